Context: an optimization exercise on an open-source flow, tuned for small area and a short achievable clock period. The choices shown serve that exercise and are no tape-out recipe. Where RTL was checked, it was by simulation tests only, not by an equivalence proof against the original. Runs are listed by start time; runs that overlapped did not see each other's results, and the first one shown may already differ from the original design. The series may have gaps, and a smaller design here may also do less where the tests do not look. No functional check of the RTL was part of runs 1, 5 to 8, 11, 12, 15 to 17, 24 to 26, 30, 34, 35, 37 and 38. The clock port is modelled as an ideal driver; clocking choices that lean on that would not hold on a real chip. Power and IR drop assume default switching activity.

===== flow/run.sh =====
#!/bin/bash
# synth_recipe.tcl (not shown) runs the flow's synth.tcl, then flattens the netlist and writes it again
# the make line also repeats each setting of config.mk as NAME=value (left out here)
make -C /OpenROAD-flow-scripts/flow DESIGN_CONFIG=/design/flow/config.mk WORK_HOME=/design/flow/orfs CLKGATE_MAP_FILE= SYNTH_SCRIPT=/design/flow/synth_recipe.tcl finish

===== flow/config.mk =====
export PLATFORM = sky130hd
export DESIGN_NAME = Scrambler
export DESIGN_NICKNAME = Scrambler
export VERILOG_FILES = /design/flow/design.v
export SDC_FILE = /design/flow/constraint.sdc
export NUM_CORES = 4
export LEC_CHECK = 0
export CAP_MARGIN = 20
export CORE_MARGIN = 2
export CORE_UTILIZATION = 40
export SLEW_MARGIN = 20

===== flow/constraint.sdc =====
create_clock -name core_clock -period 6.0 [get_ports {clock}]
set_input_delay 1.2000 -clock core_clock [delete_from_list [all_inputs] [get_ports {clock}]]
set_output_delay 1.2000 -clock core_clock [all_outputs]
set_load 0.01 [all_outputs]

===== flow/design.v =====
module Scrambler(
  input         clock,
  input         reset,
  input  [63:0] io_in,
  output [63:0] io_out
);
  reg [63:0] z1;  
  reg [63:0] z2;  
  reg [63:0] z3;  
  reg [63:0] z4;  
  reg [63:0] z5;  
  reg [63:0] z6;  
  reg [63:0] z7;  
  reg [63:0] z8;  
  reg [63:0] z9;  
  reg [63:0] z10;  
  reg [63:0] z11;  
  reg [63:0] z12;  
  reg [63:0] z13;  
  reg [63:0] z14;  
  reg [63:0] z15;  
  reg [63:0] z16;  
  reg [63:0] z17;  
  reg [63:0] z18;  
  reg [63:0] z19;  
  reg [63:0] z20;  
  reg [63:0] z21;  
  reg [63:0] z22;  
  reg [63:0] z23;  
  wire [63:0] y0 = z18 + z23;  
  assign io_out = y0 + io_in;  
  always @(posedge clock) begin
    if (reset) begin
      z1 <= 64'h0;
      z2 <= 64'h0;
      z3 <= 64'h0;
      z4 <= 64'h0;
      z5 <= 64'h0;
      z6 <= 64'h0;
      z7 <= 64'h0;
      z8 <= 64'h0;
      z9 <= 64'h0;
      z10 <= 64'h0;
      z11 <= 64'h0;
      z12 <= 64'h0;
      z13 <= 64'h0;
      z14 <= 64'h0;
      z15 <= 64'h0;
      z16 <= 64'h0;
      z17 <= 64'h0;
      z18 <= 64'h0;
      z19 <= 64'h0;
      z20 <= 64'h0;
      z21 <= 64'h0;
      z22 <= 64'h0;
      z23 <= 64'h0;
    end else begin
      z1 <= io_out;  
      z2 <= z1;  
      z3 <= z2;  
      z4 <= z3;  
      z5 <= z4;  
      z6 <= z5;  
      z7 <= z6;  
      z8 <= z7;  
      z9 <= z8;  
      z10 <= z9;  
      z11 <= z10;  
      z12 <= z11;  
      z13 <= z12;  
      z14 <= z13;  
      z15 <= z14;  
      z16 <= z15;  
      z17 <= z16;  
      z18 <= z17;  
      z19 <= z18;  
      z20 <= z19;  
      z21 <= z20;  
      z22 <= z21;  
      z23 <= z22;  
    end
  end
endmodule

==> out/qor.csv, run 1 <==
stage,metric,value,unit
routing,Post-route DRC,0,
floorplan,Ports,130,
min_path,Hold Crit Class,flip-flop to flip-flop,
clocking,Num CTS Buffers,145,
floorplan,Die Ht,337.7,um
sta,unrepaired setup endpoints after global routing,true,
synthesis,"FF+latch count, synth",1472,
synthesis,Synth Flop Type,dfxtp_1,
floorplan,num rows,122,
worst_setup_path,CP Launch Type,input pin,
floorplan,Chip Width,337.7,um
power,total power,19.27,mW
clocking,Root Driver,clkbuf_16,
grt,number of global-route vias before repair,21820,
synthesis,Synth cell types,69,
synthesis,post-synthesis async set-or-reset flop share,0,%
routing,Detailed Routing Iterations Pass 1,6,
routing,final WL,74860,um
synthesis,Post-synth EDFFs,0,
routing,post-DR wirelength/cell,13.20,um
clocking,clock sinks,1472,
status,outcome,no timing/DRC/antenna violations,
floorplan,DIE AREA,0.1140,sq mm
synthesis,Synth area leader,dfxtp_1,
synthesis,cells after synthesis,3724,
sta,fin crit share,98.68,%
grt,Total GRT Usage,13.10,%
routing,drt via density,4.145,
synthesis,Synth area leaders,"dfxtp_1 (66%), nor2b_1 (21%), fa_1 (2.9%)",
run,Max Cap Viol,0,
routing,post-route ant nets,0,
placed_design,HPWL Detailed,47320,um
grt,grt total ovfl,0,
worst_setup_path,Worst setup startpoint,io_in[23],
worst_setup_path,critical path data arrival time,4.72,ns
power,Peak VDD IR,0.2577,mV
sta,Setup Skew,0.02993,ns
synthesis,sequential area share after synthesis,66.17,%
clocking,H-tree Lvls,4,
sta,fmax,0.1689,GHz
cells_and_area,layout cells sized above 1,14.76,%
placed_design,Port-buffer cells,129,
synthesis,Syn. warnings,1,
floorplan,Initial Util,40.29,%
power,LEAKAGE,22.22,nW
worst_setup_path,Setup crit end,io_out[63],
clocking,clk buf depth,3,
worst_setup_path,"Data required, critical path",4.80,ns
sta,Max Slew Vio Count,0,
sta,Max-slew headroom,37.60,%
grt,first-pass GRT wire length,116800,um
cells_and_area,"Area growth, synth to finish",21.94,%
power,P_int,15.23,mW
routing,Via Count,23510,
synthesis,Syn Std Cell Area,0.04453,sq mm
sta,Slew @ Worst Pin,0.9360,ns
clocking,later-pin clock latency in the skew report,0.73,ns
power,Logic pwr share,3.0,%
sta,setup slack after layout,0.07927,ns
grt,antenna violations before repair,11,
synthesis,Yosys top cell area share,66.17,%
power,Clock Power Share,45.9,%
sta,Setup-failing EPs final,0,
power,sequential share of power,51.1,%
power,PwrDens,355.0,mW/mm^2
sta,Tmin final,5.921,ns
cells_and_area,Final #Nets,4260,
placed_design,Place WS,-0.7148,ns
placed_design,Placer Congestion,0.8306,
synthesis,Synthesized Nets,3916,
sta,Fin. Hold Viols,0,
worst_setup_path,Worst setup EP type,primary output,
grt,largest net degree at the start of global routing,208,
power,Psw,4.047,mW
worst_setup_path,Setup CP Type,input pin to primary output,
clocking,clock-pin slew on the worst setup and hold paths,0.06,ns
floorplan,Core Region,0.1105,sq mm
clocking,CTS tree,yes,
worst_setup_path,Crit Path Max Fanout,4,
worst_setup_path,reg2reg start,z23[22],
worst_setup_path,reg2reg setup slack,1.76,ns
worst_setup_path,reg2reg path depth,18,
routing,DR iter-0 viols,1054,
worst_setup_path,RR Endpoint,z1[63],
power,Sw Share,20.99,%
synthesis,syn_area_per_cell,11.96,sq um
-- stage by stage --
| step | hold slack [ns] | setup TNS (ns) | instances | utilization (%) | instance area (sq um) |
|---|---|---|---|---|---|
| after floorplan | 0.4138 | 0 | 3724 | - | 44530 |
| after global placement | 0.4150 | -18.47 | 5383 | 44.05 | 48680 |
| after detailed placement | 0.4204 | -17.71 | 5383 | 44.05 | 48680 |
| after CTS | 0.4242 | -0.2099 | 5654 | 48.71 | 53840 |
| after global routing | 0.4207 | -0.06074 | 5668 | 49.13 | 54290 |
| final | 0.4220 | 0 | 5672 | 49.14 | 54300 |
-- power groups by stage --
| stage | combinational, mW | sequential, mW | clock [mW] |
|---|---|---|---|
| after floorplan | 0.298 | 10.1 | 0 |
| after global placement | 0.570 | 10.1 | 0 |
| after detailed placement | 0.569 | 10.1 | 0 |
| after CTS | 0.575 | 9.85 | 9.15 |
| after global routing | 0.630 | 9.85 | 9.57 |
| final | 0.575 | 9.86 | 8.84 |
-- logic make-up after synthesis --
| kind of cell | synth area share [%] |
|---|---|
| flip-flops | 66.17 |
| buffers and inverters | 2.149 |
| multiplexers | 0.05899 |
| AO/OA/AOI/OAI | 3.535 |
| adder cells (fa/ha/maj) | 4.619 |
| XOR/XNOR | 1.239 |
| AND/OR/NAND/NOR | 22.22 |
-- per-layer routing --
| metal | routed length, um | track usage, % | vias up |
|---|---|---|---|
| met2 | 30240 | 18.20 | 320 |
| met3 | 3204 | 3.160 | 159 |
| met4 | 2384 | 5.957 | 4 |
| met5 | 19 | 0 | - |
| met1 | 39010 | 19.05 | 10770 |
| li1 | - | - | 12260 |
-- worst max-delay path, cell delays in order --
cell           delay (ns)
dlygate4sd2_1        0.29
fa_1                 0.54
ha_4                 0.31
nand4_1              0.21
nor3_4               0.23
inv_1                0.06
o22a_1               0.22
a311o_1              0.37
buf_6                0.14
a21oi_4              0.20
buf_6                0.14
buf_4                0.11
a21oi_4              0.07
o211ai_1             0.23
o31ai_2              0.10
nor2_1               0.13
buf_2                0.16
-- cell type report --
type / instances / area (sq um)
Clock buffer: 212 / 4233
Sequential cell: 1472 / 29470
Timing Repair Buffer: 393 / 3337
Multi-Input combinational cell: 2035 / 14750
Antenna cell: 5 / 12.51
Clock inverter: 46 / 561.8
Fill cell: 9832 / 56210
Inverter: 21 / 78.83
Tap cell: 1488 / 1862
-- worst min path at each step --
stage | start | endpoint | slack [ns] | depth (start not counted)
2_1_floorplan | z9[0] | z10[0] | 0.41 | 1
3_3_place_gp | z21[16] | z22[16] | 0.41 | 1
3_5_place_dp | z12[38] | z13[38] | 0.42 | 1
4_1_cts | z4[39] | z5[39] | 0.42 | 1
5_1_grt | z4[39] | z5[39] | 0.42 | 1
6_report | z4[39] | z5[39] | 0.42 | 1
-- cell usage after synthesis (12+ instances only) --
master    count
nor2b_1    1470
o211ai_1     12
inv_1        21
nor2_1       28
a21oi_1      76
nand2_1      59
clkbuf_1    168
xor2_1       31
xnor2_1      32
fa_1         64
a21o_1       39
dfxtp_1    1472
nand4_1      25
o21ai_0      28
ha_1         62
-- cells in the final DEF (no fill, tap or decap), types with 17 or more instances in the layout --
cell type        count
fa_1                57
xnor2_1             26
ha_4                23
nand4_1             25
inv_1               21
a21o_1              39
clkbuf_16          147
clkinv_2            17
dfxtp_1           1472
dlygate4sd2_1       26
ha_1                37
clkdlybuf4s50_1     58
buf_4              257
nor2b_1           1470
clkbuf_8            31
nor2_1              25
a21oi_1             56
clkbuf_1            34
nand2_1             58
dlymetal6s2s_1      24
a21oi_2             17
o21ai_0             23
xor2_1              31
-- timing repair --
| action | in CTS | in global routing |
|---|---|---|
| pin swaps | 39 | 78 |
| resized for setup | 130 | 91 |
| setup buffers | 13 | 15 |
| hold buffers | 0 | 0 |
| endpoints found under the setup margin | 46 | 29 |
==> inputs of run 2 (changes only) <==
==> flow/design.v (replaced) <==
module Scrambler(
  input         clock,
  input         reset,
  input  [63:0] io_in,
  output [63:0] io_out
);
  reg [63:0] c1;
  reg [63:0] c2;
  reg [63:0] c3;
  reg [63:0] c4;
  reg [63:0] c5;
  reg [63:0] c6;
  reg [63:0] c7;
  reg [63:0] c8;
  reg [63:0] c9;
  reg [63:0] c10;
  reg [63:0] c11;
  reg [63:0] c12;
  reg [63:0] c13;
  reg [63:0] c14;
  reg [63:0] c15;
  reg [63:0] c16;
  reg [63:0] c17;
  reg [63:0] c18;
  reg [63:0] c19;
  reg [63:0] c20;
  reg [63:0] c21;
  reg [63:0] c22;
  reg [63:0] c23;
  reg  [4:0] cnt;    
  reg        vb;     
  reg        va;     
  wire [63:0] c1m  = va ? c1  : 64'h0;
  wire [63:0] c19m = vb ? c19 : 64'h0;
  wire [63:0] s    = c1m + c19m;
  assign io_out = io_in + c1m;
  always @(posedge clock) begin
    c23 <= io_out;
    c22 <= c23;
    c21 <= c22;
    c20 <= c21;
    c19 <= c20;
    c18 <= io_in + s;
    c17 <= c18;
    c16 <= c17;
    c15 <= c16;
    c14 <= c15;
    c13 <= c14;
    c12 <= c13;
    c11 <= c12;
    c10 <= c11;
    c9 <= c10;
    c8 <= c9;
    c7 <= c8;
    c6 <= c7;
    c5 <= c6;
    c4 <= c5;
    c3 <= c4;
    c2 <= c3;
    c1 <= c2;
  end
  always @(posedge clock) begin
    if (reset) begin
      cnt <= 5'd0;
      va  <= 1'b0;
      vb  <= 1'b0;
    end else begin
      if (!va) cnt <= cnt + 5'd1;
      if (cnt == 5'd4)  vb <= 1'b1;
      if (cnt == 5'd17) va <= 1'b1;
    end
  end
endmodule
==> run 2 against run 1 <==
Net effect:
- cell count decreased by 17%
- combinational power grew 14%
- die area shrank 11%
- worst setup slack gained 0.097 ns
- sequential power is 12% higher
- clock power shrank 2.8%
- cell area fell by 9.7%
- worst hold slack got worse by 0.12 ns
- non-clock buffer count fell by 13
- utilization up 0.78 points
- critical endpoint is now io_out[33]
- largest cell class unchanged
==> out/qor.csv, run 2 <==
stage,metric,value,unit,change
floorplan,Chip Width,318.6,um,-5.7%
worst_setup_path,"Data required, critical path",4.80,ns,about the same
placed_design,Post-Place Cells,4430,,-18%
worst_setup_path,Worst setup startpoint,io_in[2],,
floorplan,Initial Util,40.27,%,about the same
floorplan,Ports,130,,unchanged
sta,setup slack after layout,0.1758,ns,+0.09651 ns
synthesis,Synth top cells by count,"dfxtp_1 (1479), a21oi_1 (142), and2_1 (137), ha_1 (128), nand2_1 (110)",,
floorplan,DIE AREA,0.1015,sq mm,-11%
synthesis,Synth Flop Type,dfxtp_1,,
worst_setup_path,CP Launch Type,input pin,,
power,Clock Power Share,42.4,%,-3.5 points
sta,Setup Skew,0.02071,ns,-0.009228 ns
routing,DR iter-0 viols,1158,,+9.9%
grt,number of global-route vias before repair,20580,,-5.7%
cells_and_area,most frequent cells in the layout,"dfxtp_1 (1477), buf_4 (248), clkbuf_16 (142)",,
worst_setup_path,RR Endpoint,c18[41],,
placed_design,Placer Congestion,0.8551,,+2.9%
sta,fin crit share,97.07,%,-1.6 points
sta,Total Negative Setup Slacks,0,ns,unchanged
cells_and_area,Non-Filler Instances,4699,,-17%
synthesis,Post-synth EDFFs,0,,unchanged
routing,Via Count,21000,,-11%
floorplan,Core Region,0.09828,sq mm,-11%
synthesis,syn_area_per_cell,13.91,sq um,+16%
synthesis,Syn. warnings,1,,unchanged
grt,grt total ovfl,0,,unchanged
synthesis,Yosys top cell area share,74.81,%,+8.6 points
clocking,"Hold-fix buffers, CTS",0,,unchanged
min_path,Hold Crit Class,flip-flop to flip-flop,,
worst_setup_path,reg2reg path depth,13,,-5
power,P_int,16.08,mW,+5.6%
worst_setup_path,Setup CP Type,input pin to primary output,,
synthesis,"FF+latch count, synth",1479,,+0.48%
power,Peak VDD IR,0.2303,mV,-11%
floorplan,Die Ht,318.6,um,-5.7%
sta,Max-slew headroom,36.55,%,-1.1 points
synthesis,sequential area share after synthesis,74.81,%,+8.6 points
cells_and_area,layout cells sized above 1,16.25,%,+1.5 points
cells_and_area,"Area growth, synth to finish",23.94,%,
power,Psw,4.175,mW,+3.2%
routing,Post-route DRC,0,,unchanged
power,total power,20.25,mW,+5.1%
synthesis,Synth area leader,dfxtp_1,,
clocking,Num CTS Buffers,138,,-4.8%
synthesis,post-synthesis async set-or-reset flop share,0,%,unchanged
sta,unrepaired setup endpoints after global routing,true,,
sta,Tmin final,5.824,ns,-0.09651 ns
clocking,H-tree Lvls,4,,unchanged
clocking,clock sinks,1479,,+0.48%
grt,antenna violations before repair,6,,-5
power,sequential share of power,54.4,%,+3.3 points
worst_setup_path,critical path data arrival time,4.62,ns,-0.10 ns
cells_and_area,fill cell count,8493,,-14%
clocking,later-pin clock latency in the skew report,0.73,ns,about the same
clocking,clock-pin slew on the worst setup and hold paths,0.06,ns,about the same
synthesis,Synth area leaders,"dfxtp_1 (75%), ha_1 (4.0%), fa_1 (3.3%)",,
cells_and_area,Final #Nets,3552,,-17%
power,PwrDens,412.9,mW/mm^2,+16%
clocking,CTS tree,yes,,
grt,largest net degree at the start of global routing,47,,-77%
power,Sw Share,20.61,%,-0.38 points
sta,Max Slew Vio Count,0,,unchanged
routing,post-DR wirelength/cell,16.37,um,+24%
run,Max Cap Viol,0,,unchanged
grt,Total GRT Usage,15.16,%,+2.1 points
clocking,Root Driver,clkbuf_16,,
cells_and_area,final core occ,49.91,%,+0.78 points
grt,first-pass GRT wire length,116500,um,-0.21%
routing,drt via density,4.469,,+7.8%
placed_design,HPWL Detailed,55540,um,+17%
status,outcome,no timing/DRC/antenna violations,,
sta,Setup-failing EPs final,0,,unchanged
worst_setup_path,Crit Path Max Fanout,4,,unchanged
worst_setup_path,Worst setup EP type,primary output,,
routing,Detailed Routing Iterations Pass 1,6,,unchanged
synthesis,"count leader, synth",dfxtp_1,,
power,Logic pwr share,3.2,%,+0.2 points
synthesis,Synthesized Nets,3104,,-21%
worst_setup_path,reg2reg start,vb,,
routing,final WL,76910,um,+2.7%
clocking,clk buf depth,3,,unchanged
synthesis,Synth cell types,82,,+19%
floorplan,num rows,115,,-5.7%
routing,post-route ant nets,0,,unchanged
cells_and_area,"most common cell after layout, fill and taps aside",dfxtp_1,,
placed_design,Place WS,-0.7481,ns,-0.03326 ns
synthesis,Syn Std Cell Area,0.03958,sq mm,-11%
sta,Slew @ Worst Pin,0.9415,ns,+0.005457 ns
synthesis,cells after synthesis,2845,,-24%
sta,Fin. Hold Viols,0,,unchanged
worst_setup_path,reg2reg setup slack,1.31,ns,-0.45 ns
power,LEAKAGE,21.43,nW,-3.6%
sta,fmax,0.1717,GHz,+1.7%
placed_design,Port-buffer cells,129,,unchanged
worst_setup_path,Setup crit end,io_out[33],,
[run 2: worst max-delay path: stages]
cell	delay [ns]
clkdlybuf4s50_1	0.46
ha_1	0.39
nand3_1	0.20
nor2_2	0.15
o21ai_0	0.09
buf_4	0.14
a21o_1	0.18
o311a_4	0.40
buf_4	0.17
o21ai_2	0.16
a21oi_1	0.09
buf_4	0.17
xnor2_2	0.23
clkdlybuf4s50_1	0.59
[run 2: stage by stage]
stage,cell area [sq um],hold WS (ns)
after global placement,44020,0.3095
final,49050,0.3056
after floorplan,39580,0.3096
after CTS,48810,0.3024
after detailed placement,44020,0.3121
after global routing,49030,0.2981
[run 2: how the worst min path moves through the flow]
stage                 start       to  slack (ns)  cells past startpoint
floorplan            c11[0]   c10[0]        0.31                      0
global placement    c20[49]  c19[49]        0.31                      0
detailed placement  c11[25]  c10[25]        0.31                      0
CTS                 c14[29]  c13[29]        0.30                      0
global route        c14[29]  c13[29]        0.30                      0
finish              c14[29]  c13[29]        0.31                      0
[run 2: cell families (layout without fill, tap and decap cells)]
kind of cell | after synthesis | count (layout) | synth area share [%]
flip-flops | 1479 | 1479 | 74.81
AND/OR/NAND/NOR | 501 | 501 | 6.658
adder cells (fa/ha/maj) | 193 | 193 | 7.335
AO/OA/AOI/OAI | 445 | 445 | 7.407
other | 0 | 9 | 0
multiplexers | 1 | 1 | 0.02529
buffers and inverters | 103 | 661 | 1.040
XOR/XNOR | 123 | 123 | 2.722
[run 2: what timing repair did]
action / CTS / global route
setup buffers: 7 / 2
resized for setup: 44 / 46
pin swaps: 18 / 11
gates cloned: 0 / 1
endpoints found under the setup margin: 28 / 22
[run 2: layout make-up]
type,instances,area [sq um],area share (%)
clock buffers,191,3926,8.005
diodes,9,22.52,0.04592
clock inverters,59,680.7,1.388
inverters,31,116.4,0.2372
multi-input cells,1263,9851,20.08
well taps,1287,1610,3.283
repair buffers,380,3229,6.584
flip-flops and latches,1479,29610,60.37
[run 2: power groups by stage]
stage / combinational, mW / sequential, mW / clock (mW)
2_1_floorplan: 0.313 / 11.1 / 0
3_3_place_gp: 0.649 / 11.2 / 0
3_5_place_dp: 0.646 / 11.2 / 0
4_1_cts: 0.654 / 11.0 / 8.85
5_1_grt: 0.713 / 11.1 / 9.26
6_report: 0.657 / 11.0 / 8.59
[run 2: routing by layer]
metal	GRT usage, %	part of all wire [%]
met5	0	0.017
met2	22.08	41
met4	6.603	3.2
met1	21.60	50
met3	3.332	5.0
==> inputs of run 3 (changes only) <==
--- a/flow/config.mk
+++ b/flow/config.mk
@@ -7,2 +7,3 @@
 export LEC_CHECK = 0
+export ABC_CLOCK_PERIOD_IN_PS = 3000
 export CAP_MARGIN = 20
@@ -10,2 +11,3 @@
 export CORE_UTILIZATION = 40
+export SETUP_SLACK_MARGIN = 2.2
 export SLEW_MARGIN = 20
==> run 3 against run 2 <==
Net effect:
- still clean on timing, DRC and antenna
- flip-flop and latch count stayed put
- area after synthesis stayed put
- synthesized cell count stayed put
- worst hold slack worse by 0.015 ns
- sequential power hardly changed
- global-route usage is 0.31 points higher
- clock power is 2% higher
- cell area is 6.3% higher
- combinational power is 16% higher
- fmax is 7.4% higher
- wire length is 4.0% higher
==> out/qor.csv, run 3 <==
stage,metric,value,unit,change
sta,unrepaired setup endpoints after global routing,true,,
synthesis,cells after synthesis,2845,,unchanged
cells_and_area,"Area growth, synth to finish",31.74,%,
floorplan,num rows,115,,unchanged
clocking,Num CTS Buffers,138,,unchanged
worst_setup_path,"Data required, critical path",4.80,ns,about the same
clocking,clock-pin slew on the worst setup and hold paths,0.08,ns,+0.02 ns
routing,post-route ant nets,0,,unchanged
clocking,"Hold-fix buffers, CTS",0,,unchanged
power,LEAKAGE,22.45,nW,+4.8%
worst_setup_path,Worst setup EP type,primary output,,
cells_and_area,most frequent cells in the layout,"dfxtp_1 (1477), buf_4 (220), clkbuf_16 (143)",,
routing,post-DR wirelength/cell,16.96,um,+3.6%
clocking,CTS tree,yes,,
cells_and_area,layout cells sized above 1,27.70,%,+11 points
synthesis,Syn Std Cell Area,0.03958,sq mm,unchanged
sta,fin crit share,90.38,%,-6.7 points
cells_and_area,Finished Cell Area,0.05214,sq mm,+6.3%
synthesis,Synth area leader,dfxtp_1,,
clocking,Root Driver,clkbuf_16,,
routing,Post-route DRC,0,,unchanged
status,outcome,no timing/DRC/antenna violations,,
floorplan,Initial Util,40.27,%,unchanged
placed_design,Port-buffer cells,129,,unchanged
clocking,later-pin clock latency in the skew report,0.73,ns,about the same
worst_setup_path,Setup CP Type,input pin to primary output,,
min_path,hold path depth,0,,unchanged
min_path,hold_sp,c2[26],,
synthesis,post-synthesis async set-or-reset flop share,0,%,unchanged
sta,Max-slew headroom,53.26,%,+17 points
sta,Setup Skew,0.03749,ns,+0.01678 ns
floorplan,Chip Width,318.6,um,unchanged
sta,Fin. Hold Viols,0,,unchanged
floorplan,Core Region,0.09828,sq mm,unchanged
routing,WL met2,35780,um,+12%
cells_and_area,Final #Nets,3585,,+0.93%
routing,Detailed Routing Iterations Pass 1,7,,+1
worst_setup_path,CP max stage delay,0.34,ns,-0.25 ns
synthesis,sequential area share after synthesis,74.81,%,unchanged
routing,top routing layer used,met4,,
worst_setup_path,critical path data arrival time,4.22,ns,-0.40 ns
power,PwrDens,393.5,mW/mm^2,-4.7%
synthesis,Post-synth EDFFs,0,,unchanged
worst_setup_path,RR Endpoint,c18[59],,
sta,Max Slew Vio Count,0,,unchanged
worst_setup_path,Crit Path Max Fanout,3,,-1
clocking,clk buf depth,3,,unchanged
min_path,Hold Crit Class,flip-flop to flip-flop,,
clocking,H-tree Lvls,4,,unchanged
routing,Via Count,21300,,+1.4%
routing,met3 wire len,3655,um,-4.0%
synthesis,Synthesized Nets,3104,,unchanged
grt,largest net degree at the start of global routing,40,,-15%
cells_and_area,fill cell count,8101,,-4.6%
routing,DR iter-0 viols,1147,,-0.95%
worst_setup_path,reg2reg setup slack,1.85,ns,+0.54 ns
placed_design,HPWL Detailed,54390,um,-2.1%
worst_setup_path,reg2reg path depth,18,,+5
synthesis,post-synthesis compound-gate area fraction,7.407,%,unchanged
synthesis,syn_area_per_cell,13.91,sq um,unchanged
power,Peak VDD IR,0.2665,mV,+16%
clocking,clock sinks,1479,,unchanged
synthesis,Syn. warnings,1,,unchanged
synthesis,"FF+latch count, synth",1479,,unchanged
synthesis,Synth Flop Type,dfxtp_1,,
worst_setup_path,"Slowest-stage cell, CP",fa_2,,
synthesis,Post-Synth Adder-Cell Area,7.335,%,unchanged
routing,final WL,79990,um,+4.0%
routing,DRT met1 WL,38990,um,+0.73%
floorplan,DIE AREA,0.1015,sq mm,unchanged
worst_setup_path,reg2reg start,va,,
synthesis,mux cell area share after synthesis,0.02529,%,unchanged
synthesis,Synth cell types,82,,unchanged
grt,number of global-route vias before repair,20790,,+1.0%
sta,Setup-failing EPs final,0,,unchanged
synthesis,largest family of logic cells by synthesized area,compound AO/OA/AOI/OAI gates,,
sta,Tmin final,5.423,ns,-0.4017 ns
synthesis,Synth area leaders,"dfxtp_1 (75%), ha_1 (4.0%), fa_1 (3.3%)",,
floorplan,Ports,130,,unchanged
grt,grt total ovfl,0,,unchanged
routing,drt via density,4.515,,+1.0%
grt,Total GRT Usage,15.47,%,+0.31 points
run,Max Cap Viol,0,,unchanged
synthesis,Yosys top cell area share,74.81,%,unchanged
cells_and_area,"most common cell after layout, fill and taps aside",dfxtp_1,,
sta,Slew @ Worst Pin,0.6938,ns,-0.2477 ns
placed_design,dpl cell area,0.04411,sq mm,+0.20%
synthesis,Post-Synth XOR/XNOR Area,2.722,%,unchanged
placed_design,Placer Congestion,0.8688,,+1.6%
synthesis,"count leader, synth",dfxtp_1,,
worst_setup_path,critical-path cell list,dlygate4sd2_1 > ha_4 > inv_2 > fa_2 > nand2b_4 > a21oi_4 > o21ai_4 > a21oi_4 > a211oi_4 > o31a_1 > buf_6 > o41ai_4 > buf_6 > a31oi_4 > xnor2_2 > buf_2,,
grt,first-pass GRT wire length,119900,um,+2.9%
sta,fmax,0.1844,GHz,+7.4%
floorplan,Die Ht,318.6,um,unchanged
synthesis,Post-Synth Simple-Gate Area,6.658,%,unchanged
synthesis,Synth top cells by count,"dfxtp_1 (1479), a21oi_1 (142), and2_1 (137), ha_1 (128), nand2_1 (110)",,
grt,antenna violations before repair,2,,-4
power,total power,20.51,mW,+1.3%
min_path,Hold Path End,c1[26],,
worst_setup_path,CP Launch Type,input pin,,
[run 3: cell count changes in the layout (fill, tap and decap cells not counted), moves of 28 or more]
cell             delta
buf_6              +71
ha_1               -59
buf_4              -28
clkdlybuf4s50_1    -80
xnor2_1            -41
and2_1             -32
a21oi_1            -36
ha_4               +43
[run 3: cells by family (layout without fill, tap and decap cells)]
logic type | after synthesis | after routing
adders and majority gates | 193 | 193
xor gates and xnor gates | 123 | 123
buffers and inverters | 103 | 687
muxes | 1 | 1
AOI/OAI and AO/OA | 445 | 445
and+or+nand+nor | 501 | 501
DFF | 1479 | 1479
other | 0 | 1
[run 3: worst max-delay path by stage]
stage	from	to	slack (ns)
2_1_floorplan	io_in[0]	io_out[58]	1.30
3_3_place_gp	io_in[0]	io_out[58]	-0.21
3_5_place_dp	io_in[0]	io_out[58]	-0.23
4_1_cts	va	io_out[60]	0.50
5_1_grt	va	io_out[58]	0.42
6_report	io_in[0]	io_out[58]	0.58
[run 3: routing by layer]
layer	GRT usage (%)	vias up
met1	21.74	10290
li1	-	10480
met3	3.472	125
met2	23.63	409
met4	5.024	0
met5	0	-
[run 3: final cells by class]
cell class | count | area [sq um] | share of cell area, %
antenna | 1 | 2.502 | 0.004800
clock buffer | 207 | 4169 | 7.996
clock inverter | 36 | 509.2 | 0.9767
inverter | 31 | 118.9 | 0.2280
multi-input combinational | 1263 | 12420 | 23.82
sequential | 1479 | 29620 | 56.80
tap | 1287 | 1610 | 3.089
timing repair buffer | 413 | 3692 | 7.082
[run 3: critical path, delay by kind of cell]
| family | cells | cell delay (ns) |
|---|---|---|
| adders and majority gates | 2 | 0.49 |
| buffers and inverters | 5 | 0.77 |
| xor gates and xnor gates | 1 | 0.19 |
| AOI/OAI and AO/OA | 7 | 1.38 |
| and+or+nand+nor | 1 | 0.18 |
[run 3: through the flow]
step | utilization, % | setup TNS [ns] | hold WS [ns] | cells | worst slack, ns
after floorplan | - | 0 | 0.3096 | 2845 | 1.297
after global placement | 44.88 | -0.8034 | 0.3098 | 4352 | -0.2088
after detailed placement | 44.88 | -0.9385 | 0.3121 | 4352 | -0.2288
after CTS | 50.99 | 0 | 0.2894 | 4644 | 0.4999
after global routing | 53.05 | 0 | 0.3023 | 4716 | 0.4201
final | 53.05 | 0 | 0.2902 | 4717 | 0.5774
[run 3: power breakdown]
group,switching [mW],internal (mW),leakage (nW)
registers,0.201,10.8,12.5
logic,0.429,0.333,7.69
clock network,3.50,5.24,2.29
total,4.13,16.4,22.5
[run 3: timing repair]
item	4_1_cts	5_1_grt
endpoints found under the setup margin	110	109
resized for setup	427	347
pin swaps	80	106
gates cloned	4	0
buffers inserted	45	72
==> inputs of run 4 (changes only) <==
--- a/flow/config.mk
+++ b/flow/config.mk
@@ -10,3 +10,4 @@
 export CORE_MARGIN = 2
-export CORE_UTILIZATION = 40
+export CORE_UTILIZATION = 55
+export CTS_BUF_LIST = sky130_fd_sc_hd__clkbuf_4 sky130_fd_sc_hd__clkbuf_8
 export SETUP_SLACK_MARGIN = 2.2
==> run 4 against run 3 <==
Net effect:
- still clean
- synthesized cell count unchanged
- die area down 27%
- via count grew 4.5%
- combinational power about the same
==> out/qor.csv, run 4 <==
stage,metric,value,unit,change
status,outcome,no timing/DRC/antenna violations,,
sta,Slew @ Worst Pin,0.6031,ns,-0.09065 ns
sta,Max-slew headroom,59.79,%,+6.5 points
routing,final WL,83830,um,+4.8%
synthesis,Synth top cells by count,"dfxtp_1 (1479), a21oi_1 (142), and2_1 (137), ha_1 (128), nand2_1 (110)",,
routing,Via Count,22260,,+4.5%
placed_design,Post-Place Cells,4007,,-7.9%
floorplan,Chip Width,272.3,um,-15%
synthesis,"FF+latch count, synth",1479,,unchanged
clocking,clock-pin slew on the worst setup and hold paths,0.06,ns,-0.02 ns
synthesis,syn_area_per_cell,13.91,sq um,unchanged
synthesis,cells after synthesis,2845,,unchanged
clocking,H-tree Lvls,4,,unchanged
clocking,Root Driver,clkbuf_8,,
cells_and_area,most frequent cells in the layout,"dfxtp_1 (1477), clkbuf_8 (257), buf_4 (211)",,
placed_design,Placer Congestion,0.9035,,+4.0%
sta,Tmin final,5.475,ns,+0.05208 ns
routing,Post-route DRC,0,,unchanged
power,PwrDens,388.7,mW/mm^2,-1.2%
floorplan,num rows,98,,-15%
run,Max Cap Viol,0,,unchanged
floorplan,Initial Util,55.46,%,+15 points
routing,post-DR wirelength/cell,18.56,um,+9.5%
cells_and_area,Final #Nets,3656,,+2.0%
worst_setup_path,"Data required, critical path",4.80,ns,about the same
clocking,clk buf depth,3,,unchanged
sta,unrepaired setup endpoints after global routing,true,,
grt,antenna violations before repair,1,,-1
sta,fin crit share,91.24,%,+0.87 points
worst_setup_path,Worst setup EP type,primary output,,
synthesis,"count leader, synth",dfxtp_1,,
sta,Setup Skew,0.03772,ns,+0.0002380 ns
power,LEAKAGE,22.68,nW,+0.99%
synthesis,Syn. warnings,1,,unchanged
grt,largest net degree at the start of global routing,38,,-5.0%
grt,Total GRT Usage,21.98,%,+6.5 points
floorplan,Ports,130,,unchanged
routing,DR iter-0 viols,1044,,-9.0%
floorplan,Core Region,0.07136,sq mm,-27%
clocking,CTS tree,yes,,
worst_setup_path,critical path data arrival time,4.27,ns,+0.05 ns
grt,number of global-route vias before repair,22980,,+11%
synthesis,Synth cell types,82,,unchanged
sta,setup slack after layout,0.5254,ns,-0.05208 ns
sta,Max Slew Vio Count,0,,unchanged
synthesis,Synth Flop Type,dfxtp_1,,
synthesis,Post-synth EDFFs,0,,unchanged
sta,Total Negative Setup Slacks,0,ns,unchanged
floorplan,Die Ht,272.3,um,-15%
cells_and_area,"most common cell after layout, fill and taps aside",dfxtp_1,,
synthesis,Yosys top cell area share,74.81,%,unchanged
routing,drt via density,4.929,,+9.2%
cells_and_area,Non-Filler Instances,4516,,-4.3%
sta,Fin. Hold Viols,0,,unchanged
synthesis,post-synthesis async set-or-reset flop share,0,%,unchanged
cells_and_area,final core occ,72.90,%,+20 points
worst_setup_path,Crit Path Max Fanout,5,,+2
placed_design,Port-buffer cells,129,,unchanged
clocking,"Hold-fix buffers, CTS",0,,unchanged
placed_design,HPWL Detailed,53580,um,-1.5%
power,Peak VDD IR,0.3737,mV,+40%
routing,post-route ant nets,0,,unchanged
clocking,later-pin clock latency in the skew report,0.84,ns,+0.11 ns
worst_setup_path,Setup CP Type,flip-flop to primary output,,
synthesis,Synth area leaders,"dfxtp_1 (75%), ha_1 (4.0%), fa_1 (3.3%)",,
min_path,Hold Crit Class,flip-flop to flip-flop,,
synthesis,Synth area leader,dfxtp_1,,
cells_and_area,"Area growth, synth to finish",31.45,%,
synthesis,Synthesized Nets,3104,,unchanged
cells_and_area,layout cells sized above 1,31.82,%,+4.1 points
grt,first-pass GRT wire length,125200,um,+4.4%
placed_design,Place WS,-0.3652,ns,-0.1364 ns
sta,Setup-failing EPs final,0,,unchanged
routing,Detailed Routing Iterations Pass 1,5,,-2
floorplan,DIE AREA,0.07412,sq mm,-27%
clocking,Num CTS Buffers,204,,+48%
sta,fmax,0.1827,GHz,-0.95%
clocking,clock sinks,1479,,unchanged
synthesis,sequential area share after synthesis,74.81,%,unchanged
worst_setup_path,CP Launch Type,flip-flop,,
grt,grt total ovfl,0,,unchanged
synthesis,Syn Std Cell Area,0.03958,sq mm,unchanged
power,total power,20.22,mW,-1.4%
[run 4: report_power, final]
group	internal (mW)	switching, mW	leakage, nW
Combinational	0.338	0.426	7.74
Sequential	10.8	0.235	12.5
Clock	4.78	3.63	2.47
Total	15.9	4.29	22.7
[run 4: final timing paths]
| check | slack (ns) | from | cells after the start | endpoint |
|---|---|---|---|---|
| min | 0.29 | c17[55] | 0 | c16[55] |
| min reg2reg | 0.29 | c17[55] | 0 | c16[55] |
| max | 0.53 | va | 15 | io_out[41] |
| max reg2reg | 1.97 | va | 15 | c18[45] |
[run 4: layout make-up]
cell class	instances	area (sq um)
Sequential cell	1479	29620
Fill cell	4617	19340
Multi-Input combinational cell	1263	12660
Clock buffer	313	3958
Timing Repair Buffer	418	3745
Tap cell	950	1189
Clock inverter	60	734.5
Inverter	31	116.4
Antenna cell	2	5.005
[run 4: layer usage]
metal | track usage, % | routed length (um) | up-vias | part of all wire [%]
li1 | - | - | 10680 | -
met1 | 30.26 | 39220 | 10840 | 47
met2 | 34.27 | 38730 | 574 | 46
met3 | 4.249 | 3613 | 164 | 4.3
met4 | 8.965 | 2272 | 0 | 2.7
met5 | 0 | 0 | - | 0
[run 4: critical path: stages (launching register included)]
cell      delay (ns)
dfxtp_4         0.37
buf_12          0.16
buf_12          0.16
and2_4          0.15
ha_4            0.28
and3_4          0.19
nand4_1         0.17
buf_4           0.20
buf_6           0.11
o311a_4         0.39
buf_8           0.14
o21ai_4         0.16
a21oi_4         0.09
o21a_1          0.23
a311oi_4        0.43
buf_2           0.22
[run 4: logic make-up (layout without fill, tap and decap cells)]
kind of cell               after synthesis  after routing  share of synthesized area, %
adders and majority gates              193            193                         7.335
and+or+nand+nor                        501            501                         6.658
muxes                                    1              1                       0.02529
buffers and inverters                  103            822                         1.040
DFF                                   1479           1479                         74.81
xor gates and xnor gates               123            123                         2.722
other                                    0              2                             0
AOI/OAI and AO/OA                      445            445                         7.407
[run 4: what timing repair did]
action | 4_1_cts | 5_1_grt
pin swaps | 97 | 130
cloned | 3 | 0
setup endpoints to repair | 111 | 112
resized for setup | 447 | 352
setup buffers | 46 | 85
[run 4: stage by stage]
| step | area (sq um) | hold WS [ns] |
|---|---|---|
| detailed placement | 43620 | 0.3121 |
| CTS | 49810 | 0.2964 |
| global placement | 43620 | 0.3095 |
| global route | 52020 | 0.2989 |
| floorplan | 40300 | 0.3096 |
| finish | 52020 | 0.2946 |
==> inputs of run 5 (changes only) <==
--- a/flow/design.v
+++ b/flow/design.v
@@ -1 +1,22 @@
+module add64_sk(input [63:0] a, input [63:0] b, output [63:0] s);
+  reg [63:0] g, p, gn, pn;
+  integer i, d;
+  always @* begin
+    g = a & b;
+    p = a ^ b;
+    for (d = 1; d < 64; d = d * 2) begin
+      gn = g;
+      pn = p;
+      for (i = 0; i < 64; i = i + 1) begin
+        if ((i / d) % 2 == 1) begin
+          gn[i] = g[i] | (p[i] & g[(i / d) * d - 1]);
+          pn[i] = p[i] & p[(i / d) * d - 1];
+        end
+      end
+      g = gn;
+      p = pn;
+    end
+  end
+  assign s = a ^ b ^ {g[62:0], 1'b0};
+endmodule
 module Scrambler(
@@ -32,6 +53,6 @@
   reg        va;     
-  wire [63:0] c1m  = va ? c1  : 64'h0;
-  wire [63:0] c19m = vb ? c19 : 64'h0;
-  wire [63:0] s    = c1m + c19m;
-  assign io_out = io_in + c1m;
+  wire vb_next = !reset && (vb || cnt == 5'd4);
+  wire va_next = !reset && (va || cnt == 5'd17);
+  wire [63:0] s = c1 + c19;
+  add64_sk u_out (.a(io_in), .b(c1), .s(io_out));
   always @(posedge clock) begin
@@ -41,3 +62,3 @@
     c20 <= c21;
-    c19 <= c20;
+    c19 <= vb_next ? c20 : 64'h0;
     c18 <= io_in + s;
@@ -59,3 +80,3 @@
     c2 <= c3;
-    c1 <= c2;
+    c1  <= va_next ? c2 : 64'h0;
   end
@@ -64,9 +85,7 @@
       cnt <= 5'd0;
-      va  <= 1'b0;
-      vb  <= 1'b0;
-    end else begin
-      if (!va) cnt <= cnt + 5'd1;
-      if (cnt == 5'd4)  vb <= 1'b1;
-      if (cnt == 5'd17) va <= 1'b1;
+    end else if (!va) begin
+      cnt <= cnt + 5'd1;
     end
+    vb <= vb_next;
+    va <= va_next;
   end
--- a/flow/config.mk
+++ b/flow/config.mk
@@ -11,4 +11,3 @@
 export CORE_UTILIZATION = 55
-export CTS_BUF_LIST = sky130_fd_sc_hd__clkbuf_4 sky130_fd_sc_hd__clkbuf_8
-export SETUP_SLACK_MARGIN = 2.2
+export SETUP_SLACK_MARGIN = 2.0
 export SLEW_MARGIN = 20
==> run 5 against run 4 <==
Net effect:
- non-clock buffer count is 69 lower
- sequential share of layout area is 4.3 points higher
- still clean
- synthesized cell count is 10% lower
- largest cell class unchanged
- highest routed layer unchanged
- fmax is 0.21% lower
- worst setup slack worse by 0.011 ns
- utilization is 2.3 points lower
- clock-buffer cell count is 121 lower
- cell count is 10% lower
- sequential power hardly changed
- critical path depth is 2 higher
- wire length is 22% lower
- clock skew is 0.018 ns lower
==> out/qor.csv, run 5 <==
stage,metric,value,unit,change
worst_setup_path,reg2reg start,c1[0],,
cells_and_area,area of the multi-input gates,0.009978,sq mm,-21%
floorplan,Die Ht,267.1,um,-1.9%
cells_and_area,most frequent cells in the layout,"dfxtp_1 (1479), buf_4 (199), clkbuf_16 (140)",,
synthesis,sequential area share after synthesis,77.80,%,+3.0 points
synthesis,syn_area_per_cell,14.86,sq um,+6.8%
synthesis,Synth cell types,62,,-24%
routing,Via Count,18890,,-15%
synthesis,Post-synth EDFFs,0,,unchanged
cells_and_area,Final #Nets,3275,,-10%
synthesis,"count leader, synth",dfxtp_1,,
min_path,Hold Crit Class,flip-flop to flip-flop,,
clocking,Root Driver,clkbuf_16,,
sta,Total Negative Setup Slacks,0,ns,unchanged
placed_design,Post-Place Cells,3705,,-7.5%
clocking,"Hold-fix buffers, CTS",0,,unchanged
cells_and_area,Finished Cell Area,0.04839,sq mm,-7.0%
worst_setup_path,"Data required, critical path",4.80,ns,about the same
synthesis,Syn Std Cell Area,0.03806,sq mm,-3.8%
clocking,clock-pin slew on the worst setup and hold paths,0.06,ns,about the same
floorplan,Initial Util,55.49,%,about the same
grt,first-pass GRT wire length,102300,um,-18%
worst_setup_path,Worst setup EP type,primary output,,
grt,grt total ovfl,0,,unchanged
power,PwrDens,419.5,mW/mm^2,+7.9%
routing,final WL,65200,um,-22%
clocking,clk buf depth,3,,unchanged
grt,Total GRT Usage,18.51,%,-3.5 points
placed_design,Placer Congestion,0.8524,,-5.7%
worst_setup_path,CP Launch Type,input pin,,
clocking,later-pin clock latency in the skew report,0.71,ns,-0.13 ns
cells_and_area,"Area growth, synth to finish",27.14,%,
routing,Post-route DRC,0,,unchanged
run,Max Cap Viol,0,,unchanged
synthesis,Synth top cells by count,"dfxtp_1 (1479), and2_1 (136), ha_1 (127), a21oi_1 (101), fa_1 (70)",,
sta,Setup Skew,0.01933,ns,-0.01840 ns
grt,number of global-route vias before repair,19480,,-15%
power,Peak VDD IR,0.3436,mV,-8.0%
clocking,Num CTS Buffers,137,,-33%
sta,Fin. Hold Viols,0,,unchanged
placed_design,dpl cell area,0.04160,sq mm,-4.6%
cells_and_area,layout cells sized above 1,23.94,%,-7.9 points
grt,antenna violations before repair,2,,+1
floorplan,Chip Width,267.1,um,-1.9%
placed_design,HPWL Detailed,41210,um,-23%
routing,drt via density,4.658,,-5.5%
clocking,H-tree Lvls,4,,unchanged
sta,fin crit share,91.44,%,+0.19 points
clocking,clock sinks,1479,,unchanged
sta,Tmin final,5.486,ns,+0.01147 ns
cells_and_area,Seq. cell area,0.02961,sq mm,about the same
sta,unrepaired setup endpoints after global routing,true,,
clocking,CTS tree,yes,,
floorplan,num rows,96,,-2.0%
synthesis,Syn. warnings,2,,+1
floorplan,DIE AREA,0.07132,sq mm,-3.8%
synthesis,Synth area leaders,"dfxtp_1 (78%), ha_1 (4.2%), fa_1 (3.7%)",,
synthesis,Synth Flop Type,dfxtp_1,,
sta,Max-slew headroom,30.95,%,-29 points
sta,fmax,0.1823,GHz,-0.21%
floorplan,Ports,130,,unchanged
sta,Setup-failing EPs final,0,,unchanged
synthesis,cells after synthesis,2561,,-10%
power,LEAKAGE,21.29,nW,-6.1%
synthesis,Synthesized Nets,2824,,-9.0%
worst_setup_path,Worst setup startpoint,io_in[30],,
sta,WHS,0.3124,ns,+0.01778 ns
sta,Max Slew Vio Count,0,,unchanged
routing,Detailed Routing Iterations Pass 1,4,,-1
routing,DR iter-0 viols,696,,-33%
cells_and_area,"most common cell after layout, fill and taps aside",dfxtp_1,,
grt,largest net degree at the start of global routing,54,,+42%
synthesis,post-synthesis async set-or-reset flop share,0,%,unchanged
placed_design,Port-buffer cells,129,,unchanged
synthesis,Yosys top cell area share,77.80,%,+3.0 points
routing,post-DR wirelength/cell,16.08,um,-13%
min_path,hold_sp,c22[13],,
sta,Slew @ Worst Pin,1.033,ns,+0.4301 ns
worst_setup_path,critical path data arrival time,4.29,ns,+0.02 ns
cells_and_area,fill cell count,4673,,+1.2%
worst_setup_path,Crit Path Max Fanout,3,,-2
floorplan,Core Region,0.06859,sq mm,-3.9%
synthesis,"FF+latch count, synth",1479,,unchanged
cells_and_area,Non-Filler Instances,4056,,-10%
status,outcome,no timing/DRC/antenna violations,,
routing,post-route ant nets,0,,unchanged
synthesis,Synth area leader,dfxtp_1,,
worst_setup_path,Setup CP Type,input pin to primary output,,
[run 5: cell types whose count changed after synthesis, sizes merged, moves of 12 or more]
| cell | change |
|---|---|
| o21ai | -24 |
| a21o | -15 |
| a21oi | -45 |
| clkbuf | -18 |
| buf | -17 |
| nor2 | -33 |
| nand3 | -17 |
| xor2 | -12 |
| nand2 | -53 |
[run 5: power by group]
part           switching (mW)  leakage (nW)  internal, mW
combinational           0.326          6.56         0.283
clock                    3.57          2.30          5.13
sequential              0.216          12.4          10.8
[run 5: path summary, 6_finish.rpt]
kind / end / slack [ns] / cells past startpoint
worst max-delay path: io_out[61] / 0.51 / 17
worst min register to register: c21[13] / 0.31 / 0
worst max register to register: c23[47] / 0.78 / 33
worst min-delay path: c21[13] / 0.31 / 0
[run 5: stage by stage]
step	worst slack, ns	power (mW)	utilization [%]
4_1_cts	0.3228	20.49	68.32
2_1_floorplan	1.092	11.39	-
3_3_place_gp	-0.4124	11.71	60.65
5_1_grt	0.3801	21.09	70.55
3_5_place_dp	-0.4679	11.73	60.65
6_report	0.5139	20.30	70.55
[run 5: area by class of cell]
type,count,share of cell area [%]
multi-input cells,1008,20.62
clock inverters,59,1.541
well taps,931,2.407
clock buffers,192,8.161
inverters,37,0.2922
repair buffers,349,5.782
diodes,1,0.005172
flip-flops and latches,1479,61.19
[run 5: logic make-up (layout without fill, tap and decap cells)]
group           after synthesis  after routing  share of synthesized area (%)
flops                      1479           1479                          77.80
simple gates                375            375                          5.369
compound gates              319            319                          5.549
fa+ha+maj                   197            197                          7.857
xor+xnor                    115            115                          2.646
buf+inv                      74            637                         0.7298
mux                           2              2                        0.05260
other cells                   0              1                              0
[run 5: what timing repair did]
| item | 4_1_cts | 5_1_grt |
|---|---|---|
| setup buffers | 43 | 56 |
| setup endpoints to repair | 97 | 96 |
| resized for setup | 324 | 275 |
| pin swaps | 78 | 129 |
[run 5: routing by layer]
metal / vias up / GRT usage (%) / share of wire, %
li1: 9355 / - / -
met1: 9134 / 24.88 / 47
met2: 291 / 29.41 / 48
met3: 113 / 3.567 / 3.1
met4: 0 / 7.971 / 2.4
met5: - / 0 / 0
[run 5: worst max-delay path, stage by stage]
cell and delay [ns]:
clkdlybuf4s15_1 0.25, ha_4 0.28, and4_4 0.20, and2_1 0.16
a221oi_2 0.21, buf_4 0.19, o22ai_4 0.09, a2111oi_4 0.33
o21ai_4 0.15, a31o_1 0.26, buf_4 0.14, buf_6 0.10
buf_6 0.11, o21a_1 0.17, nor2_2 0.15, xnor2_2 0.13
buf_2 0.15
==> inputs of run 6 (changes only) <==
--- a/flow/design.v
+++ b/flow/design.v
@@ -1,22 +1 @@
-module add64_sk(input [63:0] a, input [63:0] b, output [63:0] s);
-  reg [63:0] g, p, gn, pn;
-  integer i, d;
-  always @* begin
-    g = a & b;
-    p = a ^ b;
-    for (d = 1; d < 64; d = d * 2) begin
-      gn = g;
-      pn = p;
-      for (i = 0; i < 64; i = i + 1) begin
-        if ((i / d) % 2 == 1) begin
-          gn[i] = g[i] | (p[i] & g[(i / d) * d - 1]);
-          pn[i] = p[i] & p[(i / d) * d - 1];
-        end
-      end
-      g = gn;
-      p = pn;
-    end
-  end
-  assign s = a ^ b ^ {g[62:0], 1'b0};
-endmodule
 module Scrambler(
@@ -56,3 +35,3 @@
   wire [63:0] s = c1 + c19;
-  add64_sk u_out (.a(io_in), .b(c1), .s(io_out));
+  assign io_out = io_in + c1;
   always @(posedge clock) begin
==> run 6 against run 5 <==
Net effect:
- still clean on timing, DRC and antenna
- cell area up 4.2%
- flip-flop and latch count unchanged
- utilization up 1.1 points
- total power about the same
- clock-buffer cell count down 10
- sequential share of layout area down 2.5 points
- combinational power up 12%
- via count up 12%
- worst hold slack worse by 0.0015 ns
- wire length up 16%
- sequential power about the same
==> out/qor.csv, run 6 <==
stage,metric,value,unit,change
synthesis,Synthesized Nets,3058,,+8.3%
floorplan,DIE AREA,0.07357,sq mm,+3.2%
cells_and_area,fill cell count,4692,,+0.41%
min_path,Hold Crit Class,flip-flop to flip-flop,,
cells_and_area,"Area growth, synth to finish",28.35,%,
sta,Setup-failing EPs final,0,,unchanged
status,outcome,no timing/DRC/antenna violations,,
routing,Detailed Routing Iterations Pass 1,6,,+2
synthesis,Synth top cells by count,"dfxtp_1 (1479), and2_1 (139), a21oi_1 (138), ha_1 (128), nor2_1 (93)",,
clocking,clock-pin slew on the worst setup and hold paths,0.06,ns,about the same
min_path,hold path depth,0,,unchanged
sta,Max-slew headroom,40.74,%,+9.8 points
sta,Slew @ Worst Pin,0.8889,ns,-0.1444 ns
floorplan,Initial Util,55.80,%,+0.31 points
clocking,H-tree Lvls,4,,unchanged
floorplan,Core Region,0.07039,sq mm,+2.6%
cells_and_area,layout cells sized above 1,25.04,%,+1.1 points
worst_setup_path,reg2reg setup slack,2.25,ns,+1.47 ns
sta,Fin. Hold Viols,0,,unchanged
synthesis,"FF+latch count, synth",1479,,unchanged
sta,fmax,0.1821,GHz,about the same
routing,final WL,75790,um,+16%
sta,Setup Skew,0.02612,ns,+0.006793 ns
cells_and_area,"most common cell after layout, fill and taps aside",dfxtp_1,,
floorplan,Die Ht,271.2,um,+1.6%
sta,WHS,0.3109,ns,-0.001463 ns
sta,fin crit share,91.52,%,about the same
synthesis,cells after synthesis,2799,,+9.3%
grt,largest net degree at the start of global routing,66,,+22%
power,LEAKAGE,22.06,nW,+3.6%
worst_setup_path,Setup CP Type,input pin to primary output,,
power,Peak VDD IR,0.3202,mV,-6.8%
synthesis,Synth area leader,dfxtp_1,,
routing,DR iter-0 viols,1061,,+52%
worst_setup_path,CP Launch Type,input pin,,
clocking,Root Driver,clkbuf_16,,
synthesis,Synth area leaders,"dfxtp_1 (75%), ha_1 (4.1%), fa_1 (3.3%)",,
sta,Max Slew Vio Count,0,,unchanged
placed_design,Port-buffer cells,129,,unchanged
clocking,clock sinks,1479,,unchanged
worst_setup_path,critical path data arrival time,4.29,ns,about the same
worst_setup_path,reg2reg path depth,14,,-58%
synthesis,Synth Flop Type,dfxtp_1,,
grt,number of global-route vias before repair,21570,,+11%
synthesis,Syn Std Cell Area,0.03928,sq mm,+3.2%
power,PwrDens,402.5,mW/mm^2,-4.1%
cells_and_area,final core occ,71.62,%,+1.1 points
routing,post-route ant nets,0,,unchanged
cells_and_area,Final #Nets,3502,,+6.9%
worst_setup_path,Worst setup EP type,primary output,,
worst_setup_path,"Data required, critical path",4.80,ns,about the same
grt,antenna violations before repair,2,,unchanged
run,Max Cap Viol,0,,unchanged
synthesis,"count leader, synth",dfxtp_1,,
clocking,clk buf depth,3,,unchanged
grt,first-pass GRT wire length,117000,um,+14%
clocking,later-pin clock latency in the skew report,0.72,ns,about the same
synthesis,Yosys top cell area share,75.38,%,-2.4 points
routing,post-DR wirelength/cell,17.65,um,+9.8%
sta,Tmin final,5.491,ns,+0.005282 ns
synthesis,post-synthesis async set-or-reset flop share,0,%,unchanged
clocking,"Hold-fix buffers, CTS",0,,unchanged
worst_setup_path,Crit Path Max Fanout,3,,unchanged
clocking,Num CTS Buffers,135,,-1.5%
synthesis,syn_area_per_cell,14.03,sq um,-5.6%
synthesis,Synth cell types,72,,+16%
cells_and_area,most frequent cells in the layout,"dfxtp_1 (1478), buf_4 (180), and2_1 (135), clkbuf_16 (135), a21oi_1 (97)",,
sta,unrepaired setup endpoints after global routing,true,,
routing,Via Count,21190,,+12%
floorplan,num rows,97,,+1.0%
grt,Total GRT Usage,20.38,%,+1.9 points
synthesis,Syn. warnings,1,,-1
synthesis,Post-synth EDFFs,0,,unchanged
clocking,CTS tree,yes,,
power,total power,20.29,mW,about the same
placed_design,Placer Congestion,0.9338,,+9.5%
routing,Post-route DRC,0,,unchanged
floorplan,Ports,130,,unchanged
placed_design,HPWL Detailed,49100,um,+19%
grt,grt total ovfl,0,,unchanged
floorplan,Chip Width,271.2,um,+1.6%
synthesis,sequential area share after synthesis,75.38,%,-2.4 points
routing,drt via density,4.935,,+6.0%
run 6: cell types whose count changed after synthesis, moves of 5 or more:
| cell | before | now |
|---|---|---|
| nor2b_1 | 17 | 10 |
| a21o_1 | 63 | 84 |
| o21ai_1 | 1 | 12 |
| a221oi_1 | 1 | 7 |
| nand3_1 | 16 | 41 |
| fa_1 | 70 | 65 |
| nor2_1 | 60 | 93 |
| a21oi_1 | 101 | 138 |
| nand2_1 | 57 | 83 |
| o21a_1 | 10 | 17 |
| o21bai_1 | 17 | 31 |
| o21ai_0 | 51 | 62 |
| clkbuf_1 | 37 | 60 |
run 6: logic make-up after synthesis:
group | share of synthesized area (%)
xor+xnor | 2.631
compound gates | 7.447
mux | 0.07963
buf+inv | 0.9906
flops | 75.38
simple gates | 6.087
fa+ha+maj | 7.390
run 6: metrics by stage:
step / setup TNS, ns / worst slack, ns / cells / instance area [sq um]
2_1_floorplan: 0 / 1.145 / 2799 / 39930
3_3_place_gp: -3.292 / -0.4042 / 3942 / 43140
3_5_place_dp: -3.651 / -0.3928 / 3942 / 43140
4_1_cts: 0 / 0.5406 / 4234 / 49080
5_1_grt: 0 / 0.4536 / 4291 / 50410
6_report: 0 / 0.5086 / 4293 / 50420
run 6: metal layers:
layer	GRT usage [%]	wire, um
met1	28.13	35600
met2	32.15	35000
met3	3.777	3097
met4	7.620	2092
met5	0	0
run 6: worst max-delay path, stage by stage:
cell and delay (ns):
buf_6 0.10, ha_4 0.15, inv_2 0.05, fa_2 0.21, nor2b_2 0.05, o31a_1 0.25
o31a_1 0.28, o21a_4 0.24, a21oi_4 0.29, buf_6 0.16, o21bai_4 0.06, a311o_2 0.48
a21bo_4 0.27, a21oi_4 0.17, xnor2_2 0.14, buf_2 0.17
run 6: final timing paths:
| check | startpoint | to |
|---|---|---|
| worst max-delay path | io_in[0] | io_out[40] |
| worst min-delay path | c5[18] | c4[18] |
| worst max register to register | c1[7] | c18[54] |
| worst min register to register | c5[18] | c4[18] |
run 6: layout make-up:
cell class | instances | area [sq um] | share of cell area (%)
Antenna cell | 2 | 5.005 | 0.009927
Clock buffer | 182 | 3865 | 7.666
Clock inverter | 63 | 790.8 | 1.568
Inverter | 39 | 146.4 | 0.2904
Multi-Input combinational cell | 1217 | 11670 | 23.14
Sequential cell | 1479 | 29610 | 58.73
Tap cell | 940 | 1176 | 2.333
Timing Repair Buffer | 371 | 3159 | 6.266
run 6: repair_timing:
item | in CTS | in global routing
buffers inserted | 47 | 57
resized for setup | 526 | 202
endpoints found under the setup margin | 97 | 86
pin swaps | 101 | 109
run 6: report_power, final:
group          internal [mW]  total (mW)  leakage (nW)  switching (mW)
logic                  0.302       0.685          7.37           0.383
clock network           4.97        8.65          2.27            3.68
registers               10.7        11.0          12.4           0.211
--- run 7: outline of the changes from run 6 ---
flow/design.v: 71 -> 1718 lines; modules unchanged: 0
  sg_nand2: new, 1 line
  sg_nor2: new, 1 line
  sg_inv: new, 1 line
  sg_xor2: new, 1 line
  sg_xnor2: new, 1 line, not shown
  sg_aoi21: new, 1 line, not shown
  sg_oai21: new, 1 line, not shown
  add64_ks: new, 1640 lines, not shown
  Scrambler: edited, 71 -> 71 lines, not shown
==> module sg_nand2 as of run 7 <==
module sg_nand2(input a, input b, output y);  assign y = ~(a & b); endmodule
==> module sg_nor2 as of run 7 <==
module sg_nor2(input a, input b, output y);   assign y = ~(a | b); endmodule
==> module sg_inv as of run 7 <==
module sg_inv(input a, output y);             assign y = ~a; endmodule
==> module sg_xor2 as of run 7 <==
module sg_xor2(input a, input b, output y);   assign y = a ^ b; endmodule
--- a/flow/config.mk
+++ b/flow/config.mk
@@ -7,3 +7,2 @@
 export LEC_CHECK = 0
-export ABC_CLOCK_PERIOD_IN_PS = 3000
 export CAP_MARGIN = 20
@@ -11,3 +10,5 @@
 export CORE_UTILIZATION = 55
-export SETUP_SLACK_MARGIN = 2.0
+export SETUP_SLACK_MARGIN = 2.5
 export SLEW_MARGIN = 20
+export SYNTH_HIERARCHICAL = 1
+export SYNTH_MINIMUM_KEEP_SIZE = 0
==> run 7 against run 6 <==
Net effect:
- first-iteration DRC count grew 18%
- critical path type unchanged
- highest routed layer is now met5
- critical endpoint is now io_out[62]
- worst setup slack improved by 1.2 ns
- clock power up 0.5%
- critical path depth shrank 4
- area after synthesis grew 0.71%
- register-to-register slack improved by 0.28 ns
==> out/qor.csv, run 7 <==
stage,metric,value,unit,change
synthesis,"FF+latch count, synth",1480,,+0.068%
cells_and_area,most frequent cells in the layout,"dfxtp_1 (1473), and2_1 (192), nand2_1 (143)",,
worst_setup_path,cell seen most often among critical-path stages,a21oi_4,,
floorplan,Core Region,0.07136,sq mm,+1.4%
floorplan,DIE AREA,0.07409,sq mm,+0.70%
worst_setup_path,Setup CP Type,input pin to primary output,,
clocking,later-pin clock latency in the skew report,0.73,ns,about the same
sta,Tmin final,4.288,ns,-1.203 ns
clocking,CTS tree,yes,,
grt,number of global-route vias before repair,23930,,+11%
grt,largest net degree at the start of global routing,43,,-35%
power,LEAKAGE,21.89,nW,-0.77%
cells_and_area,Non-Filler Instances,4623,,+7.7%
power,total power,19.96,mW,-1.6%
synthesis,Syn Std Cell Area,0.03956,sq mm,+0.71%
sta,Max-slew headroom,32.52,%,-8.2 points
placed_design,Post-Place Cells,4164,,+5.6%
cells_and_area,"most common cell after layout, fill and taps aside",dfxtp_1,,
sta,fin crit share,71.47,%,-20 points
cells_and_area,Final #Nets,3699,,+5.6%
power,PwrDens,373.9,mW/mm^2,-7.1%
routing,met3 wire len,3750,um,+21%
worst_setup_path,CP max stage delay,0.26,ns,-0.22 ns
synthesis,Post-Synth Simple-Gate Area,9.017,%,+2.9 points
synthesis,Synth top cells by count,"dfxtp_1 (1480), nor2_1 (248), nand2_1 (238), and2_1 (194), o21ai_1 (187)",,
power,Peak VDD IR,0.3357,mV,+4.8%
grt,first-pass GRT wire length,137800,um,+18%
clocking,H-tree Lvls,4,,unchanged
cells_and_area,Seq. cell area,0.02964,sq mm,+0.11%
synthesis,Synth Flop Type,dfxtp_1,,
sta,setup slack after layout,1.712,ns,+1.203 ns
sta,Slew @ Worst Pin,1.003,ns,+0.1140 ns
synthesis,Synth area leaders,"dfxtp_1 (75%), a21oi_2 (3.3%), and2_1 (3.1%)",,
synthesis,largest family of logic cells by synthesized area,simple AND/OR/NAND/NOR gates,,
sta,unrepaired setup endpoints after global routing,true,,
cells_and_area,"Area growth, synth to finish",34.95,%,
synthesis,Post-synth EDFFs,0,,unchanged
worst_setup_path,"delay-heaviest family, CP",compound AO/OA/AOI/OAI gates,,
synthesis,sequential area share after synthesis,74.89,%,-0.48 points
clocking,clk buf depth,3,,unchanged
synthesis,"count leader, synth",dfxtp_1,,
worst_setup_path,CP Launch Type,input pin,,
worst_setup_path,CP Buf/Inv Count,4,,unchanged
cells_and_area,fill cell count,4512,,-3.8%
synthesis,cells after synthesis,3117,,+11%
sta,Setup Skew,0.03249,ns,+0.006367 ns
clocking,clock sinks,1480,,+0.068%
grt,grt total ovfl,0,,unchanged
worst_setup_path,Crit Path Max Fanout,3,,unchanged
sta,Setup-failing EPs final,0,,unchanged
worst_setup_path,Worst setup EP type,primary output,,
clocking,Root Driver,clkbuf_16,,
routing,top routing layer used,met5,,
worst_setup_path,"Slowest-stage cell, CP",a21oi_4,,
floorplan,Initial Util,55.44,%,-0.37 points
synthesis,Post-Synth XOR/XNOR Area,4.206,%,+1.6 points
synthesis,mux cell area share after synthesis,0.02530,%,-0.054 points
routing,DR iter-0 viols,1254,,+18%
synthesis,post-synthesis async set-or-reset flop share,0,%,unchanged
placed_design,HPWL Detailed,60890,um,+24%
sta,Total Negative Setup Slacks,0,ns,unchanged
routing,post-DR wirelength/cell,19.90,um,+13%
worst_setup_path,"Data required, critical path",4.80,ns,about the same
routing,WL met2,43870,um,+25%
worst_setup_path,critical path data arrival time,3.09,ns,-1.20 ns
cells_and_area,layout cells sized above 1,35.30,%,+10 points
routing,DRT met1 WL,40630,um,+14%
floorplan,num rows,98,,+1.0%
synthesis,Synth area leader,dfxtp_1,,
run,Max Cap Viol,0,,unchanged
routing,final WL,92010,um,+21%
min_path,Hold Crit Class,flip-flop to flip-flop,,
synthesis,syn_area_per_cell,12.69,sq um,-9.6%
floorplan,Ports,130,,unchanged
placed_design,Placer Congestion,0.9523,,+2.0%
placed_design,Port-buffer cells,129,,unchanged
clocking,clock-pin slew on the worst setup and hold paths,0.06,ns,about the same
cells_and_area,area of the multi-input gates,0.01426,sq mm,+22%
clocking,"Hold-fix buffers, CTS",0,,unchanged
synthesis,Synthesized Nets,3250,,+6.3%
status,outcome,no timing/DRC/antenna violations,,
floorplan,Die Ht,272.2,um,+0.35%
routing,Post-route DRC,0,,unchanged
synthesis,post-synthesis compound-gate area fraction,8.916,%,+1.5 points
synthesis,Yosys top cell area share,74.89,%,-0.48 points
synthesis,Post-Synth Adder-Cell Area,2.138,%,-5.3 points
sta,Max Slew Vio Count,0,,unchanged
routing,post-route ant nets,0,,unchanged
synthesis,Synth cell types,64,,-11%
grt,antenna violations before repair,8,,+6
placed_design,Place WS,0.3843,ns,+0.7771 ns
floorplan,Chip Width,272.2,um,+0.35%
routing,Detailed Routing Iterations Pass 1,5,,-1
worst_setup_path,critical-path cell list,buf_8 > nor2_4 > buf_6 > nor2_4 > a21oi_4 > o21ai_4 > a21oi_4 > o21ai_4 > buf_6 > a21oi_4 > xnor2_2 > buf_2,,
grt,Total GRT Usage,24.79,%,+4.4 points
clocking,Num CTS Buffers,134,,-0.74%
sta,fmax,0.2332,GHz,+28%
routing,Via Count,23060,,+8.9%
synthesis,Syn. warnings,7,,+6
sta,Fin. Hold Viols,0,,unchanged
routing,drt via density,4.989,,+1.1%
==> run 7: cell types whose count changed in the layout (fill, tap and decap cells not counted), sizes merged, moves of 27 or more <==
cell   previous run  this run
xor2             47       113
nor2             93       248
nand3            41        14
ha              128        66
and2            139       194
a21o             84        31
nand2            83       240
a21oi           141       227
o21ai            75       209
fa               65         1
==> run 7: area by class of cell <==
cell class | count | area share [%]
clock buffer | 185 | 7.263
inverter | 42 | 0.3328
timing repair buffer | 353 | 6.468
antenna | 2 | 0.009374
multi-input combinational | 1555 | 26.71
clock inverter | 56 | 1.469
sequential | 1480 | 55.52
tap | 950 | 2.226
==> run 7: worst paths after layout <==
check	start	to	slack (ns)	cells after the start
setup reg to reg	m1	q1[55]	2.53	13
hold / removal	q2[7]	q3[7]	0.30	0
setup / recovery	io_in[9]	io_out[62]	1.71	12
hold reg to reg	q2[7]	q3[7]	0.30	0
==> run 7: repair_timing <==
action / 4_1_cts / 5_1_grt
endpoints found under the setup margin: 102 / 79
pin swaps: 304 / 148
setup buffers: 170 / 44
cloned: 0 / 1
resized for setup: 1410 / 156
==> run 7: per-stage QoR <==
stage	utilization, %	hold WS (ns)	area [sq um]
floorplan	-	0.3096	39970
finish	74.81	0.2984	53390
CTS	73.32	0.3038	52320
global route	74.80	0.3057	53380
global placement	59.36	0.3095	42360
detailed placement	59.36	0.3121	42360
==> run 7: logic make-up after synthesis <==
| kind of cell | after synthesis |
|---|---|
| XOR/XNOR | 190 |
| flip-flops | 1480 |
| adder cells (fa/ha/maj) | 67 |
| multiplexers | 1 |
| AND/OR/NAND/NOR | 763 |
| buffers and inverters | 82 |
| AO/OA/AOI/OAI | 534 |
==> run 7: power by group <==
part / internal, mW / switching [mW] / total (mW)
sequential: 10.5 / 0.166 / 10.7
clock: 5.04 / 3.65 / 8.69
combinational: 0.252 / 0.356 / 0.609
==> run 7: Yosys stat by module (local to each module, per instance) <==
module	cell area, sq um	copies in the design	flops+latches
sg_inv	3.754	16	0
Scrambler	34830	1	1480
sg_xor2	8.758	85	0
add64_ks	7.507	1	0
sg_oai21	5.005	168	0
sg_aoi21	8.758	147	0
sg_nor2	3.754	209	0
sg_xnor2	8.758	42	0
sg_nand2	3.754	169	0
==> run 7: layer usage <==
| layer | GRT usage, % | up-vias |
|---|---|---|
| met5 | 0 | - |
| met2 | 41.25 | 541 |
| li1 | - | 11150 |
| met1 | 32.41 | 11160 |
| met3 | 4.117 | 202 |
| met4 | 9.803 | 6 |
==> inputs of run 8 (changes only) <==
--- a/flow/config.mk
+++ b/flow/config.mk
@@ -9,3 +9,5 @@
 export CORE_MARGIN = 2
-export CORE_UTILIZATION = 55
+export CORE_UTILIZATION = 65
+export CTS_CLUSTER_DIAMETER = 60
+export CTS_CLUSTER_SIZE = 24
 export SETUP_SLACK_MARGIN = 2.5
==> run 8 against run 7 <==
Net effect:
- still clean on timing, DRC and antenna
- clock-buffer cell count shrank 108
- critical path depth is the same
- flip-flop and latch count stayed put
- cell area fell by 5.2%
- clock skew increased by 0.0092 ns
- sequential power is essentially flat
- fmax down 1.4%
- die area is 15% lower
- register-to-register slack got worse by 0.24 ns
- cell count down 7.2%
- first-iteration DRC count grew 36%
- via count grew 2.5%
- largest cell class unchanged
- largest power group unchanged
==> out/qor.csv, run 8 <==
stage,metric,value,unit,change
clocking,CTS tree,yes,,
cells_and_area,Seq. cell area,0.02964,sq mm,about the same
routing,drt via density,5.509,,+10%
power,LEAKAGE,20.58,nW,-6.0%
routing,post-route ant nets,0,,unchanged
synthesis,Synth Flop Type,dfxtp_1,,
synthesis,Syn. warnings,7,,unchanged
worst_setup_path,Crit Path Max Fanout,3,,unchanged
worst_setup_path,CP Launch Type,input pin,,
floorplan,num rows,90,,-8.2%
cells_and_area,"Area growth, synth to finish",27.97,%,
clocking,H-tree Lvls,3,,-1
grt,number of global-route vias before repair,24220,,+1.2%
cells_and_area,layout cells sized above 1,32.62,%,-2.7 points
placed_design,HPWL Detailed,60500,um,-0.64%
floorplan,DIE AREA,0.06285,sq mm,-15%
clocking,clk buf depth,3,,unchanged
synthesis,post-synthesis async set-or-reset flop share,0,%,unchanged
routing,Detailed Routing Iterations Pass 1,5,,unchanged
synthesis,"FF+latch count, synth",1480,,unchanged
cells_and_area,final core occ,84.03,%,+9.2 points
synthesis,syn_area_per_cell,12.69,sq um,unchanged
routing,Via Count,23650,,+2.5%
clocking,clock-pin slew on the worst setup and hold paths,0.09,ns,+0.03 ns
cells_and_area,most frequent cells in the layout,"dfxtp_1 (1478), and2_1 (187), nand2_1 (142)",,
routing,Post-route DRC,0,,unchanged
routing,final WL,100700,um,+9.5%
sta,Setup-failing EPs final,0,,unchanged
synthesis,cells after synthesis,3117,,unchanged
floorplan,Chip Width,250.7,um,-7.9%
status,outcome,no timing/DRC/antenna violations,,
synthesis,Synth top cells by count,"dfxtp_1 (1480), nor2_1 (248), nand2_1 (238), and2_1 (194), o21ai_1 (187)",,
clocking,Root Driver,clkbuf_16,,
sta,Slew @ Worst Pin,1.138,ns,+0.1348 ns
worst_setup_path,Worst setup EP type,primary output,,
cells_and_area,area of the multi-input gates,0.01444,sq mm,+1.2%
sta,Setup Skew,0.04164,ns,+0.009153 ns
synthesis,Synthesized Nets,3250,,unchanged
clocking,later-pin clock latency in the skew report,0.65,ns,-0.08 ns
grt,antenna violations before repair,7,,-1
sta,fin crit share,72.46,%,+0.99 points
placed_design,Placer Congestion,0.9755,,+2.4%
grt,grt total ovfl,0,,unchanged
cells_and_area,Final #Nets,3628,,-1.9%
floorplan,Die Ht,250.7,um,-7.9%
sta,Total Negative Setup Slacks,0,ns,unchanged
sta,unrepaired setup endpoints after global routing,true,,
sta,Max-slew headroom,23.45,%,-9.1 points
synthesis,Synth cell types,64,,unchanged
cells_and_area,fill cell count,2812,,-38%
power,Peak VDD IR,0.2860,mV,-15%
clocking,clock sinks,1480,,unchanged
sta,fmax,0.2300,GHz,-1.4%
synthesis,Post-synth EDFFs,0,,unchanged
routing,DR iter-0 viols,1704,,+36%
worst_setup_path,"Data required, critical path",4.80,ns,about the same
clocking,Num CTS Buffers,73,,-46%
floorplan,Core Region,0.06025,sq mm,-16%
worst_setup_path,critical path data arrival time,3.15,ns,+0.06 ns
synthesis,"count leader, synth",dfxtp_1,,
synthesis,Synth area leaders,"dfxtp_1 (75%), a21oi_2 (3.3%), and2_1 (3.1%)",,
synthesis,Yosys top cell area share,74.89,%,unchanged
synthesis,Synth area leader,dfxtp_1,,
sta,Fin. Hold Viols,0,,unchanged
sta,Max Slew Vio Count,0,,unchanged
grt,largest net degree at the start of global routing,37,,-14%
grt,first-pass GRT wire length,142700,um,+3.5%
worst_setup_path,reg2reg path depth,14,,+1
placed_design,Port-buffer cells,129,,unchanged
min_path,hold path depth,0,,unchanged
sta,Tmin final,4.348,ns,+0.05941 ns
synthesis,Syn Std Cell Area,0.03956,sq mm,unchanged
synthesis,sequential area share after synthesis,74.89,%,unchanged
cells_and_area,"most common cell after layout, fill and taps aside",dfxtp_1,,
floorplan,Ports,130,,unchanged
min_path,Hold Crit Class,flip-flop to flip-flop,,
grt,Total GRT Usage,30.23,%,+5.4 points
floorplan,Initial Util,65.67,%,+10 points
power,PwrDens,328.4,mW/mm^2,-12%
routing,post-DR wirelength/cell,23.47,um,+18%
run,Max Cap Viol,0,,unchanged
worst_setup_path,Setup CP Type,input pin to primary output,,
==> run 8: power by group <==
| part | leakage [nW] | total, mW | switching [mW] | internal, mW |
|---|---|---|---|---|
| clock | 1.01 | 5.31 | 2.96 | 2.35 |
| sequential | 12.4 | 10.7 | 0.192 | 10.5 |
| combinational | 7.21 | 0.637 | 0.380 | 0.257 |
==> run 8: cell families (layout without fill, tap and decap cells) <==
kind of cell	Yosys count	after routing	share of synthesized area, %
compound gates	534	534	8.916
xor+xnor	190	190	4.206
other cells	0	3	0
simple gates	763	763	9.017
flops	1480	1480	74.89
mux	1	1	0.02530
buf+inv	82	472	0.8033
fa+ha+maj	67	67	2.138
==> run 8: stage by stage <==
step | cells | cell area [sq um] | hold WS [ns] | setup slack [ns] | power [mW]
after detailed placement | 3992 | 42120 | 0.3121 | 0.4116 | 11.31
after global placement | 3992 | 42120 | 0.3095 | 0.4194 | 11.26
after CTS | 4231 | 49230 | 0.3141 | 1.792 | 16.57
after global routing | 4290 | 50620 | 0.3250 | 1.629 | 17.08
after floorplan | 3117 | 39970 | 0.3096 | 2.455 | 11.03
final | 4292 | 50630 | 0.3192 | 1.652 | 16.62
==> run 8: per-module statistics from Yosys (local to each module, per instance) <==
| module | area [sq um] | cells |
|---|---|---|
| sg_aoi21 | 8.758 | 1 |
| sg_nand2 | 3.754 | 1 |
| sg_xor2 | 8.758 | 1 |
| sg_xnor2 | 8.758 | 1 |
| sg_nor2 | 3.754 | 1 |
| Scrambler | 34830 | 2280 |
| sg_oai21 | 5.005 | 1 |
| add64_ks | 7.507 | 1 |
| sg_inv | 3.754 | 1 |
==> run 8: timing repair <==
action,4_1_cts,5_1_grt
endpoints found under the setup margin,98,80
gates resized for setup,1337,232
pin swaps,284,142
hold buffers,0,0
buffers inserted,152,58
cloned,0,0
==> run 8: final timing paths <==
path	start	to	slack [ns]
max	io_in[10]	io_out[35]	1.65
min	p5[46]	p6[46]	0.32
max reg2reg	m6	q1[60]	2.29
min reg2reg	p5[46]	p6[46]	0.32
==> run 8: routing by layer <==
| metal | up-vias | track usage [%] | share of wire [%] |
|---|---|---|---|
| li1 | 10880 | - | - |
| met1 | 11500 | 37.69 | 39 |
| met2 | 938 | 51.79 | 49 |
| met3 | 320 | 5.435 | 6.3 |
| met4 | 4 | 13.00 | 5.1 |
| met5 | - | 0 | 0.020 |
==> run 8: area by class of cell <==
cell class / instances / share of cell area [%]
Clock inverter: 10 / 0.3287
Tap cell: 782 / 1.933
Multi-Input combinational cell: 1555 / 28.52
Antenna cell: 3 / 0.01483
Inverter: 42 / 0.3262
Timing Repair Buffer: 343 / 6.601
Sequential cell: 1480 / 58.54
Clock buffer: 77 / 3.742
==> run 8: critical path, stage by stage <==
cell,delay [ns]
buf_8,0.11
nor2_4,0.20
buf_6,0.14
nor2_4,0.05
a21oi_4,0.21
o21ai_2,0.12
a21oi_2,0.24
buf_4,0.18
o21ai_4,0.06
a21oi_4,0.24
xnor2_2,0.19
buf_2,0.19
==> inputs of run 9 (changes only) <==
--- a/flow/design.v
+++ b/flow/design.v
@@ -1677,6 +1677,5 @@
   reg  [4:0] cnt;    
-  reg        m1;     
   reg        m6;     
-  reg        m17;    
-  wire m17_next = !reset && (m17 || cnt == 5'd16);
+  reg        m18;    
+  wire m18_next = !reset && (m18 || cnt == 5'd17);
   add64_ks u_out (.a(io_in), .b(q17), .s(io_out));
@@ -1689,3 +1688,3 @@
     p6  <= p5;
-    q1  <= (m1 ? p1 : 64'h0) + (m6 ? p6 : 64'h0);
+    q1  <= p1 + (m6 ? p6 : 64'h0);
     q2 <= q1;
@@ -1705,3 +1704,3 @@
     q16 <= q15;
-    q17 <= m17_next ? q16 : 64'h0;
+    q17 <= m18_next ? q16 : 64'h0;
   end
@@ -1710,8 +1709,7 @@
       cnt <= 5'd0;
-    end else if (!m17) begin
+    end else if (!m18) begin
       cnt <= cnt + 5'd1;
     end
-    m1  <= !reset;
     m6  <= !reset && (m6 || cnt == 5'd5);
-    m17 <= m17_next;
+    m18 <= m18_next;
   end
--- a/flow/config.mk
+++ b/flow/config.mk
@@ -12,3 +12,3 @@
 export CTS_CLUSTER_SIZE = 24
-export SETUP_SLACK_MARGIN = 2.5
+export SETUP_SLACK_MARGIN = 2.0
 export SLEW_MARGIN = 20
==> run 9 against run 8 <==
Net effect:
- sequential power about the same
- critical path depth down 1
- register-to-register slack worse by 0.38 ns
- via count down 0.91%
- highest routed layer unchanged
- critical endpoint is now io_out[54]
- synthesized cell count down 3.1%
==> out/qor.csv, run 9 <==
stage,metric,value,unit,change
status,outcome,no timing/DRC/antenna violations,,
clocking,later-pin clock latency in the skew report,0.64,ns,about the same
clocking,"Hold-fix buffers, CTS",0,,unchanged
cells_and_area,"most common cell after layout, fill and taps aside",dfxtp_1,,
worst_setup_path,CP max stage delay,0.26,ns,+0.02 ns
cells_and_area,layout cells sized above 1,31.55,%,-1.1 points
synthesis,Synth Flop Type,dfxtp_1,,
sta,Setup Skew,0.02559,ns,-0.01605 ns
cells_and_area,most frequent cells in the layout,"dfxtp_1 (1478), nor2_4 (151), and2_1 (128)",,
grt,first-pass GRT wire length,147000,um,+3.0%
synthesis,Synth top cells by count,"dfxtp_1 (1479), nor2_1 (246), nand2_1 (223), o21ai_1 (175), a21oi_2 (153)",,
placed_design,Port-buffer cells,129,,unchanged
synthesis,Synthesized Nets,3151,,-3.0%
floorplan,Die Ht,249.2,um,-0.61%
sta,Tmin final,4.376,ns,+0.02811 ns
sta,Total Negative Setup Slacks,0,ns,unchanged
synthesis,post-synthesis compound-gate area fraction,9.332,%,+0.42 points
routing,drt via density,5.623,,+2.1%
floorplan,Initial Util,65.95,%,+0.28 points
worst_setup_path,"Slowest-stage cell, CP",a21oi_4,,
routing,final WL,102800,um,+2.1%
floorplan,num rows,89,,-1.1%
synthesis,Synth area leaders,"dfxtp_1 (76%), a21oi_2 (3.4%), xor2_1 (2.5%)",,
worst_setup_path,Crit Path Max Fanout,3,,unchanged
floorplan,Ports,130,,unchanged
min_path,Hold Crit Class,flip-flop to flip-flop,,
sta,Max Slew Vio Count,0,,unchanged
sta,fmax,0.2285,GHz,-0.64%
grt,Total GRT Usage,31.50,%,+1.3 points
grt,largest net degree at the start of global routing,41,,+11%
synthesis,"count leader, synth",dfxtp_1,,
synthesis,Yosys top cell area share,75.78,%,+0.89 points
synthesis,Synth cell types,64,,unchanged
synthesis,post-synthesis async set-or-reset flop share,0,%,unchanged
synthesis,mux cell area share after synthesis,0,%,-0.025 points
sta,Setup-failing EPs final,0,,unchanged
clocking,Root Driver,clkbuf_16,,
clocking,H-tree Lvls,3,,unchanged
power,Peak VDD IR,0.4481,mV,+57%
routing,DR iter-0 viols,1636,,-4.0%
worst_setup_path,CP Launch Type,input pin,,
synthesis,cells after synthesis,3019,,-3.1%
sta,Slew @ Worst Pin,1.032,ns,-0.1053 ns
floorplan,Chip Width,249.2,um,-0.61%
routing,Detailed Routing Iterations Pass 1,5,,unchanged
placed_design,Placer Congestion,0.9701,,-0.55%
synthesis,syn_area_per_cell,12.94,sq um,+2.0%
synthesis,Syn. warnings,7,,unchanged
worst_setup_path,critical path data arrival time,3.18,ns,+0.03 ns
worst_setup_path,Setup CP Type,input pin to primary output,,
power,LEAKAGE,20.19,nW,-1.9%
worst_setup_path,critical-path cell list,buf_8 > nand2_1 > o21ai_4 > a21oi_4 > buf_4 > o21ai_4 > a21oi_4 > o21ai_4 > a21oi_4 > xnor2_2 > buf_2,,
routing,Via Count,23430,,-0.91%
clocking,clock sinks,1479,,-0.068%
worst_setup_path,Worst setup EP type,primary output,,
synthesis,Syn Std Cell Area,0.03907,sq mm,-1.2%
placed_design,HPWL Detailed,63010,um,+4.1%
floorplan,DIE AREA,0.06209,sq mm,-1.2%
clocking,clock-pin slew on the worst setup and hold paths,0.09,ns,about the same
synthesis,Synth area leader,dfxtp_1,,
synthesis,sequential area share after synthesis,75.78,%,+0.89 points
grt,antenna violations before repair,5,,-2
synthesis,Post-Synth Adder-Cell Area,2.133,%,-0.0052 points
grt,number of global-route vias before repair,24070,,-0.63%
clocking,Num CTS Buffers,74,,+1.4%
routing,post-route ant nets,0,,unchanged
sta,unrepaired setup endpoints after global routing,true,,
sta,Fin. Hold Viols,0,,unchanged
clocking,CTS tree,yes,,
clocking,clk buf depth,3,,unchanged
cells_and_area,"Area growth, synth to finish",26.08,%,
routing,Post-route DRC,0,,unchanged
routing,post-DR wirelength/cell,24.67,um,+5.1%
power,total power,16.73,mW,+0.65%
power,PwrDens,339.7,mW/mm^2,+3.4%
synthesis,Post-Synth XOR/XNOR Area,4.327,%,+0.12 points
grt,grt total ovfl,0,,unchanged
synthesis,largest family of logic cells by synthesized area,compound AO/OA/AOI/OAI gates,,
sta,Max-slew headroom,31.17,%,+7.7 points
synthesis,"FF+latch count, synth",1479,,-0.068%
synthesis,Post-synth EDFFs,0,,unchanged
worst_setup_path,"Data required, critical path",4.80,ns,about the same
synthesis,Post-Synth Simple-Gate Area,7.689,%,-1.3 points
cells_and_area,Final #Nets,3510,,-3.3%
run,Max Cap Viol,0,,unchanged
sta,fin crit share,72.93,%,+0.47 points
floorplan,Core Region,0.05924,sq mm,-1.7%
## run 9: critical path: cells and delay by family
kind	cells	cell delay, ns
buffers and inverters	3	0.48
and+or+nand+nor	1	0.21
AOI/OAI and AO/OA	6	1.12
xor gates and xnor gates	1	0.17
## run 9: cells by family (layout without fill, tap and decap cells)
kind of cell | Yosys count | after routing
flops | 1479 | 1479
simple gates | 668 | 668
compound gates | 540 | 540
xor+xnor | 193 | 193
buf+inv | 73 | 445
fa+ha+maj | 66 | 66
other cells | 0 | 3
## run 9: per-layer routing
layer | global-route usage (%) | routed length [um]
met5 | 0 | 41
met4 | 13.27 | 5199
met3 | 5.361 | 6337
met2 | 53.50 | 49770
met1 | 40.00 | 41470
## run 9: per-module statistics from Yosys, one instance, submodules excluded, excerpt
module	flip-flops and latches	cell area, sq um
sg_xnor2	0	8.758
sg_nor2	0	3.754
sg_inv	0	3.754
sg_xor2	0	8.758
Scrambler	1479	34340
sg_oai21	0	5.005
sg_nand2	0	3.754
sg_aoi21	0	8.758
## run 9: through the flow
| stage | cell area (sq um) | hold WS, ns | cells | util [%] | setup slack (ns) |
|---|---|---|---|---|---|
| 2_1_floorplan | 39070 | 0.3096 | 3019 | - | 2.013 |
| 3_3_place_gp | 41330 | 0.3095 | 3902 | 69.77 | 0.2827 |
| 3_5_place_dp | 41330 | 0.3121 | 3902 | 69.77 | 0.3041 |
| 4_1_cts | 48560 | 0.3221 | 4131 | 81.97 | 1.771 |
| 5_1_grt | 49260 | 0.3262 | 4165 | 83.14 | 1.595 |
| 6_report | 49260 | 0.3221 | 4167 | 83.15 | 1.624 |
## run 9: worst paths after layout
path,from,end,slack [ns],cells past startpoint
max reg2reg,m6,q1[63],1.91,13
min reg2reg,q6[18],q7[18],0.32,0
max,io_in[11],io_out[54],1.62,11
min,q6[18],q7[18],0.32,0
## run 9: power by group
part           switching (mW)  internal [mW]  leakage, nW  total (mW)
combinational           0.392          0.244         6.73       0.636
sequential              0.221           10.5         12.5        10.8
clock                    3.00           2.33         1.01        5.33
total                    3.61           13.1         20.2        16.7
## run 9: area by class of cell
type / count / area, sq um
Multi-Input combinational cell: 1467 / 13390
Inverter: 33 / 146.4
Clock buffer: 77 / 1904
Fill cell: 2773 / 9981
Tap cell: 773 / 967.2
Sequential cell: 1479 / 29610
Clock inverter: 12 / 158.9
Antenna cell: 3 / 7.507
Timing Repair Buffer: 323 / 3073
## run 9: timing repair
action,in CTS,in global routing
gates resized for setup,1418,90
hold endpoints to repair,0,0
pin swaps,297,101
setup buffers,140,33
endpoints found under the setup margin,75,72
==> inputs of run 10 (changes only) <==
--- a/flow/config.mk
+++ b/flow/config.mk
@@ -12,3 +12,3 @@
 export CTS_CLUSTER_SIZE = 24
-export SETUP_SLACK_MARGIN = 2.0
+export SETUP_SLACK_MARGIN = 2.5
 export SLEW_MARGIN = 20
@@ -16 +16,2 @@
 export SYNTH_MINIMUM_KEEP_SIZE = 0
+export TNS_END_PERCENT = 5
==> run 10 against run 9 <==
Net effect:
- cell count shrank 1.1%
- area after synthesis did not move
- clock-buffer cell count decreased by 2
- largest power group unchanged
- critical path type unchanged
==> out/qor.csv, run 10 <==
stage,metric,value,unit,change
grt,largest net degree at the start of global routing,62,,+51%
clocking,CTS tree,yes,,
placed_design,dpl cell area,0.04150,sq mm,+0.41%
placed_design,Place WS,0.4416,ns,+0.1375 ns
power,LEAKAGE,19.80,nW,-1.9%
clocking,clock-pin slew on the worst setup and hold paths,0.10,ns,about the same
placed_design,Post-Place Cells,3887,,-0.38%
floorplan,Chip Width,249.2,um,unchanged
worst_setup_path,CP Launch Type,input pin,,
grt,first-pass GRT wire length,136800,um,-7.0%
floorplan,num rows,89,,unchanged
sta,fin crit share,71.41,%,-1.5 points
sta,WHS,0.3160,ns,-0.006121 ns
clocking,clk buf depth,3,,unchanged
sta,fmax,0.2334,GHz,+2.1%
grt,grt total ovfl,0,,unchanged
min_path,Hold Crit Class,flip-flop to flip-flop,,
synthesis,Synth area leader,dfxtp_1,,
sta,Setup-failing EPs final,0,,unchanged
cells_and_area,Non-Filler Instances,4123,,-1.1%
grt,Total GRT Usage,29.09,%,-2.4 points
synthesis,Synth area leaders,"dfxtp_1 (76%), a21oi_2 (3.4%), xor2_1 (2.5%)",,
clocking,H-tree Lvls,3,,unchanged
synthesis,Synth top cells by count,"dfxtp_1 (1479), nor2_1 (246), nand2_1 (223), o21ai_1 (175), a21oi_2 (153)",,
synthesis,syn_area_per_cell,12.94,sq um,unchanged
placed_design,Placer Congestion,0.9332,,-3.8%
sta,unrepaired setup endpoints after global routing,true,,
sta,Total Negative Setup Slacks,0,ns,unchanged
synthesis,Syn. warnings,7,,unchanged
clocking,Root Driver,clkbuf_16,,
grt,antenna violations before repair,5,,unchanged
floorplan,Ports,130,,unchanged
power,PwrDens,344.0,mW/mm^2,+1.3%
sta,Setup Skew,0.02861,ns,+0.003026 ns
routing,drt via density,5.414,,-3.7%
cells_and_area,Finished Cell Area,0.04833,sq mm,-1.9%
power,Peak VDD IR,0.3864,mV,-14%
synthesis,Syn Std Cell Area,0.03907,sq mm,unchanged
synthesis,Synth cell types,64,,unchanged
placed_design,Port-buffer cells,129,,unchanged
routing,Via Count,22320,,-4.7%
synthesis,Synthesized Nets,3151,,unchanged
clocking,Num CTS Buffers,73,,-1.4%
sta,Fin. Hold Viols,0,,unchanged
clocking,clock sinks,1479,,unchanged
power,total power,16.63,mW,-0.63%
placed_design,HPWL Detailed,59630,um,-5.4%
floorplan,Die Ht,249.2,um,unchanged
worst_setup_path,"Data required, critical path",4.80,ns,about the same
synthesis,sequential area share after synthesis,75.78,%,unchanged
synthesis,Synth Flop Type,dfxtp_1,,
floorplan,Core Region,0.05924,sq mm,unchanged
worst_setup_path,critical path data arrival time,3.08,ns,-0.10 ns
sta,Max Slew Vio Count,0,,unchanged
synthesis,Post-synth EDFFs,0,,unchanged
synthesis,"count leader, synth",dfxtp_1,,
synthesis,post-synthesis async set-or-reset flop share,0,%,unchanged
floorplan,Initial Util,65.95,%,unchanged
routing,post-route ant nets,0,,unchanged
routing,final WL,93390,um,-9.2%
clocking,later-pin clock latency in the skew report,0.65,ns,about the same
synthesis,"FF+latch count, synth",1479,,unchanged
run,Max Cap Viol,0,,unchanged
floorplan,DIE AREA,0.06209,sq mm,unchanged
synthesis,Yosys top cell area share,75.78,%,unchanged
synthesis,cells after synthesis,3019,,unchanged
worst_setup_path,Setup CP Type,input pin to primary output,,
cells_and_area,final core occ,81.58,%,-1.6 points
routing,Detailed Routing Iterations Pass 1,5,,unchanged
sta,Tmin final,4.285,ns,-0.09112 ns
cells_and_area,most frequent cells in the layout,"dfxtp_1 (1478), nor2_4 (141), nand2_1 (131)",,
sta,Max-slew headroom,38.26,%,+7.1 points
sta,Slew @ Worst Pin,0.9163,ns,-0.1161 ns
clocking,"Hold-fix buffers, CTS",0,,unchanged
status,outcome,no timing/DRC/antenna violations,,
routing,post-DR wirelength/cell,22.65,um,-8.2%
routing,DR iter-0 viols,1360,,-17%
routing,Post-route DRC,0,,unchanged
worst_setup_path,Crit Path Max Fanout,4,,+1
grt,number of global-route vias before repair,23390,,-2.8%
worst_setup_path,Worst setup EP type,primary output,,
cells_and_area,layout cells sized above 1,29.62,%,-1.9 points
cells_and_area,"most common cell after layout, fill and taps aside",dfxtp_1,,
cells_and_area,"Area growth, synth to finish",23.70,%,
sta,setup slack after layout,1.715,ns,+0.09112 ns
cells_and_area,Final #Nets,3470,,-1.1%
## run 10: logic make-up (layout without fill, tap and decap cells)
family / count (synthesis) / count (layout) / synth area share, %
adder cells (fa/ha/maj): 66 / 66 / 2.133
AO/OA/AOI/OAI: 540 / 540 / 9.332
buffers and inverters: 73 / 403 / 0.7366
other: 0 / 1 / 0
AND/OR/NAND/NOR: 668 / 668 / 7.689
XOR/XNOR: 193 / 193 / 4.327
flip-flops: 1479 / 1479 / 75.78
## run 10: modules after synthesis (local to each module, per instance)
module / cells inside / copies in the design / flip-flops and latches / cell area, sq um
sg_xor2: 1 / 85 / 0 / 8.758
sg_nand2: 1 / 169 / 0 / 3.754
sg_aoi21: 1 / 147 / 0 / 8.758
sg_oai21: 1 / 168 / 0 / 5.005
add64_ks: 1 / 1 / 0 / 7.507
Scrambler: 2182 / 1 / 1479 / 34340
sg_inv: 1 / 16 / 0 / 3.754
sg_nor2: 1 / 209 / 0 / 3.754
sg_xnor2: 1 / 42 / 0 / 8.758
## run 10: power by group
part / switching [mW] / total, mW / internal [mW]
clock network: 2.93 / 5.30 / 2.37
registers: 0.207 / 10.7 / 10.5
logic: 0.361 / 0.573 / 0.211
## run 10: critical path, cell delays in order
cell	delay, ns
buf_6	0.10
nor2_4	0.05
o21ai_4	0.29
inv_2	0.10
o21ai_4	0.22
buf_6	0.14
a21oi_4	0.06
buf_12	0.14
o21ai_4	0.22
a21oi_4	0.11
xnor2_2	0.24
buf_2	0.19
## run 10: repair_timing
action	in CTS	in global routing
setup endpoints to repair	98	101
pin swaps	229	147
resized for setup	1046	183
buffers inserted	113	36
## run 10: final timing paths
kind / startpoint / endpoint / slack (ns) / cells after the start
hold reg to reg: q1[35] / q2[35] / 0.32 / 0
hold / removal: q1[35] / q2[35] / 0.32 / 0
setup / recovery: io_in[1] / io_out[62] / 1.72 / 12
setup reg to reg: m6 / q1[63] / 1.99 / 14
## run 10: routing by layer
| layer | vias up | routed length [um] | GRT usage, % |
|---|---|---|---|
| li1 | 10480 | - | - |
| met1 | 10890 | 38510 | 36.91 |
| met2 | 699 | 46100 | 49.63 |
| met3 | 244 | 5017 | 5.214 |
| met4 | 6 | 3719 | 11.45 |
| met5 | - | 43 | 0 |
## run 10: final cells by class
| type | instances | area, sq um |
|---|---|---|
| sequential | 1479 | 29610 |
| multi-input combinational | 1467 | 13080 |
| fill | 3017 | 10910 |
| timing repair buffer | 284 | 2480 |
| clock buffer | 75 | 1877 |
| tap | 773 | 967.2 |
| clock inverter | 11 | 186.4 |
| inverter | 33 | 123.9 |
| antenna | 1 | 2.502 |
==> run 11: too many edits to list; what changed since run 10 <==
flow/design.v: 1716 -> 1588 lines; modules unchanged: 8
  add64_ks: edited, 1640 -> 1512 lines, shown in part
==> module add64_ks as of run 11, first 102 of 1512 lines <==
module add64_ks(input [63:0] a, input [63:0] b, output [63:0] s);
  wire g0_0;
  wire x_0;
  wire g0_1;
  wire x_1;
  wire g0_2;
  wire x_2;
  wire g0_3;
  wire x_3;
  wire g0_4;
  wire x_4;
  wire g0_5;
  wire x_5;
  wire g0_6;
  wire x_6;
  wire g0_7;
  wire x_7;
  wire g0_8;
  wire x_8;
  wire g0_9;
  wire x_9;
  wire g0_10;
  wire x_10;
  wire g0_11;
  wire x_11;
  wire g0_12;
  wire x_12;
  wire g0_13;
  wire x_13;
  wire g0_14;
  wire x_14;
  wire g0_15;
  wire x_15;
  wire g0_16;
  wire x_16;
  wire g0_17;
  wire x_17;
  wire g0_18;
  wire x_18;
  wire g0_19;
  wire x_19;
  wire g0_20;
  wire x_20;
  wire g0_21;
  wire x_21;
  wire g0_22;
  wire x_22;
  wire g0_23;
  wire x_23;
  wire g0_24;
  wire x_24;
  wire g0_25;
  wire x_25;
  wire g0_26;
  wire x_26;
  wire g0_27;
  wire x_27;
  wire g0_28;
  wire x_28;
  wire g0_29;
  wire x_29;
  wire g0_30;
  wire x_30;
  wire g0_31;
  wire x_31;
  wire g0_32;
  wire x_32;
  wire g0_33;
  wire x_33;
  wire g0_34;
  wire x_34;
  wire g0_35;
  wire x_35;
  wire g0_36;
  wire x_36;
  wire g0_37;
  wire x_37;
  wire g0_38;
  wire x_38;
  wire g0_39;
  wire x_39;
  wire g0_40;
  wire x_40;
  wire g0_41;
  wire x_41;
  wire g0_42;
  wire x_42;
  wire g0_43;
  wire x_43;
  wire g0_44;
  wire x_44;
  wire g0_45;
  wire x_45;
  wire g0_46;
  wire x_46;
  wire g0_47;
  wire x_47;
  wire g0_48;
  wire x_48;
  wire g0_49;
  wire x_49;
  wire g0_50;
==> run 11 against run 10 <==
Net effect:
- largest power group unchanged
- clock-buffer cell count stayed put
- critical path type is now flip-flop to flip-flop
- flip-flop and latch count is the same
- synthesized cell count decreased by 2.1%
- cell area is 1.2% higher
- die area is 0.60% lower
- area after synthesis fell by 0.61%
- clock power shrank 0.9%
==> out/qor.csv, run 11 <==
stage,metric,value,unit,change
status,outcome,no timing/DRC/antenna violations,,
worst_setup_path,Crit Path Max Fanout,31,,+27
floorplan,num rows,89,,unchanged
synthesis,Syn Std Cell Area,0.03883,sq mm,-0.61%
cells_and_area,layout cells sized above 1,31.10,%,+1.5 points
worst_setup_path,Worst setup EP type,flip-flop,,
routing,DR iter-0 viols,1620,,+19%
cells_and_area,"Area growth, synth to finish",26.00,%,
placed_design,dpl cell area,0.04164,sq mm,+0.33%
power,Peak VDD IR,0.3972,mV,+2.8%
placed_design,Placer Congestion,0.9810,,+5.1%
sta,fin crit share,75.18,%,+3.8 points
grt,largest net degree at the start of global routing,39,,-37%
sta,Max-slew headroom,34.89,%,-3.4 points
worst_setup_path,CP Launch Type,flip-flop,,
synthesis,"count leader, synth",dfxtp_1,,
synthesis,Synth top cells by count,"dfxtp_1 (1479), nand2_1 (223), nor2_1 (184), o21ai_1 (175), a21oi_2 (153)",,
routing,Detailed Routing Iterations Pass 1,7,,+2
floorplan,Die Ht,248.4,um,-0.30%
cells_and_area,Final #Nets,3528,,+1.7%
floorplan,Core Region,0.05902,sq mm,-0.38%
placed_design,Post-Place Cells,3851,,-0.93%
sta,Tmin final,4.511,ns,+0.2263 ns
synthesis,Post-synth EDFFs,0,,unchanged
sta,fmax,0.2217,GHz,-5.0%
clocking,H-tree Lvls,3,,unchanged
sta,unrepaired setup endpoints after global routing,true,,
floorplan,Chip Width,248.4,um,-0.30%
synthesis,cells after synthesis,2957,,-2.1%
sta,Fin. Hold Viols,0,,unchanged
synthesis,syn_area_per_cell,13.13,sq um,+1.5%
routing,post-DR wirelength/cell,23.23,um,+2.6%
grt,met1 GRT Util,39.03,%,+2.1 points
sta,Setup Skew,0.02287,ns,-0.005743 ns
grt,met3 usage,4.397,%,-0.82 points
cells_and_area,final core occ,82.91,%,+1.3 points
worst_setup_path,"Data required, critical path",6.52,ns,+1.72 ns
clocking,Num CTS Buffers,73,,unchanged
worst_setup_path,Worst setup startpoint,m6,,
sta,Max Slew Vio Count,0,,unchanged
grt,grt total ovfl,0,,unchanged
worst_setup_path,reg2reg start,m6,,
synthesis,Yosys top cell area share,76.24,%,+0.46 points
synthesis,Syn. warnings,7,,unchanged
clocking,Root Driver,clkbuf_16,,
grt,Total GRT Usage,30.48,%,+1.4 points
clocking,clock sinks,1479,,unchanged
routing,Via Count,23030,,+3.2%
synthesis,Synth cell types,63,,-1.6%
placed_design,Port-buffer cells,129,,unchanged
synthesis,Synth Flop Type,dfxtp_1,,
power,PwrDens,340.6,mW/mm^2,-0.99%
routing,Post-route DRC,0,,unchanged
run,Max Cap Viol,0,,unchanged
clocking,clk buf depth,3,,unchanged
sta,Total Negative Setup Slacks,0,ns,unchanged
placed_design,HPWL Detailed,61470,um,+3.1%
synthesis,Synth area leader,dfxtp_1,,
synthesis,"FF+latch count, synth",1479,,unchanged
synthesis,sequential area share after synthesis,76.24,%,+0.46 points
cells_and_area,Finished Cell Area,0.04893,sq mm,+1.2%
floorplan,Ports,130,,unchanged
clocking,CTS tree,yes,,
grt,GR peak layer,met2,,
cells_and_area,"most common cell after layout, fill and taps aside",dfxtp_1,,
worst_setup_path,critical path data arrival time,5.03,ns,+1.95 ns
clocking,clock-pin slew on the worst setup and hold paths,0.09,ns,about the same
routing,post-route ant nets,0,,unchanged
grt,number of global-route vias before repair,24100,,+3.0%
floorplan,DIE AREA,0.06172,sq mm,-0.60%
clocking,"Hold-fix buffers, CTS",0,,unchanged
grt,antenna violations before repair,4,,-1
worst_setup_path,Setup CP Type,flip-flop to flip-flop,,
power,LEAKAGE,19.87,nW,+0.35%
sta,Slew @ Worst Pin,0.9665,ns,+0.05010 ns
grt,first-pass GRT wire length,142500,um,+4.2%
floorplan,Initial Util,65.80,%,-0.15 points
grt,routing usage on met2,51.85,%,+2.2 points
cells_and_area,Non-Filler Instances,4183,,+1.5%
routing,final WL,97180,um,+4.1%
synthesis,Synthesized Nets,3089,,-2.0%
routing,drt via density,5.505,,+1.7%
min_path,hold_sp,q3[35],,
synthesis,Synth area leaders,"dfxtp_1 (76%), a21oi_2 (3.5%), xnor2_1 (2.8%)",,
cells_and_area,most frequent cells in the layout,"dfxtp_1 (1478), buf_4 (228), nand2_1 (158)",,
clocking,later-pin clock latency in the skew report,0.64,ns,about the same
sta,Setup-failing EPs final,0,,unchanged
sta,WHS,0.3166,ns,+0.0005590 ns
synthesis,post-synthesis async set-or-reset flop share,0,%,unchanged
min_path,Hold Crit Class,flip-flop to flip-flop,,
[run 11: cell count changes after synthesis]
cell     previous run  this run
buf_4               1         0
inv_1              33        34
nor2_1            246       184
xnor2_1            83       126
xor2_1            110        67
[run 11: cells by family after synthesis]
group / Yosys count / share of synthesized area, %
DFF: 1479 / 76.24
and+or+nand+nor: 606 / 7.137
buffers and inverters: 73 / 0.7314
xor gates and xnor gates: 193 / 4.353
AOI/OAI and AO/OA: 540 / 9.389
adders and majority gates: 66 / 2.146
[run 11: per-layer routing]
layer	share of wire, %	wire [um]
met5	0	0
met2	49	47700
met1	41	40010
met3	5.2	5082
met4	4.5	4384
[run 11: cell type report]
| class | instances | area [sq um] |
|---|---|---|
| inverter | 34 | 133.9 |
| antenna | 2 | 5.005 |
| clock inverter | 12 | 167.7 |
| timing repair buffer | 403 | 3437 |
| multi-input combinational | 1405 | 12750 |
| clock buffer | 75 | 1866 |
| fill | 2884 | 10090 |
| tap | 773 | 967.2 |
| sequential | 1479 | 29610 |
[run 11: modules after synthesis (local to each module, per instance), excerpt]
module | copies in the design | cells inside
sg_nor2 | 147 | 1
sg_inv | 17 | 1
sg_xnor2 | 85 | 1
sg_aoi21 | 147 | 1
sg_nand2 | 169 | 1
sg_xor2 | 42 | 1
sg_oai21 | 168 | 1
[run 11: path summary, 6_finish.rpt]
path                                to  slack [ns]  cells after the start
worst max-delay path            q1[63]        1.49                     12
worst min-delay path            q4[35]        0.32                      0
worst max register to register  q1[63]        1.49                     12
worst min register to register  q4[35]        0.32                      0
[run 11: where the power goes]
| part | total (mW) | switching, mW | internal (mW) |
|---|---|---|---|
| combinational | 0.664 | 0.384 | 0.280 |
| sequential | 10.8 | 0.212 | 10.5 |
| clock | 5.25 | 2.93 | 2.32 |
[run 11: worst max-delay path, cell delays in order (launching register included)]
cell     delay, ns
dfxtp_2       0.79
and2_1        0.24
ha_1          0.32
nand2_1       0.16
o21a_1        0.22
o21ai_0       0.75
o21ai_0       0.34
a21oi_1       0.46
o21ai_1       0.17
buf_4         0.21
o31ai_1       0.40
a21oi_1       0.15
xnor2_1       0.14
[run 11: what timing repair did]
item / in CTS / in global routing
setup endpoints to repair: 99 / 106
cloned: 0 / 0
pin swaps: 248 / 140
setup buffers: 206 / 37
gates resized for setup: 961 / 148
[run 11: stage by stage]
stage          setup slack, ns  power (mW)
5_1_grt                  1.442       17.15
2_1_floorplan            2.338       11.11
6_report                 1.489       16.67
4_1_cts                  1.595       16.65
3_5_place_dp            0.3388       11.42
3_3_place_gp            0.3109       11.36
==> run 12: too many edits to list; what changed since run 11 <==
flow/design.v: 1588 -> 1200 lines; modules unchanged: 7
  add64: new, 1124 lines, shown in part
  Scrambler: edited, 69 -> 69 lines
  removed: add64_ks
==> module add64 as of run 12, first 83 of 1124 lines <==
module add64(input [63:0] a, input [63:0] b, output [63:0] s);
  wire g0_0;
  wire p0_0;
  wire x_0;
  wire g0_1;
  wire p0_1;
  wire x_1;
  wire g0_2;
  wire p0_2;
  wire x_2;
  wire g0_3;
  wire p0_3;
  wire x_3;
  wire g0_4;
  wire p0_4;
  wire x_4;
  wire g0_5;
  wire p0_5;
  wire x_5;
  wire g0_6;
  wire p0_6;
  wire x_6;
  wire g0_7;
  wire p0_7;
  wire x_7;
  wire g0_8;
  wire p0_8;
  wire x_8;
  wire g0_9;
  wire p0_9;
  wire x_9;
  wire g0_10;
  wire p0_10;
  wire x_10;
  wire g0_11;
  wire p0_11;
  wire x_11;
  wire g0_12;
  wire p0_12;
  wire x_12;
  wire g0_13;
  wire p0_13;
  wire x_13;
  wire g0_14;
  wire p0_14;
  wire x_14;
  wire g0_15;
  wire p0_15;
  wire x_15;
  wire g0_16;
  wire p0_16;
  wire x_16;
  wire g0_17;
  wire p0_17;
  wire x_17;
  wire g0_18;
  wire p0_18;
  wire x_18;
  wire g0_19;
  wire p0_19;
  wire x_19;
  wire g0_20;
  wire p0_20;
  wire x_20;
  wire g0_21;
  wire p0_21;
  wire x_21;
  wire g0_22;
  wire p0_22;
  wire x_22;
  wire g0_23;
  wire p0_23;
  wire x_23;
  wire g0_24;
  wire p0_24;
  wire x_24;
  wire g0_25;
  wire p0_25;
  wire x_25;
  wire g0_26;
  wire p0_26;
  wire x_26;
  wire g0_27;
==> module Scrambler, changes in run 12 <==
@@ -33,3 +33,3 @@
   wire m18_next = !reset && (m18 || cnt == 5'd17);
-  add64_ks u_out (.a(io_in), .b(q17), .s(io_out));
+  add64 u_out (.a(io_in), .b(q17), .s(io_out));
   always @(posedge clock) begin
==> run 12 against run 11 <==
Net effect:
- clock skew rose by 0.015 ns
- die area fell by 3.0%
- still clean on timing, DRC and antenna
- sequential share of layout area grew 4.8 points
- synthesized cell count fell by 6.6%
- global-route usage is 1.6 points lower
==> out/qor.csv, run 12 <==
stage,metric,value,unit,change
status,outcome,no timing/DRC/antenna violations,,
clocking,CTS tree,yes,,
clocking,clock-pin slew on the worst setup and hold paths,0.09,ns,about the same
synthesis,"count leader, synth",dfxtp_1,,
sta,Setup-failing EPs final,0,,unchanged
sta,unrepaired setup endpoints after global routing,true,,
worst_setup_path,Setup CP Type,input pin to primary output,,
cells_and_area,layout cells sized above 1,23.84,%,-7.3 points
synthesis,Synth area leader,dfxtp_1,,
synthesis,cells after synthesis,2761,,-6.6%
clocking,clk buf depth,3,,unchanged
clocking,Root Driver,clkbuf_16,,
sta,Max-slew headroom,55.90,%,+21 points
routing,post-DR wirelength/cell,22.81,um,-1.8%
cells_and_area,most frequent cells in the layout,"dfxtp_1 (1478), and2_1 (128), buf_4 (119)",,
sta,Total Negative Setup Slacks,0,ns,unchanged
synthesis,Synth Flop Type,dfxtp_1,,
synthesis,Synth cell types,64,,+1.6%
grt,grt total ovfl,0,,unchanged
power,PwrDens,368.1,mW/mm^2,+8.1%
clocking,later-pin clock latency in the skew report,0.64,ns,about the same
routing,DR iter-0 viols,1312,,-19%
cells_and_area,Seq. cell area,0.02961,sq mm,unchanged
cells_and_area,area of the multi-input gates,0.01039,sq mm,-18%
sta,Max Slew Vio Count,0,,unchanged
power,Peak VDD IR,0.3344,mV,-16%
floorplan,Initial Util,65.52,%,-0.28 points
synthesis,Synth top cells by count,"dfxtp_1 (1479), nor2_1 (171), nand2_1 (169), xor2_1 (131), and2_1 (128)",,
clocking,clock sinks,1479,,unchanged
routing,post-route ant nets,0,,unchanged
clocking,H-tree Lvls,3,,unchanged
worst_setup_path,CP max stage delay,0.28,ns,-0.51 ns
synthesis,Syn Std Cell Area,0.03766,sq mm,-3.0%
floorplan,DIE AREA,0.05988,sq mm,-3.0%
floorplan,Core Region,0.05748,sq mm,-2.6%
worst_setup_path,CP Launch Type,input pin,,
worst_setup_path,"Data required, critical path",4.80,ns,-1.72 ns
routing,Detailed Routing Iterations Pass 1,5,,-2
cells_and_area,"Area growth, synth to finish",20.46,%,
sta,Tmin final,4.488,ns,-0.02241 ns
grt,first-pass GRT wire length,129500,um,-9.1%
clocking,Num CTS Buffers,75,,+2.7%
synthesis,post-synthesis async set-or-reset flop share,0,%,unchanged
worst_setup_path,"Slowest-stage cell, CP",xor2_2,,
synthesis,syn_area_per_cell,13.64,sq um,+3.9%
sta,Fin. Hold Viols,0,,unchanged
cells_and_area,fill cell count,3082,,+6.9%
grt,Total GRT Usage,28.88,%,-1.6 points
synthesis,Yosys top cell area share,78.62,%,+2.4 points
floorplan,Ports,130,,unchanged
min_path,Hold Crit Class,flip-flop to flip-flop,,
grt,number of global-route vias before repair,21380,,-11%
worst_setup_path,critical-path cell list,clkdlybuf4s15_2 > nor2_4 > nor2_4 > buf_4 > nand2_4 > nor2_4 > nand2_2 > o21ai_4 > a21oi_4 > buf_12 > o21ai_2 > xor2_2 > buf_2,,
routing,final WL,87530,um,-9.9%
placed_design,Placer Congestion,0.9430,,-3.9%
sta,fmax,0.2228,GHz,+0.50%
floorplan,Die Ht,244.7,um,-1.5%
synthesis,sequential area share after synthesis,78.62,%,+2.4 points
grt,antenna violations before repair,7,,+3
synthesis,Synth area leaders,"dfxtp_1 (79%), xor2_1 (3.0%), ha_1 (2.2%)",,
routing,Post-route DRC,0,,unchanged
cells_and_area,Final #Nets,3189,,-9.6%
synthesis,Syn. warnings,7,,unchanged
sta,setup slack after layout,1.512,ns,+0.02241 ns
placed_design,Port-buffer cells,129,,unchanged
floorplan,Chip Width,244.7,um,-1.5%
sta,Setup Skew,0.03778,ns,+0.01491 ns
worst_setup_path,critical path data arrival time,3.29,ns,-1.74 ns
worst_setup_path,Crit Path Max Fanout,3,,-90%
sta,fin crit share,74.81,%,-0.37 points
synthesis,"FF+latch count, synth",1479,,unchanged
sta,Slew @ Worst Pin,0.6615,ns,-0.3050 ns
synthesis,Synthesized Nets,2893,,-6.3%
worst_setup_path,Worst setup EP type,primary output,,
grt,largest net degree at the start of global routing,46,,+18%
run,Max Cap Viol,0,,unchanged
worst_setup_path,cell seen most often among critical-path stages,nor2_4,,
power,LEAKAGE,19.13,nW,-3.7%
placed_design,Place WS,0.3594,ns,+0.02062 ns
routing,Via Count,20110,,-13%
worst_setup_path,"delay-heaviest family, CP",buffers and inverters,,
cells_and_area,"most common cell after layout, fill and taps aside",dfxtp_1,,
worst_setup_path,CP Buf/Inv Count,4,,+3
floorplan,num rows,88,,-1.1%
placed_design,HPWL Detailed,53030,um,-14%
routing,drt via density,5.241,,-4.8%
synthesis,Post-synth EDFFs,0,,unchanged
[run 12: cell types whose count changed after synthesis, sizes merged]
cell	change
a21oi	-75
o21ai	-54
xnor2	-64
inv	-1
nand2	-54
buf	+1
nor2	-13
xor2	+64
[run 12: final timing paths]
check                 start         end  slack, ns  cells past startpoint
setup / recovery  io_in[39]  io_out[41]       1.51                     13
setup reg to reg         m6      q1[63]       1.91                     11
hold reg to reg       p2[4]       p3[4]       0.31                      0
hold / removal        p2[4]       p3[4]       0.31                      0
[run 12: final cells by class]
class	count	area share, %
sequential	1479	65.27
multi-input combinational	1209	22.91
timing repair buffer	259	4.733
clock buffer	82	4.380
tap	765	2.110
inverter	33	0.3006
clock inverter	9	0.2896
antenna	1	0.005516
[run 12: cells by family after synthesis]
family,Yosys count,synth area share (%)
flops,1479,78.62
simple gates,539,6.692
compound gates,411,7.220
xor+xnor,193,4.489
buf+inv,73,0.7642
fa+ha+maj,66,2.213
[run 12: what timing repair did]
action | 4_1_cts | 5_1_grt
pin swaps | 194 | 110
resized for setup | 848 | 110
buffers inserted | 101 | 24
hold buffers | 0 | 0
endpoints found under the setup margin | 88 | 94
[run 12: worst reg2reg max path, stage by stage, from the launching register on]
cell and delay [ns]:
dfxtp_2 0.63, and2_1 0.24, ha_1 0.21, a21oi_1 0.13, nand4b_1 0.33, a211oi_1 0.53, o21ai_0 0.25, a21oi_1 0.55
o21ai_1 0.36, o31ai_1 0.45, a21oi_1 0.15, xnor2_1 0.14
[run 12: report_power, final]
| part | internal [mW] | leakage, nW | total (mW) | switching (mW) |
|---|---|---|---|---|
| registers | 10.5 | 12.5 | 10.8 | 0.237 |
| logic | 0.185 | 5.64 | 0.497 | 0.313 |
| clock network | 2.41 | 1.04 | 5.42 | 3.01 |
[run 12: metal layers]
metal  track usage [%]  vias up  part of all wire (%)
li1                  -     9540                     -
met5                 0        -                 0.049
met4             8.824        8                   3.2
met2             48.61      491                    48
met3             4.669      177                   5.1
met1             38.62     9895                    43
[run 12: Yosys stat by module (local to each module, per instance), excerpt]
module,copies in the design,cells,area (sq um),flops+latches
add64,1,1,7.507,0
sg_nor2,134,1,3.754,0
sg_nand2,115,1,3.754,0
Scrambler,1,2182,34340,1479
sg_inv,16,1,3.754,0
sg_xnor2,21,1,8.758,0
[run 12: stage by stage]
step	total power, mW	cells	hold slack, ns	instance area [sq um]	util, %
6_report	16.70	3837	0.3126	45360	78.93
5_1_grt	17.18	3836	0.3169	45360	78.92
4_1_cts	16.67	3812	0.3203	44880	78.09
3_5_place_dp	11.36	3620	0.3121	39950	69.51
3_3_place_gp	11.31	3620	0.3095	39950	69.51
2_1_floorplan	11.08	2761	0.3096	37820	-
==> run 13: too many edits to list; what changed since run 12 <==
flow/design.v: 1200 -> 1052 lines; modules unchanged: 8
  add64: edited, 1124 -> 976 lines, shown in part
==> module add64, changes in run 13, first 93 of 887 lines <==
@@ -257,119 +257,75 @@
   wire g2_3;
-  wire g2_5;
-  wire p2_5;
   wire g2_7;
   wire p2_7;
-  wire g2_9;
-  wire p2_9;
   wire g2_11;
   wire p2_11;
-  wire g2_13;
-  wire p2_13;
   wire g2_15;
   wire p2_15;
-  wire g2_17;
-  wire p2_17;
   wire g2_19;
   wire p2_19;
-  wire g2_21;
-  wire p2_21;
   wire g2_23;
   wire p2_23;
-  wire g2_25;
-  wire p2_25;
   wire g2_27;
   wire p2_27;
-  wire g2_29;
-  wire p2_29;
   wire g2_31;
   wire p2_31;
-  wire g2_33;
-  wire p2_33;
   wire g2_35;
   wire p2_35;
-  wire g2_37;
-  wire p2_37;
   wire g2_39;
   wire p2_39;
-  wire g2_41;
-  wire p2_41;
   wire g2_43;
   wire p2_43;
-  wire g2_45;
-  wire p2_45;
   wire g2_47;
   wire p2_47;
-  wire g2_49;
-  wire p2_49;
   wire g2_51;
   wire p2_51;
-  wire g2_53;
-  wire p2_53;
   wire g2_55;
   wire p2_55;
-  wire g2_57;
-  wire p2_57;
   wire g2_59;
   wire p2_59;
-  wire g2_61;
-  wire p2_61;
   wire g2_63;
   wire p2_63;
-  wire g1_1_n;
+  wire g2_3_n;
   wire g3_5;
   wire g3_7;
-  wire g3_9;
-  wire p3_9;
-  wire g3_11;
-  wire p3_11;
+  wire g2_11_n;
   wire g3_13;
   wire p3_13;
+  wire p2_11_n;
   wire g3_15;
   wire p3_15;
-  wire g3_17;
-  wire p3_17;
-  wire g3_19;
-  wire p3_19;
+  wire g2_19_n;
   wire g3_21;
   wire p3_21;
+  wire p2_19_n;
   wire g3_23;
   wire p3_23;
-  wire g3_25;
-  wire p3_25;
-  wire g3_27;
-  wire p3_27;
+  wire g2_27_n;
   wire g3_29;
   wire p3_29;
==> run 13 against run 12 <==
Net effect:
- largest cell class unchanged
- the layout now fails its checks (antenna rules)
- area after synthesis fell by 1.2%
- first-iteration DRC count fell by 22%
- largest power group unchanged
- critical endpoint is now io_out[25]
- sequential power about the same
==> out/qor.csv, run 13 <==
stage,metric,value,unit,change
status,outcome,finished with violations,,
status,violated checks,antenna rules,,
min_path,Hold Crit Class,flip-flop to flip-flop,,
cells_and_area,"most common cell after layout, fill and taps aside",dfxtp_1,,
floorplan,num rows,87,,-1.1%
routing,DRT met1 WL,31480,um,-17%
floorplan,Initial Util,65.88,%,+0.36 points
routing,DR iter-0 viols,1027,,-22%
synthesis,Syn Std Cell Area,0.03722,sq mm,-1.2%
sta,unrepaired setup endpoints after global routing,true,,
synthesis,Synth top cells by count,"dfxtp_1 (1479), nand2_1 (147), nor2_1 (144), xor2_1 (136), and2_1 (128)",,
grt,Total GRT Usage,21.16,%,-7.7 points
routing,post-route ant nets,1,,+1
synthesis,Post-synth EDFFs,0,,unchanged
worst_setup_path,Worst setup EP type,primary output,,
synthesis,Synth cell types,64,,unchanged
clocking,CTS tree,yes,,
power,PwrDens,381.2,mW/mm^2,+3.5%
clocking,clock-pin slew on the worst setup and hold paths,0.09,ns,about the same
placed_design,Place WS,0.4099,ns,+0.05051 ns
grt,antenna violations before repair,2,,-5
clocking,H-tree Lvls,3,,unchanged
placed_design,Placer Congestion,0.8752,,-7.2%
sta,Max Slew Vio Count,0,,unchanged
grt,grt total ovfl,0,,unchanged
sta,Tmin final,4.481,ns,-0.007080 ns
synthesis,Yosys top cell area share,79.55,%,+0.93 points
synthesis,"count leader, synth",dfxtp_1,,
clocking,"Hold-fix buffers, CTS",0,,unchanged
worst_setup_path,CP Launch Type,input pin,,
sta,fin crit share,74.69,%,-0.12 points
clocking,later-pin clock latency in the skew report,0.63,ns,about the same
placed_design,Post-Place Cells,3540,,-2.2%
routing,WL met2,27370,um,-35%
floorplan,DIE AREA,0.05919,sq mm,-1.1%
synthesis,Synth Flop Type,dfxtp_1,,
grt,first-pass GRT wire length,98410,um,-24%
placed_design,HPWL Detailed,38690,um,-27%
routing,top routing layer used,met4,,
grt,largest net degree at the start of global routing,46,,unchanged
cells_and_area,Final #Nets,3085,,-3.3%
sta,Total Negative Setup Slacks,0,ns,unchanged
synthesis,post-synthesis async set-or-reset flop share,0,%,unchanged
cells_and_area,"Area growth, synth to finish",15.58,%,
cells_and_area,Non-Filler Instances,3729,,-2.8%
synthesis,syn_area_per_cell,13.85,sq um,+1.6%
power,Peak VDD IR,0.2877,mV,-14%
clocking,Root Driver,clkbuf_16,,
cells_and_area,Finished Cell Area,0.04302,sq mm,-5.2%
cells_and_area,layout cells sized above 1,16.98,%,-6.9 points
sta,Setup-failing EPs final,0,,unchanged
cells_and_area,most frequent cells in the layout,"dfxtp_1 (1478), and2_1 (128), xor2_1 (128)",,
sta,Max-slew headroom,40.30,%,-16 points
worst_setup_path,"Data required, critical path",4.80,ns,about the same
run,Max Cap Viol,0,,unchanged
worst_setup_path,Crit Path Max Fanout,4,,+1
routing,Post-route DRC,0,,unchanged
synthesis,cells after synthesis,2687,,-2.7%
placed_design,dpl cell area,0.03948,sq mm,-1.2%
routing,final WL,62470,um,-29%
cells_and_area,final core occ,76.14,%,-2.8 points
sta,Fin. Hold Viols,0,,unchanged
power,total power,16.40,mW,-1.8%
synthesis,Synth area leader,dfxtp_1,,
routing,drt via density,4.928,,-6.0%
floorplan,Core Region,0.05650,sq mm,-1.7%
clocking,Num CTS Buffers,74,,-1.3%
routing,post-DR wirelength/cell,16.75,um,-27%
sta,setup slack after layout,1.519,ns,+0.007080 ns
floorplan,Ports,130,,unchanged
floorplan,Die Ht,243.3,um,-0.58%
synthesis,sequential area share after synthesis,79.55,%,+0.93 points
placed_design,Port-buffer cells,129,,unchanged
clocking,clock sinks,1479,,unchanged
synthesis,Synthesized Nets,2819,,-2.6%
sta,WHS,0.3153,ns,+0.002676 ns
routing,Via Count,18380,,-8.6%
clocking,clk buf depth,3,,unchanged
power,LEAKAGE,18.43,nW,-3.7%
sta,fmax,0.2231,GHz,+0.16%
worst_setup_path,Setup CP Type,input pin to primary output,,
worst_setup_path,critical path data arrival time,3.28,ns,about the same
synthesis,"FF+latch count, synth",1479,,unchanged
synthesis,Synth area leaders,"dfxtp_1 (80%), xor2_1 (3.2%), ha_1 (2.2%)",,
routing,met3 wire len,2106,um,-53%
grt,number of global-route vias before repair,18630,,-13%
routing,Detailed Routing Iterations Pass 1,5,,unchanged
sta,Slew @ Worst Pin,0.8955,ns,+0.2341 ns
sta,Setup Skew,0.02573,ns,-0.01205 ns
floorplan,Chip Width,243.3,um,-0.58%
synthesis,Syn. warnings,7,,unchanged
## run 13: cell count changes after synthesis, sizes merged
cell,delta
xor2,+5
inv,+24
xnor2,-5
nand2,-22
a21oi,-27
nor2,-27
o21ai,-22
## run 13: what timing repair did
item / in CTS / in global routing
setup endpoints to repair: 96 / 101
buffers inserted: 74 / 19
resized for setup: 416 / 113
pin swaps: 99 / 72
cloned: 0 / 0
## run 13: cell type report
class	instances	area, sq um
fillers	3433	13480
clock buffers	80	1958
diodes	5	12.51
multi-input cells	1111	8267
well taps	756	945.9
inverters	57	239.0
repair buffers	230	1842
flip-flops and latches	1479	29610
clock inverters	11	138.9
## run 13: routing by layer
metal | up-vias | GRT usage (%)
li1 | 9172 | -
met1 | 8765 | 31.43
met2 | 320 | 32.19
met3 | 120 | 3.228
met4 | 0 | 6.586
met5 | - | 0
## run 13: worst max-delay path, stage by stage
cell,delay (ns)
buf_8,0.10
nor2_4,0.10
nor2_1,0.06
buf_4,0.16
a21oi_4,0.15
o21ai_4,0.09
a21oi_4,0.14
buf_12,0.15
clkinvlp_4,0.22
a21oi_4,0.22
o21ai_1,0.11
xor2_1,0.19
buf_4,0.16
clkdlybuf4s15_2,0.22
## run 13: final timing paths
kind | to | startpoint | slack (ns) | cells after the start
worst max-delay path | io_out[25] | io_in[14] | 1.52 | 14
worst min register to register | p4[57] | p3[57] | 0.32 | 0
worst max register to register | q1[55] | m6 | 2.14 | 11
worst min-delay path | p4[57] | p3[57] | 0.32 | 0
## run 13: report_power, final
part / internal (mW) / leakage, nW / switching (mW) / total (mW)
sequential: 10.5 / 12.5 / 0.197 / 10.7
combinational: 0.167 / 4.94 / 0.235 / 0.402
clock: 2.41 / 1.03 / 2.85 / 5.26
## run 13: Yosys stat by module, one instance, submodules excluded
module     times used  cells  flip-flops and latches  area [sq um]
add64               1      1                       0         7.507
sg_xnor2           16      1                       0         8.758
sg_nor2           107      1                       0         3.754
sg_xor2           111      1                       0         8.758
sg_nand2           93      1                       0         3.754
Scrambler           1   2182                    1479         34340
sg_aoi21           45      1                       0         8.758
sg_oai21           92      1                       0         5.005
sg_inv             40      1                       0         3.754
## run 13: kinds of logic (layout without fill, tap and decap cells)
family	count (synthesis)	in the layout	synth area share (%)
flip-flops	1479	1479	79.55
adder cells (fa/ha/maj)	66	66	2.239
AND/OR/NAND/NOR	490	490	6.277
XOR/XNOR	193	193	4.542
AO/OA/AOI/OAI	362	362	6.374
buffers and inverters	97	378	1.015
other	0	5	0
==> inputs of run 14 (changes only) <==
--- a/flow/config.mk
+++ b/flow/config.mk
@@ -12,3 +12,3 @@
 export CTS_CLUSTER_SIZE = 24
-export SETUP_SLACK_MARGIN = 2.5
+export SETUP_SLACK_MARGIN = 2.0
 export SLEW_MARGIN = 20
==> run 14 against run 13 <==
Net effect:
- largest power group unchanged
- worst setup slack got worse by 0.0050 ns
- flip-flop and latch count did not move
- register-to-register slack got worse by 0.07 ns
- die area did not move
- global-route usage did not move
- clock skew fell by 0.0031 ns
- still fails the layout checks on antenna rules
- critical path type unchanged
==> out/qor.csv, run 14 <==
stage,metric,value,unit,change
cells_and_area,"Area growth, synth to finish",15.58,%,unchanged
power,Clock Power Share,32.1,%,about the same
power,Psw,3.285,mW,about the same
placed_design,HPWL Detailed,38690,um,unchanged
synthesis,Synth top cells by count,"dfxtp_1 (1479), nand2_1 (147), nor2_1 (144), xor2_1 (136), and2_1 (128)",,
grt,antenna violations before repair,2,,unchanged
cells_and_area,layout cells sized above 1,16.95,%,-0.034 points
sta,Setup Skew,0.02260,ns,-0.003129 ns
routing,Via Count,18390,,+0.060%
synthesis,"FF+latch count, synth",1479,,unchanged
worst_setup_path,"Data required, critical path",4.80,ns,about the same
clocking,clk buf depth,3,,unchanged
synthesis,Synthesized Nets,2819,,unchanged
worst_setup_path,CP Launch Type,input pin,,
placed_design,dpl cell area,0.03948,sq mm,unchanged
clocking,"Hold-fix buffers, CTS",0,,unchanged
sta,fin crit share,74.77,%,+0.084 points
sta,Setup-failing EPs final,0,,unchanged
cells_and_area,"most common cell after layout, fill and taps aside",dfxtp_1,,
synthesis,Syn Std Cell Area,0.03722,sq mm,unchanged
sta,unrepaired setup endpoints after global routing,true,,
worst_setup_path,reg2reg start,m6,,
routing,Post-route DRC,0,,unchanged
grt,number of global-route vias before repair,18640,,+0.0054%
status,violated checks,antenna rules,,
sta,Slew @ Worst Pin,0.8950,ns,-0.0005043 ns
clocking,Num CTS Buffers,74,,unchanged
power,LEAKAGE,18.43,nW,about the same
synthesis,post-synthesis async set-or-reset flop share,0,%,unchanged
cells_and_area,Non-Filler Instances,3729,,unchanged
floorplan,Ports,130,,unchanged
worst_setup_path,Crit Path Max Fanout,4,,unchanged
sta,Tmin final,4.486,ns,+0.005030 ns
floorplan,Core Region,0.05650,sq mm,unchanged
cells_and_area,Finished Cell Area,0.04302,sq mm,unchanged
sta,Fin. Hold Viols,0,,unchanged
power,Sw Share,20.03,%,about the same
synthesis,Synth area leaders,"dfxtp_1 (80%), xor2_1 (3.2%), ha_1 (2.2%)",,
grt,grt total ovfl,0,,unchanged
worst_setup_path,Setup crit end,io_out[25],,
synthesis,syn_area_per_cell,13.85,sq um,unchanged
synthesis,Post-synth EDFFs,0,,unchanged
grt,Total GRT Usage,21.16,%,unchanged
worst_setup_path,CP max stage delay,0.23,ns,about the same
clocking,Root Driver,clkbuf_16,,
synthesis,Synth area leader,dfxtp_1,,
floorplan,DIE AREA,0.05919,sq mm,unchanged
cells_and_area,fill cell count,3433,,unchanged
routing,drt via density,4.931,,about the same
status,outcome,finished with violations,,
routing,post-DR wirelength/cell,16.77,um,+0.13%
grt,largest net degree at the start of global routing,46,,unchanged
sta,Max Slew Vio Count,0,,unchanged
worst_setup_path,Setup CP Type,input pin to primary output,,
sta,Max-slew headroom,40.33,%,about the same
worst_setup_path,RR Endpoint,q1[55],,
worst_setup_path,reg2reg path depth,11,,unchanged
clocking,clock-pin slew on the worst setup and hold paths,0.09,ns,about the same
clocking,clock sinks,1479,,unchanged
placed_design,Placer Congestion,0.8752,,unchanged
power,PwrDens,381.2,mW/mm^2,about the same
routing,final WL,62550,um,+0.13%
sta,Total Negative Setup Slacks,0,ns,unchanged
worst_setup_path,reg2reg setup slack,2.07,ns,-0.07 ns
worst_setup_path,cell seen most often among critical-path stages,a21oi_4,,
worst_setup_path,Worst setup startpoint,io_in[14],,
worst_setup_path,Worst setup EP type,primary output,,
power,Peak VDD IR,0.2877,mV,about the same
worst_setup_path,critical-path cell list,buf_8 > nor2_4 > nor2_1 > buf_4 > a21oi_4 > o21ai_4 > a21oi_4 > buf_12 > clkinvlp_4 > a21oi_4 > o21ai_1 > xor2_1 > buf_4 > clkdlybuf4s15_2,,
placed_design,Post-Place Cells,3540,,unchanged
clocking,H-tree Lvls,3,,unchanged
worst_setup_path,critical path data arrival time,3.29,ns,about the same
clocking,later-pin clock latency in the skew report,0.62,ns,about the same
synthesis,Synth cell types,64,,unchanged
floorplan,Die Ht,243.3,um,unchanged
power,total power,16.40,mW,about the same
synthesis,Yosys top cell area share,79.55,%,unchanged
routing,DR iter-0 viols,1025,,-0.19%
clocking,CTS tree,yes,,
synthesis,Synth Flop Type,dfxtp_1,,
run,Max Cap Viol,0,,unchanged
floorplan,Initial Util,65.88,%,unchanged
placed_design,Port-buffer cells,129,,unchanged
synthesis,cells after synthesis,2687,,unchanged
power,P_int,13.11,mW,about the same
floorplan,Chip Width,243.3,um,unchanged
grt,first-pass GRT wire length,98410,um,unchanged
synthesis,"count leader, synth",dfxtp_1,,
synthesis,sequential area share after synthesis,79.55,%,unchanged
worst_setup_path,"Slowest-stage cell, CP",a21oi_4,,
synthesis,Syn. warnings,7,,unchanged
min_path,Hold Crit Class,flip-flop to flip-flop,,
sta,fmax,0.2229,GHz,-0.11%
routing,Detailed Routing Iterations Pass 1,5,,unchanged
cells_and_area,Final #Nets,3085,,unchanged
power,sequential share of power,65.5,%,about the same
cells_and_area,most frequent cells in the layout,"dfxtp_1 (1478), and2_1 (128), xor2_1 (128)",,
routing,post-route ant nets,1,,unchanged
floorplan,num rows,87,,unchanged
power,Logic pwr share,2.5,%,about the same
==> run 14: worst min path at each step <==
stage               startpoint     end  cells past startpoint  slack [ns]
floorplan                p2[0]   p3[0]                      0        0.31
global placement        q6[56]  q7[56]                      0        0.31
global route            q4[42]  q5[42]                      0        0.32
detailed placement      q5[45]  q6[45]                      0        0.31
CTS                     p3[57]  p4[57]                      0        0.32
finish                  p3[57]  p4[57]                      0        0.31
==> run 14: worst max-delay path, delay by kind of cell <==
family                 cells  cell delay (ns)
AO/OA/AOI/OAI              5             0.72
XOR/XNOR                   1             0.19
buffers and inverters      6             1.01
AND/OR/NAND/NOR            2             0.16
==> run 14: Yosys stat by module, one instance, submodules excluded <==
module	flip-flops and latches	cells
Scrambler	1479	2182
add64	0	1
sg_aoi21	0	1
sg_inv	0	1
sg_nand2	0	1
sg_nor2	0	1
sg_oai21	0	1
sg_xnor2	0	1
sg_xor2	0	1
==> run 14: stage by stage <==
| step | worst slack [ns] | hold WS [ns] | util [%] |
|---|---|---|---|
| after floorplan | 1.940 | 0.3096 | - |
| after global placement | 0.4536 | 0.3095 | 69.89 |
| after detailed placement | 0.4099 | 0.3121 | 69.89 |
| after CTS | 1.550 | 0.3206 | 75.48 |
| after global routing | 1.442 | 0.3224 | 76.12 |
| final | 1.514 | 0.3149 | 76.14 |
==> run 14: kinds of logic (layout without fill, tap and decap cells) <==
group	after synthesis	count (layout)	share of synthesized area, %
flops	1479	1479	79.55
simple gates	490	490	6.277
compound gates	362	362	6.374
xor+xnor	193	193	4.542
buf+inv	97	378	1.015
fa+ha+maj	66	66	2.239
other cells	0	5	0
==> run 14: layout make-up <==
| class | instances | area, sq um | share of cell area (%) |
|---|---|---|---|
| diodes | 5 | 12.51 | 0.02909 |
| clock buffers | 80 | 1958 | 4.552 |
| clock inverters | 11 | 138.9 | 0.3229 |
| inverters | 57 | 239.0 | 0.5556 |
| multi-input cells | 1111 | 8267 | 19.22 |
| flip-flops and latches | 1479 | 29610 | 68.84 |
| well taps | 756 | 945.9 | 2.199 |
| repair buffers | 230 | 1842 | 4.282 |
==> run 14: power groups by stage <==
| stage | Sequential [mW] | Clock [mW] | Combinational (mW) |
|---|---|---|---|
| after floorplan | 10.9 | 0 | 0.208 |
| after global placement | 10.9 | 0 | 0.360 |
| after detailed placement | 11.0 | 0 | 0.366 |
| after CTS | 10.8 | 5.39 | 0.383 |
| after global routing | 10.8 | 5.74 | 0.435 |
| final | 10.7 | 5.26 | 0.402 |
==> run 14: per-layer routing <==
metal | vias to the layer above | track usage (%) | part of all wire (%)
met5 | - | 0 | 0
met4 | 0 | 6.586 | 2.4
met1 | 8769 | 31.43 | 50
met3 | 119 | 3.228 | 3.5
li1 | 9166 | - | -
met2 | 334 | 32.19 | 44
==> run 14: repair_timing <==
action / CTS / global route
pin swaps: 99 / 71
setup buffers: 74 / 19
resized for setup: 416 / 112
endpoints found under the setup margin: 70 / 78
--- run 15: outline of the changes from run 14 ---
flow/design.v: 1052 -> 1108 lines; modules unchanged: 8
  add64: edited, 976 -> 1032 lines, not shown
--- a/flow/config.mk
+++ b/flow/config.mk
@@ -10,5 +10,5 @@
 export CORE_UTILIZATION = 65
-export CTS_CLUSTER_DIAMETER = 60
-export CTS_CLUSTER_SIZE = 24
-export SETUP_SLACK_MARGIN = 2.0
+export CTS_CLUSTER_DIAMETER = 80
+export CTS_CLUSTER_SIZE = 32
+export SETUP_SLACK_MARGIN = 2.5
 export SLEW_MARGIN = 20
==> run 15 against run 14 <==
Net effect:
- now clean on timing, DRC and antenna
- clock-buffer cell count shrank 27
- area after synthesis grew 0.39%
- flip-flop and latch count did not move
- worst hold slack gained 0.0024 ns
- via count decreased by 0.29%
- sequential share of layout area increased by 1.4 points
- sequential power hardly changed
- worst setup slack got worse by 0.092 ns
- non-clock buffer count decreased by 27
- register-to-register slack got worse by 0.13 ns
- total power shrank 5.6%
- fmax fell by 2.0%
- critical path type unchanged
- largest cell class unchanged
- largest power group unchanged
==> out/qor.csv, run 15 <==
stage,metric,value,unit,change
status,outcome,no timing/DRC/antenna violations,,
cells_and_area,Final #Nets,3065,,-0.65%
sta,fmax,0.2184,GHz,-2.0%
synthesis,"FF+latch count, synth",1479,,unchanged
routing,post-route ant nets,0,,-1
floorplan,Core Region,0.05660,sq mm,+0.19%
clocking,clk buf depth,3,,unchanged
power,sequential share of power,69.3,%,+3.8 points
clocking,later-pin clock latency in the skew report,0.64,ns,+0.02 ns
min_path,Hold Path End,q15[3],,
routing,drt via density,4.963,,+0.66%
power,Sw Share,20.01,%,-0.021 points
power,total power,15.48,mW,-5.6%
power,LEAKAGE,18.12,nW,-1.6%
sta,Slew @ Worst Pin,0.9709,ns,+0.07589 ns
floorplan,Die Ht,243.8,um,+0.19%
min_path,Hold Crit Class,flip-flop to flip-flop,,
grt,largest net degree at the start of global routing,35,,-24%
sta,Setup-failing EPs final,0,,unchanged
clocking,clock-pin slew on the worst setup and hold paths,0.11,ns,+0.02 ns
sta,setup slack after layout,1.421,ns,-0.09236 ns
grt,antenna violations before repair,4,,+2
placed_design,HPWL Detailed,38960,um,+0.69%
routing,Detailed Routing Iterations Pass 1,5,,unchanged
floorplan,Initial Util,66.01,%,+0.13 points
synthesis,"count leader, synth",dfxtp_1,,
grt,grt total ovfl,0,,unchanged
synthesis,sequential area share after synthesis,79.24,%,-0.31 points
synthesis,Synthesized Nets,2847,,+0.99%
synthesis,Synth top cells by count,"dfxtp_1 (1479), nor2_1 (149), nand2_1 (142), and2_1 (128), xor2_1 (120)",,
clocking,H-tree Lvls,2,,-1
worst_setup_path,reg2reg setup slack,1.94,ns,-0.13 ns
sta,Setup Skew,0.02059,ns,-0.002009 ns
synthesis,Post-synth EDFFs,0,,unchanged
floorplan,num rows,87,,unchanged
clocking,Root Driver,clkbuf_16,,
worst_setup_path,critical-path cell list,clkdlybuf4s15_2 > nor2_2 > o21ai_1 > a21oi_2 > o21ai_2 > a21oi_4 > buf_12 > o21ai_4 > buf_12 > buf_12 > buf_16 > a21oi_4 > o21ai_2 > xor2_2 > buf_2,,
sta,unrepaired setup endpoints after global routing,true,,
power,Clock Power Share,28.1,%,-4.0 points
grt,first-pass GRT wire length,96220,um,-2.2%
cells_and_area,area of the multi-input gates,0.008109,sq mm,-1.9%
power,PwrDens,367.0,mW/mm^2,-3.7%
clocking,"Hold-fix buffers, CTS",0,,unchanged
cells_and_area,final core occ,74.51,%,-1.6 points
worst_setup_path,Setup CP Type,input pin to primary output,,
worst_setup_path,reg2reg path depth,12,,+1
synthesis,Yosys top cell area share,79.24,%,-0.31 points
routing,final WL,61670,um,-1.4%
worst_setup_path,critical path data arrival time,3.38,ns,+0.09 ns
cells_and_area,"most common cell after layout, fill and taps aside",dfxtp_1,,
min_path,hold_sp,q14[3],,
placed_design,dpl cell area,0.03960,sq mm,+0.29%
routing,DR iter-0 viols,1193,,+16%
routing,Via Count,18340,,-0.29%
run,Max Cap Viol,0,,unchanged
floorplan,DIE AREA,0.05942,sq mm,+0.39%
min_path,hold path depth,0,,unchanged
worst_setup_path,"Data required, critical path",4.80,ns,about the same
cells_and_area,Seq. cell area,0.02961,sq mm,about the same
routing,Post-route DRC,0,,unchanged
sta,fin crit share,76.31,%,+1.5 points
power,Peak VDD IR,0.3073,mV,+6.8%
cells_and_area,layout cells sized above 1,13.18,%,-3.8 points
power,P_int,12.38,mW,-5.6%
worst_setup_path,reg2reg start,m6,,
worst_setup_path,Worst setup EP type,primary output,,
synthesis,syn_area_per_cell,13.76,sq um,-0.64%
worst_setup_path,Crit Path Max Fanout,8,,+4
synthesis,Syn Std Cell Area,0.03736,sq mm,+0.39%
synthesis,Synth cell types,64,,unchanged
cells_and_area,most frequent cells in the layout,"dfxtp_1 (1478), and2_1 (128), nand2_1 (119)",,
synthesis,post-synthesis async set-or-reset flop share,0,%,unchanged
synthesis,cells after synthesis,2715,,+1.0%
sta,Fin. Hold Viols,0,,unchanged
worst_setup_path,cell seen most often among critical-path stages,buf_12,,
grt,Total GRT Usage,20.67,%,-0.49 points
sta,Tmin final,4.579,ns,+0.09236 ns
floorplan,Chip Width,243.8,um,+0.19%
routing,post-DR wirelength/cell,16.69,um,-0.47%
placed_design,Place WS,0.3836,ns,-0.02629 ns
worst_setup_path,CP Launch Type,input pin,,
grt,number of global-route vias before repair,18160,,-2.5%
cells_and_area,"Area growth, synth to finish",12.88,%,
floorplan,Ports,130,,unchanged
sta,Max Slew Vio Count,0,,unchanged
clocking,clock sinks,1479,,unchanged
clocking,CTS tree,yes,,
power,Psw,3.097,mW,-5.7%
sta,Max-slew headroom,35.12,%,-5.2 points
worst_setup_path,CP max stage delay,0.22,ns,about the same
sta,Total Negative Setup Slacks,0,ns,unchanged
synthesis,Synth area leader,dfxtp_1,,
power,Logic pwr share,2.6,%,about the same
worst_setup_path,"Slowest-stage cell, CP",xor2_2,,
placed_design,Port-buffer cells,129,,unchanged
placed_design,Placer Congestion,0.8665,,-0.99%
synthesis,Syn. warnings,7,,unchanged
cells_and_area,fill cell count,3628,,+5.7%
clocking,Num CTS Buffers,53,,-28%
worst_setup_path,RR Endpoint,q1[55],,
synthesis,Synth area leaders,"dfxtp_1 (79%), xor2_1 (2.8%), ha_1 (2.2%)",,
cells_and_area,Finished Cell Area,0.04218,sq mm,-2.0%
synthesis,Synth Flop Type,dfxtp_1,,
run 15: worst max-delay path by stage:
stage | from | end | slack (ns)
after global placement | io_in[0] | io_out[49] | 0.47
after detailed placement | io_in[0] | io_out[49] | 0.38
after CTS | io_in[9] | io_out[47] | 1.42
final | io_in[13] | io_out[45] | 1.42
after global routing | io_in[5] | io_out[45] | 1.35
after floorplan | io_in[0] | io_out[35] | 1.85
run 15: modules after synthesis (local to each module, per instance):
| module | flip-flops and latches | area, sq um |
|---|---|---|
| Scrambler | 1479 | 34340 |
| sg_inv | 0 | 3.754 |
| sg_oai21 | 0 | 5.005 |
| sg_nor2 | 0 | 3.754 |
| sg_xor2 | 0 | 8.758 |
| add64 | 0 | 7.507 |
| sg_xnor2 | 0 | 8.758 |
| sg_aoi21 | 0 | 8.758 |
| sg_nand2 | 0 | 3.754 |
run 15: layout make-up:
type | count | area share, %
flip-flops and latches | 1479 | 70.21
multi-input cells | 1111 | 19.23
repair buffers | 203 | 4.189
clock buffers | 53 | 3.145
well taps | 756 | 2.243
inverters | 85 | 0.7565
clock inverters | 6 | 0.2284
diodes | 1 | 0.005933
run 15: layer usage:
metal  vias up  wire length, um  track usage (%)
li1       9109                -                -
met1      8728            29990            30.07
met2       385            27520            32.14
met3       113             2499            2.787
met4         0             1662            7.012
met5         -                0                0
run 15: metrics by stage:
step | std cells | hold WS (ns)
2_1_floorplan | 2715 | 0.3096
3_3_place_gp | 3568 | 0.3096
3_5_place_dp | 3568 | 0.3121
4_1_cts | 3683 | 0.3195
5_1_grt | 3693 | 0.3232
6_report | 3694 | 0.3173
run 15: cell families after synthesis:
kind of cell / after synthesis / share of synthesized area (%)
compound gates: 362 / 6.460
xor+xnor: 193 / 4.524
fa+ha+maj: 66 / 2.230
buf+inv: 125 / 1.293
flops: 1479 / 79.24
simple gates: 490 / 6.252
run 15: power by group through the flow:
stage	registers (mW)	logic [mW]	clock network, mW
after floorplan	10.9	0.212	0
after global placement	10.9	0.363	0
after detailed placement	11.0	0.371	0
after CTS	10.7	0.387	4.46
after global routing	10.8	0.435	4.77
final	10.7	0.402	4.34
run 15: repair_timing:
action,4_1_cts,5_1_grt
cloned,2,0
pin swaps,82,37
resized for setup,324,56
endpoints found under the setup margin,88,92
setup buffers,54,10
endpoints found under the hold margin,0,0
run 15: worst max-delay path: cells and delay by family:
kind            cells  cell delay (ns)
buf+inv             6             0.95
simple gates        1             0.14
compound gates      7             0.83
xor+xnor            1             0.22
==> inputs of run 16 (changes only) <==
--- a/flow/config.mk
+++ b/flow/config.mk
@@ -10,4 +10,4 @@
 export CORE_UTILIZATION = 65
-export CTS_CLUSTER_DIAMETER = 80
-export CTS_CLUSTER_SIZE = 32
+export CTS_CLUSTER_DIAMETER = 60
+export CTS_CLUSTER_SIZE = 24
 export SETUP_SLACK_MARGIN = 2.5
==> run 16 against run 15 <==
Net effect:
- clock-buffer cell count grew 28
- flip-flop and latch count is the same
- cell area rose by 1.9%
- largest cell class unchanged
- largest power group unchanged
- sequential power barely moved
- die area unchanged
- worst setup slack worse by 0.014 ns
- clock skew up 0.0010 ns
- fmax fell by 0.31%
==> out/qor.csv, run 16 <==
stage,metric,value,unit,change
synthesis,syn_area_per_cell,13.76,sq um,unchanged
power,LEAKAGE,18.52,nW,+2.2%
clocking,clock sinks,1479,,unchanged
synthesis,"FF+latch count, synth",1479,,unchanged
cells_and_area,"Area growth, synth to finish",15.04,%,
synthesis,Synth cell types,64,,unchanged
cells_and_area,layout cells sized above 1,14.92,%,+1.7 points
worst_setup_path,reg2reg setup slack,1.90,ns,-0.04 ns
worst_setup_path,CP max stage delay,0.27,ns,+0.05 ns
synthesis,cells after synthesis,2715,,unchanged
worst_setup_path,critical path data arrival time,3.39,ns,about the same
worst_setup_path,reg2reg start,m6,,
placed_design,dpl cell area,0.03960,sq mm,unchanged
cells_and_area,Finished Cell Area,0.04299,sq mm,+1.9%
grt,number of global-route vias before repair,18490,,+1.8%
sta,Tmin final,4.593,ns,+0.01440 ns
cells_and_area,most frequent cells in the layout,"dfxtp_1 (1478), and2_1 (128), nand2_1 (121)",,
synthesis,Post-Synth Adder-Cell Area,2.230,%,unchanged
sta,Setup Skew,0.02163,ns,+0.001046 ns
sta,Setup-failing EPs final,0,,unchanged
grt,Total GRT Usage,21.06,%,+0.40 points
placed_design,HPWL Detailed,38960,um,unchanged
clocking,later-pin clock latency in the skew report,0.63,ns,about the same
floorplan,num rows,87,,unchanged
routing,post-route ant nets,0,,unchanged
synthesis,post-synthesis compound-gate area fraction,6.459,%,unchanged
sta,Slew @ Worst Pin,0.9671,ns,-0.003802 ns
floorplan,Core Region,0.05660,sq mm,unchanged
min_path,hold path depth,0,,unchanged
synthesis,Post-Synth XOR/XNOR Area,4.524,%,unchanged
power,Peak VDD IR,0.3112,mV,+1.3%
clocking,clk buf depth,3,,unchanged
synthesis,Post-synth EDFFs,0,,unchanged
grt,largest net degree at the start of global routing,35,,unchanged
cells_and_area,Final #Nets,3092,,+0.88%
worst_setup_path,"Data required, critical path",4.80,ns,about the same
sta,setup slack after layout,1.407,ns,-0.01440 ns
power,Sw Share,19.98,%,-0.025 points
synthesis,Synthesized Nets,2847,,unchanged
placed_design,Placer Congestion,0.8665,,unchanged
synthesis,largest family of logic cells by synthesized area,compound AO/OA/AOI/OAI gates,,
min_path,Hold Path End,p3[25],,
placed_design,Port-buffer cells,129,,unchanged
worst_setup_path,RR Endpoint,q1[55],,
sta,Max Slew Vio Count,0,,unchanged
grt,first-pass GRT wire length,98080,um,+1.9%
synthesis,Post-Synth Simple-Gate Area,6.252,%,unchanged
status,outcome,no timing/DRC/antenna violations,,
placed_design,Place WS,0.3836,ns,unchanged
synthesis,mux cell area share after synthesis,0,%,unchanged
clocking,Root Driver,clkbuf_16,,
floorplan,Ports,130,,unchanged
floorplan,Chip Width,243.8,um,unchanged
synthesis,Synth top cells by count,"dfxtp_1 (1479), nor2_1 (149), nand2_1 (142), and2_1 (128), xor2_1 (120)",,
min_path,hold_sp,p2[25],,
routing,Via Count,18510,,+0.94%
routing,Detailed Routing Iterations Pass 1,5,,unchanged
clocking,"Hold-fix buffers, CTS",0,,unchanged
floorplan,Die Ht,243.8,um,unchanged
routing,Post-route DRC,0,,unchanged
synthesis,Syn Std Cell Area,0.03736,sq mm,unchanged
cells_and_area,"most common cell after layout, fill and taps aside",dfxtp_1,,
sta,fmax,0.2177,GHz,-0.31%
clocking,Num CTS Buffers,74,,+40%
synthesis,"count leader, synth",dfxtp_1,,
synthesis,Synth Flop Type,dfxtp_1,,
grt,antenna violations before repair,5,,+1
synthesis,Synth area leaders,"dfxtp_1 (79%), xor2_1 (2.8%), ha_1 (2.2%)",,
grt,grt total ovfl,0,,unchanged
cells_and_area,final core occ,75.94,%,+1.4 points
synthesis,Yosys top cell area share,79.24,%,unchanged
sta,unrepaired setup endpoints after global routing,true,,
worst_setup_path,Crit Path Max Fanout,8,,unchanged
routing,DR iter-0 viols,1255,,+5.2%
clocking,clock-pin slew on the worst setup and hold paths,0.08,ns,-0.03 ns
worst_setup_path,"Slowest-stage cell, CP",a21oi_4,,
power,sequential share of power,65.4,%,-3.9 points
power,Logic pwr share,2.5,%,about the same
clocking,CTS tree,yes,,
floorplan,Initial Util,66.01,%,unchanged
min_path,Hold Crit Class,flip-flop to flip-flop,,
run,Max Cap Viol,0,,unchanged
floorplan,DIE AREA,0.05942,sq mm,unchanged
worst_setup_path,reg2reg path depth,12,,unchanged
clocking,H-tree Lvls,3,,+1
routing,drt via density,4.958,,-0.11%
synthesis,Synth area leader,dfxtp_1,,
power,Clock Power Share,32.1,%,+4.0 points
sta,fin crit share,76.55,%,+0.24 points
worst_setup_path,Setup CP Type,input pin to primary output,,
synthesis,Syn. warnings,7,,unchanged
routing,final WL,62490,um,+1.3%
sta,Max-slew headroom,35.37,%,+0.25 points
worst_setup_path,critical-path cell list,buf_2 > nor2_4 > nor2_4 > a21oi_4 > o21ai_2 > a21oi_4 > buf_12 > o21ai_4 > buf_12 > buf_12 > buf_16 > a21oi_4 > o21ai_2 > xor2_2 > buf_2,,
power,Psw,3.276,mW,+5.8%
power,PwrDens,381.3,mW/mm^2,+3.9%
worst_setup_path,Worst setup EP type,primary output,,
sta,Total Negative Setup Slacks,0,ns,unchanged
routing,post-DR wirelength/cell,16.74,um,+0.27%
power,P_int,13.12,mW,+5.9%
synthesis,sequential area share after synthesis,79.24,%,unchanged
synthesis,post-synthesis async set-or-reset flop share,0,%,unchanged
sta,Fin. Hold Viols,0,,unchanged
worst_setup_path,CP Launch Type,input pin,,
[run 16: cell counts after synthesis]
No cell type changed its count.
[run 16: routing by layer]
| metal | vias to the layer above | track usage, % | part of all wire [%] |
|---|---|---|---|
| met2 | 383 | 32.56 | 45 |
| met4 | 0 | 6.367 | 2.7 |
| met3 | 113 | 3.690 | 3.9 |
| li1 | 9185 | - | - |
| met1 | 8827 | 30.56 | 49 |
| met5 | - | 0 | 0 |
[run 16: critical path: cells and delay by family]
| family | cells | cell delay (ns) |
|---|---|---|
| AO/OA/AOI/OAI | 6 | 0.88 |
| XOR/XNOR | 1 | 0.22 |
| AND/OR/NAND/NOR | 2 | 0.17 |
| buffers and inverters | 6 | 0.88 |
[run 16: area by class of cell]
cell class	instances	area [sq um]
Clock buffer	81	1962
Inverter	85	319.1
Antenna cell	1	2.502
Clock inverter	11	130.1
Timing Repair Buffer	209	1790
Fill cell	3497	13620
Tap cell	756	945.9
Sequential cell	1479	29610
Multi-Input combinational cell	1111	8225
[run 16: worst max path at each step]
stage	cells after the start	to	from
global route	15	io_out[51]	io_in[10]
finish	15	io_out[45]	io_in[10]
CTS	11	io_out[22]	io_in[13]
detailed placement	12	io_out[49]	io_in[0]
floorplan	9	io_out[35]	io_in[0]
global placement	12	io_out[49]	io_in[0]
[run 16: power by group through the flow]
stage | logic, mW | registers [mW] | clock network, mW
floorplan | 0.212 | 10.9 | 0
global placement | 0.363 | 10.9 | 0
detailed placement | 0.371 | 11.0 | 0
CTS | 0.389 | 10.7 | 5.38
global route | 0.437 | 10.8 | 5.72
finish | 0.404 | 10.7 | 5.26
[run 16: logic make-up after synthesis]
logic type	count (synthesis)
AOI/OAI and AO/OA	362
xor gates and xnor gates	193
adders and majority gates	66
buffers and inverters	125
DFF	1479
and+or+nand+nor	490
[run 16: repair_timing]
action,4_1_cts,5_1_grt
setup endpoints to repair,88,91
gates resized for setup,355,66
pin swaps,85,41
setup buffers,57,13
cloned,2,0
[run 16: modules after synthesis, one instance, submodules excluded]
| module | flip-flops and latches | copies in the design | area [sq um] |
|---|---|---|---|
| Scrambler | 1479 | 1 | 34340 |
| sg_oai21 | 0 | 81 | 5.005 |
| add64 | 0 | 1 | 7.507 |
| sg_inv | 0 | 68 | 3.754 |
| sg_xnor2 | 0 | 32 | 8.758 |
| sg_aoi21 | 0 | 56 | 8.758 |
| sg_xor2 | 0 | 95 | 8.758 |
| sg_nor2 | 0 | 112 | 3.754 |
| sg_nand2 | 0 | 88 | 3.754 |
[run 16: stage by stage]
stage / instances / hold slack (ns) / total power [mW]
finish: 3733 / 0.3166 / 16.39
global route: 3732 / 0.3059 / 16.96
CTS: 3719 / 0.3163 / 16.51
detailed placement: 3568 / 0.3121 / 11.33
global placement: 3568 / 0.3096 / 11.29
floorplan: 2715 / 0.3096 / 11.08
## Run 17: large edit since run 16, in outline
flow/design.v: 1108 -> 1117 lines; modules unchanged: 7
  add64: edited, 1032 -> 1040 lines, shown in part
  Scrambler: edited, 69 -> 70 lines
==> module add64, changes in run 17, first 44 of 778 lines <==
@@ -1,2 +1,2 @@
-module add64(input [63:0] a, input [63:0] b, output [63:0] s);
+module add64(input [63:0] a, input [63:0] b, output [63:0] s, output [63:0] s2);
   wire g0_0;
@@ -287,46 +287,45 @@
   wire p2_63;
-  wire g1_5_n;
-  wire p1_5_n;
+  wire g2_3_n;
   wire g3_5;
   wire g3_7;
-  wire g1_13_n;
-  wire p1_13_n;
+  wire g2_11_n;
   wire g3_13;
   wire p3_13;
+  wire p2_11_n;
   wire g3_15;
   wire p3_15;
-  wire g1_21_n;
-  wire p1_21_n;
+  wire g2_19_n;
   wire g3_21;
   wire p3_21;
+  wire p2_19_n;
   wire g3_23;
   wire p3_23;
-  wire g1_29_n;
-  wire p1_29_n;
+  wire g2_27_n;
   wire g3_29;
   wire p3_29;
+  wire p2_27_n;
   wire g3_31;
   wire p3_31;
-  wire g1_37_n;
-  wire p1_37_n;
+  wire g2_35_n;
   wire g3_37;
   wire p3_37;
+  wire p2_35_n;
   wire g3_39;
   wire p3_39;
-  wire g1_45_n;
==> module Scrambler, changes in run 17 <==
@@ -33,5 +33,6 @@
   wire m18_next = !reset && (m18 || cnt == 5'd17);
-  add64 u_out (.a(io_in), .b(q17), .s(io_out));
+  wire [63:0] io_out2;   
+  add64 u_out (.a(io_in), .b(q17), .s(io_out), .s2(io_out2));
   always @(posedge clock) begin
-    p1  <= io_out;
+    p1  <= io_out2;
     p2  <= p1;
--- a/flow/config.mk
+++ b/flow/config.mk
@@ -10,4 +10,4 @@
 export CORE_UTILIZATION = 65
-export CTS_CLUSTER_DIAMETER = 60
-export CTS_CLUSTER_SIZE = 24
+export CTS_CLUSTER_DIAMETER = 80
+export CTS_CLUSTER_SIZE = 32
 export SETUP_SLACK_MARGIN = 2.5
==> run 17 against run 16 <==
Net effect:
- still clean
- worst setup slack improved by 0.15 ns
- synthesized cell count increased by 1.3%
- via count increased by 0.98%
- critical path type unchanged
==> out/qor.csv, run 17 <==
stage,metric,value,unit,change
routing,DR iter-0 viols,1093,,-13%
synthesis,Synth area leaders,"dfxtp_1 (78%), xor2_1 (4.2%), ha_1 (2.2%)",,
grt,first-pass GRT wire length,97470,um,-0.63%
synthesis,Synth top cells by count,"dfxtp_1 (1479), xor2_1 (183), nand2_1 (147), nor2_1 (144), and2_1 (128)",,
synthesis,Synth area leader,dfxtp_1,,
routing,drt via density,4.926,,-0.64%
sta,Setup-failing EPs final,0,,unchanged
worst_setup_path,Crit Path Max Fanout,4,,-4
grt,largest net degree at the start of global routing,37,,+5.7%
cells_and_area,fill cell count,3632,,+3.9%
clocking,"Hold-fix buffers, CTS",0,,unchanged
clocking,H-tree Lvls,2,,-1
floorplan,Core Region,0.05759,sq mm,+1.7%
worst_setup_path,CP Launch Type,input pin,,
run,Max Cap Viol,0,,unchanged
placed_design,HPWL Detailed,38960,um,about the same
power,LEAKAGE,18.73,nW,+1.1%
worst_setup_path,"Data required, critical path",4.80,ns,about the same
cells_and_area,Final #Nets,3154,,+2.0%
power,PwrDens,356.9,mW/mm^2,-6.4%
synthesis,post-synthesis async set-or-reset flop share,0,%,unchanged
clocking,clock sinks,1479,,unchanged
floorplan,Ports,130,,unchanged
grt,grt total ovfl,0,,unchanged
synthesis,Syn. warnings,7,,unchanged
clocking,clk buf depth,3,,unchanged
worst_setup_path,Setup CP Type,input pin to primary output,,
sta,Max-slew headroom,39.03,%,+3.7 points
routing,post-DR wirelength/cell,16.41,um,-2.0%
grt,antenna violations before repair,2,,-3
cells_and_area,"Area growth, synth to finish",15.12,%,about the same
clocking,Root Driver,clkbuf_16,,
sta,Fin. Hold Viols,0,,unchanged
sta,Setup Skew,0.01797,ns,-0.003665 ns
floorplan,Die Ht,245.1,um,+0.54%
synthesis,Synth cell types,64,,unchanged
cells_and_area,most frequent cells in the layout,"dfxtp_1 (1478), xor2_1 (183), and2_1 (128)",,
placed_design,Placer Congestion,0.9046,,+4.4%
sta,Total Negative Setup Slacks,0,ns,unchanged
synthesis,sequential area share after synthesis,78.38,%,-0.87 points
sta,Tmin final,4.445,ns,-0.1483 ns
floorplan,DIE AREA,0.06006,sq mm,+1.1%
placed_design,Port-buffer cells,129,,unchanged
worst_setup_path,Worst setup EP type,primary output,,
clocking,clock-pin slew on the worst setup and hold paths,0.11,ns,+0.03 ns
synthesis,"FF+latch count, synth",1479,,unchanged
routing,post-route ant nets,0,,unchanged
cells_and_area,layout cells sized above 1,17.40,%,+2.5 points
synthesis,Syn Std Cell Area,0.03778,sq mm,+1.1%
clocking,CTS tree,yes,,
grt,number of global-route vias before repair,18770,,+1.5%
floorplan,Initial Util,65.60,%,-0.41 points
grt,Total GRT Usage,20.54,%,-0.52 points
sta,Max Slew Vio Count,0,,unchanged
synthesis,Synthesized Nets,2883,,+1.3%
synthesis,"count leader, synth",dfxtp_1,,
sta,unrepaired setup endpoints after global routing,true,,
synthesis,Synth Flop Type,dfxtp_1,,
synthesis,syn_area_per_cell,13.73,sq um,-0.22%
routing,Detailed Routing Iterations Pass 1,5,,unchanged
clocking,Num CTS Buffers,53,,-28%
synthesis,Post-synth EDFFs,0,,unchanged
routing,Via Count,18690,,+0.98%
cells_and_area,final core occ,75.52,%,-0.42 points
status,outcome,no timing/DRC/antenna violations,,
floorplan,num rows,88,,+1.1%
power,Peak VDD IR,0.3192,mV,+2.6%
synthesis,Yosys top cell area share,78.38,%,-0.87 points
synthesis,cells after synthesis,2751,,+1.3%
worst_setup_path,critical path data arrival time,3.24,ns,-0.15 ns
routing,final WL,62260,um,-0.38%
cells_and_area,"most common cell after layout, fill and taps aside",dfxtp_1,,
clocking,later-pin clock latency in the skew report,0.64,ns,about the same
routing,Post-route DRC,0,,unchanged
sta,fmax,0.2250,GHz,+3.3%
sta,Slew @ Worst Pin,0.9145,ns,-0.05262 ns
sta,fin crit share,74.08,%,-2.5 points
floorplan,Chip Width,245.1,um,+0.54%
min_path,Hold Crit Class,flip-flop to flip-flop,,
==> run 17: cell count changes after synthesis, sizes merged <==
cell	delta
nand2	+5
xor2	+63
buf	+1
inv	-28
a21oi	-11
o21ai	+11
nor2	-5
==> run 17: cell families (layout without fill, tap and decap cells) <==
kind of cell	Yosys count	after routing	share of synthesized area [%]
buffers and inverters	98	375	1.020
AO/OA/AOI/OAI	362	362	6.280
flip-flops	1479	1479	78.38
other	0	1	0
XOR/XNOR	256	256	5.935
adder cells (fa/ha/maj)	66	66	2.206
AND/OR/NAND/NOR	490	490	6.184
==> run 17: what timing repair did <==
action	in CTS	in global routing
pin swaps	129	75
gates resized for setup	491	124
cloned	2	0
buffers inserted	88	27
endpoints found under the hold margin	0	0
endpoints found under the setup margin	81	90
==> run 17: modules after synthesis, one instance, submodules excluded <==
module	copies in the design	cells inside
Scrambler	1	2182
add64	1	2
sg_aoi21	45	1
sg_xnor2	32	1
sg_xor2	158	1
sg_oai21	92	1
sg_inv	40	1
sg_nand2	93	1
sg_nor2	107	1
==> run 17: cell type report <==
cell class	count	area, sq um	area share [%]
sequential	1479	29610	68.09
clock inverter	5	93.84	0.2158
antenna	1	2.502	0.005754
inverter	57	239.0	0.5495
multi-input combinational	1174	9081	20.88
clock buffer	56	1348	3.099
timing repair inverter	1	6.256	0.01439
tap	765	957.2	2.201
timing repair buffer	256	2151	4.946
==> run 17: path summary, 6_finish.rpt <==
kind	startpoint	slack, ns	end	cells after the start
setup reg to reg	m6	2.13	q1[62]	12
hold reg to reg	p5[8]	0.33	p6[8]	0
hold / removal	p5[8]	0.33	p6[8]	0
setup / recovery	io_in[11]	1.56	io_out[32]	14
==> run 17: worst max-delay path, cell delays in order <==
cell and delay, ns:
buf_2 0.14, nor2_4 0.15, o21ai_2 0.08, a21oi_4 0.17, o21ai_4 0.09, a21oi_4 0.13, buf_12 0.15, o21ai_4 0.06
buf_12 0.15, buf_12 0.13, buf_16 0.15, buf_12 0.13, xor2_1 0.19, dlygate4sd2_1 0.30
==> run 17: per-layer routing <==
metal	wire length, um	global-route usage [%]	vias to the layer above
met3	2109	2.504	114
met2	26970	31.62	320
li1	-	-	9376
met1	31570	30.58	8880
met5	0	0	-
met4	1608	6.313	0
==> run 17: through the flow <==
stage	hold WS, ns	area, sq um	power (mW)	setup slack [ns]	instances
floorplan	0.3096	37970	11.09	1.760	2751
global placement	0.3096	40140	11.31	0.2690	3615
detailed placement	0.3121	40140	11.34	0.2302	3615
CTS	0.3270	43030	15.61	1.571	3766
global route	0.3270	43490	16.06	1.453	3793
finish	0.3260	43490	15.52	1.555	3794
==> run 17: power by group <==
group,internal (mW),switching (mW),leakage [nW],total (mW)
clock network,1.69,2.67,0.706,4.36
logic,0.177,0.252,5.57,0.429
registers,10.5,0.188,12.5,10.7
total,12.4,3.11,18.7,15.5
==> inputs of run 18 (changes only) <==
==> flow/design.v: back to that of run 13 <==
==> run 18 against run 17 <==
Net effect:
- still clean on timing, DRC and antenna
- worst hold slack worse by 0.0017 ns
- combinational power down 6.8%
- clock skew is 0.0031 ns higher
- via count is 3.8% lower
- largest power group unchanged
==> out/qor.csv, run 18 <==
stage,metric,value,unit,change
worst_setup_path,"Slowest-stage cell, CP",dlygate4sd2_1,,
clocking,later-pin clock latency in the skew report,0.63,ns,about the same
synthesis,Post-Synth Adder-Cell Area,2.239,%,+0.033 points
synthesis,Post-Synth Simple-Gate Area,6.276,%,+0.093 points
worst_setup_path,critical-path cell list,dlygate4sd2_1 > nor2_2 > nor2_4 > nand2_4 > nor2_4 > buf_4 > buf_4 > inv_1 > nor2_1 > a21oi_4 > o21ai_1 > xor2_1 > buf_2,,
min_path,Hold Crit Class,flip-flop to flip-flop,,
synthesis,sequential area share after synthesis,79.55,%,+1.2 points
routing,post-route ant nets,0,,unchanged
clocking,Num CTS Buffers,53,,unchanged
grt,first-pass GRT wire length,94070,um,-3.5%
synthesis,Post-synth EDFFs,0,,unchanged
power,P_int,12.35,mW,-0.47%
worst_setup_path,"Data required, critical path",4.80,ns,about the same
clocking,CTS tree,yes,,
power,Sw Share,20.00,%,-0.065 points
synthesis,mux cell area share after synthesis,0,%,unchanged
worst_setup_path,Worst setup EP type,primary output,,
clocking,Root Driver,clkbuf_16,,
floorplan,Core Region,0.05650,sq mm,-1.9%
routing,DR iter-0 viols,1074,,-1.7%
synthesis,cells after synthesis,2687,,-2.3%
sta,unrepaired setup endpoints after global routing,true,,
worst_setup_path,reg2reg start,m6,,
floorplan,Die Ht,243.3,um,-0.73%
clocking,H-tree Lvls,2,,unchanged
routing,Detailed Routing Iterations Pass 1,5,,unchanged
power,Psw,3.087,mW,-0.87%
worst_setup_path,Worst setup startpoint,io_in[35],,
synthesis,syn_area_per_cell,13.85,sq um,+0.87%
sta,fin crit share,74.26,%,+0.18 points
synthesis,post-synthesis async set-or-reset flop share,0,%,unchanged
worst_setup_path,CP max stage delay,0.30,ns,about the same
worst_setup_path,Setup CP Type,input pin to primary output,,
run,Max Cap Viol,0,,unchanged
grt,Total GRT Usage,20.06,%,-0.48 points
synthesis,Synth area leaders,"dfxtp_1 (80%), xor2_1 (3.2%), ha_1 (2.2%)",,
placed_design,HPWL Detailed,38690,um,-0.70%
floorplan,Ports,130,,unchanged
synthesis,post-synthesis compound-gate area fraction,6.374,%,+0.094 points
sta,Slew @ Worst Pin,0.8984,ns,-0.01606 ns
sta,Setup-failing EPs final,0,,unchanged
power,Peak VDD IR,0.2774,mV,-13%
grt,largest net degree at the start of global routing,46,,+24%
sta,Setup Skew,0.02112,ns,+0.003146 ns
worst_setup_path,critical path data arrival time,3.26,ns,+0.02 ns
routing,Via Count,17990,,-3.8%
cells_and_area,final core occ,74.64,%,-0.88 points
synthesis,"FF+latch count, synth",1479,,unchanged
floorplan,DIE AREA,0.05919,sq mm,-1.5%
synthesis,Synth area leader,dfxtp_1,,
clocking,clock-pin slew on the worst setup and hold paths,0.12,ns,about the same
worst_setup_path,CP Launch Type,input pin,,
floorplan,Chip Width,243.3,um,-0.73%
cells_and_area,Final #Nets,3041,,-3.6%
worst_setup_path,Crit Path Max Fanout,3,,-1
power,LEAKAGE,18.01,nW,-3.8%
sta,Max-slew headroom,39.96,%,+0.93 points
grt,grt total ovfl,0,,unchanged
worst_setup_path,"delay-heaviest family, CP",buffers and inverters,,
synthesis,Synth Flop Type,dfxtp_1,,
grt,number of global-route vias before repair,18040,,-3.9%
synthesis,Yosys top cell area share,79.55,%,+1.2 points
cells_and_area,"Area growth, synth to finish",13.30,%,
worst_setup_path,reg2reg setup slack,2.22,ns,+0.09 ns
power,Clock Power Share,27.9,%,-0.2 points
power,total power,15.43,mW,-0.55%
synthesis,Synth cell types,64,,unchanged
synthesis,Syn. warnings,7,,unchanged
power,PwrDens,366.0,mW/mm^2,+2.6%
floorplan,num rows,87,,-1.1%
worst_setup_path,RR Endpoint,q1[52],,
synthesis,Syn Std Cell Area,0.03722,sq mm,-1.5%
floorplan,Initial Util,65.88,%,+0.28 points
worst_setup_path,WP depth,13,,-1
worst_setup_path,reg2reg path depth,13,,+1
sta,Total Negative Setup Slacks,0,ns,unchanged
synthesis,"count leader, synth",dfxtp_1,,
worst_setup_path,CP Buf/Inv Count,5,,-2
sta,Max Slew Vio Count,0,,unchanged
routing,drt via density,4.902,,-0.49%
cells_and_area,"most common cell after layout, fill and taps aside",dfxtp_1,,
worst_setup_path,Setup crit end,io_out[45],,
clocking,clk buf depth,3,,unchanged
synthesis,Post-Synth XOR/XNOR Area,4.542,%,-1.4 points
status,outcome,no timing/DRC/antenna violations,,
routing,Post-route DRC,0,,unchanged
routing,post-DR wirelength/cell,16.39,um,about the same
power,sequential share of power,69.5,%,+0.4 points
cells_and_area,most frequent cells in the layout,"dfxtp_1 (1478), xor2_1 (130), and2_1 (128)",,
power,Logic pwr share,2.6,%,-0.2 points
synthesis,Synthesized Nets,2819,,-2.2%
sta,Fin. Hold Viols,0,,unchanged
sta,Tmin final,4.455,ns,+0.01061 ns
placed_design,Placer Congestion,0.8752,,-3.3%
routing,final WL,60150,um,-3.4%
placed_design,Port-buffer cells,129,,unchanged
clocking,clock sinks,1479,,unchanged
grt,antenna violations before repair,3,,+1
sta,fmax,0.2244,GHz,-0.24%
synthesis,Synth top cells by count,"dfxtp_1 (1479), nand2_1 (147), nor2_1 (144), xor2_1 (136), and2_1 (128)",,
cells_and_area,layout cells sized above 1,14.70,%,-2.7 points
cells_and_area,fill cell count,3588,,-1.2%
synthesis,largest family of logic cells by synthesized area,compound AO/OA/AOI/OAI gates,,
==> run 18: cell types whose count changed in the layout (fill, tap and decap cells not counted), sizes merged, moves of 2 or more <==
| cell | before | now |
|---|---|---|
| clkbuf | 70 | 65 |
| dlygate4sd2 | 26 | 47 |
| xor2 | 183 | 136 |
| xnor2 | 73 | 57 |
| dlymetal6s2s | 4 | 1 |
| buf | 171 | 111 |
| clkinv | 3 | 1 |
| clkdlybuf4s50 | 28 | 24 |
==> run 18: power groups by stage <==
stage	sequential, mW	clock (mW)	combinational (mW)
2_1_floorplan	10.9	0	0.208
3_3_place_gp	10.9	0	0.360
3_5_place_dp	11.0	0	0.366
4_1_cts	10.8	4.42	0.381
5_1_grt	10.8	4.75	0.433
6_report	10.7	4.30	0.400
==> run 18: cell families after synthesis <==
family	count (synthesis)
buf+inv	97
fa+ha+maj	66
flops	1479
compound gates	362
simple gates	490
xor+xnor	193
==> run 18: Yosys stat by module, one instance, submodules excluded <==
module     area (sq um)  times used
sg_xnor2          8.758          16
sg_nand2          3.754          93
Scrambler         34340           1
sg_inv            3.754          40
sg_xor2           8.758         111
sg_nor2           3.754         107
sg_oai21          5.005          92
add64             7.507           1
sg_aoi21          8.758          45
==> run 18: final cells by class <==
| class | instances | area, sq um | area share (%) |
|---|---|---|---|
| repair buffers | 207 | 1749 | 4.148 |
| flip-flops and latches | 1479 | 29610 | 70.23 |
| clock buffers | 54 | 1340 | 3.178 |
| multi-input cells | 1111 | 8215 | 19.48 |
| diodes | 1 | 2.502 | 0.005935 |
| well taps | 756 | 945.9 | 2.243 |
| inverters | 57 | 232.7 | 0.5519 |
| clock inverters | 4 | 68.82 | 0.1632 |
==> run 18: how the worst min path moves through the flow <==
| stage | from | to | slack [ns] | cells after the start |
|---|---|---|---|---|
| 2_1_floorplan | p2[0] | p3[0] | 0.31 | 0 |
| 3_3_place_gp | q6[56] | q7[56] | 0.31 | 0 |
| 3_5_place_dp | q5[45] | q6[45] | 0.31 | 0 |
| 4_1_cts | q6[28] | q7[28] | 0.33 | 0 |
| 5_1_grt | q15[20] | q16[20] | 0.33 | 0 |
| 6_report | q2[20] | q3[20] | 0.32 | 0 |
==> run 18: metal layers <==
layer / global-route usage, % / part of all wire, % / wire [um] / up-vias
met4: 4.980 / 2.1 / 1281 / 0
met5: 0 / 0 / 0 / -
met3: 3.018 / 3.9 / 2321 / 98
met2: 30.15 / 42 / 25400 / 312
li1: - / - / - / 9063
met1: 30.68 / 52 / 31150 / 8512
==> run 18: stage by stage <==
stage / worst slack, ns / hold WS (ns) / instance area (sq um) / std cells
2_1_floorplan: 1.940 / 0.3096 / 37340 / 2687
3_3_place_gp: 0.4536 / 0.3095 / 39480 / 3540
3_5_place_dp: 0.4099 / 0.3121 / 39480 / 3540
4_1_cts: 1.560 / 0.3285 / 41850 / 3656
5_1_grt: 1.464 / 0.3272 / 42160 / 3668
6_report: 1.545 / 0.3243 / 42170 / 3669
==> run 18: timing repair <==
item	4_1_cts	5_1_grt
hold buffers	0	0
buffers inserted	58	12
pin swaps	95	43
endpoints found under the setup margin	96	101
gates resized for setup	403	81
==> inputs of run 19 (changes only) <==
==> flow/flow/run.sh (new file) <==
#!/bin/bash
# Layout flow: the standard flow (standard.sh, the ORFS make targets), run
# in two steps.  Synthesis is the standard one, unchanged.  The rest of the
# layout differs from the standard flow in two settings only:
#  - the port buffers that buffer_ports inserts are plain buffers (buf_2)
#    rather than the delay cell it would pick on its own, and
#  - the resizer may swap a cell for one of another footprint
#    (MATCH_CELL_FOOTPRINT=0; sky130hd's platform config sets it to 1).
# Each step's full output goes to its own log file in the work folder.
set -euo pipefail
bash standard.sh synth > run_synth.log 2>&1
bash standard.sh "BUFFER_PORTS_ARGS=-buffer_cell sky130_fd_sc_hd__buf_2" \
  MATCH_CELL_FOOTPRINT=0 finish > run_layout.log 2>&1
==> flow/standard.sh (new file) <==
#!/bin/bash
# synth_recipe.tcl (not shown) runs the flow's synth.tcl, then flattens the netlist and writes it again
# the make line also repeats each setting of config.mk as NAME=value (left out here)
make -C /OpenROAD-flow-scripts/flow DESIGN_CONFIG=/design/flow/config.mk WORK_HOME=/design/flow/orfs CLKGATE_MAP_FILE= SYNTH_SCRIPT=/design/flow/synth_recipe.tcl "${@:-finish}"
removed: flow/run.sh
==> run 19 against run 18 <==
Net effect:
- still clean on timing, DRC and antenna
- clock skew shrank 0.0044 ns
- flip-flop and latch count unchanged
- cell area fell by 2.8%
- clock-buffer cell count increased by 1
- sequential power is essentially flat
- combinational power is 11% lower
- first-iteration DRC count down 9.1%
- critical path type unchanged
- critical endpoint is now io_out[39]
==> out/qor.csv, run 19 <==
stage,metric,value,unit,change
floorplan,Core Region,0.05650,sq mm,unchanged
worst_setup_path,"Data required, critical path",4.80,ns,about the same
grt,grt total ovfl,0,,unchanged
placed_design,Port-buffer cells,129,,unchanged
synthesis,post-synthesis async set-or-reset flop share,0,%,unchanged
synthesis,Post-synth EDFFs,0,,unchanged
floorplan,DIE AREA,0.05919,sq mm,unchanged
run,Max Cap Viol,0,,unchanged
grt,routing usage on met2,29.04,%,-1.1 points
cells_and_area,Final #Nets,3002,,-1.3%
worst_setup_path,reg2reg start,m6,,
synthesis,Syn Std Cell Area,0.03722,sq mm,unchanged
synthesis,Synth top cells by count,"dfxtp_1 (1479), nand2_1 (147), nor2_1 (144), xor2_1 (136), and2_1 (128)",,
synthesis,cells after synthesis,2687,,unchanged
clocking,CTS tree,yes,,
worst_setup_path,Worst setup startpoint,io_in[8],,
cells_and_area,most frequent cells in the layout,"dfxtp_1 (1478), xor2_1 (135), nand2_1 (132)",,
worst_setup_path,critical path data arrival time,3.27,ns,about the same
routing,drt via density,4.892,,-0.20%
synthesis,Synthesized Nets,2819,,unchanged
routing,post-route ant nets,0,,unchanged
placed_design,Placer Congestion,0.9008,,+2.9%
grt,met1 GRT Util,29.06,%,-1.6 points
sta,fmax,0.2239,GHz,-0.24%
min_path,Hold Crit Class,flip-flop to flip-flop,,
power,LEAKAGE,17.61,nW,-2.2%
power,PwrDens,376.6,mW/mm^2,+2.9%
sta,Setup-failing EPs final,0,,unchanged
worst_setup_path,Worst setup EP type,primary output,,
clocking,H-tree Lvls,2,,unchanged
synthesis,syn_area_per_cell,13.85,sq um,unchanged
routing,Detailed Routing Iterations Pass 1,7,,+2
sta,Total Negative Setup Slacks,0,ns,unchanged
clocking,clock sinks,1479,,unchanged
grt,antenna violations before repair,8,,+5
cells_and_area,"Area growth, synth to finish",10.11,%,
grt,first-pass GRT wire length,91590,um,-2.6%
grt,largest net degree at the start of global routing,42,,-8.7%
routing,Via Count,17800,,-1.0%
worst_setup_path,CP Launch Type,input pin,,
clocking,Num CTS Buffers,53,,unchanged
worst_setup_path,reg2reg setup slack,1.94,ns,-0.28 ns
sta,Slew @ Worst Pin,0.8163,ns,-0.08211 ns
grt,Total GRT Usage,19.54,%,-0.52 points
cells_and_area,layout cells sized above 1,13.36,%,-1.3 points
routing,post-DR wirelength/cell,15.91,um,-2.9%
sta,Setup Skew,0.01668,ns,-0.004438 ns
synthesis,Synth area leaders,"dfxtp_1 (80%), xor2_1 (3.2%), ha_1 (2.2%)",,
synthesis,Syn. warnings,7,,unchanged
routing,final WL,57890,um,-3.8%
synthesis,Synth Flop Type,dfxtp_1,,
sta,Tmin final,4.466,ns,+0.01074 ns
clocking,Root Driver,clkbuf_16,,
floorplan,Ports,130,,unchanged
status,outcome,no timing/DRC/antenna violations,,
floorplan,Die Ht,243.3,um,unchanged
placed_design,HPWL Detailed,38630,um,-0.15%
routing,Post-route DRC,0,,unchanged
synthesis,sequential area share after synthesis,79.55,%,unchanged
sta,Max-slew headroom,45.45,%,+5.5 points
power,Peak VDD IR,0.3343,mV,+21%
grt,number of global-route vias before repair,17680,,-2.0%
worst_setup_path,Crit Path Max Fanout,7,,+4
grt,met3 usage,3.977,%,+0.96 points
sta,Fin. Hold Viols,0,,unchanged
clocking,clk buf depth,3,,unchanged
sta,unrepaired setup endpoints after global routing,true,,
worst_setup_path,Setup CP Type,input pin to primary output,,
synthesis,Synth area leader,dfxtp_1,,
clocking,clock-pin slew on the worst setup and hold paths,0.10,ns,-0.02 ns
grt,GR peak layer,met1,,
floorplan,Initial Util,65.88,%,unchanged
min_path,hold_sp,q15[6],,
clocking,later-pin clock latency in the skew report,0.63,ns,about the same
cells_and_area,"most common cell after layout, fill and taps aside",dfxtp_1,,
floorplan,Chip Width,243.3,um,unchanged
synthesis,Yosys top cell area share,79.55,%,unchanged
sta,Max Slew Vio Count,0,,unchanged
floorplan,num rows,87,,unchanged
clocking,"Hold-fix buffers, CTS",0,,unchanged
synthesis,"count leader, synth",dfxtp_1,,
synthesis,Synth cell types,64,,unchanged
synthesis,"FF+latch count, synth",1479,,unchanged
sta,WHS,0.3204,ns,-0.003965 ns
routing,DR iter-0 viols,976,,-9.1%
sta,fin crit share,74.44,%,+0.18 points
run 19: cell count changes in the layout (fill, tap and decap cells not counted), moves of 24 or more:
cell	previous run	this run
buf_2	26	116
buf_4	74	47
clkdlybuf4s50_1	24	0
dlygate4sd2_1	47	0
nor2_1	64	100
o21ai_1	49	75
o21ai_2	36	11
run 19: cell families (layout without fill, tap and decap cells):
logic type	after synthesis	count (layout)	share of synthesized area (%)
and+or+nand+nor	490	490	6.277
adders and majority gates	66	66	2.239
DFF	1479	1479	79.55
AOI/OAI and AO/OA	362	362	6.374
xor gates and xnor gates	193	193	4.542
buffers and inverters	97	285	1.015
other	0	7	0
run 19: stage by stage:
stage / total power, mW / cells / setup slack, ns / utilization, % / instance area [sq um]
2_1_floorplan: 11.07 / 2687 / 1.940 / - / 37340
3_3_place_gp: 11.25 / 3535 / 1.106 / 68.68 / 38800
3_5_place_dp: 11.28 / 3535 / 1.006 / 68.68 / 38800
4_1_cts: 15.56 / 3612 / 1.498 / 71.85 / 40590
6_report: 15.43 / 3638 / 1.534 / 72.54 / 40980
5_1_grt: 16.00 / 3633 / 1.401 / 72.52 / 40970
run 19: layout make-up:
class / count / area, sq um
sequential: 1479 / 29610
clock buffer: 55 / 1344
timing repair buffer: 168 / 1006
tap: 756 / 945.9
clock inverter: 5 / 98.84
inverter: 57 / 219.0
antenna: 7 / 17.52
multi-input combinational: 1111 / 7739
fill: 3706 / 15510
run 19: critical path: stages:
cell      delay (ns)
buf_4           0.11
nand2_4         0.06
o21ai_4         0.19
a21oi_4         0.11
o21ai_2         0.19
a21oi_4         0.08
o21ai_4         0.21
clkinv_4        0.21
buf_12          0.20
o21ai_4         0.14
inv_2           0.05
o21ai_2         0.12
xor2_1          0.22
buf_2           0.17
run 19: modules after synthesis, one instance, submodules excluded:
| module | cells | flip-flops and latches |
|---|---|---|
| sg_xnor2 | 1 | 0 |
| sg_nand2 | 1 | 0 |
| sg_oai21 | 1 | 0 |
| sg_xor2 | 1 | 0 |
| sg_aoi21 | 1 | 0 |
| Scrambler | 2182 | 1479 |
| sg_inv | 1 | 0 |
| sg_nor2 | 1 | 0 |
| add64 | 1 | 0 |
run 19: layer usage:
layer  vias to the layer above  part of all wire [%]  wire (um)
met5                         -                  0.11         62
met4                        12                   2.5       1431
met3                       108                   4.9       2861
met2                       324                    42      24460
met1                      8353                    50      29080
li1                       9000                     -          -
run 19: power by group:
part	switching, mW	internal, mW	leakage [nW]
Clock	2.67	1.68	0.706
Combinational	0.222	0.133	4.45
Sequential	0.187	10.5	12.5
Total	3.07	12.4	17.6
run 19: repair_timing:
| item | CTS | global route |
|---|---|---|
| buffers inserted | 17 | 19 |
| pin swaps | 19 | 37 |
| setup endpoints to repair | 88 | 95 |
| gates resized for setup | 57 | 66 |
run 19: final timing paths:
kind / end / depth (start not counted)
setup / recovery: io_out[39] / 14
hold / removal: q16[6] / 0
hold reg to reg: q16[6] / 0
setup reg to reg: q1[55] / 12
==> inputs of run 20 (changes only) <==
--- a/flow/config.mk
+++ b/flow/config.mk
@@ -9,3 +9,3 @@
 export CORE_MARGIN = 2
-export CORE_UTILIZATION = 65
+export CORE_UTILIZATION = 75
 export CTS_CLUSTER_DIAMETER = 80
==> run 20 against run 19 <==
Net effect:
- still clean on timing, DRC and antenna
- sequential share of layout area fell by 0.19 points
- register-to-register slack barely moved
- clock skew rose by 0.025 ns
- area after synthesis did not move
- wire length rose by 29%
- critical path depth rose by 1
- worst hold slack improved by 0.0015 ns
- critical path type unchanged
- largest cell class unchanged
- highest routed layer unchanged
==> out/qor.csv, run 20 <==
stage,metric,value,unit,change
status,outcome,no timing/DRC/antenna violations,,
clocking,clock-pin slew on the worst setup and hold paths,0.11,ns,about the same
routing,post-route ant nets,0,,unchanged
routing,final WL,74510,um,+29%
synthesis,Post-synth EDFFs,0,,unchanged
worst_setup_path,Crit Path Max Fanout,5,,-2
routing,Detailed Routing Iterations Pass 1,6,,-1
cells_and_area,Non-Filler Instances,3552,,-2.4%
run,Max Cap Viol,0,,unchanged
synthesis,Synthesized Nets,2819,,unchanged
routing,post-DR wirelength/cell,20.98,um,+32%
clocking,Root Driver,clkbuf_16,,
synthesis,Syn Std Cell Area,0.03722,sq mm,unchanged
cells_and_area,layout cells sized above 1,14.32,%,+0.96 points
synthesis,"count leader, synth",dfxtp_1,,
worst_setup_path,CP Launch Type,input pin,,
clocking,clock sinks,1479,,unchanged
floorplan,Core Region,0.04895,sq mm,-13%
sta,Fin. Hold Viols,0,,unchanged
worst_setup_path,Worst setup startpoint,io_in[9],,
placed_design,HPWL Detailed,41300,um,+6.9%
power,total power,15.54,mW,+0.65%
clocking,CTS tree,yes,,
worst_setup_path,reg2reg path depth,12,,unchanged
sta,fin crit share,77.97,%,+3.5 points
routing,DR iter-0 viols,1391,,+43%
synthesis,Synth Flop Type,dfxtp_1,,
floorplan,Initial Util,76.03,%,+10 points
synthesis,Synth area leader,dfxtp_1,,
grt,first-pass GRT wire length,106400,um,+16%
min_path,hold_sp,p3[41],,
clocking,H-tree Lvls,2,,unchanged
routing,drt via density,5.402,,+10%
synthesis,"FF+latch count, synth",1479,,unchanged
grt,largest net degree at the start of global routing,66,,+57%
grt,antenna violations before repair,9,,+1
sta,unrepaired setup endpoints after global routing,true,,
synthesis,Synth top cells by count,"dfxtp_1 (1479), nand2_1 (147), nor2_1 (144), xor2_1 (136), and2_1 (128)",,
sta,Total Negative Setup Slacks,0,ns,unchanged
clocking,Num CTS Buffers,52,,-1.9%
synthesis,Synth cell types,64,,unchanged
power,LEAKAGE,17.69,nW,+0.46%
worst_setup_path,critical path data arrival time,3.48,ns,+0.21 ns
clocking,clk buf depth,3,,unchanged
sta,fmax,0.2138,GHz,-4.5%
power,PwrDens,378.1,mW/mm^2,+0.39%
cells_and_area,Final #Nets,3013,,+0.37%
sta,Slew @ Worst Pin,0.8246,ns,+0.008259 ns
sta,Max-slew headroom,45.03,%,-0.42 points
cells_and_area,"most common cell after layout, fill and taps aside",dfxtp_1,,
synthesis,syn_area_per_cell,13.85,sq um,unchanged
cells_and_area,Finished Cell Area,0.04109,sq mm,+0.26%
worst_setup_path,Worst setup EP type,primary output,,
worst_setup_path,Setup CP Type,input pin to primary output,,
routing,Post-route DRC,0,,unchanged
placed_design,Port-buffer cells,129,,unchanged
power,Peak VDD IR,0.3877,mV,+16%
synthesis,Yosys top cell area share,79.55,%,unchanged
grt,Total GRT Usage,27.46,%,+7.9 points
synthesis,Syn. warnings,7,,unchanged
floorplan,num rows,81,,-6.9%
sta,Setup Skew,0.04155,ns,+0.02487 ns
placed_design,Post-Place Cells,3444,,-2.6%
cells_and_area,fill cell count,2263,,-39%
clocking,later-pin clock latency in the skew report,0.67,ns,+0.04 ns
clocking,"Hold-fix buffers, CTS",0,,unchanged
sta,Tmin final,4.678,ns,+0.2121 ns
floorplan,Die Ht,226.8,um,-6.8%
placed_design,dpl cell area,0.03869,sq mm,-0.28%
grt,number of global-route vias before repair,19040,,+7.7%
placed_design,Placer Congestion,0.9068,,+0.67%
sta,Setup-failing EPs final,0,,unchanged
cells_and_area,most frequent cells in the layout,"dfxtp_1 (1478), nand2_1 (132), xor2_1 (132)",,
synthesis,cells after synthesis,2687,,unchanged
cells_and_area,"Area growth, synth to finish",10.39,%,
synthesis,Synth area leaders,"dfxtp_1 (80%), xor2_1 (3.2%), ha_1 (2.2%)",,
synthesis,sequential area share after synthesis,79.55,%,unchanged
routing,Via Count,19190,,+7.8%
min_path,Hold Crit Class,flip-flop to flip-flop,,
floorplan,DIE AREA,0.05142,sq mm,-13%
worst_setup_path,"Data required, critical path",4.80,ns,about the same
floorplan,Ports,130,,unchanged
floorplan,Chip Width,226.8,um,-6.8%
worst_setup_path,reg2reg start,m6,,
synthesis,post-synthesis async set-or-reset flop share,0,%,unchanged
min_path,hold path depth,0,,unchanged
sta,Max Slew Vio Count,0,,unchanged
grt,grt total ovfl,0,,unchanged
sta,WHS,0.3218,ns,+0.001465 ns
run 20: cell counts after synthesis:
Identical to the previous run, type by type.
run 20: timing repair:
item,in CTS,in global routing
setup endpoints to repair,84,92
cloned,0,1
setup buffers,32,14
gates resized for setup,77,93
pin swaps,22,32
run 20: where the power goes:
| group | total [mW] | switching (mW) | leakage, nW | internal [mW] |
|---|---|---|---|---|
| clock network | 4.36 | 2.74 | 0.678 | 1.62 |
| registers | 10.8 | 0.237 | 12.5 | 10.5 |
| logic | 0.388 | 0.249 | 4.56 | 0.139 |
run 20: layer usage:
layer	track usage [%]	vias up	wire length [um]
met4	8.277	10	2470
met3	4.885	207	3811
li1	-	9008	-
met2	46.28	652	36130
met1	36.54	9311	32040
met5	0	-	57
run 20: critical path, cell delays in order:
cell and delay (ns):
buf_6 0.11, nor2_4 0.06, o21ai_4 0.25, a21oi_4 0.10, o21ai_2 0.22, a21oi_4 0.06
buf_12 0.15, o21ai_4 0.15, buf_12 0.18, clkinv_16 0.09, o21ai_2 0.21, inv_1 0.09
o21ai_1 0.18, xor2_1 0.20, buf_2 0.17
run 20: final timing paths:
kind / slack (ns) / to
setup reg to reg: 1.94 / q1[55]
hold reg to reg: 0.32 / p4[41]
setup / recovery: 1.32 / io_out[49]
hold / removal: 0.32 / p4[41]
run 20: kinds of logic (layout without fill, tap and decap cells):
logic type | count (synthesis) | in the layout | synth area share [%]
xor gates and xnor gates | 193 | 193 | 4.542
DFF | 1479 | 1479 | 79.55
AOI/OAI and AO/OA | 362 | 362 | 6.374
adders and majority gates | 66 | 66 | 2.239
and+or+nand+nor | 490 | 490 | 6.277
other | 0 | 3 | 0
buffers and inverters | 97 | 295 | 1.015
run 20: final cells by class:
type                    instances  area [sq um]  share of cell area, %
flip-flops and latches       1479         29610                  72.07
multi-input cells            1111          7879                  19.18
clock buffers                  53          1326                  3.228
repair buffers                179          1135                  2.762
well taps                     664         830.8                  2.022
inverters                      57         240.2                 0.5847
clock inverters                 5         47.55                 0.1157
repair inverters                1         11.26                0.02741
diodes                          3         7.507                0.01827
run 20: per-stage QoR:
stage	utilization, %	worst slack [ns]
2_1_floorplan	-	1.940
3_3_place_gp	79.04	1.079
3_5_place_dp	79.04	1.024
4_1_cts	82.99	1.504
5_1_grt	83.94	1.308
6_report	83.94	1.322
run 20: per-module statistics from Yosys (local to each module, per instance):
| module | times used | area [sq um] | cells inside | flip-flops and latches |
|---|---|---|---|---|
| sg_xnor2 | 16 | 8.758 | 1 | 0 |
| sg_inv | 40 | 3.754 | 1 | 0 |
| sg_oai21 | 92 | 5.005 | 1 | 0 |
| Scrambler | 1 | 34340 | 2182 | 1479 |
| add64 | 1 | 7.507 | 1 | 0 |
| sg_nor2 | 107 | 3.754 | 1 | 0 |
| sg_nand2 | 93 | 3.754 | 1 | 0 |
| sg_aoi21 | 45 | 8.758 | 1 | 0 |
| sg_xor2 | 111 | 8.758 | 1 | 0 |
## Run 21: large edit since run 20, in outline
flow/design.v: 1052 -> 1892 lines; modules unchanged: 7
  sg_nand3: new, 1 line
  sg_nor2b: new, 1 line
  add_out: new, 976 lines, not shown
  add_q: new, 836 lines, not shown
  Scrambler: edited, 69 -> 71 lines, not shown
  removed: add64
==> module sg_nand3 as of run 21 <==
module sg_nand3(input a, input b, input c, output y);  assign y = ~(a & b & c); endmodule
==> module sg_nor2b as of run 21 <==
module sg_nor2b(input a, input b_n, output y); assign y = ~(a | ~b_n); endmodule
==> flow/flow/run.sh (replaced) <==
#!/bin/bash
# Layout flow: the standard flow (standard.sh, the ORFS make targets), run
# in two steps.  Synthesis is the standard one, unchanged.  The rest of the
# layout differs from the standard flow in three settings only:
#  - the port buffers that buffer_ports inserts are plain buffers (buf_2)
#    rather than the delay cell it would pick on its own,
#  - the resizer may swap a cell for one of another footprint
#    (MATCH_CELL_FOOTPRINT=0; sky130hd's platform config sets it to 1), and
#  - after global routing, ORFS's power recovery downsizes gates on paths
#    with slack to spare (RECOVER_POWER, percent of those paths).
# Each step's full output goes to its own log file in the work folder.
set -euo pipefail
bash standard.sh synth > run_synth.log 2>&1
bash standard.sh "BUFFER_PORTS_ARGS=-buffer_cell sky130_fd_sc_hd__buf_2" \
  MATCH_CELL_FOOTPRINT=0 RECOVER_POWER=40 finish > run_layout.log 2>&1
--- a/flow/config.mk
+++ b/flow/config.mk
@@ -9,3 +9,3 @@
 export CORE_MARGIN = 2
-export CORE_UTILIZATION = 75
+export CORE_UTILIZATION = 65
 export CTS_CLUSTER_DIAMETER = 80
==> run 21 against run 20 <==
Net effect:
- still clean on timing, DRC and antenna
- wire length decreased by 32%
- clock-buffer cell count increased by 1
- total power decreased by 1.5%
- via count decreased by 14%
- cell area decreased by 2.4%
- flip-flop and latch count unchanged
- die area increased by 13%
- register-to-register slack improved by 0.75 ns
- critical path type unchanged
- highest routed layer is now met4
==> out/qor.csv, run 21 <==
stage,metric,value,unit,change
routing,post-DR wirelength/cell,14.53,um,-31%
worst_setup_path,CP Launch Type,input pin,,
synthesis,sequential area share after synthesis,81.37,%,+1.8 points
cells_and_area,"most common cell after layout, fill and taps aside",dfxtp_1,,
sta,Slew @ Worst Pin,0.9373,ns,+0.1127 ns
sta,fmax,0.2269,GHz,+6.1%
worst_setup_path,reg2reg path depth,14,,+2
synthesis,Yosys top cell area share,81.37,%,+1.8 points
power,PwrDens,381.6,mW/mm^2,+0.94%
clocking,clk buf depth,3,,unchanged
routing,Detailed Routing Iterations Pass 1,5,,-1
floorplan,Chip Width,240.6,um,+6.1%
synthesis,Synthesized Nets,2584,,-8.3%
synthesis,"count leader, synth",dfxtp_1,,
clocking,later-pin clock latency in the skew report,0.64,ns,-0.03 ns
worst_setup_path,critical path data arrival time,3.21,ns,-0.27 ns
floorplan,Die Ht,240.6,um,+6.1%
synthesis,syn_area_per_cell,14.46,sq um,+4.4%
sta,Max-slew headroom,37.38,%,-7.7 points
sta,fin crit share,73.47,%,-4.5 points
synthesis,largest family of logic cells by synthesized area,simple AND/OR/NAND/NOR gates,,
power,sequential share of power,70.0,%,+0.6 points
power,Sw Share,19.59,%,-1.2 points
synthesis,post-synthesis compound-gate area fraction,5.856,%,-0.52 points
sta,setup slack after layout,1.592,ns,+0.2704 ns
placed_design,Post-Place Cells,3388,,-1.6%
placed_design,Place WS,1.188,ns,+0.1646 ns
synthesis,Synth Flop Type,dfxtp_1,,
clocking,"Hold-fix buffers, CTS",0,,unchanged
routing,Post-route DRC,0,,unchanged
floorplan,Ports,130,,unchanged
power,Clock Power Share,27.9,%,-0.2 points
sta,Setup Skew,0.02904,ns,-0.01251 ns
power,total power,15.30,mW,-1.5%
clocking,H-tree Lvls,2,,unchanged
grt,number of global-route vias before repair,15960,,-16%
sta,Total Negative Setup Slacks,0,ns,unchanged
synthesis,Post-Synth Simple-Gate Area,7.207,%,+0.93 points
synthesis,Post-synth EDFFs,0,,unchanged
routing,DR iter-0 viols,719,,-48%
run,Max Cap Viol,0,,unchanged
placed_design,HPWL Detailed,31800,um,-23%
worst_setup_path,Crit Path Max Fanout,8,,+3
clocking,Root Driver,clkbuf_16,,
power,Logic pwr share,2.1,%,-0.4 points
synthesis,Synth top cells by count,"dfxtp_1 (1479), o21ai_1 (170), xor2_1 (156), nor2_1 (151), a21oi_2 (145)",,
cells_and_area,most frequent cells in the layout,"dfxtp_1 (1478), xor2_1 (155), o21ai_1 (138), a21oi_2 (138), buf_2 (126)",,
synthesis,Synth area leader,dfxtp_1,,
routing,Via Count,16410,,-14%
min_path,Hold Crit Class,flip-flop to flip-flop,,
sta,unrepaired setup endpoints after global routing,true,,
clocking,clock sinks,1479,,unchanged
synthesis,Syn Std Cell Area,0.03639,sq mm,-2.2%
power,Peak VDD IR,0.2715,mV,-30%
synthesis,cells after synthesis,2516,,-6.4%
cells_and_area,"Area growth, synth to finish",10.20,%,
synthesis,post-synthesis async set-or-reset flop share,0,%,unchanged
placed_design,dpl cell area,0.03807,sq mm,-1.6%
sta,Setup-failing EPs final,0,,unchanged
sta,Max Slew Vio Count,0,,unchanged
clocking,CTS tree,yes,,
cells_and_area,Non-Filler Instances,3475,,-2.2%
cells_and_area,layout cells sized above 1,18.67,%,+4.4 points
floorplan,Initial Util,65.92,%,-10 points
cells_and_area,Finished Cell Area,0.04010,sq mm,-2.4%
routing,drt via density,4.723,,-13%
placed_design,Port-buffer cells,129,,unchanged
grt,Total GRT Usage,17.13,%,-10 points
worst_setup_path,"Data required, critical path",4.80,ns,about the same
grt,antenna violations before repair,2,,-7
clocking,Num CTS Buffers,52,,unchanged
floorplan,num rows,86,,+6.2%
placed_design,Placer Congestion,0.8108,,-11%
clocking,clock-pin slew on the worst setup and hold paths,0.11,ns,about the same
grt,grt total ovfl,0,,unchanged
sta,Tmin final,4.408,ns,-0.2704 ns
min_path,hold path depth,0,,unchanged
status,outcome,no timing/DRC/antenna violations,,
synthesis,"FF+latch count, synth",1479,,unchanged
cells_and_area,Final #Nets,2791,,-7.4%
grt,first-pass GRT wire length,78430,um,-26%
worst_setup_path,Setup CP Type,input pin to primary output,,
power,LEAKAGE,17.14,nW,-3.1%
routing,post-route ant nets,0,,unchanged
floorplan,DIE AREA,0.05789,sq mm,+13%
routing,final WL,50510,um,-32%
sta,Fin. Hold Viols,0,,unchanged
synthesis,Post-Synth Adder-Cell Area,0.06877,%,-2.2 points
synthesis,Post-Synth XOR/XNOR Area,4.670,%,+0.13 points
synthesis,Syn. warnings,7,,unchanged
grt,largest net degree at the start of global routing,52,,-21%
synthesis,Synth cell types,20,,-69%
worst_setup_path,Worst setup EP type,primary output,,
power,Psw,2.997,mW,-7.2%
synthesis,mux cell area share after synthesis,0,%,unchanged
cells_and_area,fill cell count,3727,,+65%
power,P_int,12.31,mW,about the same
floorplan,Core Region,0.05520,sq mm,+13%
synthesis,Synth area leaders,"dfxtp_1 (81%), xor2_1 (3.8%), a21oi_2 (3.5%)",,
==> run 21: changes by cell type after synthesis, moves of 20 or more <==
cell and change:
a21oi_2 +94, a21oi_1 -73, o21ai_1 +71, and2_1 -64, nor2b_4 +64, ha_1 -63, nand3_1 +51, nand2_1 -38
clkbuf_1 -31, a21o_1 -30, o21ai_0 -30, nand4_1 -21, xor2_1 +20
==> run 21: worst max-delay path: stages <==
cell and delay [ns]:
buf_4 0.12, nand2_2 0.07, o21ai_2 0.19, a21oi_4 0.08, o21ai_4 0.20, a21oi_4 0.08, buf_12 0.14, o21ai_4 0.14
buf_12 0.16, buf_16 0.17, a21oi_4 0.08, o21ai_2 0.13, xor2_1 0.24, buf_2 0.18
==> run 21: final cells by class <==
cell class / instances / area (sq um) / share of cell area [%]
Multi-Input combinational cell: 970 / 6913 / 17.24
Inverter: 58 / 234.0 / 0.5835
Clock buffer: 54 / 1330 / 3.317
Clock inverter: 3 / 53.80 / 0.1342
Tap cell: 748 / 935.9 / 2.334
Antenna cell: 1 / 2.502 / 0.006241
Sequential cell: 1479 / 29610 / 73.85
Timing Repair Buffer: 162 / 1016 / 2.534
==> run 21: final timing paths <==
path	startpoint	end	slack [ns]
max	io_in[2]	io_out[45]	1.59
min	p5[17]	p6[17]	0.32
max reg2reg	m6	q1[63]	2.69
min reg2reg	p5[17]	p6[17]	0.32
==> run 21: kinds of logic (layout without fill, tap and decap cells) <==
group,count (synthesis),in the layout
compound gates,317,317
xor+xnor,194,194
fa+ha+maj,2,2
buf+inv,67,277
flops,1479,1479
other cells,0,1
simple gates,457,457
==> run 21: through the flow <==
step / utilization, % / hold slack [ns]
2_1_floorplan: - / 0.3096
3_3_place_gp: 68.97 / 0.3095
3_5_place_dp: 68.97 / 0.3121
4_1_cts: 72.02 / 0.3319
5_1_grt: 72.64 / 0.3314
6_report: 72.64 / 0.3228
==> run 21: repair_timing <==
action                     CTS  global route
pin swaps                   14            16
resized for setup           44            49
setup endpoints to repair   82            90
buffers inserted            14            15
==> run 21: power groups by stage <==
stage	logic, mW	clock network (mW)	registers, mW
after floorplan	0.196	0	10.9
after global placement	0.287	0	10.9
after detailed placement	0.294	0	10.9
after CTS	0.302	4.40	10.7
after global routing	0.348	4.74	10.8
final	0.319	4.27	10.7
==> run 21: layer usage <==
layer  global-route usage, %  part of all wire, %
met1                   23.58                   49
met2                   27.68                   45
met3                   3.546                  3.5
met4                   4.894                  2.2
met5                       0                    0
==> run 21: per-module statistics from Yosys (local to each module, per instance), a selection <==
| module | cells inside | area [sq um] | copies in the design | flip-flops and latches |
|---|---|---|---|---|
| sg_nor2b | 1 | 13.76 | 64 | 0 |
| Scrambler | 1573 | 30230 | 1 | 1479 |
| sg_nand3 | 1 | 5.005 | 64 | 0 |
| sg_aoi21 | 1 | 8.758 | 145 | 0 |
| sg_xnor2 | 1 | 8.758 | 37 | 0 |
| sg_inv | 1 | 3.754 | 56 | 0 |
| add_out | 1 | 7.507 | 1 | 0 |
| sg_nor2 | 1 | 3.754 | 143 | 0 |
==> inputs of run 22 (changes only) <==
==> flow/flow/run.sh (replaced) <==
#!/bin/bash
# Layout flow: the standard flow (standard.sh, the ORFS make targets), run
# in two steps.  Synthesis is the standard one, unchanged.  The rest of the
# layout differs from the standard flow in two settings only:
#  - the port buffers that buffer_ports inserts are plain buffers (buf_2)
#    rather than the delay cell it would pick on its own, and
#  - the resizer may swap a cell for one of another footprint
#    (MATCH_CELL_FOOTPRINT=0; sky130hd's platform config sets it to 1).
# Each step's full output goes to its own log file in the work folder.
set -euo pipefail
bash standard.sh synth > run_synth.log 2>&1
bash standard.sh "BUFFER_PORTS_ARGS=-buffer_cell sky130_fd_sc_hd__buf_2" \
  MATCH_CELL_FOOTPRINT=0 finish > run_layout.log 2>&1
==> run 22 against run 21 <==
Net effect:
- synthesized cell count unchanged
- clock-buffer cell count unchanged
- non-clock buffer count unchanged
- area after synthesis unchanged
- worst setup slack unchanged
- global-route usage unchanged
- sequential power about the same
- fmax unchanged
- flip-flop and latch count unchanged
- wire length unchanged
- clock skew unchanged
- sequential share of layout area unchanged
- critical endpoint unchanged
- largest power group unchanged
==> out/qor.csv, run 22 <==
stage,metric,value,unit,change
sta,Slew @ Worst Pin,0.9373,ns,unchanged
sta,Tmin final,4.408,ns,unchanged
placed_design,Placer Congestion,0.8108,,unchanged
clocking,clock sinks,1479,,unchanged
power,LEAKAGE,17.14,nW,unchanged
grt,met1 GRT Util,23.58,%,unchanged
worst_setup_path,"Data required, critical path",4.80,ns,about the same
floorplan,num rows,86,,unchanged
cells_and_area,"most common cell after layout, fill and taps aside",dfxtp_1,,
grt,largest net degree at the start of global routing,52,,unchanged
routing,drt via density,4.723,,unchanged
min_path,Hold Path End,p6[17],,
floorplan,Core Region,0.05520,sq mm,unchanged
power,Peak VDD IR,0.2715,mV,unchanged
worst_setup_path,Setup CP Type,input pin to primary output,,
worst_setup_path,cell seen most often among critical-path stages,a21oi_4,,
cells_and_area,"Area growth, synth to finish",10.20,%,unchanged
floorplan,Chip Width,240.6,um,unchanged
worst_setup_path,CP max stage delay,0.24,ns,about the same
synthesis,post-synthesis async set-or-reset flop share,0,%,unchanged
sta,Setup Skew,0.02904,ns,unchanged
placed_design,HPWL Detailed,31800,um,unchanged
synthesis,Synth top cells by count,"dfxtp_1 (1479), o21ai_1 (170), xor2_1 (156), nor2_1 (151), a21oi_2 (145)",,
routing,post-route ant nets,0,,unchanged
clocking,Num CTS Buffers,52,,unchanged
placed_design,Port-buffer cells,129,,unchanged
clocking,later-pin clock latency in the skew report,0.64,ns,about the same
worst_setup_path,Worst setup EP type,primary output,,
worst_setup_path,reg2reg path depth,14,,unchanged
clocking,Root Driver,clkbuf_16,,
placed_design,Post-Place Cells,3388,,unchanged
sta,fmax,0.2269,GHz,unchanged
grt,number of global-route vias before repair,15960,,unchanged
synthesis,Synth area leader,dfxtp_1,,
routing,post-DR wirelength/cell,14.53,um,unchanged
worst_setup_path,Worst setup startpoint,io_in[2],,
grt,grt total ovfl,0,,unchanged
synthesis,"count leader, synth",dfxtp_1,,
sta,fin crit share,73.47,%,unchanged
synthesis,Synthesized Nets,2584,,unchanged
synthesis,Synth area leaders,"dfxtp_1 (81%), xor2_1 (3.8%), a21oi_2 (3.5%)",,
cells_and_area,Final #Nets,2791,,unchanged
synthesis,Synth Flop Type,dfxtp_1,,
sta,unrepaired setup endpoints after global routing,true,,
worst_setup_path,reg2reg setup slack,2.69,ns,about the same
synthesis,syn_area_per_cell,14.46,sq um,unchanged
routing,Via Count,16410,,unchanged
sta,Total Negative Setup Slacks,0,ns,unchanged
min_path,hold_sp,p5[17],,
cells_and_area,Non-Filler Instances,3475,,unchanged
min_path,hold path depth,0,,unchanged
sta,Fin. Hold Viols,0,,unchanged
sta,Max Slew Vio Count,0,,unchanged
clocking,H-tree Lvls,2,,unchanged
grt,antenna violations before repair,2,,unchanged
clocking,CTS tree,yes,,
synthesis,Yosys top cell area share,81.37,%,unchanged
worst_setup_path,reg2reg start,m6,,
routing,Detailed Routing Iterations Pass 1,5,,unchanged
synthesis,Syn. warnings,7,,unchanged
sta,Max-slew headroom,37.38,%,unchanged
floorplan,DIE AREA,0.05789,sq mm,unchanged
power,total power,15.30,mW,unchanged
sta,setup slack after layout,1.592,ns,unchanged
sta,WHS,0.3228,ns,unchanged
worst_setup_path,RR Endpoint,q1[63],,
synthesis,sequential area share after synthesis,81.37,%,unchanged
worst_setup_path,critical-path cell list,buf_4 > nand2_2 > o21ai_2 > a21oi_4 > o21ai_4 > a21oi_4 > buf_12 > o21ai_4 > buf_12 > buf_16 > a21oi_4 > o21ai_2 > xor2_1 > buf_2,,
synthesis,"FF+latch count, synth",1479,,unchanged
routing,Post-route DRC,0,,unchanged
floorplan,Initial Util,65.92,%,unchanged
grt,met3 usage,3.546,%,unchanged
synthesis,cells after synthesis,2516,,unchanged
placed_design,Place WS,1.188,ns,unchanged
grt,routing usage on met2,27.68,%,unchanged
synthesis,Syn Std Cell Area,0.03639,sq mm,unchanged
clocking,clk buf depth,3,,unchanged
sta,Setup-failing EPs final,0,,unchanged
min_path,Hold Crit Class,flip-flop to flip-flop,,
run,Max Cap Viol,0,,unchanged
synthesis,Synth cell types,20,,unchanged
cells_and_area,layout cells sized above 1,18.67,%,unchanged
cells_and_area,most frequent cells in the layout,"dfxtp_1 (1478), xor2_1 (155), o21ai_1 (138), a21oi_2 (138), buf_2 (126)",,
worst_setup_path,Crit Path Max Fanout,8,,unchanged
routing,DR iter-0 viols,719,,unchanged
floorplan,Die Ht,240.6,um,unchanged
grt,Total GRT Usage,17.13,%,unchanged
worst_setup_path,critical path data arrival time,3.21,ns,about the same
grt,first-pass GRT wire length,78430,um,unchanged
floorplan,Ports,130,,unchanged
worst_setup_path,CP Launch Type,input pin,,
clocking,clock-pin slew on the worst setup and hold paths,0.11,ns,about the same
clocking,"Hold-fix buffers, CTS",0,,unchanged
routing,final WL,50510,um,unchanged
status,outcome,no timing/DRC/antenna violations,,
grt,GR peak layer,met2,,
worst_setup_path,"Slowest-stage cell, CP",xor2_1,,
power,PwrDens,381.6,mW/mm^2,unchanged
synthesis,Post-synth EDFFs,0,,unchanged
[run 22: per-layer routing]
| metal | wire (um) | up-vias | part of all wire [%] |
|---|---|---|---|
| met3 | 1743 | 77 | 3.5 |
| met5 | 0 | - | 0 |
| met4 | 1129 | 0 | 2.2 |
| met1 | 24850 | 7796 | 49 |
| met2 | 22780 | 175 | 45 |
| li1 | - | 8364 | - |
[run 22: through the flow]
stage          util [%]  instance area, sq um
3_5_place_dp      68.97                 38070
5_1_grt           72.64                 40100
6_report          72.64                 40100
3_3_place_gp      68.97                 38070
4_1_cts           72.02                 39760
2_1_floorplan         -                 36530
[run 22: power breakdown]
group          switching, mW  total (mW)  internal, mW
registers              0.191        10.7          10.5
clock network           2.62        4.27          1.65
logic                  0.188       0.319         0.131
total                   3.00        15.3          12.3
[run 22: layout make-up]
cell class | instances | area, sq um
Multi-Input combinational cell | 970 | 6913
Clock buffer | 54 | 1330
Clock inverter | 3 | 53.80
Timing Repair Buffer | 162 | 1016
Tap cell | 748 | 935.9
Inverter | 58 | 234.0
Sequential cell | 1479 | 29610
Fill cell | 3727 | 15100
Antenna cell | 1 | 2.502
[run 22: logic make-up after synthesis]
group	after synthesis	share of synthesized area, %
DFF	1479	81.37
and+or+nand+nor	457	7.207
AOI/OAI and AO/OA	317	5.856
xor gates and xnor gates	194	4.670
buffers and inverters	67	0.8287
adders and majority gates	2	0.06876
[run 22: critical path: cells and delay by family]
| kind | cells | cell delay [ns] |
|---|---|---|
| XOR/XNOR | 1 | 0.24 |
| buffers and inverters | 5 | 0.77 |
| AND/OR/NAND/NOR | 1 | 0.07 |
| AO/OA/AOI/OAI | 7 | 0.90 |
[run 22: repair_timing]
item,CTS,global route
buffers inserted,14,15
gates resized for setup,44,49
hold endpoints to repair,0,0
endpoints found under the setup margin,82,90
pin swaps,14,16
[run 22: worst max path at each step]
| stage | endpoint | slack [ns] | cells past startpoint |
|---|---|---|---|
| detailed placement | io_out[63] | 1.19 | 13 |
| global route | io_out[37] | 1.52 | 15 |
| finish | io_out[45] | 1.59 | 14 |
| global placement | io_out[63] | 1.27 | 13 |
| CTS | io_out[63] | 1.53 | 15 |
| floorplan | io_out[49] | 1.94 | 11 |
[run 22: per-module statistics from Yosys (local to each module, per instance)]
module,cell area (sq um),times used
sg_nand2,3.754,109
sg_oai21,5.005,170
Scrambler,30230,1
sg_nor2b,13.76,64
sg_xor2,8.758,153
sg_aoi21,8.758,145
add_out,7.507,1
sg_nand3,5.005,64
add_q,7.507,1
sg_inv,3.754,56
sg_xnor2,8.758,37
sg_nor2,3.754,143
## Run 23: large edit since run 22, in outline
flow/design.v: 1892 -> 1893 lines; modules unchanged: 10
  add_q: edited, 836 -> 836 lines, not shown
  Scrambler: edited, 71 -> 72 lines
==> module Scrambler, changes in run 23 <==
@@ -33,5 +33,6 @@
   wire m18_next = !reset && (m18 || cnt == 5'd17);
+  wire m6_next  = !reset && (m6 || cnt == 5'd5);
   add_out u_out (.a(io_in), .b(q17), .s(io_out));
   wire [63:0] q1_next;   
-  add_q u_q (.a(p1), .b(p6), .m(m6), .s(q1_next));
+  add_q u_q (.a(p1), .b(p6), .s(q1_next));
   always @(posedge clock) begin
@@ -42,3 +43,3 @@
     p5  <= p4;
-    p6  <= p5;
+    p6  <= m6_next ? p5 : 64'h0;
     q1  <= q1_next;
@@ -67,3 +68,3 @@
     end
-    m6  <= !reset && (m6 || cnt == 5'd5);
+    m6  <= m6_next;
     m18 <= m18_next;
==> run 23 against run 22 <==
Net effect:
- non-clock buffer count increased by 6
- still clean on timing, DRC and antenna
- highest routed layer unchanged
- critical endpoint is now io_out[24]
- critical path type unchanged
- worst hold slack got worse by 0.0083 ns
- fmax decreased by 2.4%
- synthesized cell count increased by 2.7%
==> out/qor.csv, run 23 <==
stage,metric,value,unit,change
synthesis,Synth area leaders,"dfxtp_1 (82%), xor2_1 (5.3%), o21ai_1 (2.4%)",,
worst_setup_path,CP max stage delay,0.29,ns,+0.05 ns
clocking,CTS tree,yes,,
floorplan,DIE AREA,0.05745,sq mm,-0.75%
synthesis,post-synthesis async set-or-reset flop share,0,%,unchanged
synthesis,Synth area leader,dfxtp_1,,
synthesis,"count leader, synth",dfxtp_1,,
cells_and_area,layout cells sized above 1,13.10,%,-5.6 points
sta,Tmin final,4.514,ns,+0.1065 ns
cells_and_area,"most common cell after layout, fill and taps aside",dfxtp_1,,
placed_design,Placer Congestion,0.8345,,+2.9%
clocking,clk buf depth,3,,unchanged
synthesis,sequential area share after synthesis,82.00,%,+0.63 points
floorplan,Initial Util,65.67,%,-0.25 points
worst_setup_path,"Slowest-stage cell, CP",xnor2_1,,
floorplan,Die Ht,239.7,um,-0.38%
placed_design,Port-buffer cells,129,,unchanged
power,PwrDens,383.4,mW/mm^2,+0.45%
sta,Max Slew Vio Count,0,,unchanged
worst_setup_path,Crit Path Max Fanout,6,,-2
sta,Setup-failing EPs final,0,,unchanged
floorplan,num rows,86,,unchanged
placed_design,Post-Place Cells,3449,,+1.8%
worst_setup_path,Worst setup EP type,primary output,,
synthesis,Yosys top cell area share,82.00,%,+0.63 points
synthesis,cells after synthesis,2584,,+2.7%
floorplan,Core Region,0.05499,sq mm,-0.39%
worst_setup_path,Setup CP Type,input pin to primary output,,
sta,Slew @ Worst Pin,0.8938,ns,-0.04353 ns
min_path,Hold Crit Class,flip-flop to flip-flop,,
routing,final WL,49210,um,-2.6%
worst_setup_path,critical path data arrival time,3.31,ns,+0.10 ns
clocking,Num CTS Buffers,52,,unchanged
cells_and_area,"Area growth, synth to finish",9.865,%,
grt,largest net degree at the start of global routing,48,,-7.7%
synthesis,Post-synth EDFFs,0,,unchanged
cells_and_area,Final #Nets,2858,,+2.4%
power,LEAKAGE,16.95,nW,-1.1%
routing,DR iter-0 viols,633,,-12%
synthesis,Syn Std Cell Area,0.03611,sq mm,-0.77%
synthesis,Synth top cells by count,"dfxtp_1 (1479), xor2_1 (220), nor2_1 (211), nand2_1 (172), o21ai_1 (170)",,
synthesis,Synth cell types,17,,-15%
worst_setup_path,critical-path cell list,buf_2 > nor2_1 > nor2_2 > a21oi_2 > o21ai_4 > a21oi_4 > buf_12 > buf_6 > clkinvlp_4 > a21oi_2 > xnor2_1 > buf_2,,
sta,Fin. Hold Viols,0,,unchanged
routing,post-DR wirelength/cell,13.89,um,-4.5%
power,Peak VDD IR,0.3313,mV,+22%
sta,fmax,0.2215,GHz,-2.4%
worst_setup_path,"Data required, critical path",4.80,ns,about the same
grt,antenna violations before repair,5,,+3
floorplan,Ports,130,,unchanged
clocking,later-pin clock latency in the skew report,0.64,ns,about the same
sta,WHS,0.3146,ns,-0.008275 ns
synthesis,Syn. warnings,7,,unchanged
clocking,H-tree Lvls,2,,unchanged
status,outcome,no timing/DRC/antenna violations,,
clocking,"Hold-fix buffers, CTS",0,,unchanged
worst_setup_path,CP Launch Type,input pin,,
grt,Total GRT Usage,17.34,%,+0.20 points
placed_design,HPWL Detailed,31210,um,-1.8%
synthesis,Synth Flop Type,dfxtp_1,,
routing,Post-route DRC,0,,unchanged
clocking,clock-pin slew on the worst setup and hold paths,0.11,ns,about the same
synthesis,"FF+latch count, synth",1479,,unchanged
routing,Detailed Routing Iterations Pass 1,5,,unchanged
floorplan,Chip Width,239.7,um,-0.38%
cells_and_area,Finished Cell Area,0.03967,sq mm,-1.1%
worst_setup_path,"delay-heaviest family, CP",buffers and inverters,,
synthesis,Synthesized Nets,2652,,+2.6%
grt,grt total ovfl,0,,unchanged
grt,first-pass GRT wire length,79250,um,+1.0%
sta,Setup Skew,0.02324,ns,-0.005796 ns
run,Max Cap Viol,0,,unchanged
sta,fin crit share,75.24,%,+1.8 points
sta,unrepaired setup endpoints after global routing,true,,
placed_design,dpl cell area,0.03773,sq mm,-0.90%
sta,Total Negative Setup Slacks,0,ns,unchanged
routing,post-route ant nets,0,,unchanged
cells_and_area,most frequent cells in the layout,"dfxtp_1 (1479), xor2_1 (218), nor2_1 (190)",,
worst_setup_path,CP Buf/Inv Count,5,,unchanged
cells_and_area,Non-Filler Instances,3544,,+2.0%
routing,drt via density,4.654,,-1.5%
sta,Max-slew headroom,40.28,%,+2.9 points
cells_and_area,fill cell count,3751,,+0.64%
routing,Via Count,16490,,+0.49%
clocking,Root Driver,clkbuf_16,,
clocking,clock sinks,1479,,unchanged
synthesis,syn_area_per_cell,13.97,sq um,-3.4%
grt,number of global-route vias before repair,16160,,+1.3%
power,total power,15.21,mW,-0.62%
==> run 23: kinds of logic (layout without fill, tap and decap cells) <==
logic type,count (synthesis),after routing,share of synthesized area [%]
AOI/OAI and AO/OA,254,254,4.363
DFF,1479,1479,82.00
and+or+nand+nor,516,516,6.327
other,0,2,0
buffers and inverters,75,285,0.9841
xor gates and xnor gates,258,258,6.258
adders and majority gates,2,2,0.06929
==> run 23: routing by layer <==
| layer | global-route usage, % | vias to the layer above | part of all wire (%) |
|---|---|---|---|
| met4 | 4.886 | 0 | 2.1 |
| li1 | - | 8428 | - |
| met1 | 24.65 | 7769 | 50 |
| met2 | 27.47 | 216 | 45 |
| met3 | 3.100 | 80 | 3.6 |
| met5 | 0 | - | 0 |
==> run 23: final cells by class <==
class / instances / area, sq um / share of cell area, %
clock inverter: 5 / 51.30 / 0.1293
multi-input combinational: 1030 / 6521 / 16.44
antenna: 2 / 5.005 / 0.01262
clock buffer: 53 / 1326 / 3.343
timing repair buffer: 168 / 984.7 / 2.482
tap: 748 / 935.9 / 2.359
inverter: 59 / 237.7 / 0.5993
sequential: 1479 / 29610 / 74.64
==> run 23: final timing paths <==
| kind | cells after the start | slack, ns | endpoint | startpoint |
|---|---|---|---|---|
| min | 0 | 0.31 | q12[50] | q11[50] |
| max | 12 | 1.49 | io_out[24] | io_in[6] |
| max reg2reg | 14 | 2.08 | q1[63] | p1[0] |
| min reg2reg | 0 | 0.31 | q12[50] | q11[50] |
==> run 23: Yosys stat by module (local to each module, per instance) <==
module	area, sq um	flip-flops and latches	cells
sg_nand2	3.754	0	1
add_out	7.507	0	1
sg_aoi21	8.758	0	1
Scrambler	30680	1479	1644
sg_inv	3.754	0	1
sg_oai21	5.005	0	1
sg_nor2	3.754	0	1
sg_xor2	8.758	0	1
sg_xnor2	8.758	0	1
add_q	7.507	0	1
==> run 23: timing repair <==
item | in CTS | in global routing
buffers inserted | 27 | 8
gates resized for setup | 29 | 35
endpoints found under the hold margin | 0 | 0
pin swaps | 12 | 14
endpoints found under the setup margin | 71 | 76
==> run 23: worst register-to-register path, delay by kind of cell (launching register included) <==
kind / cells / cell delay, ns
buf+inv: 2 / 0.30
simple gates: 1 / 0.10
compound gates: 10 / 2.94
xor+xnor: 1 / 0.15
flops: 1 / 0.38
==> run 23: metrics by stage <==
step,worst slack [ns],utilization (%)
floorplan,1.940,-
global placement,0.8766,68.62
detailed placement,0.8169,68.62
CTS,1.465,71.78
global route,1.408,72.14
finish,1.486,72.15
==> run 23: power by group <==
group	internal, mW	total, mW	switching [mW]
logic	0.109	0.270	0.161
clock network	1.61	4.22	2.60
registers	10.5	10.7	0.186
total	12.3	15.2	2.95
--- run 24: outline of the changes from run 23 ---
flow/design.v: 1893 -> 2123 lines; modules unchanged: 11
  add_out: edited, 976 -> 1206 lines, not shown
==> run 24 against run 23 <==
Net effect:
- still clean
- utilization fell by 0.17 points
- clock power rose by 3%
- cell area rose by 1.9%
- global-route usage rose by 0.075 points
- worst hold slack improved by 0.0063 ns
- combinational power rose by 4%
- total power rose by 0.93%
- cell count rose by 3.5%
- first-iteration DRC count rose by 26%
- flip-flop and latch count did not move
- clock skew fell by 0.0024 ns
- critical path type unchanged
- critical endpoint is now io_out[42]
- largest cell class unchanged
==> out/qor.csv, run 24 <==
stage,metric,value,unit,change
placed_design,Placer Congestion,0.8378,,+0.40%
synthesis,Post-Synth XOR/XNOR Area,6.154,%,-0.10 points
worst_setup_path,Worst setup startpoint,io_in[5],,
grt,Total GRT Usage,17.41,%,+0.075 points
synthesis,Syn Std Cell Area,0.03672,sq mm,+1.7%
routing,final WL,51730,um,+5.1%
floorplan,Ports,130,,unchanged
cells_and_area,area of the multi-input gates,0.007086,sq mm,+8.7%
synthesis,Synth Flop Type,dfxtp_1,,
synthesis,sequential area share after synthesis,80.63,%,-1.4 points
clocking,CTS tree,yes,,
clocking,clock-pin slew on the worst setup and hold paths,0.11,ns,about the same
synthesis,cells after synthesis,2699,,+4.5%
clocking,clock sinks,1479,,unchanged
synthesis,"FF+latch count, synth",1479,,unchanged
worst_setup_path,Crit Path Max Fanout,12,,+6
min_path,Hold Crit Class,flip-flop to flip-flop,,
worst_setup_path,reg2reg path depth,14,,unchanged
power,Sw Share,19.67,%,+0.26 points
synthesis,Yosys top cell area share,80.63,%,-1.4 points
synthesis,post-synthesis async set-or-reset flop share,0,%,unchanged
sta,fin crit share,73.08,%,-2.2 points
worst_setup_path,"Data required, critical path",4.80,ns,about the same
synthesis,"count leader, synth",dfxtp_1,,
cells_and_area,Final #Nets,2973,,+4.0%
cells_and_area,most frequent cells in the layout,"dfxtp_1 (1479), xor2_1 (203), nor2_1 (201)",,
grt,antenna violations before repair,0,,-5
power,Psw,3.019,mW,+2.3%
cells_and_area,Finished Cell Area,0.04043,sq mm,+1.9%
synthesis,Synth top cells by count,"dfxtp_1 (1479), nor2_1 (243), xor2_1 (205), nand2_1 (189), o21ai_1 (187)",,
sta,Total Negative Setup Slacks,0,ns,unchanged
sta,Fin. Hold Viols,0,,unchanged
grt,first-pass GRT wire length,82720,um,+4.4%
power,Clock Power Share,28.3,%,+0.6 points
routing,drt via density,4.687,,+0.71%
synthesis,Synth area leaders,"dfxtp_1 (81%), xor2_1 (4.9%), a21oi_2 (2.7%)",,
clocking,H-tree Lvls,2,,unchanged
run,Max Cap Viol,0,,unchanged
sta,Tmin final,4.385,ns,-0.1294 ns
clocking,clk buf depth,3,,unchanged
worst_setup_path,reg2reg start,p1[0],,
sta,Max-slew headroom,32.37,%,-7.9 points
floorplan,Chip Width,241.7,um,+0.83%
worst_setup_path,Setup crit end,io_out[42],,
sta,fmax,0.2280,GHz,+3.0%
status,outcome,no timing/DRC/antenna violations,,
synthesis,mux cell area share after synthesis,0,%,unchanged
synthesis,largest family of logic cells by synthesized area,simple AND/OR/NAND/NOR gates,,
worst_setup_path,reg2reg setup slack,2.21,ns,+0.13 ns
worst_setup_path,critical path data arrival time,3.19,ns,-0.12 ns
floorplan,num rows,87,,+1.2%
clocking,later-pin clock latency in the skew report,0.63,ns,about the same
worst_setup_path,RR Endpoint,q1[63],,
grt,grt total ovfl,0,,unchanged
sta,unrepaired setup endpoints after global routing,true,,
placed_design,HPWL Detailed,32120,um,+2.9%
routing,post-DR wirelength/cell,14.10,um,+1.6%
sta,Max Slew Vio Count,0,,unchanged
power,Logic pwr share,1.8,%,about the same
synthesis,Synthesized Nets,2767,,+4.3%
placed_design,Port-buffer cells,129,,unchanged
floorplan,Core Region,0.05617,sq mm,+2.2%
routing,Via Count,17190,,+4.2%
floorplan,Initial Util,65.38,%,-0.29 points
synthesis,post-synthesis compound-gate area fraction,5.285,%,+0.92 points
sta,WHS,0.3209,ns,+0.006306 ns
cells_and_area,"most common cell after layout, fill and taps aside",dfxtp_1,,
synthesis,Synth cell types,17,,unchanged
floorplan,Die Ht,241.7,um,+0.83%
worst_setup_path,CP Launch Type,input pin,,
sta,setup slack after layout,1.615,ns,+0.1294 ns
synthesis,Synth area leader,dfxtp_1,,
cells_and_area,final core occ,71.98,%,-0.17 points
power,sequential share of power,69.9,%,-0.6 points
synthesis,Post-Synth Adder-Cell Area,0.06815,%,-0.0012 points
worst_setup_path,Setup CP Type,input pin to primary output,,
cells_and_area,diodes inserted,0,,-2
clocking,Num CTS Buffers,53,,+1.9%
cells_and_area,fill cell count,3858,,+2.9%
routing,DR iter-0 viols,797,,+26%
power,P_int,12.33,mW,+0.60%
cells_and_area,layout cells sized above 1,14.77,%,+1.7 points
floorplan,DIE AREA,0.05841,sq mm,+1.7%
routing,post-route ant nets,0,,unchanged
clocking,Root Driver,clkbuf_16,,
synthesis,syn_area_per_cell,13.61,sq um,-2.6%
sta,Setup Skew,0.02080,ns,-0.002438 ns
worst_setup_path,Worst setup EP type,primary output,,
placed_design,dpl cell area,0.03837,sq mm,+1.7%
routing,Detailed Routing Iterations Pass 1,5,,unchanged
sta,Setup-failing EPs final,0,,unchanged
routing,Post-route DRC,0,,unchanged
synthesis,Post-synth EDFFs,0,,unchanged
grt,number of global-route vias before repair,16600,,+2.7%
synthesis,Syn. warnings,7,,unchanged
sta,Slew @ Worst Pin,1.012,ns,+0.1184 ns
synthesis,Post-Synth Simple-Gate Area,6.723,%,+0.40 points
power,LEAKAGE,17.08,nW,+0.78%
power,Peak VDD IR,0.3005,mV,-9.3%
cells_and_area,Seq. cell area,0.02961,sq mm,unchanged
grt,largest net degree at the start of global routing,66,,+38%
placed_design,Place WS,0.9753,ns,+0.1583 ns
power,PwrDens,379.7,mW/mm^2,-0.96%
cells_and_area,"Area growth, synth to finish",10.10,%,
==> run 24: changes by cell type in the layout (fill, tap and decap cells not counted), moves of 9 or more <==
cell / previous run / this run
a21oi_2: 73 / 111
buf_4: 37 / 28
xnor2_1: 37 / 50
inv_1: 55 / 72
nor2_2: 17 / 34
nand2_1: 167 / 178
o21ai_1: 146 / 162
nor2_1: 190 / 201
xor2_1: 218 / 203
==> run 24: worst max-delay path, stage by stage <==
cell and delay (ns):
buf_2 0.12, nor2_2 0.06, nor2_2 0.15, nand2_2 0.10, o21ai_4 0.25, a21oi_4 0.14, o21ai_4 0.22, clkinvlp_4 0.17
buf_12 0.18, o21ai_1 0.17, xor2_1 0.21, buf_2 0.17
==> run 24: power by group through the flow <==
stage / combinational, mW / sequential (mW) / clock, mW
finish: 0.282 / 10.7 / 4.35
global route: 0.311 / 10.8 / 4.82
global placement: 0.257 / 10.9 / 0
CTS: 0.272 / 10.7 / 4.50
detailed placement: 0.262 / 11.0 / 0
floorplan: 0.171 / 10.9 / 0
==> run 24: logic make-up (layout without fill, tap and decap cells) <==
logic type               after synthesis  after routing
flip-flops                          1479           1479
AO/OA/AOI/OAI                        303            303
AND/OR/NAND/NOR                      565            565
buffers and inverters                 92            305
XOR/XNOR                             258            258
adder cells (fa/ha/maj)                2              2
==> run 24: worst min path at each step <==
| stage | to | slack [ns] | depth (start not counted) | startpoint |
|---|---|---|---|---|
| 3_5_place_dp | q12[58] | 0.31 | 0 | q11[58] |
| 2_1_floorplan | p3[0] | 0.31 | 0 | p2[0] |
| 3_3_place_gp | q14[7] | 0.31 | 0 | q13[7] |
| 6_report | p5[7] | 0.32 | 0 | p4[7] |
| 4_1_cts | p5[7] | 0.32 | 0 | p4[7] |
| 5_1_grt | p5[7] | 0.33 | 0 | p4[7] |
==> run 24: area by class of cell <==
type | instances | share of cell area, %
Timing Repair Buffer | 167 | 2.553
Sequential cell | 1479 | 73.23
Clock buffer | 56 | 3.413
Clock inverter | 6 | 0.1919
Multi-Input combinational cell | 1128 | 17.53
Inverter | 76 | 0.7427
Tap cell | 756 | 2.340
==> run 24: per-module statistics from Yosys, one instance, submodules excluded <==
module     times used  area, sq um  flip-flops and latches
sg_nand2          189        3.754                       0
sg_xor2           202        8.758                       0
sg_oai21          187        5.005                       0
sg_aoi21          113        8.758                       0
sg_inv             73        3.754                       0
add_q               1        7.507                       0
Scrambler           1        30680                    1479
add_out             1        7.507                       0
sg_xnor2           52        8.758                       0
sg_nor2           237        3.754                       0
==> run 24: through the flow <==
step / instances / total power, mW
after detailed placement: 3577 / 11.21
after CTS: 3659 / 15.51
after global routing: 3668 / 15.93
after floorplan: 2699 / 11.04
final: 3668 / 15.35
after global placement: 3577 / 11.19
==> run 24: routing by layer <==
| metal | GRT usage, % | wire (um) | vias to the layer above |
|---|---|---|---|
| met4 | 5.537 | 1169 | 0 |
| met3 | 2.608 | 1655 | 84 |
| li1 | - | - | 8808 |
| met5 | 0 | 0 | - |
| met1 | 25.41 | 26000 | 8084 |
| met2 | 27.03 | 22910 | 215 |
==> run 24: repair_timing <==
item                                    4_1_cts  5_1_grt
hold buffers                                  0        0
endpoints found under the setup margin       70       74
pin swaps                                    12       14
setup buffers                                20        9
endpoints found under the hold margin         0        0
gates resized for setup                      48       43
## Run 25: large edit since run 24, in outline
flow/design.v: 2123 -> 2041 lines; modules unchanged: 11
  add_out: edited, 1206 -> 1124 lines, not shown
==> run 25 against run 24 <==
Net effect:
- largest power group unchanged
- highest routed layer is now met5
- sequential share of layout area is 0.89 points lower
- critical path type unchanged
- global-route usage grew 2.6 points
- critical path depth did not move
==> out/qor.csv, run 25 <==
stage,metric,value,unit,change
status,outcome,no timing/DRC/antenna violations,,
routing,Detailed Routing Iterations Pass 1,4,,-1
synthesis,Syn Std Cell Area,0.03655,sq mm,-0.47%
grt,antenna violations before repair,14,,+14
worst_setup_path,Worst setup EP type,primary output,,
worst_setup_path,Worst setup startpoint,io_in[4],,
grt,number of global-route vias before repair,17000,,+2.4%
power,Logic pwr share,2.1,%,+0.3 points
placed_design,dpl cell area,0.03823,sq mm,-0.35%
sta,Max-slew headroom,54.50,%,+22 points
worst_setup_path,WP depth,12,,unchanged
clocking,clock-pin slew on the worst setup and hold paths,0.11,ns,about the same
synthesis,cells after synthesis,2658,,-1.5%
min_path,Hold Crit Class,flip-flop to flip-flop,,
synthesis,Synth top cells by count,"dfxtp_1 (1479), nor2_1 (238), xor2_1 (215), nand2_1 (194), o21ai_1 (192)",,
routing,WL met2,26900,um,+17%
routing,met3 wire len,2079,um,+26%
clocking,later-pin clock latency in the skew report,0.64,ns,about the same
floorplan,Ports,130,,unchanged
clocking,Root Driver,clkbuf_16,,
synthesis,Syn. warnings,7,,unchanged
power,Peak VDD IR,0.3524,mV,+17%
floorplan,Initial Util,66.08,%,+0.71 points
power,PwrDens,374.1,mW/mm^2,-1.5%
run,Max Cap Viol,0,,unchanged
grt,grt total ovfl,0,,unchanged
routing,DRT met1 WL,27020,um,+3.9%
clocking,"Hold-fix buffers, CTS",0,,unchanged
worst_setup_path,CP Buf/Inv Count,4,,unchanged
worst_setup_path,critical path data arrival time,3.13,ns,-0.06 ns
routing,drt via density,4.753,,+1.4%
worst_setup_path,Crit Path Max Fanout,4,,-8
worst_setup_path,reg2reg start,p1[0],,
power,Sw Share,19.73,%,+0.058 points
clocking,Num CTS Buffers,52,,-1.9%
synthesis,Post-synth EDFFs,0,,unchanged
worst_setup_path,cell seen most often among critical-path stages,o21ai_4,,
power,LEAKAGE,17.08,nW,about the same
power,P_int,12.29,mW,-0.32%
routing,post-route ant nets,0,,unchanged
routing,DR iter-0 viols,578,,-27%
clocking,clk buf depth,3,,unchanged
clocking,H-tree Lvls,2,,unchanged
grt,largest net degree at the start of global routing,47,,-29%
synthesis,Synth area leader,dfxtp_1,,
routing,top routing layer used,met5,,
sta,Fin. Hold Viols,0,,unchanged
worst_setup_path,CP max stage delay,0.27,ns,+0.02 ns
power,total power,15.31,mW,-0.24%
cells_and_area,"most common cell after layout, fill and taps aside",dfxtp_1,,
floorplan,num rows,86,,-1.1%
min_path,Hold Path End,q4[48],,
synthesis,post-synthesis async set-or-reset flop share,0,%,unchanged
worst_setup_path,reg2reg setup slack,2.13,ns,-0.08 ns
grt,first-pass GRT wire length,88110,um,+6.5%
synthesis,Yosys top cell area share,81.01,%,+0.38 points
cells_and_area,Non-Filler Instances,3626,,-1.1%
floorplan,Core Region,0.05531,sq mm,-1.5%
worst_setup_path,RR Endpoint,q1[63],,
grt,Total GRT Usage,19.97,%,+2.6 points
sta,Total Negative Setup Slacks,0,ns,unchanged
cells_and_area,"Area growth, synth to finish",11.98,%,
sta,fin crit share,72.22,%,-0.86 points
floorplan,DIE AREA,0.05814,sq mm,-0.46%
placed_design,Placer Congestion,0.8553,,+2.1%
floorplan,Die Ht,241.1,um,-0.23%
cells_and_area,Finished Cell Area,0.04093,sq mm,+1.2%
synthesis,Synth cell types,17,,unchanged
placed_design,Port-buffer cells,129,,unchanged
synthesis,Synth Flop Type,dfxtp_1,,
cells_and_area,most frequent cells in the layout,"dfxtp_1 (1479), xor2_1 (205), nand2_1 (176)",,
routing,Post-route DRC,0,,unchanged
worst_setup_path,"Slowest-stage cell, CP",o21ai_4,,
sta,unrepaired setup endpoints after global routing,true,,
worst_setup_path,reg2reg path depth,14,,unchanged
placed_design,HPWL Detailed,39420,um,+23%
routing,final WL,58150,um,+12%
worst_setup_path,Setup CP Type,input pin to primary output,,
cells_and_area,fill cell count,3665,,-5.0%
power,Clock Power Share,27.9,%,-0.4 points
synthesis,syn_area_per_cell,13.75,sq um,+1.1%
worst_setup_path,"delay-heaviest family, CP",compound AO/OA/AOI/OAI gates,,
cells_and_area,layout cells sized above 1,18.38,%,+3.6 points
floorplan,Chip Width,241.1,um,-0.23%
worst_setup_path,CP Launch Type,input pin,,
worst_setup_path,"Data required, critical path",4.80,ns,about the same
synthesis,"count leader, synth",dfxtp_1,,
synthesis,Synthesized Nets,2726,,-1.5%
sta,Setup Skew,0.02894,ns,+0.008140 ns
worst_setup_path,critical-path cell list,buf_2 > nand2_1 > o21ai_4 > a21oi_4 > o21ai_4 > a21oi_4 > o21ai_4 > inv_1 > o21ai_1 > xor2_1 > buf_4 > buf_2,,
sta,fmax,0.2308,GHz,+1.2%
clocking,clock sinks,1479,,unchanged
min_path,hold path depth,0,,unchanged
sta,Setup-failing EPs final,0,,unchanged
routing,Via Count,17240,,+0.26%
routing,post-DR wirelength/cell,16.04,um,+14%
synthesis,"FF+latch count, synth",1479,,unchanged
sta,Max Slew Vio Count,0,,unchanged
cells_and_area,Final #Nets,2937,,-1.2%
clocking,CTS tree,yes,,
min_path,hold_sp,q3[48],,
power,Psw,3.021,mW,about the same
placed_design,Post-Place Cells,3523,,-1.5%
power,sequential share of power,70.0,%,about the same
sta,Tmin final,4.333,ns,-0.05181 ns
synthesis,Synth area leaders,"dfxtp_1 (81%), xor2_1 (5.2%), o21ai_1 (2.6%)",,
synthesis,sequential area share after synthesis,81.01,%,+0.38 points
sta,Slew @ Worst Pin,0.6780,ns,-0.3342 ns
## run 25: changes by cell type in the layout (fill, tap and decap cells not counted), moves of 9 or more
| cell | delta |
|---|---|
| nor2_1 | -53 |
| inv_1 | -45 |
| o21ai_1 | -30 |
| nor2_4 | +29 |
| o21ai_2 | +23 |
| a21oi_2 | -22 |
| nor2_2 | +19 |
| a21oi_4 | +17 |
| buf_4 | +14 |
| o21ai_4 | +12 |
| xnor2_1 | -9 |
## run 25: cell families (layout without fill, tap and decap cells)
family / count (synthesis) / in the layout / synth area share [%]
AO/OA/AOI/OAI: 303 / 303 / 5.258
XOR/XNOR: 258 / 258 / 6.183
adder cells (fa/ha/maj): 2 / 2 / 0.06846
AND/OR/NAND/NOR: 565 / 565 / 6.754
buffers and inverters: 51 / 265 / 0.7257
other: 0 / 6 / 0
flip-flops: 1479 / 1479 / 81.01
## run 25: repair_timing
item,in CTS,in global routing
endpoints found under the setup margin,70,74
resized for setup,165,75
setup buffers,38,2
pin swaps,56,18
gates cloned,0,0
## run 25: worst max-delay path by stage
stage / endpoint / slack [ns]
6_report: io_out[29] / 1.67
5_1_grt: io_out[29] / 1.63
3_5_place_dp: io_out[31] / 1.29
2_1_floorplan: io_out[63] / 2.27
3_3_place_gp: io_out[31] / 1.33
4_1_cts: io_out[57] / 1.74
## run 25: routing by layer
metal	vias up	track usage, %
met5	-	0
met4	10	7.931
met3	129	3.580
met2	234	32.89
met1	8121	26.38
li1	8741	-
## run 25: power by group through the flow
stage | logic, mW | clock network (mW) | registers [mW]
after global placement | 0.264 | 0 | 10.9
after CTS | 0.304 | 4.39 | 10.7
final | 0.315 | 4.28 | 10.7
after global routing | 0.343 | 4.71 | 10.8
after floorplan | 0.165 | 0 | 10.9
after detailed placement | 0.272 | 0 | 11.0
## run 25: final cells by class
type	count	area, sq um	area share (%)
inverters	35	133.9	0.3271
multi-input cells	1128	7775	19.00
well taps	748	935.9	2.287
diodes	6	15.01	0.03668
flip-flops and latches	1479	29610	72.34
repair buffers	173	1060	2.589
clock buffers	54	1351	3.302
clock inverters	3	48.80	0.1192
## run 25: metrics by stage
stage | util [%] | setup slack (ns) | hold WS [ns]
3_5_place_dp | 69.13 | 1.295 | 0.3121
5_1_grt | 73.99 | 1.633 | 0.3260
4_1_cts | 73.44 | 1.742 | 0.3226
2_1_floorplan | - | 2.273 | 0.3096
6_report | 74.00 | 1.667 | 0.3218
3_3_place_gp | 69.08 | 1.331 | 0.3095
## run 25: modules after synthesis, one instance, submodules excluded
module	flops+latches	cells inside	cell area, sq um
Scrambler	1479	1644	30680
sg_aoi21	0	1	8.758
sg_xnor2	0	1	8.758
sg_xor2	0	1	8.758
add_out	0	1	7.507
add_q	0	1	7.507
sg_oai21	0	1	5.005
sg_inv	0	1	3.754
sg_nand2	0	1	3.754
sg_nor2	0	1	3.754
## run 25: worst reg2reg max path: stages, from the launching register on
cell,delay [ns]
dfxtp_1,0.41
nand2_1,0.12
o21ai_1,0.35
a21oi_2,0.16
o21ai_1,0.45
a21oi_2,0.21
o21ai_1,0.19
buf_4,0.21
inv_1,0.10
o21ai_1,0.56
a21oi_2,0.21
o21ai_1,0.38
a21oi_2,0.14
o21ai_1,0.18
xor2_1,0.15
==> inputs of run 26 (changes only) <==
==> flow/flow/run.sh (replaced) <==
#!/bin/bash
# Layout flow: the standard flow (standard.sh, the ORFS make targets), run
# in two steps.
#  - Synthesis is the standard one, with ABC told that each gate drives a
#    1 fF load (ABC_LOAD_IN_FF=1; sky130hd's default is 5).  The design's
#    adders are written as one-gate modules that synthesis maps one at a
#    time, and with the default load ABC maps each to a larger drive
#    strength (a21oi_2 for an and-or-invert gate) than most of them need;
#    the resizer later upsizes the gates that timing needs.  The registers
#    are the same as the standard synthesis's.
#  - The port buffers that buffer_ports inserts are plain buffers (buf_2)
#    rather than the delay cell it would pick on its own.
#  - The resizer may swap a cell for one of another footprint
#    (MATCH_CELL_FOOTPRINT=0; sky130hd's platform config sets it to 1).
# Each step's full output goes to its own log file in the work folder.
set -euo pipefail
bash standard.sh ABC_LOAD_IN_FF=1 synth > run_synth.log 2>&1
bash standard.sh "BUFFER_PORTS_ARGS=-buffer_cell sky130_fd_sc_hd__buf_2" \
  MATCH_CELL_FOOTPRINT=0 finish > run_layout.log 2>&1
==> run 26 against run 25 <==
Net effect:
- non-clock buffer count increased by 16
- synthesized cell count unchanged
- sequential power about the same
- register-to-register slack got worse by 0.11 ns
- area after synthesis decreased by 0.94%
- via count increased by 2.0%
- sequential share of layout area decreased by 0.28 points
- cell count increased by 0.41%
- cell area increased by 0.39%
- clock power about the same
- wire length increased by 6.7%
- first-iteration DRC count increased by 85%
==> out/qor.csv, run 26 <==
stage,metric,value,unit,change
floorplan,Ports,130,,unchanged
clocking,clock-pin slew on the worst setup and hold paths,0.11,ns,about the same
floorplan,num rows,86,,unchanged
synthesis,Synth cell types,20,,+3
sta,unrepaired setup endpoints after global routing,true,,
cells_and_area,most frequent cells in the layout,"dfxtp_1 (1479), xor2_1 (212), nand2_1 (175)",,
clocking,clk buf depth,3,,unchanged
floorplan,DIE AREA,0.05760,sq mm,-0.93%
synthesis,Post-synth EDFFs,0,,unchanged
sta,Total Negative Setup Slacks,0,ns,unchanged
floorplan,Initial Util,65.72,%,-0.37 points
placed_design,Place WS,1.139,ns,-0.1560 ns
cells_and_area,"Area growth, synth to finish",13.48,%,
status,outcome,no timing/DRC/antenna violations,,
synthesis,Syn Std Cell Area,0.03620,sq mm,-0.94%
routing,Detailed Routing Iterations Pass 1,5,,+1
power,total power,15.32,mW,about the same
clocking,H-tree Lvls,2,,unchanged
run,Max Cap Viol,0,,unchanged
routing,Via Count,17580,,+2.0%
power,LEAKAGE,17.08,nW,about the same
worst_setup_path,CP max stage delay,0.34,ns,+0.07 ns
clocking,clock sinks,1479,,unchanged
min_path,Hold Crit Class,flip-flop to flip-flop,,
sta,Max-slew headroom,30.07,%,-24 points
cells_and_area,layout cells sized above 1,17.88,%,-0.50 points
routing,post-route ant nets,0,,unchanged
grt,number of global-route vias before repair,17670,,+4.0%
cells_and_area,Final #Nets,2953,,+0.54%
synthesis,post-synthesis async set-or-reset flop share,0,%,unchanged
worst_setup_path,CP Launch Type,input pin,,
grt,first-pass GRT wire length,93850,um,+6.5%
routing,final WL,62030,um,+6.7%
synthesis,syn_area_per_cell,13.62,sq um,-0.94%
synthesis,Syn. warnings,7,,unchanged
synthesis,Synthesized Nets,2726,,unchanged
sta,Max Slew Vio Count,0,,unchanged
floorplan,Chip Width,240.0,um,-0.46%
grt,Total GRT Usage,21.32,%,+1.3 points
synthesis,Synth area leader,dfxtp_1,,
synthesis,"FF+latch count, synth",1479,,unchanged
sta,setup slack after layout,1.690,ns,+0.02345 ns
synthesis,Yosys top cell area share,81.78,%,+0.77 points
routing,post-DR wirelength/cell,17.04,um,+6.2%
worst_setup_path,"Data required, critical path",4.80,ns,about the same
sta,fin crit share,71.83,%,-0.39 points
sta,Fin. Hold Viols,0,,unchanged
routing,drt via density,4.829,,+1.6%
worst_setup_path,critical-path cell list,buf_2 > nor2_4 > nor2_4 > nand2_2 > nor2_2 > nand2_1 > o21ai_4 > buf_4 > xor2_1 > buf_2,,
clocking,Num CTS Buffers,52,,unchanged
floorplan,Core Region,0.05509,sq mm,-0.39%
grt,grt total ovfl,0,,unchanged
cells_and_area,area of the multi-input gates,0.007863,sq mm,+1.1%
synthesis,Synth top cells by count,"dfxtp_1 (1479), nor2_1 (238), xor2_1 (215), nand2_1 (194), o21ai_1 (192)",,
floorplan,Die Ht,240.0,um,-0.46%
cells_and_area,Finished Cell Area,0.04109,sq mm,+0.39%
worst_setup_path,Setup CP Type,input pin to primary output,,
sta,Tmin final,4.310,ns,-0.02345 ns
cells_and_area,fill cell count,3581,,-2.3%
power,Peak VDD IR,0.3466,mV,-1.6%
cells_and_area,"most common cell after layout, fill and taps aside",dfxtp_1,,
placed_design,Placer Congestion,0.8526,,-0.32%
clocking,Root Driver,clkbuf_16,,
synthesis,sequential area share after synthesis,81.78,%,+0.77 points
synthesis,Synth Flop Type,dfxtp_1,,
power,PwrDens,372.9,mW/mm^2,-0.33%
sta,Setup Skew,0.02324,ns,-0.005705 ns
worst_setup_path,Crit Path Max Fanout,3,,-1
synthesis,"count leader, synth",dfxtp_1,,
sta,Setup-failing EPs final,0,,unchanged
grt,largest net degree at the start of global routing,36,,-23%
cells_and_area,Seq. cell area,0.02961,sq mm,unchanged
cells_and_area,final core occ,74.58,%,+0.58 points
grt,antenna violations before repair,6,,-8
routing,DR iter-0 viols,1072,,+85%
routing,Post-route DRC,0,,unchanged
sta,Slew @ Worst Pin,1.047,ns,+0.3686 ns
sta,fmax,0.2320,GHz,+0.54%
clocking,later-pin clock latency in the skew report,0.64,ns,about the same
placed_design,Port-buffer cells,129,,unchanged
worst_setup_path,Worst setup EP type,primary output,,
placed_design,HPWL Detailed,40730,um,+3.3%
synthesis,Synth area leaders,"dfxtp_1 (82%), xor2_1 (5.2%), o21ai_1 (2.7%)",,
worst_setup_path,"Slowest-stage cell, CP",xor2_1,,
clocking,CTS tree,yes,,
placed_design,dpl cell area,0.03783,sq mm,-1.0%
worst_setup_path,critical path data arrival time,3.11,ns,-0.02 ns
synthesis,cells after synthesis,2658,,unchanged
[run 26: changes by cell type after synthesis, sizes merged]
cell / change
clkbuf: +2
buf: -2
[run 26: critical path, delay by kind of cell]
family / cells / cell delay (ns)
and+or+nand+nor: 5 / 0.83
buffers and inverters: 3 / 0.50
xor gates and xnor gates: 1 / 0.34
AOI/OAI and AO/OA: 1 / 0.24
[run 26: logic make-up after synthesis]
family	count (synthesis)	share of synthesized area, %
flip-flops	1479	81.78
XOR/XNOR	258	6.241
buffers and inverters	51	0.8502
adder cells (fa/ha/maj)	2	0.06911
AO/OA/AOI/OAI	303	4.209
AND/OR/NAND/NOR	565	6.850
[run 26: report_power, final]
part	total (mW)	leakage (nW)	switching, mW	internal [mW]
Clock	4.26	0.680	2.64	1.62
Sequential	10.7	12.4	0.201	10.5
Combinational	0.323	3.97	0.203	0.120
[run 26: final timing paths]
kind / start / end / slack (ns) / cells after the start
max reg2reg: p1[0] / q1[63] / 2.02 / 13
min reg2reg: q7[12] / q8[12] / 0.32 / 0
max: io_in[25] / io_out[30] / 1.69 / 10
min: q7[12] / q8[12] / 0.32 / 0
[run 26: cell type report]
cell class,instances,area share (%)
Antenna cell,2,0.01218
Clock buffer,55,3.246
Clock inverter,5,0.1249
Inverter,35,0.3380
Multi-Input combinational cell,1128,19.14
Sequential cell,1479,72.06
Tap cell,748,2.278
Timing Repair Buffer,189,2.802
[run 26: per-layer routing]
| metal | track usage [%] | wire length (um) | vias up |
|---|---|---|---|
| met5 | 0 | 33 | - |
| met4 | 7.322 | 1944 | 6 |
| met3 | 3.341 | 2015 | 106 |
| met2 | 34.94 | 28890 | 228 |
| met1 | 29.07 | 29140 | 8456 |
| li1 | - | - | 8785 |
[run 26: Yosys stat by module, one instance, submodules excluded]
module     cell area [sq um]  copies in the design  flops+latches  cells
Scrambler              30740                     1           1479   1644
sg_xnor2               8.758                    42              0      1
sg_xor2                8.758                   212              0      1
add_out                7.507                     1              0      1
add_q                  7.507                     1              0      1
sg_aoi21               5.005                   108              0      1
sg_oai21               5.005                   192              0      1
sg_inv                 3.754                    32              0      1
sg_nand2               3.754                   194              0      1
sg_nor2                3.754                   232              0      1
[run 26: timing repair]
item                       4_1_cts  5_1_grt
hold buffers                     0        0
resized for setup              224      114
setup buffers                   43       15
setup endpoints to repair       75       82
pin swaps                       50       50
[run 26: stage by stage]
step / hold WS [ns] / std cells
after global routing: 0.3259 / 3640
after global placement: 0.3096 / 3521
after floorplan: 0.3096 / 2658
after CTS: 0.3252 / 3624
final: 0.3241 / 3641
after detailed placement: 0.3121 / 3521
==> inputs of run 27 (changes only) <==
==> flow/design.v: back to that of run 23 <==
==> run 27 against run 26 <==
Net effect:
- non-clock buffer count down 40
- via count fell by 7.2%
- clock power hardly changed
- cell count fell by 4.4%
- worst setup slack worse by 0.21 ns
- total power down 0.51%
- utilization shrank 3.1 points
==> out/qor.csv, run 27 <==
stage,metric,value,unit,change
floorplan,Ports,130,,unchanged
worst_setup_path,CP Buf/Inv Count,4,,+1
grt,grt total ovfl,0,,unchanged
worst_setup_path,reg2reg path depth,13,,unchanged
power,Psw,2.945,mW,-3.4%
floorplan,Chip Width,238.9,um,-0.46%
worst_setup_path,RR Endpoint,q1[63],,
clocking,clk buf depth,3,,unchanged
cells_and_area,"Area growth, synth to finish",9.349,%,
cells_and_area,most frequent cells in the layout,"dfxtp_1 (1479), xor2_1 (219), nor2_1 (198)",,
clocking,"Hold-fix buffers, CTS",0,,unchanged
grt,first-pass GRT wire length,78030,um,-17%
floorplan,Core Region,0.05488,sq mm,-0.39%
synthesis,largest family of logic cells by synthesized area,simple AND/OR/NAND/NOR gates,,
floorplan,Initial Util,65.36,%,-0.36 points
floorplan,num rows,86,,unchanged
sta,fmax,0.2213,GHz,-4.6%
placed_design,dpl cell area,0.03738,sq mm,-1.2%
grt,Total GRT Usage,17.30,%,-4.0 points
synthesis,Synth area leaders,"dfxtp_1 (83%), xor2_1 (5.4%), o21ai_1 (2.4%)",,
clocking,CTS tree,yes,,
synthesis,Synth area leader,dfxtp_1,,
grt,antenna violations before repair,6,,unchanged
synthesis,sequential area share after synthesis,82.55,%,+0.77 points
min_path,hold path depth,0,,unchanged
worst_setup_path,CP Launch Type,input pin,,
clocking,later-pin clock latency in the skew report,0.63,ns,about the same
synthesis,post-synthesis async set-or-reset flop share,0,%,unchanged
sta,fin crit share,75.32,%,+3.5 points
cells_and_area,"most common cell after layout, fill and taps aside",dfxtp_1,,
synthesis,Syn. warnings,7,,unchanged
synthesis,Synth top cells by count,"dfxtp_1 (1479), xor2_1 (220), nor2_1 (211), nand2_1 (172), o21ai_1 (170)",,
synthesis,Syn Std Cell Area,0.03587,sq mm,-0.94%
worst_setup_path,CP max stage delay,0.29,ns,-0.05 ns
routing,Post-route DRC,0,,unchanged
cells_and_area,final core occ,71.47,%,-3.1 points
routing,WL met2,20920,um,-28%
routing,DRT met1 WL,25190,um,-14%
power,LEAKAGE,16.69,nW,-2.2%
worst_setup_path,Worst setup EP type,primary output,,
synthesis,Synth Flop Type,dfxtp_1,,
sta,Total Negative Setup Slacks,0,ns,unchanged
sta,Tmin final,4.519,ns,+0.2093 ns
sta,Setup-failing EPs final,0,,unchanged
synthesis,Synthesized Nets,2652,,-2.7%
synthesis,Post-Synth XOR/XNOR Area,6.300,%,+0.059 points
placed_design,HPWL Detailed,31400,um,-23%
routing,met3 wire len,1971,um,-2.2%
synthesis,Post-Synth Simple-Gate Area,6.402,%,-0.45 points
routing,Detailed Routing Iterations Pass 1,5,,unchanged
placed_design,Placer Congestion,0.7946,,-6.8%
floorplan,Die Ht,238.9,um,-0.46%
min_path,hold_sp,p2[5],,
routing,post-DR wirelength/cell,14.15,um,-17%
floorplan,DIE AREA,0.05707,sq mm,-0.92%
min_path,Hold Path End,p3[5],,
routing,Via Count,16320,,-7.2%
worst_setup_path,"Slowest-stage cell, CP",xor2_1,,
power,Logic pwr share,1.7,%,-0.4 points
clocking,clock-pin slew on the worst setup and hold paths,0.10,ns,about the same
sta,Setup Skew,0.02118,ns,-0.002054 ns
worst_setup_path,critical path data arrival time,3.32,ns,+0.21 ns
worst_setup_path,"Data required, critical path",4.80,ns,about the same
power,Peak VDD IR,0.3262,mV,-5.9%
synthesis,post-synthesis compound-gate area fraction,3.565,%,-0.64 points
synthesis,Yosys top cell area share,82.55,%,+0.77 points
sta,Max Slew Vio Count,0,,unchanged
clocking,Num CTS Buffers,52,,unchanged
power,Sw Share,19.32,%,-0.57 points
cells_and_area,area of the multi-input gates,0.006252,sq mm,-20%
synthesis,mux cell area share after synthesis,0,%,unchanged
sta,Fin. Hold Viols,0,,unchanged
worst_setup_path,Crit Path Max Fanout,8,,+5
placed_design,Port-buffer cells,129,,unchanged
synthesis,"FF+latch count, synth",1479,,unchanged
worst_setup_path,reg2reg start,p1[0],,
routing,DR iter-0 viols,841,,-22%
worst_setup_path,critical-path cell list,buf_4 > nor2_4 > o21ai_4 > a21oi_4 > o21ai_4 > a21oi_4 > o21ai_4 > buf_12 > buf_12 > a21oi_4 > o21ai_1 > xor2_1 > buf_2,,
cells_and_area,Seq. cell area,0.02961,sq mm,unchanged
synthesis,cells after synthesis,2584,,-2.8%
power,sequential share of power,70.3,%,+0.2 points
synthesis,"count leader, synth",dfxtp_1,,
power,Clock Power Share,28.0,%,+0.2 points
routing,top routing layer used,met5,,
cells_and_area,Final #Nets,2839,,-3.9%
sta,Slew @ Worst Pin,0.7369,ns,-0.3097 ns
synthesis,Post-Synth Adder-Cell Area,0.06977,%,+0.00065 points
grt,largest net degree at the start of global routing,48,,+33%
routing,final WL,49240,um,-21%
worst_setup_path,reg2reg setup slack,1.90,ns,-0.12 ns
synthesis,Synth cell types,20,,unchanged
worst_setup_path,"delay-heaviest family, CP",compound AO/OA/AOI/OAI gates,,
worst_setup_path,Setup CP Type,input pin to primary output,,
min_path,Hold Crit Class,flip-flop to flip-flop,,
cells_and_area,layout cells sized above 1,10.31,%,-7.6 points
clocking,Root Driver,clkbuf_16,,
routing,drt via density,4.692,,-2.8%
power,PwrDens,388.7,mW/mm^2,+4.2%
cells_and_area,Finished Cell Area,0.03922,sq mm,-4.5%
status,outcome,no timing/DRC/antenna violations,,
run,Max Cap Viol,0,,unchanged
cells_and_area,fill cell count,3771,,+5.3%
synthesis,Post-synth EDFFs,0,,unchanged
clocking,H-tree Lvls,2,,unchanged
worst_setup_path,Worst setup startpoint,io_in[1],,
sta,unrepaired setup endpoints after global routing,true,,
power,P_int,12.30,mW,+0.20%
sta,Max-slew headroom,50.87,%,+21 points
synthesis,syn_area_per_cell,13.88,sq um,+1.9%
grt,number of global-route vias before repair,15610,,-12%
clocking,clock sinks,1479,,unchanged
routing,post-route ant nets,0,,unchanged
## run 27: cell types whose count changed after synthesis
cell     change
a21oi_1     -27
inv_1       +24
nor2_1      -27
nand2_1     -22
xor2_1       +5
xnor2_1      -5
o21ai_1     -22
## run 27: Yosys stat by module, one instance, submodules excluded, excerpt
module,copies in the design,cell area [sq um]
Scrambler,1,30740
add_out,1,7.507
add_q,1,7.507
sg_aoi21,81,5.005
sg_inv,56,3.754
sg_nand2,172,3.754
sg_nor2,205,3.754
sg_xnor2,37,8.758
## run 27: cell type report
cell class              instances  share of cell area [%]
diodes                          2                 0.01276
inverters                      59                  0.6125
multi-input cells            1030                   15.94
well taps                     704                   2.246
clock inverters                 2                  0.1276
flip-flops and latches       1479                   75.50
repair buffers                149                   2.147
clock buffers                  54                   3.417
## run 27: through the flow
stage / hold WS, ns / setup WS [ns] / power [mW] / std cells
after floorplan: 0.3096 / 2.039 / 11.02 / 2584
after global placement: 0.3095 / 0.9217 / 11.16 / 3405
after detailed placement: 0.3121 / 0.8779 / 11.20 / 3405
after CTS: 0.3226 / 1.410 / 15.40 / 3466
after global routing: 0.3214 / 1.341 / 15.84 / 3478
final: 0.3233 / 1.481 / 15.24 / 3479
## run 27: per-layer routing
layer  track usage [%]  up-vias
li1                  -     8392
met1             25.32     7622
met2             26.31      217
met3             3.164       83
met4             5.492        8
met5                 0        -
## run 27: cell families (layout without fill, tap and decap cells)
logic type | after synthesis | after routing
flops | 1479 | 1479
simple gates | 516 | 516
xor+xnor | 258 | 258
compound gates | 254 | 254
buf+inv | 75 | 264
fa+ha+maj | 2 | 2
other cells | 0 | 2
## run 27: power groups by stage
stage	combinational, mW	clock, mW	sequential (mW)
after CTS	0.252	4.41	10.7
after detailed placement	0.246	0	11.0
after global placement	0.239	0	10.9
after floorplan	0.154	0	10.9
final	0.257	4.27	10.7
after global routing	0.286	4.75	10.8
## run 27: worst max-delay path by stage
| stage | end | slack, ns | cells after the start |
|---|---|---|---|
| finish | io_out[47] | 1.48 | 13 |
| global route | io_out[19] | 1.34 | 12 |
| global placement | io_out[39] | 0.92 | 13 |
| detailed placement | io_out[39] | 0.88 | 13 |
| CTS | io_out[39] | 1.41 | 15 |
| floorplan | io_out[63] | 2.04 | 11 |
## run 27: what timing repair did
item                                    4_1_cts  5_1_grt
resized for setup                            26       54
endpoints found under the setup margin       79       89
buffers inserted                              5       11
pin swaps                                    10       16
==> inputs of run 28 (changes only) <==
==> flow/flow/run.sh (replaced) <==
#!/bin/bash
# Layout flow: the standard flow (standard.sh, the ORFS make targets), run
# in two steps.  Synthesis is the standard one, unchanged.  The rest of the
# layout differs from the standard flow in these settings only:
#  - the pins are placed by flow/io.tcl (ORFS IO_CONSTRAINTS): io_in[i] and
#    io_out[i] side by side along the bottom edge in bit order, so that the
#    adder between them can be placed compactly;
#  - the port buffers that buffer_ports inserts are plain buffers (buf_2)
#    rather than the delay cell it would pick on its own;
#  - the resizer may swap a cell for one of another footprint
#    (MATCH_CELL_FOOTPRINT=0; sky130hd's platform config sets it to 1).
# Each step's full output goes to its own log file in the work folder.
set -euo pipefail
here=$(pwd)
bash standard.sh synth > run_synth.log 2>&1
bash standard.sh "IO_CONSTRAINTS=$here/flow/io.tcl" IO_PIN_STEP=4 \
  "BUFFER_PORTS_ARGS=-buffer_cell sky130_fd_sc_hd__buf_2" \
  MATCH_CELL_FOOTPRINT=0 finish > run_layout.log 2>&1
==> flow/flow/io.tcl (new file) <==
# Pin placement, sourced at the end of floorplanning (ORFS IO_CONSTRAINTS).
# io_in[i] and io_out[i] sit side by side along the bottom edge, in bit order
# (bit 0 at the left), so that the io_in -> io_out adder can be placed as a
# compact strip next to its pins.  clock and reset go on the left edge.
set die [ord::get_die_area]
set W [expr {[lindex $die 2] - [lindex $die 0]}]
set H [expr {[lindex $die 3] - [lindex $die 1]}]
set pitch 0.46
set offset 0.23
set step $::env(IO_PIN_STEP)
set n 128
set span [expr {($n - 1) * $step * $pitch}]
set k [expr {int((($W - $span) / 2.0 - $offset) / $pitch)}]
for {set i 0} {$i < 64} {incr i} {
  foreach p [list "io_in\[$i\]" "io_out\[$i\]"] {
    place_pin -pin_name $p -layer met2 \
      -location [list [expr {$offset + $k * $pitch}] 0.242] -force_to_die_boundary
    incr k $step
  }
}
# the left edge's horizontal pins use met3 on a 0.68 um pitch (offset 0.34)
set row [expr {int(($H / 2.0 - 0.34) / 0.68)}]
place_pin -pin_name clock -layer met3 \
  -location [list 0.4 [expr {0.34 + $row * 0.68}]] -force_to_die_boundary
place_pin -pin_name reset -layer met3 \
  -location [list 0.4 [expr {0.34 + ($row + 8) * 0.68}]] -force_to_die_boundary
==> run 28 against run 27 <==
Net effect:
- still clean on timing, DRC and antenna
- global-route usage is 3.6 points higher
- total power is 0.89% higher
- worst hold slack improved by 0.0012 ns
- cell area up 2.0%
- non-clock buffer count is 27 higher
- worst setup slack gained 0.12 ns
- first-iteration DRC count down 10%
- critical path type unchanged
- largest power group unchanged
==> out/qor.csv, run 28 <==
stage,metric,value,unit,change
status,outcome,no timing/DRC/antenna violations,,
synthesis,Synthesized Nets,2652,,unchanged
cells_and_area,layout cells sized above 1,15.26,%,+4.9 points
cells_and_area,Final #Nets,2868,,+1.0%
cells_and_area,diodes inserted,0,,-2
sta,Total Negative Setup Slacks,0,ns,unchanged
floorplan,Core Region,0.05499,sq mm,+0.20%
synthesis,Synth Flop Type,dfxtp_1,,
synthesis,Post-synth EDFFs,0,,unchanged
sta,Max Slew Vio Count,0,,unchanged
clocking,H-tree Lvls,2,,unchanged
sta,setup slack after layout,1.603,ns,+0.1219 ns
power,LEAKAGE,17.06,nW,+2.2%
grt,grt total ovfl,0,,unchanged
routing,Detailed Routing Iterations Pass 1,5,,unchanged
sta,fmax,0.2274,GHz,+2.8%
grt,Total GRT Usage,20.91,%,+3.6 points
sta,Tmin final,4.397,ns,-0.1219 ns
sta,Setup-failing EPs final,0,,unchanged
sta,Fin. Hold Viols,0,,unchanged
clocking,Num CTS Buffers,53,,+1.9%
grt,antenna violations before repair,2,,-4
synthesis,Syn Std Cell Area,0.03611,sq mm,+0.68%
worst_setup_path,critical path data arrival time,3.20,ns,-0.12 ns
synthesis,Synth area leaders,"dfxtp_1 (82%), xor2_1 (5.3%), o21ai_1 (2.4%)",,
worst_setup_path,Crit Path Max Fanout,5,,-3
synthesis,"count leader, synth",dfxtp_1,,
power,PwrDens,384.5,mW/mm^2,-1.1%
floorplan,Initial Util,65.67,%,+0.31 points
grt,number of global-route vias before repair,16520,,+5.8%
worst_setup_path,"Data required, critical path",4.80,ns,about the same
clocking,"Hold-fix buffers, CTS",0,,unchanged
routing,Via Count,16730,,+2.5%
routing,DR iter-0 viols,753,,-10%
floorplan,DIE AREA,0.05745,sq mm,+0.67%
min_path,Hold Crit Class,flip-flop to flip-flop,,
clocking,later-pin clock latency in the skew report,0.63,ns,about the same
synthesis,"FF+latch count, synth",1479,,unchanged
placed_design,HPWL Detailed,40730,um,+30%
synthesis,Synth top cells by count,"dfxtp_1 (1479), xor2_1 (220), nor2_1 (211), nand2_1 (172), o21ai_1 (170)",,
synthesis,Syn. warnings,7,,unchanged
routing,final WL,60600,um,+23%
worst_setup_path,Worst setup EP type,primary output,,
sta,fin crit share,73.29,%,-2.0 points
routing,Post-route DRC,0,,unchanged
grt,first-pass GRT wire length,90360,um,+16%
sta,Max-slew headroom,50.81,%,-0.058 points
cells_and_area,"Area growth, synth to finish",10.76,%,
routing,post-route ant nets,0,,unchanged
worst_setup_path,Setup CP Type,input pin to primary output,,
cells_and_area,fill cell count,3760,,-0.29%
routing,post-DR wirelength/cell,17.06,um,+21%
placed_design,Placer Congestion,0.8823,,+11%
sta,Slew @ Worst Pin,0.7378,ns,+0.0008632 ns
routing,drt via density,4.708,,+0.35%
synthesis,post-synthesis async set-or-reset flop share,0,%,unchanged
clocking,Root Driver,clkbuf_16,,
sta,Setup Skew,0.02123,ns,+0.00004930 ns
synthesis,syn_area_per_cell,13.97,sq um,+0.68%
cells_and_area,most frequent cells in the layout,"dfxtp_1 (1479), xor2_1 (216), nand2_1 (157)",,
clocking,clk buf depth,3,,unchanged
floorplan,num rows,86,,unchanged
synthesis,sequential area share after synthesis,82.00,%,-0.55 points
placed_design,Place WS,1.265,ns,+0.3873 ns
synthesis,Synth area leader,dfxtp_1,,
floorplan,Die Ht,239.7,um,+0.33%
floorplan,Ports,0,,-100%
run,Max Cap Viol,0,,unchanged
cells_and_area,"most common cell after layout, fill and taps aside",dfxtp_1,,
synthesis,Yosys top cell area share,82.00,%,-0.55 points
clocking,clock sinks,1479,,unchanged
sta,unrepaired setup endpoints after global routing,true,,
clocking,clock-pin slew on the worst setup and hold paths,0.11,ns,about the same
synthesis,Synth cell types,17,,-15%
placed_design,Port-buffer cells,129,,unchanged
worst_setup_path,CP Launch Type,input pin,,
floorplan,Chip Width,239.7,um,+0.33%
synthesis,cells after synthesis,2584,,unchanged
clocking,CTS tree,yes,,
grt,largest net degree at the start of global routing,66,,+38%
power,Peak VDD IR,0.3386,mV,+3.8%
run 28: cell types whose count changed after synthesis:
cell      delta
buf_2        +2
and2_2       -9
buf_6        -2
buf_8        -5
and2_0     -111
buf_4        +7
clkbuf_1     -2
and2_1     +120
a21oi_1     -79
a21oi_2     +79
run 28: final timing paths:
path,slack (ns),start,cells past startpoint,endpoint
setup / recovery,1.60,io_in[18],13,io_out[43]
hold / removal,0.32,q14[30],0,q15[30]
setup reg to reg,2.02,p6[0],13,q1[63]
hold reg to reg,0.32,q14[30],0,q15[30]
run 28: area by class of cell:
| cell class | instances | area [sq um] | area share (%) |
|---|---|---|---|
| repair inverters | 1 | 6.256 | 0.01564 |
| clock inverters | 6 | 82.58 | 0.2065 |
| flip-flops and latches | 1479 | 29610 | 74.03 |
| well taps | 748 | 935.9 | 2.340 |
| inverters | 59 | 229.0 | 0.5725 |
| clock buffers | 54 | 1340 | 3.351 |
| repair buffers | 176 | 1084 | 2.709 |
| multi-input cells | 1030 | 6708 | 16.77 |
run 28: timing repair:
action / CTS / global route
pin swaps: 21 / 47
gates cloned: 1 / 0
resized for setup: 47 / 100
endpoints found under the setup margin: 72 / 76
buffers inserted: 20 / 25
run 28: logic make-up after synthesis:
group	count (synthesis)	synth area share (%)
compound gates	254	4.363
xor+xnor	258	6.258
fa+ha+maj	2	0.06929
buf+inv	75	0.9841
flops	1479	82.00
simple gates	516	6.327
run 28: metrics by stage:
step | instance area [sq um] | hold slack (ns) | instances | utilization, % | power (mW)
floorplan | 36230 | 0.3096 | 2584 | - | 11.03
global placement | 37720 | 0.3099 | 3447 | 68.59 | 11.26
detailed placement | 37720 | 0.3121 | 3447 | 68.59 | 11.27
CTS | 39460 | 0.3276 | 3528 | 71.77 | 15.49
global route | 39990 | 0.3339 | 3553 | 72.73 | 15.91
finish | 39990 | 0.3245 | 3553 | 72.73 | 15.38
run 28: critical path, cell delays in order:
cell	delay, ns
buf_2	0.12
nor2_2	0.05
nor2_2	0.16
nand2_2	0.10
nor2_4	0.15
nand2_2	0.09
o21ai_4	0.28
clkinv_4	0.19
o21ai_4	0.20
inv_2	0.05
o21ai_2	0.14
xor2_1	0.25
buf_2	0.18
run 28: routing by layer:
metal,part of all wire [%],global-route usage [%]
met1,38,22.17
met2,56,42.06
met3,2.2,2.386
met4,3.5,7.273
met5,0,0
run 28: power breakdown:
part,switching [mW],internal [mW]
combinational,0.184,0.117
clock,2.66,1.64
sequential,0.234,10.5
run 28: modules after synthesis, one instance, submodules excluded, excerpt:
module | flip-flops and latches | area [sq um] | times used | cells
sg_xnor2 | 0 | 8.758 | 37 | 1
sg_xor2 | 0 | 8.758 | 217 | 1
sg_nor2 | 0 | 3.754 | 205 | 1
Scrambler | 1479 | 30680 | 1 | 1644
sg_aoi21 | 0 | 8.758 | 81 | 1
sg_nand2 | 0 | 3.754 | 172 | 1
sg_oai21 | 0 | 5.005 | 170 | 1
==> inputs of run 29 (changes only) <==
--- a/flow/flow/run.sh
+++ b/flow/flow/run.sh
@@ -15,3 +15,3 @@
 bash standard.sh synth > run_synth.log 2>&1
-bash standard.sh "IO_CONSTRAINTS=$here/flow/io.tcl" IO_PIN_STEP=4 \
+bash standard.sh "IO_CONSTRAINTS=$here/flow/io.tcl" IO_PIN_STEP=2 \
   "BUFFER_PORTS_ARGS=-buffer_cell sky130_fd_sc_hd__buf_2" \
==> run 29 against run 28 <==
Net effect:
- worst hold slack improved by 0.0010 ns
- sequential power about the same
- fmax increased by 0.61%
- combinational power decreased by 3%
- clock skew increased by 0.013 ns
- cell area decreased by 0.41%
- highest routed layer unchanged
- die area unchanged
- non-clock buffer count decreased by 17
- via count decreased by 0.79%
- utilization decreased by 0.30 points
==> out/qor.csv, run 29 <==
stage,metric,value,unit,change
status,outcome,no timing/DRC/antenna violations,,
routing,final WL,61460,um,+1.4%
grt,grt total ovfl,0,,unchanged
clocking,CTS tree,yes,,
synthesis,sequential area share after synthesis,82.00,%,unchanged
sta,Fin. Hold Viols,0,,unchanged
synthesis,cells after synthesis,2584,,unchanged
routing,drt via density,4.685,,-0.48%
worst_setup_path,CP Buf/Inv Count,3,,-1
grt,largest net degree at the start of global routing,66,,unchanged
floorplan,num rows,86,,unchanged
grt,number of global-route vias before repair,16620,,+0.59%
sta,fin crit share,72.84,%,-0.45 points
clocking,clock sinks,1479,,unchanged
synthesis,Synth area leaders,"dfxtp_1 (82%), xor2_1 (5.3%), o21ai_1 (2.4%)",,
power,P_int,12.38,mW,+0.71%
synthesis,Synth cell types,17,,unchanged
placed_design,Post-Place Cells,3448,,+0.029%
synthesis,Synth top cells by count,"dfxtp_1 (1479), xor2_1 (220), nor2_1 (211), nand2_1 (172), o21ai_1 (170)",,
placed_design,HPWL Detailed,42160,um,+3.5%
routing,Detailed Routing Iterations Pass 1,5,,unchanged
worst_setup_path,critical-path cell list,buf_2 > nor2_2 > o21ai_2 > a21oi_2 > o21ai_4 > a21oi_4 > o21ai_4 > buf_8 > a21oi_2 > o21ai_1 > xor2_1 > buf_2,,
clocking,Num CTS Buffers,54,,+1.9%
sta,Setup-failing EPs final,0,,unchanged
cells_and_area,"Area growth, synth to finish",10.30,%,
power,Psw,3.090,mW,+0.28%
synthesis,"count leader, synth",dfxtp_1,,
synthesis,syn_area_per_cell,13.97,sq um,unchanged
floorplan,Initial Util,65.67,%,unchanged
power,PwrDens,388.5,mW/mm^2,+1.0%
cells_and_area,"most common cell after layout, fill and taps aside",dfxtp_1,,
routing,post-DR wirelength/cell,17.35,um,+1.7%
clocking,H-tree Lvls,2,,unchanged
floorplan,Ports,0,,unchanged
worst_setup_path,Crit Path Max Fanout,7,,+2
sta,Slew @ Worst Pin,0.8172,ns,+0.07937 ns
grt,first-pass GRT wire length,92780,um,+2.7%
synthesis,Synth Flop Type,dfxtp_1,,
run,Max Cap Viol,0,,unchanged
synthesis,post-synthesis async set-or-reset flop share,0,%,unchanged
sta,Total Negative Setup Slacks,0,ns,unchanged
cells_and_area,Non-Filler Instances,3542,,-0.31%
routing,Via Count,16600,,-0.79%
clocking,"Hold-fix buffers, CTS",0,,unchanged
synthesis,"FF+latch count, synth",1479,,unchanged
cells_and_area,most frequent cells in the layout,"dfxtp_1 (1479), xor2_1 (214), nor2_1 (172)",,
routing,DR iter-0 viols,654,,-13%
clocking,later-pin clock latency in the skew report,0.64,ns,about the same
power,LEAKAGE,16.99,nW,-0.40%
cells_and_area,Final #Nets,2852,,-0.56%
worst_setup_path,CP max stage delay,0.34,ns,+0.06 ns
synthesis,Syn. warnings,7,,unchanged
floorplan,Core Region,0.05499,sq mm,unchanged
worst_setup_path,Worst setup EP type,primary output,,
grt,antenna violations before repair,6,,+4
sta,Tmin final,4.370,ns,-0.02684 ns
worst_setup_path,"Slowest-stage cell, CP",xor2_1,,
worst_setup_path,Setup CP Type,input pin to primary output,,
power,Peak VDD IR,0.3325,mV,-1.8%
synthesis,Yosys top cell area share,82.00,%,unchanged
sta,Setup Skew,0.03384,ns,+0.01261 ns
sta,fmax,0.2288,GHz,+0.61%
synthesis,Synth area leader,dfxtp_1,,
power,Clock Power Share,28.6,%,+0.6 points
clocking,clk buf depth,3,,unchanged
synthesis,Post-synth EDFFs,0,,unchanged
routing,post-route ant nets,0,,unchanged
cells_and_area,fill cell count,3589,,-4.5%
worst_setup_path,"Data required, critical path",4.80,ns,about the same
power,sequential share of power,69.5,%,-0.5 points
cells_and_area,layout cells sized above 1,13.94,%,-1.3 points
synthesis,Syn Std Cell Area,0.03611,sq mm,unchanged
placed_design,Placer Congestion,0.8915,,+1.0%
routing,Post-route DRC,0,,unchanged
power,Sw Share,19.97,%,-0.068 points
power,Logic pwr share,1.9,%,about the same
sta,Max Slew Vio Count,0,,unchanged
floorplan,Die Ht,239.7,um,unchanged
min_path,Hold Crit Class,flip-flop to flip-flop,,
worst_setup_path,critical path data arrival time,3.17,ns,-0.03 ns
floorplan,DIE AREA,0.05745,sq mm,unchanged
floorplan,Chip Width,239.7,um,unchanged
sta,Max-slew headroom,45.52,%,-5.3 points
placed_design,Port-buffer cells,129,,unchanged
sta,unrepaired setup endpoints after global routing,true,,
synthesis,Synthesized Nets,2652,,unchanged
worst_setup_path,CP Launch Type,input pin,,
grt,Total GRT Usage,21.63,%,+0.71 points
clocking,Root Driver,clkbuf_16,,
clocking,clock-pin slew on the worst setup and hold paths,0.11,ns,about the same
worst_setup_path,"delay-heaviest family, CP",compound AO/OA/AOI/OAI gates,,
==> run 29: cell counts after synthesis <==
No cell type changed its count.
==> run 29: final timing paths <==
path,startpoint,endpoint,slack (ns),cells past startpoint
worst max-delay path,io_in[5],io_out[55],1.63,12
worst min-delay path,q11[19],q12[19],0.33,0
worst max register to register,p1[0],q1[63],1.90,13
worst min register to register,q11[19],q12[19],0.33,0
==> run 29: modules after synthesis (local to each module, per instance) <==
module     area, sq um  cells  flops+latches
sg_nand2         3.754      1              0
Scrambler        30680   1644           1479
sg_nor2          3.754      1              0
sg_xnor2         8.758      1              0
sg_aoi21         8.758      1              0
sg_xor2          8.758      1              0
add_out          7.507      1              0
add_q            7.507      1              0
sg_inv           3.754      1              0
sg_oai21         5.005      1              0
==> run 29: cells by family (layout without fill, tap and decap cells) <==
family,Yosys count,in the layout,share of synthesized area [%]
other,0,3,0
AO/OA/AOI/OAI,254,254,4.363
buffers and inverters,75,282,0.9841
AND/OR/NAND/NOR,516,516,6.327
XOR/XNOR,258,258,6.258
adder cells (fa/ha/maj),2,2,0.06929
flip-flops,1479,1479,82.00
==> run 29: area by class of cell <==
cell class                 count  area, sq um  share of cell area [%]
sequential                  1479        29610                   74.34
multi-input combinational   1030         6606                   16.59
clock buffer                  56         1380                   3.465
tap                          748        935.9                   2.350
timing repair buffer         159        924.6                   2.322
inverter                      59        226.5                  0.5686
clock inverter                 7        132.6                  0.3330
antenna                        3        7.507                 0.01885
timing repair inverter         1        6.256                 0.01571
==> run 29: stage by stage <==
step                utilization, %  total power [mW]  cell area [sq um]  hold WS [ns]  worst slack, ns
finish                       72.43             15.47              39830        0.3255            1.630
global placement             68.61             11.23              37720        0.3097            1.149
floorplan                        -             11.03              36230        0.3096            1.940
detailed placement           68.61             11.25              37720        0.3121            1.094
global route                 72.43             16.01              39830        0.3318            1.473
CTS                          72.14             15.60              39670        0.3316            1.579
==> run 29: timing repair <==
item,CTS,global route
setup buffers,22,5
pin swaps,13,9
endpoints found under the setup margin,75,80
gates cloned,1,0
gates resized for setup,55,39
==> run 29: metal layers <==
metal  wire, um  track usage, %
met1      24050           23.56
met2      32310           40.54
met3       1558           3.008
met4       3542           11.46
met5          0               0
==> run 29: power by group through the flow <==
stage          logic (mW)  clock network [mW]  registers, mW
2_1_floorplan       0.160                   0           10.9
3_3_place_gp        0.265                   0           11.0
3_5_place_dp        0.269                   0           11.0
4_1_cts             0.288                4.54           10.8
5_1_grt             0.321                4.86           10.8
6_report            0.293                4.43           10.8
==> run 29: worst reg2reg max path, cell delays in order (launching register included) <==
cell     delay [ns]
dfxtp_1        0.40
nand2_1        0.10
o21ai_1        0.32
a21oi_2        0.17
o21ai_1        0.49
a21oi_2        0.25
o21ai_1        0.63
inv_1          0.21
o21ai_1        0.43
a21oi_2        0.18
o21ai_1        0.39
a21oi_2        0.13
o21ai_1        0.19
xor2_1         0.15
==> inputs of run 30 (changes only) <==
--- a/flow/design.v
+++ b/flow/design.v
@@ -9,3 +9,3 @@
 module sg_oai21(input a1, input a2, input b1, output y); assign y = ~((a1 | a2) & b1); endmodule
-module add_out(input [63:0] a, input [63:0] b, output [63:0] s);
+module add_out(input [63:0] a, input [63:0] b, output [63:0] s, output [63:0] s2);
   wire g0_0;
@@ -921,65 +921,129 @@
   assign s[0] = x_0;
+  assign s2[0] = x_0;
   sg_xnor2 u456 (.a(x_1), .b(g0_0), .y(s[1]));
-  sg_xor2 u457 (.a(x_2), .b(g1_1), .y(s[2]));
-  sg_xor2 u458 (.a(x_3), .b(g7_2), .y(s[3]));
-  sg_xnor2 u459 (.a(x_4), .b(g2_3), .y(s[4]));
-  sg_xor2 u460 (.a(x_5), .b(g7_4), .y(s[5]));
-  sg_xnor2 u461 (.a(x_6), .b(g3_5), .y(s[6]));
-  sg_xor2 u462 (.a(x_7), .b(g7_6), .y(s[7]));
-  sg_xor2 u463 (.a(x_8), .b(g3_7), .y(s[8]));
-  sg_xor2 u464 (.a(x_9), .b(g7_8), .y(s[9]));
-  sg_xnor2 u465 (.a(x_10), .b(g4_9), .y(s[10]));
-  sg_xor2 u466 (.a(x_11), .b(g7_10), .y(s[11]));
-  sg_xor2 u467 (.a(x_12), .b(g4_11), .y(s[12]));
-  sg_xor2 u468 (.a(x_13), .b(g7_12), .y(s[13]));
-  sg_xor2 u469 (.a(x_14), .b(g4_13), .y(s[14]));
-  sg_xor2 u470 (.a(x_15), .b(g7_14), .y(s[15]));
-  sg_xnor2 u471 (.a(x_16), .b(g4_15), .y(s[16]));
-  sg_xor2 u472 (.a(x_17), .b(g7_16), .y(s[17]));
-  sg_xnor2 u473 (.a(x_18), .b(g5_17), .y(s[18]));
-  sg_xor2 u474 (.a(x_19), .b(g7_18), .y(s[19]));
-  sg_xor2 u475 (.a(x_20), .b(g5_19), .y(s[20]));
-  sg_xor2 u476 (.a(x_21), .b(g7_20), .y(s[21]));
-  sg_xor2 u477 (.a(x_22), .b(g5_21), .y(s[22]));
-  sg_xor2 u478 (.a(x_23), .b(g7_22), .y(s[23]));
-  sg_xnor2 u479 (.a(x_24), .b(g5_23), .y(s[24]));
-  sg_xor2 u480 (.a(x_25), .b(g7_24), .y(s[25]));
-  sg_xor2 u481 (.a(x_26), .b(g5_25), .y(s[26]));
-  sg_xor2 u482 (.a(x_27), .b(g7_26), .y(s[27]));
-  sg_xnor2 u483 (.a(x_28), .b(g5_27), .y(s[28]));
-  sg_xor2 u484 (.a(x_29), .b(g7_28), .y(s[29]));
-  sg_xnor2 u485 (.a(x_30), .b(g5_29), .y(s[30]));
-  sg_xor2 u486 (.a(x_31), .b(g7_30), .y(s[31]));
-  sg_xor2 u487 (.a(x_32), .b(g5_31), .y(s[32]));
-  sg_xor2 u488 (.a(x_33), .b(g7_32), .y(s[33]));
-  sg_xnor2 u489 (.a(x_34), .b(g6_33), .y(s[34]));
-  sg_xor2 u490 (.a(x_35), .b(g7_34), .y(s[35]));
-  sg_xor2 u491 (.a(x_36), .b(g6_35), .y(s[36]));
-  sg_xor2 u492 (.a(x_37), .b(g7_36), .y(s[37]));
-  sg_xor2 u493 (.a(x_38), .b(g6_37), .y(s[38]));
-  sg_xor2 u494 (.a(x_39), .b(g7_38), .y(s[39]));
-  sg_xnor2 u495 (.a(x_40), .b(g6_39), .y(s[40]));
-  sg_xor2 u496 (.a(x_41), .b(g7_40), .y(s[41]));
-  sg_xor2 u497 (.a(x_42), .b(g6_41), .y(s[42]));
-  sg_xor2 u498 (.a(x_43), .b(g7_42), .y(s[43]));
-  sg_xnor2 u499 (.a(x_44), .b(g6_43), .y(s[44]));
-  sg_xor2 u500 (.a(x_45), .b(g7_44), .y(s[45]));
-  sg_xnor2 u501 (.a(x_46), .b(g6_45), .y(s[46]));
-  sg_xor2 u502 (.a(x_47), .b(g7_46), .y(s[47]));
-  sg_xor2 u503 (.a(x_48), .b(g6_47), .y(s[48]));
-  sg_xor2 u504 (.a(x_49), .b(g7_48), .y(s[49]));
-  sg_xor2 u505 (.a(x_50), .b(g6_49), .y(s[50]));
-  sg_xor2 u506 (.a(x_51), .b(g7_50), .y(s[51]));
-  sg_xnor2 u507 (.a(x_52), .b(g6_51), .y(s[52]));
-  sg_xor2 u508 (.a(x_53), .b(g7_52), .y(s[53]));
-  sg_xnor2 u509 (.a(x_54), .b(g6_53), .y(s[54]));
-  sg_xor2 u510 (.a(x_55), .b(g7_54), .y(s[55]));
-  sg_xor2 u511 (.a(x_56), .b(g6_55), .y(s[56]));
-  sg_xor2 u512 (.a(x_57), .b(g7_56), .y(s[57]));
-  sg_xnor2 u513 (.a(x_58), .b(g6_57), .y(s[58]));
-  sg_xor2 u514 (.a(x_59), .b(g7_58), .y(s[59]));
-  sg_xor2 u515 (.a(x_60), .b(g6_59), .y(s[60]));
-  sg_xor2 u516 (.a(x_61), .b(g7_60), .y(s[61]));
-  sg_xor2 u517 (.a(x_62), .b(g6_61), .y(s[62]));
-  sg_xor2 u518 (.a(x_63), .b(g7_62), .y(s[63]));
+  sg_xnor2 u457 (.a(x_1), .b(g0_0), .y(s2[1]));
+  sg_xor2 u458 (.a(x_2), .b(g1_1), .y(s[2]));
+  sg_xor2 u459 (.a(x_2), .b(g1_1), .y(s2[2]));
+  sg_xor2 u460 (.a(x_3), .b(g7_2), .y(s[3]));
+  sg_xor2 u461 (.a(x_3), .b(g7_2), .y(s2[3]));
+  sg_xnor2 u462 (.a(x_4), .b(g2_3), .y(s[4]));
+  sg_xnor2 u463 (.a(x_4), .b(g2_3), .y(s2[4]));
+  sg_xor2 u464 (.a(x_5), .b(g7_4), .y(s[5]));
+  sg_xor2 u465 (.a(x_5), .b(g7_4), .y(s2[5]));
+  sg_xnor2 u466 (.a(x_6), .b(g3_5), .y(s[6]));
+  sg_xnor2 u467 (.a(x_6), .b(g3_5), .y(s2[6]));
+  sg_xor2 u468 (.a(x_7), .b(g7_6), .y(s[7]));
+  sg_xor2 u469 (.a(x_7), .b(g7_6), .y(s2[7]));
+  sg_xor2 u470 (.a(x_8), .b(g3_7), .y(s[8]));
+  sg_xor2 u471 (.a(x_8), .b(g3_7), .y(s2[8]));
+  sg_xor2 u472 (.a(x_9), .b(g7_8), .y(s[9]));
+  sg_xor2 u473 (.a(x_9), .b(g7_8), .y(s2[9]));
+  sg_xnor2 u474 (.a(x_10), .b(g4_9), .y(s[10]));
+  sg_xnor2 u475 (.a(x_10), .b(g4_9), .y(s2[10]));
+  sg_xor2 u476 (.a(x_11), .b(g7_10), .y(s[11]));
+  sg_xor2 u477 (.a(x_11), .b(g7_10), .y(s2[11]));
+  sg_xor2 u478 (.a(x_12), .b(g4_11), .y(s[12]));
+  sg_xor2 u479 (.a(x_12), .b(g4_11), .y(s2[12]));
+  sg_xor2 u480 (.a(x_13), .b(g7_12), .y(s[13]));
+  sg_xor2 u481 (.a(x_13), .b(g7_12), .y(s2[13]));
+  sg_xor2 u482 (.a(x_14), .b(g4_13), .y(s[14]));
+  sg_xor2 u483 (.a(x_14), .b(g4_13), .y(s2[14]));
+  sg_xor2 u484 (.a(x_15), .b(g7_14), .y(s[15]));
+  sg_xor2 u485 (.a(x_15), .b(g7_14), .y(s2[15]));
+  sg_xnor2 u486 (.a(x_16), .b(g4_15), .y(s[16]));
+  sg_xnor2 u487 (.a(x_16), .b(g4_15), .y(s2[16]));
+  sg_xor2 u488 (.a(x_17), .b(g7_16), .y(s[17]));
+  sg_xor2 u489 (.a(x_17), .b(g7_16), .y(s2[17]));
+  sg_xnor2 u490 (.a(x_18), .b(g5_17), .y(s[18]));
+  sg_xnor2 u491 (.a(x_18), .b(g5_17), .y(s2[18]));
+  sg_xor2 u492 (.a(x_19), .b(g7_18), .y(s[19]));
+  sg_xor2 u493 (.a(x_19), .b(g7_18), .y(s2[19]));
+  sg_xor2 u494 (.a(x_20), .b(g5_19), .y(s[20]));
+  sg_xor2 u495 (.a(x_20), .b(g5_19), .y(s2[20]));
+  sg_xor2 u496 (.a(x_21), .b(g7_20), .y(s[21]));
+  sg_xor2 u497 (.a(x_21), .b(g7_20), .y(s2[21]));
+  sg_xor2 u498 (.a(x_22), .b(g5_21), .y(s[22]));
+  sg_xor2 u499 (.a(x_22), .b(g5_21), .y(s2[22]));
+  sg_xor2 u500 (.a(x_23), .b(g7_22), .y(s[23]));
+  sg_xor2 u501 (.a(x_23), .b(g7_22), .y(s2[23]));
+  sg_xnor2 u502 (.a(x_24), .b(g5_23), .y(s[24]));
+  sg_xnor2 u503 (.a(x_24), .b(g5_23), .y(s2[24]));
+  sg_xor2 u504 (.a(x_25), .b(g7_24), .y(s[25]));
+  sg_xor2 u505 (.a(x_25), .b(g7_24), .y(s2[25]));
+  sg_xor2 u506 (.a(x_26), .b(g5_25), .y(s[26]));
+  sg_xor2 u507 (.a(x_26), .b(g5_25), .y(s2[26]));
+  sg_xor2 u508 (.a(x_27), .b(g7_26), .y(s[27]));
+  sg_xor2 u509 (.a(x_27), .b(g7_26), .y(s2[27]));
+  sg_xnor2 u510 (.a(x_28), .b(g5_27), .y(s[28]));
+  sg_xnor2 u511 (.a(x_28), .b(g5_27), .y(s2[28]));
+  sg_xor2 u512 (.a(x_29), .b(g7_28), .y(s[29]));
+  sg_xor2 u513 (.a(x_29), .b(g7_28), .y(s2[29]));
+  sg_xnor2 u514 (.a(x_30), .b(g5_29), .y(s[30]));
+  sg_xnor2 u515 (.a(x_30), .b(g5_29), .y(s2[30]));
+  sg_xor2 u516 (.a(x_31), .b(g7_30), .y(s[31]));
+  sg_xor2 u517 (.a(x_31), .b(g7_30), .y(s2[31]));
+  sg_xor2 u518 (.a(x_32), .b(g5_31), .y(s[32]));
+  sg_xor2 u519 (.a(x_32), .b(g5_31), .y(s2[32]));
+  sg_xor2 u520 (.a(x_33), .b(g7_32), .y(s[33]));
+  sg_xor2 u521 (.a(x_33), .b(g7_32), .y(s2[33]));
+  sg_xnor2 u522 (.a(x_34), .b(g6_33), .y(s[34]));
+  sg_xnor2 u523 (.a(x_34), .b(g6_33), .y(s2[34]));
+  sg_xor2 u524 (.a(x_35), .b(g7_34), .y(s[35]));
+  sg_xor2 u525 (.a(x_35), .b(g7_34), .y(s2[35]));
+  sg_xor2 u526 (.a(x_36), .b(g6_35), .y(s[36]));
+  sg_xor2 u527 (.a(x_36), .b(g6_35), .y(s2[36]));
+  sg_xor2 u528 (.a(x_37), .b(g7_36), .y(s[37]));
+  sg_xor2 u529 (.a(x_37), .b(g7_36), .y(s2[37]));
+  sg_xor2 u530 (.a(x_38), .b(g6_37), .y(s[38]));
+  sg_xor2 u531 (.a(x_38), .b(g6_37), .y(s2[38]));
+  sg_xor2 u532 (.a(x_39), .b(g7_38), .y(s[39]));
+  sg_xor2 u533 (.a(x_39), .b(g7_38), .y(s2[39]));
+  sg_xnor2 u534 (.a(x_40), .b(g6_39), .y(s[40]));
+  sg_xnor2 u535 (.a(x_40), .b(g6_39), .y(s2[40]));
+  sg_xor2 u536 (.a(x_41), .b(g7_40), .y(s[41]));
+  sg_xor2 u537 (.a(x_41), .b(g7_40), .y(s2[41]));
+  sg_xor2 u538 (.a(x_42), .b(g6_41), .y(s[42]));
+  sg_xor2 u539 (.a(x_42), .b(g6_41), .y(s2[42]));
+  sg_xor2 u540 (.a(x_43), .b(g7_42), .y(s[43]));
+  sg_xor2 u541 (.a(x_43), .b(g7_42), .y(s2[43]));
+  sg_xnor2 u542 (.a(x_44), .b(g6_43), .y(s[44]));
+  sg_xnor2 u543 (.a(x_44), .b(g6_43), .y(s2[44]));
+  sg_xor2 u544 (.a(x_45), .b(g7_44), .y(s[45]));
+  sg_xor2 u545 (.a(x_45), .b(g7_44), .y(s2[45]));
+  sg_xnor2 u546 (.a(x_46), .b(g6_45), .y(s[46]));
+  sg_xnor2 u547 (.a(x_46), .b(g6_45), .y(s2[46]));
+  sg_xor2 u548 (.a(x_47), .b(g7_46), .y(s[47]));
+  sg_xor2 u549 (.a(x_47), .b(g7_46), .y(s2[47]));
+  sg_xor2 u550 (.a(x_48), .b(g6_47), .y(s[48]));
+  sg_xor2 u551 (.a(x_48), .b(g6_47), .y(s2[48]));
+  sg_xor2 u552 (.a(x_49), .b(g7_48), .y(s[49]));
+  sg_xor2 u553 (.a(x_49), .b(g7_48), .y(s2[49]));
+  sg_xor2 u554 (.a(x_50), .b(g6_49), .y(s[50]));
+  sg_xor2 u555 (.a(x_50), .b(g6_49), .y(s2[50]));
+  sg_xor2 u556 (.a(x_51), .b(g7_50), .y(s[51]));
+  sg_xor2 u557 (.a(x_51), .b(g7_50), .y(s2[51]));
+  sg_xnor2 u558 (.a(x_52), .b(g6_51), .y(s[52]));
+  sg_xnor2 u559 (.a(x_52), .b(g6_51), .y(s2[52]));
+  sg_xor2 u560 (.a(x_53), .b(g7_52), .y(s[53]));
+  sg_xor2 u561 (.a(x_53), .b(g7_52), .y(s2[53]));
+  sg_xnor2 u562 (.a(x_54), .b(g6_53), .y(s[54]));
+  sg_xnor2 u563 (.a(x_54), .b(g6_53), .y(s2[54]));
+  sg_xor2 u564 (.a(x_55), .b(g7_54), .y(s[55]));
+  sg_xor2 u565 (.a(x_55), .b(g7_54), .y(s2[55]));
+  sg_xor2 u566 (.a(x_56), .b(g6_55), .y(s[56]));
+  sg_xor2 u567 (.a(x_56), .b(g6_55), .y(s2[56]));
+  sg_xor2 u568 (.a(x_57), .b(g7_56), .y(s[57]));
+  sg_xor2 u569 (.a(x_57), .b(g7_56), .y(s2[57]));
+  sg_xnor2 u570 (.a(x_58), .b(g6_57), .y(s[58]));
+  sg_xnor2 u571 (.a(x_58), .b(g6_57), .y(s2[58]));
+  sg_xor2 u572 (.a(x_59), .b(g7_58), .y(s[59]));
+  sg_xor2 u573 (.a(x_59), .b(g7_58), .y(s2[59]));
+  sg_xor2 u574 (.a(x_60), .b(g6_59), .y(s[60]));
+  sg_xor2 u575 (.a(x_60), .b(g6_59), .y(s2[60]));
+  sg_xor2 u576 (.a(x_61), .b(g7_60), .y(s[61]));
+  sg_xor2 u577 (.a(x_61), .b(g7_60), .y(s2[61]));
+  sg_xor2 u578 (.a(x_62), .b(g6_61), .y(s[62]));
+  sg_xor2 u579 (.a(x_62), .b(g6_61), .y(s2[62]));
+  sg_xor2 u580 (.a(x_63), .b(g7_62), .y(s[63]));
+  sg_xor2 u581 (.a(x_63), .b(g7_62), .y(s2[63]));
 endmodule
@@ -1855,3 +1919,4 @@
   wire m6_next  = !reset && (m6 || cnt == 5'd5);
-  add_out u_out (.a(io_in), .b(q17), .s(io_out));
+  wire [63:0] io_out2;   
+  add_out u_out (.a(io_in), .b(q17), .s(io_out), .s2(io_out2));
   wire [63:0] q1_next;   
@@ -1859,3 +1924,3 @@
   always @(posedge clock) begin
-    p1  <= io_out;
+    p1  <= io_out2;
     p2  <= p1;
==> run 30 against run 29 <==
Net effect:
- still clean on timing, DRC and antenna
- sequential power is essentially flat
- synthesized cell count grew 2.5%
- utilization grew 0.11 points
- critical path depth shrank 1
- clock power shrank 3%
- critical path type unchanged
==> out/qor.csv, run 30 <==
stage,metric,value,unit,change
worst_setup_path,CP Launch Type,input pin,,
power,PwrDens,377.4,mW/mm^2,-2.9%
routing,Detailed Routing Iterations Pass 1,4,,-1
worst_setup_path,critical path data arrival time,3.16,ns,about the same
clocking,"Hold-fix buffers, CTS",0,,unchanged
routing,post-route ant nets,0,,unchanged
worst_setup_path,reg2reg start,p1[0],,
synthesis,Syn Std Cell Area,0.03667,sq mm,+1.5%
synthesis,Post-synth EDFFs,0,,unchanged
floorplan,Core Region,0.05606,sq mm,+2.0%
routing,Post-route DRC,0,,unchanged
cells_and_area,"Area growth, synth to finish",10.91,%,
placed_design,Post-Place Cells,3518,,+2.0%
synthesis,"count leader, synth",dfxtp_1,,
run,Max Cap Viol,0,,unchanged
synthesis,sequential area share after synthesis,80.75,%,-1.3 points
cells_and_area,Final #Nets,2934,,+2.9%
worst_setup_path,"delay-heaviest family, CP",compound AO/OA/AOI/OAI gates,,
min_path,hold_sp,q3[19],,
worst_setup_path,Worst setup EP type,primary output,,
grt,number of global-route vias before repair,17280,,+3.9%
synthesis,largest family of logic cells by synthesized area,XOR/XNOR gates,,
routing,DR iter-0 viols,799,,+22%
floorplan,Chip Width,241.5,um,+0.76%
clocking,clock sinks,1479,,unchanged
synthesis,Post-Synth XOR/XNOR Area,7.667,%,+1.4 points
sta,Total Negative Setup Slacks,0,ns,unchanged
worst_setup_path,Setup CP Type,input pin to primary output,,
synthesis,"FF+latch count, synth",1479,,unchanged
sta,Setup-failing EPs final,0,,unchanged
sta,Max Slew Vio Count,0,,unchanged
synthesis,Syn. warnings,7,,unchanged
sta,fin crit share,72.69,%,-0.15 points
clocking,H-tree Lvls,2,,unchanged
grt,grt total ovfl,0,,unchanged
sta,Fin. Hold Viols,0,,unchanged
synthesis,mux cell area share after synthesis,0,%,unchanged
routing,final WL,62410,um,+1.5%
clocking,clk buf depth,3,,unchanged
sta,Slew @ Worst Pin,0.8393,ns,+0.02212 ns
worst_setup_path,"Slowest-stage cell, CP",xor2_1,,
synthesis,Post-Synth Adder-Cell Area,0.06825,%,-0.0011 points
synthesis,post-synthesis compound-gate area fraction,4.296,%,-0.067 points
worst_setup_path,Crit Path Max Fanout,4,,-3
clocking,Num CTS Buffers,52,,-3.7%
cells_and_area,Non-Filler Instances,3629,,+2.5%
synthesis,Synth top cells by count,"dfxtp_1 (1479), xor2_1 (267), nor2_1 (211), nand2_1 (172), o21ai_1 (170)",,
synthesis,cells after synthesis,2648,,+2.5%
placed_design,Port-buffer cells,129,,unchanged
grt,first-pass GRT wire length,94190,um,+1.5%
clocking,clock-pin slew on the worst setup and hold paths,0.11,ns,about the same
sta,Setup Skew,0.02811,ns,-0.005730 ns
cells_and_area,layout cells sized above 1,15.40,%,+1.5 points
worst_setup_path,"Data required, critical path",4.80,ns,about the same
synthesis,Synth area leaders,"dfxtp_1 (81%), xor2_1 (6.4%), o21ai_1 (2.3%)",,
synthesis,Yosys top cell area share,80.75,%,-1.3 points
floorplan,Ports,0,,unchanged
synthesis,Post-Synth Simple-Gate Area,6.231,%,-0.097 points
clocking,later-pin clock latency in the skew report,0.64,ns,about the same
sta,Tmin final,4.361,ns,-0.009260 ns
grt,antenna violations before repair,3,,-3
grt,largest net degree at the start of global routing,65,,-1.5%
power,LEAKAGE,17.48,nW,+2.9%
sta,fmax,0.2293,GHz,+0.21%
routing,drt via density,4.696,,+0.23%
floorplan,Initial Util,65.41,%,-0.26 points
min_path,Hold Crit Class,flip-flop to flip-flop,,
sta,unrepaired setup endpoints after global routing,true,,
synthesis,Synthesized Nets,2716,,+2.4%
synthesis,post-synthesis async set-or-reset flop share,0,%,unchanged
placed_design,HPWL Detailed,43130,um,+2.3%
synthesis,Synth Flop Type,dfxtp_1,,
power,Peak VDD IR,0.3275,mV,-1.5%
worst_setup_path,critical-path cell list,buf_2 > nand2_1 > o21ai_2 > a21oi_2 > o21ai_4 > inv_1 > o21ai_1 > a21oi_4 > o21ai_1 > xor2_1 > buf_2,,
worst_setup_path,CP Buf/Inv Count,3,,unchanged
sta,Max-slew headroom,43.86,%,-1.7 points
floorplan,Die Ht,241.5,um,+0.76%
grt,Total GRT Usage,21.08,%,-0.55 points
synthesis,syn_area_per_cell,13.85,sq um,-0.91%
routing,post-DR wirelength/cell,17.20,um,-0.89%
worst_setup_path,CP max stage delay,0.33,ns,about the same
worst_setup_path,Worst setup startpoint,io_in[16],,
placed_design,Placer Congestion,0.8692,,-2.5%
synthesis,Synth cell types,17,,unchanged
status,outcome,no timing/DRC/antenna violations,,
cells_and_area,"most common cell after layout, fill and taps aside",dfxtp_1,,
routing,Via Count,17040,,+2.7%
cells_and_area,most frequent cells in the layout,"dfxtp_1 (1479), xor2_1 (263), nor2_1 (159)",,
clocking,Root Driver,clkbuf_16,,
clocking,CTS tree,yes,,
floorplan,DIE AREA,0.05833,sq mm,+1.5%
floorplan,num rows,87,,+1.2%
synthesis,Synth area leader,dfxtp_1,,
[run 30: layout make-up]
class,count,area [sq um]
Tap cell,756,945.9
Inverter,59,226.5
Sequential cell,1479,29610
Clock buffer,54,1329
Fill cell,3663,15390
Clock inverter,4,75.07
Timing Repair inverter,1,6.256
Multi-Input combinational cell,1093,7355
Timing Repair Buffer,180,1116
Antenna cell,3,7.507
[run 30: modules after synthesis, one instance, submodules excluded]
module,cells,copies in the design,area [sq um]
Scrambler,1644,1,30680
add_out,2,1,15.01
add_q,1,1,7.507
sg_aoi21,1,81,8.758
sg_inv,1,56,3.754
sg_nand2,1,172,3.754
sg_nor2,1,205,3.754
sg_oai21,1,170,5.005
sg_xnor2,1,53,8.758
sg_xor2,1,264,8.758
[run 30: per-stage QoR]
stage,instance area (sq um),setup WS (ns),hold slack [ns],util [%],power [mW]
after floorplan,36860,1.653,0.3096,-,11.05
final,40670,1.639,0.3156,72.55,15.35
after CTS,40280,1.676,0.3131,71.86,15.46
after detailed placement,38350,1.010,0.3121,68.41,11.27
after global placement,38350,1.029,0.3096,68.41,11.25
after global routing,40670,1.602,0.3263,72.55,15.89
[run 30: final timing paths]
path                end  slack [ns]  cells past startpoint
max reg2reg      q1[63]        2.07                     13
max          io_out[29]        1.64                     11
min              q4[19]        0.32                      0
min reg2reg      q4[19]        0.32                      0
[run 30: layer usage]
layer / global-route usage, % / vias up / routed length [um]
met3: 2.630 / 152 / 1274
met1: 23.38 / 8054 / 24610
met4: 12.50 / 0 / 4164
met5: 0 / - / 0
met2: 38.69 / 196 / 32360
li1: - / 8640 / -
[run 30: logic make-up (layout without fill, tap and decap cells)]
group / count (synthesis) / after routing
DFF: 1479 / 1479
and+or+nand+nor: 516 / 516
xor gates and xnor gates: 321 / 321
AOI/OAI and AO/OA: 254 / 254
buffers and inverters: 76 / 298
adders and majority gates: 2 / 2
other: 0 / 3
[run 30: repair_timing]
action | CTS | global route
pin swaps | 35 | 48
setup endpoints to repair | 69 | 77
buffers inserted | 32 | 17
gates resized for setup | 75 | 79
cloned | 1 | 0
[run 30: power by group]
group | switching (mW) | internal, mW | leakage (nW) | total, mW
sequential | 0.207 | 10.5 | 12.4 | 10.7
combinational | 0.206 | 0.121 | 4.36 | 0.328
clock | 2.62 | 1.66 | 0.691 | 4.28
==> inputs of run 31 (changes only) <==
==> flow/design.v: back to that of run 23 <==
--- a/flow/flow/run.sh
+++ b/flow/flow/run.sh
@@ -15,3 +15,3 @@
 bash standard.sh synth > run_synth.log 2>&1
-bash standard.sh "IO_CONSTRAINTS=$here/flow/io.tcl" IO_PIN_STEP=2 \
+bash standard.sh "IO_CONSTRAINTS=$here/flow/io.tcl" IO_PIN_STEP=1 \
   "BUFFER_PORTS_ARGS=-buffer_cell sky130_fd_sc_hd__buf_2" \
==> run 31 against run 30 <==
Net effect:
- clock-buffer cell count increased by 4
- cell count down 2.2%
- total power rose by 1.8%
- first-iteration DRC count increased by 0.63%
- area after synthesis shrank 1.5%
- sequential share of layout area rose by 1.4 points
- via count rose by 0.13%
- global-route usage rose by 2.2 points
- utilization about the same
- wire length is 6.2% higher
- die area fell by 1.5%
- combinational power fell by 6.7%
- critical endpoint is now io_out[17]
- largest power group unchanged
==> out/qor.csv, run 31 <==
stage,metric,value,unit,change
floorplan,Initial Util,65.67,%,+0.26 points
clocking,clock sinks,1479,,unchanged
run,Max Cap Viol,0,,unchanged
worst_setup_path,"Data required, critical path",4.80,ns,about the same
grt,largest net degree at the start of global routing,66,,+1.5%
cells_and_area,"most common cell after layout, fill and taps aside",dfxtp_1,,
power,Peak VDD IR,0.3318,mV,+1.3%
synthesis,Synth area leaders,"dfxtp_1 (82%), xor2_1 (5.3%), o21ai_1 (2.4%)",,
cells_and_area,layout cells sized above 1,13.85,%,-1.6 points
worst_setup_path,critical path data arrival time,3.22,ns,+0.06 ns
floorplan,DIE AREA,0.05745,sq mm,-1.5%
routing,post-route ant nets,0,,unchanged
routing,met3 wire len,2139,um,+68%
routing,Detailed Routing Iterations Pass 1,6,,+2
synthesis,Yosys top cell area share,82.00,%,+1.3 points
synthesis,cells after synthesis,2584,,-2.4%
floorplan,Die Ht,239.7,um,-0.75%
synthesis,Syn. warnings,7,,unchanged
sta,Tmin final,4.422,ns,+0.06062 ns
clocking,CTS tree,yes,,
synthesis,"count leader, synth",dfxtp_1,,
routing,post-DR wirelength/cell,18.67,um,+8.6%
sta,fin crit share,73.70,%,+1.0 points
min_path,Hold Crit Class,flip-flop to flip-flop,,
synthesis,Post-synth EDFFs,0,,unchanged
cells_and_area,"Area growth, synth to finish",10.54,%,
synthesis,Synthesized Nets,2652,,-2.4%
worst_setup_path,Setup CP Type,input pin to primary output,,
grt,number of global-route vias before repair,17120,,-0.90%
grt,antenna violations before repair,15,,+12
cells_and_area,fill cell count,3487,,-4.8%
floorplan,Chip Width,239.7,um,-0.75%
synthesis,Synth Flop Type,dfxtp_1,,
sta,setup slack after layout,1.578,ns,-0.06062 ns
synthesis,Synth area leader,dfxtp_1,,
clocking,"Hold-fix buffers, CTS",0,,unchanged
status,outcome,no timing/DRC/antenna violations,,
routing,DRT met1 WL,26010,um,+5.7%
worst_setup_path,"Slowest-stage cell, CP",xor2_1,,
sta,Setup-failing EPs final,0,,unchanged
routing,DR iter-0 viols,804,,+0.63%
placed_design,HPWL Detailed,45260,um,+4.9%
sta,fmax,0.2262,GHz,-1.4%
grt,first-pass GRT wire length,98210,um,+4.3%
placed_design,Placer Congestion,0.9533,,+9.7%
sta,unrepaired setup endpoints after global routing,true,,
cells_and_area,most frequent cells in the layout,"dfxtp_1 (1479), xor2_1 (212), nor2_1 (178)",,
synthesis,sequential area share after synthesis,82.00,%,+1.3 points
sta,Setup Skew,0.02989,ns,+0.001782 ns
synthesis,Synth cell types,17,,unchanged
clocking,later-pin clock latency in the skew report,0.64,ns,about the same
clocking,clock-pin slew on the worst setup and hold paths,0.10,ns,about the same
floorplan,Ports,0,,unchanged
routing,final WL,66280,um,+6.2%
sta,Max-slew headroom,45.35,%,+1.5 points
sta,Max Slew Vio Count,0,,unchanged
synthesis,post-synthesis async set-or-reset flop share,0,%,unchanged
clocking,clk buf depth,3,,unchanged
synthesis,syn_area_per_cell,13.97,sq um,+0.91%
clocking,Root Driver,clkbuf_16,,
clocking,Num CTS Buffers,56,,+7.7%
floorplan,Core Region,0.05499,sq mm,-1.9%
placed_design,Port-buffer cells,129,,unchanged
worst_setup_path,Worst setup EP type,primary output,,
worst_setup_path,critical-path cell list,buf_2 > nor2_1 > nor2_2 > a21oi_4 > o21ai_4 > a21oi_4 > buf_4 > o21ai_1 > xor2_1 > buf_2,,
sta,Total Negative Setup Slacks,0,ns,unchanged
synthesis,"FF+latch count, synth",1479,,unchanged
grt,Total GRT Usage,23.25,%,+2.2 points
routing,drt via density,4.807,,+2.4%
worst_setup_path,CP max stage delay,0.59,ns,+0.26 ns
worst_setup_path,CP Launch Type,input pin,,
sta,Fin. Hold Viols,0,,unchanged
routing,top routing layer used,met5,,
worst_setup_path,Crit Path Max Fanout,6,,+2
clocking,H-tree Lvls,2,,unchanged
sta,Slew @ Worst Pin,0.8198,ns,-0.01953 ns
routing,Post-route DRC,0,,unchanged
placed_design,Place WS,1.179,ns,+0.1689 ns
routing,WL met2,33270,um,+2.8%
synthesis,Synth top cells by count,"dfxtp_1 (1479), xor2_1 (220), nor2_1 (211), nand2_1 (172), o21ai_1 (170)",,
power,PwrDens,391.7,mW/mm^2,+3.8%
grt,grt total ovfl,0,,unchanged
power,LEAKAGE,17.03,nW,-2.6%
synthesis,Syn Std Cell Area,0.03611,sq mm,-1.5%
floorplan,num rows,86,,-1.1%
cells_and_area,Final #Nets,2856,,-2.7%
routing,Via Count,17060,,+0.13%
==> run 31: stage by stage <==
step                area (sq um)  hold WS (ns)  std cells  utilization, %  power, mW
floorplan                  36230        0.3096       2584               -      11.03
global placement           37780        0.3096       3456           68.72      11.22
detailed placement         37780        0.3121       3456           68.72      11.26
CTS                        39740        0.2998       3536           72.27      15.77
global route               39920        0.3095       3550           72.59      16.18
finish                     39920        0.3012       3550           72.59      15.63
==> run 31: where the power goes <==
group          total [mW]  leakage, nW  internal, mW  switching [mW]
registers            10.8         12.4          10.5           0.216
logic               0.306         3.81         0.111           0.195
clock network        4.58        0.789          1.80            2.77
==> run 31: timing repair <==
action                                  4_1_cts  5_1_grt
endpoints found under the setup margin       77       81
pin swaps                                    11        7
buffers inserted                             15        7
gates resized for setup                      44       34
==> run 31: area by class of cell <==
type                    count  area (sq um)  share of cell area [%]
repair buffers            162         913.4                   2.288
well taps                 748         935.9                   2.345
flip-flops and latches   1479         29610                   74.18
inverters                  59         226.5                  0.5674
clock inverters             7         186.4                  0.4671
multi-input cells        1030          6576                   16.48
clock buffers              58          1451                   3.636
diodes                      7         17.52                 0.04388
==> run 31: layer usage <==
layer | vias to the layer above | GRT usage (%)
met2 | 303 | 41.37
met5 | - | 0
met1 | 8114 | 25.81
met4 | 4 | 14.85
met3 | 213 | 3.872
li1 | 8430 | -
==> run 31: critical path, delay by kind of cell <==
family          cells  cell delay (ns)
compound gates      4             0.63
xor+xnor            1             0.59
buf+inv             3             0.55
simple gates        2             0.24
==> run 31: kinds of logic (layout without fill, tap and decap cells) <==
family,count (synthesis),after routing,share of synthesized area [%]
flip-flops,1479,1479,82.00
AND/OR/NAND/NOR,516,516,6.327
XOR/XNOR,258,258,6.258
AO/OA/AOI/OAI,254,254,4.363
buffers and inverters,75,286,0.9841
adder cells (fa/ha/maj),2,2,0.06929
other,0,7,0
==> run 31: path summary, 6_finish.rpt <==
kind / endpoint / slack [ns] / startpoint / depth (start not counted)
worst min register to register: q7[2] / 0.30 / q6[2] / 0
worst max register to register: q1[63] / 1.77 / p1[0] / 13
worst max-delay path: io_out[17] / 1.58 / io_in[2] / 10
worst min-delay path: q7[2] / 0.30 / q6[2] / 0
==> run 31: Yosys stat by module, one instance, submodules excluded, a selection <==
module,copies in the design,cells,flops+latches
sg_xnor2,37,1,0
sg_xor2,217,1,0
sg_inv,56,1,0
sg_nand2,172,1,0
sg_aoi21,81,1,0
add_out,1,1,0
add_q,1,1,0
Scrambler,1,1644,1479
==> inputs of run 32 (changes only) <==
--- a/flow/flow/run.sh
+++ b/flow/flow/run.sh
@@ -15,3 +15,3 @@
 bash standard.sh synth > run_synth.log 2>&1
-bash standard.sh "IO_CONSTRAINTS=$here/flow/io.tcl" IO_PIN_STEP=1 \
+bash standard.sh "IO_CONSTRAINTS=$here/flow/io.tcl" IO_PIN_STEP=2 \
   "BUFFER_PORTS_ARGS=-buffer_cell sky130_fd_sc_hd__buf_2" \
--- a/flow/config.mk
+++ b/flow/config.mk
@@ -9,3 +9,3 @@
 export CORE_MARGIN = 2
-export CORE_UTILIZATION = 65
+export CORE_UTILIZATION = 72
 export CTS_CLUSTER_DIAMETER = 80
==> run 32 against run 31 <==
Net effect:
- still clean on timing, DRC and antenna
- wire length is 1.8% lower
- clock-buffer cell count decreased by 4
- total power shrank 1.8%
- die area decreased by 9.6%
- combinational power increased by 2%
- critical path type unchanged
- highest routed layer is now met4
==> out/qor.csv, run 32 <==
stage,metric,value,unit,change
power,P_int,12.28,mW,-1.3%
sta,Max Slew Vio Count,0,,unchanged
synthesis,Synth top cells by count,"dfxtp_1 (1479), xor2_1 (220), nor2_1 (211), nand2_1 (172), o21ai_1 (170)",,
routing,Post-route DRC,0,,unchanged
placed_design,Post-Place Cells,3372,,-2.4%
worst_setup_path,reg2reg path depth,13,,unchanged
power,sequential share of power,70.2,%,+1.4 points
sta,Setup-failing EPs final,0,,unchanged
sta,Max-slew headroom,50.96,%,+5.6 points
grt,grt total ovfl,0,,unchanged
synthesis,Synth cell types,17,,unchanged
floorplan,Chip Width,227.9,um,-4.9%
min_path,hold_sp,q2[29],,
clocking,later-pin clock latency in the skew report,0.64,ns,about the same
worst_setup_path,CP Launch Type,input pin,,
power,total power,15.36,mW,-1.8%
worst_setup_path,"Data required, critical path",4.80,ns,about the same
floorplan,num rows,82,,-4.7%
power,PwrDens,384.1,mW/mm^2,-1.9%
clocking,"Hold-fix buffers, CTS",0,,unchanged
cells_and_area,final core occ,80.17,%,+7.6 points
clocking,H-tree Lvls,2,,unchanged
routing,post-DR wirelength/cell,18.71,um,+0.19%
worst_setup_path,reg2reg start,p1[0],,
sta,Total Negative Setup Slacks,0,ns,unchanged
synthesis,Synth Flop Type,dfxtp_1,,
synthesis,Synth area leader,dfxtp_1,,
cells_and_area,layout cells sized above 1,15.29,%,+1.4 points
worst_setup_path,Worst setup EP type,primary output,,
synthesis,Yosys top cell area share,82.00,%,unchanged
cells_and_area,most frequent cells in the layout,"dfxtp_1 (1479), xor2_1 (208), nand2_1 (159)",,
cells_and_area,Final #Nets,2863,,+0.25%
floorplan,DIE AREA,0.05196,sq mm,-9.6%
sta,Slew @ Worst Pin,0.7355,ns,-0.08424 ns
synthesis,cells after synthesis,2584,,unchanged
synthesis,Syn Std Cell Area,0.03611,sq mm,unchanged
routing,DR iter-0 viols,803,,-0.12%
grt,antenna violations before repair,10,,-5
sta,WHS,0.3280,ns,+0.02677 ns
sta,fin crit share,72.72,%,-0.98 points
worst_setup_path,reg2reg setup slack,1.96,ns,+0.19 ns
min_path,Hold Path End,q3[29],,
power,Psw,3.071,mW,-3.5%
grt,first-pass GRT wire length,97610,um,-0.62%
sta,Setup Skew,0.01863,ns,-0.01126 ns
cells_and_area,"most common cell after layout, fill and taps aside",dfxtp_1,,
floorplan,Ports,0,,unchanged
routing,drt via density,4.916,,+2.3%
synthesis,"count leader, synth",dfxtp_1,,
routing,Detailed Routing Iterations Pass 1,5,,-1
min_path,hold path depth,0,,unchanged
min_path,Hold Crit Class,flip-flop to flip-flop,,
cells_and_area,"Area growth, synth to finish",10.71,%,
worst_setup_path,RR Endpoint,q1[63],,
clocking,clock sinks,1479,,unchanged
power,Sw Share,20.00,%,-0.36 points
synthesis,Synthesized Nets,2652,,unchanged
grt,Total GRT Usage,24.86,%,+1.6 points
synthesis,Synth area leaders,"dfxtp_1 (82%), xor2_1 (5.3%), o21ai_1 (2.4%)",,
synthesis,syn_area_per_cell,13.97,sq um,unchanged
placed_design,Placer Congestion,0.9441,,-0.97%
synthesis,"FF+latch count, synth",1479,,unchanged
floorplan,Initial Util,72.42,%,+6.7 points
sta,unrepaired setup endpoints after global routing,true,,
clocking,Root Driver,clkbuf_16,,
routing,Via Count,17100,,+0.22%
floorplan,Core Region,0.04986,sq mm,-9.3%
power,Logic pwr share,2.0,%,about the same
power,Clock Power Share,27.8,%,-1.5 points
placed_design,HPWL Detailed,43160,um,-4.6%
cells_and_area,Finished Cell Area,0.03997,sq mm,+0.15%
cells_and_area,fill cell count,2726,,-22%
worst_setup_path,Crit Path Max Fanout,5,,-1
placed_design,Port-buffer cells,129,,unchanged
floorplan,Die Ht,227.9,um,-4.9%
clocking,Num CTS Buffers,52,,-7.1%
run,Max Cap Viol,0,,unchanged
sta,setup slack after layout,1.637,ns,+0.05869 ns
synthesis,Post-synth EDFFs,0,,unchanged
power,LEAKAGE,17.06,nW,+0.16%
sta,Fin. Hold Viols,0,,unchanged
worst_setup_path,critical path data arrival time,3.16,ns,-0.06 ns
synthesis,sequential area share after synthesis,82.00,%,unchanged
worst_setup_path,Setup CP Type,input pin to primary output,,
routing,final WL,65080,um,-1.8%
synthesis,post-synthesis async set-or-reset flop share,0,%,unchanged
grt,number of global-route vias before repair,17440,,+1.9%
power,Peak VDD IR,0.3648,mV,+9.9%
sta,Tmin final,4.363,ns,-0.05869 ns
grt,largest net degree at the start of global routing,65,,-1.5%
routing,post-route ant nets,0,,unchanged
status,outcome,no timing/DRC/antenna violations,,
synthesis,Syn. warnings,7,,unchanged
placed_design,dpl cell area,0.03763,sq mm,-0.41%
sta,fmax,0.2292,GHz,+1.3%
clocking,CTS tree,yes,,
placed_design,Place WS,1.134,ns,-0.04512 ns
cells_and_area,Non-Filler Instances,3479,,-2.0%
clocking,clk buf depth,3,,unchanged
clocking,clock-pin slew on the worst setup and hold paths,0.11,ns,about the same
==> run 32: cell counts after synthesis <==
No cell type changed its count.
==> run 32: per-module statistics from Yosys, one instance, submodules excluded <==
module | cell area [sq um] | flip-flops and latches
sg_nor2 | 3.754 | 0
sg_xor2 | 8.758 | 0
sg_aoi21 | 8.758 | 0
sg_inv | 3.754 | 0
sg_oai21 | 5.005 | 0
add_q | 7.507 | 0
Scrambler | 30680 | 1479
sg_nand2 | 3.754 | 0
add_out | 7.507 | 0
sg_xnor2 | 8.758 | 0
==> run 32: worst max-delay path by stage <==
stage	from	endpoint	slack, ns	depth (start not counted)
after floorplan	io_in[0]	io_out[49]	1.94	11
after global placement	io_in[0]	io_out[37]	1.18	13
after detailed placement	io_in[0]	io_out[37]	1.13	13
after CTS	io_in[0]	io_out[43]	1.65	13
after global routing	io_in[10]	io_out[57]	1.57	13
final	io_in[10]	io_out[37]	1.64	13
==> run 32: kinds of logic after synthesis <==
| logic type | count (synthesis) | synth area share (%) |
|---|---|---|
| xor gates and xnor gates | 258 | 6.258 |
| adders and majority gates | 2 | 0.06929 |
| AOI/OAI and AO/OA | 254 | 4.363 |
| DFF | 1479 | 82.00 |
| and+or+nand+nor | 516 | 6.327 |
| buffers and inverters | 75 | 0.9841 |
==> run 32: worst max-delay path: stages <==
cell,delay (ns)
buf_4,0.10
nand2_1,0.08
o21ai_2,0.19
a21oi_4,0.06
o21ai_2,0.19
a21oi_4,0.08
o21ai_4,0.26
clkinv_4,0.19
o21ai_4,0.19
inv_1,0.08
o21ai_2,0.15
xor2_2,0.20
buf_2,0.17
==> run 32: what timing repair did <==
action	CTS	global route
resized for setup	63	101
pin swaps	32	37
endpoints found under the setup margin	71	81
setup buffers	25	15
gates cloned	1	0
==> run 32: final cells by class <==
cell class                 instances  area (sq um)  area share [%]
timing repair buffer             172          1065           2.664
antenna                            8         20.02         0.05008
clock inverter                     4         45.04          0.1127
inverter                          59         226.5          0.5665
multi-input combinational       1030          6823           17.07
tap                              672         840.8           2.103
sequential                      1479         29610           74.07
clock buffer                      54          1340           3.352
timing repair inverter             1         6.256         0.01565
==> run 32: routing by layer <==
metal	up-vias	GRT usage (%)	wire length, um
li1	8435	-	-
met5	-	0	0
met2	328	45.30	33680
met4	0	16.28	5010
met1	8124	27.11	24590
met3	215	3.413	1808
==> run 32: power groups by stage <==
| stage | combinational (mW) | clock, mW | sequential (mW) |
|---|---|---|---|
| 6_report | 0.313 | 4.27 | 10.8 |
| 5_1_grt | 0.337 | 4.68 | 10.8 |
| 4_1_cts | 0.291 | 4.35 | 10.8 |
| 3_5_place_dp | 0.271 | 0 | 11.0 |
| 3_3_place_gp | 0.264 | 0 | 11.0 |
| 2_1_floorplan | 0.160 | 0 | 10.9 |
==> inputs of run 33 (changes only) <==
--- a/flow/config.mk
+++ b/flow/config.mk
@@ -9,3 +9,3 @@
 export CORE_MARGIN = 2
-export CORE_UTILIZATION = 72
+export CORE_UTILIZATION = 65
 export CTS_CLUSTER_DIAMETER = 80
@@ -16,2 +16 @@
 export SYNTH_MINIMUM_KEEP_SIZE = 0
-export TNS_END_PERCENT = 5
==> run 33 against run 32 <==
Net effect:
- clock skew up 0.012 ns
- critical path type is now flip-flop to primary output
- via count up 1.5%
- still clean
- cell count up 4.9%
- sequential share of layout area down 3.5 points
==> out/qor.csv, run 33 <==
stage,metric,value,unit,change
floorplan,Die Ht,239.7,um,+5.2%
floorplan,DIE AREA,0.05745,sq mm,+11%
power,total power,15.55,mW,+1.3%
synthesis,cells after synthesis,2584,,unchanged
cells_and_area,layout cells sized above 1,21.55,%,+6.3 points
clocking,later-pin clock latency in the skew report,0.64,ns,about the same
routing,Via Count,17360,,+1.5%
routing,drt via density,4.760,,-3.2%
status,outcome,no timing/DRC/antenna violations,,
sta,Fin. Hold Viols,0,,unchanged
routing,final WL,66480,um,+2.1%
routing,Detailed Routing Iterations Pass 1,5,,unchanged
routing,post-route ant nets,0,,unchanged
floorplan,Chip Width,239.7,um,+5.2%
cells_and_area,most frequent cells in the layout,"dfxtp_1 (1478), xor2_1 (191), nand2_1 (150)",,
worst_setup_path,Setup CP Type,flip-flop to primary output,,
synthesis,Yosys top cell area share,82.00,%,unchanged
synthesis,Post-synth EDFFs,0,,unchanged
clocking,clock sinks,1479,,unchanged
synthesis,Syn. warnings,7,,unchanged
worst_setup_path,"Data required, critical path",4.80,ns,about the same
synthesis,post-synthesis async set-or-reset flop share,0,%,unchanged
worst_setup_path,CP Launch Type,flip-flop,,
sta,Setup-failing EPs final,0,,unchanged
clocking,clock-pin slew on the worst setup and hold paths,0.11,ns,about the same
min_path,hold path depth,0,,unchanged
cells_and_area,Non-Filler Instances,3648,,+4.9%
power,Peak VDD IR,0.2988,mV,-18%
cells_and_area,final core occ,76.28,%,-3.9 points
sta,unrepaired setup endpoints after global routing,true,,
floorplan,Ports,0,,unchanged
clocking,Num CTS Buffers,54,,+3.8%
min_path,Hold Crit Class,flip-flop to flip-flop,,
clocking,"Hold-fix buffers, CTS",0,,unchanged
worst_setup_path,critical path data arrival time,3.24,ns,+0.08 ns
synthesis,"count leader, synth",dfxtp_1,,
routing,post-DR wirelength/cell,18.22,um,-2.6%
routing,DR iter-0 viols,868,,+8.1%
sta,fin crit share,73.96,%,+1.2 points
power,PwrDens,370.8,mW/mm^2,-3.5%
synthesis,Synth Flop Type,dfxtp_1,,
floorplan,num rows,86,,+4.9%
sta,Total Negative Setup Slacks,0,ns,unchanged
clocking,CTS tree,yes,,
run,Max Cap Viol,0,,unchanged
grt,grt total ovfl,0,,unchanged
synthesis,"FF+latch count, synth",1479,,unchanged
sta,Max-slew headroom,52.47,%,+1.5 points
sta,setup slack after layout,1.562,ns,-0.07475 ns
cells_and_area,"Area growth, synth to finish",16.15,%,
synthesis,syn_area_per_cell,13.97,sq um,unchanged
clocking,Root Driver,clkbuf_16,,
worst_setup_path,Crit Path Max Fanout,4,,-1
grt,Total GRT Usage,22.54,%,-2.3 points
clocking,clk buf depth,3,,unchanged
sta,Tmin final,4.438,ns,+0.07475 ns
synthesis,Synthesized Nets,2652,,unchanged
power,LEAKAGE,17.85,nW,+4.7%
placed_design,Place WS,1.128,ns,-0.005590 ns
sta,Setup Skew,0.03025,ns,+0.01161 ns
grt,first-pass GRT wire length,96890,um,-0.74%
sta,fmax,0.2253,GHz,-1.7%
placed_design,HPWL Detailed,42850,um,-0.72%
grt,antenna violations before repair,4,,-6
synthesis,Synth area leader,dfxtp_1,,
synthesis,Synth area leaders,"dfxtp_1 (82%), xor2_1 (5.3%), o21ai_1 (2.4%)",,
synthesis,Synth cell types,17,,unchanged
routing,Post-route DRC,0,,unchanged
cells_and_area,"most common cell after layout, fill and taps aside",dfxtp_1,,
synthesis,Syn Std Cell Area,0.03611,sq mm,unchanged
placed_design,Placer Congestion,0.8829,,-6.5%
placed_design,Post-Place Cells,3448,,+2.3%
placed_design,Port-buffer cells,129,,unchanged
sta,Slew @ Worst Pin,0.7129,ns,-0.02261 ns
clocking,H-tree Lvls,2,,unchanged
grt,number of global-route vias before repair,17550,,+0.65%
worst_setup_path,Worst setup EP type,primary output,,
grt,largest net degree at the start of global routing,65,,unchanged
floorplan,Core Region,0.05499,sq mm,+10%
synthesis,Synth top cells by count,"dfxtp_1 (1479), xor2_1 (220), nor2_1 (211), nand2_1 (172), o21ai_1 (170)",,
sta,Max Slew Vio Count,0,,unchanged
cells_and_area,Final #Nets,2958,,+3.3%
synthesis,sequential area share after synthesis,82.00,%,unchanged
worst_setup_path,reg2reg path depth,13,,unchanged
floorplan,Initial Util,65.67,%,-6.7 points
[run 33: area by class of cell]
class | instances | area [sq um]
repair inverters | 1 | 11.26
clock inverters | 6 | 110.1
fillers | 3358 | 13050
clock buffers | 56 | 1390
well taps | 748 | 935.9
inverters | 59 | 234.0
multi-input cells | 1030 | 7700
flip-flops and latches | 1479 | 29610
diodes | 4 | 10.01
repair buffers | 265 | 1939
[run 33: critical path: stages (launching register included)]
cell,delay [ns]
dfxtp_1,0.62
nor2_2,0.10
nor2_2,0.20
nand2_2,0.12
nor2_4,0.16
nand2_2,0.08
o21ai_4,0.27
buf_6,0.17
inv_8,0.05
o21ai_4,0.18
inv_1,0.07
o21ai_2,0.14
xor2_1,0.25
buf_2,0.18
[run 33: power breakdown]
group          switching [mW]  internal, mW
registers               0.220          10.5
clock network            2.71          1.71
logic                   0.222         0.163
total                    3.15          12.4
[run 33: metrics by stage]
stage	hold slack, ns	area [sq um]
3_5_place_dp	0.3121	37790
6_report	0.3287	41940
3_3_place_gp	0.3096	37790
5_1_grt	0.3336	41940
4_1_cts	0.3314	40980
2_1_floorplan	0.3096	36300
[run 33: what timing repair did]
item / in CTS / in global routing
setup endpoints to repair: 70 / 62
pin swaps: 66 / 73
endpoints found under the hold margin: 0 / 0
resized for setup: 203 / 142
buffers inserted: 84 / 49
gates cloned: 1 / 0
[run 33: layer usage]
metal | vias to the layer above | share of wire [%] | track usage [%] | routed length [um]
met5 | - | 0 | 0 | 0
met4 | 0 | 8.1 | 15.63 | 5380
met3 | 215 | 3.3 | 3.123 | 2207
met2 | 291 | 50 | 40.73 | 33250
met1 | 8253 | 39 | 24.39 | 25630
li1 | 8604 | - | - | -
[run 33: modules after synthesis, one instance, submodules excluded]
module     cells inside  area, sq um
sg_nor2               1        3.754
add_q                 1        7.507
Scrambler          1644        30680
sg_inv                1        3.754
sg_oai21              1        5.005
sg_nand2              1        3.754
sg_aoi21              1        8.758
add_out               1        7.507
sg_xor2               1        8.758
sg_xnor2              1        8.758
[run 33: worst paths after layout]
kind                      to  slack (ns)  startpoint
hold / removal        q2[54]        0.33      q1[54]
setup reg to reg      q1[63]        2.75       p1[0]
setup / recovery  io_out[51]        1.56     q17[31]
hold reg to reg       q2[54]        0.33      q1[54]
[run 33: kinds of logic (layout without fill, tap and decap cells)]
family                   Yosys count  after routing  share of synthesized area (%)
AO/OA/AOI/OAI                    254            254                          4.363
XOR/XNOR                         258            258                          6.258
adder cells (fa/ha/maj)            2              2                        0.06929
buffers and inverters             75            387                         0.9841
flip-flops                      1479           1479                          82.00
other                              0              4                              0
AND/OR/NAND/NOR                  516            516                          6.327
## Run 34: large edit since run 33, in outline
flow/design.v: 1893 -> 2557 lines; modules unchanged: 11
  add_out: edited, 976 -> 1640 lines, shown in part
==> module add_out, changes in run 34, first 86 of 1654 lines <==
@@ -194,264 +194,596 @@
   wire g1_1;
+  wire g1_2;
+  wire p1_2;
   wire g1_3;
   wire p1_3;
+  wire g1_4;
+  wire p1_4;
   wire g1_5;
   wire p1_5;
+  wire g1_6;
+  wire p1_6;
   wire g1_7;
   wire p1_7;
+  wire g1_8;
+  wire p1_8;
   wire g1_9;
   wire p1_9;
+  wire g1_10;
+  wire p1_10;
   wire g1_11;
   wire p1_11;
+  wire g1_12;
+  wire p1_12;
   wire g1_13;
   wire p1_13;
+  wire g1_14;
+  wire p1_14;
   wire g1_15;
   wire p1_15;
+  wire g1_16;
+  wire p1_16;
   wire g1_17;
   wire p1_17;
+  wire g1_18;
+  wire p1_18;
   wire g1_19;
   wire p1_19;
+  wire g1_20;
+  wire p1_20;
   wire g1_21;
   wire p1_21;
+  wire g1_22;
+  wire p1_22;
   wire g1_23;
   wire p1_23;
+  wire g1_24;
+  wire p1_24;
   wire g1_25;
   wire p1_25;
+  wire g1_26;
+  wire p1_26;
   wire g1_27;
   wire p1_27;
+  wire g1_28;
+  wire p1_28;
   wire g1_29;
   wire p1_29;
+  wire g1_30;
+  wire p1_30;
   wire g1_31;
   wire p1_31;
+  wire g1_32;
+  wire p1_32;
   wire g1_33;
   wire p1_33;
+  wire g1_34;
+  wire p1_34;
   wire g1_35;
   wire p1_35;
+  wire g1_36;
+  wire p1_36;
   wire g1_37;
   wire p1_37;
+  wire g1_38;
+  wire p1_38;
   wire g1_39;
   wire p1_39;
+  wire g1_40;
+  wire p1_40;
   wire g1_41;
   wire p1_41;
+  wire g1_42;
+  wire p1_42;
   wire g1_43;
   wire p1_43;
--- a/flow/config.mk
+++ b/flow/config.mk
@@ -16 +16,2 @@
 export SYNTH_MINIMUM_KEEP_SIZE = 0
+export TNS_END_PERCENT = 5
==> run 34 against run 33 <==
Net effect:
- cell area up 4.5%
- clock-buffer cell count shrank 2
- non-clock buffer count decreased by 58
- global-route usage increased by 9.6 points
- cell count is 8.0% higher
- fmax increased by 4.4%
- critical path type is now input pin to primary output
==> out/qor.csv, run 34 <==
stage,metric,value,unit,change
cells_and_area,most frequent cells in the layout,"dfxtp_1 (1479), nand2_1 (218), xor2_1 (183)",,
clocking,"Hold-fix buffers, CTS",0,,unchanged
routing,drt via density,5.277,,+11%
synthesis,post-synthesis async set-or-reset flop share,0,%,unchanged
cells_and_area,"Area growth, synth to finish",15.43,%,
worst_setup_path,critical path data arrival time,3.05,ns,-0.19 ns
sta,WHS,0.2960,ns,-0.03269 ns
cells_and_area,final core occ,75.95,%,-0.33 points
clocking,clk buf depth,3,,unchanged
synthesis,cells after synthesis,2916,,+13%
sta,unrepaired setup endpoints after global routing,true,,
power,LEAKAGE,17.87,nW,about the same
cells_and_area,layout cells sized above 1,23.72,%,+2.2 points
clocking,Num CTS Buffers,53,,-1.9%
routing,Via Count,20790,,+20%
power,PwrDens,358.3,mW/mm^2,-3.4%
cells_and_area,area of the multi-input gates,0.01024,sq mm,+33%
min_path,hold path depth,0,,unchanged
floorplan,Die Ht,245.7,um,+2.5%
clocking,later-pin clock latency in the skew report,0.64,ns,about the same
worst_setup_path,Worst setup EP type,primary output,,
placed_design,Placer Congestion,1.087,,+23%
worst_setup_path,reg2reg path depth,13,,unchanged
clocking,H-tree Lvls,2,,unchanged
placed_design,dpl cell area,0.03982,sq mm,+5.4%
worst_setup_path,CP Launch Type,input pin,,
sta,Tmin final,4.249,ns,-0.1886 ns
synthesis,Synth cell types,17,,unchanged
cells_and_area,Seq. cell area,0.02961,sq mm,about the same
clocking,clock-pin slew on the worst setup and hold paths,0.11,ns,about the same
status,outcome,no timing/DRC/antenna violations,,
cells_and_area,Non-Filler Instances,3940,,+8.0%
sta,Max Slew Vio Count,0,,unchanged
synthesis,Post-synth EDFFs,0,,unchanged
sta,fmax,0.2353,GHz,+4.4%
synthesis,Synthesized Nets,2984,,+13%
worst_setup_path,Crit Path Max Fanout,3,,-1
synthesis,Yosys top cell area share,78.00,%,-4.0 points
cells_and_area,Final #Nets,3230,,+9.2%
routing,final WL,96990,um,+46%
routing,DR iter-0 viols,1280,,+47%
synthesis,Synth Flop Type,dfxtp_1,,
placed_design,Port-buffer cells,129,,unchanged
run,Max Cap Viol,0,,unchanged
synthesis,"count leader, synth",dfxtp_1,,
grt,number of global-route vias before repair,22310,,+27%
clocking,Root Driver,clkbuf_16,,
routing,Post-route DRC,0,,unchanged
sta,Setup-failing EPs final,0,,unchanged
floorplan,Initial Util,65.79,%,+0.12 points
floorplan,DIE AREA,0.06035,sq mm,+5.0%
routing,post-DR wirelength/cell,24.62,um,+35%
floorplan,Chip Width,245.7,um,+2.5%
synthesis,Syn. warnings,7,,unchanged
worst_setup_path,"Data required, critical path",4.80,ns,about the same
floorplan,Ports,0,,unchanged
synthesis,Syn Std Cell Area,0.03796,sq mm,+5.1%
sta,Total Negative Setup Slacks,0,ns,unchanged
sta,Fin. Hold Viols,0,,unchanged
worst_setup_path,reg2reg setup slack,1.99,ns,-0.76 ns
floorplan,num rows,88,,+2.3%
placed_design,Place WS,1.231,ns,+0.1030 ns
floorplan,Core Region,0.05770,sq mm,+4.9%
grt,grt total ovfl,0,,unchanged
placed_design,HPWL Detailed,68680,um,+60%
grt,Total GRT Usage,32.10,%,+9.6 points
worst_setup_path,Setup CP Type,input pin to primary output,,
sta,setup slack after layout,1.751,ns,+0.1886 ns
sta,Setup Skew,0.03104,ns,+0.0007935 ns
synthesis,"FF+latch count, synth",1479,,unchanged
grt,largest net degree at the start of global routing,66,,+1.5%
sta,Max-slew headroom,43.53,%,-8.9 points
routing,post-route ant nets,0,,unchanged
cells_and_area,fill cell count,3232,,-3.8%
synthesis,Synth area leader,dfxtp_1,,
routing,Detailed Routing Iterations Pass 1,8,,+3
synthesis,syn_area_per_cell,13.02,sq um,-6.8%
cells_and_area,"most common cell after layout, fill and taps aside",dfxtp_1,,
clocking,CTS tree,yes,,
clocking,clock sinks,1479,,unchanged
synthesis,sequential area share after synthesis,78.00,%,-4.0 points
synthesis,Synth top cells by count,"dfxtp_1 (1479), nor2_1 (313), nand2_1 (248), o21ai_1 (246), xor2_1 (194)",,
synthesis,Synth area leaders,"dfxtp_1 (78%), xor2_1 (4.5%), a21oi_2 (4.2%)",,
power,total power,15.70,mW,+0.96%
grt,antenna violations before repair,15,,+11
power,Peak VDD IR,0.3809,mV,+27%
placed_design,Post-Place Cells,3805,,+10%
sta,fin crit share,70.82,%,-3.1 points
grt,first-pass GRT wire length,140200,um,+45%
sta,Slew @ Worst Pin,0.8470,ns,+0.1341 ns
min_path,Hold Crit Class,flip-flop to flip-flop,,
cells_and_area,Finished Cell Area,0.04382,sq mm,+4.5%
[run 34: cell count changes in the layout (fill, tap and decap cells not counted), moves of 33 or more]
| cell | delta |
|---|---|
| buf_4 | -57 |
| o21ai_1 | +64 |
| a21oi_2 | +80 |
| nor2_2 | +46 |
| nand2_1 | +68 |
| nor2_1 | +33 |
[run 34: critical path, stage by stage]
cell and delay, ns:
buf_2 0.16, nor2_4 0.06, nor2_2 0.21, nand2_2 0.16, nor2_4 0.21, nand2_1 0.19
o21ai_4 0.30, xor2_1 0.35, buf_2 0.21
[run 34: path summary, 6_finish.rpt]
check | start | end
max | io_in[11] | io_out[19]
max reg2reg | p1[0] | q1[63]
min reg2reg | q5[2] | q6[2]
min | q5[2] | q6[2]
[run 34: report_power, final]
part | total [mW] | switching [mW] | internal, mW
clock network | 4.45 | 2.80 | 1.65
logic | 0.447 | 0.298 | 0.149
registers | 10.8 | 0.261 | 10.5
total | 15.7 | 3.36 | 12.3
[run 34: final cells by class]
type,count,area share [%]
timing repair buffer,207,3.172
tap,765,2.184
clock inverter,5,0.2941
antenna,9,0.05140
sequential,1479,67.57
clock buffer,54,3.058
multi-input combinational,1386,23.37
inverter,35,0.2998
[run 34: per-layer routing]
| metal | vias up | track usage, % | routed length [um] |
|---|---|---|---|
| met2 | 639 | 59.22 | 50860 |
| li1 | 9722 | - | - |
| met3 | 299 | 3.820 | 3326 |
| met1 | 10130 | 34.13 | 34810 |
| met5 | - | 0 | 26 |
| met4 | 4 | 22.01 | 7968 |
[run 34: per-module statistics from Yosys, one instance, submodules excluded, excerpt]
module    cells inside  area (sq um)  copies in the design  flip-flops and latches
sg_aoi21             1         8.758                   183                       0
add_out              1         7.507                     1                       0
sg_xnor2             1         8.758                    63                       0
sg_inv               1         3.754                    32                       0
sg_oai21             1         5.005                   246                       0
add_q                1         7.507                     1                       0
sg_nor2              1         3.754                   307                       0
sg_nand2             1         3.754                   248                       0
[run 34: repair_timing]
action	CTS	global route
hold endpoints to repair	0	0
pin swaps	74	53
gates resized for setup	271	151
endpoints found under the setup margin	82	76
setup buffers	55	12
[run 34: kinds of logic (layout without fill, tap and decap cells)]
family / after synthesis / after routing / share of synthesized area, %
buffers and inverters: 51 / 301 / 0.6988
XOR/XNOR: 258 / 258 / 5.953
AO/OA/AOI/OAI: 432 / 432 / 7.505
other: 0 / 9 / 0
flip-flops: 1479 / 1479 / 78.00
adder cells (fa/ha/maj): 2 / 2 / 0.06591
AND/OR/NAND/NOR: 694 / 694 / 7.779
==> inputs of run 35 (changes only) <==
==> flow/design.v: back to that of run 25 <==
==> run 35 against run 34 <==
Net effect:
- critical endpoint is now io_out[14]
- worst hold slack better by 0.014 ns
- combinational power shrank 19%
- sequential share of layout area is 3.2 points higher
==> out/qor.csv, run 35 <==
stage,metric,value,unit,change
sta,Setup-failing EPs final,0,,unchanged
worst_setup_path,critical-path cell list,buf_8 > nand2_8 > o21ai_4 > inv_2 > o21ai_4 > a21oi_4 > buf_4 > xnor2_1 > buf_2,,
worst_setup_path,critical path data arrival time,3.10,ns,+0.05 ns
synthesis,largest family of logic cells by synthesized area,simple AND/OR/NAND/NOR gates,,
placed_design,HPWL Detailed,49100,um,-29%
worst_setup_path,"delay-heaviest family, CP",buffers and inverters,,
clocking,Root Driver,clkbuf_16,,
routing,DR iter-0 viols,705,,-45%
worst_setup_path,CP max stage delay,0.57,ns,+0.22 ns
run,Max Cap Viol,0,,unchanged
synthesis,Synth top cells by count,"dfxtp_1 (1479), nor2_1 (238), xor2_1 (215), nand2_1 (194), o21ai_1 (192)",,
clocking,later-pin clock latency in the skew report,0.65,ns,about the same
sta,Max Slew Vio Count,0,,unchanged
synthesis,Post-Synth Simple-Gate Area,6.754,%,-1.0 points
cells_and_area,Final #Nets,2962,,-8.3%
routing,WL met2,35550,um,-30%
min_path,Hold Crit Class,flip-flop to flip-flop,,
clocking,"Hold-fix buffers, CTS",0,,unchanged
worst_setup_path,"Slowest-stage cell, CP",xnor2_1,,
placed_design,Port-buffer cells,129,,unchanged
grt,antenna violations before repair,9,,-6
routing,Post-route DRC,0,,unchanged
synthesis,Synth Flop Type,dfxtp_1,,
routing,top routing layer used,met5,,
power,PwrDens,373.1,mW/mm^2,+4.1%
clocking,CTS tree,yes,,
synthesis,Post-Synth Adder-Cell Area,0.06847,%,+0.0025 points
sta,Fin. Hold Viols,0,,unchanged
synthesis,Post-Synth XOR/XNOR Area,6.183,%,+0.23 points
synthesis,mux cell area share after synthesis,0,%,unchanged
routing,met3 wire len,1989,um,-40%
cells_and_area,fill cell count,3423,,+5.9%
grt,number of global-route vias before repair,18120,,-19%
synthesis,Synth area leader,dfxtp_1,,
routing,drt via density,4.831,,-8.5%
floorplan,Die Ht,241.1,um,-1.8%
worst_setup_path,CP Launch Type,input pin,,
clocking,clock-pin slew on the worst setup and hold paths,0.11,ns,about the same
grt,first-pass GRT wire length,103800,um,-26%
routing,post-DR wirelength/cell,19.14,um,-22%
placed_design,Place WS,1.133,ns,-0.09818 ns
synthesis,"count leader, synth",dfxtp_1,,
synthesis,post-synthesis async set-or-reset flop share,0,%,unchanged
sta,Max-slew headroom,46.47,%,+2.9 points
synthesis,Syn Std Cell Area,0.03655,sq mm,-3.7%
worst_setup_path,CP Buf/Inv Count,4,,+2
sta,Tmin final,4.299,ns,+0.05017 ns
floorplan,Chip Width,241.1,um,-1.8%
cells_and_area,most frequent cells in the layout,"dfxtp_1 (1479), xor2_1 (192), nand2_1 (162)",,
synthesis,syn_area_per_cell,13.75,sq um,+5.6%
grt,largest net degree at the start of global routing,66,,unchanged
synthesis,"FF+latch count, synth",1479,,unchanged
sta,Total Negative Setup Slacks,0,ns,unchanged
worst_setup_path,Crit Path Max Fanout,4,,+1
sta,Setup Skew,0.04241,ns,+0.01137 ns
clocking,clock sinks,1479,,unchanged
clocking,clk buf depth,3,,unchanged
synthesis,Post-synth EDFFs,0,,unchanged
clocking,Num CTS Buffers,55,,+3.8%
floorplan,num rows,86,,-2.3%
sta,fin crit share,71.66,%,+0.84 points
synthesis,post-synthesis compound-gate area fraction,5.258,%,-2.2 points
synthesis,Synthesized Nets,2726,,-8.6%
routing,Detailed Routing Iterations Pass 1,5,,-3
power,Peak VDD IR,0.3464,mV,-9.1%
synthesis,Synth cell types,17,,unchanged
synthesis,Syn. warnings,7,,unchanged
routing,post-route ant nets,0,,unchanged
routing,Via Count,17650,,-15%
power,LEAKAGE,17.44,nW,-2.4%
worst_setup_path,Setup CP Type,input pin to primary output,,
synthesis,Synth area leaders,"dfxtp_1 (81%), xor2_1 (5.2%), o21ai_1 (2.6%)",,
synthesis,Yosys top cell area share,81.01,%,+3.0 points
synthesis,cells after synthesis,2658,,-8.8%
placed_design,Placer Congestion,0.9469,,-13%
cells_and_area,layout cells sized above 1,20.72,%,-3.0 points
floorplan,Core Region,0.05531,sq mm,-4.1%
routing,DRT met1 WL,26960,um,-23%
floorplan,Ports,0,,unchanged
worst_setup_path,reg2reg path depth,13,,unchanged
min_path,hold path depth,0,,unchanged
cells_and_area,"Area growth, synth to finish",14.44,%,
sta,Slew @ Worst Pin,0.8030,ns,-0.04405 ns
sta,unrepaired setup endpoints after global routing,true,,
synthesis,sequential area share after synthesis,81.01,%,+3.0 points
grt,grt total ovfl,0,,unchanged
worst_setup_path,Worst setup EP type,primary output,,
cells_and_area,final core occ,75.63,%,-0.32 points
sta,setup slack after layout,1.701,ns,-0.05017 ns
cells_and_area,"most common cell after layout, fill and taps aside",dfxtp_1,,
cells_and_area,area of the multi-input gates,0.008333,sq mm,-19%
status,outcome,no timing/DRC/antenna violations,,
clocking,H-tree Lvls,2,,unchanged
worst_setup_path,cell seen most often among critical-path stages,o21ai_4,,
worst_setup_path,"Data required, critical path",4.80,ns,about the same
worst_setup_path,WP depth,9,,unchanged
floorplan,Initial Util,66.08,%,+0.29 points
sta,fmax,0.2326,GHz,-1.2%
routing,final WL,69910,um,-28%
grt,Total GRT Usage,24.34,%,-7.8 points
cells_and_area,Seq. cell area,0.02961,sq mm,unchanged
floorplan,DIE AREA,0.05814,sq mm,-3.7%
==> run 35: changes by cell type after synthesis <==
cell     previous run  this run
xnor2_1            64        43
nor2_1            313       238
a21oi_2           183       108
nand2_1           248       194
o21ai_1           246       192
xor2_1            194       215
==> run 35: worst paths after layout <==
check | start | end | slack (ns)
worst max register to register | p1[0] | q1[63] | 1.96
worst min register to register | q15[27] | q16[27] | 0.31
worst min-delay path | q15[27] | q16[27] | 0.31
worst max-delay path | io_in[0] | io_out[14] | 1.70
==> run 35: cells by family (layout without fill, tap and decap cells) <==
| family | count (synthesis) | in the layout |
|---|---|---|
| xor+xnor | 258 | 258 |
| fa+ha+maj | 2 | 2 |
| compound gates | 303 | 303 |
| flops | 1479 | 1479 |
| buf+inv | 51 | 293 |
| simple gates | 565 | 565 |
| other cells | 0 | 5 |
==> run 35: power breakdown <==
group / total, mW / switching (mW) / leakage (nW) / internal [mW]
registers: 10.8 / 0.218 / 12.4 / 10.5
clock network: 4.49 / 2.75 / 0.754 / 1.74
logic: 0.361 / 0.229 / 4.25 / 0.131
==> run 35: per-module statistics from Yosys, one instance, submodules excluded <==
module	area [sq um]	cells inside	flops+latches	times used
sg_nand2	3.754	1	0	194
sg_nor2	3.754	1	0	232
sg_xor2	8.758	1	0	212
sg_xnor2	8.758	1	0	42
add_out	7.507	1	0	1
sg_aoi21	8.758	1	0	108
sg_inv	3.754	1	0	32
add_q	7.507	1	0	1
sg_oai21	5.005	1	0	192
Scrambler	30680	1644	1479	1
==> run 35: cell type report <==
cell class,instances,share of cell area (%)
antenna,5,0.02991
clock buffer,56,3.350
clock inverter,7,0.3859
inverter,35,0.3141
multi-input combinational,1128,19.92
sequential,1479,70.79
tap,748,2.238
timing repair buffer,195,2.973
==> run 35: metrics by stage <==
| stage | hold slack (ns) | power (mW) | std cells | area, sq um |
|---|---|---|---|---|
| final | 0.3096 | 15.61 | 3653 | 41830 |
| after global routing | 0.3137 | 16.12 | 3652 | 41830 |
| after CTS | 0.3132 | 15.71 | 3637 | 41270 |
| after detailed placement | 0.3121 | 11.27 | 3522 | 38200 |
| after global placement | 0.3096 | 11.23 | 3522 | 38200 |
| after floorplan | 0.3096 | 11.03 | 2658 | 36710 |
==> run 35: repair_timing <==
item                                    CTS  global route
resized for setup                       223           114
endpoints found under the setup margin   77            75
buffers inserted                         52            11
cloned                                    0             0
pin swaps                                70            61
==> run 35: per-layer routing <==
metal	up-vias	global-route usage [%]
li1	8784	-
met1	8430	26.60
met2	262	43.71
met3	170	3.408
met4	2	16.87
met5	-	0
## Run 36: large edit since run 35, in outline
flow/design.v: 2041 -> 1893 lines; modules unchanged: 9
  add_out: edited, 1124 -> 976 lines, not shown
  add_q: edited, 836 -> 836 lines, not shown
  Scrambler: edited, 72 -> 72 lines
==> module Scrambler, changes in run 36 <==
@@ -60,3 +60,3 @@
     q16 <= q15;
-    q17 <= m18_next ? q16 : 64'h0;
+    q17 <= m18_next ? ~q16 : 64'h0;
   end
==> run 36 against run 35 <==
Net effect:
- fmax is 4.6% lower
- total power is 0.65% lower
- via count is 4.2% lower
- combinational power is 9.1% higher
- worst hold slack better by 0.0046 ns
- critical endpoint is now io_out[36]
- largest power group unchanged
- highest routed layer is now met4
==> out/qor.csv, run 36 <==
stage,metric,value,unit,change
status,outcome,no timing/DRC/antenna violations,,
grt,antenna violations before repair,11,,+2
cells_and_area,"Area growth, synth to finish",11.38,%,
sta,fin crit share,75.08,%,+3.4 points
sta,unrepaired setup endpoints after global routing,true,,
routing,DR iter-0 viols,735,,+4.3%
clocking,later-pin clock latency in the skew report,0.66,ns,about the same
worst_setup_path,Setup CP Type,input pin to primary output,,
synthesis,"count leader, synth",dfxtp_1,,
floorplan,Chip Width,241.4,um,+0.10%
power,LEAKAGE,17.67,nW,+1.3%
synthesis,Synth area leaders,"dfxtp_1 (81%), nor2b_4 (4.8%), nor2_1 (2.9%)",,
grt,grt total ovfl,0,,unchanged
sta,setup slack after layout,1.495,ns,-0.2055 ns
cells_and_area,final core occ,72.77,%,-2.9 points
worst_setup_path,Worst setup startpoint,io_in[16],,
floorplan,num rows,87,,+1.2%
worst_setup_path,CP Launch Type,input pin,,
synthesis,Post-Synth Simple-Gate Area,10.67,%,+3.9 points
min_path,Hold Crit Class,flip-flop to flip-flop,,
floorplan,DIE AREA,0.05826,sq mm,+0.21%
routing,final WL,63120,um,-9.7%
power,PwrDens,380.0,mW/mm^2,+1.9%
synthesis,post-synthesis async set-or-reset flop share,0,%,unchanged
sta,WHS,0.3142,ns,+0.004602 ns
routing,post-route ant nets,0,,unchanged
sta,Max Slew Vio Count,0,,unchanged
synthesis,mux cell area share after synthesis,0,%,unchanged
clocking,clock-pin slew on the worst setup and hold paths,0.10,ns,about the same
placed_design,Port-buffer cells,129,,unchanged
clocking,Root Driver,clkbuf_16,,
worst_setup_path,critical-path cell list,buf_2 > nand2_1 > o21ai_2 > a21oi_2 > o21ai_4 > a21oi_2 > o21ai_4 > clkinv_4 > buf_6 > o21ai_4 > xor2_1 > buf_2,,
worst_setup_path,Worst setup EP type,primary output,,
floorplan,Die Ht,241.4,um,+0.10%
synthesis,sequential area share after synthesis,80.84,%,-0.17 points
sta,Fin. Hold Viols,0,,unchanged
worst_setup_path,"Data required, critical path",4.80,ns,about the same
synthesis,Synth top cells by count,"dfxtp_1 (1479), nor2_1 (279), nand2_1 (174), o21ai_1 (170), nor2b_4 (128)",,
worst_setup_path,reg2reg start,p1[0],,
sta,Total Negative Setup Slacks,0,ns,unchanged
synthesis,cells after synthesis,2590,,-2.6%
floorplan,Core Region,0.05606,sq mm,+1.4%
grt,largest net degree at the start of global routing,66,,unchanged
run,Max Cap Viol,0,,unchanged
placed_design,Placer Congestion,0.9138,,-3.5%
synthesis,Synth Flop Type,dfxtp_1,,
sta,Tmin final,4.505,ns,+0.2055 ns
sta,Setup Skew,0.05207,ns,+0.009661 ns
cells_and_area,fill cell count,3578,,+4.5%
sta,Slew @ Worst Pin,0.8775,ns,+0.07453 ns
cells_and_area,Final #Nets,2885,,-2.6%
min_path,hold_sp,q14[1],,
routing,drt via density,4.721,,-2.3%
synthesis,Post-Synth Adder-Cell Area,0.06832,%,-0.00015 points
synthesis,"FF+latch count, synth",1479,,unchanged
synthesis,Post-Synth XOR/XNOR Area,3.109,%,-3.1 points
cells_and_area,layout cells sized above 1,21.05,%,+0.32 points
synthesis,Synth area leader,dfxtp_1,,
sta,Setup-failing EPs final,0,,unchanged
worst_setup_path,"Slowest-stage cell, CP",xor2_1,,
clocking,Num CTS Buffers,54,,-1.8%
power,Peak VDD IR,0.3333,mV,-3.8%
clocking,H-tree Lvls,2,,unchanged
synthesis,largest family of logic cells by synthesized area,simple AND/OR/NAND/NOR gates,,
clocking,"Hold-fix buffers, CTS",0,,unchanged
synthesis,post-synthesis compound-gate area fraction,4.308,%,-0.95 points
routing,post-DR wirelength/cell,17.62,um,-7.9%
worst_setup_path,critical path data arrival time,3.30,ns,+0.20 ns
routing,Post-route DRC,0,,unchanged
clocking,CTS tree,yes,,
cells_and_area,"most common cell after layout, fill and taps aside",dfxtp_1,,
floorplan,Initial Util,65.33,%,-0.75 points
placed_design,Place WS,1.120,ns,-0.01318 ns
power,total power,15.50,mW,-0.65%
routing,Detailed Routing Iterations Pass 1,4,,-1
worst_setup_path,cell seen most often among critical-path stages,o21ai_4,,
sta,fmax,0.2220,GHz,-4.6%
sta,Max-slew headroom,41.50,%,-5.0 points
cells_and_area,area of the multi-input gates,0.007380,sq mm,-11%
grt,number of global-route vias before repair,16970,,-6.4%
placed_design,HPWL Detailed,43880,um,-11%
synthesis,Synth cell types,21,,+4
synthesis,Post-synth EDFFs,0,,unchanged
routing,Via Count,16910,,-4.2%
clocking,clk buf depth,3,,unchanged
floorplan,Ports,0,,unchanged
worst_setup_path,CP max stage delay,0.39,ns,-0.18 ns
synthesis,Syn. warnings,7,,unchanged
cells_and_area,most frequent cells in the layout,"dfxtp_1 (1478), nor2_1 (208), nand2_1 (157)",,
synthesis,Yosys top cell area share,80.84,%,-0.17 points
synthesis,Syn Std Cell Area,0.03663,sq mm,+0.21%
grt,first-pass GRT wire length,93020,um,-10%
synthesis,syn_area_per_cell,14.14,sq um,+2.8%
cells_and_area,Seq. cell area,0.02961,sq mm,about the same
worst_setup_path,Crit Path Max Fanout,5,,+1
clocking,clock sinks,1479,,unchanged
grt,Total GRT Usage,21.53,%,-2.8 points
synthesis,Synthesized Nets,2658,,-2.5%
==> run 36: path summary, 6_finish.rpt <==
kind | to | slack (ns) | cells after the start
hold / removal | q15[1] | 0.31 | 0
setup / recovery | io_out[36] | 1.50 | 12
hold reg to reg | q15[1] | 0.31 | 0
setup reg to reg | q1[63] | 1.91 | 13
==> run 36: modules after synthesis, one instance, submodules excluded, excerpt <==
module     cells inside  times used  flip-flops and latches  cell area (sq um)
sg_inv                1          57                       0              3.754
sg_nand2              1         174                       0              3.754
sg_xor2               1          68                       0              8.758
sg_aoi21              1          81                       0              8.758
sg_oai21              1         170                       0              5.005
sg_nor2b              1         128                       0              13.76
Scrambler          1644           1                    1479              30540
sg_xnor2              1          58                       0              8.758
sg_nor2               1         209                       0              3.754
add_out               1           1                       0              7.507
==> run 36: cell type report <==
type	count	area share, %
flip-flops and latches	1479	72.58
multi-input cells	1036	18.09
clock buffers	54	3.312
repair buffers	185	2.770
well taps	756	2.319
inverters	60	0.5643
clock inverters	7	0.3220
diodes	4	0.02454
repair inverters	1	0.01534
==> run 36: through the flow <==
step	instance area, sq um	cells
after floorplan	36700	2590
after global placement	38210	3465
after detailed placement	38210	3465
after CTS	40240	3557
after global routing	40790	3582
final	40790	3582
==> run 36: critical path: cells and delay by family <==
kind | cells | cell delay [ns]
AOI/OAI and AO/OA | 6 | 0.94
and+or+nand+nor | 1 | 0.10
buffers and inverters | 4 | 0.66
xor gates and xnor gates | 1 | 0.39
==> run 36: kinds of logic (layout without fill, tap and decap cells) <==
group,after synthesis,after routing
xor gates and xnor gates,130,130
buffers and inverters,75,307
adders and majority gates,2,2
other,0,4
AOI/OAI and AO/OA,254,254
DFF,1479,1479
and+or+nand+nor,650,650
==> run 36: metal layers <==
| metal | up-vias | wire, um | share of wire, % | track usage [%] |
|---|---|---|---|---|
| met5 | - | 0 | 0 | 0 |
| met4 | 0 | 5012 | 7.9 | 14.68 |
| met1 | 7977 | 24020 | 38 | 22.57 |
| met2 | 248 | 32450 | 51 | 39.64 |
| li1 | 8496 | - | - | - |
| met3 | 189 | 1635 | 2.6 | 3.384 |
==> run 36: where the power goes <==
part / internal [mW] / switching, mW
sequential: 10.5 / 0.210
clock: 1.68 / 2.70
combinational: 0.159 / 0.235
total: 12.4 / 3.15
==> run 36: what timing repair did <==
action / CTS / global route
gates resized for setup: 82 / 99
endpoints found under the setup margin: 74 / 83
gates cloned: 1 / 0
pin swaps: 30 / 43
buffers inserted: 30 / 21
--- run 37: outline of the changes from run 36 ---
flow/design.v: 1893 -> 1923 lines; modules unchanged: 11
  add_out: edited, 976 -> 1006 lines, not shown
--- a/flow/flow/run.sh
+++ b/flow/flow/run.sh
@@ -2,4 +2,10 @@
 # Layout flow: the standard flow (standard.sh, the ORFS make targets), run
-# in two steps.  Synthesis is the standard one, unchanged.  The rest of the
-# layout differs from the standard flow in these settings only:
+# in two steps.  The layout differs from the standard flow in these settings
+# only:
+#  - synthesis is the standard one with ABC told that each gate drives a
+#    1 fF load (ABC_LOAD_IN_FF=1; sky130hd's default is 5).  The adders are
+#    written as one-gate modules that synthesis maps one at a time, and with
+#    the default load ABC maps each to a larger drive strength than most
+#    need (a21oi_2, nor2b_4); the resizer later upsizes the gates that timing
+#    needs.  The registers are those of the standard synthesis;
 #  - the pins are placed by flow/io.tcl (ORFS IO_CONSTRAINTS): io_in[i] and
@@ -14,3 +20,3 @@
 here=$(pwd)
-bash standard.sh synth > run_synth.log 2>&1
+bash standard.sh ABC_LOAD_IN_FF=1 synth > run_synth.log 2>&1
 bash standard.sh "IO_CONSTRAINTS=$here/flow/io.tcl" IO_PIN_STEP=2 \
==> run 37 against run 36 <==
Net effect:
- largest power group unchanged
- utilization up 0.75 points
- critical path depth up 2
- highest routed layer unchanged
- sequential power about the same
- combinational power down 19%
- die area down 3.1%
- largest cell class unchanged
- clock-buffer cell count up 1
- area after synthesis down 3.2%
- via count down 0.11%
- synthesized cell count up 0.58%
- still clean on timing, DRC and antenna
- worst hold slack better by 0.0086 ns
- total power down 0.89%
==> out/qor.csv, run 37 <==
stage,metric,value,unit,change
floorplan,Initial Util,65.77,%,+0.43 points
synthesis,Synth area leaders,"dfxtp_1 (83%), nor2_1 (3.0%), o21ai_1 (2.5%)",,
floorplan,Die Ht,237.6,um,-1.6%
floorplan,DIE AREA,0.05644,sq mm,-3.1%
sta,Max Slew Vio Count,0,,unchanged
cells_and_area,final core occ,73.51,%,+0.75 points
worst_setup_path,cell seen most often among critical-path stages,o21ai_4,,
sta,unrepaired setup endpoints after global routing,true,,
sta,Tmin final,4.442,ns,-0.06320 ns
floorplan,Ports,0,,unchanged
clocking,clk buf depth,3,,unchanged
cells_and_area,Non-Filler Instances,3528,,-1.5%
synthesis,syn_area_per_cell,13.61,sq um,-3.7%
synthesis,cells after synthesis,2605,,+0.58%
worst_setup_path,CP Launch Type,input pin,,
synthesis,Post-Synth Adder-Cell Area,0.07057,%,+0.0022 points
routing,Post-route DRC,0,,unchanged
grt,first-pass GRT wire length,94270,um,+1.3%
worst_setup_path,Setup crit end,io_out[51],,
placed_design,dpl cell area,0.03707,sq mm,-3.0%
floorplan,num rows,85,,-2.3%
synthesis,Post-Synth Simple-Gate Area,8.320,%,-2.3 points
worst_setup_path,CP Buf/Inv Count,5,,+1
synthesis,Post-synth EDFFs,0,,unchanged
placed_design,Placer Congestion,0.9462,,+3.5%
worst_setup_path,Crit Path Max Fanout,7,,+2
synthesis,Yosys top cell area share,83.49,%,+2.7 points
worst_setup_path,CP max stage delay,0.29,ns,-0.10 ns
synthesis,Synth cell types,23,,+9.5%
cells_and_area,"most common cell after layout, fill and taps aside",dfxtp_1,,
worst_setup_path,Setup CP Type,input pin to primary output,,
cells_and_area,Final #Nets,2889,,+0.14%
clocking,Root Driver,clkbuf_16,,
routing,post-DR wirelength/cell,17.73,um,+0.59%
routing,final WL,62530,um,-0.93%
synthesis,Synthesized Nets,2673,,+0.56%
run,Max Cap Viol,0,,unchanged
routing,Detailed Routing Iterations Pass 1,5,,+1
synthesis,"FF+latch count, synth",1479,,unchanged
floorplan,Chip Width,237.6,um,-1.6%
worst_setup_path,reg2reg path depth,13,,unchanged
clocking,CTS tree,yes,,
worst_setup_path,critical path data arrival time,3.24,ns,-0.06 ns
cells_and_area,layout cells sized above 1,14.37,%,-6.7 points
cells_and_area,Finished Cell Area,0.03964,sq mm,-2.8%
worst_setup_path,Worst setup startpoint,io_in[4],,
synthesis,Synth top cells by count,"dfxtp_1 (1479), nor2_1 (279), o21ai_1 (175), nand2_1 (174), nor2b_1 (129)",,
synthesis,Post-Synth XOR/XNOR Area,3.211,%,+0.10 points
synthesis,sequential area share after synthesis,83.49,%,+2.7 points
status,outcome,no timing/DRC/antenna violations,,
grt,largest net degree at the start of global routing,66,,unchanged
worst_setup_path,Worst setup EP type,primary output,,
routing,post-route ant nets,0,,unchanged
placed_design,Post-Place Cells,3419,,-1.3%
power,LEAKAGE,16.29,nW,-7.8%
worst_setup_path,RR Endpoint,q1[63],,
sta,Slew @ Worst Pin,0.9179,ns,+0.04037 ns
synthesis,post-synthesis async set-or-reset flop share,0,%,unchanged
floorplan,Core Region,0.05392,sq mm,-3.8%
synthesis,largest family of logic cells by synthesized area,simple AND/OR/NAND/NOR gates,,
cells_and_area,"Area growth, synth to finish",11.78,%,
min_path,Hold Crit Class,flip-flop to flip-flop,,
clocking,Num CTS Buffers,53,,-1.9%
routing,DR iter-0 viols,793,,+7.9%
grt,antenna violations before repair,5,,-6
worst_setup_path,reg2reg start,p1[0],,
worst_setup_path,reg2reg setup slack,2.07,ns,+0.16 ns
synthesis,post-synthesis compound-gate area fraction,3.715,%,-0.59 points
worst_setup_path,WP depth,14,,+2
synthesis,mux cell area share after synthesis,0,%,unchanged
clocking,"Hold-fix buffers, CTS",0,,unchanged
worst_setup_path,"Slowest-stage cell, CP",xor2_2,,
synthesis,Syn Std Cell Area,0.03546,sq mm,-3.2%
sta,Fin. Hold Viols,0,,unchanged
power,Peak VDD IR,0.2909,mV,-13%
cells_and_area,most frequent cells in the layout,"dfxtp_1 (1479), nor2_1 (219), nand2_1 (161)",,
grt,Total GRT Usage,22.12,%,+0.59 points
power,PwrDens,387.6,mW/mm^2,+2.0%
sta,Total Negative Setup Slacks,0,ns,unchanged
grt,number of global-route vias before repair,17360,,+2.3%
sta,Setup Skew,0.03629,ns,-0.01577 ns
clocking,clock-pin slew on the worst setup and hold paths,0.11,ns,about the same
sta,Setup-failing EPs final,0,,unchanged
power,total power,15.37,mW,-0.89%
placed_design,HPWL Detailed,42050,um,-4.2%
sta,fin crit share,74.03,%,-1.1 points
clocking,clock sinks,1479,,unchanged
synthesis,Synth Flop Type,dfxtp_1,,
routing,drt via density,4.788,,+1.4%
clocking,H-tree Lvls,2,,unchanged
sta,fmax,0.2251,GHz,+1.4%
placed_design,Port-buffer cells,129,,unchanged
worst_setup_path,"delay-heaviest family, CP",compound AO/OA/AOI/OAI gates,,
synthesis,Syn. warnings,7,,unchanged
routing,Via Count,16890,,-0.11%
worst_setup_path,"Data required, critical path",4.80,ns,about the same
synthesis,"count leader, synth",dfxtp_1,,
grt,grt total ovfl,0,,unchanged
synthesis,Synth area leader,dfxtp_1,,
sta,Max-slew headroom,38.81,%,-2.7 points
clocking,later-pin clock latency in the skew report,0.64,ns,-0.02 ns
worst_setup_path,critical-path cell list,buf_2 > nor2_2 > nor2_4 > nand2_2 > o21ai_4 > a21oi_4 > buf_12 > o21ai_4 > inv_2 > o21ai_4 > inv_2 > o21ai_2 > xor2_2 > buf_2,,
==> run 37: worst min path at each step <==
| stage | from | end | cells after the start |
|---|---|---|---|
| 2_1_floorplan | p2[0] | p3[0] | 0 |
| 3_3_place_gp | q12[23] | q13[23] | 0 |
| 3_5_place_dp | q2[5] | q3[5] | 0 |
| 4_1_cts | p3[34] | p4[34] | 0 |
| 5_1_grt | p4[50] | p5[50] | 0 |
| 6_report | q14[1] | q15[1] | 0 |
==> run 37: report_power, final <==
part | total, mW | leakage, nW | internal [mW] | switching, mW
logic | 0.321 | 3.16 | 0.118 | 0.203
clock network | 4.31 | 0.701 | 1.66 | 2.65
registers | 10.7 | 12.4 | 10.5 | 0.212
==> run 37: layout make-up <==
class	instances	area [sq um]
Antenna cell	7	17.52
Clock buffer	55	1355
Clock inverter	4	77.57
Fill cell	3559	14280
Inverter	67	251.5
Multi-Input combinational cell	1044	6402
Sequential cell	1479	29610
Tap cell	696	870.8
Timing Repair Buffer	176	1056
==> run 37: Yosys stat by module, one instance, submodules excluded, excerpt <==
module | flip-flops and latches | cells | area, sq um | copies in the design
sg_oai21 | 0 | 1 | 5.005 | 175
Scrambler | 1479 | 1644 | 30580 | 1
sg_nand2 | 0 | 1 | 3.754 | 174
sg_aoi21 | 0 | 1 | 5.005 | 84
sg_xnor2 | 0 | 1 | 8.758 | 58
add_out | 0 | 1 | 7.507 | 1
sg_nor2b | 0 | 1 | 6.256 | 128
sg_nor2 | 0 | 1 | 3.754 | 209
sg_inv | 0 | 1 | 3.754 | 64
sg_xor2 | 0 | 1 | 8.758 | 68
==> run 37: metrics by stage <==
step / setup WS, ns / hold slack [ns]
2_1_floorplan: 2.086 / 0.3096
3_3_place_gp: 1.244 / 0.3095
3_5_place_dp: 1.228 / 0.3121
4_1_cts: 1.599 / 0.3194
5_1_grt: 1.499 / 0.3275
6_report: 1.558 / 0.3228
==> run 37: cell families (layout without fill, tap and decap cells) <==
family	count (synthesis)	in the layout
buf+inv	82	302
xor+xnor	130	130
fa+ha+maj	2	2
other cells	0	7
simple gates	650	650
compound gates	262	262
flops	1479	1479
==> run 37: repair_timing <==
action                     CTS  global route
hold endpoints to repair     0             0
setup endpoints to repair   75            85
resized for setup           80           100
pin swaps                   32            44
setup buffers               21            22
==> run 37: per-layer routing <==
layer	up-vias	GRT usage [%]	share of wire, %
li1	8506	-	-
met1	7944	24.20	39
met2	262	40.46	52
met3	179	3.124	2.6
met4	0	13.82	6.9
met5	-	0	0
==> run 37: worst reg2reg max path, cell delays in order (launching register included) <==
cell     delay, ns
dfxtp_1       0.35
nand2_1       0.14
o21ai_1       0.15
a21oi_1       0.41
o21ai_1       0.27
a21oi_1       0.65
o21ai_2       0.27
inv_1         0.21
o21ai_1       0.17
a21oi_1       0.43
o21ai_1       0.24
a21oi_1       0.27
o21ai_1       0.13
xnor2_1       0.13
==> run 38: too many edits to list; what changed since run 37 <==
flow/design.v: 1923 -> 1909 lines; modules unchanged: 11
  add_out: edited, 1006 -> 992 lines, not shown
==> run 38 against run 37 <==
Net effect:
- still clean on timing, DRC and antenna
- wire length down 1.4%
- area after synthesis about the same
- synthesized cell count down 0.27%
- fmax down 0.81%
- worst setup slack worse by 0.036 ns
- clock-buffer cell count up 2
- cell count down 0.65%
- sequential power about the same
- global-route usage down 0.45 points
- non-clock buffer count down 17
- cell area down 0.87%
- sequential share of layout area up 0.66 points
- critical path type unchanged
- critical endpoint is now io_out[34]
==> out/qor.csv, run 38 <==
stage,metric,value,unit,change
status,outcome,no timing/DRC/antenna violations,,
synthesis,Synth top cells by count,"dfxtp_1 (1479), nor2_1 (279), nand2_1 (174), o21ai_1 (172), nor2b_1 (129)",,
min_path,hold_sp,p4[10],,
sta,Fin. Hold Viols,0,,unchanged
sta,fmax,0.2233,GHz,-0.81%
clocking,later-pin clock latency in the skew report,0.64,ns,about the same
cells_and_area,most frequent cells in the layout,"dfxtp_1 (1479), nor2_1 (237), nand2_1 (161)",,
clocking,clock sinks,1479,,unchanged
sta,Max Slew Vio Count,0,,unchanged
synthesis,Syn Std Cell Area,0.03543,sq mm,about the same
routing,Detailed Routing Iterations Pass 1,4,,-1
routing,Post-route DRC,0,,unchanged
cells_and_area,final core occ,73.02,%,-0.50 points
worst_setup_path,reg2reg setup slack,2.02,ns,-0.05 ns
synthesis,Synth Flop Type,dfxtp_1,,
cells_and_area,Finished Cell Area,0.03929,sq mm,-0.87%
synthesis,cells after synthesis,2598,,-0.27%
grt,first-pass GRT wire length,91650,um,-2.8%
grt,number of global-route vias before repair,16770,,-3.4%
routing,DR iter-0 viols,796,,+0.38%
sta,Setup-failing EPs final,0,,unchanged
synthesis,Synth area leader,dfxtp_1,,
sta,Max-slew headroom,45.53,%,+6.7 points
power,Psw,3.140,mW,+2.3%
placed_design,Post-Place Cells,3410,,-0.26%
power,sequential share of power,69.2,%,-0.7 points
floorplan,DIE AREA,0.05639,sq mm,about the same
routing,Via Count,16790,,-0.60%
worst_setup_path,Setup CP Type,input pin to primary output,,
clocking,CTS tree,yes,,
power,LEAKAGE,16.14,nW,-0.89%
min_path,Hold Crit Class,flip-flop to flip-flop,,
floorplan,num rows,85,,unchanged
clocking,H-tree Lvls,2,,unchanged
synthesis,sequential area share after synthesis,83.57,%,about the same
synthesis,post-synthesis async set-or-reset flop share,0,%,unchanged
synthesis,Yosys top cell area share,83.57,%,about the same
synthesis,"FF+latch count, synth",1479,,unchanged
power,Clock Power Share,28.9,%,+0.8 points
cells_and_area,Non-Filler Instances,3505,,-0.65%
placed_design,dpl cell area,0.03696,sq mm,-0.29%
placed_design,Port-buffer cells,129,,unchanged
run,Max Cap Viol,0,,unchanged
worst_setup_path,CP max stage delay,0.49,ns,+0.20 ns
sta,Tmin final,4.478,ns,+0.03622 ns
sta,Slew @ Worst Pin,0.8171,ns,-0.1008 ns
synthesis,syn_area_per_cell,13.64,sq um,+0.18%
routing,post-route ant nets,0,,unchanged
grt,antenna violations before repair,5,,unchanged
sta,setup slack after layout,1.522,ns,-0.03622 ns
worst_setup_path,Worst setup EP type,primary output,,
routing,post-DR wirelength/cell,17.60,um,-0.72%
clocking,Root Driver,clkbuf_16,,
placed_design,Place WS,1.200,ns,-0.02876 ns
worst_setup_path,critical path data arrival time,3.28,ns,+0.04 ns
placed_design,Placer Congestion,0.8803,,-7.0%
sta,Total Negative Setup Slacks,0,ns,unchanged
clocking,Num CTS Buffers,55,,+3.8%
worst_setup_path,RR Endpoint,q1[63],,
min_path,Hold Path End,p5[10],,
synthesis,Synthesized Nets,2666,,-0.26%
power,P_int,12.37,mW,+0.63%
clocking,clk buf depth,3,,unchanged
routing,drt via density,4.790,,about the same
sta,Setup Skew,0.03847,ns,+0.002174 ns
worst_setup_path,"Slowest-stage cell, CP",xnor2_1,,
power,Logic pwr share,2.0,%,about the same
power,Sw Share,20.24,%,+0.26 points
grt,largest net degree at the start of global routing,66,,unchanged
worst_setup_path,"Data required, critical path",4.80,ns,about the same
floorplan,Chip Width,237.5,um,about the same
synthesis,"count leader, synth",dfxtp_1,,
cells_and_area,"Area growth, synth to finish",10.90,%,
floorplan,Initial Util,65.84,%,+0.072 points
sta,fin crit share,74.63,%,+0.60 points
clocking,clock-pin slew on the worst setup and hold paths,0.11,ns,about the same
synthesis,Synth area leaders,"dfxtp_1 (84%), nor2_1 (3.0%), o21ai_1 (2.4%)",,
sta,unrepaired setup endpoints after global routing,true,,
cells_and_area,layout cells sized above 1,12.72,%,-1.7 points
power,Peak VDD IR,0.3311,mV,+14%
cells_and_area,fill cell count,3521,,-1.1%
synthesis,Syn. warnings,7,,unchanged
grt,Total GRT Usage,21.67,%,-0.45 points
synthesis,Post-synth EDFFs,0,,unchanged
routing,final WL,61680,um,-1.4%
power,PwrDens,394.8,mW/mm^2,+1.9%
floorplan,Ports,0,,unchanged
worst_setup_path,CP Launch Type,input pin,,
placed_design,HPWL Detailed,42790,um,+1.8%
grt,grt total ovfl,0,,unchanged
synthesis,Synth cell types,23,,unchanged
cells_and_area,"most common cell after layout, fill and taps aside",dfxtp_1,,
floorplan,Core Region,0.05381,sq mm,-0.20%
floorplan,Die Ht,237.5,um,about the same
worst_setup_path,Crit Path Max Fanout,5,,-2
min_path,hold path depth,0,,unchanged
worst_setup_path,reg2reg path depth,13,,unchanged
worst_setup_path,critical-path cell list,buf_2 > nor2_2 > nor2_2 > nand2_2 > o21ai_4 > a21oi_4 > o21ai_4 > buf_4 > a21oi_2 > xnor2_1 > buf_2,,
cells_and_area,Final #Nets,2867,,-0.76%
worst_setup_path,reg2reg start,p1[0],,
-- run 38: Yosys stat by module, one instance, submodules excluded, a selection --
module     times used  cell area [sq um]  cells
Scrambler           1              30580   1644
add_out             1              7.507      1
sg_aoi21           83              5.005      1
sg_inv             61              3.754      1
sg_nand2          174              3.754      1
sg_nor2           209              3.754      1
sg_nor2b          128              6.256      1
sg_oai21          172              5.005      1
sg_xnor2           58              8.758      1
sg_xor2            68              8.758      1
-- run 38: power groups by stage --
stage	sequential [mW]	clock, mW	combinational [mW]
5_1_grt	10.8	4.91	0.333
4_1_cts	10.7	4.58	0.295
2_1_floorplan	10.8	0	0.167
3_3_place_gp	10.9	0	0.274
3_5_place_dp	11.0	0	0.279
6_report	10.7	4.48	0.308
-- run 38: area by class of cell --
cell class	instances	area (sq um)	share of cell area (%)
Sequential cell	1479	29610	75.35
Multi-Input combinational cell	1040	6092	15.50
Clock buffer	57	1405	3.576
Timing Repair Buffer	159	899.6	2.290
Tap cell	696	870.8	2.216
Inverter	64	242.7	0.6178
Clock inverter	8	168.9	0.4299
Antenna cell	2	5.005	0.01274
-- run 38: kinds of logic after synthesis --
family,Yosys count,share of synthesized area [%]
xor+xnor,130,3.214
compound gates,258,3.662
buf+inv,79,1.158
fa+ha+maj,2,0.07062
flops,1479,83.57
simple gates,650,8.327
-- run 38: critical path, delay by kind of cell --
kind / cells / cell delay (ns)
and+or+nand+nor: 3 / 0.32
buffers and inverters: 3 / 0.50
xor gates and xnor gates: 1 / 0.49
AOI/OAI and AO/OA: 4 / 0.76
-- run 38: how the worst max path moves through the flow --
stage / startpoint / endpoint / slack, ns / cells past startpoint
floorplan: io_in[0] / io_out[49] / 2.12 / 11
detailed placement: io_in[0] / io_out[43] / 1.20 / 13
global placement: io_in[0] / io_out[43] / 1.21 / 13
CTS: io_in[6] / io_out[25] / 1.59 / 11
global route: io_in[8] / io_out[43] / 1.48 / 13
finish: io_in[5] / io_out[34] / 1.52 / 11
-- run 38: through the flow --
step	power, mW	hold slack [ns]
floorplan	11.01	0.3096
global placement	11.21	0.3097
detailed placement	11.24	0.3121
CTS	15.62	0.3126
global route	16.04	0.3248
finish	15.51	0.3213
-- run 38: per-layer routing --
layer | global-route usage [%] | up-vias | share of wire, %
met3 | 2.683 | 161 | 2.5
met2 | 40.67 | 266 | 52
met4 | 12.24 | 0 | 6.2
li1 | - | 8472 | -
met5 | 0 | - | 0
met1 | 23.59 | 7890 | 39
-- run 38: what timing repair did --
action / in CTS / in global routing
setup endpoints to repair: 74 / 83
pin swaps: 21 / 30
hold buffers: 0 / 0
setup buffers: 16 / 12
gates resized for setup: 48 / 82
==> inputs of run 39 (changes only) <==
==> flow/design.v: back to that of run 36 <==
==> run 39 against run 38 <==
Net effect:
- area after synthesis barely moved
- global-route usage is 0.31 points higher
- sequential power is essentially flat
- synthesized cell count is 0.31% lower
- clock-buffer cell count shrank 2
- critical path depth rose by 2
- die area about the same
- largest power group unchanged
- via count increased by 0.29%
- critical path type unchanged
- fmax up 2.4%
- cell area grew 0.50%
- cell count rose by 0.23%
==> out/qor.csv, run 39 <==
stage,metric,value,unit,change
status,outcome,no timing/DRC/antenna violations,,
sta,fin crit share,72.86,%,-1.8 points
synthesis,Post-synth EDFFs,0,,unchanged
clocking,Root Driver,clkbuf_16,,
clocking,later-pin clock latency in the skew report,0.64,ns,about the same
worst_setup_path,"Data required, critical path",4.80,ns,about the same
sta,Max Slew Vio Count,0,,unchanged
sta,Setup Skew,0.03334,ns,-0.005128 ns
sta,WHS,0.3123,ns,-0.008992 ns
worst_setup_path,Setup CP Type,input pin to primary output,,
floorplan,Initial Util,65.77,%,about the same
cells_and_area,area of the multi-input gates,0.006143,sq mm,+0.84%
worst_setup_path,Crit Path Max Fanout,6,,+1
routing,post-DR wirelength/cell,17.63,um,+0.17%
grt,first-pass GRT wire length,93010,um,+1.5%
synthesis,Synth top cells by count,"dfxtp_1 (1479), nor2_1 (279), nand2_1 (174), o21ai_1 (170), nor2b_1 (129)",,
grt,antenna violations before repair,8,,+3
clocking,clk buf depth,3,,unchanged
routing,final WL,61920,um,+0.40%
synthesis,"count leader, synth",dfxtp_1,,
clocking,clock-pin slew on the worst setup and hold paths,0.11,ns,about the same
sta,Total Negative Setup Slacks,0,ns,unchanged
floorplan,Ports,0,,unchanged
cells_and_area,Seq. cell area,0.02961,sq mm,unchanged
synthesis,sequential area share after synthesis,83.65,%,about the same
synthesis,Yosys top cell area share,83.65,%,about the same
synthesis,Synth Flop Type,dfxtp_1,,
synthesis,syn_area_per_cell,13.67,sq um,+0.21%
sta,Setup-failing EPs final,0,,unchanged
sta,Slew @ Worst Pin,0.8719,ns,+0.05476 ns
power,Clock Power Share,28.8,%,about the same
grt,grt total ovfl,0,,unchanged
grt,largest net degree at the start of global routing,66,,unchanged
power,P_int,12.42,mW,+0.37%
power,Psw,3.092,mW,-1.5%
worst_setup_path,Worst setup EP type,primary output,,
routing,drt via density,4.793,,about the same
floorplan,Die Ht,237.4,um,about the same
cells_and_area,"Area growth, synth to finish",11.57,%,
sta,Tmin final,4.372,ns,-0.1063 ns
cells_and_area,most frequent cells in the layout,"dfxtp_1 (1479), nor2_1 (228), nand2_1 (157)",,
power,Logic pwr share,2.0,%,about the same
synthesis,"FF+latch count, synth",1479,,unchanged
sta,Fin. Hold Viols,0,,unchanged
sta,setup slack after layout,1.628,ns,+0.1063 ns
cells_and_area,fill cell count,3471,,-1.4%
clocking,H-tree Lvls,2,,unchanged
sta,unrepaired setup endpoints after global routing,true,,
grt,number of global-route vias before repair,16940,,+0.98%
floorplan,Core Region,0.05381,sq mm,unchanged
routing,Detailed Routing Iterations Pass 1,7,,+3
clocking,clock sinks,1479,,unchanged
routing,Via Count,16840,,+0.29%
power,PwrDens,392.8,mW/mm^2,-0.52%
worst_setup_path,critical path data arrival time,3.17,ns,-0.11 ns
placed_design,dpl cell area,0.03690,sq mm,-0.18%
floorplan,num rows,85,,unchanged
synthesis,Synth area leaders,"dfxtp_1 (84%), nor2_1 (3.0%), o21ai_1 (2.4%)",,
placed_design,Place WS,1.094,ns,-0.1061 ns
clocking,"Hold-fix buffers, CTS",0,,unchanged
routing,post-route ant nets,0,,unchanged
floorplan,DIE AREA,0.05634,sq mm,about the same
synthesis,Synth area leader,dfxtp_1,,
power,sequential share of power,69.2,%,about the same
power,LEAKAGE,16.24,nW,+0.59%
sta,fmax,0.2287,GHz,+2.4%
synthesis,Synth cell types,23,,unchanged
clocking,Num CTS Buffers,54,,-1.8%
synthesis,Syn. warnings,7,,unchanged
min_path,Hold Crit Class,flip-flop to flip-flop,,
min_path,hold path depth,0,,unchanged
routing,Post-route DRC,0,,unchanged
cells_and_area,Final #Nets,2875,,+0.28%
routing,DR iter-0 viols,741,,-6.9%
cells_and_area,Finished Cell Area,0.03949,sq mm,+0.50%
grt,Total GRT Usage,21.98,%,+0.31 points
power,Sw Share,19.93,%,-0.31 points
placed_design,Port-buffer cells,129,,unchanged
cells_and_area,layout cells sized above 1,13.79,%,+1.1 points
synthesis,Syn Std Cell Area,0.03540,sq mm,about the same
power,Peak VDD IR,0.3716,mV,+12%
clocking,CTS tree,yes,,
synthesis,post-synthesis async set-or-reset flop share,0,%,unchanged
synthesis,cells after synthesis,2590,,-0.31%
placed_design,Placer Congestion,0.8828,,+0.28%
sta,Max-slew headroom,41.88,%,-3.7 points
power,total power,15.51,mW,about the same
run,Max Cap Viol,0,,unchanged
worst_setup_path,CP Launch Type,input pin,,
synthesis,Synthesized Nets,2658,,-0.30%
worst_setup_path,reg2reg path depth,13,,unchanged
floorplan,Chip Width,237.4,um,about the same
placed_design,HPWL Detailed,42040,um,-1.8%
cells_and_area,"most common cell after layout, fill and taps aside",dfxtp_1,,
## run 39: modules after synthesis, one instance, submodules excluded, excerpt
module,cell area (sq um),cells
add_out,7.507,1
sg_xnor2,8.758,1
sg_xor2,8.758,1
Scrambler,30580,1644
sg_nor2b,6.256,1
sg_nor2,3.754,1
sg_inv,3.754,1
sg_nand2,3.754,1
sg_oai21,5.005,1
sg_aoi21,5.005,1
## run 39: routing by layer
layer | GRT usage, % | share of wire (%) | vias to the layer above
met5 | 0 | 0 | -
met4 | 14.98 | 7.9 | 0
met3 | 3.008 | 2.6 | 184
met2 | 40.12 | 51 | 264
met1 | 23.67 | 38 | 7921
li1 | - | - | 8469
## run 39: worst paths after layout
kind	start	end	slack [ns]
worst max-delay path	io_in[7]	io_out[59]	1.63
worst min-delay path	q15[5]	q16[5]	0.31
worst max register to register	p1[0]	q1[63]	1.98
worst min register to register	q15[5]	q16[5]	0.31
## run 39: power by group through the flow
stage	sequential (mW)	clock [mW]	combinational (mW)
4_1_cts	10.8	4.59	0.298
3_5_place_dp	11.0	0	0.277
5_1_grt	10.8	4.92	0.341
2_1_floorplan	10.8	0	0.167
3_3_place_gp	10.9	0	0.272
6_report	10.7	4.47	0.314
## run 39: kinds of logic (layout without fill, tap and decap cells)
| kind of cell | count (synthesis) | in the layout | synth area share (%) |
|---|---|---|---|
| flip-flops | 1479 | 1479 | 83.65 |
| AND/OR/NAND/NOR | 650 | 650 | 8.335 |
| AO/OA/AOI/OAI | 254 | 254 | 3.609 |
| XOR/XNOR | 130 | 130 | 3.217 |
| buffers and inverters | 75 | 299 | 1.117 |
| adder cells (fa/ha/maj) | 2 | 2 | 0.07069 |
| other | 0 | 3 | 0 |
## run 39: what timing repair did
action / CTS / global route
setup endpoints to repair: 76 / 90
hold endpoints to repair: 0 / 0
resized for setup: 96 / 87
pin swaps: 37 / 36
setup buffers: 27 / 17
cloned: 1 / 0
## run 39: cell type report
| class | count | area share (%) |
|---|---|---|
| Timing Repair Buffer | 175 | 2.709 |
| Tap cell | 696 | 2.205 |
| Inverter | 60 | 0.5830 |
| Multi-Input combinational cell | 1036 | 15.56 |
| Timing Repair inverter | 1 | 0.02852 |
| Antenna cell | 3 | 0.01901 |
| Clock inverter | 8 | 0.4372 |
| Sequential cell | 1479 | 74.98 |
| Clock buffer | 55 | 3.485 |
## run 39: stage by stage
step	utilization, %	cells
floorplan	-	2590
global placement	68.56	3402
detailed placement	68.56	3402
CTS	72.52	3493
global route	73.38	3512
finish	73.38	3513
## run 39: critical path, cell delays in order
cell     delay [ns]
buf_6          0.10
nor2_4         0.16
nor2_4         0.07
a21oi_2        0.19
o21ai_4        0.11
a21oi_4        0.24
o21ai_4        0.11
buf_6          0.14
buf_12         0.14
a21oi_4        0.16
o21ai_2        0.07
xor2_1         0.29
buf_2          0.20
==> inputs of run 40 (changes only) <==
--- a/flow/config.mk
+++ b/flow/config.mk
@@ -12,2 +12,3 @@
 export CTS_CLUSTER_SIZE = 32
+export PLACE_DENSITY = 0.75
 export SETUP_SLACK_MARGIN = 2.5
==> run 40 against run 39 <==
Net effect:
- critical endpoint is now io_out[55]
- critical path type unchanged
- first-iteration DRC count increased by 13%
- worst hold slack improved by 0.012 ns
- via count about the same
- flip-flop and latch count unchanged
- die area unchanged
- still clean on timing, DRC and antenna
- combinational power decreased by 3%
- wire length increased by 0.38%
==> out/qor.csv, run 40 <==
stage,metric,value,unit,change
placed_design,Placer Congestion,0.8581,,-2.8%
routing,Post-route DRC,0,,unchanged
cells_and_area,"Area growth, synth to finish",10.47,%,
sta,Tmin final,4.445,ns,+0.07284 ns
grt,Total GRT Usage,21.92,%,-0.058 points
synthesis,sequential area share after synthesis,83.65,%,unchanged
sta,Slew @ Worst Pin,0.9411,ns,+0.06920 ns
floorplan,num rows,85,,unchanged
worst_setup_path,Worst setup EP type,primary output,,
synthesis,syn_area_per_cell,13.67,sq um,unchanged
synthesis,post-synthesis compound-gate area fraction,3.609,%,unchanged
cells_and_area,Final #Nets,2862,,-0.45%
min_path,Hold Crit Class,flip-flop to flip-flop,,
synthesis,Post-Synth Adder-Cell Area,0.07070,%,unchanged
clocking,"Hold-fix buffers, CTS",0,,unchanged
floorplan,Core Region,0.05381,sq mm,unchanged
sta,Max-slew headroom,37.26,%,-4.6 points
synthesis,Yosys top cell area share,83.65,%,unchanged
sta,Setup-failing EPs final,0,,unchanged
grt,antenna violations before repair,9,,+1
clocking,Num CTS Buffers,54,,unchanged
synthesis,Syn. warnings,7,,unchanged
sta,unrepaired setup endpoints after global routing,true,,
worst_setup_path,reg2reg start,p1[0],,
grt,first-pass GRT wire length,92800,um,-0.23%
synthesis,cells after synthesis,2590,,unchanged
sta,Setup Skew,0.02414,ns,-0.009196 ns
synthesis,mux cell area share after synthesis,0,%,unchanged
clocking,clock sinks,1479,,unchanged
status,outcome,no timing/DRC/antenna violations,,
routing,final WL,62160,um,+0.38%
clocking,clock-pin slew on the worst setup and hold paths,0.11,ns,about the same
power,PwrDens,395.8,mW/mm^2,+0.79%
cells_and_area,Finished Cell Area,0.03910,sq mm,-0.99%
cells_and_area,layout cells sized above 1,12.07,%,-1.7 points
power,Peak VDD IR,0.2865,mV,-23%
synthesis,post-synthesis async set-or-reset flop share,0,%,unchanged
worst_setup_path,CP Launch Type,input pin,,
worst_setup_path,critical path data arrival time,3.24,ns,+0.07 ns
worst_setup_path,reg2reg setup slack,1.86,ns,-0.12 ns
min_path,Hold Path End,q14[36],,
synthesis,Post-Synth XOR/XNOR Area,3.217,%,unchanged
synthesis,Synth Flop Type,dfxtp_1,,
sta,Max Slew Vio Count,0,,unchanged
synthesis,"FF+latch count, synth",1479,,unchanged
cells_and_area,most frequent cells in the layout,"dfxtp_1 (1479), nor2_1 (239), nand2_1 (165)",,
grt,largest net degree at the start of global routing,66,,unchanged
clocking,CTS tree,yes,,
grt,grt total ovfl,0,,unchanged
run,Max Cap Viol,0,,unchanged
placed_design,Port-buffer cells,129,,unchanged
clocking,H-tree Lvls,2,,unchanged
synthesis,largest family of logic cells by synthesized area,simple AND/OR/NAND/NOR gates,,
synthesis,Synth area leaders,"dfxtp_1 (84%), nor2_1 (3.0%), o21ai_1 (2.4%)",,
synthesis,"count leader, synth",dfxtp_1,,
worst_setup_path,"Data required, critical path",4.80,ns,about the same
synthesis,Synthesized Nets,2658,,unchanged
min_path,hold path depth,0,,unchanged
worst_setup_path,Worst setup startpoint,io_in[33],,
placed_design,HPWL Detailed,42380,um,+0.81%
floorplan,Die Ht,237.4,um,unchanged
synthesis,Post-synth EDFFs,0,,unchanged
floorplan,Ports,0,,unchanged
routing,DR iter-0 viols,839,,+13%
synthesis,Syn Std Cell Area,0.03540,sq mm,unchanged
worst_setup_path,Crit Path Max Fanout,4,,-2
sta,fmax,0.2250,GHz,-1.6%
floorplan,Initial Util,65.77,%,unchanged
synthesis,Post-Synth Simple-Gate Area,8.335,%,unchanged
placed_design,dpl cell area,0.03690,sq mm,unchanged
cells_and_area,"most common cell after layout, fill and taps aside",dfxtp_1,,
routing,drt via density,4.814,,+0.43%
worst_setup_path,Setup CP Type,input pin to primary output,,
floorplan,DIE AREA,0.05634,sq mm,unchanged
routing,Via Count,16850,,+0.059%
clocking,later-pin clock latency in the skew report,0.64,ns,about the same
power,LEAKAGE,16.09,nW,-0.95%
synthesis,Synth top cells by count,"dfxtp_1 (1479), nor2_1 (279), nand2_1 (174), o21ai_1 (170), nor2b_1 (129)",,
worst_setup_path,RR Endpoint,q1[63],,
synthesis,Synth cell types,23,,unchanged
synthesis,Synth area leader,dfxtp_1,,
sta,Fin. Hold Viols,0,,unchanged
grt,number of global-route vias before repair,17120,,+1.1%
sta,Total Negative Setup Slacks,0,ns,unchanged
min_path,hold_sp,q13[36],,
routing,post-route ant nets,0,,unchanged
sta,fin crit share,74.07,%,+1.2 points
clocking,Root Driver,clkbuf_16,,
routing,Detailed Routing Iterations Pass 1,4,,-3
clocking,clk buf depth,3,,unchanged
worst_setup_path,reg2reg path depth,13,,unchanged
routing,post-DR wirelength/cell,17.76,um,+0.76%
floorplan,Chip Width,237.4,um,unchanged
run 40: worst max-delay path: stages:
cell,delay (ns)
buf_2,0.12
nor2_1,0.19
o21ai_1,0.13
a21oi_2,0.24
o21ai_2,0.14
a21oi_2,0.21
buf_4,0.15
o21ai_1,0.08
a21oi_2,0.16
o21ai_1,0.14
xor2_2,0.29
buf_2,0.19
run 40: worst max path at each step:
stage | end | cells past startpoint
final | io_out[55] | 12
after floorplan | io_out[63] | 11
after CTS | io_out[57] | 13
after global routing | io_out[57] | 13
after global placement | io_out[41] | 11
after detailed placement | io_out[41] | 11
run 40: cells by family after synthesis:
kind of cell | count (synthesis)
flops | 1479
simple gates | 650
compound gates | 254
xor+xnor | 130
buf+inv | 75
fa+ha+maj | 2
run 40: per-module statistics from Yosys, one instance, submodules excluded, excerpt:
module     cell area, sq um  flops+latches  times used  cells inside
sg_inv                3.754              0          57             1
sg_oai21              5.005              0         170             1
Scrambler             30580           1479           1          1644
sg_xor2               8.758              0          68             1
sg_xnor2              8.758              0          58             1
sg_nand2              3.754              0         174             1
run 40: layer usage:
metal / wire [um] / track usage (%) / vias to the layer above
met5: 0 / 0 / -
met4: 5312 / 16.35 / 0
met3: 1398 / 2.729 / 186
met2: 31570 / 39.66 / 257
met1: 23880 / 23.53 / 7960
li1: - / - / 8445
run 40: through the flow:
step	hold slack (ns)	util [%]	power, mW	cells	worst slack, ns
floorplan	0.3096	-	11.01	2590	2.036
global placement	0.3096	68.56	11.20	3402	1.190
detailed placement	0.3121	68.56	11.23	3402	1.165
CTS	0.3242	71.93	15.59	3484	1.479
global route	0.3264	72.66	16.01	3500	1.485
finish	0.3242	72.66	15.48	3500	1.556
run 40: area by class of cell:
cell class / count / area (sq um)
Sequential cell: 1479 / 29610
Tap cell: 696 / 870.8
Timing Repair Buffer: 162 / 932.1
Clock inverter: 7 / 136.4
Clock buffer: 56 / 1380
Fill cell: 3540 / 14710
Timing Repair inverter: 1 / 6.256
Antenna cell: 3 / 7.507
Multi-Input combinational cell: 1036 / 5929
Inverter: 60 / 230.2
run 40: repair_timing:
item                                   CTS  global route
pin swaps                               19            39
gates cloned                             1             0
setup endpoints to repair               74            85
endpoints found under the hold margin    0             0
buffers inserted                        18            13
resized for setup                       35            80
run 40: where the power goes:
group / internal (mW) / switching [mW] / leakage (nW)
registers: 10.5 / 0.208 / 12.4
clock network: 1.74 / 2.70 / 0.739
logic: 0.110 / 0.196 / 2.92
total: 12.4 / 3.11 / 16.1
==> inputs of run 41 (changes only) <==
--- a/flow/config.mk
+++ b/flow/config.mk
@@ -12,3 +12,3 @@
 export CTS_CLUSTER_SIZE = 32
-export PLACE_DENSITY = 0.75
+export PLACE_DENSITY = 0.9
 export SETUP_SLACK_MARGIN = 2.5
==> run 41 against run 40 <==
Net effect:
- still clean
- non-clock buffer count increased by 9
- worst setup slack got worse by 0.20 ns
- clock-buffer cell count unchanged
- first-iteration DRC count increased by 56%
- wire length increased by 25%
- clock power increased by 0.9%
- global-route usage increased by 4.3 points
- critical path type unchanged
==> out/qor.csv, run 41 <==
stage,metric,value,unit,change
cells_and_area,final core occ,73.06,%,+0.40 points
placed_design,Place WS,1.224,ns,+0.05969 ns
placed_design,dpl cell area,0.03690,sq mm,unchanged
power,LEAKAGE,16.17,nW,+0.51%
floorplan,Die Ht,237.4,um,unchanged
sta,Tmin final,4.649,ns,+0.2045 ns
clocking,clk buf depth,3,,unchanged
min_path,Hold Crit Class,flip-flop to flip-flop,,
cells_and_area,layout cells sized above 1,13.31,%,+1.2 points
clocking,Root Driver,clkbuf_16,,
floorplan,Chip Width,237.4,um,unchanged
sta,Fin. Hold Viols,0,,unchanged
clocking,CTS tree,yes,,
synthesis,Syn Std Cell Area,0.03540,sq mm,unchanged
grt,first-pass GRT wire length,110000,um,+18%
sta,WHS,0.3205,ns,-0.003618 ns
synthesis,syn_area_per_cell,13.67,sq um,unchanged
clocking,clock-pin slew on the worst setup and hold paths,0.11,ns,about the same
sta,Max Slew Vio Count,0,,unchanged
clocking,Num CTS Buffers,53,,-1.9%
worst_setup_path,critical path data arrival time,3.45,ns,+0.21 ns
synthesis,sequential area share after synthesis,83.65,%,unchanged
sta,Total Negative Setup Slacks,0,ns,unchanged
cells_and_area,"Area growth, synth to finish",11.07,%,
synthesis,Syn. warnings,7,,unchanged
routing,Detailed Routing Iterations Pass 1,7,,+3
floorplan,Ports,0,,unchanged
sta,fin crit share,77.48,%,+3.4 points
placed_design,Placer Congestion,0.8998,,+4.9%
worst_setup_path,Crit Path Max Fanout,5,,+1
synthesis,cells after synthesis,2590,,unchanged
sta,Setup-failing EPs final,0,,unchanged
synthesis,"FF+latch count, synth",1479,,unchanged
worst_setup_path,Setup crit end,io_out[55],,
grt,grt total ovfl,0,,unchanged
worst_setup_path,reg2reg start,p1[2],,
synthesis,Synth top cells by count,"dfxtp_1 (1479), nor2_1 (279), nand2_1 (174), o21ai_1 (170), nor2b_1 (129)",,
synthesis,"count leader, synth",dfxtp_1,,
worst_setup_path,CP Launch Type,input pin,,
power,Peak VDD IR,0.3806,mV,+33%
routing,DR iter-0 viols,1312,,+56%
placed_design,HPWL Detailed,47090,um,+11%
routing,final WL,77530,um,+25%
routing,drt via density,5.238,,+8.8%
placed_design,Port-buffer cells,129,,unchanged
synthesis,Synth cell types,23,,unchanged
synthesis,Synthesized Nets,2658,,unchanged
worst_setup_path,reg2reg path depth,13,,unchanged
cells_and_area,"most common cell after layout, fill and taps aside",dfxtp_1,,
routing,Post-route DRC,0,,unchanged
clocking,H-tree Lvls,2,,unchanged
routing,Via Count,18370,,+9.0%
grt,Total GRT Usage,26.24,%,+4.3 points
worst_setup_path,RR Endpoint,q1[63],,
grt,largest net degree at the start of global routing,66,,unchanged
synthesis,post-synthesis async set-or-reset flop share,0,%,unchanged
clocking,later-pin clock latency in the skew report,0.65,ns,about the same
status,outcome,no timing/DRC/antenna violations,,
cells_and_area,Final #Nets,2870,,+0.28%
worst_setup_path,Setup CP Type,input pin to primary output,,
sta,fmax,0.2151,GHz,-4.4%
synthesis,Synth area leader,dfxtp_1,,
synthesis,Post-synth EDFFs,0,,unchanged
routing,post-DR wirelength/cell,22.11,um,+25%
grt,number of global-route vias before repair,19050,,+11%
floorplan,num rows,85,,unchanged
run,Max Cap Viol,0,,unchanged
worst_setup_path,Worst setup startpoint,io_in[10],,
floorplan,Core Region,0.05381,sq mm,unchanged
sta,setup slack after layout,1.351,ns,-0.2045 ns
floorplan,Initial Util,65.77,%,unchanged
synthesis,Yosys top cell area share,83.65,%,unchanged
synthesis,Synth Flop Type,dfxtp_1,,
synthesis,Synth area leaders,"dfxtp_1 (84%), nor2_1 (3.0%), o21ai_1 (2.4%)",,
grt,antenna violations before repair,10,,+1
routing,post-route ant nets,0,,unchanged
cells_and_area,most frequent cells in the layout,"dfxtp_1 (1479), nor2_1 (228), nand2_1 (160)",,
worst_setup_path,Worst setup EP type,primary output,,
clocking,clock sinks,1479,,unchanged
power,PwrDens,397.2,mW/mm^2,+0.33%
sta,Setup Skew,0.03406,ns,+0.009917 ns
cells_and_area,Finished Cell Area,0.03931,sq mm,+0.54%
sta,Max-slew headroom,40.39,%,+3.1 points
sta,unrepaired setup endpoints after global routing,true,,
floorplan,DIE AREA,0.05634,sq mm,unchanged
worst_setup_path,reg2reg setup slack,1.77,ns,-0.09 ns
worst_setup_path,"Data required, critical path",4.80,ns,about the same
sta,Slew @ Worst Pin,0.8942,ns,-0.04687 ns
-- run 41: cell counts after synthesis --
No cell type changed its count.
-- run 41: final cells by class --
type	count	area [sq um]
Sequential cell	1479	29610
Tap cell	696	870.8
Timing Repair inverter	1	6.256
Clock buffer	56	1390
Antenna cell	1	2.502
Clock inverter	6	76.32
Inverter	60	230.2
Timing Repair Buffer	171	1040
Multi-Input combinational cell	1036	6090
Fill cell	3016	14500
-- run 41: how the worst min path moves through the flow --
stage / cells past startpoint / slack (ns) / start / end
2_1_floorplan: 0 / 0.31 / p2[0] / p3[0]
3_3_place_gp: 0 / 0.31 / q3[45] / q4[45]
3_5_place_dp: 0 / 0.31 / p3[3] / p4[3]
4_1_cts: 0 / 0.32 / q13[25] / q14[25]
5_1_grt: 0 / 0.33 / p4[2] / p5[2]
6_report: 0 / 0.32 / p4[60] / p5[60]
-- run 41: per-module statistics from Yosys, one instance, submodules excluded, excerpt --
module / flops+latches / copies in the design
Scrambler: 1479 / 1
add_out: 0 / 1
sg_aoi21: 0 / 81
sg_inv: 0 / 57
sg_nand2: 0 / 174
sg_nor2: 0 / 209
sg_oai21: 0 / 170
sg_xnor2: 0 / 58
sg_xor2: 0 / 68
-- run 41: power by group --
part           leakage [nW]  internal [mW]  switching [mW]
clock                 0.719           1.70            2.78
sequential             12.4           10.5           0.258
combinational          3.02          0.116           0.233
-- run 41: cell families (layout without fill, tap and decap cells) --
family	count (synthesis)	count (layout)	synth area share, %
DFF	1479	1479	83.65
other	0	1	0
and+or+nand+nor	650	650	8.335
adders and majority gates	2	2	0.07069
buffers and inverters	75	294	1.117
AOI/OAI and AO/OA	254	254	3.609
xor gates and xnor gates	130	130	3.217
-- run 41: per-layer routing --
| layer | track usage, % | vias to the layer above | wire (um) |
|---|---|---|---|
| met5 | 0 | - | 40 |
| met4 | 21.31 | 6 | 7321 |
| met3 | 4.680 | 396 | 3570 |
| met2 | 47.57 | 727 | 40050 |
| met1 | 26.38 | 8773 | 26540 |
| li1 | - | 8464 | - |
-- run 41: through the flow --
stage / cells / power (mW)
floorplan: 2590 / 11.01
global placement: 3402 / 11.19
detailed placement: 3402 / 11.27
CTS: 3486 / 15.59
global route: 3505 / 16.05
finish: 3506 / 15.61
-- run 41: worst max-delay path, cell delays in order --
cell and delay, ns:
buf_2 0.11, nor2_2 0.17, nor2_2 0.10, a21oi_2 0.32
o21ai_2 0.14, a21oi_4 0.23, o21ai_4 0.13, buf_6 0.14
buf_12 0.13, a21oi_4 0.17, o21ai_1 0.12, xor2_2 0.29
buf_2 0.19
-- run 41: repair_timing --
action,4_1_cts,5_1_grt
setup buffers,21,19
pin swaps,30,48
setup endpoints to repair,82,90
gates resized for setup,71,89
hold buffers,0,0
gates cloned,1,0
==> inputs of run 42 (changes only) <==
--- a/flow/design.v
+++ b/flow/design.v
@@ -985,3 +985,3 @@
 endmodule
-module add_q(input [63:0] a, input [63:0] b, output [63:0] s);
+module add_q(input [63:0] a, input [63:0] b, input m, output [63:0] s);
   wire g0_0;
@@ -1371,193 +1371,193 @@
   wire g11_62;
-  sg_nand2 u1 (.a(a[0]), .b(b[0]), .y(g0_0));
-  sg_nor2 u2 (.a(a[0]), .b(b[0]), .y(p0_0));
+  sg_nand3 u1 (.a(a[0]), .b(b[0]), .c(m), .y(g0_0));
+  sg_aoi21 u2 (.a1(b[0]), .a2(m), .b1(a[0]), .y(p0_0));
   sg_nor2b u3 (.a(p0_0), .b_n(g0_0), .y(x_0));
-  sg_nand2 u4 (.a(a[1]), .b(b[1]), .y(g0_1));
-  sg_nor2 u5 (.a(a[1]), .b(b[1]), .y(p0_1));
+  sg_nand3 u4 (.a(a[1]), .b(b[1]), .c(m), .y(g0_1));
+  sg_aoi21 u5 (.a1(b[1]), .a2(m), .b1(a[1]), .y(p0_1));
   sg_nor2b u6 (.a(p0_1), .b_n(g0_1), .y(x_1));
-  sg_nand2 u7 (.a(a[2]), .b(b[2]), .y(g0_2));
-  sg_nor2 u8 (.a(a[2]), .b(b[2]), .y(p0_2));
+  sg_nand3 u7 (.a(a[2]), .b(b[2]), .c(m), .y(g0_2));
+  sg_aoi21 u8 (.a1(b[2]), .a2(m), .b1(a[2]), .y(p0_2));
   sg_nor2b u9 (.a(p0_2), .b_n(g0_2), .y(x_2));
-  sg_nand2 u10 (.a(a[3]), .b(b[3]), .y(g0_3));
-  sg_nor2 u11 (.a(a[3]), .b(b[3]), .y(p0_3));
+  sg_nand3 u10 (.a(a[3]), .b(b[3]), .c(m), .y(g0_3));
+  sg_aoi21 u11 (.a1(b[3]), .a2(m), .b1(a[3]), .y(p0_3));
   sg_nor2b u12 (.a(p0_3), .b_n(g0_3), .y(x_3));
-  sg_nand2 u13 (.a(a[4]), .b(b[4]), .y(g0_4));
-  sg_nor2 u14 (.a(a[4]), .b(b[4]), .y(p0_4));
+  sg_nand3 u13 (.a(a[4]), .b(b[4]), .c(m), .y(g0_4));
+  sg_aoi21 u14 (.a1(b[4]), .a2(m), .b1(a[4]), .y(p0_4));
   sg_nor2b u15 (.a(p0_4), .b_n(g0_4), .y(x_4));
-  sg_nand2 u16 (.a(a[5]), .b(b[5]), .y(g0_5));
-  sg_nor2 u17 (.a(a[5]), .b(b[5]), .y(p0_5));
+  sg_nand3 u16 (.a(a[5]), .b(b[5]), .c(m), .y(g0_5));
+  sg_aoi21 u17 (.a1(b[5]), .a2(m), .b1(a[5]), .y(p0_5));
   sg_nor2b u18 (.a(p0_5), .b_n(g0_5), .y(x_5));
-  sg_nand2 u19 (.a(a[6]), .b(b[6]), .y(g0_6));
-  sg_nor2 u20 (.a(a[6]), .b(b[6]), .y(p0_6));
+  sg_nand3 u19 (.a(a[6]), .b(b[6]), .c(m), .y(g0_6));
+  sg_aoi21 u20 (.a1(b[6]), .a2(m), .b1(a[6]), .y(p0_6));
   sg_nor2b u21 (.a(p0_6), .b_n(g0_6), .y(x_6));
-  sg_nand2 u22 (.a(a[7]), .b(b[7]), .y(g0_7));
-  sg_nor2 u23 (.a(a[7]), .b(b[7]), .y(p0_7));
+  sg_nand3 u22 (.a(a[7]), .b(b[7]), .c(m), .y(g0_7));
+  sg_aoi21 u23 (.a1(b[7]), .a2(m), .b1(a[7]), .y(p0_7));
   sg_nor2b u24 (.a(p0_7), .b_n(g0_7), .y(x_7));
-  sg_nand2 u25 (.a(a[8]), .b(b[8]), .y(g0_8));
-  sg_nor2 u26 (.a(a[8]), .b(b[8]), .y(p0_8));
+  sg_nand3 u25 (.a(a[8]), .b(b[8]), .c(m), .y(g0_8));
+  sg_aoi21 u26 (.a1(b[8]), .a2(m), .b1(a[8]), .y(p0_8));
   sg_nor2b u27 (.a(p0_8), .b_n(g0_8), .y(x_8));
-  sg_nand2 u28 (.a(a[9]), .b(b[9]), .y(g0_9));
-  sg_nor2 u29 (.a(a[9]), .b(b[9]), .y(p0_9));
+  sg_nand3 u28 (.a(a[9]), .b(b[9]), .c(m), .y(g0_9));
+  sg_aoi21 u29 (.a1(b[9]), .a2(m), .b1(a[9]), .y(p0_9));
   sg_nor2b u30 (.a(p0_9), .b_n(g0_9), .y(x_9));
-  sg_nand2 u31 (.a(a[10]), .b(b[10]), .y(g0_10));
-  sg_nor2 u32 (.a(a[10]), .b(b[10]), .y(p0_10));
+  sg_nand3 u31 (.a(a[10]), .b(b[10]), .c(m), .y(g0_10));
+  sg_aoi21 u32 (.a1(b[10]), .a2(m), .b1(a[10]), .y(p0_10));
   sg_nor2b u33 (.a(p0_10), .b_n(g0_10), .y(x_10));
-  sg_nand2 u34 (.a(a[11]), .b(b[11]), .y(g0_11));
-  sg_nor2 u35 (.a(a[11]), .b(b[11]), .y(p0_11));
+  sg_nand3 u34 (.a(a[11]), .b(b[11]), .c(m), .y(g0_11));
+  sg_aoi21 u35 (.a1(b[11]), .a2(m), .b1(a[11]), .y(p0_11));
   sg_nor2b u36 (.a(p0_11), .b_n(g0_11), .y(x_11));
-  sg_nand2 u37 (.a(a[12]), .b(b[12]), .y(g0_12));
-  sg_nor2 u38 (.a(a[12]), .b(b[12]), .y(p0_12));
+  sg_nand3 u37 (.a(a[12]), .b(b[12]), .c(m), .y(g0_12));
+  sg_aoi21 u38 (.a1(b[12]), .a2(m), .b1(a[12]), .y(p0_12));
   sg_nor2b u39 (.a(p0_12), .b_n(g0_12), .y(x_12));
-  sg_nand2 u40 (.a(a[13]), .b(b[13]), .y(g0_13));
-  sg_nor2 u41 (.a(a[13]), .b(b[13]), .y(p0_13));
+  sg_nand3 u40 (.a(a[13]), .b(b[13]), .c(m), .y(g0_13));
+  sg_aoi21 u41 (.a1(b[13]), .a2(m), .b1(a[13]), .y(p0_13));
   sg_nor2b u42 (.a(p0_13), .b_n(g0_13), .y(x_13));
-  sg_nand2 u43 (.a(a[14]), .b(b[14]), .y(g0_14));
-  sg_nor2 u44 (.a(a[14]), .b(b[14]), .y(p0_14));
+  sg_nand3 u43 (.a(a[14]), .b(b[14]), .c(m), .y(g0_14));
+  sg_aoi21 u44 (.a1(b[14]), .a2(m), .b1(a[14]), .y(p0_14));
   sg_nor2b u45 (.a(p0_14), .b_n(g0_14), .y(x_14));
-  sg_nand2 u46 (.a(a[15]), .b(b[15]), .y(g0_15));
-  sg_nor2 u47 (.a(a[15]), .b(b[15]), .y(p0_15));
+  sg_nand3 u46 (.a(a[15]), .b(b[15]), .c(m), .y(g0_15));
+  sg_aoi21 u47 (.a1(b[15]), .a2(m), .b1(a[15]), .y(p0_15));
   sg_nor2b u48 (.a(p0_15), .b_n(g0_15), .y(x_15));
-  sg_nand2 u49 (.a(a[16]), .b(b[16]), .y(g0_16));
-  sg_nor2 u50 (.a(a[16]), .b(b[16]), .y(p0_16));
+  sg_nand3 u49 (.a(a[16]), .b(b[16]), .c(m), .y(g0_16));
+  sg_aoi21 u50 (.a1(b[16]), .a2(m), .b1(a[16]), .y(p0_16));
   sg_nor2b u51 (.a(p0_16), .b_n(g0_16), .y(x_16));
-  sg_nand2 u52 (.a(a[17]), .b(b[17]), .y(g0_17));
-  sg_nor2 u53 (.a(a[17]), .b(b[17]), .y(p0_17));
+  sg_nand3 u52 (.a(a[17]), .b(b[17]), .c(m), .y(g0_17));
+  sg_aoi21 u53 (.a1(b[17]), .a2(m), .b1(a[17]), .y(p0_17));
   sg_nor2b u54 (.a(p0_17), .b_n(g0_17), .y(x_17));
-  sg_nand2 u55 (.a(a[18]), .b(b[18]), .y(g0_18));
-  sg_nor2 u56 (.a(a[18]), .b(b[18]), .y(p0_18));
+  sg_nand3 u55 (.a(a[18]), .b(b[18]), .c(m), .y(g0_18));
+  sg_aoi21 u56 (.a1(b[18]), .a2(m), .b1(a[18]), .y(p0_18));
   sg_nor2b u57 (.a(p0_18), .b_n(g0_18), .y(x_18));
-  sg_nand2 u58 (.a(a[19]), .b(b[19]), .y(g0_19));
-  sg_nor2 u59 (.a(a[19]), .b(b[19]), .y(p0_19));
+  sg_nand3 u58 (.a(a[19]), .b(b[19]), .c(m), .y(g0_19));
+  sg_aoi21 u59 (.a1(b[19]), .a2(m), .b1(a[19]), .y(p0_19));
   sg_nor2b u60 (.a(p0_19), .b_n(g0_19), .y(x_19));
-  sg_nand2 u61 (.a(a[20]), .b(b[20]), .y(g0_20));
-  sg_nor2 u62 (.a(a[20]), .b(b[20]), .y(p0_20));
+  sg_nand3 u61 (.a(a[20]), .b(b[20]), .c(m), .y(g0_20));
+  sg_aoi21 u62 (.a1(b[20]), .a2(m), .b1(a[20]), .y(p0_20));
   sg_nor2b u63 (.a(p0_20), .b_n(g0_20), .y(x_20));
-  sg_nand2 u64 (.a(a[21]), .b(b[21]), .y(g0_21));
-  sg_nor2 u65 (.a(a[21]), .b(b[21]), .y(p0_21));
+  sg_nand3 u64 (.a(a[21]), .b(b[21]), .c(m), .y(g0_21));
+  sg_aoi21 u65 (.a1(b[21]), .a2(m), .b1(a[21]), .y(p0_21));
   sg_nor2b u66 (.a(p0_21), .b_n(g0_21), .y(x_21));
-  sg_nand2 u67 (.a(a[22]), .b(b[22]), .y(g0_22));
-  sg_nor2 u68 (.a(a[22]), .b(b[22]), .y(p0_22));
+  sg_nand3 u67 (.a(a[22]), .b(b[22]), .c(m), .y(g0_22));
+  sg_aoi21 u68 (.a1(b[22]), .a2(m), .b1(a[22]), .y(p0_22));
   sg_nor2b u69 (.a(p0_22), .b_n(g0_22), .y(x_22));
-  sg_nand2 u70 (.a(a[23]), .b(b[23]), .y(g0_23));
-  sg_nor2 u71 (.a(a[23]), .b(b[23]), .y(p0_23));
+  sg_nand3 u70 (.a(a[23]), .b(b[23]), .c(m), .y(g0_23));
+  sg_aoi21 u71 (.a1(b[23]), .a2(m), .b1(a[23]), .y(p0_23));
   sg_nor2b u72 (.a(p0_23), .b_n(g0_23), .y(x_23));
-  sg_nand2 u73 (.a(a[24]), .b(b[24]), .y(g0_24));
-  sg_nor2 u74 (.a(a[24]), .b(b[24]), .y(p0_24));
+  sg_nand3 u73 (.a(a[24]), .b(b[24]), .c(m), .y(g0_24));
+  sg_aoi21 u74 (.a1(b[24]), .a2(m), .b1(a[24]), .y(p0_24));
   sg_nor2b u75 (.a(p0_24), .b_n(g0_24), .y(x_24));
-  sg_nand2 u76 (.a(a[25]), .b(b[25]), .y(g0_25));
-  sg_nor2 u77 (.a(a[25]), .b(b[25]), .y(p0_25));
+  sg_nand3 u76 (.a(a[25]), .b(b[25]), .c(m), .y(g0_25));
+  sg_aoi21 u77 (.a1(b[25]), .a2(m), .b1(a[25]), .y(p0_25));
   sg_nor2b u78 (.a(p0_25), .b_n(g0_25), .y(x_25));
-  sg_nand2 u79 (.a(a[26]), .b(b[26]), .y(g0_26));
-  sg_nor2 u80 (.a(a[26]), .b(b[26]), .y(p0_26));
+  sg_nand3 u79 (.a(a[26]), .b(b[26]), .c(m), .y(g0_26));
+  sg_aoi21 u80 (.a1(b[26]), .a2(m), .b1(a[26]), .y(p0_26));
   sg_nor2b u81 (.a(p0_26), .b_n(g0_26), .y(x_26));
-  sg_nand2 u82 (.a(a[27]), .b(b[27]), .y(g0_27));
-  sg_nor2 u83 (.a(a[27]), .b(b[27]), .y(p0_27));
+  sg_nand3 u82 (.a(a[27]), .b(b[27]), .c(m), .y(g0_27));
+  sg_aoi21 u83 (.a1(b[27]), .a2(m), .b1(a[27]), .y(p0_27));
   sg_nor2b u84 (.a(p0_27), .b_n(g0_27), .y(x_27));
-  sg_nand2 u85 (.a(a[28]), .b(b[28]), .y(g0_28));
-  sg_nor2 u86 (.a(a[28]), .b(b[28]), .y(p0_28));
+  sg_nand3 u85 (.a(a[28]), .b(b[28]), .c(m), .y(g0_28));
+  sg_aoi21 u86 (.a1(b[28]), .a2(m), .b1(a[28]), .y(p0_28));
   sg_nor2b u87 (.a(p0_28), .b_n(g0_28), .y(x_28));
-  sg_nand2 u88 (.a(a[29]), .b(b[29]), .y(g0_29));
-  sg_nor2 u89 (.a(a[29]), .b(b[29]), .y(p0_29));
+  sg_nand3 u88 (.a(a[29]), .b(b[29]), .c(m), .y(g0_29));
+  sg_aoi21 u89 (.a1(b[29]), .a2(m), .b1(a[29]), .y(p0_29));
   sg_nor2b u90 (.a(p0_29), .b_n(g0_29), .y(x_29));
-  sg_nand2 u91 (.a(a[30]), .b(b[30]), .y(g0_30));
-  sg_nor2 u92 (.a(a[30]), .b(b[30]), .y(p0_30));
+  sg_nand3 u91 (.a(a[30]), .b(b[30]), .c(m), .y(g0_30));
+  sg_aoi21 u92 (.a1(b[30]), .a2(m), .b1(a[30]), .y(p0_30));
   sg_nor2b u93 (.a(p0_30), .b_n(g0_30), .y(x_30));
-  sg_nand2 u94 (.a(a[31]), .b(b[31]), .y(g0_31));
-  sg_nor2 u95 (.a(a[31]), .b(b[31]), .y(p0_31));
+  sg_nand3 u94 (.a(a[31]), .b(b[31]), .c(m), .y(g0_31));
+  sg_aoi21 u95 (.a1(b[31]), .a2(m), .b1(a[31]), .y(p0_31));
   sg_nor2b u96 (.a(p0_31), .b_n(g0_31), .y(x_31));
-  sg_nand2 u97 (.a(a[32]), .b(b[32]), .y(g0_32));
-  sg_nor2 u98 (.a(a[32]), .b(b[32]), .y(p0_32));
+  sg_nand3 u97 (.a(a[32]), .b(b[32]), .c(m), .y(g0_32));
+  sg_aoi21 u98 (.a1(b[32]), .a2(m), .b1(a[32]), .y(p0_32));
   sg_nor2b u99 (.a(p0_32), .b_n(g0_32), .y(x_32));
-  sg_nand2 u100 (.a(a[33]), .b(b[33]), .y(g0_33));
-  sg_nor2 u101 (.a(a[33]), .b(b[33]), .y(p0_33));
+  sg_nand3 u100 (.a(a[33]), .b(b[33]), .c(m), .y(g0_33));
+  sg_aoi21 u101 (.a1(b[33]), .a2(m), .b1(a[33]), .y(p0_33));
   sg_nor2b u102 (.a(p0_33), .b_n(g0_33), .y(x_33));
-  sg_nand2 u103 (.a(a[34]), .b(b[34]), .y(g0_34));
-  sg_nor2 u104 (.a(a[34]), .b(b[34]), .y(p0_34));
+  sg_nand3 u103 (.a(a[34]), .b(b[34]), .c(m), .y(g0_34));
+  sg_aoi21 u104 (.a1(b[34]), .a2(m), .b1(a[34]), .y(p0_34));
   sg_nor2b u105 (.a(p0_34), .b_n(g0_34), .y(x_34));
-  sg_nand2 u106 (.a(a[35]), .b(b[35]), .y(g0_35));
-  sg_nor2 u107 (.a(a[35]), .b(b[35]), .y(p0_35));
+  sg_nand3 u106 (.a(a[35]), .b(b[35]), .c(m), .y(g0_35));
+  sg_aoi21 u107 (.a1(b[35]), .a2(m), .b1(a[35]), .y(p0_35));
   sg_nor2b u108 (.a(p0_35), .b_n(g0_35), .y(x_35));
-  sg_nand2 u109 (.a(a[36]), .b(b[36]), .y(g0_36));
-  sg_nor2 u110 (.a(a[36]), .b(b[36]), .y(p0_36));
+  sg_nand3 u109 (.a(a[36]), .b(b[36]), .c(m), .y(g0_36));
+  sg_aoi21 u110 (.a1(b[36]), .a2(m), .b1(a[36]), .y(p0_36));
   sg_nor2b u111 (.a(p0_36), .b_n(g0_36), .y(x_36));
-  sg_nand2 u112 (.a(a[37]), .b(b[37]), .y(g0_37));
-  sg_nor2 u113 (.a(a[37]), .b(b[37]), .y(p0_37));
+  sg_nand3 u112 (.a(a[37]), .b(b[37]), .c(m), .y(g0_37));
+  sg_aoi21 u113 (.a1(b[37]), .a2(m), .b1(a[37]), .y(p0_37));
   sg_nor2b u114 (.a(p0_37), .b_n(g0_37), .y(x_37));
-  sg_nand2 u115 (.a(a[38]), .b(b[38]), .y(g0_38));
-  sg_nor2 u116 (.a(a[38]), .b(b[38]), .y(p0_38));
+  sg_nand3 u115 (.a(a[38]), .b(b[38]), .c(m), .y(g0_38));
+  sg_aoi21 u116 (.a1(b[38]), .a2(m), .b1(a[38]), .y(p0_38));
   sg_nor2b u117 (.a(p0_38), .b_n(g0_38), .y(x_38));
-  sg_nand2 u118 (.a(a[39]), .b(b[39]), .y(g0_39));
-  sg_nor2 u119 (.a(a[39]), .b(b[39]), .y(p0_39));
+  sg_nand3 u118 (.a(a[39]), .b(b[39]), .c(m), .y(g0_39));
+  sg_aoi21 u119 (.a1(b[39]), .a2(m), .b1(a[39]), .y(p0_39));
   sg_nor2b u120 (.a(p0_39), .b_n(g0_39), .y(x_39));
-  sg_nand2 u121 (.a(a[40]), .b(b[40]), .y(g0_40));
-  sg_nor2 u122 (.a(a[40]), .b(b[40]), .y(p0_40));
+  sg_nand3 u121 (.a(a[40]), .b(b[40]), .c(m), .y(g0_40));
+  sg_aoi21 u122 (.a1(b[40]), .a2(m), .b1(a[40]), .y(p0_40));
   sg_nor2b u123 (.a(p0_40), .b_n(g0_40), .y(x_40));
-  sg_nand2 u124 (.a(a[41]), .b(b[41]), .y(g0_41));
-  sg_nor2 u125 (.a(a[41]), .b(b[41]), .y(p0_41));
+  sg_nand3 u124 (.a(a[41]), .b(b[41]), .c(m), .y(g0_41));
+  sg_aoi21 u125 (.a1(b[41]), .a2(m), .b1(a[41]), .y(p0_41));
   sg_nor2b u126 (.a(p0_41), .b_n(g0_41), .y(x_41));
-  sg_nand2 u127 (.a(a[42]), .b(b[42]), .y(g0_42));
-  sg_nor2 u128 (.a(a[42]), .b(b[42]), .y(p0_42));
+  sg_nand3 u127 (.a(a[42]), .b(b[42]), .c(m), .y(g0_42));
+  sg_aoi21 u128 (.a1(b[42]), .a2(m), .b1(a[42]), .y(p0_42));
   sg_nor2b u129 (.a(p0_42), .b_n(g0_42), .y(x_42));
-  sg_nand2 u130 (.a(a[43]), .b(b[43]), .y(g0_43));
-  sg_nor2 u131 (.a(a[43]), .b(b[43]), .y(p0_43));
+  sg_nand3 u130 (.a(a[43]), .b(b[43]), .c(m), .y(g0_43));
+  sg_aoi21 u131 (.a1(b[43]), .a2(m), .b1(a[43]), .y(p0_43));
   sg_nor2b u132 (.a(p0_43), .b_n(g0_43), .y(x_43));
-  sg_nand2 u133 (.a(a[44]), .b(b[44]), .y(g0_44));
-  sg_nor2 u134 (.a(a[44]), .b(b[44]), .y(p0_44));
+  sg_nand3 u133 (.a(a[44]), .b(b[44]), .c(m), .y(g0_44));
+  sg_aoi21 u134 (.a1(b[44]), .a2(m), .b1(a[44]), .y(p0_44));
   sg_nor2b u135 (.a(p0_44), .b_n(g0_44), .y(x_44));
-  sg_nand2 u136 (.a(a[45]), .b(b[45]), .y(g0_45));
-  sg_nor2 u137 (.a(a[45]), .b(b[45]), .y(p0_45));
+  sg_nand3 u136 (.a(a[45]), .b(b[45]), .c(m), .y(g0_45));
+  sg_aoi21 u137 (.a1(b[45]), .a2(m), .b1(a[45]), .y(p0_45));
   sg_nor2b u138 (.a(p0_45), .b_n(g0_45), .y(x_45));
-  sg_nand2 u139 (.a(a[46]), .b(b[46]), .y(g0_46));
-  sg_nor2 u140 (.a(a[46]), .b(b[46]), .y(p0_46));
+  sg_nand3 u139 (.a(a[46]), .b(b[46]), .c(m), .y(g0_46));
+  sg_aoi21 u140 (.a1(b[46]), .a2(m), .b1(a[46]), .y(p0_46));
   sg_nor2b u141 (.a(p0_46), .b_n(g0_46), .y(x_46));
-  sg_nand2 u142 (.a(a[47]), .b(b[47]), .y(g0_47));
-  sg_nor2 u143 (.a(a[47]), .b(b[47]), .y(p0_47));
+  sg_nand3 u142 (.a(a[47]), .b(b[47]), .c(m), .y(g0_47));
+  sg_aoi21 u143 (.a1(b[47]), .a2(m), .b1(a[47]), .y(p0_47));
   sg_nor2b u144 (.a(p0_47), .b_n(g0_47), .y(x_47));
-  sg_nand2 u145 (.a(a[48]), .b(b[48]), .y(g0_48));
-  sg_nor2 u146 (.a(a[48]), .b(b[48]), .y(p0_48));
+  sg_nand3 u145 (.a(a[48]), .b(b[48]), .c(m), .y(g0_48));
+  sg_aoi21 u146 (.a1(b[48]), .a2(m), .b1(a[48]), .y(p0_48));
   sg_nor2b u147 (.a(p0_48), .b_n(g0_48), .y(x_48));
-  sg_nand2 u148 (.a(a[49]), .b(b[49]), .y(g0_49));
-  sg_nor2 u149 (.a(a[49]), .b(b[49]), .y(p0_49));
+  sg_nand3 u148 (.a(a[49]), .b(b[49]), .c(m), .y(g0_49));
+  sg_aoi21 u149 (.a1(b[49]), .a2(m), .b1(a[49]), .y(p0_49));
   sg_nor2b u150 (.a(p0_49), .b_n(g0_49), .y(x_49));
-  sg_nand2 u151 (.a(a[50]), .b(b[50]), .y(g0_50));
-  sg_nor2 u152 (.a(a[50]), .b(b[50]), .y(p0_50));
+  sg_nand3 u151 (.a(a[50]), .b(b[50]), .c(m), .y(g0_50));
+  sg_aoi21 u152 (.a1(b[50]), .a2(m), .b1(a[50]), .y(p0_50));
   sg_nor2b u153 (.a(p0_50), .b_n(g0_50), .y(x_50));
-  sg_nand2 u154 (.a(a[51]), .b(b[51]), .y(g0_51));
-  sg_nor2 u155 (.a(a[51]), .b(b[51]), .y(p0_51));
+  sg_nand3 u154 (.a(a[51]), .b(b[51]), .c(m), .y(g0_51));
+  sg_aoi21 u155 (.a1(b[51]), .a2(m), .b1(a[51]), .y(p0_51));
   sg_nor2b u156 (.a(p0_51), .b_n(g0_51), .y(x_51));
-  sg_nand2 u157 (.a(a[52]), .b(b[52]), .y(g0_52));
-  sg_nor2 u158 (.a(a[52]), .b(b[52]), .y(p0_52));
+  sg_nand3 u157 (.a(a[52]), .b(b[52]), .c(m), .y(g0_52));
+  sg_aoi21 u158 (.a1(b[52]), .a2(m), .b1(a[52]), .y(p0_52));
   sg_nor2b u159 (.a(p0_52), .b_n(g0_52), .y(x_52));
-  sg_nand2 u160 (.a(a[53]), .b(b[53]), .y(g0_53));
-  sg_nor2 u161 (.a(a[53]), .b(b[53]), .y(p0_53));
+  sg_nand3 u160 (.a(a[53]), .b(b[53]), .c(m), .y(g0_53));
+  sg_aoi21 u161 (.a1(b[53]), .a2(m), .b1(a[53]), .y(p0_53));
   sg_nor2b u162 (.a(p0_53), .b_n(g0_53), .y(x_53));
-  sg_nand2 u163 (.a(a[54]), .b(b[54]), .y(g0_54));
-  sg_nor2 u164 (.a(a[54]), .b(b[54]), .y(p0_54));
+  sg_nand3 u163 (.a(a[54]), .b(b[54]), .c(m), .y(g0_54));
+  sg_aoi21 u164 (.a1(b[54]), .a2(m), .b1(a[54]), .y(p0_54));
   sg_nor2b u165 (.a(p0_54), .b_n(g0_54), .y(x_54));
-  sg_nand2 u166 (.a(a[55]), .b(b[55]), .y(g0_55));
-  sg_nor2 u167 (.a(a[55]), .b(b[55]), .y(p0_55));
+  sg_nand3 u166 (.a(a[55]), .b(b[55]), .c(m), .y(g0_55));
+  sg_aoi21 u167 (.a1(b[55]), .a2(m), .b1(a[55]), .y(p0_55));
   sg_nor2b u168 (.a(p0_55), .b_n(g0_55), .y(x_55));
-  sg_nand2 u169 (.a(a[56]), .b(b[56]), .y(g0_56));
-  sg_nor2 u170 (.a(a[56]), .b(b[56]), .y(p0_56));
+  sg_nand3 u169 (.a(a[56]), .b(b[56]), .c(m), .y(g0_56));
+  sg_aoi21 u170 (.a1(b[56]), .a2(m), .b1(a[56]), .y(p0_56));
   sg_nor2b u171 (.a(p0_56), .b_n(g0_56), .y(x_56));
-  sg_nand2 u172 (.a(a[57]), .b(b[57]), .y(g0_57));
-  sg_nor2 u173 (.a(a[57]), .b(b[57]), .y(p0_57));
+  sg_nand3 u172 (.a(a[57]), .b(b[57]), .c(m), .y(g0_57));
+  sg_aoi21 u173 (.a1(b[57]), .a2(m), .b1(a[57]), .y(p0_57));
   sg_nor2b u174 (.a(p0_57), .b_n(g0_57), .y(x_57));
-  sg_nand2 u175 (.a(a[58]), .b(b[58]), .y(g0_58));
-  sg_nor2 u176 (.a(a[58]), .b(b[58]), .y(p0_58));
+  sg_nand3 u175 (.a(a[58]), .b(b[58]), .c(m), .y(g0_58));
+  sg_aoi21 u176 (.a1(b[58]), .a2(m), .b1(a[58]), .y(p0_58));
   sg_nor2b u177 (.a(p0_58), .b_n(g0_58), .y(x_58));
-  sg_nand2 u178 (.a(a[59]), .b(b[59]), .y(g0_59));
-  sg_nor2 u179 (.a(a[59]), .b(b[59]), .y(p0_59));
+  sg_nand3 u178 (.a(a[59]), .b(b[59]), .c(m), .y(g0_59));
+  sg_aoi21 u179 (.a1(b[59]), .a2(m), .b1(a[59]), .y(p0_59));
   sg_nor2b u180 (.a(p0_59), .b_n(g0_59), .y(x_59));
-  sg_nand2 u181 (.a(a[60]), .b(b[60]), .y(g0_60));
-  sg_nor2 u182 (.a(a[60]), .b(b[60]), .y(p0_60));
+  sg_nand3 u181 (.a(a[60]), .b(b[60]), .c(m), .y(g0_60));
+  sg_aoi21 u182 (.a1(b[60]), .a2(m), .b1(a[60]), .y(p0_60));
   sg_nor2b u183 (.a(p0_60), .b_n(g0_60), .y(x_60));
-  sg_nand2 u184 (.a(a[61]), .b(b[61]), .y(g0_61));
-  sg_nor2 u185 (.a(a[61]), .b(b[61]), .y(p0_61));
+  sg_nand3 u184 (.a(a[61]), .b(b[61]), .c(m), .y(g0_61));
+  sg_aoi21 u185 (.a1(b[61]), .a2(m), .b1(a[61]), .y(p0_61));
   sg_nor2b u186 (.a(p0_61), .b_n(g0_61), .y(x_61));
-  sg_nand2 u187 (.a(a[62]), .b(b[62]), .y(g0_62));
-  sg_nor2 u188 (.a(a[62]), .b(b[62]), .y(p0_62));
+  sg_nand3 u187 (.a(a[62]), .b(b[62]), .c(m), .y(g0_62));
+  sg_aoi21 u188 (.a1(b[62]), .a2(m), .b1(a[62]), .y(p0_62));
   sg_nor2b u189 (.a(p0_62), .b_n(g0_62), .y(x_62));
-  sg_nand2 u190 (.a(a[63]), .b(b[63]), .y(g0_63));
-  sg_nor2 u191 (.a(a[63]), .b(b[63]), .y(p0_63));
+  sg_nand3 u190 (.a(a[63]), .b(b[63]), .c(m), .y(g0_63));
+  sg_aoi21 u191 (.a1(b[63]), .a2(m), .b1(a[63]), .y(p0_63));
   sg_nor2b u192 (.a(p0_63), .b_n(g0_63), .y(x_63));
@@ -1857,3 +1857,3 @@
   wire [63:0] q1_next;   
-  add_q u_q (.a(p1), .b(p6), .s(q1_next));
+  add_q u_q (.a(p1), .b(p6), .m(m6), .s(q1_next));
   always @(posedge clock) begin
@@ -1864,3 +1864,3 @@
     p5  <= p4;
-    p6  <= m6_next ? p5 : 64'h0;
+    p6  <= p5;
     q1  <= q1_next;
--- a/flow/config.mk
+++ b/flow/config.mk
@@ -12,3 +12,2 @@
 export CTS_CLUSTER_SIZE = 32
-export PLACE_DENSITY = 0.9
 export SETUP_SLACK_MARGIN = 2.5
==> run 42 against run 41 <==
Net effect:
- cell area decreased by 1.4%
- area after synthesis decreased by 0.97%
- wire length decreased by 19%
- total power decreased by 1.4%
- via count decreased by 9.2%
- synthesized cell count decreased by 2.7%
- worst setup slack improved by 0.28 ns
- critical path type unchanged
- largest cell class unchanged
- highest routed layer is now met4
==> out/qor.csv, run 42 <==
stage,metric,value,unit,change
status,outcome,no timing/DRC/antenna violations,,
synthesis,Post-synth EDFFs,0,,unchanged
sta,Total Negative Setup Slacks,0,ns,unchanged
sta,Tmin final,4.372,ns,-0.2768 ns
clocking,clk buf depth,3,,unchanged
power,Peak VDD IR,0.3427,mV,-10%
worst_setup_path,Worst setup EP type,primary output,,
min_path,Hold Crit Class,flip-flop to flip-flop,,
floorplan,Chip Width,236.2,um,-0.48%
synthesis,"FF+latch count, synth",1479,,unchanged
min_path,hold_sp,p3[34],,
sta,fmax,0.2287,GHz,+6.3%
worst_setup_path,Crit Path Max Fanout,6,,+1
synthesis,Syn. warnings,7,,unchanged
routing,final WL,63040,um,-19%
placed_design,Post-Place Cells,3339,,-1.9%
floorplan,Die Ht,236.2,um,-0.48%
routing,drt via density,4.861,,-7.2%
grt,grt total ovfl,0,,unchanged
cells_and_area,Non-Filler Instances,3429,,-2.2%
placed_design,Placer Congestion,0.9038,,+0.44%
synthesis,Syn Std Cell Area,0.03505,sq mm,-0.97%
power,PwrDens,397.1,mW/mm^2,about the same
floorplan,Ports,0,,unchanged
sta,fin crit share,72.87,%,-4.6 points
grt,Total GRT Usage,22.30,%,-3.9 points
grt,first-pass GRT wire length,93470,um,-15%
cells_and_area,fill cell count,3514,,+17%
floorplan,DIE AREA,0.05580,sq mm,-0.95%
clocking,later-pin clock latency in the skew report,0.64,ns,about the same
run,Max Cap Viol,0,,unchanged
worst_setup_path,RR Endpoint,q1[63],,
grt,number of global-route vias before repair,16830,,-12%
sta,unrepaired setup endpoints after global routing,true,,
clocking,CTS tree,yes,,
synthesis,Synth area leaders,"dfxtp_1 (84%), o21ai_1 (2.4%), nor2_1 (2.3%)",,
worst_setup_path,"Data required, critical path",4.80,ns,about the same
sta,Max-slew headroom,44.91,%,+4.5 points
worst_setup_path,CP Launch Type,input pin,,
worst_setup_path,reg2reg start,m6,,
synthesis,syn_area_per_cell,13.91,sq um,+1.8%
routing,post-DR wirelength/cell,18.38,um,-17%
synthesis,"count leader, synth",dfxtp_1,,
cells_and_area,Final #Nets,2790,,-2.8%
routing,DR iter-0 viols,741,,-44%
cells_and_area,most frequent cells in the layout,"dfxtp_1 (1478), nor2_1 (177), o21ai_1 (144)",,
clocking,clock sinks,1479,,unchanged
cells_and_area,layout cells sized above 1,11.91,%,-1.4 points
clocking,H-tree Lvls,2,,unchanged
clocking,Num CTS Buffers,53,,unchanged
clocking,"Hold-fix buffers, CTS",0,,unchanged
synthesis,Synth area leader,dfxtp_1,,
placed_design,Place WS,1.033,ns,-0.1912 ns
sta,Setup Skew,0.03648,ns,+0.002421 ns
cells_and_area,final core occ,72.32,%,-0.73 points
grt,antenna violations before repair,7,,-3
sta,Max Slew Vio Count,0,,unchanged
sta,Slew @ Worst Pin,0.8205,ns,-0.07370 ns
routing,Detailed Routing Iterations Pass 1,7,,unchanged
floorplan,num rows,85,,unchanged
synthesis,Yosys top cell area share,84.47,%,+0.82 points
worst_setup_path,critical path data arrival time,3.17,ns,-0.28 ns
worst_setup_path,reg2reg setup slack,2.07,ns,+0.30 ns
sta,Fin. Hold Viols,0,,unchanged
worst_setup_path,Worst setup startpoint,io_in[22],,
synthesis,Synth top cells by count,"dfxtp_1 (1479), nor2_1 (216), o21ai_1 (170), a21oi_1 (146), nor2b_1 (129)",,
sta,setup slack after layout,1.628,ns,+0.2768 ns
synthesis,Synth Flop Type,dfxtp_1,,
placed_design,Port-buffer cells,129,,unchanged
power,LEAKAGE,15.86,nW,-1.9%
routing,Post-route DRC,0,,unchanged
sta,Setup-failing EPs final,0,,unchanged
grt,largest net degree at the start of global routing,66,,unchanged
worst_setup_path,Setup CP Type,input pin to primary output,,
synthesis,post-synthesis async set-or-reset flop share,0,%,unchanged
min_path,hold path depth,0,,unchanged
synthesis,cells after synthesis,2520,,-2.7%
worst_setup_path,reg2reg path depth,13,,unchanged
cells_and_area,"most common cell after layout, fill and taps aside",dfxtp_1,,
min_path,Hold Path End,p4[34],,
routing,Via Count,16670,,-9.2%
routing,post-route ant nets,0,,unchanged
synthesis,Synth cell types,18,,-22%
clocking,clock-pin slew on the worst setup and hold paths,0.11,ns,about the same
floorplan,Core Region,0.05360,sq mm,-0.40%
synthesis,sequential area share after synthesis,84.47,%,+0.82 points
placed_design,HPWL Detailed,42700,um,-9.3%
synthesis,Synthesized Nets,2588,,-2.6%
cells_and_area,"Area growth, synth to finish",10.59,%,
clocking,Root Driver,clkbuf_16,,
floorplan,Initial Util,65.39,%,-0.38 points
-- run 42: changes by cell type after synthesis, sizes merged, moves of 7 or more --
cell   previous run  this run
nand3             0        64
nand2           174       110
a21oi            83       146
buf              14         7
and2             64         0
nor2            279       216
-- run 42: Yosys stat by module (local to each module, per instance), excerpt --
module     area, sq um  cells  flip-flops and latches  times used
add_out          7.507      1                       0           1
sg_aoi21         5.005      1                       0         145
sg_nor2b         6.256      1                       0         128
sg_nand3         5.005      1                       0          64
sg_xor2          8.758      1                       0          68
sg_xnor2         8.758      1                       0          58
sg_oai21         5.005      1                       0         170
sg_nor2          3.754      1                       0         145
Scrambler        30070   1574                    1479           1
sg_inv           3.754      1                       0          57
sg_nand2         3.754      1                       0         110
-- run 42: cell type report --
type | instances | area (sq um) | share of cell area, %
Antenna cell | 5 | 12.51 | 0.03228
Clock buffer | 56 | 1338 | 3.450
Clock inverter | 5 | 83.83 | 0.2163
Inverter | 61 | 241.5 | 0.6229
Multi-Input combinational cell | 972 | 5690 | 14.68
Sequential cell | 1479 | 29610 | 76.39
Tap cell | 696 | 870.8 | 2.246
Timing Repair Buffer | 154 | 907.1 | 2.340
Timing Repair inverter | 1 | 8.758 | 0.02259
-- run 42: what timing repair did --
action / CTS / global route
buffers inserted: 20 / 3
gates resized for setup: 47 / 74
pin swaps: 15 / 22
setup endpoints to repair: 89 / 91
gates cloned: 1 / 0
-- run 42: kinds of logic (layout without fill, tap and decap cells) --
logic type | Yosys count | count (layout) | synth area share [%]
fa+ha+maj | 2 | 2 | 0.07138
buf+inv | 69 | 277 | 0.8674
other cells | 0 | 5 | 0
flops | 1479 | 1479 | 84.47
xor+xnor | 130 | 130 | 3.248
compound gates | 318 | 318 | 4.558
simple gates | 522 | 522 | 6.786
-- run 42: how the worst max path moves through the flow --
stage	slack, ns	endpoint	depth (start not counted)
6_report	1.63	io_out[55]	13
5_1_grt	1.55	io_out[45]	14
4_1_cts	1.58	io_out[57]	14
3_5_place_dp	1.03	io_out[43]	13
3_3_place_gp	1.04	io_out[43]	13
2_1_floorplan	2.04	io_out[63]	11
-- run 42: metrics by stage --
step / cell area, sq um / hold WS (ns) / power [mW]
floorplan: 35180 / 0.3096 / 11.04
detailed placement: 36640 / 0.3121 / 11.28
global placement: 36640 / 0.3095 / 11.25
finish: 38760 / 0.3151 / 15.39
global route: 38760 / 0.3206 / 15.91
CTS: 38460 / 0.3155 / 15.50
-- run 42: routing by layer --
layer	global-route usage (%)	part of all wire [%]
met5	0	0
met3	2.961	2.4
met2	42.15	53
met4	12.89	6.3
met1	23.74	38
-- run 42: where the power goes --
part	total, mW	internal (mW)	switching, mW
clock	4.31	1.64	2.67
sequential	10.8	10.5	0.233
combinational	0.309	0.110	0.199
-- run 42: critical path, cell delays in order --
cell and delay [ns]:
buf_2 0.11, nor2_1 0.19, nor2_1 0.09, a21oi_1 0.20
o21ai_2 0.12, a21oi_2 0.18, o21ai_4 0.08, buf_12 0.15
buf_12 0.14, a21oi_4 0.16, o21ai_1 0.11, xor2_1 0.24
buf_2 0.18
==> inputs of run 43 (changes only) <==
--- a/flow/config.mk
+++ b/flow/config.mk
@@ -10,4 +10,5 @@
 export CORE_UTILIZATION = 65
-export CTS_CLUSTER_DIAMETER = 80
-export CTS_CLUSTER_SIZE = 32
+export CTS_BUF_LIST = sky130_fd_sc_hd__clkbuf_8
+export CTS_CLUSTER_DIAMETER = 60
+export CTS_CLUSTER_SIZE = 20
 export SETUP_SLACK_MARGIN = 2.5
==> run 43 against run 42 <==
Net effect:
- area after synthesis did not move
- via count rose by 1.4%
- clock skew fell by 0.0094 ns
- highest routed layer is now met5
==> out/qor.csv, run 43 <==
stage,metric,value,unit,change
power,total power,15.21,mW,-1.2%
power,sequential share of power,70.8,%,+0.8 points
sta,setup slack after layout,1.595,ns,-0.03289 ns
sta,Setup Skew,0.02705,ns,-0.009436 ns
routing,Post-route DRC,0,,unchanged
worst_setup_path,RR Endpoint,q1[63],,
power,LEAKAGE,16.07,nW,+1.3%
sta,fin crit share,73.42,%,+0.55 points
floorplan,Die Ht,236.2,um,unchanged
grt,first-pass GRT wire length,91730,um,-1.9%
placed_design,Port-buffer cells,129,,unchanged
power,Psw,3.131,mW,+0.82%
synthesis,Syn Std Cell Area,0.03505,sq mm,unchanged
placed_design,Place WS,1.033,ns,unchanged
power,PwrDens,388.0,mW/mm^2,-2.3%
floorplan,DIE AREA,0.05580,sq mm,unchanged
synthesis,syn_area_per_cell,13.91,sq um,unchanged
floorplan,Chip Width,236.2,um,unchanged
status,outcome,no timing/DRC/antenna violations,,
placed_design,HPWL Detailed,42700,um,unchanged
clocking,clock sinks,1479,,unchanged
cells_and_area,most frequent cells in the layout,"dfxtp_1 (1476), nor2_1 (166), o21ai_1 (130)",,
clocking,"Hold-fix buffers, CTS",0,,unchanged
synthesis,cells after synthesis,2520,,unchanged
worst_setup_path,Worst setup EP type,primary output,,
min_path,Hold Path End,p3[62],,
sta,fmax,0.2270,GHz,-0.75%
worst_setup_path,critical path data arrival time,3.21,ns,+0.04 ns
sta,Setup-failing EPs final,0,,unchanged
min_path,hold_sp,p2[62],,
cells_and_area,area of the multi-input gates,0.006067,sq mm,+6.6%
cells_and_area,fill cell count,3502,,-0.34%
synthesis,Synth area leader,dfxtp_1,,
routing,post-route ant nets,0,,unchanged
cells_and_area,Final #Nets,2839,,+1.8%
power,Logic pwr share,2.1,%,about the same
worst_setup_path,"Data required, critical path",4.80,ns,about the same
routing,DR iter-0 viols,761,,+2.7%
synthesis,Yosys top cell area share,84.47,%,unchanged
synthesis,Synthesized Nets,2588,,unchanged
worst_setup_path,"Slowest-stage cell, CP",xor2_2,,
synthesis,"count leader, synth",dfxtp_1,,
grt,Total GRT Usage,21.90,%,-0.40 points
grt,largest net degree at the start of global routing,66,,unchanged
placed_design,Placer Congestion,0.9038,,unchanged
worst_setup_path,reg2reg start,m6,,
routing,drt via density,4.858,,about the same
clocking,later-pin clock latency in the skew report,0.70,ns,+0.06 ns
sta,Total Negative Setup Slacks,0,ns,unchanged
power,Clock Power Share,27.1,%,-0.9 points
worst_setup_path,reg2reg path depth,15,,+2
power,P_int,12.08,mW,-1.7%
worst_setup_path,reg2reg setup slack,2.74,ns,+0.67 ns
clocking,Root Driver,clkbuf_8,,
sta,Max-slew headroom,46.61,%,+1.7 points
worst_setup_path,"delay-heaviest family, CP",compound AO/OA/AOI/OAI gates,,
synthesis,Synth area leaders,"dfxtp_1 (84%), o21ai_1 (2.4%), nor2_1 (2.3%)",,
min_path,Hold Crit Class,flip-flop to flip-flop,,
worst_setup_path,Setup CP Type,input pin to primary output,,
synthesis,sequential area share after synthesis,84.47,%,unchanged
sta,Slew @ Worst Pin,0.8008,ns,-0.01968 ns
grt,number of global-route vias before repair,16970,,+0.78%
worst_setup_path,Crit Path Max Fanout,5,,-1
synthesis,Synth top cells by count,"dfxtp_1 (1479), nor2_1 (216), o21ai_1 (170), a21oi_1 (146), nor2b_1 (129)",,
worst_setup_path,CP Launch Type,input pin,,
power,Peak VDD IR,0.3749,mV,+9.4%
synthesis,"FF+latch count, synth",1479,,unchanged
floorplan,num rows,85,,unchanged
floorplan,Initial Util,65.39,%,unchanged
routing,Detailed Routing Iterations Pass 1,5,,-2
min_path,hold path depth,0,,unchanged
power,Sw Share,20.59,%,+0.42 points
synthesis,Syn. warnings,7,,unchanged
sta,WHS,0.3219,ns,+0.006848 ns
clocking,Num CTS Buffers,87,,+64%
sta,Tmin final,4.405,ns,+0.03289 ns
sta,Max Slew Vio Count,0,,unchanged
clocking,clock-pin slew on the worst setup and hold paths,0.11,ns,about the same
grt,grt total ovfl,0,,unchanged
worst_setup_path,CP Buf/Inv Count,4,,unchanged
cells_and_area,layout cells sized above 1,15.70,%,+3.8 points
routing,post-DR wirelength/cell,17.81,um,-3.1%
worst_setup_path,CP max stage delay,0.25,ns,about the same
routing,Via Count,16910,,+1.4%
floorplan,Ports,0,,unchanged
routing,final WL,61980,um,-1.7%
synthesis,post-synthesis async set-or-reset flop share,0,%,unchanged
worst_setup_path,critical-path cell list,buf_2 > nor2_2 > nor2_4 > a21oi_2 > o21ai_4 > a21oi_4 > buf_6 > clkinvlp_4 > a21oi_4 > o21ai_2 > xor2_2 > buf_2,,
cells_and_area,"most common cell after layout, fill and taps aside",dfxtp_1,,
clocking,clk buf depth,3,,unchanged
sta,unrepaired setup endpoints after global routing,true,,
synthesis,Synth Flop Type,dfxtp_1,,
cells_and_area,"Area growth, synth to finish",11.82,%,
synthesis,Synth cell types,18,,unchanged
synthesis,Post-synth EDFFs,0,,unchanged
cells_and_area,Seq. cell area,0.02961,sq mm,about the same
sta,Fin. Hold Viols,0,,unchanged
clocking,H-tree Lvls,3,,+1
run,Max Cap Viol,0,,unchanged
grt,antenna violations before repair,6,,-1
clocking,CTS tree,yes,,
floorplan,Core Region,0.05360,sq mm,unchanged
run 43: kinds of logic after synthesis:
family,share of synthesized area [%]
AOI/OAI and AO/OA,4.558
xor gates and xnor gates,3.248
adders and majority gates,0.07138
buffers and inverters,0.8674
DFF,84.47
and+or+nand+nor,6.786
run 43: worst max-delay path by stage:
| stage | from | endpoint | slack [ns] | cells past startpoint |
|---|---|---|---|---|
| floorplan | io_in[0] | io_out[63] | 2.04 | 11 |
| global route | io_in[6] | io_out[28] | 1.54 | 12 |
| finish | io_in[6] | io_out[31] | 1.59 | 12 |
| global placement | io_in[0] | io_out[43] | 1.04 | 13 |
| CTS | io_in[0] | io_out[57] | 1.54 | 13 |
| detailed placement | io_in[0] | io_out[43] | 1.03 | 13 |
run 43: routing by layer:
layer | share of wire (%) | up-vias | track usage (%) | wire length, um
met4 | 6.9 | 2 | 12.72 | 4291
li1 | - | 8450 | - | -
met5 | 0.021 | - | 0 | 13
met3 | 2.9 | 179 | 3.897 | 1776
met2 | 52 | 307 | 40.53 | 32010
met1 | 39 | 7968 | 23.39 | 23890
run 43: final cells by class:
cell class / instances / area share [%]
Sequential cell: 1479 / 75.55
Multi-Input combinational cell: 972 / 15.48
Clock buffer: 91 / 3.195
Timing Repair Buffer: 169 / 2.621
Tap cell: 696 / 2.222
Inverter: 61 / 0.6065
Clock inverter: 10 / 0.3001
Timing Repair inverter: 1 / 0.01596
Antenna cell: 1 / 0.006384
run 43: power groups by stage:
stage / Clock (mW) / Combinational (mW) / Sequential, mW
3_3_place_gp: 0 / 0.273 / 11.0
3_5_place_dp: 0 / 0.278 / 11.0
5_1_grt: 4.57 / 0.350 / 10.8
4_1_cts: 4.24 / 0.295 / 10.8
2_1_floorplan: 0 / 0.161 / 10.9
6_report: 4.12 / 0.326 / 10.8
run 43: Yosys stat by module (local to each module, per instance), excerpt:
module | cells | area, sq um | flops+latches | times used
Scrambler | 1574 | 30070 | 1479 | 1
add_out | 1 | 7.507 | 0 | 1
sg_aoi21 | 1 | 5.005 | 0 | 145
sg_inv | 1 | 3.754 | 0 | 57
sg_nand2 | 1 | 3.754 | 0 | 110
sg_nand3 | 1 | 5.005 | 0 | 64
sg_nor2 | 1 | 3.754 | 0 | 145
sg_nor2b | 1 | 6.256 | 0 | 128
sg_oai21 | 1 | 5.005 | 0 | 170
sg_xnor2 | 1 | 8.758 | 0 | 58
sg_xor2 | 1 | 8.758 | 0 | 68
run 43: metrics by stage:
| stage | cells | cell area, sq um | utilization [%] |
|---|---|---|---|
| final | 3480 | 39200 | 73.13 |
| after global routing | 3480 | 39200 | 73.13 |
| after CTS | 3458 | 38350 | 71.55 |
| after detailed placement | 3339 | 36640 | 68.36 |
| after global placement | 3339 | 36640 | 68.36 |
| after floorplan | 2520 | 35180 | - |
run 43: what timing repair did:
item,in CTS,in global routing
setup buffers,17,21
gates resized for setup,44,162
gates cloned,1,0
pin swaps,17,57
setup endpoints to repair,90,95
==> inputs of run 44 (changes only) <==
--- a/flow/flow/run.sh
+++ b/flow/flow/run.sh
@@ -13,3 +13,3 @@
 #    adder between them can be placed compactly;
-#  - the port buffers that buffer_ports inserts are plain buffers (buf_2)
+#  - the port buffers that buffer_ports inserts are plain buffers (buf_1)
 #    rather than the delay cell it would pick on its own;
@@ -22,3 +22,3 @@
 bash standard.sh "IO_CONSTRAINTS=$here/flow/io.tcl" IO_PIN_STEP=2 \
-  "BUFFER_PORTS_ARGS=-buffer_cell sky130_fd_sc_hd__buf_2" \
+  "BUFFER_PORTS_ARGS=-buffer_cell sky130_fd_sc_hd__buf_1" \
   MATCH_CELL_FOOTPRINT=0 finish > run_layout.log 2>&1
--- a/flow/config.mk
+++ b/flow/config.mk
@@ -10,5 +10,4 @@
 export CORE_UTILIZATION = 65
-export CTS_BUF_LIST = sky130_fd_sc_hd__clkbuf_8
-export CTS_CLUSTER_DIAMETER = 60
-export CTS_CLUSTER_SIZE = 20
+export CTS_CLUSTER_DIAMETER = 80
+export CTS_CLUSTER_SIZE = 32
 export SETUP_SLACK_MARGIN = 2.5
==> run 44 against run 43 <==
Net effect:
- critical path depth rose by 1
- flip-flop and latch count did not move
- register-to-register slack got worse by 0.67 ns
- clock power rose by 8.0%
- sequential share of layout area rose by 0.11 points
- combinational power fell by 3%
- wire length rose by 1.1%
- clock skew rose by 0.0035 ns
- synthesized cell count did not move
- clock-buffer cell count fell by 34
- cell count fell by 1.0%
- non-clock buffer count rose by 3
- highest routed layer is now met4
==> out/qor.csv, run 44 <==
stage,metric,value,unit,change
status,outcome,no timing/DRC/antenna violations,,
synthesis,Synth top cells by count,"dfxtp_1 (1479), nor2_1 (216), o21ai_1 (170), a21oi_1 (146), nor2b_1 (129)",,
placed_design,HPWL Detailed,42090,um,-1.4%
power,Peak VDD IR,0.3281,mV,-12%
run,Max Cap Viol,0,,unchanged
power,total power,15.54,mW,+2.2%
placed_design,Placer Congestion,0.8741,,-3.3%
sta,fmax,0.2300,GHz,+1.3%
power,sequential share of power,69.3,%,-1.5 points
cells_and_area,Final #Nets,2808,,-1.1%
routing,final WL,62680,um,+1.1%
sta,setup slack after layout,1.652,ns,+0.05669 ns
sta,Slew @ Worst Pin,0.8130,ns,+0.01219 ns
floorplan,Chip Width,236.2,um,unchanged
placed_design,Port-buffer cells,129,,unchanged
sta,Fin. Hold Viols,0,,unchanged
synthesis,cells after synthesis,2520,,unchanged
cells_and_area,diodes inserted,0,,-1
synthesis,Syn. warnings,7,,unchanged
grt,first-pass GRT wire length,92950,um,+1.3%
power,Logic pwr share,2.0,%,about the same
worst_setup_path,CP Launch Type,input pin,,
worst_setup_path,"Data required, critical path",4.80,ns,about the same
cells_and_area,"Area growth, synth to finish",11.65,%,
floorplan,Core Region,0.05360,sq mm,unchanged
synthesis,Post-synth EDFFs,0,,unchanged
synthesis,Post-Synth Adder-Cell Area,0.07139,%,unchanged
clocking,clock-pin slew on the worst setup and hold paths,0.11,ns,about the same
grt,antenna violations before repair,6,,unchanged
sta,Tmin final,4.348,ns,-0.05669 ns
synthesis,largest family of logic cells by synthesized area,simple AND/OR/NAND/NOR gates,,
cells_and_area,"most common cell after layout, fill and taps aside",dfxtp_1,,
routing,post-route ant nets,0,,unchanged
sta,Total Negative Setup Slacks,0,ns,unchanged
min_path,Hold Crit Class,flip-flop to flip-flop,,
routing,drt via density,4.877,,+0.38%
sta,fin crit share,72.47,%,-0.94 points
synthesis,"FF+latch count, synth",1479,,unchanged
synthesis,Post-Synth XOR/XNOR Area,3.248,%,unchanged
synthesis,sequential area share after synthesis,84.47,%,unchanged
routing,Detailed Routing Iterations Pass 1,5,,unchanged
routing,Post-route DRC,0,,unchanged
routing,Via Count,16800,,-0.66%
power,LEAKAGE,15.82,nW,-1.6%
sta,Setup Skew,0.03059,ns,+0.003547 ns
synthesis,Synth area leaders,"dfxtp_1 (84%), o21ai_1 (2.4%), nor2_1 (2.3%)",,
sta,Max-slew headroom,45.80,%,-0.81 points
grt,largest net degree at the start of global routing,66,,unchanged
worst_setup_path,Worst setup EP type,primary output,,
grt,number of global-route vias before repair,16740,,-1.3%
synthesis,post-synthesis async set-or-reset flop share,0,%,unchanged
sta,unrepaired setup endpoints after global routing,true,,
clocking,clock sinks,1479,,unchanged
floorplan,Die Ht,236.2,um,unchanged
worst_setup_path,Crit Path Max Fanout,9,,+4
grt,grt total ovfl,0,,unchanged
floorplan,Ports,0,,unchanged
sta,Max Slew Vio Count,0,,unchanged
power,PwrDens,396.9,mW/mm^2,+2.3%
power,Sw Share,20.25,%,-0.34 points
synthesis,mux cell area share after synthesis,0,%,unchanged
power,Clock Power Share,28.7,%,+1.6 points
routing,DR iter-0 viols,811,,+6.6%
synthesis,"count leader, synth",dfxtp_1,,
cells_and_area,layout cells sized above 1,10.74,%,-5.0 points
synthesis,Synth cell types,18,,unchanged
clocking,CTS tree,yes,,
power,Psw,3.146,mW,+0.47%
synthesis,Post-Synth Simple-Gate Area,6.786,%,unchanged
power,P_int,12.39,mW,+2.6%
clocking,clk buf depth,3,,unchanged
clocking,H-tree Lvls,2,,-1
synthesis,post-synthesis compound-gate area fraction,4.558,%,unchanged
synthesis,Synthesized Nets,2588,,unchanged
floorplan,num rows,85,,unchanged
cells_and_area,most frequent cells in the layout,"dfxtp_1 (1478), nor2_1 (161), o21ai_1 (136)",,
clocking,later-pin clock latency in the skew report,0.64,ns,-0.06 ns
cells_and_area,fill cell count,3523,,+0.60%
synthesis,syn_area_per_cell,13.91,sq um,unchanged
placed_design,Place WS,1.194,ns,+0.1611 ns
grt,Total GRT Usage,22.18,%,+0.28 points
clocking,Num CTS Buffers,54,,-38%
floorplan,DIE AREA,0.05580,sq mm,unchanged
worst_setup_path,Setup CP Type,input pin to primary output,,
synthesis,Synth area leader,dfxtp_1,,
routing,post-DR wirelength/cell,18.20,um,+2.2%
synthesis,Yosys top cell area share,84.47,%,unchanged
synthesis,Synth Flop Type,dfxtp_1,,
sta,Setup-failing EPs final,0,,unchanged
clocking,"Hold-fix buffers, CTS",0,,unchanged
worst_setup_path,critical path data arrival time,3.15,ns,-0.06 ns
clocking,Root Driver,clkbuf_16,,
synthesis,Syn Std Cell Area,0.03505,sq mm,unchanged
floorplan,Initial Util,65.39,%,unchanged
run 44: changes by cell type in the layout (fill, tap and decap cells not counted), sizes merged:
cell	previous run	this run
diode	1	0
clkinvlp	1	0
clkinv	2	3
inv	69	64
bufinv	0	1
buf	168	150
clkbuf	92	79
run 44: power by group through the flow:
| stage | registers [mW] | clock network [mW] | logic, mW |
|---|---|---|---|
| floorplan | 10.9 | 0 | 0.161 |
| global placement | 11.0 | 0 | 0.264 |
| detailed placement | 11.0 | 0 | 0.269 |
| CTS | 10.8 | 4.55 | 0.299 |
| global route | 10.8 | 4.89 | 0.338 |
| finish | 10.8 | 4.45 | 0.315 |
run 44: path summary, 6_finish.rpt:
path              startpoint    endpoint  slack (ns)  cells past startpoint
setup reg to reg          m6      q1[63]        2.07                     13
hold / removal       q14[24]     q15[24]        0.33                      0
setup / recovery   io_in[28]  io_out[42]        1.65                     13
hold reg to reg      q14[24]     q15[24]        0.33                      0
run 44: kinds of logic (layout without fill, tap and decap cells):
| family | after synthesis | count (layout) |
|---|---|---|
| adder cells (fa/ha/maj) | 2 | 2 |
| AO/OA/AOI/OAI | 318 | 318 |
| XOR/XNOR | 130 | 130 |
| AND/OR/NAND/NOR | 522 | 522 |
| buffers and inverters | 69 | 297 |
| flip-flops | 1479 | 1479 |
run 44: what timing repair did:
item                       in CTS  in global routing
gates resized for setup       154                 79
pin swaps                      46                 41
buffers inserted               26                 14
cloned                          1                  0
setup endpoints to repair      98                 98
run 44: layer usage:
metal  vias up  wire, um  global-route usage (%)
met3       177      1499                   2.844
met2       258     32610                   41.38
li1       8389         -                       -
met1      7971     24330                   24.05
met5         -         0                       0
met4         0      4239                   13.12
run 44: Yosys stat by module (local to each module, per instance), a selection:
module,flops+latches,times used,cell area (sq um),cells inside
Scrambler,1479,1,30070,1574
add_out,0,1,7.507,1
sg_aoi21,0,145,5.005,1
sg_inv,0,57,3.754,1
sg_nand2,0,110,3.754,1
sg_nand3,0,64,5.005,1
sg_nor2,0,145,3.754,1
sg_nor2b,0,128,6.256,1
sg_oai21,0,170,5.005,1
sg_xnor2,0,58,8.758,1
sg_xor2,0,68,8.758,1
run 44: layout make-up:
cell class	count	area, sq um	area share [%]
Inverter	61	241.5	0.6170
Clock inverter	7	132.6	0.3389
Timing Repair Buffer	172	969.7	2.478
Sequential cell	1479	29610	75.66
Multi-Input combinational cell	972	5927	15.14
Tap cell	696	870.8	2.225
Clock buffer	57	1384	3.536
run 44: stage by stage:
| step | area, sq um | utilization, % | instances | hold WS, ns |
|---|---|---|---|---|
| floorplan | 35180 | - | 2520 | 0.3096 |
| global placement | 36480 | 68.06 | 3339 | 0.3097 |
| finish | 39140 | 73.02 | 3444 | 0.3259 |
| detailed placement | 36480 | 68.06 | 3339 | 0.3121 |
| global route | 39140 | 73.02 | 3444 | 0.3342 |
| CTS | 38760 | 72.32 | 3430 | 0.3296 |
run 44: worst max-delay path, cell delays in order:
cell,delay [ns]
buf_1,0.15
nor2_1,0.10
nor2_2,0.16
nand2_2,0.10
nor2_4,0.11
nand2_1,0.10
o21ai_4,0.23
buf_12,0.17
inv_12,0.06
o21ai_4,0.16
buf_12,0.13
xor2_4,0.27
buf_1,0.19
==> inputs of run 45 (changes only) <==
--- a/flow/flow/run.sh
+++ b/flow/flow/run.sh
@@ -13,6 +13,8 @@
 #    adder between them can be placed compactly;
-#  - the port buffers that buffer_ports inserts are plain buffers (buf_1)
+#  - the port buffers that buffer_ports inserts are plain buffers (buf_2)
 #    rather than the delay cell it would pick on its own;
 #  - the resizer may swap a cell for one of another footprint
-#    (MATCH_CELL_FOOTPRINT=0; sky130hd's platform config sets it to 1).
+#    (MATCH_CELL_FOOTPRINT=0; sky130hd's platform config sets it to 1);
+#  - after CTS, flow/post_cts.tcl (ORFS POST_CTS_TCL hook) runs a second
+#    round of timing repair.
 # Each step's full output goes to its own log file in the work folder.
@@ -22,3 +24,3 @@
 bash standard.sh "IO_CONSTRAINTS=$here/flow/io.tcl" IO_PIN_STEP=2 \
-  "BUFFER_PORTS_ARGS=-buffer_cell sky130_fd_sc_hd__buf_1" \
-  MATCH_CELL_FOOTPRINT=0 finish > run_layout.log 2>&1
+  "BUFFER_PORTS_ARGS=-buffer_cell sky130_fd_sc_hd__buf_2" \
+  MATCH_CELL_FOOTPRINT=0 "POST_CTS_TCL=$here/flow/post_cts.tcl" finish > run_layout.log 2>&1
==> flow/flow/post_cts.tcl (new file) <==
# Sourced at the end of ORFS's CTS step (POST_CTS_TCL), after its own timing
# repair and detailed placement: a second round of setup repair over every
# violating endpoint (against the same margin), then hold repair, then
# detailed placement again to legalize what the repair changed.
log_cmd estimate_parasitics -placement
log_cmd repair_timing -setup -setup_margin $::env(SETUP_SLACK_MARGIN) -repair_tns 100 -verbose
log_cmd repair_timing -hold -hold_margin 0 -verbose
log_cmd detailed_placement
check_placement -verbose
==> run 45 against run 44 <==
Net effect:
- clock power decreased by 3%
- largest power group unchanged
- sequential power about the same
- clock skew increased by 0.0058 ns
- register-to-register slack improved by 0.60 ns
- highest routed layer is now met5
- critical path depth unchanged
- die area unchanged
- total power decreased by 0.62%
- worst setup slack got worse by 0.0098 ns
- synthesized cell count unchanged
==> out/qor.csv, run 45 <==
stage,metric,value,unit,change
status,outcome,no timing/DRC/antenna violations,,
sta,Tmin final,4.358,ns,+0.009790 ns
grt,antenna violations before repair,5,,-1
worst_setup_path,"delay-heaviest family, CP",simple AND/OR/NAND/NOR gates,,
cells_and_area,Seq. cell area,0.02961,sq mm,about the same
routing,Post-route DRC,0,,unchanged
floorplan,DIE AREA,0.05580,sq mm,unchanged
grt,Total GRT Usage,22.83,%,+0.64 points
floorplan,Die Ht,236.2,um,unchanged
routing,final WL,64090,um,+2.3%
sta,Setup Skew,0.03636,ns,+0.005771 ns
synthesis,"count leader, synth",dfxtp_1,,
clocking,later-pin clock latency in the skew report,0.64,ns,about the same
power,Peak VDD IR,0.3361,mV,+2.4%
routing,DR iter-0 viols,734,,-9.5%
floorplan,num rows,85,,unchanged
sta,Total Negative Setup Slacks,0,ns,unchanged
synthesis,post-synthesis async set-or-reset flop share,0,%,unchanged
grt,first-pass GRT wire length,95810,um,+3.1%
cells_and_area,"Area growth, synth to finish",13.47,%,
synthesis,syn_area_per_cell,13.91,sq um,unchanged
cells_and_area,Final #Nets,2848,,+1.4%
sta,unrepaired setup endpoints after global routing,true,,
routing,post-route ant nets,0,,unchanged
synthesis,cells after synthesis,2520,,unchanged
worst_setup_path,reg2reg path depth,14,,+1
sta,Slew @ Worst Pin,0.8165,ns,+0.003460 ns
synthesis,Synth area leaders,"dfxtp_1 (84%), o21ai_1 (2.4%), nor2_1 (2.3%)",,
clocking,clock sinks,1479,,unchanged
sta,Fin. Hold Viols,0,,unchanged
sta,fmax,0.2295,GHz,-0.22%
cells_and_area,most frequent cells in the layout,"dfxtp_1 (1477), nor2_1 (166), nor2b_1 (129)",,
placed_design,HPWL Detailed,42700,um,+1.4%
sta,fin crit share,72.64,%,+0.16 points
grt,met1 GRT Util,24.39,%,+0.34 points
worst_setup_path,Crit Path Max Fanout,5,,-4
worst_setup_path,Setup CP Type,input pin to primary output,,
grt,number of global-route vias before repair,17320,,+3.5%
cells_and_area,"most common cell after layout, fill and taps aside",dfxtp_1,,
worst_setup_path,Worst setup EP type,primary output,,
synthesis,Synth top cells by count,"dfxtp_1 (1479), nor2_1 (216), o21ai_1 (170), a21oi_1 (146), nor2b_1 (129)",,
synthesis,Synth cell types,18,,unchanged
placed_design,dpl cell area,0.03664,sq mm,+0.44%
synthesis,Yosys top cell area share,84.47,%,unchanged
synthesis,Post-synth EDFFs,0,,unchanged
run,Max Cap Viol,0,,unchanged
routing,Detailed Routing Iterations Pass 1,7,,+2
routing,post-DR wirelength/cell,18.39,um,+1.0%
floorplan,Chip Width,236.2,um,unchanged
grt,met3 usage,2.926,%,+0.082 points
worst_setup_path,CP max stage delay,0.25,ns,-0.02 ns
floorplan,Initial Util,65.39,%,unchanged
synthesis,Synth Flop Type,dfxtp_1,,
min_path,Hold Crit Class,flip-flop to flip-flop,,
sta,Max-slew headroom,45.57,%,-0.23 points
clocking,clock-pin slew on the worst setup and hold paths,0.11,ns,about the same
power,LEAKAGE,16.31,nW,+3.2%
min_path,hold path depth,0,,unchanged
cells_and_area,fill cell count,3396,,-3.6%
clocking,CTS tree,yes,,
floorplan,Ports,0,,unchanged
worst_setup_path,CP Launch Type,input pin,,
worst_setup_path,critical-path cell list,buf_2 > nor2_1 > nor2_2 > nand2_2 > nor2_4 > nand2_4 > inv_2 > nand2_1 > o21ai_4 > inv_2 > o21ai_2 > xor2_2 > buf_2,,
placed_design,Port-buffer cells,129,,unchanged
worst_setup_path,"Data required, critical path",4.80,ns,about the same
routing,drt via density,4.842,,-0.72%
synthesis,Synthesized Nets,2588,,unchanged
synthesis,Syn. warnings,7,,unchanged
cells_and_area,area of the multi-input gates,0.006231,sq mm,+5.1%
cells_and_area,layout cells sized above 1,16.33,%,+5.6 points
floorplan,Core Region,0.05360,sq mm,unchanged
synthesis,"FF+latch count, synth",1479,,unchanged
synthesis,Synth area leader,dfxtp_1,,
worst_setup_path,"Slowest-stage cell, CP",xor2_2,,
sta,Setup-failing EPs final,0,,unchanged
sta,Max Slew Vio Count,0,,unchanged
grt,largest net degree at the start of global routing,66,,unchanged
cells_and_area,Finished Cell Area,0.03977,sq mm,+1.6%
synthesis,Syn Std Cell Area,0.03505,sq mm,unchanged
routing,Via Count,16880,,+0.49%
power,total power,15.44,mW,-0.62%
worst_setup_path,WP depth,13,,unchanged
worst_setup_path,CP Buf/Inv Count,4,,-1
worst_setup_path,critical path data arrival time,3.16,ns,about the same
synthesis,sequential area share after synthesis,84.47,%,unchanged
power,PwrDens,388.2,mW/mm^2,-2.2%
grt,routing usage on met2,42.70,%,+1.3 points
grt,GR peak layer,met2,,
grt,grt total ovfl,0,,unchanged
placed_design,Placer Congestion,0.9038,,+3.4%
## run 45: final cells by class
cell class	count	share of cell area, %
inverters	61	0.6071
well taps	696	2.189
clock buffers	56	3.363
repair buffers	212	3.463
repair inverters	1	0.02202
clock inverters	5	0.2108
flip-flops and latches	1479	74.45
multi-input cells	972	15.67
diodes	4	0.02517
## run 45: power by group
part | switching [mW] | internal (mW)
combinational | 0.213 | 0.135
sequential | 0.232 | 10.5
clock | 2.68 | 1.64
total | 3.12 | 12.3
## run 45: cell families after synthesis
group	after synthesis	synth area share, %
adders and majority gates	2	0.07138
DFF	1479	84.47
AOI/OAI and AO/OA	318	4.558
xor gates and xnor gates	130	3.248
buffers and inverters	69	0.8674
and+or+nand+nor	522	6.786
## run 45: per-module statistics from Yosys, one instance, submodules excluded, a selection
module	flip-flops and latches	cells
add_out	0	1
sg_aoi21	0	1
sg_nand2	0	1
sg_oai21	0	1
sg_xor2	0	1
sg_xnor2	0	1
sg_inv	0	1
Scrambler	1479	1574
sg_nor2	0	1
sg_nor2b	0	1
sg_nand3	0	1
## run 45: routing by layer
layer	vias to the layer above	routed length, um
met5	-	12
met4	2	4470
met3	168	1520
met2	265	33480
met1	7978	24610
li1	8465	-
## run 45: metrics by stage
| step | utilization (%) | setup slack, ns | hold WS, ns | std cells |
|---|---|---|---|---|
| after floorplan | - | 2.036 | 0.3096 | 2520 |
| after global placement | 68.36 | 1.037 | 0.3095 | 3339 |
| after detailed placement | 68.36 | 1.033 | 0.3121 | 3339 |
| after global routing | 74.20 | 1.561 | 0.3206 | 3485 |
| final | 74.20 | 1.642 | 0.3148 | 3486 |
## run 45: worst reg2reg max path, delay by kind of cell (launching register included)
family | cells | cell delay, ns
compound gates | 7 | 1.48
buf+inv | 2 | 0.65
flops | 1 | 0.52
simple gates | 4 | 0.48
xor+xnor | 1 | 0.13
## run 45: worst paths after layout
kind / end / startpoint / slack [ns]
worst max-delay path: io_out[57] / io_in[32] / 1.64
worst min-delay path: p4[34] / p3[34] / 0.31
worst max register to register: q1[63] / m6 / 2.67
worst min register to register: p4[34] / p3[34] / 0.31
==> inputs of run 46 (changes only) <==
--- a/flow/flow/run.sh
+++ b/flow/flow/run.sh
@@ -16,5 +16,3 @@
 #  - the resizer may swap a cell for one of another footprint
-#    (MATCH_CELL_FOOTPRINT=0; sky130hd's platform config sets it to 1);
-#  - after CTS, flow/post_cts.tcl (ORFS POST_CTS_TCL hook) runs a second
-#    round of timing repair.
+#    (MATCH_CELL_FOOTPRINT=0; sky130hd's platform config sets it to 1).
 # Each step's full output goes to its own log file in the work folder.
@@ -25,2 +23,2 @@
   "BUFFER_PORTS_ARGS=-buffer_cell sky130_fd_sc_hd__buf_2" \
-  MATCH_CELL_FOOTPRINT=0 "POST_CTS_TCL=$here/flow/post_cts.tcl" finish > run_layout.log 2>&1
+  MATCH_CELL_FOOTPRINT=0 finish > run_layout.log 2>&1
--- a/flow/config.mk
+++ b/flow/config.mk
@@ -9,3 +9,3 @@
 export CORE_MARGIN = 2
-export CORE_UTILIZATION = 65
+export CORE_UTILIZATION = 60
 export CTS_CLUSTER_DIAMETER = 80
removed: flow/flow/post_cts.tcl
==> run 46 against run 45 <==
Net effect:
- global-route usage fell by 2.6 points
- non-clock buffer count is 56 lower
- sequential power hardly changed
- die area rose by 8.2%
- largest cell class unchanged
==> out/qor.csv, run 46 <==
stage,metric,value,unit,change
routing,DR iter-0 viols,728,,-0.82%
worst_setup_path,Setup crit end,io_out[49],,
worst_setup_path,Setup CP Type,input pin to primary output,,
routing,WL met2,31940,um,-4.6%
sta,Max-slew headroom,45.44,%,-0.13 points
worst_setup_path,reg2reg start,m6,,
grt,antenna violations before repair,6,,+1
routing,Via Count,16620,,-1.5%
routing,post-DR wirelength/cell,17.59,um,-4.3%
power,Sw Share,20.20,%,-0.037 points
cells_and_area,most frequent cells in the layout,"dfxtp_1 (1478), nor2_1 (174), o21ai_1 (146)",,
routing,drt via density,4.749,,-1.9%
synthesis,Yosys top cell area share,84.47,%,unchanged
floorplan,num rows,88,,+3.5%
power,LEAKAGE,15.92,nW,-2.4%
synthesis,Synth area leader,dfxtp_1,,
synthesis,Synth Flop Type,dfxtp_1,,
cells_and_area,layout cells sized above 1,12.41,%,-3.9 points
synthesis,"count leader, synth",dfxtp_1,,
routing,post-route ant nets,0,,unchanged
synthesis,cells after synthesis,2520,,unchanged
sta,Setup-failing EPs final,0,,unchanged
grt,first-pass GRT wire length,90890,um,-5.1%
worst_setup_path,Crit Path Max Fanout,9,,+4
placed_design,HPWL Detailed,42860,um,+0.39%
worst_setup_path,"Data required, critical path",4.80,ns,about the same
synthesis,Synth area leaders,"dfxtp_1 (84%), o21ai_1 (2.4%), nor2_1 (2.3%)",,
routing,Detailed Routing Iterations Pass 1,5,,-2
worst_setup_path,reg2reg path depth,13,,-1
sta,WHS,0.3033,ns,-0.01147 ns
synthesis,Synthesized Nets,2588,,unchanged
synthesis,Post-synth EDFFs,0,,unchanged
worst_setup_path,reg2reg setup slack,2.63,ns,-0.04 ns
power,Peak VDD IR,0.3400,mV,+1.2%
power,P_int,12.37,mW,+0.45%
sta,setup slack after layout,1.658,ns,+0.01619 ns
clocking,clock sinks,1479,,unchanged
synthesis,sequential area share after synthesis,84.47,%,unchanged
min_path,Hold Crit Class,flip-flop to flip-flop,,
cells_and_area,"most common cell after layout, fill and taps aside",dfxtp_1,,
power,Clock Power Share,28.6,%,+0.6 points
cells_and_area,area of the multi-input gates,0.005772,sq mm,-7.4%
floorplan,Ports,0,,unchanged
worst_setup_path,RR Endpoint,q1[63],,
routing,final WL,61560,um,-4.0%
clocking,CTS tree,yes,,
grt,number of global-route vias before repair,16390,,-5.4%
clocking,clk buf depth,3,,
grt,grt total ovfl,0,,unchanged
worst_setup_path,Worst setup EP type,primary output,,
clocking,Root Driver,clkbuf_16,,
synthesis,Syn Std Cell Area,0.03505,sq mm,unchanged
worst_setup_path,CP Launch Type,input pin,,
clocking,Num CTS Buffers,54,,
placed_design,Port-buffer cells,129,,unchanged
status,outcome,no timing/DRC/antenna violations,,
sta,Setup Skew,0.03505,ns,-0.001313 ns
placed_design,Place WS,1.059,ns,+0.02615 ns
grt,largest net degree at the start of global routing,66,,unchanged
synthesis,"FF+latch count, synth",1479,,unchanged
power,Psw,3.131,mW,+0.22%
synthesis,Syn. warnings,7,,unchanged
routing,top routing layer used,met4,,
sta,Total Negative Setup Slacks,0,ns,unchanged
synthesis,post-synthesis async set-or-reset flop share,0,%,unchanged
sta,fmax,0.2303,GHz,+0.37%
grt,Total GRT Usage,20.19,%,-2.6 points
sta,Max Slew Vio Count,0,,unchanged
clocking,H-tree Lvls,2,,
sta,Tmin final,4.342,ns,-0.01619 ns
floorplan,Initial Util,60.75,%,-4.6 points
synthesis,syn_area_per_cell,13.91,sq um,unchanged
clocking,later-pin clock latency in the skew report,0.65,ns,about the same
synthesis,Synth top cells by count,"dfxtp_1 (1479), nor2_1 (216), o21ai_1 (170), a21oi_1 (146), nor2b_1 (129)",,
cells_and_area,Seq. cell area,0.02961,sq mm,about the same
power,PwrDens,397.4,mW/mm^2,+2.4%
floorplan,Die Ht,245.7,um,+4.0%
run,Max Cap Viol,0,,unchanged
power,total power,15.50,mW,+0.40%
floorplan,DIE AREA,0.06037,sq mm,+8.2%
routing,met3 wire len,1517,um,-0.20%
cells_and_area,"Area growth, synth to finish",11.30,%,
routing,Post-route DRC,0,,unchanged
clocking,clock-pin slew on the worst setup and hold paths,0.11,ns,about the same
floorplan,Core Region,0.05770,sq mm,+7.6%
power,sequential share of power,69.5,%,-0.3 points
placed_design,Placer Congestion,0.8820,,-2.4%
worst_setup_path,Worst setup startpoint,io_in[0],,
sta,Fin. Hold Viols,0,,unchanged
routing,DRT met1 WL,23630,um,-4.0%
power,Logic pwr share,2.0,%,-0.3 points
cells_and_area,Final #Nets,2792,,-2.0%
cells_and_area,final core occ,67.62,%,-6.6 points
sta,unrepaired setup endpoints after global routing,true,,
sta,fin crit share,72.37,%,-0.27 points
floorplan,Chip Width,245.7,um,+4.0%
worst_setup_path,critical path data arrival time,3.14,ns,-0.02 ns
synthesis,Synth cell types,18,,unchanged
cells_and_area,fill cell count,4105,,+21%
sta,Slew @ Worst Pin,0.8184,ns,+0.001898 ns
run 46: cell types whose count changed in the layout (fill, tap and decap cells not counted), sizes merged:
cell    delta
buf       -56
clkinv     +3
inv        -2
clkbuf     +1
diode      -1
run 46: per-layer routing:
layer  vias to the layer above  track usage [%]
met5                         -                0
met4                         0            12.50
met3                       160            2.641
met2                       248            37.37
met1                      7851            21.76
li1                       8362                -
run 46: repair_timing:
item | 4_1_cts | 5_1_grt
pin swaps | 18 | 21
buffers inserted | 17 | 8
gates resized for setup | 54 | 77
hold buffers | 0 | 0
endpoints found under the setup margin | 92 | 67
run 46: kinds of logic (layout without fill, tap and decap cells):
| kind of cell | count (synthesis) | count (layout) | synth area share [%] |
|---|---|---|---|
| DFF | 1479 | 1479 | 84.47 |
| adders and majority gates | 2 | 2 | 0.07138 |
| AOI/OAI and AO/OA | 318 | 318 | 4.558 |
| buffers and inverters | 69 | 281 | 0.8674 |
| xor gates and xnor gates | 130 | 130 | 3.248 |
| other | 0 | 3 | 0 |
| and+or+nand+nor | 522 | 522 | 6.786 |
run 46: final cells by class:
| cell class | instances | area share (%) |
|---|---|---|
| tap | 765 | 2.453 |
| timing repair buffer | 156 | 2.300 |
| inverter | 61 | 0.5933 |
| clock inverter | 7 | 0.3624 |
| sequential | 1479 | 75.90 |
| clock buffer | 57 | 3.573 |
| antenna | 3 | 0.01924 |
| multi-input combinational | 972 | 14.79 |
run 46: Yosys stat by module (local to each module, per instance), excerpt:
module / cell area [sq um] / flops+latches / times used
sg_xnor2: 8.758 / 0 / 58
sg_nand3: 5.005 / 0 / 64
sg_nand2: 3.754 / 0 / 110
sg_inv: 3.754 / 0 / 57
sg_oai21: 5.005 / 0 / 170
add_out: 7.507 / 0 / 1
sg_aoi21: 5.005 / 0 / 145
run 46: per-stage QoR:
step	cell area [sq um]	std cells
3_3_place_gp	36730	3408
5_1_grt	39010	3499
4_1_cts	38660	3489
3_5_place_dp	36730	3408
6_report	39010	3500
2_1_floorplan	35180	2520
run 46: worst min-delay path by stage:
stage | start | endpoint | slack, ns | cells past startpoint
6_report | p5[0] | p6[0] | 0.30 | 0
5_1_grt | p5[0] | p6[0] | 0.31 | 0
4_1_cts | p5[0] | p6[0] | 0.31 | 0
3_5_place_dp | q9[62] | q10[62] | 0.31 | 0
3_3_place_gp | q14[3] | q15[3] | 0.31 | 0
2_1_floorplan | p2[0] | p3[0] | 0.31 | 0
run 46: worst max-delay path, stage by stage:
cell,delay (ns)
clkbuf_4,0.15
nand2_8,0.06
o21ai_4,0.16
a21oi_4,0.09
o21ai_4,0.19
a21oi_4,0.12
o21ai_4,0.21
inv_4,0.13
o21ai_2,0.16
inv_1,0.06
o21ai_1,0.20
xor2_2,0.23
buf_2,0.17
run 46: power groups by stage:
stage	Clock (mW)	Sequential (mW)	Combinational [mW]
after floorplan	0	10.9	0.161
after global placement	0	11.0	0.276
after detailed placement	0	11.0	0.280
after CTS	4.55	10.8	0.298
after global routing	4.88	10.8	0.334
final	4.43	10.8	0.308
==> inputs of run 47 (changes only) <==
--- a/flow/config.mk
+++ b/flow/config.mk
@@ -9,3 +9,3 @@
 export CORE_MARGIN = 2
-export CORE_UTILIZATION = 60
+export CORE_UTILIZATION = 70
 export CTS_CLUSTER_DIAMETER = 80
==> run 47 against run 46 <==
Net effect:
- still clean on timing, DRC and antenna
- critical path depth is the same
- register-to-register slack worse by 0.20 ns
- sequential power barely moved
- flip-flop and latch count unchanged
- die area is 14% lower
- first-iteration DRC count rose by 37%
- total power is 0.10% higher
- worst hold slack improved by 0.020 ns
- synthesized cell count is the same
- worst setup slack worse by 0.052 ns
- critical path type unchanged
- highest routed layer unchanged
==> out/qor.csv, run 47 <==
stage,metric,value,unit,change
synthesis,Synth area leader,dfxtp_1,,
power,P_int,12.34,mW,-0.27%
grt,largest net degree at the start of global routing,66,,unchanged
grt,grt total ovfl,0,,unchanged
synthesis,sequential area share after synthesis,84.47,%,unchanged
synthesis,Synth top cells by count,"dfxtp_1 (1479), nor2_1 (216), o21ai_1 (170), a21oi_1 (146), nor2b_1 (129)",,
sta,fin crit share,73.23,%,+0.86 points
routing,final WL,69030,um,+12%
clocking,clock-pin slew on the worst setup and hold paths,0.11,ns,about the same
synthesis,syn_area_per_cell,13.91,sq um,unchanged
clocking,CTS tree,yes,,
power,LEAKAGE,15.96,nW,+0.24%
clocking,"Hold-fix buffers, CTS",0,,unchanged
routing,top routing layer used,met4,,
routing,DRT met1 WL,25090,um,+6.2%
sta,Max Slew Vio Count,0,,unchanged
floorplan,num rows,82,,-6.8%
clocking,clock sinks,1479,,unchanged
routing,Via Count,17230,,+3.6%
synthesis,Syn Std Cell Area,0.03505,sq mm,unchanged
routing,Detailed Routing Iterations Pass 1,5,,unchanged
synthesis,Post-Synth Adder-Cell Area,0.07139,%,unchanged
power,sequential share of power,69.6,%,about the same
power,Peak VDD IR,0.3174,mV,-6.6%
sta,Fin. Hold Viols,0,,unchanged
floorplan,Chip Width,227.8,um,-7.3%
clocking,Root Driver,clkbuf_16,,
sta,Setup Skew,0.03121,ns,-0.003845 ns
clocking,later-pin clock latency in the skew report,0.64,ns,about the same
worst_setup_path,Worst setup EP type,primary output,,
synthesis,Post-synth EDFFs,0,,unchanged
power,Sw Share,20.50,%,+0.30 points
sta,Slew @ Worst Pin,0.8369,ns,+0.01852 ns
synthesis,Post-Synth Simple-Gate Area,6.786,%,unchanged
placed_design,Placer Congestion,0.8615,,-2.3%
synthesis,Yosys top cell area share,84.47,%,unchanged
cells_and_area,fill cell count,2732,,-33%
cells_and_area,layout cells sized above 1,12.37,%,-0.036 points
synthesis,largest family of logic cells by synthesized area,simple AND/OR/NAND/NOR gates,,
grt,number of global-route vias before repair,18140,,+11%
routing,Post-route DRC,0,,unchanged
grt,first-pass GRT wire length,103500,um,+14%
worst_setup_path,Setup CP Type,input pin to primary output,,
power,Psw,3.181,mW,+1.6%
sta,Total Negative Setup Slacks,0,ns,unchanged
grt,antenna violations before repair,6,,unchanged
synthesis,Synth cell types,18,,unchanged
sta,Max-slew headroom,44.21,%,-1.2 points
cells_and_area,most frequent cells in the layout,"dfxtp_1 (1478), nor2_1 (182), o21ai_1 (136)",,
sta,fmax,0.2276,GHz,-1.2%
worst_setup_path,critical path data arrival time,3.19,ns,+0.05 ns
synthesis,post-synthesis async set-or-reset flop share,0,%,unchanged
worst_setup_path,"Data required, critical path",4.80,ns,about the same
power,Clock Power Share,28.3,%,-0.3 points
clocking,clk buf depth,3,,unchanged
run,Max Cap Viol,0,,unchanged
worst_setup_path,CP Launch Type,input pin,,
placed_design,Port-buffer cells,129,,unchanged
cells_and_area,"most common cell after layout, fill and taps aside",dfxtp_1,,
synthesis,"count leader, synth",dfxtp_1,,
floorplan,Initial Util,70.44,%,+9.7 points
synthesis,Syn. warnings,7,,unchanged
cells_and_area,"Area growth, synth to finish",10.92,%,
status,outcome,no timing/DRC/antenna violations,,
placed_design,HPWL Detailed,44320,um,+3.4%
power,Logic pwr share,2.0,%,about the same
min_path,Hold Crit Class,flip-flop to flip-flop,,
synthesis,Synthesized Nets,2588,,unchanged
worst_setup_path,Crit Path Max Fanout,6,,-3
floorplan,Ports,0,,unchanged
floorplan,Core Region,0.04976,sq mm,-14%
sta,Tmin final,4.394,ns,+0.05182 ns
routing,WL met2,36720,um,+15%
synthesis,Post-Synth XOR/XNOR Area,3.248,%,unchanged
synthesis,Synth area leaders,"dfxtp_1 (84%), o21ai_1 (2.4%), nor2_1 (2.3%)",,
cells_and_area,Final #Nets,2803,,+0.39%
power,PwrDens,399.1,mW/mm^2,+0.44%
routing,post-route ant nets,0,,unchanged
clocking,Num CTS Buffers,53,,-1.9%
clocking,H-tree Lvls,2,,unchanged
routing,post-DR wirelength/cell,20.21,um,+15%
floorplan,DIE AREA,0.05188,sq mm,-14%
routing,met3 wire len,2057,um,+36%
synthesis,"FF+latch count, synth",1479,,unchanged
grt,Total GRT Usage,26.53,%,+6.3 points
synthesis,mux cell area share after synthesis,0,%,unchanged
cells_and_area,final core occ,78.14,%,+11 points
routing,DR iter-0 viols,999,,+37%
synthesis,Synth Flop Type,dfxtp_1,,
sta,Setup-failing EPs final,0,,unchanged
synthesis,cells after synthesis,2520,,unchanged
routing,drt via density,5.042,,+6.2%
synthesis,post-synthesis compound-gate area fraction,4.558,%,unchanged
sta,unrepaired setup endpoints after global routing,true,,
floorplan,Die Ht,227.8,um,-7.3%
[run 47: cell counts after synthesis]
No cell type changed its count.
[run 47: final timing paths]
kind	startpoint	end	slack, ns	depth (start not counted)
setup / recovery	io_in[14]	io_out[45]	1.61	13
hold reg to reg	p4[39]	p5[39]	0.32	0
hold / removal	p4[39]	p5[39]	0.32	0
setup reg to reg	m6	q1[63]	2.43	14
[run 47: logic make-up after synthesis]
| logic type | Yosys count |
|---|---|
| buf+inv | 69 |
| flops | 1479 |
| fa+ha+maj | 2 |
| simple gates | 522 |
| xor+xnor | 130 |
| compound gates | 318 |
[run 47: worst max-delay path: stages]
cell and delay, ns:
buf_2 0.11, nor2_1 0.17, nor2_1 0.09, a21oi_1 0.20, o21ai_2 0.10, a21oi_4 0.23, o21ai_4 0.11, buf_6 0.14
buf_4 0.15, a21oi_4 0.15, o21ai_2 0.10, xor2_2 0.24, buf_2 0.18
[run 47: per-layer routing]
metal	track usage, %	vias up
met3	3.562	221
li1	-	8392
met5	0	-
met1	27.42	8191
met4	17.80	0
met2	49.86	421
[run 47: Yosys stat by module (local to each module, per instance), a selection]
module / flops+latches / cells / copies in the design
sg_inv: 0 / 1 / 57
sg_aoi21: 0 / 1 / 145
sg_nor2: 0 / 1 / 145
sg_nor2b: 0 / 1 / 128
sg_xnor2: 0 / 1 / 58
Scrambler: 1479 / 1574 / 1
sg_nand2: 0 / 1 / 110
sg_oai21: 0 / 1 / 170
sg_nand3: 0 / 1 / 64
add_out: 0 / 1 / 1
sg_xor2: 0 / 1 / 68
[run 47: stage by stage]
| stage | setup WS [ns] | power [mW] | hold WS (ns) | area, sq um | instances |
|---|---|---|---|---|---|
| floorplan | 2.036 | 11.04 | 0.3096 | 35180 | 2520 |
| global placement | 1.245 | 11.24 | 0.3095 | 36610 | 3315 |
| detailed placement | 1.184 | 11.29 | 0.3121 | 36610 | 3315 |
| CTS | 1.602 | 15.58 | 0.3304 | 38560 | 3404 |
| global route | 1.517 | 15.98 | 0.3340 | 38870 | 3413 |
| finish | 1.606 | 15.52 | 0.3229 | 38880 | 3416 |
[run 47: what timing repair did]
action                                  in CTS  in global routing
endpoints found under the hold margin        0                  0
gates resized for setup                     59                 65
endpoints found under the setup margin      96                 67
pin swaps                                   23                 26
buffers inserted                            29                  8
[run 47: power groups by stage]
stage                     Combinational, mW  Clock [mW]  Sequential (mW)
after floorplan                       0.161           0             10.9
after global placement                0.268           0             11.0
after detailed placement              0.277           0             11.0
after CTS                             0.301        4.46             10.8
after global routing                  0.338        4.78             10.9
final                                 0.316        4.40             10.8
[run 47: final cells by class]
class	count	area, sq um	share of cell area [%]
tap	672	840.8	2.163
antenna	4	10.01	0.02574
sequential	1479	29610	76.16
clock buffer	56	1380	3.549
multi-input combinational	972	5734	14.75
inverter	61	234.0	0.6018
timing repair buffer	168	998.5	2.568
clock inverter	4	71.32	0.1834

[what the ideal ports hide]
The flow's constraints put no driver on any port. The routed layouts listed below were extracted and timed again, unchanged, in two steps. Step 1, drivers: a clkbuf_16 drives clock and a buf_2 each remaining input, both assumed. Step 2 moves the port delays by t, midway between the first and last clock arrival at a register: inputs arrive t later, outputs are due t later. That takes back most of the time a late clock gives input paths. Slacks: no drivers / after step 1 / after step 2; pairs: no drivers / after step 1.
| run | shift t [ns] | setup WS [ns] | worst slew at a driven data input, ns |
|---|---|---|---|
| run 1 | 0.787 | 0.079 / 0.061 / 0.061 | 0.09 |
| run 2 | 0.784 | 0.176 / 0.146 / 0.146 | 0.07 |
| run 3 | 0.775 | 0.577 / 0.534 / 0.553 | 0.08 |
| run 4 | 0.887 | 0.525 / 0.463 / 0.568 | 0.05 |
| run 5 | 0.762 | 0.514 / 0.485 / -0.212 | 0.06 |
| run 6 | 0.768 | 0.509 / 0.477 / 0.477 | 0.06 |
| run 7 | 0.782 | 1.712 / 1.655 / 1.655 | 0.12 |
| run 8 | 0.695 | 1.652 / 1.605 / 1.605 | 0.11 |
| run 9 | 0.690 | 1.624 / 1.543 / 1.543 | 0.12 |
| run 10 | 0.693 | 1.715 / 1.663 / 1.663 | 0.09 |
| run 11 | 0.694 | 1.489 / 1.433 / 1.433 | 0.09 |
| run 12 | 0.684 | 1.512 / 1.446 / 1.446 | 0.18 |
| run 13 | 0.676 | 1.519 / 1.476 / 1.476 | 0.06 |
| run 14 | 0.675 | 1.514 / 1.471 / 1.471 | 0.06 |
| run 15 | 0.690 | 1.421 / 1.382 / 1.382 | 0.08 |
| run 16 | 0.678 | 1.407 / 1.380 / 1.380 | 0.08 |
| run 17 | 0.688 | 1.555 / 1.512 / 1.512 | 0.06 |
| run 18 | 0.683 | 1.545 / 1.522 / 1.522 | 0.07 |
| run 19 | 0.677 | 1.534 / 1.499 / 1.499 | 0.07 |
| run 20 | 0.711 | 1.322 / 1.253 / 1.253 | 0.08 |
| run 21 | 0.679 | 1.592 / 1.568 / 1.568 | 0.08 |
| run 22 | 0.679 | 1.592 / 1.568 / 1.568 | 0.08 |
| run 23 | 0.685 | 1.486 / 1.466 / 1.466 | 0.08 |
| run 24 | 0.681 | 1.615 / 1.593 / 1.593 | 0.07 |
| run 25 | 0.690 | 1.667 / 1.611 / 1.611 | 0.09 |
| run 26 | 0.686 | 1.690 / 1.635 / 1.635 | 0.10 |
| run 27 | 0.673 | 1.481 / 1.457 / 1.457 | 0.08 |
| run 28 | 0.669 | 1.603 / 1.562 / 1.562 | 0.06 |
| run 29 | 0.663 | 1.630 / 1.577 / 1.577 | 0.09 |
| run 30 | 0.665 | 1.639 / 1.597 / 1.597 | 0.09 |
| run 31 | 0.669 | 1.578 / 1.456 / 1.456 | 0.19 |
| run 32 | 0.672 | 1.637 / 1.577 / 1.577 | 0.13 |
| run 33 | 0.667 | 1.562 / 1.500 / 1.500 | 0.14 |
| run 34 | 0.683 | 1.751 / 1.679 / 1.679 | 0.13 |
| run 35 | 0.677 | 1.701 / 1.638 / 1.638 | 0.11 |
| run 36 | 0.674 | 1.495 / 1.465 / 1.465 | 0.10 |
| run 37 | 0.661 | 1.558 / 1.525 / 1.525 | 0.07 |
| run 38 | 0.667 | 1.522 / 1.501 / 1.501 | 0.07 |
| run 39 | 0.669 | 1.628 / 1.595 / 1.595 | 0.08 |
| run 40 | 0.671 | 1.556 / 1.532 / 1.532 | 0.09 |
| run 41 | 0.686 | 1.351 / 1.306 / 1.306 | 0.07 |
| run 42 | 0.665 | 1.628 / 1.605 / 1.605 | 0.08 |
| run 43 | 0.728 | 1.595 / 1.567 / 1.567 | 0.07 |
| run 44 | 0.668 | 1.652 / 1.623 / 1.623 | 0.07 |
| run 45 | 0.666 | 1.642 / 1.590 / 1.590 | 0.08 |
| run 46 | 0.668 | 1.658 / 1.618 / 1.618 | 0.07 |
| run 47 | 0.670 | 1.606 / 1.561 / 1.561 | 0.06 |
With both steps, setup timing fails in run 5, where it was met with ideal ports. The setup slack of run 5, which loses most, moves by -0.029 ns with the drivers and by -0.726 ns with both steps.
